This is an optimization exercise on Yosys and OpenROAD, whose aim is small area and a short achievable clock period, not a production implementation. RTL that was checked went through simulation tests only; none was proved equivalent to the original. Order is by start time. A run may have started before the one above it ended, and the first run may already hold edits. Not every run is shown, and edits may drop behaviour that the tests do not exercise. Only the layout flow was run in runs 2 to 7, 9, 10, 12, 15, 18, 20 and 23; the RTL was not checked for function there.

File: flow/run.sh
#!/bin/bash
# synth_recipe.tcl (not shown) runs the flow's synth.tcl, then flattens the netlist and writes it again
# the make line also repeats each setting of config.mk as NAME=value (left out here)
make -C /OpenROAD-flow-scripts/flow DESIGN_CONFIG=/design/flow/config.mk WORK_HOME=/design/flow/orfs CLKGATE_MAP_FILE= SYNTH_SCRIPT=/design/flow/synth_recipe.tcl finish
File: flow/config.mk
export PLATFORM = sky130hd
export DESIGN_NAME = Subsystem
export DESIGN_NICKNAME = Subsystem
export VERILOG_FILES = /design/flow/design.v
export SDC_FILE = /design/flow/constraint.sdc
export NUM_CORES = 4
export LEC_CHECK = 0
export CAP_MARGIN = 20
export CORE_MARGIN = 2
export CORE_UTILIZATION = 40
export SLEW_MARGIN = 20
File: flow/StepTable.mem
0007
0008
0009
000a
000b
000c
000d
000e
0010
0011
0013
0015
0017
0019
001c
001f
0022
0025
0029
002d
0032
0037
003c
0042
0049
0050
0058
0061
006b
0076
0082
008f
009d
00ad
00be
00d1
00e6
00fd
0117
0133
0151
0173
0198
01c1
01ee
0220
0256
0292
02d4
031c
036c
03c3
0424
048e
0502
0583
0610
06ab
0756
0812
08e0
09c3
0abd
0bd0
0cff
0e4c
0fba
114c
1307
14ee
1706
1954
1bdc
1ea5
21b6
2515
28ca
2cdf
315b
364b
3bb9
41b2
4844
4f7e
5771
602f
69ce
7462
7fff
File: flow/IndexTable.mem
ff
ff
ff
ff
02
04
06
08
ff
ff
ff
ff
02
04
06
08
File: flow/constraint.sdc
create_clock -name core_clock -period 15.0 [get_ports {clk}]
set_input_delay 3.0000 -clock core_clock [delete_from_list [all_inputs] [get_ports {clk}]]
set_output_delay 3.0000 -clock core_clock [all_outputs]
set_load 0.01 [all_outputs]
File: flow/design.v
 module quantizer(
    input   logic   [15:0]                                      diff_in,
    input   logic   [14:0]                                      step_size_in,
    input   logic                                               sign_in,
    output  logic   signed  [2:0]                               data_out,
    output  logic   signed  [16:0]                              diff_out
 );
    logic   signed  [16:0]                                  temp_result1;
    logic   signed  [16:0]                                  temp_result2;
    logic   signed  [16:0]                                  temp_result3;
    logic   [15:0]                                          temp_diff1;
    logic   [15:0]                                          temp_diff2;
    logic   [14:0]                                          temp_step1;
    logic   [14:0]                                          temp_step2;
    always_comb begin
        temp_result1                                    =   {5'b0, step_size_in[14:3]};
        if (diff_in >= step_size_in) begin
            data_out[2]                                 =   1;
            temp_diff1                                  =   diff_in - step_size_in;
            temp_result2                                =   temp_result1 + step_size_in;
        end
        else begin
            data_out[2]                                 =   0;
            temp_diff1                                  =   diff_in;
            temp_result2                                =   temp_result1;
        end
        temp_step1                                      =   {1'b0, step_size_in[14:1]};
        if (temp_diff1 >= temp_step1) begin
            data_out[1]                                 =   1;
            temp_diff2                                  =   temp_diff1 - temp_step1;
            temp_result3                                =   temp_result2 + temp_step1;
        end
        else begin
            data_out[1]                                 =   0;
            temp_diff2                                  =   temp_diff1;
            temp_result3                                =   temp_result2;
        end
        temp_step2                                      =   {1'b0, temp_step1[14:1]};
        if (temp_diff2 >= temp_step2) begin
            data_out[0]                                 =   1;
            diff_out                                    =   temp_result3 + temp_step2;
        end
        else begin
            data_out[0]                                 =   0;
            diff_out                                    =   temp_result3;
        end
    end
 endmodule
 module predictor
 (
    input   logic                                               clk,
    input   logic                                               rst,
    input   logic   signed  [15:0]                              pre_sample_in,
    input   logic   signed  [16:0]                              diff_in,
    input   logic   signed  [3:0]                               temp_result_in,
    input   logic   [7:0]                                       index_in,
    output  logic   signed  [15:0]                              pre_sample_out,
    output  logic   [7:0]                                       index_out
 );
    logic   [7:0]                                          index_table      [15:0];
    initial begin
        $readmemh("IndexTable.mem", index_table);
    end
    logic   signed  [8:0]                                   temp_index;
    logic   signed  [15:0]                                  temp_pre_sample;
    always_ff @(posedge clk) begin
        if (rst) begin
            temp_index                                  <=  0;
            temp_pre_sample                             <=  0;
        end
        else begin
            temp_index                                  <=  $signed({1'b0,index_in}) + $signed(index_table[$unsigned(temp_result_in)]);
            temp_pre_sample                             <=  (temp_result_in[3] == 0)? pre_sample_in + diff_in : pre_sample_in - diff_in;
        end
    end
    always_comb begin
        if (temp_index[8] == 1) begin
            index_out                           =   0;
        end
        else if (temp_index > 88) begin
            index_out                           =   88;
        end
        else begin
            index_out                           =   temp_index[7:0];
        end
        if (temp_pre_sample > 32767) begin
            pre_sample_out                      =   32767;
        end
        else if (temp_pre_sample < -32767) begin
            pre_sample_out                      =   -32767;
        end
        else begin
            pre_sample_out                      =   temp_pre_sample;
        end
    end
 endmodule
 module predict_updator
 (
    input   logic   signed  [3:0]                               code_in,
    input   logic   signed  [15:0]                              predict_in,
    input   logic   [14:0]                                      step_size_in,
    output  logic   signed  [15:0]                              predict_out
 );
    logic   signed  [15:0]                                  step_size;
    assign  step_size                                   =   $signed({1'b0, step_size_in});
    logic   signed  [15:0]                                  diff_temp1;
    logic   signed  [15:0]                                  diff_temp2;
    logic   signed  [15:0]                                  diff_temp3;
    logic   signed  [15:0]                                  diff_temp4;
    logic   signed  [16:0]                                  temp_result;
    always_comb begin
        diff_temp1                                      =   {3'b0, step_size[15:3]};
        if (code_in[2]) begin
            diff_temp2                                  =   diff_temp1 + step_size;
        end
        else begin
            diff_temp2                                  =   diff_temp1;
        end
        if (code_in[1]) begin
            diff_temp3                                  =   diff_temp2 + {1'b0, step_size[15:1]};
        end
        else begin
            diff_temp3                                  =   diff_temp2;
        end
        if (code_in[0]) begin
            diff_temp4                                  =   diff_temp3 + {2'b0, step_size[15:2]};
        end
        else begin
            diff_temp4                                  =   diff_temp3;
        end
    end
    always_comb begin
        temp_result                                     =  (code_in[3] == 0)? predict_in + diff_temp4 : predict_in - diff_temp4;
        if (temp_result > 32767) begin
            predict_out                         =   32767;
        end
        else if (temp_result < -32767) begin
            predict_out                         =   -32767;
        end
        else begin
            predict_out                         =   temp_result;
        end
    end
 endmodule
module index_updator
(
    input   logic                                               clk,
    input   logic                                               rst,
    input   logic   [7:0]                                       index_in,
    input   logic   signed  [3:0]                               code_in,
    output  logic   [7:0]                                       index_out
);
    logic   [7:0]                                          index_table      [15:0];
    initial begin
        $readmemh("IndexTable.mem", index_table);
    end
    logic   signed  [8:0]                                   temp_index;
    always_ff @(posedge clk) begin
        if (rst) begin
            temp_index                                  <=  0;
        end
        else begin
            temp_index                                  <=  $signed({1'b0,index_in}) + $signed(index_table[$unsigned(code_in)]);
        end
    end
    always_comb begin
        if (temp_index[8] == 1) begin
            index_out                           =   0;
        end
        else if (temp_index > 88) begin
            index_out                           =   88;
        end
        else begin
            index_out                           =   temp_index[7:0];
        end
    end
endmodule
 module ADPCMEncoder
 (
    input   logic                                               clk,
    input   logic                                               rst,
    input   logic   signed  [15:0]                              data_in,
    input   logic                                               eanble_in,
    output  logic   signed  [3:0]                               data_out,
    output  logic                                               valid_out
 );
    logic   signed  [15:0]                                  temp_data;
    logic                                                   temp_valid;
    always_ff @(posedge clk) begin
        if (rst) begin
            temp_data                                   <=  0;
            temp_valid                                  <=  0;
        end
        else begin
            temp_data                                   <=  data_in;
            temp_valid                                  <=  eanble_in;
        end
    end     
    logic   signed  [15:0]                                  pre_sample;
    logic   [7:0]                                           index;
    logic   [14:0]                                          step_table      [88:0];
    initial begin
        $readmemh("StepTable.mem", step_table);
    end
    logic   [14:0]                                          step_size;
    assign  step_size                                   =   step_table[index];
    logic   signed  [16:0]                                  diff;
    logic   signed  [3:0]                                   temp_result;
    logic   signed  [16:0]                                  quant_diff;
    always_comb begin
        if (temp_data >= pre_sample) begin
            temp_result[3]                              =   0;
            diff                                        =   {temp_data[15], temp_data} - {pre_sample[15], pre_sample};
        end
        else begin
            temp_result[3]                              =   1;
            diff                                        =   {pre_sample[15], pre_sample} - {temp_data[15], temp_data};
        end
    end
    quantizer   quantizer_inst
    (
        .diff_in                                        (diff[15:0]),
        .step_size_in                                   (step_size),
        .sign_in                                        (temp_result[3]),
        .data_out                                       (temp_result[2:0]),
        .diff_out                                       (quant_diff)
    );
    always_ff @(posedge clk) begin
        if (rst) begin
            data_out                                    <=  0;
            valid_out                                   <=  0;
        end
        else begin
            data_out                                    <=  temp_result;
            valid_out                                   <=  temp_valid;
        end
    end
    logic   signed  [15:0]                                  pre_sample_temp;
    logic           [7:0]                                   index_temp;
    predictor predictor_inst
    (
        .clk                                            (clk),
        .rst                                            (rst),
        .pre_sample_in                                  (pre_sample),
        .diff_in                                        (quant_diff),
        .temp_result_in                                 (temp_result),
        .index_in                                       (index),
        .pre_sample_out                                 (pre_sample_temp),
        .index_out                                      (index_temp)
    );
    assign  pre_sample                                  =   pre_sample_temp;
    assign  index                                       =   index_temp;
 endmodule
module ADPCMDecoder
(
    input   logic                                               clk,
    input   logic                                               rst,
    input   logic   signed  [3:0]                               data_in,
    input   logic                                               enable_in,
    output  logic   signed  [15:0]                              data_out,
    output  logic                                               valid_out
);
    logic   signed  [3:0]                                   temp_code;
    logic                                                   temp_enable;
    always_ff @(posedge clk) begin
        if (rst) begin
            temp_code                                   <=  0;
            temp_enable                                 <=  0;
        end
        else begin
            if (enable_in) begin
                temp_code                               <=  data_in;
                temp_enable                             <=  1;
            end
            else begin
                temp_code                               <=  0;
                temp_enable                             <=  0;
            end
        end
    end
    logic   [7:0]                                           index;
    logic   [14:0]                                          step_table      [88:0];
    initial begin
        $readmemh("StepTable.mem", step_table);
    end
    logic   [14:0]                                          step_size;
    assign  step_size                                   =   step_table[index];
    index_updator   index_updator_inst
    (
        .clk                                                (clk),
        .rst                                                (rst),
        .index_in                                           (index),
        .code_in                                            (temp_code),
        .index_out                                          (index)
    );
    logic   signed  [15:0]                                  temp_result;
    predict_updator predict_updator_inst
    (
        .code_in                                            (temp_code),
        .predict_in                                         (data_out),
        .step_size_in                                       (step_size),
        .predict_out                                        (temp_result)
    );
    always_ff @(posedge clk) begin
        if (rst) begin
            data_out                                    <=  0;
        end
        else begin
            if (temp_enable) begin
                valid_out                               <=  1;
                data_out                                <=  temp_result;
            end
            else begin
                valid_out                               <=  0;
                data_out                                <=  0;
            end
        end
    end
endmodule
`timescale 1 ns / 1 ns
module Subsystem
          (clk,
           reset_x,
           clk_enable,
           in1,
           ce_out,
           Out1,
           Out2);
  input   clk;
  input   reset_x;
  input   clk_enable;
  input   signed [15:0] in1;   
  output  ce_out;
  output  signed [15:0] Out1;   
  output  signed [3:0] Out2;   
  wire signed [3:0] adpcm_encoder2_out1;   
  wire signed [15:0] ADPCM_Decoder1_out1;   
  logic   valid1;
  logic   valid2;
  ADPCMEncoder ADPCMEncoder_inst  (.clk(clk),
                                   .rst(reset_x),
                                   .eanble_in(clk_enable),
                                   .data_in(in1),   
                                   .data_out(adpcm_encoder2_out1),   
                                   .valid_out(valid1)
                                   );
  ADPCMDecoder ADPCMDncoder_inst (.clk(clk),
                                   .rst(reset_x),
                                   .enable_in(valid1),
                                   .data_in(adpcm_encoder2_out1),   
                                   .data_out(ADPCM_Decoder1_out1),   
                                   .valid_out(valid2)
                                   );
  assign Out1 = ADPCM_Decoder1_out1;
  assign Out2 = adpcm_encoder2_out1;
  assign ce_out = clk_enable;
endmodule   
==> summary.md, run 1 <==
| Metric | Value |
|---|---|
| Status | no timing/DRC/antenna violations |
| TritonRoute pass-1 iters | 6 |
| Least-Margin Pin Slew | 0.992 ns |
| Detailed Route WL | 58,900 microns |
| Distinct cell type count after synthesis | 129 |
| Syn Inst Count | 2,455 |
| Drc violations | 0 |
| First-pass GRT wire length | 94,400 microns |
| IO Port Bufs | 39 |
| Synth area leaders | ha_1 (17%), dfxtp_1 (9.0%), a21oi_1 (5.8%) |
| Clock latency (worst-skew pair) | 0.36 ns |
| Placed cell count | 3,006 |
| Post-synth ARST share | 0% |
| Vias | 18,450 |
| Slew HR | 33.4% |
| Largest area contributor in the netlist | ha_1 |
| Clk root buf | clkbuf_16 |
| Clock skew | 0.0119 ns |
| Setup TNS | 0 ns |
| Clock transition at path regs | 0.07 ns |
| Final hold viol count | 0 |
| Row count | 77 |
| Antenna cells | 0 |
| Achievable Freq | 0.0703 GHz |
| Wire length per cell | 19.4 microns |
| Die Ht | 216 microns |
| Most frequently used flop master after synthesis | dfxtp_1 |
| Layout cells sized above 1 | 9.21% |
| DRT iter0 DRCs | 1,784 |
| Avg Inst Size Synth | 7.31 sq um |
| Yosys top cell area share | 16.8% |
| Worst hold slack | 0.445 ns |
| Synth Warn # | 7 |
| Initial Util | 40.6% |
| Fin util | 43.8% |
| CTS tree | done |
| Worst Hold Class | reg2reg |
| Post-DRT Antenna Nets | 0 |
| Placer congestion estimate | 0.970 |
| Total GRT Usage | 24.7% |
| Layout area overhead | 7.91% |
| Num CTS Buffers | 9 |
| Vias per inst | 6.08 |
| Period utilization | 94.8% |
| Required @ worst endpoint | 15.25 ns |
| Area of the multi-input gates | 0.0153 sq mm |
| Pin count of the biggest net entering global routing | 61 |
| Max-capacitance violation count | 0 |
| Setup crit start kind | flop |
| Seq/Total Area, Yosys | 9.03% |
| Final setup viols | 0 |
| Die width | 216 microns |
| Clock buffer depth | 2 |
| Commonest cells post-synth | ha_1 (241), nor2_1 (217), a21oi_1 (207), nand2_1 (176), o21ai_0 (172) |
| # IOs | 40 |
| Fillers | 4,483 |
| Critical path peak fanout | 15 |
| Fin crit period | 14.22 ns |
| Setup crit end kind | flop |
| Register area | 0.00162 sq mm |
| Slowest cell on crit path | fa_2 |
| Most common cell in the netlist | ha_1 |
| Slew Limit Fails | 0 |
| DPL Wire Length | 45,700 microns |
| Final non-filler cell total | 3,034 |
| CTS H-tree depth | 3 |
| Syn Std Cell Area | 0.0179 sq mm |
| Final nets | 2,711 |
| Arr. time, crit path | 14.47 ns |
| Global route overflow | 0 |
| Hold buffers post-CTS | 0 |
| Clk sinks | 81 |
| Number of flops mapped to enable cells by yosys | 0 |
| CP max stage delay | 0.44 ns |
| Core Area | 0.0442 sq mm |
| Critical path class | reg2reg |
| Initial antenna violation count | 0 |
| Die ar. | 0.0466 sq mm |
| #FFs+latches synth | 81 |
| Vias in the first global route | 17,628 |
==> final cells by class <==
class	count	area share (%)
Multi-Input combinational cell	2103	79.1
Sequential cell	81	8.37
Timing Repair Buffer	89	4.08
Tap cell	592	3.82
Inverter	153	2.98
Clock buffer	10	1.23
Clock inverter	6	0.375
==> cells in the final DEF (no fill, tap or decap), types with 33 or more instances in the layout <==
| master | netlist | layout |
|---|---|---|
| a21o_1 | 54 | 54 |
| a21oi_1 | 207 | 205 |
| buf_4 | 6 | 47 |
| clkdlybuf4s50_1 | 0 | 38 |
| dfxtp_1 | 81 | 81 |
| ha_1 | 241 | 238 |
| inv_1 | 144 | 144 |
| mux2_2 | 33 | 33 |
| mux2i_1 | 34 | 33 |
| nand2_1 | 176 | 176 |
| nand3_1 | 39 | 39 |
| nor2_1 | 217 | 217 |
| nor2b_1 | 65 | 62 |
| nor3_1 | 71 | 71 |
| o21a_1 | 40 | 40 |
| o21ai_0 | 172 | 166 |
| xnor2_1 | 91 | 91 |
| xor2_1 | 61 | 60 |
==> worst max-delay path, delay by kind of cell, from the launching register on <==
family / cells / cell delay [ns]
AND/OR/NAND/NOR: 22 / 4.71
flip-flops: 1 / 0.32
XOR/XNOR: 2 / 0.27
AO/OA/AOI/OAI: 26 / 4.89
buffers and inverters: 4 / 0.52
adder cells (fa/ha/maj): 8 / 2.34
multiplexers: 4 / 1.04
==> worst paths after layout <==
| check | from | to | slack [ns] | cells past startpoint |
|---|---|---|---|---|
| max | flop | flop | 0.78 | 66 |
| max reg2reg | flop | flop | 0.78 | 66 |
| min reg2reg | ADPCMEncoder_inst.temp_valid$_SDFF_PP0_ | ADPCMEncoder_inst.valid_out$_SDFF_PP0_ | 0.44 | 1 |
| min | ADPCMEncoder_inst.temp_valid$_SDFF_PP0_ | ADPCMEncoder_inst.valid_out$_SDFF_PP0_ | 0.44 | 1 |
==> logic make-up (layout without fill, tap and decap cells) <==
group / Yosys count / count (layout) / share of synthesized area, %
compound gates: 838 / 838 / 32.1
other cells: 1 / 2 / 0.0209
flops: 81 / 81 / 9.03
fa+ha+maj: 255 / 255 / 18.4
simple gates: 783 / 783 / 22.0
buf+inv: 272 / 258 / 6.51
xor+xnor: 153 / 153 / 7.55
mux: 72 / 72 / 4.36
==> layer usage <==
metal	part of all wire (%)	wire length (microns)	global-route usage (%)
met5	0	0	0
met4	2.8	1620	7.95
met3	5.5	3250	2.27
met2	47	27800	42.4
met1	45	26300	32.5
==> metrics by stage <==
stage	instance area [sq um]	setup slack (ns)
finish	19400	0.778
global route	19400	-0.0756
CTS	19100	0.175
detailed placement	18800	0.228
global placement	18800	0.568
floorplan	18000	0.0391
==> flip-flops by register name, summed over array words and instances (netlist names), 4 cells and up, named ones only <==
register                                          cells
ADPCMDncoder_inst.data_out                           16
ADPCMEncoder_inst.predictor_inst.temp_pre_sample     16
ADPCMEncoder_inst.temp_data                          16
ADPCMDncoder_inst.index_updator_inst.temp_index       9
ADPCMEncoder_inst.predictor_inst.temp_index           9
ADPCMDncoder_inst.temp_code                           4
ADPCMEncoder_inst.data_out                            4
==> what timing repair did <==
item	4_1_cts	5_1_grt
setup buffers	0	12
endpoints found under the setup margin	0	8
resized for setup	0	30
Power of run 1 is left out: the tool's default activity adds up to more than one toggle a clock period on the data nets, which glitch-free logic cannot reach.
==> run 2: changes to the inputs <==
==> flow/design.v (replaced) <==
module quantizer (
    input  logic [15:0] diff_in,
    input  logic [14:0] step_in,
    output logic [2:0]  code,
    output logic [16:0] dq
);
    logic [15:0] d1, d2;
    logic [14:0] s1, s2;
    assign s1 = {1'b0, step_in[14:1]};
    assign s2 = {2'b0, step_in[14:2]};
    always_comb begin
        code[2] = diff_in >= {1'b0, step_in};
        d1      = code[2] ? diff_in - {1'b0, step_in} : diff_in;
        code[1] = d1 >= {1'b0, s1};
        d2      = code[1] ? d1 - {1'b0, s1} : d1;
        code[0] = d2 >= {1'b0, s2};
        dq      = {5'd0, step_in[14:3]} + (code[2] ? {2'd0, step_in} : 17'd0)
                + (code[1] ? {2'd0, s1} : 17'd0) + (code[0] ? {2'd0, s2} : 17'd0);
    end
endmodule
module step_rom (
    input  logic [6:0]  idx,
    output logic [14:0] step
);
    always_comb begin
        case (idx)
            7'd0: step = 15'd7;
            7'd1: step = 15'd8;
            7'd2: step = 15'd9;
            7'd3: step = 15'd10;
            7'd4: step = 15'd11;
            7'd5: step = 15'd12;
            7'd6: step = 15'd13;
            7'd7: step = 15'd14;
            7'd8: step = 15'd16;
            7'd9: step = 15'd17;
            7'd10: step = 15'd19;
            7'd11: step = 15'd21;
            7'd12: step = 15'd23;
            7'd13: step = 15'd25;
            7'd14: step = 15'd28;
            7'd15: step = 15'd31;
            7'd16: step = 15'd34;
            7'd17: step = 15'd37;
            7'd18: step = 15'd41;
            7'd19: step = 15'd45;
            7'd20: step = 15'd50;
            7'd21: step = 15'd55;
            7'd22: step = 15'd60;
            7'd23: step = 15'd66;
            7'd24: step = 15'd73;
            7'd25: step = 15'd80;
            7'd26: step = 15'd88;
            7'd27: step = 15'd97;
            7'd28: step = 15'd107;
            7'd29: step = 15'd118;
            7'd30: step = 15'd130;
            7'd31: step = 15'd143;
            7'd32: step = 15'd157;
            7'd33: step = 15'd173;
            7'd34: step = 15'd190;
            7'd35: step = 15'd209;
            7'd36: step = 15'd230;
            7'd37: step = 15'd253;
            7'd38: step = 15'd279;
            7'd39: step = 15'd307;
            7'd40: step = 15'd337;
            7'd41: step = 15'd371;
            7'd42: step = 15'd408;
            7'd43: step = 15'd449;
            7'd44: step = 15'd494;
            7'd45: step = 15'd544;
            7'd46: step = 15'd598;
            7'd47: step = 15'd658;
            7'd48: step = 15'd724;
            7'd49: step = 15'd796;
            7'd50: step = 15'd876;
            7'd51: step = 15'd963;
            7'd52: step = 15'd1060;
            7'd53: step = 15'd1166;
            7'd54: step = 15'd1282;
            7'd55: step = 15'd1411;
            7'd56: step = 15'd1552;
            7'd57: step = 15'd1707;
            7'd58: step = 15'd1878;
            7'd59: step = 15'd2066;
            7'd60: step = 15'd2272;
            7'd61: step = 15'd2499;
            7'd62: step = 15'd2749;
            7'd63: step = 15'd3024;
            7'd64: step = 15'd3327;
            7'd65: step = 15'd3660;
            7'd66: step = 15'd4026;
            7'd67: step = 15'd4428;
            7'd68: step = 15'd4871;
            7'd69: step = 15'd5358;
            7'd70: step = 15'd5894;
            7'd71: step = 15'd6484;
            7'd72: step = 15'd7132;
            7'd73: step = 15'd7845;
            7'd74: step = 15'd8630;
            7'd75: step = 15'd9493;
            7'd76: step = 15'd10442;
            7'd77: step = 15'd11487;
            7'd78: step = 15'd12635;
            7'd79: step = 15'd13899;
            7'd80: step = 15'd15289;
            7'd81: step = 15'd16818;
            7'd82: step = 15'd18500;
            7'd83: step = 15'd20350;
            7'd84: step = 15'd22385;
            7'd85: step = 15'd24623;
            7'd86: step = 15'd27086;
            7'd87: step = 15'd29794;
            7'd88: step = 15'd32767;
            default: step = 15'd32767;
        endcase
    end
endmodule
module predict_updator (
    input  logic        [3:0]  code,
    input  logic signed [15:0] pred,
    input  logic        [14:0] step,
    output logic signed [15:0] pred_next
);
    logic [15:0] dq;
    logic signed [16:0] sum;
    always_comb begin
        dq  = {4'd0, step[14:3]} + (code[2] ? {1'b0, step} : 16'd0)
            + (code[1] ? {2'd0, step[14:1]} : 16'd0) + (code[0] ? {3'd0, step[14:2]} : 16'd0);
        sum = code[3] ? {pred[15], pred} - {dq[15], dq} : {pred[15], pred} + {dq[15], dq};
        if (sum > 17'sd32767)       pred_next = 16'sd32767;
        else if (sum < -17'sd32767) pred_next = -16'sd32767;
        else                        pred_next = sum[15:0];
    end
endmodule
module index_updator (
    input  logic [6:0] idx,
    input  logic [2:0] code,
    output logic [6:0] idx_next
);
    logic [7:0] sum;
    always_comb begin
        sum = {1'b0, idx} + {4'd0, code[1:0], 1'b0} + 8'd2;
        if (code[2]) begin
            idx_next = (sum > 8'd88) ? 7'd88 : sum[6:0];
        end else begin
            idx_next = (idx == 7'd0) ? 7'd0 : idx - 7'd1;
        end
    end
endmodule
module Subsystem
          (clk,
           reset_x,
           clk_enable,
           in1,
           ce_out,
           Out1,
           Out2);
  input   clk;
  input   reset_x;
  input   clk_enable;
  input   signed [15:0] in1;
  output  ce_out;
  output  signed [15:0] Out1;
  output  signed [3:0] Out2;
  logic signed [15:0] enc_x;       
  logic               enc_v;       
  logic        [3:0]  enc_code;    
  logic               enc_vo;      
  logic        [6:0]  enc_idx;     
  logic signed [15:0] enc_pre;     
  logic [14:0] enc_step;
  step_rom enc_rom (.idx(enc_idx), .step(enc_step));
  logic [16:0] e_diff;
  logic        e_sign;
  logic [15:0] e_mag;
  logic [2:0]  e_q;
  logic [16:0] e_dq;
  logic [15:0] e_pre_n;
  logic [6:0]  e_idx_n;
  assign e_diff = {enc_x[15], enc_x} - {enc_pre[15], enc_pre};
  assign e_sign = e_diff[16];
  assign e_mag  = e_sign ? (16'd0 - e_diff[15:0]) : e_diff[15:0];
  quantizer enc_q (.diff_in(e_mag), .step_in(enc_step), .code(e_q), .dq(e_dq));
  assign e_pre_n = e_sign ? (enc_pre - e_dq[15:0]) : (enc_pre + e_dq[15:0]);
  index_updator enc_iu (.idx(enc_idx), .code(e_q), .idx_next(e_idx_n));
  always_ff @(posedge clk) begin
    if (reset_x) begin
      enc_x    <= 16'sd0;
      enc_v    <= 1'b0;
      enc_code <= 4'd0;
      enc_vo   <= 1'b0;
      enc_idx  <= 7'd0;
      enc_pre  <= 16'sd0;
    end else begin
      enc_x    <= in1;
      enc_v    <= clk_enable;
      enc_code <= {e_sign, e_q};
      enc_vo   <= enc_v;
      enc_idx  <= e_idx_n;
      enc_pre  <= (e_pre_n == 16'h8000) ? 16'sh8001 : e_pre_n;
    end
  end
  logic        [3:0]  dec_code;    
  logic               dec_en;
  logic        [6:0]  dec_idx;
  logic signed [15:0] dec_out;     
  logic [14:0] dec_step;
  step_rom dec_rom (.idx(dec_idx), .step(dec_step));
  logic [6:0]  d_idx_n;
  index_updator dec_iu (.idx(dec_idx), .code(dec_code[2:0]), .idx_next(d_idx_n));
  logic signed [15:0] d_next;
  predict_updator dec_pu (.code(dec_code), .pred(dec_out), .step(dec_step), .pred_next(d_next));
  always_ff @(posedge clk) begin
    if (reset_x) begin
      dec_code <= 4'd0;
      dec_en   <= 1'b0;
      dec_idx  <= 7'd0;
      dec_out  <= 16'sd0;
    end else begin
      dec_code <= enc_vo ? enc_code : 4'd0;
      dec_en   <= enc_vo;
      dec_idx  <= d_idx_n;
      dec_out  <= dec_en ? d_next : 16'sd0;
    end
  end
  assign Out1   = dec_out;
  assign Out2   = enc_code;
  assign ce_out = clk_enable;
endmodule
removed: flow/IndexTable.mem
removed: flow/StepTable.mem
==> run 2 against run 1 <==
  * Still clean on timing, DRC and antenna
  * Routed wire length fell by 23%
  * Global-route usage fell by 1.7 points
  * Final area fell by 15%
==> summary.md, run 2 <==
| Metric | Value |
|---|---|
| Status | no timing/DRC/antenna violations |
| Most frequent cells in the layout | nand2_1 (202), nor2_1 (201), inv_1 (187), ha_1 (154), a21oi_1 (140) |
| Distinct cell type count after synthesis | 96 (-26%) |
| Reg-to-reg critical path startpoint | enc_pre[2]$_SDFF_PP0_ |
| Setup crit start kind | flop |
| Hold buffers post-CTS | 0 (unchanged) |
| Achievable Freq | 0.0696 GHz (-0.97%) |
| Slew HR | 32.5% (-0.95 points) |
| Vias per inst | 5.91 (-2.9%) |
| DRT iter0 DRCs | 1,323 (-26%) |
| Clock transition at path regs | 0.08 ns (about the same) |
| DPL Wire Length | 34,200 microns (-25%) |
| Largest area contributor in the netlist | ha_1 |
| Final hold viol count | 0 (unchanged) |
| Max-capacitance violation count | 0 (unchanged) |
| Most common cell in the netlist | nand2_1 |
| Required @ worst endpoint | 15.31 ns (+0.06 ns) |
| Commonest cells post-synth | nand2_1 (204), nor2_1 (202), inv_1 (188), ha_1 (168), a21oi_1 (161) |
| Avg Inst Size Synth | 7.32 sq um (about the same) |
| Clk root buf | clkbuf_16 |
| Arr. time, crit path | 14.67 ns (+0.20 ns) |
| Seq/Total Area, Yosys | 13.9% (+4.8 points) |
| Core Area | 0.0366 sq mm (-17%) |
| Clock skew | 0.0175 ns (+0.00562 ns) |
| Biggest registers after layout | dec_out (16), enc_pre (16), enc_x (16) |
| Layout cells sized above 1 | 9.87% (+0.66 points) |
| Period utilization | 95.7% (+0.93 points) |
| Least-Margin Pin Slew | 1.01 ns (+0.0198 ns) |
| Critical path peak fanout | 7 (-8) |
| Row count | 70 (-9.1%) |
| R2r setup slk | 0.64 ns (-0.14 ns) |
| #FFs+latches synth | 103 (+27%) |
| Most frequently used flop master after synthesis | dfxtp_1 |
| Antenna cells | 0 (unchanged) |
| CP most frequent cell | a21o_1 |
| Vias in the first global route | 13,967 (-21%) |
| Critical path origin | enc_pre[2]$_SDFF_PP0_ |
| Slew Limit Fails | 0 (unchanged) |
| Synth area leaders | ha_1 (14%), dfxtp_1 (14%), fa_1 (7.7%) |
| Hold path startpoint | enc_code[0]$_SDFF_PP0_ |
| Clock buffer depth | 2 (unchanged) |
| Most common cell after layout, fill and taps aside | nand2_1 |
| First-pass GRT wire length | 72,700 microns (-23%) |
| IO Port Bufs | 39 (unchanged) |
| Syn Std Cell Area | 0.0149 sq mm (-17%) |
| # IOs | 40 (unchanged) |
| Post-DRT Antenna Nets | 0 (unchanged) |
| Placer congestion estimate | 0.940 (-3.1%) |
| Yosys top cell area share | 14.1% (-2.7 points) |
| Total GRT Usage | 23.0% (-1.7 points) |
| Final setup viols | 0 (unchanged) |
| Final nets | 2,275 (-16%) |
| Drc violations | 0 (unchanged) |
| TritonRoute pass-1 iters | 5 (-1) |
| Slowest cell on crit path | or4_4 |
| Clk sinks | 103 (+27%) |
| Placed cell count | 2,478 (-18%) |
| Die width | 197 microns (-8.8%) |
| Die Ht | 197 microns (-8.8%) |
| Num CTS Buffers | 9 (unchanged) |
| Number of flops mapped to enable cells by yosys | 0 (unchanged) |
| Initial Util | 40.6% (about the same) |
| CTS H-tree depth | 3 (unchanged) |
| CTS tree | done |
| Global route overflow | 0 (unchanged) |
| Wire length per cell | 18.1 microns (-6.9%) |
| Synth Warn # | 5 (-2) |
| Setup crit end kind | flop |
| Worst Hold Class | reg2reg |
| Detailed Route WL | 45,300 microns (-23%) |
| Layout area overhead | 11.3% |
| Post-synth ARST share | 0% (unchanged) |
| Final non-filler cell total | 2,504 (-17%) |
| Syn Inst Count | 2,033 (-17%) |
| Pin count of the biggest net entering global routing | 66 (+8.2%) |
| Initial antenna violation count | 0 (unchanged) |
| CP max stage delay | 0.60 ns (+0.16 ns) |
| Die ar. | 0.0387 sq mm (-17%) |
| Vias | 14,787 (-20%) |
| Critical path class | reg2reg |
| Clock latency (worst-skew pair) | 0.37 ns (about the same) |
| Fin crit period | 14.36 ns (+0.140 ns) |
-- run 2: metal layers --
metal | GRT usage [%] | vias to the layer above | share of wire (%)
li1 | - | 7107 | -
met1 | 30.8 | 7035 | 44
met2 | 38.8 | 548 | 47
met3 | 2.36 | 97 | 5.4
met4 | 7.21 | 0 | 3.2
met5 | 0 | - | 0
-- run 2: final cells by class --
class / count / area [sq um]
Multi-Input combinational cell: 1632 / 12000
Sequential cell: 103 / 2070
Tap cell: 468 / 586
Fill cell: 3679 / 20100
Clock inverter: 7 / 98.8
Clock buffer: 9 / 225
Inverter: 194 / 728
Timing Repair Buffer: 91 / 803
-- run 2: logic make-up after synthesis --
group | after synthesis | share of synthesized area [%]
AND/OR/NAND/NOR | 693 | 22.0
XOR/XNOR | 123 | 7.44
multiplexers | 20 | 1.44
flip-flops | 103 | 13.9
buffers and inverters | 298 | 8.12
AO/OA/AOI/OAI | 568 | 25.1
adder cells (fa/ha/maj) | 228 | 22.0
-- run 2: through the flow --
stage	setup slack (ns)	instance area, sq um	hold WS, ns	utilization, %	setup TNS, ns
final	0.638	16500	0.480	45.2	0
after global placement	-0.194	15700	0.454	42.9	-0.194
after CTS	0.00602	16100	0.486	43.9	0
after global routing	-0.201	16500	0.501	45.2	-0.201
after detailed placement	-0.320	15700	0.467	42.9	-0.422
after floorplan	0.0311	14900	0.414	-	0
-- run 2: worst paths after layout --
path / to / depth (start not counted)
hold / removal: dec_code[0]$_SDFF_PP0_ / 1
hold reg to reg: dec_code[0]$_SDFF_PP0_ / 1
setup / recovery: enc_pre[0]$_SDFF_PP0_ / 74
setup reg to reg: enc_pre[0]$_SDFF_PP0_ / 74
-- run 2: repair_timing --
| action | 4_1_cts | 5_1_grt |
|---|---|---|
| gates resized for setup | 9 | 102 |
| pin swaps | 2 | 49 |
| endpoints found under the hold margin | 0 | 0 |
| buffers inserted | 0 | 10 |
| setup endpoints to repair | 3 | 23 |
-- run 2: worst max-delay path, delay by kind of cell, from the launching register on --
family | cells | cell delay, ns
buffers and inverters | 4 | 0.27
xor gates and xnor gates | 4 | 0.72
AOI/OAI and AO/OA | 36 | 5.83
DFF | 1 | 0.36
and+or+nand+nor | 19 | 3.45
muxes | 1 | 0.33
adders and majority gates | 10 | 3.27
Power of run 2 is left out for the same reason.
==> run 3: changes to the inputs <==
--- a/flow/config.mk
+++ b/flow/config.mk
@@ -6,4 +6,5 @@
 export NUM_CORES = 4
 export LEC_CHECK = 0
+export ABC_AREA = 1
 export CAP_MARGIN = 20
 export CORE_MARGIN = 2
==> run 3 against run 2 <==
  * Hold slack got worse by 0.063 ns
  * Critical endpoint is now enc_pre[11]$_SDFF_PP0_
  * Non-clock buffer count down 33
  * Sequential share of layout area increased by 0.25 points
  * Synthesized cell count is 17% higher
  * Register-to-register slack improved by 0.63 ns
==> summary.md, run 3 <==
| Metric | Value |
|---|---|
| Clock latency (worst-skew pair) | 0.38 ns (about the same) |
| Seq/Total Area, Yosys | 13.7% (-0.16 points) |
| Distinct cell type count after synthesis | 56 (-42%) |
| Mux contribution to synthesized area | 0% (-1.4 points) |
| DRT iter0 DRCs | 1,257 (-5.0%) |
| Die width | 198 microns (+0.56%) |
| Status | no timing/DRC/antenna violations |
| CP most frequent cell | nand2_1 |
| Initial Util | 40.3% (-0.30 points) |
| Layout area overhead | 7.62% |
| Arr. time, crit path | 14.00 ns (-0.67 ns) |
| Final non-filler cell total | 2,868 (+15%) |
| Reg-to-reg critical path startpoint | enc_pre[4]$_SDFF_PP0_ |
| # IOs | 40 (unchanged) |
| Syn Inst Count | 2,384 (+17%) |
| Clock transition at path regs | 0.08 ns (about the same) |
| Most frequent cells in the layout | nand2_1 (596), inv_1 (414), nor2_1 (189), ha_1 (168), a21oi_1 (160) |
| Setup crit end kind | flop |
| Synth Area in Compound Gates | 14.9% (-10 points) |
| Clk sinks | 103 (unchanged) |
| Global route overflow | 0 (unchanged) |
| Total GRT Usage | 21.8% (-1.2 points) |
| Synth Area in Adders | 21.6% (-0.45 points) |
| Die Ht | 198 microns (+0.56%) |
| Placed cell count | 2,842 (+15%) |
| Core Area | 0.0373 sq mm (+1.9%) |
| Synth Warn # | 5 (unchanged) |
| Largest area contributor in the netlist | nand2_1 |
| Yosys top cell area share | 14.9% (+0.76 points) |
| Worst Setup Slack post-DPL | 0.262 ns (+0.582 ns) |
| Cell count along the critical path | 83 (+12%) |
| Synth area leaders | nand2_1 (15%), ha_1 (14%), dfxtp_1 (14%) |
| #FFs+latches synth | 103 (unchanged) |
| Post-DRT Antenna Nets | 0 (unchanged) |
| Initial antenna violation count | 0 (unchanged) |
| Slew HR | 47.6% (+15 points) |
| Placer congestion estimate | 0.963 (+2.4%) |
| Num CTS Buffers | 9 (unchanged) |
| Layout cells sized above 1 | 4.34% (-5.5 points) |
| Antenna cells | 0 (unchanged) |
| Simple-gate share of the synthesized area | 29.4% (+7.4 points) |
| Clock buffer depth | 2 (unchanged) |
| CP max stage delay | 0.53 ns (-0.07 ns) |
| Most common cell after layout, fill and taps aside | nand2_1 |
| Wire length per cell | 14.9 microns (-18%) |
| Clk root buf | clkbuf_16 |
| Xor/xnor cell area share of the yosys netlist | 7.49% (+0.057 points) |
| Achievable Freq | 0.0728 GHz (+4.6%) |
| Vias | 14,999 (+1.4%) |
| Number of flops mapped to enable cells by yosys | 0 (unchanged) |
| Least-Margin Pin Slew | 0.784 ns (-0.228 ns) |
| Crit path buf inv count | 13 (+9) |
| Avg Inst Size Synth | 6.31 sq um (-14%) |
| Max-capacitance violation count | 0 (unchanged) |
| Fin crit period | 13.73 ns (-0.630 ns) |
| Critical path peak fanout | 21 (+14) |
| Hold path startpoint | enc_v$_SDFF_PP0_ |
| Largest family of logic cells by synthesized area | simple AND/OR/NAND/NOR gates |
| DPL Wire Length | 33,700 microns (-1.6%) |
| First-pass GRT wire length | 69,400 microns (-4.5%) |
| Hold endpoint | enc_vo$_SDFF_PP0_ |
| Row count | 71 (+1.4%) |
| Period utilization | 91.5% (-4.2 points) |
| Critical path's top delay family | compound AO/OA/AOI/OAI gates |
| Setup crit start kind | flop |
| Slowest cell on crit path | fa_1 |
| Register-to-Register Path Depth | 83 (+12%) |
| Slew Limit Fails | 0 (unchanged) |
| Final nets | 2,633 (+16%) |
| Post-synth ARST share | 0% (unchanged) |
| Worst Hold Depth | 2 (+1) |
| CTS H-tree depth | 3 (unchanged) |
| Vias in the first global route | 14,080 (+0.81%) |
| Final setup viols | 0 (unchanged) |
| Most frequently used flop master after synthesis | dfxtp_1 |
| Worst setup slack after layout | 1.27 ns (+0.630 ns) |
| Vias per inst | 5.23 (-11%) |
| Worst reg2reg endpoint | enc_pre[11]$_SDFF_PP0_ |
| IO Port Bufs | 39 (unchanged) |
| R2r setup slk | 1.27 ns (+0.63 ns) |
| Most common cell in the netlist | nand2_1 |
| Biggest registers after layout | dec_out (16), enc_pre (16), enc_x (16) |
| Syn Std Cell Area | 0.0150 sq mm (+1.2%) |
| Critical path class | reg2reg |
| Die ar. | 0.0392 sq mm (+1.1%) |
| TritonRoute pass-1 iters | 6 (+1) |
| Commonest cells post-synth | nand2_1 (597), inv_1 (415), nor2_1 (189), ha_1 (168), a21oi_1 (161) |
| Worst Hold Class | reg2reg |
| CTS tree | done |
| Required @ worst endpoint | 15.27 ns (-0.04 ns) |
| Detailed Route WL | 42,700 microns (-5.8%) |
| Clock skew | 0.0104 ns (-0.00713 ns) |
| Final hold viol count | 0 (unchanged) |
| Drc violations | 0 (unchanged) |
| Pin count of the biggest net entering global routing | 39 (-41%) |
-- run 3: cell types whose count changed in the layout (fill, tap and decap cells not counted), sizes merged, moves of 40 or more --
cell / before / now
inv: 197 / 424
nand3: 41 / 156
nand2: 205 / 616
xnor2: 78 / 38
xor2: 43 / 89
nor2b: 45 / 0
-- run 3: repair_timing --
action | CTS | global route
buffers inserted | 0 | 8
setup endpoints to repair | 0 | 16
resized for setup | 0 | 16
hold buffers | 0 | 0
endpoints found under the hold margin | 0 | 0
-- run 3: cells by family after synthesis --
family / count (synthesis)
buf+inv: 492
fa+ha+maj: 225
xor+xnor: 127
compound gates: 398
flops: 103
simple gates: 1039
-- run 3: worst min-delay path, stage by stage, from the launching register on --
cell and delay [ns]:
dfxtp_1 0.30, inv_1 0.05, nor2_1 0.03
-- run 3: how the worst max path moves through the flow --
stage                                from                     end  slack (ns)
floorplan             enc_x[0]$_SDFF_PP0_   enc_pre[6]$_SDFF_PP0_        1.90
global placement    enc_pre[0]$_SDFF_PP0_  enc_pre[11]$_SDFF_PP0_        0.73
detailed placement  enc_pre[0]$_SDFF_PP0_  enc_pre[11]$_SDFF_PP0_        0.26
CTS                 enc_pre[0]$_SDFF_PP0_  enc_pre[11]$_SDFF_PP0_        0.23
global route        enc_pre[8]$_SDFF_PP0_   enc_pre[8]$_SDFF_PP0_       -0.01
finish              enc_pre[4]$_SDFF_PP0_  enc_pre[11]$_SDFF_PP0_        1.27
-- run 3: layout make-up --
| type | instances | area [sq um] |
|---|---|---|
| inverter | 426 | 1610 |
| sequential | 103 | 2060 |
| timing repair inverter | 1 | 5.00 |
| multi-input combinational | 1790 | 11100 |
| clock buffer | 11 | 243 |
| timing repair buffer | 58 | 537 |
| clock inverter | 5 | 41.3 |
| tap | 474 | 593 |
| fill | 3956 | 21100 |
-- run 3: per-layer routing --
| layer | global-route usage (%) | vias to the layer above | routed length [microns] |
|---|---|---|---|
| li1 | - | 7628 | - |
| met1 | 29.9 | 6834 | 20300 |
| met2 | 35.6 | 475 | 19000 |
| met3 | 2.54 | 62 | 2480 |
| met4 | 6.99 | 0 | 929 |
| met5 | 0 | - | 0 |
-- run 3: stage by stage --
stage                     hold slack (ns)  instance area [sq um]  util, %  setup TNS, ns
final                               0.417                  16200     43.4              0
after global placement              0.406                  15800     42.2              0
after floorplan                     0.388                  15000        -              0
after detailed placement            0.408                  15800     42.2              0
after CTS                           0.422                  16000     43.0              0
after global routing                0.453                  16200     43.4        -0.0186
Power of run 3 is left out for the same reason.
==> run 4: changes to the inputs <==
==> flow/design.v (replaced) <==
module step_rom(idx, step);
  input [6:0] idx;
  wire [6:0] idx;
  output [14:0] step;
  wire [14:0] step;
  wire n0;
  wire n1;
  wire n10;
  wire n100;
  wire n101;
  wire n102;
  wire n103;
  wire n104;
  wire n105;
  wire n106;
  wire n107;
  wire n108;
  wire n109;
  wire n11;
  wire n110;
  wire n111;
  wire n112;
  wire n113;
  wire n114;
  wire n115;
  wire n116;
  wire n117;
  wire n118;
  wire n119;
  wire n12;
  wire n120;
  wire n121;
  wire n122;
  wire n123;
  wire n124;
  wire n125;
  wire n126;
  wire n127;
  wire n128;
  wire n129;
  wire n13;
  wire n130;
  wire n131;
  wire n132;
  wire n133;
  wire n134;
  wire n135;
  wire n136;
  wire n137;
  wire n138;
  wire n139;
  wire n14;
  wire n140;
  wire n141;
  wire n142;
  wire n143;
  wire n144;
  wire n145;
  wire n146;
  wire n147;
  wire n148;
  wire n149;
  wire n15;
  wire n150;
  wire n151;
  wire n152;
  wire n153;
  wire n154;
  wire n155;
  wire n156;
  wire n157;
  wire n158;
  wire n159;
  wire n16;
  wire n160;
  wire n161;
  wire n162;
  wire n163;
  wire n164;
  wire n165;
  wire n166;
  wire n167;
  wire n168;
  wire n169;
  wire n17;
  wire n170;
  wire n171;
  wire n172;
  wire n173;
  wire n174;
  wire n175;
  wire n176;
  wire n177;
  wire n178;
  wire n179;
  wire n18;
  wire n180;
  wire n181;
  wire n182;
  wire n183;
  wire n184;
  wire n185;
  wire n186;
  wire n187;
  wire n188;
  wire n189;
  wire n19;
  wire n190;
  wire n191;
  wire n192;
  wire n193;
  wire n194;
  wire n195;
  wire n196;
  wire n197;
  wire n198;
  wire n199;
  wire n2;
  wire n20;
  wire n200;
  wire n201;
  wire n202;
  wire n203;
  wire n204;
  wire n205;
  wire n206;
  wire n207;
  wire n208;
  wire n209;
  wire n21;
  wire n210;
  wire n211;
  wire n212;
  wire n213;
  wire n214;
  wire n215;
  wire n216;
  wire n217;
  wire n22;
  wire n23;
  wire n24;
  wire n25;
  wire n26;
  wire n27;
  wire n28;
  wire n29;
  wire n3;
  wire n30;
  wire n31;
  wire n32;
  wire n33;
  wire n34;
  wire n35;
  wire n36;
  wire n37;
  wire n38;
  wire n39;
  wire n4;
  wire n40;
  wire n41;
  wire n42;
  wire n43;
  wire n44;
  wire n45;
  wire n46;
  wire n47;
  wire n48;
  wire n49;
  wire n5;
  wire n50;
  wire n51;
  wire n52;
  wire n53;
  wire n54;
  wire n55;
  wire n56;
  wire n57;
  wire n58;
  wire n59;
  wire n6;
  wire n60;
  wire n61;
  wire n62;
  wire n63;
  wire n64;
  wire n65;
  wire n66;
  wire n67;
  wire n68;
  wire n69;
  wire n7;
  wire n70;
  wire n71;
  wire n72;
  wire n73;
  wire n74;
  wire n75;
  wire n76;
  wire n77;
  wire n78;
  wire n79;
  wire n8;
  wire n80;
  wire n81;
  wire n82;
  wire n83;
  wire n84;
  wire n85;
  wire n86;
  wire n87;
  wire n88;
  wire n89;
  wire n9;
  wire n90;
  wire n91;
  wire n92;
  wire n93;
  wire n94;
  wire n95;
  wire n96;
  wire n97;
  wire n98;
  wire n99;
  assign n195 = ~idx[6];
  assign n194 = ~(idx[2] | idx[0]);
  assign n193 = n194 & ~(idx[1]);
  assign n192 = n193 | idx[3];
  assign n191 = ~(idx[1] | idx[0]);
  assign n190 = idx[2] & ~(n191);
  assign n189 = ~((n190 | n192) & idx[4]);
  assign n188 = ~(idx[2] | idx[1]);
  assign n187 = ~n188;
  assign n186 = idx[3] & ~(idx[4]);
  assign n185 = ~((n186 & n187) | idx[5]);
  assign step[13] = ~((n185 & n189) | n195);
  assign n184 = ~idx[5];
  assign n183 = ~idx[4];
  assign n182 = ~idx[3];
  assign n181 = ~idx[2];
  assign n180 = idx[1] & idx[0];
  assign n179 = n181 & ~(n180);
  assign n178 = idx[2] & ~(idx[1]);
  assign n177 = idx[1] & ~(idx[2]);
  assign n176 = ~(n177 | n178);
  assign n175 = ~n176;
  assign n174 = n182 ? n179 : n175;
  assign n173 = ~n191;
  assign n172 = n180 & ~(n181);
  assign n171 = n172 | idx[3];
  assign n170 = n173 & ~(n171);
  assign n169 = n183 ? n174 : n170;
  assign step[12] = ~((n169 & n184) | n195);
  assign n168 = idx[3] & ~(n179);
  assign n167 = ~(idx[5] & idx[4]);
  assign n166 = n168 & ~(n167);
  assign n165 = ~(n172 | n179);
  assign n164 = idx[3] ? idx[1] : n165;
  assign n163 = idx[2] & idx[0];
  assign n162 = ~n163;
  assign n161 = idx[0] & ~(idx[1]);
  assign n160 = ~(n161 | n178);
  assign n159 = ~((n160 & n162) | idx[3]);
  assign n158 = n183 ? n164 : n159;
  assign n157 = ~(n158 & n184);
  assign step[11] = n195 ? n166 : n157;
  assign n156 = n182 & ~(n180);
  assign n155 = n178 & ~(idx[0]);
  assign n154 = n155 | ~(n156);
  assign n153 = ~(idx[3] & idx[0]);
  assign n152 = ~((n153 & n154) | idx[4]);
  assign n151 = ~((n154 & idx[4]) | n152);
  assign n150 = ~((idx[3] | idx[2]) & idx[4]);
  assign n149 = n150 | n184;
  assign n148 = n149 | n168;
  assign step[10] = ~((n148 & n195) | (n151 & n184));
  assign n147 = ~idx[1];
  assign n146 = idx[2] ? n147 : n180;
  assign n145 = n182 ? idx[2] : n146;
  assign n144 = ~(n190 & idx[3]);
  assign n143 = idx[4] ? n145 : n144;
  assign n142 = idx[5] & ~(n143);
  assign n141 = idx[2] & idx[1];
  assign n140 = ~(n180 | n191);
  assign n139 = ~((n140 | n141) & n182);
  assign n138 = idx[2] & ~(idx[0]);
  assign n137 = ~(n140 & n181);
  assign n136 = n137 & ~(n138);
  assign n135 = ~n136;
  assign n134 = n181 ? n147 : n180;
  assign n133 = n182 ? n135 : n134;
  assign n132 = idx[4] ? n139 : n133;
  assign n131 = n132 | idx[5];
  assign step[9] = n195 ? n142 : n131;
  assign n130 = ~(n178 | n193);
  assign n129 = ~n130;
  assign n128 = idx[1] & ~(idx[0]);
  assign n127 = n128 | idx[2];
  assign n126 = n138 | ~(n127);
  assign n125 = n182 ? n129 : n126;
  assign n124 = ~n141;
  assign n123 = idx[3] ? n190 : n124;
  assign n122 = idx[4] ? n125 : n123;
  assign n121 = idx[5] & ~(n122);
  assign n120 = n126 | idx[3];
  assign n119 = n161 | n181;
  assign n118 = n177 | idx[3];
  assign n117 = n118 | ~(n119);
  assign n116 = n181 & ~(n161);
  assign n115 = idx[3] & ~(n128);
  assign n114 = n115 & ~(n116);
  assign n113 = n117 & ~(n114);
  assign n112 = idx[4] ? n120 : n113;
  assign n111 = n112 | idx[5];
  assign step[8] = n195 ? n121 : n111;
  assign n110 = idx[4] & ~(idx[5]);
  assign n109 = ~n110;
  assign n108 = ~(n141 & idx[3]);
  assign n107 = idx[3] ? n116 : n135;
  assign n106 = n181 ? n147 : n140;
  assign n105 = n182 ? n141 : n106;
  assign n104 = idx[4] ? n107 : n105;
  assign n103 = ~((n104 | n184) & (n108 | n109));
  assign n102 = n181 ? n147 : n128;
  assign n101 = n182 & ~(n102);
  assign n100 = idx[1] & ~(n194);
  assign n99 = n100 | n182;
  assign n98 = ~idx[0];
  assign n97 = n181 ? n98 : n161;
  assign n96 = ~(n97 & n182);
  assign n95 = n96 & n99;
  assign n94 = idx[4] ? n101 : n95;
  assign n93 = ~(n94 & n184);
  assign step[7] = n195 ? n103 : n93;
  assign n92 = n115 ? idx[2] : n116;
  assign n91 = n182 ? n146 : n126;
  assign n90 = idx[4] ? n92 : n91;
  assign n89 = idx[3] ? n124 : n172;
  assign n88 = n89 & ~(n183);
  assign n87 = idx[5] ? n90 : n88;
  assign n86 = ~(n127 & n162);
  assign n85 = n191 | idx[2];
  assign n84 = n182 ? n86 : n85;
  assign n83 = idx[4] ? n117 : n84;
  assign n82 = n83 | idx[5];
  assign step[6] = n195 ? n87 : n82;
  assign n81 = ~((n128 & n182) | n183);
  assign n80 = ~((n137 | n182) & n96);
  assign n79 = ~((n80 & n183) | n81);
  assign n78 = ~(n79 & n184);
  assign n77 = ~(n146 & idx[3]);
  assign n76 = n77 & n171;
  assign n75 = n177 & ~(idx[0]);
  assign n74 = ~(n75 | n155);
  assign n73 = idx[0] & ~(idx[2]);
  assign n72 = n73 & ~(idx[1]);
  assign n71 = ~(n138 | n72);
  assign n70 = n182 ? n74 : n71;
  assign n69 = ~n140;
  assign n68 = idx[2] ? n128 : n69;
  assign n67 = idx[3] ? n160 : n68;
  assign n66 = idx[4] ? n70 : n67;
  assign n65 = ~((n66 | n184) & (n76 | n109));
  assign step[5] = idx[6] ? n78 : n65;
  assign n64 = n140 & ~(n181);
  assign n63 = ~(n64 | n116);
  assign n62 = ~(n172 | n194);
  assign n61 = idx[3] ? n63 : n62;
  assign n60 = ~n128;
  assign n59 = ~((n162 & n60) | idx[3]);
  assign n58 = n183 ? n61 : n59;
  assign n57 = ~(n58 & n184);
  assign n56 = n147 ? idx[0] : n194;
  assign n55 = ~(n56 & idx[3]);
  assign n54 = ~(n156 & idx[2]);
  assign n53 = n183 ? n182 : n54;
  assign n52 = ~(n53 & n55);
  assign n51 = ~n146;
  assign n50 = n116 | n190;
  assign n49 = idx[3] ? n51 : n50;
  assign n48 = n182 ? n188 : n160;
  assign n47 = n183 ? n49 : n48;
  assign n46 = n184 ? n52 : n47;
  assign step[4] = idx[6] ? n57 : n46;
  assign n45 = n147 ? n73 : n138;
  assign n44 = n182 ? n56 : n45;
  assign n43 = ~n74;
  assign n42 = n161 | n194;
  assign n41 = idx[3] ? n43 : n42;
  assign n40 = idx[4] ? n44 : n41;
  assign n39 = ~(n144 & n192);
  assign n38 = n181 ? idx[1] : n128;
  assign n37 = n181 ? idx[0] : n140;
  assign n36 = ~n37;
  assign n35 = n182 ? n38 : n36;
  assign n34 = n183 ? n39 : n35;
  assign n33 = idx[5] ? n40 : n34;
  assign n32 = n182 ? n119 : n85;
  assign n31 = n176 ^ idx[0];
  assign n30 = n31 | idx[3];
  assign n29 = n183 ? n32 : n30;
  assign n28 = n29 | idx[5];
  assign step[3] = n195 ? n33 : n28;
  assign n27 = idx[3] ? n162 : n36;
  assign n26 = ~(n190 | n193);
  assign n25 = n182 ? n26 : n42;
  assign n24 = idx[4] ? n27 : n25;
  assign n23 = idx[3] ? n60 : n100;
  assign n22 = ~n180;
  assign n21 = ~((n138 | n182) & n22);
  assign n20 = idx[4] ? n23 : n21;
  assign n19 = n20 | n184;
  assign n18 = ~((n24 | idx[5]) & n19);
  assign n17 = ~n75;
  assign n16 = n182 ? n17 : n119;
  assign n15 = n118 | n64;
  assign n14 = n183 ? n16 : n15;
  assign n13 = n14 | idx[5];
  assign step[2] = n195 ? n18 : n13;
  assign n12 = idx[2] ? n191 : n22;
  assign n11 = ~(n141 | n191);
  assign n10 = ~n11;
  assign n9 = n182 ? n12 : n10;
  assign n8 = idx[3] ? n72 : n75;
  assign n7 = n119 & ~(n8);
  assign n6 = idx[4] ? n9 : n7;
  assign n5 = n6 | n184;
  assign n4 = ~(idx[3] | idx[0]);
  assign n3 = n4 | idx[2];
  assign n2 = n181 ? n128 : n69;
  assign n1 = n182 ? n69 : n2;
  assign n0 = ~((n1 & n183) | (n3 & n81));
  assign n217 = ~((n0 | idx[5]) & n5);
  assign n216 = n141 | ~(n4);
  assign n215 = n181 ? n98 : n22;
  assign n214 = idx[3] ? n127 : n215;
  assign n213 = idx[4] ? n216 : n214;
  assign n212 = n213 | idx[5];
  assign step[1] = n195 ? n217 : n212;
  assign n211 = n181 ? n98 : n191;
  assign n210 = n182 ? n173 : n211;
  assign n209 = ~((n130 & n182) | n183);
  assign n208 = n184 & ~(n209);
  assign n207 = ~((n210 | idx[4]) & n208);
  assign n206 = ~((n127 & idx[3]) | n43);
  assign n205 = n181 ? n161 : n140;
  assign n196 = n182 ? n180 : n205;
  assign n197 = n183 ? n206 : n196;
  assign n198 = idx[3] ? n69 : n11;
  assign n199 = n181 ? n173 : n60;
  assign n200 = n182 ? n98 : n199;
  assign n201 = idx[4] ? n198 : n200;
  assign n202 = idx[5] ? n197 : n201;
  assign step[0] = idx[6] ? n207 : n202;
  assign n203 = n191 | n183;
  assign n204 = n150 & ~(idx[5]);
  assign step[14] = ~((n204 & n203) | n195);
endmodule
module index_updator (
    input  logic [6:0] idx,
    input  logic [2:0] code,
    output logic [6:0] idx_next
);
    logic [7:0] sum;
    always_comb begin
        sum = {1'b0, idx} + {4'd0, code[1:0], 1'b0} + 8'd2;
        if (code[2]) begin
            idx_next = (sum > 8'd88) ? 7'd88 : sum[6:0];
        end else begin
            idx_next = (idx == 7'd0) ? 7'd0 : idx - 7'd1;
        end
    end
endmodule
module rca #(parameter W = 16) (
    input  logic [W-1:0] a,
    input  logic [W-1:0] b,
    input  logic         ci,
    output logic [W-1:0] s,
    output logic         co
);
    logic [W:0] c;
    assign c[0] = ci;
    genvar i;
    generate for (i = 0; i < W; i = i + 1) begin : g
        assign s[i]   = a[i] ^ b[i] ^ c[i];
        assign c[i+1] = (a[i] & b[i]) | (c[i] & (a[i] ^ b[i]));
    end endgenerate
    assign co = c[W];
endmodule
module pfa #(parameter W = 16) (
    input  logic [W-1:0] a,
    input  logic [W-1:0] b,
    input  logic         ci,
    output logic [W-1:0] s,
    output logic         co
);
    localparam L = $clog2(W + 1);
    logic [W:0] g [0:L];
    logic [W:0] p [0:L];
    assign g[0][0] = ci;
    assign p[0][0] = 1'b0;
    genvar i, l;
    generate
        for (i = 0; i < W; i = i + 1) begin : gi
            assign g[0][i+1] = a[i] & b[i];
            assign p[0][i+1] = a[i] ^ b[i];
        end
        for (l = 0; l < L; l = l + 1) begin : gl
            for (i = 0; i <= W; i = i + 1) begin : gb
                if (((i >> l) & 1) == 1) begin : cmb
                    localparam integer J = ((i >> l) << l) - 1;
                    assign g[l+1][i] = g[l][i] | (p[l][i] & g[l][J]);
                    assign p[l+1][i] = p[l][i] & p[l][J];
                end else begin : pas
                    assign g[l+1][i] = g[l][i];
                    assign p[l+1][i] = p[l][i];
                end
            end
        end
        for (i = 0; i < W; i = i + 1) begin : gs
            assign s[i] = p[0][i+1] ^ g[L][i];
        end
    endgenerate
    assign co = g[L][W];
endmodule
module Subsystem
          (clk,
           reset_x,
           clk_enable,
           in1,
           ce_out,
           Out1,
           Out2);
  input   clk;
  input   reset_x;
  input   clk_enable;
  input   signed [15:0] in1;
  output  ce_out;
  output  signed [15:0] Out1;
  output  signed [3:0] Out2;
  logic [15:0] enc_x;       
  logic        enc_v;       
  logic [3:0]  enc_code;    
  logic        enc_vo;      
  logic [6:0]  enc_idx;     
  logic [15:0] enc_pre;     
  logic [14:0] es;
  step_rom enc_rom (.idx(enc_idx), .step(es));
  logic [16:0] e;
  logic        e_co;
  pfa #(17) u_e (.a({enc_x[15], enc_x}), .b(~{enc_pre[15], enc_pre}), .ci(1'b1), .s(e), .co(e_co));
  logic sgn;
  assign sgn = e[16];
  logic [15:0] en, m;
  logic        en_co;
  pfa #(16) u_en (.a(enc_pre), .b(~enc_x), .ci(1'b1), .s(en), .co(en_co));
  assign m = sgn ? en : e[15:0];
  logic [15:0] d1, d2, d3, r1, r2, r3;
  logic        b2, b1, b0;
  pfa #(16) u_q1 (.a(m),  .b(~{1'b0, es}),        .ci(1'b1), .s(d1), .co(b2));
  assign r1 = b2 ? d1 : m;
  pfa #(16) u_q2 (.a(r1), .b(~{2'b0, es[14:1]}),  .ci(1'b1), .s(d2), .co(b1));
  assign r2 = b1 ? d2 : r1;
  pfa #(16) u_q3 (.a(r2), .b(~{3'b0, es[14:2]}),  .ci(1'b1), .s(d3), .co(b0));
  assign r3 = b0 ? d3 : r2;
  logic [15:0] y, pn;
  logic        y_co, pn_co;
  rca #(16) u_y (.a(enc_x), .b({4'd0, es[14:3]} ^ {16{sgn}}), .ci(sgn), .s(y), .co(y_co));
  pfa #(16) u_p (.a(y), .b(r3 ^ {16{~sgn}}), .ci(~sgn), .s(pn), .co(pn_co));
  logic [6:0] e_idx_n;
  index_updator enc_iu (.idx(enc_idx), .code({b2, b1, b0}), .idx_next(e_idx_n));
  always_ff @(posedge clk) begin
    if (reset_x) begin
      enc_x    <= 16'd0;
      enc_v    <= 1'b0;
      enc_code <= 4'd0;
      enc_vo   <= 1'b0;
      enc_idx  <= 7'd0;
      enc_pre  <= 16'd0;
    end else begin
      enc_x    <= in1;
      enc_v    <= clk_enable;
      enc_code <= {sgn, b2, b1, b0};
      enc_vo   <= enc_v;
      enc_idx  <= e_idx_n;
      enc_pre  <= {pn[15:1], pn[0] | (pn[15] & ~|pn[14:0])};
    end
  end
  logic [3:0]  dec_code;    
  logic        dec_en;
  logic [6:0]  dec_idx;
  logic [15:0] dec_out;     
  logic [14:0] ds;
  step_rom dec_rom (.idx(dec_idx), .step(ds));
  logic [6:0]  d_idx_n;
  index_updator dec_iu (.idx(dec_idx), .code(dec_code[2:0]), .idx_next(d_idx_n));
  logic [15:0] t0, t1, t2, t3;
  assign t0 = {4'd0, ds[14:3]};
  assign t1 = dec_code[2] ? {1'b0, ds} : 16'd0;
  assign t2 = dec_code[1] ? {2'd0, ds[14:1]} : 16'd0;
  assign t3 = dec_code[0] ? {3'd0, ds[14:2]} : 16'd0;
  logic [15:0] cs1, cc1, cs2, cc2, dq;
  logic        dq_co;
  assign cs1 = t0 ^ t1 ^ t2;
  assign cc1 = {(t0[14:0] & t1[14:0]) | (t0[14:0] & t2[14:0]) | (t1[14:0] & t2[14:0]), 1'b0};
  assign cs2 = cs1 ^ cc1 ^ t3;
  assign cc2 = {(cs1[14:0] & cc1[14:0]) | (cs1[14:0] & t3[14:0]) | (cc1[14:0] & t3[14:0]), 1'b0};
  rca #(16) u_dq (.a(cs2), .b(cc2), .ci(1'b0), .s(dq), .co(dq_co));
  logic [16:0] sm;
  logic        sm_co;
  rca #(17) u_o (.a({dec_out[15], dec_out}), .b({dq[15], dq} ^ {17{dec_code[3]}}), .ci(dec_code[3]),
                  .s(sm), .co(sm_co));
  logic [15:0] d_next;
  always_comb begin
    if (sm[16] != sm[15])                  d_next = sm[16] ? 16'h8001 : 16'h7fff;
    else if (sm[15:0] == 16'h8000)         d_next = 16'h8001;
    else                                   d_next = sm[15:0];
  end
  always_ff @(posedge clk) begin
    if (reset_x) begin
      dec_code <= 4'd0;
      dec_en   <= 1'b0;
      dec_idx  <= 7'd0;
      dec_out  <= 16'd0;
    end else begin
      dec_code <= enc_vo ? enc_code : 4'd0;
      dec_en   <= enc_vo;
      dec_idx  <= d_idx_n;
      dec_out  <= dec_en ? d_next : 16'd0;
    end
  end
  assign Out1   = dec_out;
  assign Out2   = enc_code;
  assign ce_out = clk_enable;
endmodule
==> run 4 against run 3 <==
  * Final area fell by 20%
  * Global-route usage rose by 0.85 points
  * Clock-buffer cell count fell by 1
  * Non-clock buffer count fell by 6
  * Critical path type unchanged
==> summary.md, run 4 <==
| Metric | Value |
|---|---|
| Status | no timing/DRC/antenna violations |
| Xor/xnor cell area share of the yosys netlist | 6.58% (-0.91 points) |
| Reg-to-reg critical path startpoint | enc_x[1]$_SDFF_PP0_ |
| Post-route cell area | 0.0129 sq mm (-20%) |
| Most frequently used flop master after synthesis | dfxtp_1 |
| Most common cell after layout, fill and taps aside | nand2_1 |
| Worst Setup Slack post-DPL | 2.27 ns (+2.01 ns) |
| Vias | 11,398 (-24%) |
| Clock buffer depth | 2 (unchanged) |
| Worst reg2reg endpoint | enc_pre[0]$_SDFF_PP0_ |
| Vias in the first global route | 10,969 (-22%) |
| Number of flops mapped to enable cells by yosys | 0 (unchanged) |
| Slew Limit Fails | 0 (unchanged) |
| Setup Fix Bufs, Post-CTS | 0 (unchanged) |
| R2r setup slk | 2.22 ns (+0.95 ns) |
| Avg Inst Size Synth | 6.83 sq um (+8.3%) |
| Placed inst area | 0.0126 sq mm (-20%) |
| Max-capacitance violation count | 0 (unchanged) |
| Layout cells sized above 1 | 5.38% (+1.0 points) |
| Fillers | 3,031 (-23%) |
| Largest family of logic cells by synthesized area | adder cells |
| Setup TNS | 0 ns (unchanged) |
| RSZ-0062 raised after global routing | no |
| Worst Hold Class | reg2reg |
| Pin count of the biggest net entering global routing | 46 (+18%) |
| Worst Hold Depth | 2 (unchanged) |
| Die width | 176 microns (-11%) |
| Syn Inst Count | 1,734 (-27%) |
| Most common cell in the netlist | nand2_1 |
| Register-to-Register Path Depth | 65 (-22%) |
| Clk sinks | 73 (-29%) |
| Antenna cells | 0 (unchanged) |
| Distinct cell type count after synthesis | 61 (+8.9%) |
| Wire length per cell | 16.2 microns (+9.1%) |
| Placer congestion estimate | 0.956 (-0.77%) |
| First-pass GRT wire length | 55,900 microns (-19%) |
| Clock skew | 0.00636 ns (-0.00400 ns) |
| Synth Area in Compound Gates | 16.1% (+1.2 points) |
| Required @ worst endpoint | 15.29 ns (+0.02 ns) |
| Synth Area in Adders | 28.2% (+6.7 points) |
| Synth area leaders | fa_1 (15%), ha_1 (13%), dfxtp_1 (12%) |
| Clock transition at path regs | 0.06 ns (-0.02 ns) |
| #FFs+latches synth | 73 (-29%) |
| Global route overflow | 0 (unchanged) |
| Yosys top cell area share | 15.0% (+0.14 points) |
| Seq/Total Area, Yosys | 12.3% (-1.4 points) |
| Biggest registers after layout | dec_out (16), enc_pre (16), enc_x (16) |
| # IOs | 40 (unchanged) |
| Simple-gate share of the synthesized area | 25.8% (-3.7 points) |
| Slowest cell on crit path | inv_2 |
| Mux contribution to synthesized area | 0.0951% (+0.095 points) |
| Synth Warn # | 8 (+3) |
| IO Port Bufs | 39 (unchanged) |
| Critical path peak fanout | 41 (+95%) |
| Register area | 0.00146 sq mm (-29%) |
| Commonest cells post-synth | nand2_1 (331), inv_1 (274), nor2_1 (212), ha_1 (125), o21ai_0 (101) |
| Drc violations | 0 (unchanged) |
| Layout area overhead | 8.97% |
| Detailed Route WL | 34,700 microns (-19%) |
| DPL Wire Length | 27,700 microns (-18%) |
| Initial antenna violation count | 0 (unchanged) |
| Area of the multi-input gates | 0.00909 sq mm (-18%) |
| Final hold viol count | 0 (unchanged) |
| Achievable Freq | 0.0782 GHz (+7.4%) |
| Die Ht | 176 microns (-11%) |
| Post-DRT Antenna Nets | 0 (unchanged) |
| Period utilization | 85.2% (-6.3 points) |
| Setup crit start kind | flop |
| Least-Margin Pin Slew | 0.896 ns (+0.112 ns) |
| Initial Util | 40.3% (about the same) |
| Final nets | 1,975 (-25%) |
| CTS tree | done |
| Setup crit end kind | flop |
| Clock latency (worst-skew pair) | 0.35 ns (-0.03 ns) |
| Core Area | 0.0294 sq mm (-21%) |
| Hold endpoint | enc_vo$_SDFF_PP0_ |
| Arr. time, crit path | 13.07 ns (-0.93 ns) |
| Slew HR | 40.3% (-7.3 points) |
| Total GRT Usage | 22.6% (+0.85 points) |
| Post-synth ARST share | 0% (unchanged) |
| Fin crit period | 12.79 ns (-0.947 ns) |
| Clk root buf | clkbuf_16 |
| CP most frequent cell | nand2_1 |
| Critical path class | reg2reg |
| Worst setup slack after layout | 2.22 ns (+0.947 ns) |
| Largest area contributor in the netlist | fa_1 |
| TritonRoute pass-1 iters | 7 (+1) |
| Die ar. | 0.0310 sq mm (-21%) |
| Syn Std Cell Area | 0.0118 sq mm (-21%) |
| Hold buffers post-CTS | 0 (unchanged) |
| CTS H-tree depth | 3 (unchanged) |
| DRT iter0 DRCs | 919 (-27%) |
| Most frequent cells in the layout | nand2_1 (331), inv_1 (273), nor2_1 (212), ha_1 (125), o21ai_0 (101) |
| Vias per inst | 5.33 (+2.0%) |
| Final setup viols | 0 (unchanged) |
| CP max stage delay | 0.65 ns (+0.12 ns) |
| Num CTS Buffers | 9 (unchanged) |
| Row count | 63 (-11%) |
| Fin util | 43.9% (+0.51 points) |
| Gates resized, CTS repair | 0 (unchanged) |
| Hold path startpoint | enc_v$_SDFF_PP0_ |
[run 4: changes by cell type in the layout (fill, tap and decap cells not counted), sizes merged, moves of 34 or more]
cell / previous run / this run
nand2: 616 / 352
inv: 424 / 279
nand3: 156 / 84
a21oi: 165 / 104
ha: 168 / 125
o21ai: 146 / 103
xor2: 89 / 55
[run 4: critical path: cells and delay by family (launching register included)]
family / cells / cell delay [ns]
flops: 1 / 0.44
compound gates: 16 / 2.78
xor+xnor: 3 / 0.56
buf+inv: 6 / 2.02
simple gates: 33 / 4.31
fa+ha+maj: 7 / 2.55
[run 4: worst max path at each step]
stage                        startpoint               endpoint  slack [ns]  cells after the start
finish              enc_x[1]$_SDFF_PP0_  enc_pre[0]$_SDFF_PP0_        2.22                     65
global route        enc_x[3]$_SDFF_PP0_  enc_pre[0]$_SDFF_PP0_        0.91                     65
CTS                 enc_x[1]$_SDFF_PP0_  enc_pre[0]$_SDFF_PP0_        2.26                     65
detailed placement  enc_x[1]$_SDFF_PP0_  enc_pre[0]$_SDFF_PP0_        2.27                     65
global placement    enc_x[1]$_SDFF_PP0_  enc_pre[0]$_SDFF_PP0_        2.66                     66
floorplan           enc_x[7]$_SDFF_PP0_  enc_pre[0]$_SDFF_PP0_        4.19                     72
[run 4: cell type report]
cell class                 instances  area share, %
clock buffer                      10           1.77
clock inverter                     6          0.708
inverter                         284           8.26
multi-input combinational       1322           70.4
sequential                        73           11.3
tap                              390           3.78
timing repair buffer              52           3.74
[run 4: cell families after synthesis]
family,count (synthesis)
xor+xnor,89
compound gates,313
flops,73
simple gates,705
mux,1
fa+ha+maj,214
buf+inv,339
[run 4: layer usage]
layer	share of wire [%]	track usage, %	routed length (microns)
met1	44	29.5	15200
met2	47	38.2	16400
met5	0	0	0
met4	2.8	7.61	963
met3	6.2	3.53	2170
[run 4: stage by stage]
stage                     cells  hold slack [ns]
after floorplan            1734            0.388
after global placement     2121            0.413
after detailed placement   2121            0.402
after CTS                  2137            0.414
after global routing       2137            0.450
final                      2137            0.411
Power of run 4 is left out for the same reason.
==> run 5: changes to the inputs <==
--- a/flow/design.v
+++ b/flow/design.v
@@ -471,20 +471,4 @@
     end
 endmodule
-module rca #(parameter W = 16) (
-    input  logic [W-1:0] a,
-    input  logic [W-1:0] b,
-    input  logic         ci,
-    output logic [W-1:0] s,
-    output logic         co
-);
-    logic [W:0] c;
-    assign c[0] = ci;
-    genvar i;
-    generate for (i = 0; i < W; i = i + 1) begin : g
-        assign s[i]   = a[i] ^ b[i] ^ c[i];
-        assign c[i+1] = (a[i] & b[i]) | (c[i] & (a[i] ^ b[i]));
-    end endgenerate
-    assign co = c[W];
-endmodule
 module pfa #(parameter W = 16) (
     input  logic [W-1:0] a,
@@ -523,4 +507,59 @@
     assign co = g[L][W];
 endmodule
+module pfa2 #(parameter W = 16) (
+    input  logic [W-1:0] a,
+    input  logic [W-1:0] b,
+    output logic [W-1:0] s0,
+    output logic [W-1:0] s1
+);
+    localparam L = $clog2(W);
+    logic [W-1:0] g [0:L];
+    logic [W-1:0] p [0:L];
+    genvar i, l;
+    generate
+        for (i = 0; i < W; i = i + 1) begin : gi
+            assign g[0][i] = a[i] & b[i];
+            assign p[0][i] = a[i] ^ b[i];
+        end
+        for (l = 0; l < L; l = l + 1) begin : gl
+            for (i = 0; i < W; i = i + 1) begin : gb
+                if (((i >> l) & 1) == 1) begin : cmb
+                    localparam integer J = ((i >> l) << l) - 1;
+                    assign g[l+1][i] = g[l][i] | (p[l][i] & g[l][J]);
+                    assign p[l+1][i] = p[l][i] & p[l][J];
+                end else begin : pas
+                    assign g[l+1][i] = g[l][i];
+                    assign p[l+1][i] = p[l][i];
+                end
+            end
+        end
+        assign s0[0] = p[0][0];
+        assign s1[0] = ~p[0][0];
+        for (i = 1; i < W; i = i + 1) begin : gs
+            assign s0[i] = p[0][i] ^ g[L][i-1];
+            assign s1[i] = p[0][i] ^ (g[L][i-1] | p[L][i-1]);
+        end
+    endgenerate
+endmodule
+module pco #(parameter W = 16) (
+    input  logic [W-1:0] a,
+    input  logic [W-1:0] b,
+    output logic         co
+);
+    logic [W-1:0] s;
+    logic         c;
+    pfa #(W) u (.a(a), .b(b), .ci(1'b0), .s(s), .co(c));
+    assign co = c;
+endmodule
+module csa #(parameter W = 16) (
+    input  logic [W-1:0] a,
+    input  logic [W-1:0] b,
+    input  logic [W-1:0] c,
+    output logic [W-1:0] s,
+    output logic [W-1:0] cy
+);
+    assign s  = a ^ b ^ c;
+    assign cy = (a & b) | (a & c) | (b & c);
+endmodule
 module Subsystem
           (clk,
@@ -546,25 +585,49 @@
   logic [14:0] es;
   step_rom enc_rom (.idx(enc_idx), .step(es));
-  logic [16:0] e;
-  logic        e_co;
-  pfa #(17) u_e (.a({enc_x[15], enc_x}), .b(~{enc_pre[15], enc_pre}), .ci(1'b1), .s(e), .co(e_co));
+  logic [15:0] s0, sh1, sh2, sh3;    
+  assign s0  = {1'b0, es};
+  assign sh1 = {2'b0, es[14:1]};
+  assign sh2 = {3'b0, es[14:2]};
+  assign sh3 = {4'b0, es[14:3]};
+  logic [16:0] e, em1;
+  pfa2 #(17) u_e (.a({enc_x[15], enc_x}), .b(~{enc_pre[15], enc_pre}), .s0(em1), .s1(e));
   logic sgn;
   assign sgn = e[16];
-  logic [15:0] en, m;
-  logic        en_co;
-  pfa #(16) u_en (.a(enc_pre), .b(~enc_x), .ci(1'b1), .s(en), .co(en_co));
-  assign m = sgn ? en : e[15:0];
-  logic [15:0] d1, d2, d3, r1, r2, r3;
-  logic        b2, b1, b0;
-  pfa #(16) u_q1 (.a(m),  .b(~{1'b0, es}),        .ci(1'b1), .s(d1), .co(b2));
-  assign r1 = b2 ? d1 : m;
-  pfa #(16) u_q2 (.a(r1), .b(~{2'b0, es[14:1]}),  .ci(1'b1), .s(d2), .co(b1));
-  assign r2 = b1 ? d2 : r1;
-  pfa #(16) u_q3 (.a(r2), .b(~{3'b0, es[14:2]}),  .ci(1'b1), .s(d3), .co(b0));
-  assign r3 = b0 ? d3 : r2;
-  logic [15:0] y, pn;
-  logic        y_co, pn_co;
-  rca #(16) u_y (.a(enc_x), .b({4'd0, es[14:3]} ^ {16{sgn}}), .ci(sgn), .s(y), .co(y_co));
-  pfa #(16) u_p (.a(y), .b(r3 ^ {16{~sgn}}), .ci(~sgn), .s(pn), .co(pn_co));
+  logic [15:0] nm;
+  assign nm = sgn ? em1[15:0] : ~e[15:0];
+  logic c1, c2, c3, c4, c5, c6, c7;
+  logic k1, k2, k4;
+  pco #(16) u_c1 (.a(nm), .b(sh2), .co(k1));
+  pco #(16) u_c2 (.a(nm), .b(sh1), .co(k2));
+  pco #(16) u_c4 (.a(nm), .b(s0),  .co(k4));
+  assign c1 = ~k1;
+  assign c2 = ~k2;
+  assign c4 = ~k4;
+  logic [15:0] sa, ca, sb, cb, sc, cc, sd, cd;
+  logic        ka, kb, kc, kd;
+  csa #(16) u_ra (.a(nm), .b(s0),  .c(sh2), .s(sa), .cy(ca));           
+  pco #(16) u_c5 (.a(sa), .b({ca[14:0], 1'b0}), .co(ka));
+  assign c5 = ~(ka | ca[15]);
+  csa #(16) u_rb (.a(sa), .b({ca[14:0], 1'b0}), .c(sh1), .s(sb), .cy(cb));  
+  pco #(16) u_c7 (.a(sb), .b({cb[14:0], 1'b0}), .co(kb));
+  assign c7 = ~(kb | ca[15] | cb[15]);
+  csa #(16) u_rc (.a(nm), .b(sh1), .c(sh2), .s(sc), .cy(cc));          
+  pco #(16) u_c3 (.a(sc), .b({cc[14:0], 1'b0}), .co(kc));
+  assign c3 = ~(kc | cc[15]);
+  csa #(16) u_rd (.a(nm), .b(s0),  .c(sh1), .s(sd), .cy(cd));           
+  pco #(16) u_c6 (.a(sd), .b({cd[14:0], 1'b0}), .co(kd));
+  assign c6 = ~(kd | cd[15]);
+  logic b2, b1, b0;
+  assign b2 = c4;
+  assign b1 = b2 ? c6 : c2;
+  assign b0 = b2 ? (b1 ? c7 : c5) : (b1 ? c3 : c1);
+  logic [15:0] msk;
+  assign msk = {16{sgn}};
+  logic [15:0] q1, q2, q3, r1, r2, r3, pn;
+  logic        pn_co;
+  csa #(16) u_p1 (.a(enc_pre), .b(sh3 ^ msk), .c((s0 & {16{b2}}) ^ msk), .s(q1), .cy(r1));
+  csa #(16) u_p2 (.a(q1), .b({r1[14:0], sgn}), .c((sh1 & {16{b1}}) ^ msk), .s(q2), .cy(r2));
+  csa #(16) u_p3 (.a(q2), .b({r2[14:0], sgn}), .c((sh2 & {16{b0}}) ^ msk), .s(q3), .cy(r3));
+  pfa #(16) u_p (.a(q3), .b({r3[14:0], sgn}), .ci(sgn), .s(pn), .co(pn_co));
   logic [6:0] e_idx_n;
   index_updator enc_iu (.idx(enc_idx), .code({b2, b1, b0}), .idx_next(e_idx_n));
@@ -601,13 +664,11 @@
   logic [15:0] cs1, cc1, cs2, cc2, dq;
   logic        dq_co;
-  assign cs1 = t0 ^ t1 ^ t2;
-  assign cc1 = {(t0[14:0] & t1[14:0]) | (t0[14:0] & t2[14:0]) | (t1[14:0] & t2[14:0]), 1'b0};
-  assign cs2 = cs1 ^ cc1 ^ t3;
-  assign cc2 = {(cs1[14:0] & cc1[14:0]) | (cs1[14:0] & t3[14:0]) | (cc1[14:0] & t3[14:0]), 1'b0};
-  rca #(16) u_dq (.a(cs2), .b(cc2), .ci(1'b0), .s(dq), .co(dq_co));
+  csa #(16) u_d1 (.a(t0), .b(t1), .c(t2), .s(cs1), .cy(cc1));
+  csa #(16) u_d2 (.a(cs1), .b({cc1[14:0], 1'b0}), .c(t3), .s(cs2), .cy(cc2));
+  pfa #(16) u_dq (.a(cs2), .b({cc2[14:0], 1'b0}), .ci(1'b0), .s(dq), .co(dq_co));
   logic [16:0] sm;
   logic        sm_co;
-  rca #(17) u_o (.a({dec_out[15], dec_out}), .b({dq[15], dq} ^ {17{dec_code[3]}}), .ci(dec_code[3]),
-                  .s(sm), .co(sm_co));
+  pfa #(17) u_o (.a({dec_out[15], dec_out}), .b({dq[15], dq} ^ {17{dec_code[3]}}), .ci(dec_code[3]),
+                 .s(sm), .co(sm_co));
   logic [15:0] d_next;
   always_comb begin
==> run 5 against run 4 <==
  * Synthesized cell count is 20% higher
  * Hold slack gained 0.017 ns
  * Clock skew up 0.0038 ns
  * Routed wire length up 20%
  * Largest cell class unchanged
  * Critical endpoint unchanged
  * Global-route usage decreased by 0.40 points
==> summary.md, run 5 <==
| Metric | Value |
|---|---|
| Status | no timing/DRC/antenna violations |
| Wire length per cell | 16.3 microns (+0.61%) |
| Die Ht | 195 microns (+11%) |
| Total GRT Usage | 22.2% (-0.40 points) |
| Biggest registers after layout | dec_out (16), enc_pre (16), enc_x (16) |
| Critical path peak fanout | 36 (-12%) |
| Initial Util | 40.7% (+0.45 points) |
| Vias per inst | 5.26 (-1.3%) |
| Syn Std Cell Area | 0.0146 sq mm (+23%) |
| Synth Warn # | 11 (+3) |
| Most common cell in the netlist | inv_1 |
| Placed cell count | 2,538 (+20%) |
| Drc violations | 0 (unchanged) |
| Initial antenna violation count | 0 (unchanged) |
| Least-Margin Pin Slew | 1.00 ns (+0.106 ns) |
| TritonRoute pass-1 iters | 8 (+1) |
| CTS H-tree depth | 3 (unchanged) |
| Setup TNS | 0 ns (unchanged) |
| Vias | 13,444 (+18%) |
| Core Area | 0.0357 sq mm (+22%) |
| Setup Fix Bufs, Post-CTS | 0 (unchanged) |
| Slew Limit Fails | 0 (unchanged) |
| Achievable Freq | 0.101 GHz (+29%) |
| Synth area leaders | fa_1 (18%), ha_1 (16%), inv_1 (11%) |
| Placer congestion estimate | 0.956 (about the same) |
| Clock transition at path regs | 0.06 ns (about the same) |
| Required @ worst endpoint | 15.28 ns (about the same) |
| Hold buffers post-CTS | 0 (unchanged) |
| Yosys top cell area share | 18.3% (+3.2 points) |
| Period utilization | 65.8% (-19 points) |
| CTS tree | done |
| Global route overflow | 0 (unchanged) |
| Commonest cells post-synth | inv_1 (416), nand2_1 (364), nor2_1 (198), ha_1 (191), fa_1 (133) |
| Row count | 69 (+9.5%) |
| Most common cell after layout, fill and taps aside | inv_1 |
| #FFs+latches synth | 73 (unchanged) |
| Number of flops mapped to enable cells by yosys | 0 (unchanged) |
| Final hold viol count | 0 (unchanged) |
| Clock latency (worst-skew pair) | 0.35 ns (about the same) |
| Clock skew | 0.0101 ns (+0.00376 ns) |
| Layout cells sized above 1 | 6.07% (+0.69 points) |
| Die width | 195 microns (+11%) |
| Largest area contributor in the netlist | fa_1 |
| Antenna cells | 0 (unchanged) |
| Clock buffer depth | 2 (unchanged) |
| Num CTS Buffers | 9 (unchanged) |
| Distinct cell type count after synthesis | 64 (+4.9%) |
| IO Port Bufs | 39 (unchanged) |
| Final non-filler cell total | 2,554 (+20%) |
| Setup crit start kind | flop |
| Post-synth ARST share | 0% (unchanged) |
| Critical path class | reg2reg |
| First-pass GRT wire length | 68,700 microns (+23%) |
| Detailed Route WL | 41,700 microns (+20%) |
| Pin count of the biggest net entering global routing | 49 (+6.5%) |
| Vias in the first global route | 13,501 (+23%) |
| Clk sinks | 73 (unchanged) |
| Final nets | 2,431 (+23%) |
| Slew HR | 33.2% (-7.0 points) |
| Avg Inst Size Synth | 7.02 sq um (+2.7%) |
| CP max stage delay | 0.52 ns (-0.13 ns) |
| Fin crit period | 9.88 ns (-2.91 ns) |
| Syn Inst Count | 2,075 (+20%) |
| Gates resized, CTS repair | 0 (unchanged) |
| Setup crit end kind | flop |
| Arr. time, crit path | 10.15 ns (-2.92 ns) |
| DRT iter0 DRCs | 1,196 (+30%) |
| Clk root buf | clkbuf_16 |
| Seq/Total Area, Yosys | 10.0% (-2.3 points) |
| Final setup viols | 0 (unchanged) |
| Post-DRT Antenna Nets | 0 (unchanged) |
| Most frequently used flop master after synthesis | dfxtp_1 |
| Max-capacitance violation count | 0 (unchanged) |
| DPL Wire Length | 34,300 microns (+24%) |
| Slowest cell on crit path | inv_1 |
| RSZ-0062 raised after global routing | no |
| Die ar. | 0.0379 sq mm (+22%) |
| Worst Hold Class | reg2reg |
| # IOs | 40 (unchanged) |
| Most frequent cells in the layout | inv_1 (416), nand2_1 (364), nor2_1 (198), ha_1 (191), fa_1 (133) |
| Worst hold slack | 0.429 ns (+0.0173 ns) |
| Layout area overhead | 7.55% |
==> run 5: changes by cell type in the layout (fill, tap and decap cells not counted), moves of 11 or more <==
cell,previous run,this run
a211oi_1,5,16
a21oi_1,98,129
fa_1,89,133
ha_1,125,191
nor2_1,212,198
inv_2,5,16
inv_1,273,416
nand2_1,331,364
==> run 5: metal layers <==
metal	GRT usage [%]	up-vias	share of wire, %	routed length [microns]
met4	6.05	0	2.2	933
met5	0	-	0	0
li1	-	6623	-	-
met1	30.0	6296	45	18800
met2	38.1	454	47	19700
met3	2.00	71	5.7	2370
==> run 5: cell type report <==
cell class,instances,area (sq um)
Sequential cell,73,1460
Fill cell,3726,20100
Inverter,443,1680
Tap cell,461,577
Timing Repair Buffer,54,498
Clock buffer,10,239
Clock inverter,6,50.0
Multi-Input combinational cell,1507,11200
==> run 5: logic make-up after synthesis <==
family          share of synthesized area (%)
fa+ha+maj                                34.7
flops                                    10.0
buf+inv                                  13.4
compound gates                           14.2
mux                                     0.206
simple gates                             22.4
xor+xnor                                 4.98
==> run 5: worst max-delay path: cells and delay by family (launching register included) <==
kind / cells / cell delay [ns]
fa+ha+maj: 7 / 2.76
buf+inv: 9 / 1.40
xor+xnor: 1 / 0.48
compound gates: 6 / 1.32
simple gates: 22 / 3.40
flops: 1 / 0.38
==> run 5: worst paths after layout <==
path / end / slack (ns) / from / cells past startpoint
max: enc_pre[0]$_SDFF_PP0_ / 5.12 / enc_pre[0]$_SDFF_PP0_ / 45
min: dec_code[2]$_SDFF_PP0_ / 0.43 / enc_code[2]$_SDFF_PP0_ / 2
max reg2reg: enc_pre[0]$_SDFF_PP0_ / 5.12 / enc_pre[0]$_SDFF_PP0_ / 45
min reg2reg: dec_code[2]$_SDFF_PP0_ / 0.43 / enc_code[2]$_SDFF_PP0_ / 2
==> run 5: per-stage QoR <==
stage	setup WS, ns	util [%]	area [sq um]
after floorplan	6.90	-	14600
after global placement	5.54	43.0	15400
after detailed placement	5.17	43.0	15400
after CTS	5.15	43.8	15700
after global routing	4.24	43.8	15700
final	5.12	43.8	15700
Power of run 5 is left out for the same reason.
==> run 6: changes to the inputs <==
==> flow/design.v: back to that of run 4 <==
--- a/flow/config.mk
+++ b/flow/config.mk
@@ -10,3 +10,4 @@
 export CORE_MARGIN = 2
 export CORE_UTILIZATION = 40
+export SETUP_SLACK_MARGIN = 4
 export SLEW_MARGIN = 20
==> run 6 against run 5 <==
  * Register-to-register slack worse by 0.65 ns
  * Critical path type unchanged
  * Sequential cell count stayed put
  * First-iteration DRC count is 18% lower
  * Still clean on timing, DRC and antenna
==> summary.md, run 6 <==
| Metric | Value |
|---|---|
| Status | no timing/DRC/antenna violations |
| CTS H-tree depth | 3 (unchanged) |
| Slew HR | 34.7% (+1.4 points) |
| Post-synth ARST share | 0% (unchanged) |
| Die width | 176 microns (-9.6%) |
| Die ar. | 0.0310 sq mm (-18%) |
| Final nets | 2,013 (-17%) |
| Critical path origin | dec_idx[3]$_SDFF_PP0_ |
| Pin count of the biggest net entering global routing | 46 (-6.1%) |
| Seq/Total Area, Yosys | 12.3% (+2.3 points) |
| Hold buffers post-CTS | 0 (unchanged) |
| Most frequent cells in the layout | nand2_1 (324), inv_1 (265), nor2_1 (206), ha_1 (116) |
| Critical path class | reg2reg |
| Cell count along the critical path | 32 (-29%) |
| Layout area overhead | 14.5% |
| Register-to-Register Path Depth | 32 (-29%) |
| CP max stage delay | 0.55 ns (+0.03 ns) |
| Slowest cell on crit path | fa_1 |
| DPL Wire Length | 27,700 microns (-19%) |
| Crit path buf inv count | 6 (-3) |
| Total GRT Usage | 23.0% (+0.79 points) |
| #FFs+latches synth | 73 (unchanged) |
| Least-Margin Pin Slew | 0.980 ns (-0.0215 ns) |
| Synth Warn # | 8 (-3) |
| Most common cell after layout, fill and taps aside | nand2_1 |
| Clock buffer depth | 2 (unchanged) |
| Fillers | 2,981 (-20%) |
| Layout cells sized above 1 | 11.1% (+5.0 points) |
| Setup crit start kind | flop |
| Fin crit period | 10.52 ns (+0.645 ns) |
| CP most frequent cell | fa_1 |
| Slew Limit Fails | 0 (unchanged) |
| TritonRoute pass-1 iters | 8 (unchanged) |
| Yosys top cell area share | 15.0% (-3.2 points) |
| Core Area | 0.0294 sq mm (-18%) |
| Drc violations | 0 (unchanged) |
| Critical path's top delay family | adder cells |
| Most frequently used flop master after synthesis | dfxtp_1 |
| Period utilization | 70.2% (+4.3 points) |
| Initial Util | 40.3% (-0.45 points) |
| Biggest registers after layout | dec_out (16), enc_pre (16), enc_x (16) |
| Final hold viol count | 0 (unchanged) |
| Distinct cell type count after synthesis | 61 (-4.7%) |
| Crit path to | dec_out[11]$_SDFF_PP0_ |
| Worst reg2reg endpoint | dec_out[11]$_SDFF_PP0_ |
| Clock skew | 0.00825 ns (-0.00187 ns) |
| Vias | 11,660 (-13%) |
| Detailed Route WL | 36,400 microns (-13%) |
| Initial antenna violation count | 0 (unchanged) |
| Final setup viols | 0 (unchanged) |
| Achievable Freq | 0.0950 GHz (-6.1%) |
| R2r setup slk | 4.48 ns (-0.65 ns) |
| Die Ht | 176 microns (-9.6%) |
| Synth area leaders | fa_1 (15%), ha_1 (13%), dfxtp_1 (12%) |
| Largest area contributor in the netlist | fa_1 |
| Worst setup slack after layout | 4.48 ns (-0.645 ns) |
| Commonest cells post-synth | nand2_1 (331), inv_1 (274), nor2_1 (212), ha_1 (125), o21ai_0 (101) |
| DRT iter0 DRCs | 985 (-18%) |
| Reg-to-reg critical path startpoint | dec_idx[3]$_SDFF_PP0_ |
| Global route overflow | 0 (unchanged) |
| Num CTS Buffers | 9 (unchanged) |
| Syn Inst Count | 1,734 (-16%) |
| RSZ-0062 raised after global routing | yes |
| Row count | 63 (-8.7%) |
| Most common cell in the netlist | nand2_1 |
| Syn Std Cell Area | 0.0118 sq mm (-19%) |
| CTS tree | done |
| IO Port Bufs | 39 (unchanged) |
| Critical path peak fanout | 28 (-22%) |
| Clk root buf | clkbuf_16 |
| Vias per inst | 5.36 (+1.8%) |
| Clock transition at path regs | 0.06 ns (about the same) |
| Vias in the first global route | 11,099 (-18%) |
| Wire length per cell | 16.7 microns (+2.5%) |
| Antenna cells | 0 (unchanged) |
| # IOs | 40 (unchanged) |
| Number of flops mapped to enable cells by yosys | 0 (unchanged) |
| Setup TNS | 0 ns (unchanged) |
| Clk sinks | 73 (unchanged) |
| Clock latency (worst-skew pair) | 0.35 ns (about the same) |
| First-pass GRT wire length | 56,800 microns (-17%) |
| Required @ worst endpoint | 15.28 ns (about the same) |
| Worst Setup Slack post-DPL | 2.27 ns (-2.90 ns) |
| Placer congestion estimate | 0.956 (about the same) |
| Avg Inst Size Synth | 6.83 sq um (-2.6%) |
| Post-DRT Antenna Nets | 0 (unchanged) |
| Max-capacitance violation count | 0 (unchanged) |
| Setup crit end kind | flop |
| Worst Hold Class | reg2reg |
| Arr. time, crit path | 10.80 ns (+0.65 ns) |
run 6: cell types whose count changed after synthesis, sizes merged, moves of 7 or more:
cell	previous run	this run
inv	437	278
o31ai	4	11
xnor2	26	34
o21ai	111	103
o211ai	11	18
clkbuf	26	40
buf	26	15
a21oi	132	104
nand2	386	352
ha	191	125
a211oi	16	5
nand3	91	84
fa	133	89
run 6: stage by stage:
step	hold slack (ns)	cell area [sq um]	util, %	std cells
floorplan	0.388	11800	-	1734
global placement	0.413	12600	42.8	2121
detailed placement	0.402	12600	42.8	2121
CTS	0.414	13100	44.4	2148
global route	0.450	13600	46.1	2175
finish	0.409	13600	46.1	2175
run 6: cell families (layout without fill, tap and decap cells):
group                    count (synthesis)  after routing  synth area share (%)
AO/OA/AOI/OAI                          313            313                  16.1
XOR/XNOR                                89             89                  6.58
adder cells (fa/ha/maj)                214            214                  28.2
buffers and inverters                  339            388                  10.9
flip-flops                              73             73                  12.3
multiplexers                             1              1                0.0951
AND/OR/NAND/NOR                        705            707                  25.8
run 6: layer usage:
layer  part of all wire, %  global-route usage (%)  vias to the layer above
li1                      -                       -                     5703
met1                    44                    30.2                     5394
met2                    47                    38.7                      467
met3                   6.7                    3.49                       96
met4                   3.0                    7.95                        0
met5                     0                       0                        -
run 6: what timing repair did:
| item | in CTS | in global routing |
|---|---|---|
| gates cloned | 5 | 3 |
| setup buffers | 6 | 24 |
| pin swaps | 4 | 11 |
| gates resized for setup | 23 | 78 |
| endpoints found under the setup margin | 39 | 37 |
run 6: cell type report:
class / count / area [sq um] / share of cell area [%]
multi-input cells: 1324 / 9380 / 69.1
flip-flops and latches: 73 / 1490 / 11.0
inverters: 284 / 1110 / 8.21
repair buffers: 82 / 737 / 5.43
well taps: 390 / 488 / 3.60
clock buffers: 10 / 229 / 1.69
clock inverters: 6 / 91.3 / 0.673
repair inverters: 6 / 42.5 / 0.314
run 6: worst min path at each step:
stage | slack [ns] | startpoint | to | depth (start not counted)
5_1_grt | 0.45 | enc_v$_SDFF_PP0_ | enc_vo$_SDFF_PP0_ | 2
2_1_floorplan | 0.39 | enc_v$_SDFF_PP0_ | enc_vo$_SDFF_PP0_ | 2
3_3_place_gp | 0.41 | enc_v$_SDFF_PP0_ | enc_vo$_SDFF_PP0_ | 2
3_5_place_dp | 0.40 | enc_v$_SDFF_PP0_ | enc_vo$_SDFF_PP0_ | 2
4_1_cts | 0.41 | enc_v$_SDFF_PP0_ | enc_vo$_SDFF_PP0_ | 2
6_report | 0.41 | enc_v$_SDFF_PP0_ | enc_vo$_SDFF_PP0_ | 2
run 6: worst reg2reg max path: cells and delay by family (launching register included):
kind	cells	cell delay, ns
flops	1	0.30
buf+inv	6	1.08
xor+xnor	1	0.17
simple gates	5	0.71
compound gates	2	0.44
fa+ha+maj	18	7.74
Power of run 6 is left out for the same reason.
==> run 7: changes to the inputs <==
==> flow/design.v: back to that of run 5 <==
--- a/flow/config.mk
+++ b/flow/config.mk
@@ -10,4 +10,4 @@
 export CORE_MARGIN = 2
 export CORE_UTILIZATION = 40
-export SETUP_SLACK_MARGIN = 4
+export SETUP_SLACK_MARGIN = 5
 export SLEW_MARGIN = 20
==> run 7 against run 6 <==
  * Final area is 16% higher
  * Cell count up 18%
  * Hold slack better by 0.019 ns
  * First-iteration DRC count up 19%
==> summary.md, run 7 <==
| Metric | Value |
|---|---|
| Status | no timing/DRC/antenna violations |
| Most common cell in the netlist | inv_1 |
| Die width | 195 microns (+11%) |
| Vias per inst | 5.29 (-1.4%) |
| Clk sinks | 73 (unchanged) |
| Die ar. | 0.0379 sq mm (+22%) |
| Layout cells sized above 1 | 6.76% (-4.3 points) |
| Number of flops mapped to enable cells by yosys | 0 (unchanged) |
| Clk root buf | clkbuf_16 |
| Row count | 69 (+9.5%) |
| Least-Margin Pin Slew | 1.00 ns (+0.0228 ns) |
| Final nets | 2,438 (+21%) |
| Worst setup slack after layout | 5.75 ns (+1.27 ns) |
| Global route overflow | 0 (unchanged) |
| Initial Util | 40.7% (+0.45 points) |
| Slew HR | 33.1% (-1.5 points) |
| Setup TNS | 0 ns (unchanged) |
| Clock buffer depth | 2 (unchanged) |
| Layout area overhead | 8.32% |
| Biggest registers after layout | dec_out (16), enc_pre (16), enc_x (16) |
| DPL Wire Length | 34,300 microns (+24%) |
| Required @ worst endpoint | 15.27 ns (about the same) |
| Distinct cell type count after synthesis | 64 (+4.9%) |
| Most frequent cells in the layout | inv_1 (414), nand2_1 (364), nor2_1 (198), ha_1 (191), fa_1 (133) |
| Setup crit end kind | flop |
| CTS H-tree depth | 3 (unchanged) |
| Setup crit start kind | flop |
| Largest area contributor in the netlist | fa_1 |
| Worst Hold Class | reg2reg |
| Antenna cells | 0 (unchanged) |
| CTS tree | done |
| Critical path class | reg2reg |
| GR Util met1 | 30.0% (-0.12 points) |
| Post-synth ARST share | 0% (unchanged) |
| Clock transition at path regs | 0.06 ns (about the same) |
| Period utilization | 61.7% (-8.5 points) |
| Num CTS Buffers | 9 (unchanged) |
| RSZ-0062 raised after global routing | no |
| Synth area leaders | fa_1 (18%), ha_1 (16%), inv_1 (11%) |
| Seq/Total Area, Yosys | 10.0% (-2.3 points) |
| Die Ht | 195 microns (+11%) |
| Most common cell after layout, fill and taps aside | inv_1 |
| Clock skew | 0.0109 ns (+0.00261 ns) |
| Final setup viols | 0 (unchanged) |
| Detailed Route WL | 42,000 microns (+15%) |
| Pin count of the biggest net entering global routing | 49 (+6.5%) |
| Syn Std Cell Area | 0.0146 sq mm (+23%) |
| CP most frequent cell | inv_1 |
| Slew Limit Fails | 0 (unchanged) |
| Placer congestion estimate | 0.956 (about the same) |
| #FFs+latches synth | 73 (unchanged) |
| Achievable Freq | 0.108 GHz (+14%) |
| Most frequently used flop master after synthesis | dfxtp_1 |
| Wire length per cell | 16.4 microns (-2.0%) |
| Core Area | 0.0357 sq mm (+22%) |
| Synth Warn # | 11 (+3) |
| First-pass GRT wire length | 68,700 microns (+21%) |
| DRT iter0 DRCs | 1,168 (+19%) |
| Global routing's busiest layer | met2 |
| Fin crit period | 9.25 ns (-1.27 ns) |
| Met2 Use GR | 38.1% (-0.62 points) |
| Initial antenna violation count | 0 (unchanged) |
| Drc violations | 0 (unchanged) |
| Vias | 13,541 (+16%) |
| CP max stage delay | 0.52 ns (-0.03 ns) |
| Hold buffers post-CTS | 0 (unchanged) |
| Slowest cell on crit path | fa_1 |
| Critical path peak fanout | 18 (-36%) |
| Yosys top cell area share | 18.3% (+3.2 points) |
| Commonest cells post-synth | inv_1 (416), nand2_1 (364), nor2_1 (198), ha_1 (191), fa_1 (133) |
| Vias in the first global route | 13,501 (+22%) |
| Post-DRT Antenna Nets | 0 (unchanged) |
| Arr. time, crit path | 9.52 ns (-1.28 ns) |
| Avg Inst Size Synth | 7.02 sq um (+2.7%) |
| Final hold viol count | 0 (unchanged) |
| Total GRT Usage | 22.2% (-0.79 points) |
| Syn Inst Count | 2,075 (+20%) |
| Max-capacitance violation count | 0 (unchanged) |
| IO Port Bufs | 39 (unchanged) |
| Clock latency (worst-skew pair) | 0.35 ns (about the same) |
| # IOs | 40 (unchanged) |
| TritonRoute pass-1 iters | 6 (-2) |
| Grt met3 use | 2.00% (-1.5 points) |
| Worst Setup Slack post-DPL | 5.17 ns (+2.90 ns) |
## run 7: final cells by class
| cell class | count | area, sq um |
|---|---|---|
| clock inverters | 6 | 50.0 |
| multi-input cells | 1508 | 11200 |
| well taps | 461 | 577 |
| flip-flops and latches | 73 | 1460 |
| inverters | 443 | 1680 |
| clock buffers | 10 | 239 |
| repair buffers | 60 | 543 |
| fillers | 3713 | 20000 |
## run 7: worst max-delay path: cells and delay by family (launching register included)
| family | cells | cell delay [ns] |
|---|---|---|
| AO/OA/AOI/OAI | 6 | 1.36 |
| XOR/XNOR | 1 | 0.38 |
| adder cells (fa/ha/maj) | 8 | 3.22 |
| buffers and inverters | 7 | 0.69 |
| flip-flops | 1 | 0.38 |
| multiplexers | 1 | 0.23 |
| AND/OR/NAND/NOR | 22 | 2.90 |
## run 7: final timing paths
check,from,end,slack (ns),cells past startpoint
worst max-delay path,enc_pre[0]$_SDFF_PP0_,enc_pre[0]$_SDFF_PP0_,5.75,45
worst min-delay path,enc_code[2]$_SDFF_PP0_,dec_code[2]$_SDFF_PP0_,0.43,2
worst max register to register,enc_pre[0]$_SDFF_PP0_,enc_pre[0]$_SDFF_PP0_,5.75,45
worst min register to register,enc_code[2]$_SDFF_PP0_,dec_code[2]$_SDFF_PP0_,0.43,2
## run 7: cell families after synthesis
group,synth area share (%)
AND/OR/NAND/NOR,22.4
multiplexers,0.206
flip-flops,10.0
adder cells (fa/ha/maj),34.7
XOR/XNOR,4.98
buffers and inverters,13.4
AO/OA/AOI/OAI,14.2
## run 7: per-layer routing
layer | routed length (microns) | vias up
met3 | 2270 | 75
met1 | 18900 | 6358
met4 | 969 | 0
met5 | 0 | -
met2 | 19900 | 472
li1 | - | 6636
## run 7: repair_timing
item,4_1_cts,5_1_grt
endpoints found under the setup margin,0,1
setup buffers,0,6
gates resized for setup,0,13
endpoints found under the hold margin,0,0
## run 7: stage by stage
stage | instances | utilization, % | hold WS [ns] | instance area (sq um)
after floorplan | 2075 | - | 0.388 | 14600
after global placement | 2538 | 43.0 | 0.414 | 15400
after detailed placement | 2538 | 43.0 | 0.424 | 15400
after CTS | 2554 | 43.8 | 0.434 | 15700
after global routing | 2561 | 44.1 | 0.452 | 15800
final | 2561 | 44.1 | 0.429 | 15800
Power of run 7 is left out for the same reason.
==> run 8: changes to the inputs <==
--- a/flow/design.v
+++ b/flow/design.v
@@ -471,4 +471,20 @@
     end
 endmodule
+module rca #(parameter W = 16) (
+    input  logic [W-1:0] a,
+    input  logic [W-1:0] b,
+    input  logic         ci,
+    output logic [W-1:0] s,
+    output logic         co
+);
+    logic [W:0] c;
+    assign c[0] = ci;
+    genvar i;
+    generate for (i = 0; i < W; i = i + 1) begin : g
+        assign s[i]   = a[i] ^ b[i] ^ c[i];
+        assign c[i+1] = (a[i] & b[i]) | (c[i] & (a[i] ^ b[i]));
+    end endgenerate
+    assign co = c[W];
+endmodule
 module pfa #(parameter W = 16) (
     input  logic [W-1:0] a,
@@ -478,5 +494,5 @@
     output logic         co
 );
-    localparam L = $clog2(W + 1);
+    localparam L = ((W + 1) <= 2 ? 1 : (W + 1) <= 4 ? 2 : (W + 1) <= 8 ? 3 : (W + 1) <= 16 ? 4 : (W + 1) <= 32 ? 5 : 6);
     logic [W:0] g [0:L];
     logic [W:0] p [0:L];
@@ -507,59 +523,4 @@
     assign co = g[L][W];
 endmodule
-module pfa2 #(parameter W = 16) (
-    input  logic [W-1:0] a,
-    input  logic [W-1:0] b,
-    output logic [W-1:0] s0,
-    output logic [W-1:0] s1
-);
-    localparam L = $clog2(W);
-    logic [W-1:0] g [0:L];
-    logic [W-1:0] p [0:L];
-    genvar i, l;
-    generate
-        for (i = 0; i < W; i = i + 1) begin : gi
-            assign g[0][i] = a[i] & b[i];
-            assign p[0][i] = a[i] ^ b[i];
-        end
-        for (l = 0; l < L; l = l + 1) begin : gl
-            for (i = 0; i < W; i = i + 1) begin : gb
-                if (((i >> l) & 1) == 1) begin : cmb
-                    localparam integer J = ((i >> l) << l) - 1;
-                    assign g[l+1][i] = g[l][i] | (p[l][i] & g[l][J]);
-                    assign p[l+1][i] = p[l][i] & p[l][J];
-                end else begin : pas
-                    assign g[l+1][i] = g[l][i];
-                    assign p[l+1][i] = p[l][i];
-                end
-            end
-        end
-        assign s0[0] = p[0][0];
-        assign s1[0] = ~p[0][0];
-        for (i = 1; i < W; i = i + 1) begin : gs
-            assign s0[i] = p[0][i] ^ g[L][i-1];
-            assign s1[i] = p[0][i] ^ (g[L][i-1] | p[L][i-1]);
-        end
-    endgenerate
-endmodule
-module pco #(parameter W = 16) (
-    input  logic [W-1:0] a,
-    input  logic [W-1:0] b,
-    output logic         co
-);
-    logic [W-1:0] s;
-    logic         c;
-    pfa #(W) u (.a(a), .b(b), .ci(1'b0), .s(s), .co(c));
-    assign co = c;
-endmodule
-module csa #(parameter W = 16) (
-    input  logic [W-1:0] a,
-    input  logic [W-1:0] b,
-    input  logic [W-1:0] c,
-    output logic [W-1:0] s,
-    output logic [W-1:0] cy
-);
-    assign s  = a ^ b ^ c;
-    assign cy = (a & b) | (a & c) | (b & c);
-endmodule
 module Subsystem
           (clk,
@@ -585,49 +546,25 @@
   logic [14:0] es;
   step_rom enc_rom (.idx(enc_idx), .step(es));
-  logic [15:0] s0, sh1, sh2, sh3;    
-  assign s0  = {1'b0, es};
-  assign sh1 = {2'b0, es[14:1]};
-  assign sh2 = {3'b0, es[14:2]};
-  assign sh3 = {4'b0, es[14:3]};
-  logic [16:0] e, em1;
-  pfa2 #(17) u_e (.a({enc_x[15], enc_x}), .b(~{enc_pre[15], enc_pre}), .s0(em1), .s1(e));
+  logic [16:0] e;
+  logic        e_co;
+  pfa #(17) u_e (.a({enc_x[15], enc_x}), .b(~{enc_pre[15], enc_pre}), .ci(1'b1), .s(e), .co(e_co));
   logic sgn;
   assign sgn = e[16];
-  logic [15:0] nm;
-  assign nm = sgn ? em1[15:0] : ~e[15:0];
-  logic c1, c2, c3, c4, c5, c6, c7;
-  logic k1, k2, k4;
-  pco #(16) u_c1 (.a(nm), .b(sh2), .co(k1));
-  pco #(16) u_c2 (.a(nm), .b(sh1), .co(k2));
-  pco #(16) u_c4 (.a(nm), .b(s0),  .co(k4));
-  assign c1 = ~k1;
-  assign c2 = ~k2;
-  assign c4 = ~k4;
-  logic [15:0] sa, ca, sb, cb, sc, cc, sd, cd;
-  logic        ka, kb, kc, kd;
-  csa #(16) u_ra (.a(nm), .b(s0),  .c(sh2), .s(sa), .cy(ca));           
-  pco #(16) u_c5 (.a(sa), .b({ca[14:0], 1'b0}), .co(ka));
-  assign c5 = ~(ka | ca[15]);
-  csa #(16) u_rb (.a(sa), .b({ca[14:0], 1'b0}), .c(sh1), .s(sb), .cy(cb));  
-  pco #(16) u_c7 (.a(sb), .b({cb[14:0], 1'b0}), .co(kb));
-  assign c7 = ~(kb | ca[15] | cb[15]);
-  csa #(16) u_rc (.a(nm), .b(sh1), .c(sh2), .s(sc), .cy(cc));          
-  pco #(16) u_c3 (.a(sc), .b({cc[14:0], 1'b0}), .co(kc));
-  assign c3 = ~(kc | cc[15]);
-  csa #(16) u_rd (.a(nm), .b(s0),  .c(sh1), .s(sd), .cy(cd));           
-  pco #(16) u_c6 (.a(sd), .b({cd[14:0], 1'b0}), .co(kd));
-  assign c6 = ~(kd | cd[15]);
-  logic b2, b1, b0;
-  assign b2 = c4;
-  assign b1 = b2 ? c6 : c2;
-  assign b0 = b2 ? (b1 ? c7 : c5) : (b1 ? c3 : c1);
-  logic [15:0] msk;
-  assign msk = {16{sgn}};
-  logic [15:0] q1, q2, q3, r1, r2, r3, pn;
-  logic        pn_co;
-  csa #(16) u_p1 (.a(enc_pre), .b(sh3 ^ msk), .c((s0 & {16{b2}}) ^ msk), .s(q1), .cy(r1));
-  csa #(16) u_p2 (.a(q1), .b({r1[14:0], sgn}), .c((sh1 & {16{b1}}) ^ msk), .s(q2), .cy(r2));
-  csa #(16) u_p3 (.a(q2), .b({r2[14:0], sgn}), .c((sh2 & {16{b0}}) ^ msk), .s(q3), .cy(r3));
-  pfa #(16) u_p (.a(q3), .b({r3[14:0], sgn}), .ci(sgn), .s(pn), .co(pn_co));
+  logic [15:0] en, m;
+  logic        en_co;
+  pfa #(16) u_en (.a(enc_pre), .b(~enc_x), .ci(1'b1), .s(en), .co(en_co));
+  assign m = sgn ? en : e[15:0];
+  logic [15:0] d1, d2, d3, r1, r2, r3;
+  logic        b2, b1, b0;
+  pfa #(16) u_q1 (.a(m),  .b(~{1'b0, es}),        .ci(1'b1), .s(d1), .co(b2));
+  assign r1 = b2 ? d1 : m;
+  pfa #(16) u_q2 (.a(r1), .b(~{2'b0, es[14:1]}),  .ci(1'b1), .s(d2), .co(b1));
+  assign r2 = b1 ? d2 : r1;
+  pfa #(16) u_q3 (.a(r2), .b(~{3'b0, es[14:2]}),  .ci(1'b1), .s(d3), .co(b0));
+  assign r3 = b0 ? d3 : r2;
+  logic [15:0] y, pn;
+  logic        y_co, pn_co;
+  rca #(16) u_y (.a(enc_x), .b({4'd0, es[14:3]} ^ {16{sgn}}), .ci(sgn), .s(y), .co(y_co));
+  pfa #(16) u_p (.a(y), .b(r3 ^ {16{~sgn}}), .ci(~sgn), .s(pn), .co(pn_co));
   logic [6:0] e_idx_n;
   index_updator enc_iu (.idx(enc_idx), .code({b2, b1, b0}), .idx_next(e_idx_n));
@@ -664,11 +601,13 @@
   logic [15:0] cs1, cc1, cs2, cc2, dq;
   logic        dq_co;
-  csa #(16) u_d1 (.a(t0), .b(t1), .c(t2), .s(cs1), .cy(cc1));
-  csa #(16) u_d2 (.a(cs1), .b({cc1[14:0], 1'b0}), .c(t3), .s(cs2), .cy(cc2));
-  pfa #(16) u_dq (.a(cs2), .b({cc2[14:0], 1'b0}), .ci(1'b0), .s(dq), .co(dq_co));
+  assign cs1 = t0 ^ t1 ^ t2;
+  assign cc1 = {(t0[14:0] & t1[14:0]) | (t0[14:0] & t2[14:0]) | (t1[14:0] & t2[14:0]), 1'b0};
+  assign cs2 = cs1 ^ cc1 ^ t3;
+  assign cc2 = {(cs1[14:0] & cc1[14:0]) | (cs1[14:0] & t3[14:0]) | (cc1[14:0] & t3[14:0]), 1'b0};
+  rca #(16) u_dq (.a(cs2), .b(cc2), .ci(1'b0), .s(dq), .co(dq_co));
   logic [16:0] sm;
   logic        sm_co;
-  pfa #(17) u_o (.a({dec_out[15], dec_out}), .b({dq[15], dq} ^ {17{dec_code[3]}}), .ci(dec_code[3]),
-                 .s(sm), .co(sm_co));
+  rca #(17) u_o (.a({dec_out[15], dec_out}), .b({dq[15], dq} ^ {17{dec_code[3]}}), .ci(dec_code[3]),
+                  .s(sm), .co(sm_co));
   logic [15:0] d_next;
   always_comb begin
==> run 8 against run 7 <==
  * Sequential cell count stayed put
  * Still clean on timing, DRC and antenna
  * Synthesized cell count is 16% lower
  * Largest cell class unchanged
  * Via count fell by 11%
  * Fmax decreased by 5.2%
  * Critical endpoint unchanged
  * Global-route usage up 1.7 points
==> summary.md, run 8 <==
| Metric | Value |
|---|---|
| Status | no timing/DRC/antenna violations |
| Clock buffer depth | 2 (unchanged) |
| Max-capacitance violation count | 0 (unchanged) |
| Die Ht | 176 microns (-9.6%) |
| CP most frequent cell | nand2_1 |
| Vias | 12,087 (-11%) |
| Largest area contributor in the netlist | fa_1 |
| Achievable Freq | 0.102 GHz (-5.2%) |
| Slew HR | 36.0% (+2.8 points) |
| Hold buffers post-CTS | 0 (unchanged) |
| Num CTS Buffers | 9 (unchanged) |
| Commonest cells post-synth | nand2_1 (331), inv_1 (274), nor2_1 (212), ha_1 (125), o21ai_0 (101) |
| Final setup viols | 0 (unchanged) |
| Setup crit start kind | flop |
| R2r setup slk | 5.24 ns (-0.51 ns) |
| Layout area overhead | 23.2% |
| Critical path peak fanout | 9 (-9) |
| Slowest cell on crit path | fa_2 |
| CTS H-tree depth | 3 (unchanged) |
| Initial Util | 40.3% (-0.45 points) |
| Global route overflow | 0 (unchanged) |
| Yosys top cell area share | 15.0% (-3.2 points) |
| Setup crit end kind | flop |
| Seq/Total Area, Yosys | 12.3% (+2.3 points) |
| Critical path class | reg2reg |
| Arr. time, crit path | 10.05 ns (+0.53 ns) |
| Distinct cell type count after synthesis | 61 (-4.7%) |
| Worst Hold Class | reg2reg |
| Hold path startpoint | enc_v$_SDFF_PP0_ |
| CP max stage delay | 0.47 ns (-0.05 ns) |
| Avg Inst Size Synth | 6.83 sq um (-2.6%) |
| DPL Wire Length | 27,800 microns (-19%) |
| Drc violations | 0 (unchanged) |
| Initial antenna violation count | 0 (unchanged) |
| Wire length per cell | 17.0 microns (+3.4%) |
| # IOs | 40 (unchanged) |
| IO Port Bufs | 39 (unchanged) |
| Total GRT Usage | 24.0% (+1.7 points) |
| Most common cell in the netlist | nand2_1 |
| DRT iter0 DRCs | 931 (-20%) |
| Least-Margin Pin Slew | 0.960 ns (-0.0427 ns) |
| Worst reg2reg endpoint | enc_pre[0]$_SDFF_PP0_ |
| Syn Inst Count | 1,734 (-16%) |
| RSZ-0062 raised after global routing | yes |
| Die width | 176 microns (-9.6%) |
| Core Area | 0.0294 sq mm (-18%) |
| Clk root buf | clkbuf_16 |
| Vias per inst | 5.42 (+2.5%) |
| Fin crit period | 9.76 ns (+0.511 ns) |
| Syn Std Cell Area | 0.0118 sq mm (-19%) |
| Layout cells sized above 1 | 18.9% (+12 points) |
| Clk sinks | 73 (unchanged) |
| Number of flops mapped to enable cells by yosys | 0 (unchanged) |
| Placer congestion estimate | 0.959 (+0.32%) |
| Most frequent cells in the layout | nand2_1 (316), inv_1 (257), nor2_1 (197), ha_1 (101) |
| Vias in the first global route | 11,588 (-14%) |
| Worst hold slack | 0.414 ns (-0.0150 ns) |
| Most frequently used flop master after synthesis | dfxtp_1 |
| Antenna cells | 0 (unchanged) |
| Hold endpoint | enc_vo$_SDFF_PP0_ |
| Final nets | 2,069 (-15%) |
| Row count | 63 (-8.7%) |
| Slew Limit Fails | 0 (unchanged) |
| Clock transition at path regs | 0.07 ns (about the same) |
| Post-synth ARST share | 0% (unchanged) |
| Post-DRT Antenna Nets | 0 (unchanged) |
| #FFs+latches synth | 73 (unchanged) |
| Clock skew | 0.0124 ns (+0.00156 ns) |
| Clock latency (worst-skew pair) | 0.36 ns (about the same) |
| Most common cell after layout, fill and taps aside | nand2_1 |
| Register-to-Register Path Depth | 64 (+42%) |
| CTS tree | done |
| Worst Hold Depth | 2 (unchanged) |
| Synth area leaders | fa_1 (15%), ha_1 (13%), dfxtp_1 (12%) |
| Synth Warn # | 8 (-3) |
| Final hold viol count | 0 (unchanged) |
| Pin count of the biggest net entering global routing | 46 (-6.1%) |
| Period utilization | 65.1% (+3.4 points) |
| TritonRoute pass-1 iters | 6 (unchanged) |
| Die ar. | 0.0310 sq mm (-18%) |
| Biggest registers after layout | dec_out (16), enc_pre (16), enc_x (16) |
| Reg-to-reg critical path startpoint | enc_x[13]$_SDFF_PP0_ |
| Setup TNS | 0 ns (unchanged) |
| First-pass GRT wire length | 59,600 microns (-13%) |
| Detailed Route WL | 37,900 microns (-10%) |
| Required @ worst endpoint | 15.29 ns (+0.02 ns) |
-- run 8: cell type report --
| class | count | area (sq um) |
|---|---|---|
| well taps | 390 | 488 |
| flip-flops and latches | 73 | 1510 |
| repair inverters | 6 | 38.8 |
| fillers | 2855 | 14800 |
| multi-input cells | 1323 | 9870 |
| clock buffers | 10 | 239 |
| inverters | 284 | 1120 |
| repair buffers | 139 | 1250 |
| clock inverters | 6 | 72.6 |
-- run 8: worst max-delay path, delay by kind of cell (launching register included) --
kind                       cells  cell delay [ns]
and+or+nand+nor               30             3.19
adders and majority gates      6             1.83
buffers and inverters          8             1.03
DFF                            1             0.34
xor gates and xnor gates       2             0.44
AOI/OAI and AO/OA             18             2.83
-- run 8: worst max-delay path by stage --
stage,endpoint,cells past startpoint,start
5_1_grt,enc_pre[0]$_SDFF_PP0_,69,enc_x[8]$_SDFF_PP0_
3_3_place_gp,enc_pre[0]$_SDFF_PP0_,67,enc_x[6]$_SDFF_PP0_
2_1_floorplan,enc_pre[0]$_SDFF_PP0_,72,enc_x[2]$_SDFF_PP0_
4_1_cts,enc_pre[0]$_SDFF_PP0_,70,enc_x[5]$_SDFF_PP0_
6_report,enc_pre[0]$_SDFF_PP0_,64,enc_x[13]$_SDFF_PP0_
3_5_place_dp,enc_pre[0]$_SDFF_PP0_,67,enc_x[6]$_SDFF_PP0_
-- run 8: repair_timing --
| action | CTS | global route |
|---|---|---|
| endpoints found under the setup margin | 40 | 36 |
| setup buffers | 36 | 46 |
| pin swaps | 21 | 56 |
| cloned | 7 | 2 |
| resized for setup | 86 | 138 |
-- run 8: cell families after synthesis --
| family | share of synthesized area [%] |
|---|---|
| flip-flops | 12.3 |
| adder cells (fa/ha/maj) | 28.2 |
| multiplexers | 0.0951 |
| buffers and inverters | 10.9 |
| XOR/XNOR | 6.58 |
| AO/OA/AOI/OAI | 16.1 |
| AND/OR/NAND/NOR | 25.8 |
-- run 8: per-layer routing --
metal  wire length [microns]  track usage (%)  up-vias
met2                   17500             39.5      535
li1                        -                -     5803
met5                       0                0        -
met1                   16300             32.2     5642
met4                    1320             8.40        0
met3                    2710             3.17      107
-- run 8: through the flow --
stage	worst slack, ns	instance area (sq um)	utilization, %	std cells
after floorplan	4.99	11900	-	1734
after global placement	2.63	12700	43.1	2124
after detailed placement	2.26	12700	43.1	2124
after CTS	4.97	13600	46.3	2183
after global routing	4.59	14600	49.6	2231
final	5.24	14600	49.6	2231
Power of run 8 is left out for the same reason.
==> run 9: changes to the inputs <==
--- a/flow/design.v
+++ b/flow/design.v
@@ -471,20 +471,4 @@
     end
 endmodule
-module rca #(parameter W = 16) (
-    input  logic [W-1:0] a,
-    input  logic [W-1:0] b,
-    input  logic         ci,
-    output logic [W-1:0] s,
-    output logic         co
-);
-    logic [W:0] c;
-    assign c[0] = ci;
-    genvar i;
-    generate for (i = 0; i < W; i = i + 1) begin : g
-        assign s[i]   = a[i] ^ b[i] ^ c[i];
-        assign c[i+1] = (a[i] & b[i]) | (c[i] & (a[i] ^ b[i]));
-    end endgenerate
-    assign co = c[W];
-endmodule
 module pfa #(parameter W = 16) (
     input  logic [W-1:0] a,
@@ -523,4 +507,78 @@
     assign co = g[L][W];
 endmodule
+module pfa2 #(parameter W = 16) (
+    input  logic [W-1:0] a,
+    input  logic [W-1:0] b,
+    output logic [W-1:0] s0,
+    output logic [W-1:0] s1
+);
+    localparam L = (W <= 2 ? 1 : W <= 4 ? 2 : W <= 8 ? 3 : W <= 16 ? 4 : W <= 32 ? 5 : 6);
+    logic [W-1:0] g [0:L];
+    logic [W-1:0] p [0:L];
+    genvar i, l;
+    generate
+        for (i = 0; i < W; i = i + 1) begin : gi
+            assign g[0][i] = a[i] & b[i];
+            assign p[0][i] = a[i] ^ b[i];
+        end
+        for (l = 0; l < L; l = l + 1) begin : gl
+            for (i = 0; i < W; i = i + 1) begin : gb
+                if (((i >> l) & 1) == 1) begin : cmb
+                    localparam integer J = ((i >> l) << l) - 1;
+                    assign g[l+1][i] = g[l][i] | (p[l][i] & g[l][J]);
+                    assign p[l+1][i] = p[l][i] & p[l][J];
+                end else begin : pas
+                    assign g[l+1][i] = g[l][i];
+                    assign p[l+1][i] = p[l][i];
+                end
+            end
+        end
+        assign s0[0] = p[0][0];
+        assign s1[0] = ~p[0][0];
+        for (i = 1; i < W; i = i + 1) begin : gs
+            assign s0[i] = p[0][i] ^ g[L][i-1];
+            assign s1[i] = p[0][i] ^ (g[L][i-1] | p[L][i-1]);
+        end
+    endgenerate
+endmodule
+module pco #(parameter W = 16) (
+    input  logic [W-1:0] a,
+    input  logic [W-1:0] b,
+    output logic         co
+);
+    localparam L = (W <= 2 ? 1 : W <= 4 ? 2 : W <= 8 ? 3 : W <= 16 ? 4 : W <= 32 ? 5 : 6);
+    logic [W-1:0] g [0:L];
+    logic [W-1:0] t [0:L];
+    genvar i, l;
+    generate
+        for (i = 0; i < W; i = i + 1) begin : gi
+            assign g[0][i] = a[i] & b[i];
+            assign t[0][i] = a[i] | b[i];
+        end
+        for (l = 0; l < L; l = l + 1) begin : gl
+            for (i = 0; i < W; i = i + 1) begin : gb
+                if (((i >> l) & 1) == 1) begin : cmb
+                    localparam integer J = ((i >> l) << l) - 1;
+                    assign g[l+1][i] = g[l][i] | (t[l][i] & g[l][J]);
+                    assign t[l+1][i] = t[l][i] & t[l][J];
+                end else begin : pas
+                    assign g[l+1][i] = g[l][i];
+                    assign t[l+1][i] = t[l][i];
+                end
+            end
+        end
+    endgenerate
+    assign co = g[L][W-1];
+endmodule
+module csa #(parameter W = 16) (
+    input  logic [W-1:0] a,
+    input  logic [W-1:0] b,
+    input  logic [W-1:0] c,
+    output logic [W-1:0] s,
+    output logic [W-1:0] cy
+);
+    assign s  = a ^ b ^ c;
+    assign cy = (a & b) | (a & c) | (b & c);
+endmodule
 module Subsystem
           (clk,
@@ -544,27 +602,53 @@
   logic [6:0]  enc_idx;     
   logic [15:0] enc_pre;     
+  logic [15:0] pre;         
+  assign pre = {enc_pre[15:1], enc_pre[0] | (enc_pre[15] & ~|enc_pre[14:0])};
   logic [14:0] es;
   step_rom enc_rom (.idx(enc_idx), .step(es));
-  logic [16:0] e;
-  logic        e_co;
-  pfa #(17) u_e (.a({enc_x[15], enc_x}), .b(~{enc_pre[15], enc_pre}), .ci(1'b1), .s(e), .co(e_co));
+  logic [15:0] s0, sh1, sh2, sh3;    
+  assign s0  = {1'b0, es};
+  assign sh1 = {2'b0, es[14:1]};
+  assign sh2 = {3'b0, es[14:2]};
+  assign sh3 = {4'b0, es[14:3]};
+  logic [16:0] e, em1;
+  pfa2 #(17) u_e (.a({enc_x[15], enc_x}), .b(~{pre[15], pre}), .s0(em1), .s1(e));
   logic sgn;
   assign sgn = e[16];
-  logic [15:0] en, m;
-  logic        en_co;
-  pfa #(16) u_en (.a(enc_pre), .b(~enc_x), .ci(1'b1), .s(en), .co(en_co));
-  assign m = sgn ? en : e[15:0];
-  logic [15:0] d1, d2, d3, r1, r2, r3;
-  logic        b2, b1, b0;
-  pfa #(16) u_q1 (.a(m),  .b(~{1'b0, es}),        .ci(1'b1), .s(d1), .co(b2));
-  assign r1 = b2 ? d1 : m;
-  pfa #(16) u_q2 (.a(r1), .b(~{2'b0, es[14:1]}),  .ci(1'b1), .s(d2), .co(b1));
-  assign r2 = b1 ? d2 : r1;
-  pfa #(16) u_q3 (.a(r2), .b(~{3'b0, es[14:2]}),  .ci(1'b1), .s(d3), .co(b0));
-  assign r3 = b0 ? d3 : r2;
-  logic [15:0] y, pn;
-  logic        y_co, pn_co;
-  rca #(16) u_y (.a(enc_x), .b({4'd0, es[14:3]} ^ {16{sgn}}), .ci(sgn), .s(y), .co(y_co));
-  pfa #(16) u_p (.a(y), .b(r3 ^ {16{~sgn}}), .ci(~sgn), .s(pn), .co(pn_co));
+  logic [15:0] nm;
+  assign nm = sgn ? em1[15:0] : ~e[15:0];
+  logic c1, c2, c3, c4, c5, c6, c7;
+  logic k1, k2, k4;
+  pco #(16) u_c1 (.a(nm), .b(sh2), .co(k1));
+  pco #(16) u_c2 (.a(nm), .b(sh1), .co(k2));
+  pco #(16) u_c4 (.a(nm), .b(s0),  .co(k4));
+  assign c1 = ~k1;
+  assign c2 = ~k2;
+  assign c4 = ~k4;
+  logic [15:0] sa, ca, sb, cb, sc, cc, sd, cd;
+  logic        ka, kb, kc, kd;
+  csa #(16) u_ra (.a(nm), .b(s0),  .c(sh2), .s(sa), .cy(ca));           
+  pco #(16) u_c5 (.a(sa), .b({ca[14:0], 1'b0}), .co(ka));
+  assign c5 = ~(ka | ca[15]);
+  csa #(16) u_rb (.a(sa), .b({ca[14:0], 1'b0}), .c(sh1), .s(sb), .cy(cb));  
+  pco #(16) u_c7 (.a(sb), .b({cb[14:0], 1'b0}), .co(kb));
+  assign c7 = ~(kb | ca[15] | cb[15]);
+  csa #(16) u_rc (.a(nm), .b(sh1), .c(sh2), .s(sc), .cy(cc));          
+  pco #(16) u_c3 (.a(sc), .b({cc[14:0], 1'b0}), .co(kc));
+  assign c3 = ~(kc | cc[15]);
+  csa #(16) u_rd (.a(nm), .b(s0),  .c(sh1), .s(sd), .cy(cd));           
+  pco #(16) u_c6 (.a(sd), .b({cd[14:0], 1'b0}), .co(kd));
+  assign c6 = ~(kd | cd[15]);
+  logic b2, b1, b0;
+  assign b2 = c4;
+  assign b1 = b2 ? c6 : c2;
+  assign b0 = b2 ? (b1 ? c7 : c5) : (b1 ? c3 : c1);
+  logic [15:0] msk;
+  assign msk = {16{sgn}};
+  logic [15:0] q1, q2, q3, r1, r2, r3, pn;
+  logic        pn_co;
+  csa #(16) u_p1 (.a(pre), .b(sh3 ^ msk), .c((s0 & {16{b2}}) ^ msk), .s(q1), .cy(r1));
+  csa #(16) u_p2 (.a(q1), .b({r1[14:0], sgn}), .c((sh1 & {16{b1}}) ^ msk), .s(q2), .cy(r2));
+  csa #(16) u_p3 (.a(q2), .b({r2[14:0], sgn}), .c((sh2 & {16{b0}}) ^ msk), .s(q3), .cy(r3));
+  pfa #(16) u_p (.a(q3), .b({r3[14:0], sgn}), .ci(sgn), .s(pn), .co(pn_co));
   logic [6:0] e_idx_n;
   index_updator enc_iu (.idx(enc_idx), .code({b2, b1, b0}), .idx_next(e_idx_n));
@@ -583,5 +667,5 @@
       enc_vo   <= enc_v;
       enc_idx  <= e_idx_n;
-      enc_pre  <= {pn[15:1], pn[0] | (pn[15] & ~|pn[14:0])};
+      enc_pre  <= pn;
     end
   end
@@ -589,5 +673,11 @@
   logic        dec_en;
   logic [6:0]  dec_idx;
+  logic [16:0] dec_sum;     
   logic [15:0] dec_out;     
+  always_comb begin
+    if (dec_sum[16] != dec_sum[15])        dec_out = dec_sum[16] ? 16'h8001 : 16'h7fff;
+    else if (dec_sum[15:0] == 16'h8000)    dec_out = 16'h8001;
+    else                                   dec_out = dec_sum[15:0];
+  end
   logic [14:0] ds;
   step_rom dec_rom (.idx(dec_idx), .step(ds));
@@ -601,19 +691,11 @@
   logic [15:0] cs1, cc1, cs2, cc2, dq;
   logic        dq_co;
-  assign cs1 = t0 ^ t1 ^ t2;
-  assign cc1 = {(t0[14:0] & t1[14:0]) | (t0[14:0] & t2[14:0]) | (t1[14:0] & t2[14:0]), 1'b0};
-  assign cs2 = cs1 ^ cc1 ^ t3;
-  assign cc2 = {(cs1[14:0] & cc1[14:0]) | (cs1[14:0] & t3[14:0]) | (cc1[14:0] & t3[14:0]), 1'b0};
-  rca #(16) u_dq (.a(cs2), .b(cc2), .ci(1'b0), .s(dq), .co(dq_co));
+  csa #(16) u_d1 (.a(t0), .b(t1), .c(t2), .s(cs1), .cy(cc1));
+  csa #(16) u_d2 (.a(cs1), .b({cc1[14:0], 1'b0}), .c(t3), .s(cs2), .cy(cc2));
+  pfa #(16) u_dq (.a(cs2), .b({cc2[14:0], 1'b0}), .ci(1'b0), .s(dq), .co(dq_co));
   logic [16:0] sm;
   logic        sm_co;
-  rca #(17) u_o (.a({dec_out[15], dec_out}), .b({dq[15], dq} ^ {17{dec_code[3]}}), .ci(dec_code[3]),
-                  .s(sm), .co(sm_co));
-  logic [15:0] d_next;
-  always_comb begin
-    if (sm[16] != sm[15])                  d_next = sm[16] ? 16'h8001 : 16'h7fff;
-    else if (sm[15:0] == 16'h8000)         d_next = 16'h8001;
-    else                                   d_next = sm[15:0];
-  end
+  pfa #(17) u_o (.a({dec_out[15], dec_out}), .b({dq[15], dq} ^ {17{dec_code[3]}}), .ci(dec_code[3]),
+                 .s(sm), .co(sm_co));
   always_ff @(posedge clk) begin
     if (reset_x) begin
@@ -621,10 +703,10 @@
       dec_en   <= 1'b0;
       dec_idx  <= 7'd0;
-      dec_out  <= 16'd0;
+      dec_sum  <= 17'd0;
     end else begin
       dec_code <= enc_vo ? enc_code : 4'd0;
       dec_en   <= enc_vo;
       dec_idx  <= d_idx_n;
-      dec_out  <= dec_en ? d_next : 16'd0;
+      dec_sum  <= dec_en ? sm : 17'd0;
     end
   end
==> run 9 against run 8 <==
  * Setup slack gained 0.77 ns
  * Synthesized cell count grew 30%
  * Non-clock buffer count shrank 91
  * Routed wire length grew 15%
  * Hold slack lost 0.0049 ns
  * Final area grew 8.9%
  * Global-route usage shrank 0.87 points
  * Sequential share of layout area shrank 1.0 points
  * First-iteration DRC count grew 17%
  * Clock skew shrank 0.0014 ns
  * Die area grew 24%
  * Critical endpoint is now enc_pre[10]$_SDFF_PP0_
  * Highest routed layer unchanged
==> summary.md, run 9 <==
| Metric | Value |
|---|---|
| Status | no timing/DRC/antenna violations |
| Gates resized, CTS repair | 0 (-100%) |
| Row count | 70 (+11%) |
| Layout area overhead | 7.25% |
| Clock skew | 0.0110 ns (-0.00140 ns) |
| Placer congestion estimate | 0.974 (+1.6%) |
| Placed cell count | 2,714 (+28%) |
| Drc violations | 0 (unchanged) |
| Global route overflow | 0 (unchanged) |
| Syn Std Cell Area | 0.0148 sq mm (+25%) |
| Fin util | 43.5% (-6.1 points) |
| Synth Area in Compound Gates | 14.3% (-1.8 points) |
| Number of flip-flops in the largest register | 17 |
| Number of flops mapped to enable cells by yosys | 0 (unchanged) |
| Initial Util | 40.6% (+0.28 points) |
| TritonRoute pass-1 iters | 8 (+2) |
| Initial antenna violation count | 0 (unchanged) |
| Most common cell after layout, fill and taps aside | nand2_1 |
| Hold path startpoint | enc_v$_SDFF_PP0_ |
| Synth area leaders | fa_1 (17%), ha_1 (15%), nand2_1 (12%) |
| Arr. time, crit path | 9.29 ns (-0.76 ns) |
| Pin count of the biggest net entering global routing | 41 (-11%) |
| Hold endpoint | enc_vo$_SDFF_PP0_ |
| CTS H-tree depth | 3 (unchanged) |
| Mux contribution to synthesized area | 0% (-0.095 points) |
| Final hold viol count | 0 (unchanged) |
| Final setup viols | 0 (unchanged) |
| Most frequently used flop master after synthesis | dfxtp_1 |
| Largest area contributor in the netlist | fa_1 |
| Layout cells sized above 1 | 3.45% (-15 points) |
| Num CTS Buffers | 9 (unchanged) |
| Commonest cells post-synth | nand2_1 (475), inv_1 (438), nor2_1 (250), ha_1 (172), nand3_1 (138) |
| Max-capacitance violation count | 0 (unchanged) |
| RSZ-0062 raised after global routing | no |
| Fin crit period | 9.00 ns (-0.767 ns) |
| Die Ht | 196 microns (+12%) |
| Setup crit start kind | flop |
| Setup TNS | 0 ns (unchanged) |
| CTS tree | done |
| Setup Fix Bufs, Post-CTS | 0 (-100%) |
| Clk sinks | 74 (+1.4%) |
| DRT iter0 DRCs | 1,086 (+17%) |
| Final nets | 2,572 (+24%) |
| Synth Area in Adders | 31.3% (+3.0 points) |
| IO Port Bufs | 39 (unchanged) |
| Slowest cell on crit path | nand2_2 |
| Seq/Total Area, Yosys | 10.0% (-2.3 points) |
| # IOs | 40 (unchanged) |
| Least-Margin Pin Slew | 0.965 ns (+0.00446 ns) |
| Clock transition at path regs | 0.07 ns (about the same) |
| Slew HR | 35.3% (-0.73 points) |
| #FFs+latches synth | 74 (+1.4%) |
| Reg-to-reg critical path startpoint | enc_pre[9]$_SDFF_PP0_ |
| Hold buffers post-CTS | 0 (unchanged) |
| Xor/xnor cell area share of the yosys netlist | 4.49% (-2.1 points) |
| Distinct cell type count after synthesis | 63 (+3.3%) |
| DPL Wire Length | 35,200 microns (+27%) |
| Achievable Freq | 0.111 GHz (+8.5%) |
| Register-to-Register Path Depth | 44 (-31%) |
| Biggest registers after layout | dec_sum (17), enc_pre (16), enc_x (16) |
| Most frequent cells in the layout | nand2_1 (475), inv_1 (438), nor2_1 (250), ha_1 (172), nand3_1 (138) |
| Yosys top cell area share | 16.8% (+1.7 points) |
| Avg Inst Size Synth | 6.57 sq um (-3.8%) |
| Core Area | 0.0365 sq mm (+24%) |
| First-pass GRT wire length | 71,800 microns (+20%) |
| Critical path class | reg2reg |
| Most common cell in the netlist | nand2_1 |
| Post-DRT Antenna Nets | 0 (unchanged) |
| Setup crit end kind | flop |
| Die ar. | 0.0386 sq mm (+24%) |
| Detailed Route WL | 43,500 microns (+15%) |
| Vias | 14,242 (+18%) |
| Total GRT Usage | 23.1% (-0.87 points) |
| Top reg by flops | dec_sum |
| Final non-filler cell total | 2,730 (+22%) |
| Clk root buf | clkbuf_16 |
| Worst Hold Depth | 2 (unchanged) |
| Simple-gate share of the synthesized area | 26.5% (+0.70 points) |
| CP most frequent cell | nand2_1 |
| Required @ worst endpoint | 15.30 ns (about the same) |
| Worst Hold Class | reg2reg |
| CP max stage delay | 0.65 ns (+0.18 ns) |
| Clock latency (worst-skew pair) | 0.36 ns (about the same) |
| Period utilization | 60.0% (-5.1 points) |
| Synth Warn # | 14 (+6) |
| Vias per inst | 5.22 (-3.7%) |
| Worst reg2reg endpoint | enc_pre[10]$_SDFF_PP0_ |
| Wire length per cell | 15.9 microns (-6.1%) |
| R2r setup slk | 6.00 ns (+0.77 ns) |
| Critical path peak fanout | 38 (+29) |
| Vias in the first global route | 14,113 (+22%) |
| Worst hold slack | 0.409 ns (-0.00489 ns) |
| Clock buffer depth | 2 (unchanged) |
| Syn Inst Count | 2,254 (+30%) |
| Largest family of logic cells by synthesized area | adder cells |
| Die width | 196 microns (+12%) |
| Antenna cells | 0 (unchanged) |
| Slew Limit Fails | 0 (unchanged) |
| Post-synth ARST share | 0% (unchanged) |
-- run 9: cell types whose count changed after synthesis, moves of 21 or more --
cell and delta:
a21oi_1 +21, o21ai_0 +31, ha_1 +47, fa_1 +35, nor2_1 +38, nand3_1 +64
nand2_1 +144, inv_1 +164
-- run 9: worst max path at each step --
stage                            from                      to  slack, ns  depth (start not counted)
2_1_floorplan  enc_pre[14]$_SDFF_PP0_  enc_pre[14]$_SDFF_PP0_       7.71                         44
3_3_place_gp   enc_pre[14]$_SDFF_PP0_  enc_pre[14]$_SDFF_PP0_       6.31                         45
3_5_place_dp    enc_pre[9]$_SDFF_PP0_  enc_pre[14]$_SDFF_PP0_       6.08                         45
4_1_cts         enc_pre[9]$_SDFF_PP0_  enc_pre[14]$_SDFF_PP0_       6.07                         45
5_1_grt         enc_pre[9]$_SDFF_PP0_  enc_pre[14]$_SDFF_PP0_       5.23                         45
6_report        enc_pre[9]$_SDFF_PP0_  enc_pre[10]$_SDFF_PP0_       6.00                         44
-- run 9: cell families (layout without fill, tap and decap cells) --
logic type	Yosys count	in the layout
adders and majority gates	296	296
xor gates and xnor gates	76	76
and+or+nand+nor	940	940
AOI/OAI and AO/OA	358	358
buffers and inverters	510	518
DFF	74	74
-- run 9: final cells by class --
type / instances / area [sq um]
flip-flops and latches: 74 / 1480
well taps: 468 / 586
clock inverters: 7 / 100
repair buffers: 48 / 453
fillers: 3883 / 20600
multi-input cells: 1670 / 11300
clock buffers: 9 / 225
inverters: 454 / 1710
-- run 9: through the flow --
step | setup slack (ns) | instance area (sq um)
finish | 6.00 | 15900
global placement | 6.31 | 15600
global route | 5.23 | 15900
detailed placement | 6.08 | 15600
floorplan | 7.71 | 14800
CTS | 6.07 | 15900
-- run 9: routing by layer --
| layer | GRT usage [%] | vias to the layer above | wire, microns |
|---|---|---|---|
| met1 | 29.8 | 6621 | 19500 |
| li1 | - | 7084 | - |
| met4 | 9.43 | 0 | 1560 |
| met5 | 0 | - | 0 |
| met2 | 39.1 | 441 | 20300 |
| met3 | 2.93 | 96 | 2130 |
-- run 9: critical path, delay by kind of cell (launching register included) --
family                   cells  cell delay (ns)
adder cells (fa/ha/maj)      6             2.57
flip-flops                   1             0.30
AO/OA/AOI/OAI               12             2.28
AND/OR/NAND/NOR             21             3.36
buffers and inverters        5             0.44
Power of run 9 is left out for the same reason.
==> run 10: changes to the inputs <==
--- a/flow/config.mk
+++ b/flow/config.mk
@@ -9,5 +9,6 @@
 export CAP_MARGIN = 20
 export CORE_MARGIN = 2
-export CORE_UTILIZATION = 40
+export CORE_UTILIZATION = 60
+export PLACE_DENSITY = 0.75
 export SETUP_SLACK_MARGIN = 5
 export SLEW_MARGIN = 20
==> run 10 against run 9 <==
  * Still clean on timing, DRC and antenna
  * Register-to-register slack about the same
  * Sequential share of layout area increased by 0.12 points
  * Via count increased by 2.5%
  * Clock skew is 0.0011 ns lower
  * Cell count down 5.2%
  * Setup slack better by 0.012 ns
  * Fmax up 0.13%
  * Synthesized cell count is the same
  * Utilization increased by 21 points
  * Critical path depth up 2
  * Routed wire length shrank 3.3%
  * Critical path type unchanged
  * Highest routed layer unchanged
==> summary.md, run 10 <==
| Metric | Value |
|---|---|
| Hold buffers post-CTS | 0 (unchanged) |
| Worst Hold Class | reg2reg |
| Row count | 57 (-19%) |
| Biggest registers after layout | dec_sum (17), enc_pre (16), enc_x (16) |
| Layout area overhead | 5.87% |
| Period utilization | 59.9% (-0.079 points) |
| Post-synth ARST share | 0% (unchanged) |
| R2r setup slk | 6.02 ns (about the same) |
| Required @ worst endpoint | 15.25 ns (-0.05 ns) |
| Register-to-Register Path Depth | 46 (+4.5%) |
| Initial Util | 61.1% (+21 points) |
| Yosys top cell area share | 16.8% (unchanged) |
| Initial antenna violation count | 0 (unchanged) |
| CP max stage delay | 0.64 ns (about the same) |
| Post-DRT Antenna Nets | 0 (unchanged) |
| Wire length per cell | 16.3 microns (+2.0%) |
| Clock latency (worst-skew pair) | 0.35 ns (about the same) |
| Die Ht | 161 microns (-18%) |
| Clk sinks | 74 (unchanged) |
| Total GRT Usage | 32.9% (+9.8 points) |
| Synth Warn # | 14 (unchanged) |
| Number of flip-flops in the largest register | 17 (unchanged) |
| Worst reg2reg endpoint | enc_pre[15]$_SDFF_PP0_ |
| Final nets | 2,574 (+0.078%) |
| Most frequent cells in the layout | nand2_1 (475), inv_1 (438), nor2_1 (250), ha_1 (172), nand3_1 (138) |
| Die ar. | 0.0260 sq mm (-33%) |
| Slew HR | 38.7% (+3.5 points) |
| Distinct cell type count after synthesis | 63 (unchanged) |
| Num CTS Buffers | 9 (unchanged) |
| TritonRoute pass-1 iters | 7 (-1) |
| DRT iter0 DRCs | 1,288 (+19%) |
| Hold path startpoint | enc_v$_SDFF_PP0_ |
| Clk root buf | clkbuf_16 |
| Pin count of the biggest net entering global routing | 41 (unchanged) |
| Placer congestion estimate | 0.968 (-0.66%) |
| Vias per inst | 5.64 (+8.1%) |
| Least-Margin Pin Slew | 0.916 ns (-0.0491 ns) |
| Commonest cells post-synth | nand2_1 (475), inv_1 (438), nor2_1 (250), ha_1 (172), nand3_1 (138) |
| Syn Inst Count | 2,254 (unchanged) |
| Worst Hold Depth | 2 (unchanged) |
| Avg Inst Size Synth | 6.57 sq um (unchanged) |
| Seq/Total Area, Yosys | 10.0% (unchanged) |
| Gates resized, CTS repair | 0 (unchanged) |
| CP most frequent cell | nand2_1 |
| Slowest cell on crit path | nand2_2 |
| Most common cell after layout, fill and taps aside | nand2_1 |
| Top reg by flops | dec_sum |
| Met2 Use GR | 57.0% (+18 points) |
| First-pass GRT wire length | 69,200 microns (-3.6%) |
| Vias in the first global route | 13,981 (-0.94%) |
| Max-capacitance violation count | 0 (unchanged) |
| Detailed Route WL | 42,100 microns (-3.3%) |
| Setup Fix Bufs, Post-CTS | 0 (unchanged) |
| Layout cells sized above 1 | 3.45% (about the same) |
| Setup crit end kind | flop |
| Synth area leaders | fa_1 (17%), ha_1 (15%), nand2_1 (12%) |
| # IOs | 40 (unchanged) |
| Drc violations | 0 (unchanged) |
| Critical path class | reg2reg |
| Global routing's busiest layer | met2 |
| Vias | 14,601 (+2.5%) |
| Global route overflow | 0 (unchanged) |
| Setup crit start kind | flop |
| Most common cell in the netlist | nand2_1 |
| Hold endpoint | enc_vo$_SDFF_PP0_ |
| Status | no timing/DRC/antenna violations |
| Setup TNS | 0 ns (unchanged) |
| Reg-to-reg critical path startpoint | enc_pre[14]$_SDFF_PP0_ |
| CTS tree | done |
| Clock skew | 0.00995 ns (-0.00106 ns) |
| Slew Limit Fails | 0 (unchanged) |
| Die width | 161 microns (-18%) |
| Fillers | 2,274 (-41%) |
| Grt met3 use | 4.55% (+1.6 points) |
| Fin crit period | 8.98 ns (-0.0118 ns) |
| Clock buffer depth | 2 (unchanged) |
| Final hold viol count | 0 (unchanged) |
| Achievable Freq | 0.111 GHz (+0.13%) |
| RSZ-0062 raised after global routing | no |
| CTS H-tree depth | 3 (unchanged) |
| Clock transition at path regs | 0.07 ns (about the same) |
| GR Util met1 | 42.4% (+13 points) |
| Core Area | 0.0242 sq mm (-34%) |
| #FFs+latches synth | 74 (unchanged) |
| Number of flops mapped to enable cells by yosys | 0 (unchanged) |
| Syn Std Cell Area | 0.0148 sq mm (unchanged) |
| DPL Wire Length | 33,900 microns (-3.8%) |
| Largest area contributor in the netlist | fa_1 |
| Antenna cells | 0 (unchanged) |
| IO Port Bufs | 39 (unchanged) |
| Arr. time, crit path | 9.23 ns (-0.06 ns) |
| Most frequently used flop master after synthesis | dfxtp_1 |
| Critical path peak fanout | 38 (unchanged) |
| Final setup viols | 0 (unchanged) |
[run 10: cell counts after synthesis]
Identical to the previous run, type by type.
[run 10: cell families after synthesis]
| kind of cell | synth area share [%] |
|---|---|
| AO/OA/AOI/OAI | 14.3 |
| buffers and inverters | 13.5 |
| adder cells (fa/ha/maj) | 31.3 |
| XOR/XNOR | 4.49 |
| flip-flops | 10.0 |
| AND/OR/NAND/NOR | 26.5 |
[run 10: stage by stage]
step | instance area (sq um) | std cells | hold slack (ns) | util [%] | setup slack (ns)
after global placement | 15400 | 2571 | 0.390 | 63.5 | 6.45
after global routing | 15700 | 2588 | 0.442 | 64.7 | 5.19
after detailed placement | 15400 | 2571 | 0.396 | 63.5 | 6.09
after floorplan | 14800 | 2254 | 0.388 | - | 7.71
after CTS | 15700 | 2587 | 0.404 | 64.7 | 6.08
final | 15700 | 2588 | 0.404 | 64.7 | 6.02
[run 10: worst max-delay path by stage]
stage	start	endpoint	slack, ns	cells after the start
finish	enc_pre[14]$_SDFF_PP0_	enc_pre[15]$_SDFF_PP0_	6.02	46
global route	enc_pre[14]$_SDFF_PP0_	enc_pre[15]$_SDFF_PP0_	5.19	46
CTS	enc_pre[14]$_SDFF_PP0_	enc_pre[15]$_SDFF_PP0_	6.08	46
detailed placement	enc_pre[14]$_SDFF_PP0_	enc_pre[15]$_SDFF_PP0_	6.09	46
global placement	enc_pre[9]$_SDFF_PP0_	enc_pre[14]$_SDFF_PP0_	6.45	45
floorplan	enc_pre[14]$_SDFF_PP0_	enc_pre[14]$_SDFF_PP0_	7.71	44
[run 10: critical path, delay by kind of cell, from the launching register on]
kind,cells,cell delay [ns]
adder cells (fa/ha/maj),6,2.16
AO/OA/AOI/OAI,12,2.26
buffers and inverters,4,0.38
AND/OR/NAND/NOR,24,3.67
flip-flops,1,0.33
[run 10: area by class of cell]
cell class / instances / area, sq um / area share, %
clock buffers: 11 / 243 / 1.55
clock inverters: 5 / 37.5 / 0.239
inverters: 454 / 1710 / 10.9
multi-input cells: 1670 / 11300 / 72.3
flip-flops and latches: 74 / 1480 / 9.44
well taps: 324 / 405 / 2.58
repair buffers: 50 / 473 / 3.02
[run 10: metal layers]
layer / part of all wire (%) / vias up
li1: - / 7101
met1: 42 / 6763
met2: 48 / 633
met3: 7.1 / 104
met4: 3.0 / 0
met5: 0 / -
Power of run 10 is left out for the same reason.
==> run 11: changes to the inputs <==
--- a/flow/design.v
+++ b/flow/design.v
@@ -602,6 +602,8 @@
   logic [6:0]  enc_idx;     
   logic [15:0] enc_pre;     
+  logic        pflag;       
   logic [15:0] pre;         
-  assign pre = {enc_pre[15:1], enc_pre[0] | (enc_pre[15] & ~|enc_pre[14:0])};
+  assign pflag = enc_pre[15] & ~|enc_pre[14:0];
+  assign pre   = {enc_pre[15:1], enc_pre[0] | pflag};
   logic [14:0] es;
   step_rom enc_rom (.idx(enc_idx), .step(es));
@@ -611,10 +613,10 @@
   assign sh2 = {3'b0, es[14:2]};
   assign sh3 = {4'b0, es[14:3]};
-  logic [16:0] e, em1;
-  pfa2 #(17) u_e (.a({enc_x[15], enc_x}), .b(~{pre[15], pre}), .s0(em1), .s1(e));
+  logic [16:0] ex, ex1;
+  pfa2 #(17) u_e (.a({enc_x[15], enc_x}), .b(~{enc_pre[15], enc_pre}), .s0(ex1), .s1(ex));
   logic sgn;
-  assign sgn = e[16];
+  assign sgn = pflag ? ex1[16] : ex[16];
   logic [15:0] nm;
-  assign nm = sgn ? em1[15:0] : ~e[15:0];
+  assign nm = pflag ? (ex1[16] ? 16'hfffe : ~ex1[15:0]) : (ex[16] ? ex1[15:0] : ~ex[15:0]);
   logic c1, c2, c3, c4, c5, c6, c7;
   logic k1, k2, k4;
--- a/flow/config.mk
+++ b/flow/config.mk
@@ -9,6 +9,5 @@
 export CAP_MARGIN = 20
 export CORE_MARGIN = 2
-export CORE_UTILIZATION = 60
-export PLACE_DENSITY = 0.75
+export CORE_UTILIZATION = 40
 export SETUP_SLACK_MARGIN = 5
 export SLEW_MARGIN = 20
==> run 11 against run 10 <==
  * Clock skew is 0.0011 ns higher
  * Critical path depth is 14 lower
  * Final area is 3.9% higher
  * Sequential cell count stayed put
  * Die area is 52% higher
  * Global-route usage is 9.4 points lower
  * Cell count is 7.6% higher
  * Via count is 0.41% higher
  * Sequential share of layout area is 0.35 points lower
  * Setup slack better by 0.32 ns
  * Clock-buffer cell count stayed put
  * Critical path type unchanged
==> summary.md, run 11 <==
| Metric | Value |
|---|---|
| Status | no timing/DRC/antenna violations |
| Arr. time, crit path | 8.94 ns (-0.29 ns) |
| Synth Area in Adders | 31.5% (+0.20 points) |
| Most common cell after layout, fill and taps aside | nand2_1 |
| Simple-gate share of the synthesized area | 26.4% (-0.050 points) |
| Number of flip-flops in the largest register | 17 (unchanged) |
| Slew HR | 33.4% (-5.3 points) |
| Detailed Route WL | 45,500 microns (+8.0%) |
| DRT iter0 DRCs | 1,010 (-22%) |
| Final setup viols | 0 (unchanged) |
| Synth Area in Compound Gates | 14.4% (+0.077 points) |
| Max-capacitance violation count | 0 (unchanged) |
| Largest family of logic cells by synthesized area | adder cells |
| Crit path buf inv count | 4 (unchanged) |
| Most common cell in the netlist | nand2_1 |
| Setup crit end kind | flop |
| Achievable Freq | 0.115 GHz (+3.7%) |
| Layout area overhead | 7.63% |
| Die width | 199 microns (+23%) |
| Worst Hold Class | reg2reg |
| Setup crit start kind | flop |
| Num CTS Buffers | 9 (unchanged) |
| Seq/Total Area, Yosys | 9.79% (-0.21 points) |
| Core Area | 0.0375 sq mm (+55%) |
| Row count | 71 (+25%) |
| RSZ-0062 raised after global routing | no |
| Vias per inst | 5.27 (-6.7%) |
| Critical path's top delay family | adder cells |
| Layout cells sized above 1 | 5.50% (+2.1 points) |
| Placed inst area | 0.0160 sq mm (+3.9%) |
| Hold path startpoint | enc_v$_SDFF_PP0_ |
| Worst hold slack | 0.410 ns (+0.00528 ns) |
| Critical path class | reg2reg |
| Clock skew | 0.0110 ns (+0.00110 ns) |
| Wire length per cell | 16.3 microns (+0.44%) |
| TritonRoute pass-1 iters | 6 (-1) |
| Gates resized, CTS repair | 0 (unchanged) |
| Fillers | 4,005 (+76%) |
| Largest area contributor in the netlist | fa_1 |
| Vias in the first global route | 14,354 (+2.7%) |
| Pin count of the biggest net entering global routing | 43 (+4.9%) |
| Avg Inst Size Synth | 6.70 sq um (+1.9%) |
| Clock latency (worst-skew pair) | 0.36 ns (about the same) |
| Clk root buf | clkbuf_16 |
| IO Port Bufs | 39 (unchanged) |
| First-pass GRT wire length | 73,900 microns (+6.9%) |
| Clock buffer depth | 2 (unchanged) |
| Die Ht | 199 microns (+23%) |
| Synth area leaders | fa_1 (17%), ha_1 (15%), nand2_1 (11%) |
| Yosys top cell area share | 16.9% (+0.17 points) |
| Synth Warn # | 14 (unchanged) |
| Hold buffers post-CTS | 0 (unchanged) |
| Global route overflow | 0 (unchanged) |
| Xor/xnor cell area share of the yosys netlist | 4.97% (+0.47 points) |
| Most frequent cells in the layout | nand2_1 (438), inv_1 (419), nor2_1 (229), ha_1 (176), nand3_1 (154) |
| Setup TNS | 0 ns (unchanged) |
| Least-Margin Pin Slew | 0.989 ns (+0.0731 ns) |
| Antenna cells | 0 (unchanged) |
| Number of flops mapped to enable cells by yosys | 0 (unchanged) |
| Commonest cells post-synth | nand2_1 (438), inv_1 (419), nor2_1 (229), ha_1 (176), nand3_1 (154) |
| Most frequently used flop master after synthesis | dfxtp_1 |
| Syn Std Cell Area | 0.0151 sq mm (+2.2%) |
| Slowest cell on crit path | o21ai_0 |
| Setup Fix Bufs, Post-CTS | 0 (unchanged) |
| Critical path origin | enc_idx[1]$_SDFF_PP0_ |
| Post-synth ARST share | 0% (unchanged) |
| Critical path peak fanout | 16 (-58%) |
| Post-DRT Antenna Nets | 0 (unchanged) |
| Required @ worst endpoint | 15.28 ns (+0.03 ns) |
| Slew Limit Fails | 0 (unchanged) |
| Drc violations | 0 (unchanged) |
| Mux contribution to synthesized area | 0% (unchanged) |
| Period utilization | 57.7% (-2.2 points) |
| #FFs+latches synth | 74 (unchanged) |
| CP most frequent cell | nand2_1 |
| DPL Wire Length | 36,900 microns (+8.9%) |
| Final hold viol count | 0 (unchanged) |
| Placer congestion estimate | 0.919 (-5.0%) |
| Top reg by flops | dec_sum |
| Initial Util | 40.4% (-21 points) |
| CTS tree | done |
| Total GRT Usage | 23.5% (-9.4 points) |
| Clock transition at path regs | 0.06 ns (about the same) |
| CP max stage delay | 0.77 ns (+0.13 ns) |
| Biggest registers after layout | dec_sum (17), enc_pre (16), enc_x (16) |
| Vias | 14,661 (+0.41%) |
| Clk sinks | 74 (unchanged) |
| CTS H-tree depth | 3 (unchanged) |
| Final nets | 2,591 (+0.66%) |
| Fin crit period | 8.66 ns (-0.323 ns) |
| Initial antenna violation count | 0 (unchanged) |
| Post-route cell area | 0.0163 sq mm (+3.9%) |
| Die ar. | 0.0394 sq mm (+52%) |
| Reg-to-reg critical path startpoint | enc_idx[1]$_SDFF_PP0_ |
| Distinct cell type count after synthesis | 68 (+7.9%) |
| # IOs | 40 (unchanged) |
| Syn Inst Count | 2,261 (+0.31%) |
==> run 11: cell count changes after synthesis, sizes merged, moves of 5 or more <==
cell    previous run  this run
buf               27        22
clkbuf            29        35
nand2            492       453
nand3            141       161
nor2             255       245
nor4               2         9
or2                7        12
xor2              56        63
==> run 11: layer usage <==
layer / vias up / routed length (microns) / global-route usage (%)
li1: 7180 / - / -
met1: 6864 / 19200 / 29.4
met2: 519 / 22400 / 42.2
met3: 98 / 2550 / 2.34
met4: 0 / 1340 / 7.30
met5: - / 0 / 0
==> run 11: worst register-to-register path: cells and delay by family (launching register included) <==
family                   cells  cell delay [ns]
AO/OA/AOI/OAI                7             2.02
adder cells (fa/ha/maj)      7             2.78
buffers and inverters        4             0.83
flip-flops                   1             0.54
AND/OR/NAND/NOR             14             2.43
==> run 11: cell type report <==
| type | count | area [sq um] | share of cell area [%] |
|---|---|---|---|
| timing repair buffer | 53 | 490 | 3.01 |
| sequential | 74 | 1480 | 9.09 |
| clock inverter | 5 | 55.1 | 0.338 |
| inverter | 451 | 1690 | 10.4 |
| multi-input combinational | 1679 | 11700 | 71.8 |
| clock buffer | 11 | 233 | 1.43 |
| tap | 511 | 639 | 3.92 |
==> run 11: worst paths after layout <==
| kind | endpoint | depth (start not counted) | slack, ns |
|---|---|---|---|
| setup / recovery | enc_pre[7]$_SDFF_PP0_ | 32 | 6.34 |
| hold / removal | enc_vo$_SDFF_PP0_ | 2 | 0.41 |
| setup reg to reg | enc_pre[7]$_SDFF_PP0_ | 32 | 6.34 |
| hold reg to reg | enc_vo$_SDFF_PP0_ | 2 | 0.41 |
==> run 11: kinds of logic (layout without fill, tap and decap cells) <==
| group | count (synthesis) | in the layout |
|---|---|---|
| adders and majority gates | 304 | 304 |
| DFF | 74 | 74 |
| xor gates and xnor gates | 85 | 85 |
| and+or+nand+nor | 925 | 925 |
| buffers and inverters | 508 | 520 |
| AOI/OAI and AO/OA | 365 | 365 |
==> run 11: through the flow <==
stage	setup slack, ns	cells	util [%]
global route	5.49	2784	43.5
global placement	6.37	2768	42.7
finish	6.34	2784	43.5
CTS	6.36	2784	43.4
detailed placement	6.35	2768	42.7
floorplan	7.97	2261	-
Power of run 11 is left out for the same reason.
==> run 12: changes to the inputs <==
--- a/flow/design.v
+++ b/flow/design.v
@@ -471,4 +471,17 @@
     end
 endmodule
+module index_updator_fast (
+    input  logic [6:0] idx,
+    input  logic [2:0] code,
+    output logic [6:0] idx_next
+);
+    logic [6:0] dn, u2, u4, u6, u8;
+    assign dn = (idx == 7'd0)  ? 7'd0  : idx - 7'd1;
+    assign u2 = (idx >= 7'd87) ? 7'd88 : idx + 7'd2;
+    assign u4 = (idx >= 7'd85) ? 7'd88 : idx + 7'd4;
+    assign u6 = (idx >= 7'd83) ? 7'd88 : idx + 7'd6;
+    assign u8 = (idx >= 7'd81) ? 7'd88 : idx + 7'd8;
+    assign idx_next = code[2] ? (code[1] ? (code[0] ? u8 : u6) : (code[0] ? u4 : u2)) : dn;
+endmodule
 module pfa #(parameter W = 16) (
     input  logic [W-1:0] a,
@@ -654,5 +667,5 @@
   pfa #(16) u_p (.a(q3), .b({r3[14:0], sgn}), .ci(sgn), .s(pn), .co(pn_co));
   logic [6:0] e_idx_n;
-  index_updator enc_iu (.idx(enc_idx), .code({b2, b1, b0}), .idx_next(e_idx_n));
+  index_updator_fast enc_iu (.idx(enc_idx), .code({b2, b1, b0}), .idx_next(e_idx_n));
   always_ff @(posedge clk) begin
     if (reset_x) begin
@@ -682,18 +695,21 @@
     else                                   dec_out = dec_sum[15:0];
   end
-  logic [14:0] ds;
-  step_rom dec_rom (.idx(dec_idx), .step(ds));
   logic [6:0]  d_idx_n;
   index_updator dec_iu (.idx(dec_idx), .code(dec_code[2:0]), .idx_next(d_idx_n));
+  logic [3:0]  cn;
+  assign cn = enc_vo ? enc_code : 4'd0;
+  logic [14:0] ds;
+  step_rom dec_rom (.idx(d_idx_n), .step(ds));
   logic [15:0] t0, t1, t2, t3;
   assign t0 = {4'd0, ds[14:3]};
-  assign t1 = dec_code[2] ? {1'b0, ds} : 16'd0;
-  assign t2 = dec_code[1] ? {2'd0, ds[14:1]} : 16'd0;
-  assign t3 = dec_code[0] ? {3'd0, ds[14:2]} : 16'd0;
-  logic [15:0] cs1, cc1, cs2, cc2, dq;
+  assign t1 = cn[2] ? {1'b0, ds} : 16'd0;
+  assign t2 = cn[1] ? {2'd0, ds[14:1]} : 16'd0;
+  assign t3 = cn[0] ? {3'd0, ds[14:2]} : 16'd0;
+  logic [15:0] cs1, cc1, cs2, cc2, dqn;
   logic        dq_co;
   csa #(16) u_d1 (.a(t0), .b(t1), .c(t2), .s(cs1), .cy(cc1));
   csa #(16) u_d2 (.a(cs1), .b({cc1[14:0], 1'b0}), .c(t3), .s(cs2), .cy(cc2));
-  pfa #(16) u_dq (.a(cs2), .b({cc2[14:0], 1'b0}), .ci(1'b0), .s(dq), .co(dq_co));
+  pfa #(16) u_dq (.a(cs2), .b({cc2[14:0], 1'b0}), .ci(1'b0), .s(dqn), .co(dq_co));
+  logic [15:0] dq;          
   logic [16:0] sm;
   logic        sm_co;
@@ -706,9 +722,11 @@
       dec_idx  <= 7'd0;
       dec_sum  <= 17'd0;
+      dq       <= 16'd0;
     end else begin
-      dec_code <= enc_vo ? enc_code : 4'd0;
+      dec_code <= cn;
       dec_en   <= enc_vo;
       dec_idx  <= d_idx_n;
       dec_sum  <= dec_en ? sm : 17'd0;
+      dq       <= dqn;
     end
   end
--- a/flow/config.mk
+++ b/flow/config.mk
@@ -7,7 +7,7 @@
 export LEC_CHECK = 0
 export ABC_AREA = 1
-export CAP_MARGIN = 20
+export CAP_MARGIN = 50
 export CORE_MARGIN = 2
 export CORE_UTILIZATION = 40
 export SETUP_SLACK_MARGIN = 5
-export SLEW_MARGIN = 20
+export SLEW_MARGIN = 70
==> run 12 against run 11 <==
  * Critical path depth up 11
  * First-iteration DRC count grew 28%
  * Cell count rose by 6.1%
==> summary.md, run 12 <==
| Metric | Value |
|---|---|
| Clock transition at path regs | 0.07 ns (about the same) |
| Most frequently used flop master after synthesis | dfxtp_1 |
| Initial antenna violation count | 0 (unchanged) |
| Worst Setup Slack post-DPL | 6.88 ns (+0.533 ns) |
| Layout area overhead | 8.87% |
| Critical path class | reg2reg |
| Worst Hold Class | reg2reg |
| Slew HR | 68.8% (+35 points) |
| Period utilization | 54.4% (-3.4 points) |
| Initial Util | 40.3% (about the same) |
| Pin count of the biggest net entering global routing | 51 (+19%) |
| Die width | 204 microns (+2.7%) |
| Syn Std Cell Area | 0.0160 sq mm (+5.7%) |
| Clk sinks | 90 (+22%) |
| First-pass GRT wire length | 78,100 microns (+5.6%) |
| Most common cell in the netlist | nand2_1 |
| Number of flip-flops in the largest register | 17 (unchanged) |
| Largest family of logic cells by synthesized area | adder cells |
| Setup TNS | 0 ns (unchanged) |
| Die Ht | 204 microns (+2.7%) |
| Row count | 73 (+2.8%) |
| Critical path origin | enc_pre[5]$_SDFF_PP0_ |
| Least-Margin Pin Slew | 0.467 ns (-0.522 ns) |
| Detailed Route WL | 48,000 microns (+5.6%) |
| Clock skew | 0.00834 ns (-0.00271 ns) |
| Fin util | 43.9% (+0.47 points) |
| Final hold viol count | 0 (unchanged) |
| Gates resized, CTS repair | 0 (unchanged) |
| Worst setup slack after layout | 6.84 ns (+0.504 ns) |
| Syn Inst Count | 2,416 (+6.9%) |
| Post-DRT Antenna Nets | 0 (unchanged) |
| IO Port Bufs | 39 (unchanged) |
| Most common cell after layout, fill and taps aside | nand2_1 |
| Register-to-Register Path Depth | 43 (+34%) |
| Clk root buf | clkbuf_16 |
| Drc violations | 0 (unchanged) |
| Distinct cell type count after synthesis | 57 (-16%) |
| Avg Inst Size Synth | 6.62 sq um (-1.1%) |
| CP max stage delay | 0.57 ns (-0.20 ns) |
| Required @ worst endpoint | 15.26 ns (-0.02 ns) |
| Die ar. | 0.0416 sq mm (+5.5%) |
| Hold buffers post-CTS | 0 (unchanged) |
| Vias in the first global route | 14,982 (+4.4%) |
| Total GRT Usage | 23.3% (-0.12 points) |
| Achievable Freq | 0.123 GHz (+6.2%) |
| #FFs+latches synth | 90 (+22%) |
| Max-capacitance violation count | 0 (unchanged) |
| Arr. time, crit path | 8.41 ns (-0.53 ns) |
| Worst reg2reg endpoint | enc_pre[13]$_SDFF_PP0_ |
| Synth area leaders | fa_1 (16%), ha_1 (14%), nand2_1 (12%) |
| Top reg by flops | dec_sum |
| R2r setup slk | 6.84 ns (+0.50 ns) |
| Slew Limit Fails | 0 (unchanged) |
| Yosys top cell area share | 15.9% (-1.0 points) |
| Status | no timing/DRC/antenna violations |
| Mux contribution to synthesized area | 0.0704% (+0.070 points) |
| Commonest cells post-synth | nand2_1 (491), inv_1 (428), nor2_1 (302), ha_1 (181), nand3_1 (162) |
| Crit path to | enc_pre[13]$_SDFF_PP0_ |
| Layout cells sized above 1 | 6.38% (+0.88 points) |
| Synth Warn # | 14 (unchanged) |
| Vias | 15,542 (+6.0%) |
| Wire length per cell | 16.3 microns (-0.44%) |
| # IOs | 40 (unchanged) |
| Setup Fix Bufs, Post-CTS | 0 (unchanged) |
| Simple-gate share of the synthesized area | 28.4% (+2.0 points) |
| Synth Area in Compound Gates | 13.2% (-1.2 points) |
| Clock latency (worst-skew pair) | 0.37 ns (about the same) |
| CTS H-tree depth | 3 (unchanged) |
| Final setup viols | 0 (unchanged) |
| Final nets | 2,750 (+6.1%) |
| Setup crit start kind | flop |
| Fin crit period | 8.16 ns (-0.504 ns) |
| Clock buffer depth | 2 (unchanged) |
| Largest area contributor in the netlist | fa_1 |
| Vias per inst | 5.26 (about the same) |
| Most frequent cells in the layout | nand2_1 (483), inv_1 (419), nor2_1 (295), ha_1 (181), nand3_1 (161) |
| DRT iter0 DRCs | 1,297 (+28%) |
| Synth Area in Adders | 30.1% (-1.4 points) |
| Global route overflow | 0 (unchanged) |
| Number of flops mapped to enable cells by yosys | 0 (unchanged) |
| Critical path peak fanout | 28 (+12) |
| Xor/xnor cell area share of the yosys netlist | 4.71% (-0.26 points) |
| Core Area | 0.0396 sq mm (+5.7%) |
| RSZ-0062 raised after global routing | no |
| Reg-to-reg critical path startpoint | enc_pre[5]$_SDFF_PP0_ |
| Num CTS Buffers | 9 (unchanged) |
| DPL Wire Length | 38,100 microns (+3.1%) |
| Setup crit end kind | flop |
| TritonRoute pass-1 iters | 8 (+2) |
| CP most frequent cell | inv_1 |
| Placer congestion estimate | 0.977 (+6.3%) |
| CTS tree | done |
| Antenna cells | 0 (unchanged) |
| Post-synth ARST share | 0% (unchanged) |
| Slowest cell on crit path | fa_1 |
| Seq/Total Area, Yosys | 11.3% (+1.5 points) |
## run 12: cell types whose count changed after synthesis, moves of 8 or more
cell,change
nand2_1,+53
dfxtp_1,+16
a21oi_1,-15
clkinv_1,+8
nor2_1,+73
inv_1,+9
o21ai_1,+9
inv_2,-15
o21ai_2,-10
xor2_1,+9
nand3_1,+8
## run 12: worst min path at each step
stage	slack, ns	endpoint	depth (start not counted)	startpoint
3_5_place_dp	0.40	enc_vo$_SDFF_PP0_	2	enc_v$_SDFF_PP0_
6_report	0.40	enc_vo$_SDFF_PP0_	2	enc_v$_SDFF_PP0_
5_1_grt	0.45	enc_vo$_SDFF_PP0_	2	enc_v$_SDFF_PP0_
3_3_place_gp	0.39	enc_vo$_SDFF_PP0_	2	enc_v$_SDFF_PP0_
4_1_cts	0.41	enc_vo$_SDFF_PP0_	2	enc_v$_SDFF_PP0_
2_1_floorplan	0.39	enc_vo$_SDFF_PP0_	2	enc_v$_SDFF_PP0_
## run 12: stage by stage
step	cell area [sq um]	hold WS (ns)	std cells
final	17400	0.405	2953
after global routing	17400	0.446	2953
after CTS	17400	0.407	2953
after detailed placement	17000	0.396	2937
after global placement	16900	0.391	2937
after floorplan	16000	0.388	2416
## run 12: routing by layer
| layer | GRT usage (%) | routed length (microns) |
|---|---|---|
| met1 | 30.2 | 20900 |
| met5 | 0 | 0 |
| met3 | 2.79 | 2380 |
| met2 | 40.7 | 23500 |
| met4 | 6.88 | 1190 |
## run 12: final cells by class
class / instances / area (sq um)
Tap cell: 525 / 657
Timing Repair Buffer: 53 / 502
Clock inverter: 6 / 58.8
Clock buffer: 10 / 250
Sequential cell: 90 / 1810
Multi-Input combinational cell: 1816 / 12400
Fill cell: 4181 / 22200
Inverter: 453 / 1710
## run 12: logic make-up after synthesis
group                    count (synthesis)
AND/OR/NAND/NOR                       1063
buffers and inverters                  510
AO/OA/AOI/OAI                          358
adder cells (fa/ha/maj)                308
flip-flops                              90
XOR/XNOR                                86
multiplexers                             1
## run 12: critical path: cells and delay by family, from the launching register on
kind	cells	cell delay [ns]
AOI/OAI and AO/OA	11	2.07
adders and majority gates	5	2.15
buffers and inverters	8	0.90
DFF	1	0.30
and+or+nand+nor	19	2.61
Power of run 12 is left out for the same reason.
==> run 13: changes to the inputs <==
==> flow/design.v: back to that of run 11 <==
--- a/flow/config.mk
+++ b/flow/config.mk
@@ -7,7 +7,7 @@
 export LEC_CHECK = 0
 export ABC_AREA = 1
-export CAP_MARGIN = 50
+export CAP_MARGIN = 80
 export CORE_MARGIN = 2
 export CORE_UTILIZATION = 40
 export SETUP_SLACK_MARGIN = 5
-export SLEW_MARGIN = 70
+export SLEW_MARGIN = 90
==> run 13 against run 12 <==
  * The flow now stops in global routing
  * Synthesized cell count shrank 6.4%
  * Area after synthesis shrank 5.4%
==> summary.md, run 13 <==
| Metric | Value |
|---|---|
| Number of flops mapped to enable cells by yosys | 0 (unchanged) |
| Row count | 71 (-2.7%) |
| Clk sinks | 74 (-18%) |
| Initial Util | 40.4% (about the same) |
| Clk root buf | clkbuf_16 |
| Distinct cell type count after synthesis | 68 (+19%) |
| Most frequently used flop master after synthesis | dfxtp_1 |
| Total GRT Usage | 69.8% |
| Global route overflow | 187 |
| Num CTS Buffers | 9 (unchanged) |
| # IOs | 40 (unchanged) |
| Placed inst area | 0.0265 sq mm (+55%) |
| Failed at | global routing |
| Die Ht | 199 microns (-2.7%) |
| IO Port Bufs | 39 (unchanged) |
| Synth Warn # | 14 (unchanged) |
| Synth area leaders | fa_1 (17%), ha_1 (15%), nand2_1 (11%) |
| Commonest cells post-synth | nand2_1 (438), inv_1 (419), nor2_1 (229), ha_1 (176), nand3_1 (154) |
| Hold buffers post-CTS | 0 (unchanged) |
| Placer congestion estimate | 0.919 (-5.9%) |
| CTS H-tree depth | 3 (unchanged) |
| Yosys top cell area share | 16.9% (+1.0 points) |
| Pin count of the biggest net entering global routing | 16 |
| Die width | 199 microns (-2.7%) |
| DPL Wire Length | 52,900 microns (+39%) |
| Avg Inst Size Synth | 6.70 sq um (+1.1%) |
| Syn Std Cell Area | 0.0151 sq mm (-5.4%) |
| Post-synth ARST share | 0% (unchanged) |
| Largest area contributor in the netlist | fa_1 |
| Status | stopped before the end |
| Seq/Total Area, Yosys | 9.79% (-1.5 points) |
| Err | [ERROR GRT-0232] Routing congestion too high. Check the congestion heatmap in the GUI. |
| Syn Inst Count | 2,261 (-6.4%) |
| #FFs+latches synth | 74 (-18%) |
| Most common cell in the netlist | nand2_1 |
| Clock buffer depth | 2 (unchanged) |
[run 13: cell families after synthesis]
kind of cell,Yosys count,synth area share [%]
AOI/OAI and AO/OA,365,14.4
xor gates and xnor gates,85,4.97
adders and majority gates,304,31.5
buffers and inverters,508,13.0
DFF,74,9.79
and+or+nand+nor,925,26.4
[run 13: worst max path at each step]
| stage | startpoint | end | slack [ns] | depth (start not counted) |
|---|---|---|---|---|
| after floorplan | dec_idx[0]$_SDFFE_PP0P_ | dec_sum[15]$_SDFF_PP0_ | 7.97 | 38 |
| after global placement | enc_idx[1]$_SDFF_PP0_ | enc_pre[7]$_SDFF_PP0_ | 6.37 | 32 |
| after detailed placement | dec_idx[0]$_SDFFE_PP0P_ | dec_sum[15]$_SDFF_PP0_ | -7.12 | 66 |
| after CTS | dec_idx[1]$_SDFF_PP0_ | dec_sum[15]$_SDFF_PP0_ | 4.99 | 58 |
[run 13: stage by stage]
step                      setup TNS, ns  hold WS [ns]  std cells  util [%]  worst slack, ns
after floorplan                       0         0.388       2261         -             7.97
after global placement                0         0.390       2768      42.7             6.37
after detailed placement        -143.13         0.399       3371      70.6            -7.12
after CTS                             0         0.409       3539      75.6             4.99
[run 13: timing repair]
| action | CTS |
|---|---|
| setup endpoints to repair | 41 |
| pin swaps | 121 |
| gates resized for setup | 625 |
| setup buffers | 152 |
[run 13: metal layers]
layer,GRT overflow,track usage [%]
met4,107,74.4
met3,3,52.0
met5,0,16.2
met2,76,90.4
met1,1,66.9
==> run 14: changes to the inputs <==
--- a/flow/config.mk
+++ b/flow/config.mk
@@ -7,7 +7,7 @@
 export LEC_CHECK = 0
 export ABC_AREA = 1
-export CAP_MARGIN = 80
+export CAP_MARGIN = 50
 export CORE_MARGIN = 2
 export CORE_UTILIZATION = 40
 export SETUP_SLACK_MARGIN = 5
-export SLEW_MARGIN = 90
+export SLEW_MARGIN = 70
==> run 14 against run 13 <==
  * Now clean on timing, DRC and antenna
  * Area after synthesis unchanged
  * Synthesized cell count stayed put
==> summary.md, run 14 <==
| Metric | Value |
|---|---|
| Setup crit end kind | flop |
| Die ar. | 0.0394 sq mm |
| R2r setup slk | 6.84 ns |
| Least-Margin Pin Slew | 0.415 ns |
| Total GRT Usage | 23.5% |
| Vias per inst | 5.24 |
| Critical path class | reg2reg |
| Synth Warn # | 14 (unchanged) |
| Most frequent cells in the layout | nand2_1 (428), inv_1 (406), nor2_1 (224), ha_1 (176), nand3_1 (154) |
| Setup crit start kind | flop |
| CP max stage delay | 0.53 ns |
| Clock latency (worst-skew pair) | 0.36 ns |
| Post-DRT Antenna Nets | 0 |
| Final setup viols | 0 |
| Clock skew | 0.0118 ns |
| CP most frequent cell | nand2_1 |
| Die width | 199 microns (unchanged) |
| Critical path peak fanout | 17 |
| Hold buffers post-CTS | 0 (unchanged) |
| #FFs+latches synth | 74 (unchanged) |
| Global route overflow | 0 |
| RSZ-0062 raised after global routing | no |
| Required @ worst endpoint | 15.29 ns |
| Fin crit period | 8.16 ns |
| Final nets | 2,591 |
| Period utilization | 54.4% |
| Largest area contributor in the netlist | fa_1 |
| Synth area leaders | fa_1 (17%), ha_1 (15%), nand2_1 (11%) |
| Status | no timing/DRC/antenna violations |
| Register-to-Register Path Depth | 41 |
| Clock transition at path regs | 0.06 ns |
| Syn Inst Count | 2,261 (unchanged) |
| Max-capacitance violation count | 0 |
| Number of flip-flops in the largest register | 17 |
| Slowest cell on crit path | fa_1 |
| Worst Hold Depth | 2 |
| Detailed Route WL | 45,600 microns |
| Arr. time, crit path | 8.45 ns |
| Initial antenna violation count | 0 |
| Number of flops mapped to enable cells by yosys | 0 (unchanged) |
| Pin count of the biggest net entering global routing | 43 |
| Crit path buf inv count | 6 |
| Initial Util | 40.4% (unchanged) |
| First-pass GRT wire length | 74,000 microns |
| Placer congestion estimate | 0.919 (unchanged) |
| Yosys top cell area share | 16.9% (unchanged) |
| Cell count along the critical path | 41 |
| Syn Std Cell Area | 0.0151 sq mm (unchanged) |
| Clk sinks | 74 (unchanged) |
| Row count | 71 (unchanged) |
| Vias in the first global route | 14,476 |
| Clk root buf | clkbuf_16 |
| Wire length per cell | 16.4 microns |
| Distinct cell type count after synthesis | 68 (unchanged) |
| Most frequently used flop master after synthesis | dfxtp_1 |
| Final hold viol count | 0 |
| Num CTS Buffers | 9 (unchanged) |
| Seq/Total Area, Yosys | 9.79% (unchanged) |
| Slew HR | 72.0% |
| Layout area overhead | 8.98% |
| Commonest cells post-synth | nand2_1 (438), inv_1 (419), nor2_1 (229), ha_1 (176), nand3_1 (154) |
| DRT iter0 DRCs | 898 |
| Layout cells sized above 1 | 7.92% |
| Critical path's top delay family | simple AND/OR/NAND/NOR gates |
| Top reg by flops | dec_sum |
| Vias | 14,587 |
| Avg Inst Size Synth | 6.70 sq um (unchanged) |
| CTS tree | done |
| Gates resized, CTS repair | 0 (-100%) |
| IO Port Bufs | 39 (unchanged) |
| # IOs | 40 (unchanged) |
| Achievable Freq | 0.123 GHz |
| Die Ht | 199 microns (unchanged) |
| DPL Wire Length | 37,000 microns (-30%) |
| Setup TNS | 0 ns |
| Most common cell after layout, fill and taps aside | nand2_1 |
| Most common cell in the netlist | nand2_1 |
| CTS H-tree depth | 3 (unchanged) |
| Core Area | 0.0375 sq mm |
| Post-synth ARST share | 0% (unchanged) |
| Setup Fix Bufs, Post-CTS | 0 (-100%) |
| TritonRoute pass-1 iters | 5 |
| Biggest registers after layout | dec_sum (17), enc_pre (16), enc_x (16) |
| Drc violations | 0 |
| Worst Hold Class | reg2reg |
| Clock buffer depth | 2 (unchanged) |
| Slew Limit Fails | 0 |
| Antenna cells | 0 |
[run 14: cell type report]
class                   instances  area, sq um
clock buffers                  11          253
clock inverters                 5         35.0
fillers                      4006        21000
inverters                     451         1700
multi-input cells            1679        11900
flip-flops and latches         74         1500
well taps                     511          639
repair buffers                 53          498
[run 14: cell families after synthesis]
family	count (synthesis)	share of synthesized area, %
AND/OR/NAND/NOR	925	26.4
buffers and inverters	508	13.0
AO/OA/AOI/OAI	365	14.4
adder cells (fa/ha/maj)	304	31.5
XOR/XNOR	85	4.97
flip-flops	74	9.79
[run 14: per-stage QoR]
stage | setup WS, ns | hold slack, ns | std cells | utilization (%) | cell area (sq um)
2_1_floorplan | 7.97 | 0.388 | 2261 | - | 15100
3_3_place_gp | 6.37 | 0.390 | 2768 | 42.7 | 16000
3_5_place_dp | 6.81 | 0.396 | 2768 | 43.1 | 16200
4_1_cts | 6.79 | 0.405 | 2784 | 43.9 | 16500
5_1_grt | 6.07 | 0.426 | 2784 | 44.0 | 16500
6_report | 6.84 | 0.402 | 2784 | 44.0 | 16500
[run 14: final timing paths]
path,from,end
setup / recovery,enc_pre[0]$_SDFF_PP0_,enc_pre[7]$_SDFF_PP0_
hold / removal,enc_v$_SDFF_PP0_,enc_vo$_SDFF_PP0_
setup reg to reg,enc_pre[0]$_SDFF_PP0_,enc_pre[7]$_SDFF_PP0_
hold reg to reg,enc_v$_SDFF_PP0_,enc_vo$_SDFF_PP0_
[run 14: tightest hold or removal path, stage by stage, from the launching register on]
cell     delay [ns]
dfxtp_1        0.30
inv_1          0.04
nor2_1         0.03
[run 14: per-layer routing]
| layer | up-vias | part of all wire, % | global-route usage (%) |
|---|---|---|---|
| met1 | 6812 | 42 | 29.3 |
| met4 | 0 | 3.4 | 8.49 |
| met3 | 107 | 5.1 | 2.56 |
| li1 | 7177 | - | - |
| met2 | 491 | 49 | 41.9 |
| met5 | - | 0 | 0 |
Power of run 14 is left out for the same reason.
==> run 15: changes to the inputs <==
--- a/flow/design.v
+++ b/flow/design.v
@@ -627,15 +627,17 @@
   assign c2 = ~k2;
   assign c4 = ~k4;
-  logic [15:0] sa, ca, sb, cb, sc, cc, sd, cd;
+  logic [15:0] ts12;
+  logic        ts12_co;
+  pfa #(16) u_t3 (.a(sh1), .b(sh2), .ci(1'b0), .s(ts12), .co(ts12_co));
+  logic [15:0] sa, ca, sb, cb, sd, cd;
   logic        ka, kb, kc, kd;
   csa #(16) u_ra (.a(nm), .b(s0),  .c(sh2), .s(sa), .cy(ca));           
   pco #(16) u_c5 (.a(sa), .b({ca[14:0], 1'b0}), .co(ka));
   assign c5 = ~(ka | ca[15]);
-  csa #(16) u_rb (.a(sa), .b({ca[14:0], 1'b0}), .c(sh1), .s(sb), .cy(cb));  
+  csa #(16) u_rb (.a(nm), .b(s0), .c(ts12), .s(sb), .cy(cb));            
   pco #(16) u_c7 (.a(sb), .b({cb[14:0], 1'b0}), .co(kb));
-  assign c7 = ~(kb | ca[15] | cb[15]);
-  csa #(16) u_rc (.a(nm), .b(sh1), .c(sh2), .s(sc), .cy(cc));          
-  pco #(16) u_c3 (.a(sc), .b({cc[14:0], 1'b0}), .co(kc));
-  assign c3 = ~(kc | cc[15]);
+  assign c7 = ~(kb | cb[15]);
+  pco #(16) u_c3 (.a(nm), .b(ts12), .co(kc));                            
+  assign c3 = ~kc;
   csa #(16) u_rd (.a(nm), .b(s0),  .c(sh1), .s(sd), .cy(cd));           
   pco #(16) u_c6 (.a(sd), .b({cd[14:0], 1'b0}), .co(kd));
@@ -647,10 +649,10 @@
   logic [15:0] msk;
   assign msk = {16{sgn}};
-  logic [15:0] q1, q2, q3, r1, r2, r3, pn;
+  logic [15:0] v, q1, q2, r1, r2, pn;
   logic        pn_co;
+  assign v = b1 ? (b0 ? ts12 : sh1) : (b0 ? sh2 : 16'd0);               
   csa #(16) u_p1 (.a(pre), .b(sh3 ^ msk), .c((s0 & {16{b2}}) ^ msk), .s(q1), .cy(r1));
-  csa #(16) u_p2 (.a(q1), .b({r1[14:0], sgn}), .c((sh1 & {16{b1}}) ^ msk), .s(q2), .cy(r2));
-  csa #(16) u_p3 (.a(q2), .b({r2[14:0], sgn}), .c((sh2 & {16{b0}}) ^ msk), .s(q3), .cy(r3));
-  pfa #(16) u_p (.a(q3), .b({r3[14:0], sgn}), .ci(sgn), .s(pn), .co(pn_co));
+  csa #(16) u_p2 (.a(q1), .b({r1[14:0], sgn}), .c(v ^ msk), .s(q2), .cy(r2));
+  pfa #(16) u_p (.a(q2), .b({r2[14:0], sgn}), .ci(sgn), .s(pn), .co(pn_co));
   logic [6:0] e_idx_n;
   index_updator enc_iu (.idx(enc_idx), .code({b2, b1, b0}), .idx_next(e_idx_n));
==> run 15 against run 14 <==
  * Final area decreased by 1.8%
  * Largest cell class unchanged
  * Via count increased by 3.7%
  * Highest routed layer unchanged
  * Cell count increased by 0.14%
  * Still clean on timing, DRC and antenna
  * Critical path type unchanged
==> summary.md, run 15 <==
| Metric | Value |
|---|---|
| Vias per inst | 5.43 (+3.5%) |
| Final non-filler cell total | 2,788 (+0.14%) |
| Avg Inst Size Synth | 6.46 sq um (-3.5%) |
| Post-synth ARST share | 0% (unchanged) |
| Status | no timing/DRC/antenna violations |
| Row count | 70 (-1.4%) |
| Synth area leaders | fa_1 (14%), nand2_1 (13%), ha_1 (12%) |
| Most frequently used flop master after synthesis | dfxtp_1 |
| Die ar. | 0.0389 sq mm (-1.4%) |
| Grt met3 use | 2.10% (-0.46 points) |
| Fillers | 3,885 (-3.0%) |
| Clock buffer depth | 2 (unchanged) |
| Slowest cell on crit path | fa_1 |
| Die width | 197 microns (-0.70%) |
| Max-capacitance violation count | 0 (unchanged) |
| Final setup viols | 0 (unchanged) |
| Vias | 15,126 (+3.7%) |
| Most common cell in the netlist | nand2_1 |
| Most common cell after layout, fill and taps aside | nand2_1 |
| Most frequent cells in the layout | nand2_1 (518), inv_1 (356), nor2_1 (248), nand3_1 (142), ha_1 (140) |
| Global route overflow | 0 (unchanged) |
| Placer congestion estimate | 0.984 (+7.0%) |
| Setup Fix Bufs, Post-CTS | 0 (unchanged) |
| Hold buffers post-CTS | 0 (unchanged) |
| Core Area | 0.0367 sq mm (-2.1%) |
| Antenna cells | 0 (unchanged) |
| Seq/Total Area, Yosys | 9.93% (+0.14 points) |
| Setup crit end kind | flop |
| Num CTS Buffers | 9 (unchanged) |
| TritonRoute pass-1 iters | 5 (unchanged) |
| CTS tree | done |
| Biggest registers after layout | dec_sum (17), enc_pre (16), enc_x (16) |
| Die Ht | 197 microns (-0.70%) |
| Total GRT Usage | 24.9% (+1.4 points) |
| Clk sinks | 74 (unchanged) |
| Critical path class | reg2reg |
| Setup TNS | 0 ns (unchanged) |
| GR Util met1 | 34.8% (+5.5 points) |
| Gates resized, CTS repair | 0 (unchanged) |
| CP most frequent cell | nand2_1 |
| RSZ-0062 raised after global routing | no |
| Synth Warn # | 14 (unchanged) |
| Syn Inst Count | 2,309 (+2.1%) |
| Worst Hold Class | reg2reg |
| Register area | 0.00149 sq mm (-0.42%) |
| Top reg by flops | dec_sum |
| Layout area overhead | 8.59% |
| First-pass GRT wire length | 77,100 microns (+4.2%) |
| Drc violations | 0 (unchanged) |
| Vias in the first global route | 14,234 (-1.7%) |
| Clk root buf | clkbuf_16 |
| Wire length per cell | 17.3 microns (+5.8%) |
| Clock transition at path regs | 0.07 ns (about the same) |
| Distinct cell type count after synthesis | 64 (-5.9%) |
| Detailed Route WL | 48,400 microns (+5.9%) |
| Fin util | 44.2% (+0.15 points) |
| Slew HR | 69.6% (-2.3 points) |
| Largest area contributor in the netlist | fa_1 |
| Clock latency (worst-skew pair) | 0.35 ns (about the same) |
| DRT iter0 DRCs | 1,198 (+33%) |
| Initial antenna violation count | 0 (unchanged) |
| Number of flip-flops in the largest register | 17 (unchanged) |
| Commonest cells post-synth | nand2_1 (523), inv_1 (364), nor2_1 (254), nand3_1 (143), ha_1 (140) |
| Achievable Freq | 0.112 GHz (-8.8%) |
| CP max stage delay | 0.59 ns (+0.06 ns) |
| Global routing's busiest layer | met2 |
| Period utilization | 59.7% (+5.3 points) |
| Final hold viol count | 0 (unchanged) |
| Area of the multi-input gates | 0.0119 sq mm (-0.19%) |
| Syn Std Cell Area | 0.0149 sq mm (-1.4%) |
| Final nets | 2,582 (-0.35%) |
| Clock skew | 0.0141 ns (+0.00232 ns) |
| Least-Margin Pin Slew | 0.454 ns (+0.0391 ns) |
| CTS H-tree depth | 3 (unchanged) |
| Critical path peak fanout | 17 (unchanged) |
| IO Port Bufs | 39 (unchanged) |
| Required @ worst endpoint | 15.29 ns (about the same) |
| Pin count of the biggest net entering global routing | 41 (-4.7%) |
| #FFs+latches synth | 74 (unchanged) |
| Met2 Use GR | 41.0% (-0.87 points) |
| Setup crit start kind | flop |
| Fin crit period | 8.95 ns (+0.788 ns) |
| # IOs | 40 (unchanged) |
| Layout cells sized above 1 | 8.32% (+0.40 points) |
| Yosys top cell area share | 14.5% (-2.4 points) |
| Number of flops mapped to enable cells by yosys | 0 (unchanged) |
| Slew Limit Fails | 0 (unchanged) |
| Arr. time, crit path | 9.24 ns (+0.79 ns) |
| Initial Util | 40.7% (+0.28 points) |
| Post-DRT Antenna Nets | 0 (unchanged) |
| Placed cell count | 2,772 (+0.14%) |
| DPL Wire Length | 38,700 microns (+4.6%) |
| Worst hold slack | 0.414 ns (+0.0126 ns) |
run 15: final timing paths:
kind / cells after the start / slack, ns / to / start
worst max-delay path: 53 / 6.05 / enc_pre[15]$_SDFF_PP0_ / enc_idx[0]$_SDFFE_PP0P_
worst min register to register: 2 / 0.41 / dec_code[3]$_SDFF_PP0_ / enc_code[3]$_SDFF_PP0_
worst min-delay path: 2 / 0.41 / dec_code[3]$_SDFF_PP0_ / enc_code[3]$_SDFF_PP0_
worst max register to register: 53 / 6.05 / enc_pre[15]$_SDFF_PP0_ / enc_idx[0]$_SDFFE_PP0P_
run 15: cell families after synthesis:
kind of cell	share of synthesized area (%)
AOI/OAI and AO/OA	15.5
xor gates and xnor gates	5.33
adders and majority gates	26.2
buffers and inverters	11.8
DFF	9.93
and+or+nand+nor	31.2
run 15: layer usage:
layer | part of all wire [%] | wire length [microns]
met1 | 47 | 22600
met2 | 45 | 21900
met3 | 5.4 | 2600
met4 | 2.7 | 1310
met5 | 0 | 0
run 15: final cells by class:
class / count / area share, %
clock buffers: 11 / 1.50
multi-input cells: 1784 / 73.2
clock inverters: 5 / 0.232
well taps: 468 / 3.61
inverters: 388 / 9.03
repair buffers: 58 / 3.24
flip-flops and latches: 74 / 9.21
run 15: stage by stage:
step | cell area (sq um) | setup slack, ns
CTS | 16200 | 6.04
finish | 16200 | 6.05
detailed placement | 15900 | 6.08
global placement | 15700 | 5.71
floorplan | 14900 | 7.20
global route | 16200 | 5.36
run 15: critical path, delay by kind of cell (launching register included):
kind                     cells  cell delay [ns]
AO/OA/AOI/OAI               10             1.63
adder cells (fa/ha/maj)      6             2.55
flip-flops                   1             0.57
buffers and inverters        9             1.31
AND/OR/NAND/NOR             28             2.81
Power of run 15 is left out for the same reason.
==> run 16: changes to the inputs <==
--- a/flow/design.v
+++ b/flow/design.v
@@ -627,17 +627,15 @@
   assign c2 = ~k2;
   assign c4 = ~k4;
-  logic [15:0] ts12;
-  logic        ts12_co;
-  pfa #(16) u_t3 (.a(sh1), .b(sh2), .ci(1'b0), .s(ts12), .co(ts12_co));
-  logic [15:0] sa, ca, sb, cb, sd, cd;
+  logic [15:0] sa, ca, sb, cb, sc, cc, sd, cd;
   logic        ka, kb, kc, kd;
   csa #(16) u_ra (.a(nm), .b(s0),  .c(sh2), .s(sa), .cy(ca));           
   pco #(16) u_c5 (.a(sa), .b({ca[14:0], 1'b0}), .co(ka));
   assign c5 = ~(ka | ca[15]);
-  csa #(16) u_rb (.a(nm), .b(s0), .c(ts12), .s(sb), .cy(cb));            
+  csa #(16) u_rb (.a(sa), .b({ca[14:0], 1'b0}), .c(sh1), .s(sb), .cy(cb));  
   pco #(16) u_c7 (.a(sb), .b({cb[14:0], 1'b0}), .co(kb));
-  assign c7 = ~(kb | cb[15]);
-  pco #(16) u_c3 (.a(nm), .b(ts12), .co(kc));                            
-  assign c3 = ~kc;
+  assign c7 = ~(kb | ca[15] | cb[15]);
+  csa #(16) u_rc (.a(nm), .b(sh1), .c(sh2), .s(sc), .cy(cc));          
+  pco #(16) u_c3 (.a(sc), .b({cc[14:0], 1'b0}), .co(kc));
+  assign c3 = ~(kc | cc[15]);
   csa #(16) u_rd (.a(nm), .b(s0),  .c(sh1), .s(sd), .cy(cd));           
   pco #(16) u_c6 (.a(sd), .b({cd[14:0], 1'b0}), .co(kd));
@@ -649,10 +647,10 @@
   logic [15:0] msk;
   assign msk = {16{sgn}};
-  logic [15:0] v, q1, q2, r1, r2, pn;
+  logic [15:0] q1, q2, q3, r1, r2, r3, pn;
   logic        pn_co;
-  assign v = b1 ? (b0 ? ts12 : sh1) : (b0 ? sh2 : 16'd0);               
   csa #(16) u_p1 (.a(pre), .b(sh3 ^ msk), .c((s0 & {16{b2}}) ^ msk), .s(q1), .cy(r1));
-  csa #(16) u_p2 (.a(q1), .b({r1[14:0], sgn}), .c(v ^ msk), .s(q2), .cy(r2));
-  pfa #(16) u_p (.a(q2), .b({r2[14:0], sgn}), .ci(sgn), .s(pn), .co(pn_co));
+  csa #(16) u_p2 (.a(q1), .b({r1[14:0], sgn}), .c((sh1 & {16{b1}}) ^ msk), .s(q2), .cy(r2));
+  csa #(16) u_p3 (.a(q2), .b({r2[14:0], sgn}), .c((sh2 & {16{b0}}) ^ msk), .s(q3), .cy(r3));
+  pfa #(16) u_p (.a(q3), .b({r3[14:0], sgn}), .ci(sgn), .s(pn), .co(pn_co));
   logic [6:0] e_idx_n;
   index_updator enc_iu (.idx(enc_idx), .code({b2, b1, b0}), .idx_next(e_idx_n));
--- a/flow/config.mk
+++ b/flow/config.mk
@@ -7,7 +7,7 @@
 export LEC_CHECK = 0
 export ABC_AREA = 1
-export CAP_MARGIN = 50
+export CAP_MARGIN = 60
 export CORE_MARGIN = 2
 export CORE_UTILIZATION = 40
 export SETUP_SLACK_MARGIN = 5
-export SLEW_MARGIN = 70
+export SLEW_MARGIN = 80
==> run 16 against run 15 <==
  * Largest cell class unchanged
  * Global-route usage decreased by 1.3 points
  * Hold slack got worse by 0.013 ns
  * Critical path type unchanged
  * Clock skew increased by 0.0021 ns
  * Still clean
  * Fmax increased by 14%
==> summary.md, run 16 <==
| Metric | Value |
|---|---|
| Worst Setup Slack post-DPL | 7.12 ns (+1.04 ns) |
| Post-synth ARST share | 0% (unchanged) |
| Slowest cell on crit path | fa_1 |
| Syn Inst Count | 2,261 (-2.1%) |
| CTS H-tree depth | 3 (unchanged) |
| Hold buffers post-CTS | 0 (unchanged) |
| Most common cell in the netlist | nand2_1 |
| Placed cell count | 2,782 (+0.36%) |
| Initial Util | 40.4% (-0.28 points) |
| CP most frequent cell | nand2_1 |
| Total GRT Usage | 23.6% (-1.3 points) |
| Clk sinks | 74 (unchanged) |
| Core Area | 0.0375 sq mm (+2.2%) |
| Layout cells sized above 1 | 12.5% (+4.1 points) |
| Global route overflow | 0 (unchanged) |
| CTS tree | done |
| Syn Std Cell Area | 0.0151 sq mm (+1.4%) |
| Required @ worst endpoint | 15.29 ns (about the same) |
| Register area | 0.00151 sq mm (+1.4%) |
| #FFs+latches synth | 74 (unchanged) |
| Largest area contributor in the netlist | fa_1 |
| Yosys top cell area share | 16.9% (+2.4 points) |
| Setup crit start kind | flop |
| DPL Wire Length | 37,400 microns (-3.4%) |
| Clock transition at path regs | 0.07 ns (about the same) |
| Achievable Freq | 0.127 GHz (+14%) |
| Area of the multi-input gates | 0.0125 sq mm (+5.1%) |
| First-pass GRT wire length | 74,200 microns (-3.7%) |
| Fin crit period | 7.87 ns (-1.08 ns) |
| Clock skew | 0.0163 ns (+0.00212 ns) |
| Biggest registers after layout | dec_sum (17), enc_pre (16), enc_x (16) |
| Vias | 14,740 (-2.6%) |
| Final hold viol count | 0 (unchanged) |
| TritonRoute pass-1 iters | 5 (unchanged) |
| Num CTS Buffers | 9 (unchanged) |
| Wire length per cell | 16.3 microns (-6.0%) |
| Synth area leaders | fa_1 (17%), ha_1 (15%), nand2_1 (11%) |
| Layout area overhead | 14.6% |
| Vias in the first global route | 14,455 (+1.6%) |
| Slew Limit Fails | 0 (unchanged) |
| Die ar. | 0.0394 sq mm (+1.4%) |
| RSZ-0062 raised after global routing | no |
| Critical path class | reg2reg |
| Avg Inst Size Synth | 6.70 sq um (+3.6%) |
| R2r setup slk | 7.13 ns (+1.08 ns) |
| Initial antenna violation count | 0 (unchanged) |
| Worst reg2reg endpoint | enc_pre[7]$_SDFF_PP0_ |
| Placed inst area | 0.0169 sq mm (+6.2%) |
| Max-capacitance violation count | 0 (unchanged) |
| DRT iter0 DRCs | 891 (-26%) |
| Die Ht | 199 microns (+0.71%) |
| Detailed Route WL | 45,600 microns (-5.6%) |
| Fillers | 3,876 (-0.23%) |
| Top reg by flops | dec_sum |
| Post-DRT Antenna Nets | 0 (unchanged) |
| # IOs | 40 (unchanged) |
| Setup TNS | 0 ns (unchanged) |
| Clock latency (worst-skew pair) | 0.36 ns (about the same) |
| Most frequently used flop master after synthesis | dfxtp_1 |
| Final nets | 2,607 (+0.97%) |
| Arr. time, crit path | 8.16 ns (-1.08 ns) |
| IO Port Bufs | 39 (unchanged) |
| Worst setup slack after layout | 7.13 ns (+1.08 ns) |
| Final setup viols | 0 (unchanged) |
| Number of flops mapped to enable cells by yosys | 0 (unchanged) |
| Setup Fix Bufs, Post-CTS | 0 (unchanged) |
| Critical path origin | enc_pre[0]$_SDFF_PP0_ |
| Slew HR | 80.2% (+11 points) |
| Crit path to | enc_pre[7]$_SDFF_PP0_ |
| Period utilization | 52.5% (-7.2 points) |
| Final non-filler cell total | 2,799 (+0.39%) |
| Critical path peak fanout | 17 (unchanged) |
| Post-route cell area | 0.0173 sq mm (+7.0%) |
| Distinct cell type count after synthesis | 68 (+6.3%) |
| CP max stage delay | 0.48 ns (-0.11 ns) |
| Vias per inst | 5.27 (-2.9%) |
| Clock buffer depth | 2 (unchanged) |
| Most common cell after layout, fill and taps aside | nand2_1 |
| Status | no timing/DRC/antenna violations |
| Clk root buf | clkbuf_16 |
| Register-to-Register Path Depth | 44 (-17%) |
| Least-Margin Pin Slew | 0.292 ns (-0.162 ns) |
| Setup crit end kind | flop |
| Antenna cells | 0 (unchanged) |
| Seq/Total Area, Yosys | 9.79% (-0.14 points) |
| Placer congestion estimate | 0.919 (-6.6%) |
| Gates resized, CTS repair | 0 (unchanged) |
| Most frequent cells in the layout | nand2_1 (418), inv_1 (393), nor2_1 (212), ha_1 (173), nand3_1 (153) |
| Number of flip-flops in the largest register | 17 (unchanged) |
| Drc violations | 0 (unchanged) |
| Pin count of the biggest net entering global routing | 38 (-7.3%) |
| Synth Warn # | 14 (unchanged) |
| Commonest cells post-synth | nand2_1 (438), inv_1 (419), nor2_1 (229), ha_1 (176), nand3_1 (154) |
| Worst Hold Class | reg2reg |
| Row count | 71 (+1.4%) |
| Die width | 199 microns (+0.71%) |
| Reg-to-reg critical path startpoint | enc_pre[0]$_SDFF_PP0_ |
run 16: changes by cell type after synthesis, moves of 10 or more:
cell and change:
nand3_1 +11, nand4_1 -15, nand3_2 -15, nand2_2 -12
inv_2 +11, nand2_1 -85, ha_1 +36, inv_1 +55
nor2_2 +10, nor2_1 -25, o21ai_1 -13, fa_1 +20
run 16: per-layer routing:
layer	wire, microns	vias to the layer above	track usage, %
li1	-	7212	-
met1	19200	6928	29.5
met2	22500	498	41.8
met3	2410	102	2.64
met4	1530	0	8.93
met5	0	-	0
run 16: kinds of logic after synthesis:
logic type / after synthesis / synth area share, %
AO/OA/AOI/OAI: 365 / 14.4
XOR/XNOR: 85 / 4.97
adder cells (fa/ha/maj): 304 / 31.5
buffers and inverters: 508 / 13.0
flip-flops: 74 / 9.79
AND/OR/NAND/NOR: 925 / 26.4
run 16: cell type report:
class / count / area share (%)
Clock buffer: 11 / 1.46
Clock inverter: 4 / 0.296
Inverter: 451 / 10.0
Multi-Input combinational cell: 1679 / 71.9
Sequential cell: 74 / 8.73
Tap cell: 511 / 3.69
Timing Repair Buffer: 69 / 3.94
run 16: worst min-delay path by stage:
stage | end | slack [ns] | from | depth (start not counted)
2_1_floorplan | enc_vo$_SDFF_PP0_ | 0.39 | enc_v$_SDFF_PP0_ | 2
3_3_place_gp | enc_vo$_SDFF_PP0_ | 0.39 | enc_v$_SDFF_PP0_ | 2
3_5_place_dp | enc_vo$_SDFF_PP0_ | 0.39 | enc_v$_SDFF_PP0_ | 2
4_1_cts | enc_vo$_SDFF_PP0_ | 0.40 | enc_v$_SDFF_PP0_ | 2
5_1_grt | enc_vo$_SDFF_PP0_ | 0.41 | enc_v$_SDFF_PP0_ | 2
6_report | enc_vo$_SDFF_PP0_ | 0.40 | enc_v$_SDFF_PP0_ | 2
run 16: critical path, delay by kind of cell (launching register included):
| kind | cells | cell delay [ns] |
|---|---|---|
| simple gates | 26 | 3.37 |
| fa+ha+maj | 7 | 2.82 |
| buf+inv | 7 | 0.71 |
| flops | 1 | 0.43 |
| compound gates | 4 | 0.42 |
run 16: metrics by stage:
| step | utilization, % | hold WS [ns] |
|---|---|---|
| finish | 46.3 | 0.401 |
| global route | 46.3 | 0.413 |
| CTS | 45.8 | 0.401 |
| detailed placement | 45.0 | 0.392 |
| global placement | 42.7 | 0.390 |
| floorplan | - | 0.388 |
Power of run 16 is left out for the same reason.
==> run 17: changes to the inputs <==
--- a/flow/config.mk
+++ b/flow/config.mk
@@ -7,7 +7,7 @@
 export LEC_CHECK = 0
 export ABC_AREA = 1
-export CAP_MARGIN = 60
+export CAP_MARGIN = 50
 export CORE_MARGIN = 2
-export CORE_UTILIZATION = 40
+export CORE_UTILIZATION = 55
 export SETUP_SLACK_MARGIN = 5
-export SLEW_MARGIN = 80
+export SLEW_MARGIN = 70
==> run 17 against run 16 <==
  * Still clean
  * Clock-buffer cell count fell by 1
  * Sequential cell count unchanged
  * Routed wire length fell by 1.2%
  * Global-route usage increased by 7.9 points
  * Sequential share of layout area grew 0.49 points
  * Fmax down 3.2%
  * Cell count down 6.7%
  * Die area fell by 27%
  * Non-clock buffer count down 19
  * Critical endpoint unchanged
==> summary.md, run 17 <==
| Metric | Value |
|---|---|
| Commonest cells post-synth | nand2_1 (438), inv_1 (419), nor2_1 (229), ha_1 (176), nand3_1 (154) |
| Die ar. | 0.0289 sq mm (-27%) |
| CTS H-tree depth | 3 (unchanged) |
| Setup crit start kind | flop |
| Most frequent cells in the layout | nand2_1 (427), inv_1 (405), nor2_1 (223), ha_1 (176), nand3_1 (154) |
| Least-Margin Pin Slew | 0.456 ns (+0.164 ns) |
| Setup Fix Bufs, Post-CTS | 0 (unchanged) |
| Distinct cell type count after synthesis | 68 (unchanged) |
| Die width | 170 microns (-14%) |
| Post-synth ARST share | 0% (unchanged) |
| Final hold viol count | 0 (unchanged) |
| RSZ-0062 raised after global routing | no |
| Final setup viols | 0 (unchanged) |
| Core Area | 0.0270 sq mm (-28%) |
| Most frequently used flop master after synthesis | dfxtp_1 |
| IO Port Bufs | 39 (unchanged) |
| Synth Warn # | 14 (unchanged) |
| Layout area overhead | 7.76% |
| Vias per inst | 5.76 (+9.4%) |
| Die Ht | 170 microns (-14%) |
| Status | no timing/DRC/antenna violations |
| Max-capacitance violation count | 0 (unchanged) |
| Seq/Total Area, Yosys | 9.79% (unchanged) |
| Clk sinks | 74 (unchanged) |
| Clock latency (worst-skew pair) | 0.37 ns (about the same) |
| R2r setup slk | 6.87 ns (-0.26 ns) |
| Placer congestion estimate | 0.975 (+6.1%) |
| Vias | 15,037 (+2.0%) |
| Period utilization | 54.2% (+1.7 points) |
| CP max stage delay | 0.58 ns (+0.10 ns) |
| Clock buffer depth | 2 (unchanged) |
| Initial Util | 56.0% (+16 points) |
| Achievable Freq | 0.123 GHz (-3.2%) |
| First-pass GRT wire length | 72,700 microns (-2.1%) |
| Drc violations | 0 (unchanged) |
| Critical path class | reg2reg |
| Detailed Route WL | 45,100 microns (-1.2%) |
| Clk root buf | clkbuf_16 |
| Clock transition at path regs | 0.09 ns (+0.02 ns) |
| Vias in the first global route | 13,955 (-3.5%) |
| Biggest registers after layout | dec_sum (17), enc_pre (16), enc_x (16) |
| CTS tree | done |
| Critical path peak fanout | 17 (unchanged) |
| Num CTS Buffers | 9 (unchanged) |
| Most common cell after layout, fill and taps aside | nand2_1 |
| Wire length per cell | 17.3 microns (+5.9%) |
| Most common cell in the netlist | nand2_1 |
| Global route overflow | 0 (unchanged) |
| Arr. time, crit path | 8.41 ns (+0.25 ns) |
| CP most frequent cell | nand2_1 |
| Total GRT Usage | 31.5% (+7.9 points) |
| Largest area contributor in the netlist | fa_1 |
| Slew HR | 69.5% (-11 points) |
| Setup TNS | 0 ns (unchanged) |
| Antenna cells | 0 (unchanged) |
| Number of flops mapped to enable cells by yosys | 0 (unchanged) |
| Row count | 60 (-15%) |
| Worst hold slack | 0.417 ns (+0.0166 ns) |
| Final nets | 2,588 (-0.73%) |
| Top reg by flops | dec_sum |
| Avg Inst Size Synth | 6.70 sq um (unchanged) |
| Slew Limit Fails | 0 (unchanged) |
| DPL Wire Length | 36,200 microns (-3.4%) |
| Number of flip-flops in the largest register | 17 (unchanged) |
| Syn Std Cell Area | 0.0151 sq mm (unchanged) |
| Slowest cell on crit path | fa_1 |
| DRT iter0 DRCs | 1,683 (+89%) |
| Clock skew | 0.0256 ns (+0.00930 ns) |
| Setup crit end kind | flop |
| Pin count of the biggest net entering global routing | 43 (+13%) |
| Gates resized, CTS repair | 0 (unchanged) |
| Worst Hold Class | reg2reg |
| Hold buffers post-CTS | 0 (unchanged) |
| # IOs | 40 (unchanged) |
| #FFs+latches synth | 74 (unchanged) |
| Synth area leaders | fa_1 (17%), ha_1 (15%), nand2_1 (11%) |
| Fillers | 2,610 (-33%) |
| Post-DRT Antenna Nets | 0 (unchanged) |
| Syn Inst Count | 2,261 (unchanged) |
| Initial antenna violation count | 0 (unchanged) |
| Required @ worst endpoint | 15.28 ns (about the same) |
| TritonRoute pass-1 iters | 6 (+1) |
| Fin crit period | 8.13 ns (+0.260 ns) |
| Yosys top cell area share | 16.9% (unchanged) |
| Layout cells sized above 1 | 8.19% (-4.3 points) |
-- run 17: routing by layer --
metal	vias to the layer above	wire length, microns	track usage [%]
li1	7164	-	-
met1	7095	20700	46.2
met2	670	19200	48.2
met3	108	3690	3.70
met4	0	1470	10.1
met5	-	0	0
-- run 17: final cells by class --
| class | instances | area, sq um | share of cell area (%) |
|---|---|---|---|
| clock buffer | 10 | 250 | 1.53 |
| clock inverter | 6 | 53.8 | 0.330 |
| inverter | 451 | 1700 | 10.4 |
| multi-input combinational | 1679 | 11900 | 73.0 |
| sequential | 74 | 1500 | 9.22 |
| tap | 341 | 427 | 2.62 |
| timing repair buffer | 50 | 472 | 2.89 |
-- run 17: through the flow --
stage               std cells  worst slack (ns)  util, %  cell area [sq um]
global placement         2594              6.27     58.3              15800
finish                   2611              6.87     60.4              16300
CTS                      2611              6.91     60.1              16200
detailed placement       2595              6.98     59.0              15900
floorplan                2261              7.97        -              15100
global route             2611              6.34     60.4              16300
-- run 17: worst paths after layout --
kind / start / to / cells past startpoint
worst min register to register: enc_v$_SDFF_PP0_ / enc_vo$_SDFF_PP0_ / 2
worst max register to register: enc_pre[0]$_SDFF_PP0_ / enc_pre[7]$_SDFF_PP0_ / 43
worst max-delay path: enc_pre[0]$_SDFF_PP0_ / enc_pre[7]$_SDFF_PP0_ / 43
worst min-delay path: enc_v$_SDFF_PP0_ / enc_vo$_SDFF_PP0_ / 2
-- run 17: critical path: cells and delay by family (launching register included) --
family	cells	cell delay, ns
AO/OA/AOI/OAI	4	0.43
flip-flops	1	0.44
AND/OR/NAND/NOR	26	3.70
buffers and inverters	6	0.50
adder cells (fa/ha/maj)	7	2.93
-- run 17: cells by family after synthesis --
group | Yosys count | share of synthesized area (%)
xor+xnor | 85 | 4.97
fa+ha+maj | 304 | 31.5
simple gates | 925 | 26.4
compound gates | 365 | 14.4
buf+inv | 508 | 13.0
flops | 74 | 9.79
Power of run 17 is left out for the same reason.
==> run 18: changes to the inputs <==
--- a/flow/design.v
+++ b/flow/design.v
@@ -647,10 +647,11 @@
   logic [15:0] msk;
   assign msk = {16{sgn}};
-  logic [15:0] q1, q2, q3, r1, r2, r3, pn;
-  logic        pn_co;
+  logic [15:0] ts12, v, q1, q2, r1, r2, pn;
+  logic        ts12_co, pn_co;
+  pfa #(16) u_t3 (.a(sh1), .b(sh2), .ci(1'b0), .s(ts12), .co(ts12_co));
+  assign v = b1 ? (b0 ? ts12 : sh1) : (b0 ? sh2 : 16'd0);
   csa #(16) u_p1 (.a(pre), .b(sh3 ^ msk), .c((s0 & {16{b2}}) ^ msk), .s(q1), .cy(r1));
-  csa #(16) u_p2 (.a(q1), .b({r1[14:0], sgn}), .c((sh1 & {16{b1}}) ^ msk), .s(q2), .cy(r2));
-  csa #(16) u_p3 (.a(q2), .b({r2[14:0], sgn}), .c((sh2 & {16{b0}}) ^ msk), .s(q3), .cy(r3));
-  pfa #(16) u_p (.a(q3), .b({r3[14:0], sgn}), .ci(sgn), .s(pn), .co(pn_co));
+  csa #(16) u_p2 (.a(q1), .b({r1[14:0], sgn}), .c(v ^ msk), .s(q2), .cy(r2));
+  pfa #(16) u_p (.a(q2), .b({r2[14:0], sgn}), .ci(sgn), .s(pn), .co(pn_co));
   logic [6:0] e_idx_n;
   index_updator enc_iu (.idx(enc_idx), .code({b2, b1, b0}), .idx_next(e_idx_n));
--- a/flow/config.mk
+++ b/flow/config.mk
@@ -9,5 +9,5 @@
 export CAP_MARGIN = 50
 export CORE_MARGIN = 2
-export CORE_UTILIZATION = 55
+export CORE_UTILIZATION = 40
 export SETUP_SLACK_MARGIN = 5
 export SLEW_MARGIN = 70
==> run 18 against run 17 <==
  * Sequential share of layout area is 0.24 points lower
  * Setup slack worse by 0.29 ns
  * Fmax down 3.4%
  * Routed wire length up 5.5%
==> summary.md, run 18 <==
| Metric | Value |
|---|---|
| Slew Limit Fails | 0 (unchanged) |
| Avg Inst Size Synth | 6.65 sq um (-0.74%) |
| Register area | 0.00151 sq mm (+0.25%) |
| Grt met3 use | 2.14% (-1.6 points) |
| #FFs+latches synth | 74 (unchanged) |
| Distinct cell type count after synthesis | 63 (-7.4%) |
| Hold buffers post-CTS | 0 (unchanged) |
| Required @ worst endpoint | 15.24 ns (-0.04 ns) |
| Detailed Route WL | 47,600 microns (+5.5%) |
| Seq/Total Area, Yosys | 9.57% (-0.22 points) |
| Clock buffer depth | 2 (unchanged) |
| Critical path class | reg2reg |
| Arr. time, crit path | 8.66 ns (+0.25 ns) |
| Vias | 15,050 (+0.086%) |
| Number of flip-flops in the largest register | 17 (unchanged) |
| Clock skew | 0.0150 ns (-0.0105 ns) |
| Area of the multi-input gates | 0.0122 sq mm (+2.7%) |
| Most frequent cells in the layout | nand2_1 (443), inv_1 (381), nor2_1 (238), ha_1 (192), nand3_1 (159) |
| Post-synth ARST share | 0% (unchanged) |
| Die ar. | 0.0403 sq mm (+40%) |
| Most frequently used flop master after synthesis | dfxtp_1 |
| Worst hold slack | 0.408 ns (-0.00901 ns) |
| Setup crit end kind | flop |
| Period utilization | 56.1% (+1.9 points) |
| Layout cells sized above 1 | 7.86% (-0.34 points) |
| DPL Wire Length | 38,400 microns (+6.2%) |
| Commonest cells post-synth | nand2_1 (450), inv_1 (396), nor2_1 (242), ha_1 (192), nand3_1 (160) |
| Final hold viol count | 0 (unchanged) |
| # IOs | 40 (unchanged) |
| Setup crit start kind | flop |
| Largest area contributor in the netlist | ha_1 |
| Pin count of the biggest net entering global routing | 42 (-2.3%) |
| CP max stage delay | 0.52 ns (-0.06 ns) |
| Synth area leaders | ha_1 (16%), fa_1 (15%), nand2_1 (11%) |
| Clk root buf | clkbuf_16 |
| GR Util met1 | 34.8% (-11 points) |
| RSZ-0062 raised after global routing | no |
| R2r setup slk | 6.58 ns (-0.29 ns) |
| Slowest cell on crit path | fa_1 |
| Global route overflow | 0 (unchanged) |
| Max-capacitance violation count | 0 (unchanged) |
| Core Area | 0.0385 sq mm (+42%) |
| Yosys top cell area share | 15.5% (-1.4 points) |
| Antenna cells | 0 (unchanged) |
| CTS tree | done |
| Fillers | 4,043 (+55%) |
| Fin util | 43.6% (-17 points) |
| Die width | 201 microns (+18%) |
| TritonRoute pass-1 iters | 6 (unchanged) |
| CTS H-tree depth | 3 (unchanged) |
| Least-Margin Pin Slew | 0.417 ns (-0.0391 ns) |
| Die Ht | 201 microns (+18%) |
| Fin crit period | 8.42 ns (+0.290 ns) |
| Final setup viols | 0 (unchanged) |
| Drc violations | 0 (unchanged) |
| Clock transition at path regs | 0.06 ns (-0.03 ns) |
| Worst Hold Class | reg2reg |
| Wire length per cell | 16.7 microns (-3.3%) |
| Status | no timing/DRC/antenna violations |
| Final nets | 2,653 (+2.5%) |
| Number of flops mapped to enable cells by yosys | 0 (unchanged) |
| Achievable Freq | 0.119 GHz (-3.4%) |
| DRT iter0 DRCs | 1,303 (-23%) |
| Clock latency (worst-skew pair) | 0.36 ns (about the same) |
| Setup TNS | 0 ns (unchanged) |
| Slew HR | 71.8% (+2.3 points) |
| Gates resized, CTS repair | 0 (unchanged) |
| Initial Util | 40.3% (-16 points) |
| Setup Fix Bufs, Post-CTS | 0 (unchanged) |
| Syn Std Cell Area | 0.0155 sq mm (+2.3%) |
| Placer congestion estimate | 0.957 (-1.9%) |
| Synth Warn # | 14 (unchanged) |
| Global routing's busiest layer | met2 |
| Most common cell after layout, fill and taps aside | nand2_1 |
| Initial antenna violation count | 0 (unchanged) |
| Layout area overhead | 8.42% |
| Post-DRT Antenna Nets | 0 (unchanged) |
| Met2 Use GR | 37.8% (-10 points) |
| Critical path peak fanout | 40 (+23) |
| Vias in the first global route | 14,435 (+3.4%) |
| Total GRT Usage | 23.8% (-7.7 points) |
| Biggest registers after layout | dec_sum (17), enc_pre (16), enc_x (16) |
| First-pass GRT wire length | 77,500 microns (+6.7%) |
| IO Port Bufs | 39 (unchanged) |
| Num CTS Buffers | 9 (unchanged) |
| Row count | 72 (+20%) |
| Syn Inst Count | 2,330 (+3.1%) |
| Vias per inst | 5.29 (-8.2%) |
| Clk sinks | 74 (unchanged) |
| Top reg by flops | dec_sum |
| Most common cell in the netlist | nand2_1 |
| CP most frequent cell | nand2_1 |
-- run 18: layout make-up --
class / instances / area share (%)
repair buffers: 50 / 2.81
well taps: 518 / 3.86
flip-flops and latches: 74 / 8.98
clock buffers: 9 / 1.34
multi-input cells: 1766 / 72.8
clock inverters: 7 / 0.641
inverters: 423 / 9.53
-- run 18: path summary, 6_finish.rpt --
path                                        startpoint                      to  cells past startpoint
worst min register to register        enc_v$_SDFF_PP0_       enc_vo$_SDFF_PP0_                      2
worst max-delay path            enc_pre[12]$_SDFF_PP0_  enc_pre[13]$_SDFF_PP0_                     49
worst max register to register  enc_pre[12]$_SDFF_PP0_  enc_pre[13]$_SDFF_PP0_                     49
worst min-delay path                  enc_v$_SDFF_PP0_       enc_vo$_SDFF_PP0_                      2
-- run 18: critical path: cells and delay by family (launching register included) --
| family | cells | cell delay [ns] |
|---|---|---|
| AND/OR/NAND/NOR | 28 | 3.45 |
| adder cells (fa/ha/maj) | 4 | 1.80 |
| AO/OA/AOI/OAI | 9 | 1.48 |
| buffers and inverters | 8 | 1.09 |
| flip-flops | 1 | 0.46 |
-- run 18: routing by layer --
| layer | up-vias | part of all wire [%] | wire length (microns) |
|---|---|---|---|
| met2 | 515 | 44 | 21100 |
| met4 | 0 | 1.9 | 924 |
| met3 | 59 | 6.0 | 2860 |
| met5 | - | 0 | 0 |
| li1 | 7430 | - | - |
| met1 | 7046 | 48 | 22700 |
-- run 18: cells by family (layout without fill, tap and decap cells) --
family	Yosys count	after routing	share of synthesized area, %
compound gates	383	383	14.7
fa+ha+maj	310	310	30.8
simple gates	984	984	27.5
xor+xnor	89	89	5.03
flops	74	74	9.57
buf+inv	490	489	12.4
-- run 18: per-stage QoR --
step           worst slack [ns]  cell area [sq um]  std cells
2_1_floorplan              8.18              15500       2330
3_3_place_gp               6.06              16200       2828
3_5_place_dp               6.87              16400       2829
4_1_cts                    6.84              16700       2845
5_1_grt                    5.86              16800       2847
6_report                   6.58              16800       2847
Power of run 18 is left out for the same reason.
==> run 19: changes to the inputs <==
--- a/flow/design.v
+++ b/flow/design.v
@@ -647,11 +647,10 @@
   logic [15:0] msk;
   assign msk = {16{sgn}};
-  logic [15:0] ts12, v, q1, q2, r1, r2, pn;
-  logic        ts12_co, pn_co;
-  pfa #(16) u_t3 (.a(sh1), .b(sh2), .ci(1'b0), .s(ts12), .co(ts12_co));
-  assign v = b1 ? (b0 ? ts12 : sh1) : (b0 ? sh2 : 16'd0);
+  logic [15:0] q1, q2, q3, r1, r2, r3, pn;
+  logic        pn_co;
   csa #(16) u_p1 (.a(pre), .b(sh3 ^ msk), .c((s0 & {16{b2}}) ^ msk), .s(q1), .cy(r1));
-  csa #(16) u_p2 (.a(q1), .b({r1[14:0], sgn}), .c(v ^ msk), .s(q2), .cy(r2));
-  pfa #(16) u_p (.a(q2), .b({r2[14:0], sgn}), .ci(sgn), .s(pn), .co(pn_co));
+  csa #(16) u_p2 (.a(q1), .b({r1[14:0], sgn}), .c((sh1 & {16{b1}}) ^ msk), .s(q2), .cy(r2));
+  csa #(16) u_p3 (.a(q2), .b({r2[14:0], sgn}), .c((sh2 & {16{b0}}) ^ msk), .s(q3), .cy(r3));
+  pfa #(16) u_p (.a(q3), .b({r3[14:0], sgn}), .ci(sgn), .s(pn), .co(pn_co));
   logic [6:0] e_idx_n;
   index_updator enc_iu (.idx(enc_idx), .code({b2, b1, b0}), .idx_next(e_idx_n));
--- a/flow/config.mk
+++ b/flow/config.mk
@@ -9,5 +9,6 @@
 export CAP_MARGIN = 50
 export CORE_MARGIN = 2
-export CORE_UTILIZATION = 40
+export CORE_UTILIZATION = 65
+export PLACE_DENSITY = 0.7
 export SETUP_SLACK_MARGIN = 5
 export SLEW_MARGIN = 70
==> run 19 against run 18 <==
  * Still clean
  * Routed wire length is 2.4% lower
  * Sequential cell count stayed put
  * Clock-buffer cell count is 1 higher
  * Synthesized cell count is 3.0% lower
  * Via count is 2.7% higher
  * Sequential share of layout area is 0.19 points higher
  * Largest cell class unchanged
  * Highest routed layer unchanged
==> summary.md, run 19 <==
| Metric | Value |
|---|---|
| DPL Wire Length | 36,700 microns (-4.3%) |
| Hold buffers post-CTS | 0 (unchanged) |
| #FFs+latches synth | 74 (unchanged) |
| Worst Hold Class | reg2reg |
| Setup TNS | 0 ns (unchanged) |
| Drc violations | 0 (unchanged) |
| TritonRoute pass-1 iters | 9 (+3) |
| Placed inst area | 0.0159 sq mm (-2.9%) |
| Arr. time, crit path | 8.61 ns (-0.05 ns) |
| First-pass GRT wire length | 75,100 microns (-3.1%) |
| Post-DRT Antenna Nets | 0 (unchanged) |
| Reg-to-reg critical path startpoint | enc_pre[0]$_SDFF_PP0_ |
| Setup crit start kind | flop |
| # IOs | 40 (unchanged) |
| Final hold viol count | 0 (unchanged) |
| Fillers | 1,848 (-54%) |
| CP most frequent cell | nand2_1 |
| Max-capacitance violation count | 0 (unchanged) |
| Global route overflow | 0 (unchanged) |
| Achievable Freq | 0.120 GHz (+0.93%) |
| Final nets | 2,589 (-2.4%) |
| Most frequently used flop master after synthesis | dfxtp_1 |
| Least-Margin Pin Slew | 0.449 ns (+0.0322 ns) |
| Slowest cell on crit path | fa_1 |
| Initial Util | 66.5% (+26 points) |
| Most common cell after layout, fill and taps aside | nand2_1 |
| Worst setup slack after layout | 6.66 ns (+0.0779 ns) |
| Number of flip-flops in the largest register | 17 (unchanged) |
| Distinct cell type count after synthesis | 68 (+7.9%) |
| Hold endpoint | enc_vo$_SDFF_PP0_ |
| Area of the multi-input gates | 0.0119 sq mm (-2.3%) |
| Pin count of the biggest net entering global routing | 43 (+2.4%) |
| Syn Std Cell Area | 0.0151 sq mm (-2.2%) |
| Synth area leaders | fa_1 (17%), ha_1 (15%), nand2_1 (11%) |
| Row count | 55 (-24%) |
| Slew Limit Fails | 0 (unchanged) |
| Worst Setup Slack post-DPL | 6.92 ns (+0.0482 ns) |
| Setup Fix Bufs, Post-CTS | 0 (unchanged) |
| Setup crit end kind | flop |
| Die ar. | 0.0245 sq mm (-39%) |
| Final setup viols | 0 (unchanged) |
| Most frequent cells in the layout | nand2_1 (427), inv_1 (406), nor2_1 (224), ha_1 (176), nand3_1 (154) |
| Clock skew | 0.0214 ns (+0.00638 ns) |
| Required @ worst endpoint | 15.27 ns (+0.03 ns) |
| Largest area contributor in the netlist | fa_1 |
| Seq/Total Area, Yosys | 9.79% (+0.22 points) |
| Commonest cells post-synth | nand2_1 (438), inv_1 (419), nor2_1 (229), ha_1 (176), nand3_1 (154) |
| Post-synth ARST share | 0% (unchanged) |
| Yosys top cell area share | 16.9% (+1.4 points) |
| Vias per inst | 5.98 (+13%) |
| Num CTS Buffers | 9 (unchanged) |
| Clock buffer depth | 2 (unchanged) |
| Worst reg2reg endpoint | enc_pre[7]$_SDFF_PP0_ |
| Worst hold slack | 0.408 ns (-0.000277 ns) |
| CP max stage delay | 0.54 ns (+0.02 ns) |
| R2r setup slk | 6.66 ns (+0.08 ns) |
| Number of flops mapped to enable cells by yosys | 0 (unchanged) |
| Biggest registers after layout | dec_sum (17), enc_pre (16), enc_x (16) |
| Fin crit period | 8.34 ns (-0.0779 ns) |
| RSZ-0062 raised after global routing | no |
| CTS tree | done |
| Clk sinks | 74 (unchanged) |
| Initial antenna violation count | 0 (unchanged) |
| Hold path startpoint | enc_v$_SDFF_PP0_ |
| Status | no timing/DRC/antenna violations |
| Die Ht | 157 microns (-22%) |
| Avg Inst Size Synth | 6.70 sq um (+0.75%) |
| Vias in the first global route | 14,797 (+2.5%) |
| Critical path peak fanout | 16 (-60%) |
| Clock transition at path regs | 0.07 ns (about the same) |
| Period utilization | 55.6% (-0.52 points) |
| Gates resized, CTS repair | 0 (unchanged) |
| Clock latency (worst-skew pair) | 0.36 ns (about the same) |
| Vias | 15,454 (+2.7%) |
| Clk root buf | clkbuf_16 |
| Register area | 0.00150 sq mm (-0.66%) |
| Layout area overhead | 7.86% |
| Total GRT Usage | 38.5% (+15 points) |
| Syn Inst Count | 2,261 (-3.0%) |
| Worst Hold Depth | 2 (unchanged) |
| Synth Warn # | 14 (unchanged) |
| Layout cells sized above 1 | 8.19% (+0.33 points) |
| Register-to-Register Path Depth | 40 (-18%) |
| CTS H-tree depth | 3 (unchanged) |
| Post-route cell area | 0.0163 sq mm (-2.7%) |
| Critical path origin | enc_pre[0]$_SDFF_PP0_ |
| Top reg by flops | dec_sum |
| IO Port Bufs | 39 (unchanged) |
| Most common cell in the netlist | nand2_1 |
| Detailed Route WL | 46,400 microns (-2.4%) |
| Wire length per cell | 17.9 microns (+7.4%) |
| Die width | 157 microns (-22%) |
| DRT iter0 DRCs | 2,179 (+67%) |
| Core Area | 0.0228 sq mm (-41%) |
| Placer congestion estimate | 0.986 (+3.1%) |
| Slew HR | 70.1% (-1.7 points) |
| Critical path class | reg2reg |
-- run 19: changes by cell type after synthesis, moves of 6 or more --
cell,delta
inv_1,+23
nand2_1,-12
or2_2,-6
o21ai_0,+8
nand2_2,-10
nor2_1,-13
a21oi_2,-7
fa_1,+10
ha_1,-16
nor3_1,-19
inv_2,+6
o21ai_2,+11
o21ai_1,-33
nand3_1,-6
-- run 19: metal layers --
layer	up-vias	track usage, %	part of all wire [%]
li1	7170	-	-
met1	7166	52.9	41
met2	960	60.3	44
met3	158	7.12	11
met4	0	14.9	3.5
met5	-	0	0
-- run 19: layout make-up --
| type | instances | area share [%] |
|---|---|---|
| Inverter | 451 | 10.4 |
| Clock buffer | 10 | 1.53 |
| Sequential cell | 74 | 9.17 |
| Timing Repair Buffer | 51 | 2.90 |
| Tap cell | 313 | 2.40 |
| Multi-Input combinational cell | 1679 | 73.1 |
| Antenna cell | 2 | 0.0307 |
| Clock inverter | 6 | 0.429 |
-- run 19: worst max-delay path: cells and delay by family, from the launching register on --
kind	cells	cell delay, ns
buffers and inverters	6	0.57
DFF	1	0.42
adders and majority gates	7	2.76
AOI/OAI and AO/OA	5	1.06
and+or+nand+nor	22	3.42
-- run 19: how the worst max path moves through the flow --
stage	to	slack (ns)
global route	enc_pre[9]$_SDFF_PP0_	6.02
detailed placement	enc_pre[7]$_SDFF_PP0_	6.92
global placement	enc_pre[7]$_SDFF_PP0_	6.40
CTS	enc_pre[7]$_SDFF_PP0_	6.80
floorplan	dec_sum[15]$_SDFF_PP0_	7.97
finish	enc_pre[7]$_SDFF_PP0_	6.66
-- run 19: cell families (layout without fill, tap and decap cells) --
family	count (synthesis)	after routing	share of synthesized area, %
buffers and inverters	508	518	13.0
AO/OA/AOI/OAI	365	365	14.4
other	0	2	0
AND/OR/NAND/NOR	925	925	26.4
flip-flops	74	74	9.79
XOR/XNOR	85	85	4.97
adder cells (fa/ha/maj)	304	304	31.5
-- run 19: through the flow --
stage | cells | utilization [%]
3_3_place_gp | 2566 | 69.0
2_1_floorplan | 2261 | -
6_report | 2586 | 71.7
3_5_place_dp | 2567 | 69.9
4_1_cts | 2583 | 71.3
5_1_grt | 2584 | 71.7
Power of run 19 is left out for the same reason.
==> run 20: changes to the inputs <==
--- a/flow/design.v
+++ b/flow/design.v
@@ -691,13 +691,18 @@
   assign t2 = dec_code[1] ? {2'd0, ds[14:1]} : 16'd0;
   assign t3 = dec_code[0] ? {3'd0, ds[14:2]} : 16'd0;
-  logic [15:0] cs1, cc1, cs2, cc2, dq;
-  logic        dq_co;
+  logic [15:0] cs1, cc1, cs2, cc2;
   csa #(16) u_d1 (.a(t0), .b(t1), .c(t2), .s(cs1), .cy(cc1));
   csa #(16) u_d2 (.a(cs1), .b({cc1[14:0], 1'b0}), .c(t3), .s(cs2), .cy(cc2));
-  pfa #(16) u_dq (.a(cs2), .b({cc2[14:0], 1'b0}), .ci(1'b0), .s(dq), .co(dq_co));
-  logic [16:0] sm;
+  logic        k15, dq15;
+  pco #(15) u_k15 (.a(cs2[14:0]), .b({cc2[13:0], 1'b0}), .co(k15));
+  assign dq15 = cs2[15] ^ cc2[14] ^ k15;
+  logic [16:0] dm, ds1, dc1, sm;
   logic        sm_co;
-  pfa #(17) u_o (.a({dec_out[15], dec_out}), .b({dq[15], dq} ^ {17{dec_code[3]}}), .ci(dec_code[3]),
-                 .s(sm), .co(sm_co));
+  assign dm = {17{dec_code[3]}};
+  csa #(17) u_o1 (.a({dec_out[15], dec_out}), .b({1'b0, cs2} ^ dm), .c({1'b0, cc2[14:0], 1'b0} ^ dm),
+                  .s(ds1), .cy(dc1));
+  logic [16:0] smr;
+  pfa #(17) u_o (.a(ds1), .b({dc1[15:0], dec_code[3]}), .ci(dec_code[3]), .s(smr), .co(sm_co));
+  assign sm = {smr[16] ^ dq15, smr[15:0]};
   always_ff @(posedge clk) begin
     if (reset_x) begin
--- a/flow/config.mk
+++ b/flow/config.mk
@@ -9,6 +9,5 @@
 export CAP_MARGIN = 50
 export CORE_MARGIN = 2
-export CORE_UTILIZATION = 65
-export PLACE_DENSITY = 0.7
+export CORE_UTILIZATION = 40
 export SETUP_SLACK_MARGIN = 5
 export SLEW_MARGIN = 70
==> run 20 against run 19 <==
  * Hold slack got worse by 0.0021 ns
  * Clock-buffer cell count fell by 1
  * Register-to-register slack improved by 0.34 ns
  * Final area rose by 2.0%
  * Critical path type unchanged
  * Highest routed layer unchanged
==> summary.md, run 20 <==
| Metric | Value |
|---|---|
| Avg Inst Size Synth | 6.70 sq um (about the same) |
| Layout cells sized above 1 | 7.38% (-0.81 points) |
| Most frequent cells in the layout | nand2_1 (460), inv_1 (413), nor2_1 (257), ha_1 (165), fa_1 (139) |
| Total GRT Usage | 22.4% (-16 points) |
| Pin count of the biggest net entering global routing | 45 (+4.7%) |
| TritonRoute pass-1 iters | 6 (-3) |
| Syn Std Cell Area | 0.0154 sq mm (+1.6%) |
| CP max stage delay | 0.56 ns (+0.02 ns) |
| Register-to-Register Path Depth | 42 (+5.0%) |
| Row count | 71 (+29%) |
| Layout area overhead | 8.28% |
| DRT iter0 DRCs | 1,022 (-53%) |
| Setup crit end kind | flop |
| Yosys top cell area share | 18.1% (+1.2 points) |
| Num CTS Buffers | 9 (unchanged) |
| Hold buffers post-CTS | 0 (unchanged) |
| Antenna cells | 0 (-2) |
| Worst Hold Class | reg2reg |
| Initial Util | 40.8% (-26 points) |
| Largest area contributor in the netlist | fa_1 |
| Detailed Route WL | 45,000 microns (-3.0%) |
| Setup crit start kind | flop |
| Gates resized, CTS repair | 0 (unchanged) |
| Most common cell in the netlist | nand2_1 |
| #FFs+latches synth | 74 (unchanged) |
| Vias per inst | 5.27 (-12%) |
| Setup TNS | 0 ns (unchanged) |
| Clock buffer depth | 2 (unchanged) |
| Post-route cell area | 0.0167 sq mm (+2.0%) |
| Final nets | 2,622 (+1.3%) |
| Clock transition at path regs | 0.07 ns (about the same) |
| Die ar. | 0.0401 sq mm (+63%) |
| RSZ-0062 raised after global routing | no |
| Status | no timing/DRC/antenna violations |
| Global route overflow | 0 (unchanged) |
| Top reg by flops | dec_sum |
| Die width | 200 microns (+28%) |
| Biggest registers after layout | dec_sum (17), enc_pre (16), enc_x (16) |
| Placed cell count | 2,799 (+9.0%) |
| Clk sinks | 74 (unchanged) |
| Max-capacitance violation count | 0 (unchanged) |
| First-pass GRT wire length | 73,500 microns (-2.1%) |
| # IOs | 40 (unchanged) |
| Final setup viols | 0 (unchanged) |
| Critical path class | reg2reg |
| Syn Inst Count | 2,296 (+1.5%) |
| Critical path peak fanout | 17 (+1) |
| Core Area | 0.0378 sq mm (+66%) |
| Slowest cell on crit path | fa_1 |
| Seq/Total Area, Yosys | 9.63% (-0.16 points) |
| Worst setup slack after layout | 7.00 ns (+0.341 ns) |
| Number of flip-flops in the largest register | 17 (unchanged) |
| Synth Warn # | 17 (+3) |
| Clock skew | 0.0103 ns (-0.0111 ns) |
| Vias | 14,839 (-4.0%) |
| IO Port Bufs | 39 (unchanged) |
| Number of flops mapped to enable cells by yosys | 0 (unchanged) |
| Arr. time, crit path | 8.23 ns (-0.38 ns) |
| Most frequently used flop master after synthesis | dfxtp_1 |
| Most common cell after layout, fill and taps aside | nand2_1 |
| Post-DRT Antenna Nets | 0 (unchanged) |
| Required @ worst endpoint | 15.23 ns (-0.04 ns) |
| Die Ht | 200 microns (+28%) |
| CTS H-tree depth | 3 (unchanged) |
| Fin crit period | 8.00 ns (-0.341 ns) |
| Vias in the first global route | 14,423 (-2.5%) |
| Least-Margin Pin Slew | 0.422 ns (-0.0268 ns) |
| Achievable Freq | 0.125 GHz (+4.3%) |
| Slew HR | 71.6% (+1.6 points) |
| Setup Fix Bufs, Post-CTS | 0 (unchanged) |
| Clock latency (worst-skew pair) | 0.35 ns (about the same) |
| CP most frequent cell | nand2_1 |
| Final non-filler cell total | 2,815 (+8.9%) |
| Placed inst area | 0.0163 sq mm (+2.7%) |
| Clk root buf | clkbuf_16 |
| Wire length per cell | 16.0 microns (-11%) |
| Slew Limit Fails | 0 (unchanged) |
| Commonest cells post-synth | nand2_1 (466), inv_1 (423), nor2_1 (261), ha_1 (165), fa_1 (139) |
| Distinct cell type count after synthesis | 65 (-4.4%) |
| Placer congestion estimate | 1.03 (+4.3%) |
| Post-synth ARST share | 0% (unchanged) |
| Initial antenna violation count | 0 (unchanged) |
| Worst Setup Slack post-DPL | 7.05 ns (+0.127 ns) |
| CTS tree | done |
| DPL Wire Length | 36,500 microns (-0.59%) |
| Synth area leaders | fa_1 (18%), ha_1 (13%), nand2_1 (11%) |
| Drc violations | 0 (unchanged) |
| Worst Hold Depth | 2 (unchanged) |
| Period utilization | 53.3% (-2.3 points) |
| Final hold viol count | 0 (unchanged) |
==> run 20: cell types whose count changed after synthesis, sizes merged, moves of 10 or more <==
cell,before,now
o21ai,140,127
nor3,14,24
fa,128,139
ha,176,165
nand2,453,493
nand3,161,147
a21oi,120,107
xnor2,22,34
nor2,245,273
xor2,63,51
==> run 20: area by class of cell <==
class                   count  area, sq um
clock inverters             7         76.3
well taps                 511          639
fillers                  3905        21100
repair buffers             54          512
inverters                 451         1700
multi-input cells        1709        12000
clock buffers               9          225
flip-flops and latches     74         1490
==> run 20: layer usage <==
metal  part of all wire [%]  GRT usage (%)  up-vias
li1                       -              -     7208
met1                     42           28.1     6943
met2                     48           38.7      563
met3                    6.1           2.91      125
met4                    4.1           9.06        0
met5                      0              0        -
==> run 20: cells by family after synthesis <==
family / count (synthesis) / share of synthesized area (%)
flops: 74 / 9.63
xor+xnor: 85 / 4.84
compound gates: 338 / 13.3
simple gates: 982 / 27.5
fa+ha+maj: 304 / 31.5
buf+inv: 513 / 13.2
==> run 20: final timing paths <==
check                           slack [ns]              startpoint               endpoint
worst max-delay path                  7.00  enc_pre[15]$_SDFF_PP0_  enc_pre[8]$_SDFF_PP0_
worst min register to register        0.41        enc_v$_SDFF_PP0_      enc_vo$_SDFF_PP0_
worst min-delay path                  0.41        enc_v$_SDFF_PP0_      enc_vo$_SDFF_PP0_
worst max register to register        7.00  enc_pre[15]$_SDFF_PP0_  enc_pre[8]$_SDFF_PP0_
==> run 20: per-stage QoR <==
| step | hold slack [ns] | utilization [%] |
|---|---|---|
| 2_1_floorplan | 0.388 | - |
| 3_3_place_gp | 0.390 | 42.8 |
| 3_5_place_dp | 0.403 | 43.3 |
| 4_1_cts | 0.411 | 44.1 |
| 5_1_grt | 0.417 | 44.1 |
| 6_report | 0.406 | 44.1 |
==> run 20: critical path, delay by kind of cell (launching register included) <==
| kind | cells | cell delay, ns |
|---|---|---|
| AOI/OAI and AO/OA | 6 | 0.93 |
| xor gates and xnor gates | 1 | 0.16 |
| adders and majority gates | 6 | 2.72 |
| buffers and inverters | 9 | 1.12 |
| DFF | 1 | 0.45 |
| and+or+nand+nor | 20 | 2.47 |
Power of run 20 is left out for the same reason.
==> run 21: changes to the inputs <==
==> flow/design.v: back to that of run 8 <==
==> run 21 against run 20 <==
  * Cell count decreased by 20%
  * Critical endpoint is now enc_pre[0]$_SDFF_PP0_
  * Hold slack better by 0.0073 ns
  * Fmax decreased by 18%
  * Via count fell by 18%
  * Final area fell by 9.5%
  * Clock-buffer cell count is 1 higher
  * Non-clock buffer count rose by 100
  * Routed wire length decreased by 14%
  * Clock skew is 0.00064 ns lower
  * Area after synthesis down 23%
==> summary.md, run 21 <==
| Metric | Value |
|---|---|
| Post-route cell area | 0.0151 sq mm (-9.5%) |
| Avg Inst Size Synth | 6.83 sq um (+1.9%) |
| Clk root buf | clkbuf_16 |
| Worst Hold Depth | 2 (unchanged) |
| Die ar. | 0.0310 sq mm (-23%) |
| Critical path class | reg2reg |
| Register-to-Register Path Depth | 66 (+57%) |
| Post-synth ARST share | 0% (unchanged) |
| Seq/Total Area, Yosys | 12.3% (+2.7 points) |
| Most frequent cells in the layout | nand2_1 (303), inv_1 (237), nor2_1 (194), buf_4 (96), ha_1 (91) |
| Detailed Route WL | 38,600 microns (-14%) |
| Global route overflow | 0 (unchanged) |
| Most frequently used flop master after synthesis | dfxtp_1 |
| Syn Std Cell Area | 0.0118 sq mm (-23%) |
| Number of flops mapped to enable cells by yosys | 0 (unchanged) |
| Wire length per cell | 17.2 microns (+7.7%) |
| CTS tree | done |
| Worst Hold Class | reg2reg |
| DPL Wire Length | 27,900 microns (-24%) |
| R2r setup slk | 5.22 ns (-1.78 ns) |
| Yosys top cell area share | 15.0% (-3.0 points) |
| TritonRoute pass-1 iters | 6 (unchanged) |
| CP most frequent cell | nand2_1 |
| Hold endpoint | enc_vo$_SDFF_PP0_ |
| DRT iter0 DRCs | 977 (-4.4%) |
| First-pass GRT wire length | 59,500 microns (-19%) |
| Antenna cells | 0 (unchanged) |
| Required @ worst endpoint | 15.29 ns (+0.06 ns) |
| Fin util | 51.3% (+7.1 points) |
| Total GRT Usage | 24.1% (+1.7 points) |
| Hold buffers post-CTS | 0 (unchanged) |
| Clock buffer depth | 2 (unchanged) |
| Worst Setup Slack post-DPL | 2.77 ns (-4.28 ns) |
| Commonest cells post-synth | nand2_1 (331), inv_1 (274), nor2_1 (212), ha_1 (125), o21ai_0 (101) |
| Max-capacitance violation count | 0 (unchanged) |
| Die Ht | 176 microns (-12%) |
| Most common cell in the netlist | nand2_1 |
| Core Area | 0.0294 sq mm (-22%) |
| Layout area overhead | 27.2% |
| Reg-to-reg critical path startpoint | enc_x[13]$_SDFF_PP0_ |
| Fin crit period | 9.78 ns (+1.78 ns) |
| Least-Margin Pin Slew | 0.485 ns (+0.0626 ns) |
| Initial antenna violation count | 0 (unchanged) |
| Distinct cell type count after synthesis | 61 (-6.2%) |
| Num CTS Buffers | 9 (unchanged) |
| Fillers | 2,868 (-27%) |
| #FFs+latches synth | 73 (-1.4%) |
| Clock transition at path regs | 0.07 ns (about the same) |
| Post-DRT Antenna Nets | 0 (unchanged) |
| Slew Limit Fails | 0 (unchanged) |
| IO Port Bufs | 39 (unchanged) |
| Syn Inst Count | 1,734 (-24%) |
| RSZ-0062 raised after global routing | yes |
| Vias in the first global route | 11,611 (-19%) |
| CP max stage delay | 0.55 ns (about the same) |
| Clock latency (worst-skew pair) | 0.36 ns (about the same) |
| Slowest cell on crit path | fa_4 |
| Period utilization | 65.2% (+12 points) |
| Drc violations | 0 (unchanged) |
| Clock skew | 0.00963 ns (-0.000637 ns) |
| Synth area leaders | fa_1 (15%), ha_1 (13%), dfxtp_1 (12%) |
| Most common cell after layout, fill and taps aside | nand2_1 |
| Setup TNS | 0 ns (unchanged) |
| Placer congestion estimate | 0.959 (-6.7%) |
| Pin count of the biggest net entering global routing | 46 (+2.2%) |
| Largest area contributor in the netlist | fa_1 |
| Hold path startpoint | enc_v$_SDFF_PP0_ |
| Status | no timing/DRC/antenna violations |
| Clk sinks | 73 (-1.4%) |
| Arr. time, crit path | 10.07 ns (+1.84 ns) |
| Critical path peak fanout | 7 (-10) |
| Vias | 12,202 (-18%) |
| Initial Util | 40.3% (-0.46 points) |
| Row count | 63 (-11%) |
| Biggest registers after layout | dec_out (16), enc_pre (16), enc_x (16) |
| Setup crit start kind | flop |
| Layout cells sized above 1 | 23.5% (+16 points) |
| Achievable Freq | 0.102 GHz (-18%) |
| Worst reg2reg endpoint | enc_pre[0]$_SDFF_PP0_ |
| Setup crit end kind | flop |
| Die width | 176 microns (-12%) |
| CTS H-tree depth | 3 (unchanged) |
| Synth Warn # | 8 (-9) |
| Vias per inst | 5.44 (+3.2%) |
| Final setup viols | 0 (unchanged) |
| Worst setup slack after layout | 5.22 ns (-1.78 ns) |
| Slew HR | 67.6% (-4.0 points) |
| Final hold viol count | 0 (unchanged) |
| Final nets | 2,081 (-21%) |
| Placed inst area | 0.0128 sq mm (-22%) |
| # IOs | 40 (unchanged) |
run 21: worst max path at each step:
stage / from / to / slack [ns] / cells after the start
floorplan: enc_x[2]$_SDFF_PP0_ / enc_pre[0]$_SDFF_PP0_ / 4.99 / 72
global placement: enc_x[6]$_SDFF_PP0_ / enc_pre[0]$_SDFF_PP0_ / 2.63 / 67
detailed placement: enc_x[6]$_SDFF_PP0_ / enc_pre[0]$_SDFF_PP0_ / 2.77 / 69
CTS: enc_x[7]$_SDFF_PP0_ / enc_pre[0]$_SDFF_PP0_ / 4.95 / 75
global route: enc_x[13]$_SDFF_PP0_ / enc_pre[0]$_SDFF_PP0_ / 4.64 / 64
finish: enc_x[13]$_SDFF_PP0_ / enc_pre[0]$_SDFF_PP0_ / 5.22 / 66
run 21: cell type report:
| cell class | count | area [sq um] | share of cell area (%) |
|---|---|---|---|
| multi-input cells | 1322 | 10200 | 67.5 |
| flip-flops and latches | 73 | 1520 | 10.1 |
| repair buffers | 154 | 1420 | 9.39 |
| inverters | 284 | 1140 | 7.55 |
| well taps | 390 | 488 | 3.24 |
| clock buffers | 10 | 239 | 1.59 |
| clock inverters | 6 | 71.3 | 0.473 |
| repair inverters | 4 | 26.3 | 0.174 |
run 21: logic make-up after synthesis:
group	Yosys count	share of synthesized area [%]
simple gates	705	25.8
buf+inv	339	10.9
compound gates	313	16.1
fa+ha+maj	214	28.2
xor+xnor	89	6.58
flops	73	12.3
mux	1	0.0951
run 21: worst max-delay path, delay by kind of cell (launching register included):
kind / cells / cell delay, ns
compound gates: 13 / 1.75
xor+xnor: 3 / 0.55
fa+ha+maj: 8 / 2.68
buf+inv: 11 / 1.15
flops: 1 / 0.36
simple gates: 31 / 3.17
run 21: through the flow:
step	std cells	hold WS (ns)
detailed placement	2125	0.411
global route	2243	0.438
finish	2243	0.413
global placement	2124	0.412
floorplan	1734	0.388
CTS	2184	0.421
run 21: what timing repair did:
| action | CTS | global route |
|---|---|---|
| resized for setup | 93 | 210 |
| setup endpoints to repair | 39 | 36 |
| setup buffers | 39 | 55 |
| pin swaps | 27 | 89 |
| cloned | 4 | 3 |
run 21: layer usage:
metal / track usage [%] / part of all wire, %
met5: 0 / 0
met2: 39.8 / 47
met3: 4.16 / 7.9
met1: 31.8 / 41
met4: 8.13 / 3.7
Power of run 21 is left out for the same reason.
==> run 22: changes to the inputs <==
==> flow/design.v (replaced) <==
module step_rom(idx, step);
  input [6:0] idx;
  wire [6:0] idx;
  output [14:0] step;
  wire [14:0] step;
  wire n0;
  wire n1;
  wire n10;
  wire n100;
  wire n101;
  wire n102;
  wire n103;
  wire n104;
  wire n105;
  wire n106;
  wire n107;
  wire n108;
  wire n109;
  wire n11;
  wire n110;
  wire n111;
  wire n112;
  wire n113;
  wire n114;
  wire n115;
  wire n116;
  wire n117;
  wire n118;
  wire n119;
  wire n12;
  wire n120;
  wire n121;
  wire n122;
  wire n123;
  wire n124;
  wire n125;
  wire n126;
  wire n127;
  wire n128;
  wire n129;
  wire n13;
  wire n130;
  wire n131;
  wire n132;
  wire n133;
  wire n134;
  wire n135;
  wire n136;
  wire n137;
  wire n138;
  wire n139;
  wire n14;
  wire n140;
  wire n141;
  wire n142;
  wire n143;
  wire n144;
  wire n145;
  wire n146;
  wire n147;
  wire n148;
  wire n149;
  wire n15;
  wire n150;
  wire n151;
  wire n152;
  wire n153;
  wire n154;
  wire n155;
  wire n156;
  wire n157;
  wire n158;
  wire n159;
  wire n16;
  wire n160;
  wire n161;
  wire n162;
  wire n163;
  wire n164;
  wire n165;
  wire n166;
  wire n167;
  wire n168;
  wire n169;
  wire n17;
  wire n170;
  wire n171;
  wire n172;
  wire n173;
  wire n174;
  wire n175;
  wire n176;
  wire n177;
  wire n178;
  wire n179;
  wire n18;
  wire n180;
  wire n181;
  wire n182;
  wire n183;
  wire n184;
  wire n185;
  wire n186;
  wire n187;
  wire n188;
  wire n189;
  wire n19;
  wire n190;
  wire n191;
  wire n192;
  wire n193;
  wire n194;
  wire n195;
  wire n196;
  wire n197;
  wire n198;
  wire n199;
  wire n2;
  wire n20;
  wire n200;
  wire n201;
  wire n202;
  wire n203;
  wire n204;
  wire n205;
  wire n206;
  wire n207;
  wire n208;
  wire n209;
  wire n21;
  wire n210;
  wire n211;
  wire n212;
  wire n213;
  wire n22;
  wire n23;
  wire n24;
  wire n25;
  wire n26;
  wire n27;
  wire n28;
  wire n29;
  wire n3;
  wire n30;
  wire n31;
  wire n32;
  wire n33;
  wire n34;
  wire n35;
  wire n36;
  wire n37;
  wire n38;
  wire n39;
  wire n4;
  wire n40;
  wire n41;
  wire n42;
  wire n43;
  wire n44;
  wire n45;
  wire n46;
  wire n47;
  wire n48;
  wire n49;
  wire n5;
  wire n50;
  wire n51;
  wire n52;
  wire n53;
  wire n54;
  wire n55;
  wire n56;
  wire n57;
  wire n58;
  wire n59;
  wire n6;
  wire n60;
  wire n61;
  wire n62;
  wire n63;
  wire n64;
  wire n65;
  wire n66;
  wire n67;
  wire n68;
  wire n69;
  wire n7;
  wire n70;
  wire n71;
  wire n72;
  wire n73;
  wire n74;
  wire n75;
  wire n76;
  wire n77;
  wire n78;
  wire n79;
  wire n8;
  wire n80;
  wire n81;
  wire n82;
  wire n83;
  wire n84;
  wire n85;
  wire n86;
  wire n87;
  wire n88;
  wire n89;
  wire n9;
  wire n90;
  wire n91;
  wire n92;
  wire n93;
  wire n94;
  wire n95;
  wire n96;
  wire n97;
  wire n98;
  wire n99;
  assign n191 = ~idx[6];
  assign n190 = ~idx[4];
  assign n189 = idx[2] & ~(idx[3]);
  assign n188 = ~idx[3];
  assign n187 = ~(idx[1] | idx[0]);
  assign n186 = n188 & ~(n187);
  assign n185 = ~(n186 | n189);
  assign n184 = idx[2] & ~(n187);
  assign n183 = ~n184;
  assign n182 = n183 & ~(n185);
  assign n181 = n182 | n190;
  assign n180 = ~(idx[2] | idx[1]);
  assign n179 = ~n180;
  assign n178 = idx[3] & ~(idx[4]);
  assign n177 = ~((n178 & n179) | idx[5]);
  assign step[13] = ~((n177 & n181) | n191);
  assign n176 = idx[4] & ~(idx[5]);
  assign n175 = n176 & n186;
  assign n174 = idx[0] & ~(idx[1]);
  assign n173 = idx[1] & ~(idx[0]);
  assign n172 = ~(n173 | n174);
  assign n171 = ~(n172 & idx[2]);
  assign n170 = idx[2] & idx[1];
  assign n169 = ~(n170 | n180);
  assign n168 = idx[3] & ~(n169);
  assign n167 = ~(idx[5] | idx[4]);
  assign n166 = ~idx[2];
  assign n165 = idx[1] & idx[0];
  assign n164 = n166 & ~(n165);
  assign n163 = ~((n164 | idx[3]) & n167);
  assign n162 = ~((n163 | n168) & idx[6]);
  assign step[12] = ~((n171 & n175) | n162);
  assign n161 = ~idx[5];
  assign n160 = n164 | n188;
  assign n159 = ~n160;
  assign n158 = ~((n159 & idx[4]) | idx[6]);
  assign n157 = ~idx[0];
  assign n156 = idx[3] & idx[0];
  assign n155 = ~n156;
  assign n154 = ~((n155 & n166) | n168);
  assign n153 = n157 & ~(n154);
  assign n152 = ~idx[1];
  assign n151 = idx[2] ? n152 : n165;
  assign n150 = n165 | idx[3];
  assign n149 = n150 & ~(n151);
  assign n148 = ~n149;
  assign n147 = ~((n148 & n155) | n168);
  assign n146 = ~(n147 | n153);
  assign n145 = n146 | idx[3];
  assign n144 = ~((n189 | idx[1]) & n190);
  assign n143 = n145 & ~(n144);
  assign n142 = ~((n174 | idx[2]) & idx[4]);
  assign n141 = n188 & ~(n173);
  assign n140 = n141 & ~(n142);
  assign n139 = n140 | n191;
  assign step[11] = ~((n139 | n143) & (n158 | n161));
  assign n138 = ~(idx[3] | idx[2]);
  assign n137 = idx[4] & ~(n138);
  assign n136 = ~((n137 & n160) | idx[6]);
  assign n135 = n171 & ~(n150);
  assign n134 = n156 | idx[4];
  assign n133 = ~(n134 | n135);
  assign n132 = n135 & ~(n190);
  assign n131 = n132 | n191;
  assign step[10] = ~((n131 | n133) & (n136 | n161));
  assign n130 = idx[4] & ~(n154);
  assign n129 = n178 & n184;
  assign n128 = ~((n129 | n130) & idx[5]);
  assign n127 = n172 & ~(n170);
  assign n126 = idx[4] & ~(idx[3]);
  assign n125 = ~(n126 & n161);
  assign n124 = idx[1] & ~(idx[3]);
  assign n123 = n124 & ~(idx[0]);
  assign n122 = ~(idx[3] | idx[1]);
  assign n121 = ~n122;
  assign n120 = ~(idx[2] | idx[0]);
  assign n119 = idx[2] & idx[0];
  assign n118 = ~(n119 | n120);
  assign n117 = n118 & ~(n121);
  assign n116 = n117 | n123;
  assign n115 = ~n167;
  assign n114 = idx[2] & ~(idx[0]);
  assign n113 = n168 & ~(n114);
  assign n112 = n113 | n115;
  assign n111 = ~((n112 | n116) & (n125 | n127));
  assign step[9] = ~((n128 & n191) | n111);
  assign n110 = n118 | n187;
  assign n109 = idx[3] & ~(n110);
  assign n108 = idx[4] & ~(n124);
  assign n107 = n172 | ~(n138);
  assign n106 = n107 & n108;
  assign n105 = n106 & ~(n109);
  assign n104 = n190 & ~(n170);
  assign n103 = n104 & ~(idx[3]);
  assign n102 = n103 | n129;
  assign n101 = n102 | n105;
  assign n100 = idx[3] & idx[2];
  assign n99 = ~(n138 | n100);
  assign n98 = n171 & ~(n180);
  assign n97 = n98 | n99;
  assign n96 = n97 & ~(n174);
  assign n95 = n126 & ~(n110);
  assign n94 = idx[6] & ~(n95);
  assign n93 = ~((n96 | idx[4]) & n94);
  assign step[8] = ~((n93 & n161) | (n101 & n191));
  assign n92 = n165 | ~(n104);
  assign n91 = n92 | n117;
  assign n90 = n169 & ~(idx[0]);
  assign n89 = ~(n90 | n119);
  assign n88 = n89 | idx[3];
  assign n87 = n124 & ~(n157);
  assign n86 = idx[4] & ~(n87);
  assign n85 = ~(n86 & n88);
  assign n84 = ~((n85 & n91) | n191);
  assign n83 = ~(n100 & n176);
  assign n82 = ~((n90 | n165) & n178);
  assign n81 = n142 & ~(n126);
  assign n80 = n191 & ~(n103);
  assign n79 = ~((n81 | n116) & n80);
  assign n78 = n82 & ~(n79);
  assign n77 = ~((n78 | n161) & (n83 | n152));
  assign step[7] = n77 | n84;
  assign n76 = idx[3] & ~(idx[1]);
  assign n75 = n76 | n147;
  assign n74 = n188 ? n151 : n110;
  assign n73 = n74 | idx[4];
  assign n72 = n140 | n161;
  assign n71 = ~((n89 & n137) | n72);
  assign n70 = ~((n71 & n73) | (n75 & n176));
  assign n69 = ~n90;
  assign n68 = ~(idx[3] | idx[0]);
  assign n67 = ~(n68 | n156);
  assign n66 = ~((n67 & n69) | n115);
  assign n65 = ~(n99 | n169);
  assign n64 = n65 | n100;
  assign n63 = n66 & ~(n64);
  assign n62 = n114 | ~(n176);
  assign n61 = ~((n62 | n121) & idx[6]);
  assign step[6] = ~((n61 | n63) & (n70 | idx[6]));
  assign n60 = idx[3] & ~(n165);
  assign n59 = ~n60;
  assign n58 = n171 & ~(n120);
  assign n57 = n58 & ~(n59);
  assign n56 = ~n57;
  assign n55 = ~((n56 & n69) | n109);
  assign n54 = ~n120;
  assign n53 = ~((n54 & n152) | idx[4]);
  assign n52 = ~((n53 & n88) | n161);
  assign n51 = ~((n55 | n190) & n52);
  assign n50 = ~((n148 & n176) | idx[6]);
  assign n49 = ~(n170 | n187);
  assign n48 = idx[3] & ~(n49);
  assign n47 = n48 | n100;
  assign n46 = n47 | n91;
  assign n45 = n123 | n190;
  assign n44 = idx[6] & ~(idx[5]);
  assign n43 = n44 & n45;
  assign step[5] = ~((n43 & n46) | (n50 & n51));
  assign n42 = n190 & ~(n146);
  assign n41 = n165 | ~(n137);
  assign n40 = ~(n41 | n48);
  assign n39 = n178 | idx[6];
  assign n38 = ~((n45 | n95) & idx[6]);
  assign n37 = ~((n38 | n42) & (n39 | n40));
  assign n36 = ~((n117 | n159) & n104);
  assign n35 = n65 | n81;
  assign n34 = ~(n35 & n36);
  assign n33 = idx[5] & ~(idx[6]);
  assign step[4] = ~((n33 & n34) | (n37 & n161));
  assign n32 = n172 & n189;
  assign n31 = idx[4] & ~(n32);
  assign n30 = ~(n31 & n107);
  assign n29 = n118 | idx[1];
  assign n28 = ~((n99 & n29) | idx[4]);
  assign n27 = n44 & ~(n28);
  assign n26 = ~((n69 & n121) | n32);
  assign n25 = n188 & ~(n49);
  assign n24 = n25 | n172;
  assign n23 = ~((n24 | n109) & idx[4]);
  assign n22 = n23 & ~(n161);
  assign n21 = ~((n26 | idx[4]) & n22);
  assign n20 = n98 | ~(n126);
  assign n19 = ~(n183 & n185);
  assign n18 = ~((n19 | idx[4]) & n161);
  assign n17 = ~((n58 & n108) | n18);
  assign n16 = ~((n17 & n20) | idx[6]);
  assign step[3] = ~((n16 & n21) | (n27 & n30));
  assign n15 = n190 & ~(n100);
  assign n14 = n15 & ~(n90);
  assign n13 = ~((n59 | n114) & n190);
  assign n12 = n13 | n141;
  assign n11 = ~((n12 | n14) & n20);
  assign n10 = ~((n54 & n188) | n119);
  assign n9 = n10 | ~(n31);
  assign n8 = n13 | n182;
  assign n7 = n8 & n9;
  assign n6 = ~n114;
  assign n5 = idx[4] ? n173 : n114;
  assign n4 = n5 | ~(n150);
  assign n3 = ~((n9 | n6) & n4);
  assign n2 = n161 ? n7 : n3;
  assign step[2] = ~((n2 & n191) | (n11 & n44));
  assign n1 = n55 | n170;
  assign n0 = n1 & ~(idx[4]);
  assign n213 = n48 | n190;
  assign n212 = ~(n150 | n184);
  assign n211 = ~((n212 | n213) & idx[5]);
  assign n210 = ~((n179 | n188) & n190);
  assign n209 = n124 ? n157 : n58;
  assign n208 = n166 & ~(n68);
  assign n207 = ~((n208 | n45) & (n209 | n210));
  assign n206 = ~((n207 | idx[5]) & (n211 | n0));
  assign n205 = ~((n124 | n166) & idx[0]);
  assign n204 = n210 | ~(n205);
  assign n203 = n170 | ~(n68);
  assign n202 = ~((n203 & idx[4]) | idx[5]);
  assign n201 = n202 & ~(n191);
  assign step[1] = ~((n201 & n204) | (n206 & n191));
  assign n200 = ~((n67 | n173) & n44);
  assign n199 = ~(n200 | n106);
  assign n198 = n57 | n87;
  assign n197 = n198 & ~(n190);
  assign n192 = ~((n197 | n14) & idx[5]);
  assign n193 = n176 & ~(n25);
  assign n194 = ~((n172 | n188) & n193);
  assign n195 = n66 | idx[6];
  assign n196 = n194 & ~(n195);
  assign step[0] = ~((n196 & n192) | (n199 & n56));
  assign step[14] = ~((n202 & n35) | n191);
endmodule
module index_updator (
    input  logic [6:0] idx,
    input  logic [2:0] code,
    output logic [6:0] idx_next
);
    logic [7:0] sum;
    always_comb begin
        sum = {1'b0, idx} + {4'd0, code[1:0], 1'b0} + 8'd2;
        if (code[2]) begin
            idx_next = (sum > 8'd88) ? 7'd88 : sum[6:0];
        end else begin
            idx_next = (idx == 7'd0) ? 7'd0 : idx - 7'd1;
        end
    end
endmodule
module pfa #(parameter W = 16) (
    input  logic [W-1:0] a,
    input  logic [W-1:0] b,
    input  logic         ci,
    output logic [W-1:0] s,
    output logic         co
);
    localparam L = ((W + 1) <= 2 ? 1 : (W + 1) <= 4 ? 2 : (W + 1) <= 8 ? 3 : (W + 1) <= 16 ? 4 : (W + 1) <= 32 ? 5 : 6);
    logic [W:0] g [0:L];
    logic [W:0] p [0:L];
    assign g[0][0] = ci;
    assign p[0][0] = 1'b0;
    genvar i, l;
    generate
        for (i = 0; i < W; i = i + 1) begin : gi
            assign g[0][i+1] = a[i] & b[i];
            assign p[0][i+1] = a[i] ^ b[i];
        end
        for (l = 0; l < L; l = l + 1) begin : gl
            for (i = 0; i <= W; i = i + 1) begin : gb
                if (((i >> l) & 1) == 1) begin : cmb
                    localparam integer J = ((i >> l) << l) - 1;
                    assign g[l+1][i] = g[l][i] | (p[l][i] & g[l][J]);
                    assign p[l+1][i] = p[l][i] & p[l][J];
                end else begin : pas
                    assign g[l+1][i] = g[l][i];
                    assign p[l+1][i] = p[l][i];
                end
            end
        end
        for (i = 0; i < W; i = i + 1) begin : gs
            assign s[i] = p[0][i+1] ^ g[L][i];
        end
    endgenerate
    assign co = g[L][W];
endmodule
module pfa2 #(parameter W = 16) (
    input  logic [W-1:0] a,
    input  logic [W-1:0] b,
    output logic [W-1:0] s0,
    output logic [W-1:0] s1
);
    localparam L = (W <= 2 ? 1 : W <= 4 ? 2 : W <= 8 ? 3 : W <= 16 ? 4 : W <= 32 ? 5 : 6);
    logic [W-1:0] g [0:L];
    logic [W-1:0] p [0:L];
    genvar i, l;
    generate
        for (i = 0; i < W; i = i + 1) begin : gi
            assign g[0][i] = a[i] & b[i];
            assign p[0][i] = a[i] ^ b[i];
        end
        for (l = 0; l < L; l = l + 1) begin : gl
            for (i = 0; i < W; i = i + 1) begin : gb
                if (((i >> l) & 1) == 1) begin : cmb
                    localparam integer J = ((i >> l) << l) - 1;
                    assign g[l+1][i] = g[l][i] | (p[l][i] & g[l][J]);
                    assign p[l+1][i] = p[l][i] & p[l][J];
                end else begin : pas
                    assign g[l+1][i] = g[l][i];
                    assign p[l+1][i] = p[l][i];
                end
            end
        end
        assign s0[0] = p[0][0];
        assign s1[0] = ~p[0][0];
        for (i = 1; i < W; i = i + 1) begin : gs
            assign s0[i] = p[0][i] ^ g[L][i-1];
            assign s1[i] = p[0][i] ^ (g[L][i-1] | p[L][i-1]);
        end
    endgenerate
endmodule
module pco #(parameter W = 16) (
    input  logic [W-1:0] a,
    input  logic [W-1:0] b,
    output logic         co
);
    localparam L = (W <= 2 ? 1 : W <= 4 ? 2 : W <= 8 ? 3 : W <= 16 ? 4 : W <= 32 ? 5 : 6);
    logic [W-1:0] g [0:L];
    logic [W-1:0] t [0:L];
    genvar i, l;
    generate
        for (i = 0; i < W; i = i + 1) begin : gi
            assign g[0][i] = a[i] & b[i];
            assign t[0][i] = a[i] | b[i];
        end
        for (l = 0; l < L; l = l + 1) begin : gl
            for (i = 0; i < W; i = i + 1) begin : gb
                if (((i >> l) & 1) == 1) begin : cmb
                    localparam integer J = ((i >> l) << l) - 1;
                    assign g[l+1][i] = g[l][i] | (t[l][i] & g[l][J]);
                    assign t[l+1][i] = t[l][i] & t[l][J];
                end else begin : pas
                    assign g[l+1][i] = g[l][i];
                    assign t[l+1][i] = t[l][i];
                end
            end
        end
    endgenerate
    assign co = g[L][W-1];
endmodule
module csa #(parameter W = 16) (
    input  logic [W-1:0] a,
    input  logic [W-1:0] b,
    input  logic [W-1:0] c,
    output logic [W-1:0] s,
    output logic [W-1:0] cy
);
    assign s  = a ^ b ^ c;
    assign cy = (a & b) | (a & c) | (b & c);
endmodule
module Subsystem
          (clk,
           reset_x,
           clk_enable,
           in1,
           ce_out,
           Out1,
           Out2);
  input   clk;
  input   reset_x;
  input   clk_enable;
  input   signed [15:0] in1;
  output  ce_out;
  output  signed [15:0] Out1;
  output  signed [3:0] Out2;
  logic [15:0] enc_x;       
  logic        enc_v;       
  logic [3:0]  enc_code;    
  logic        enc_vo;      
  logic [6:0]  enc_idx;     
  logic [15:0] enc_pre;     
  logic        pflag;       
  logic [15:0] pre;         
  assign pflag = enc_pre[15] & ~|enc_pre[14:0];
  assign pre   = {enc_pre[15:1], enc_pre[0] | pflag};
  logic [14:0] es;
  step_rom enc_rom (.idx(enc_idx), .step(es));
  logic [15:0] s0, sh1, sh2, sh3;    
  assign s0  = {1'b0, es};
  assign sh1 = {2'b0, es[14:1]};
  assign sh2 = {3'b0, es[14:2]};
  assign sh3 = {4'b0, es[14:3]};
  logic [16:0] ex, ex1;
  pfa2 #(17) u_e (.a({enc_x[15], enc_x}), .b(~{enc_pre[15], enc_pre}), .s0(ex1), .s1(ex));
  logic sgn;
  assign sgn = pflag ? ex1[16] : ex[16];
  logic [15:0] nm;
  assign nm = pflag ? (ex1[16] ? 16'hfffe : ~ex1[15:0]) : (ex[16] ? ex1[15:0] : ~ex[15:0]);
  logic c1, c2, c3, c4, c5, c6, c7;
  logic k1, k2, k4;
  pco #(16) u_c1 (.a(nm), .b(sh2), .co(k1));
  pco #(16) u_c2 (.a(nm), .b(sh1), .co(k2));
  pco #(16) u_c4 (.a(nm), .b(s0),  .co(k4));
  assign c1 = ~k1;
  assign c2 = ~k2;
  assign c4 = ~k4;
  logic [15:0] sa, ca, sb, cb, sc, cc, sd, cd;
  logic        ka, kb, kc, kd;
  csa #(16) u_ra (.a(nm), .b(s0),  .c(sh2), .s(sa), .cy(ca));           
  pco #(16) u_c5 (.a(sa), .b({ca[14:0], 1'b0}), .co(ka));
  assign c5 = ~(ka | ca[15]);
  csa #(16) u_rb (.a(sa), .b({ca[14:0], 1'b0}), .c(sh1), .s(sb), .cy(cb));  
  pco #(16) u_c7 (.a(sb), .b({cb[14:0], 1'b0}), .co(kb));
  assign c7 = ~(kb | ca[15] | cb[15]);
  csa #(16) u_rc (.a(nm), .b(sh1), .c(sh2), .s(sc), .cy(cc));          
  pco #(16) u_c3 (.a(sc), .b({cc[14:0], 1'b0}), .co(kc));
  assign c3 = ~(kc | cc[15]);
  csa #(16) u_rd (.a(nm), .b(s0),  .c(sh1), .s(sd), .cy(cd));           
  pco #(16) u_c6 (.a(sd), .b({cd[14:0], 1'b0}), .co(kd));
  assign c6 = ~(kd | cd[15]);
  logic b2, b1, b0;
  assign b2 = c4;
  assign b1 = b2 ? c6 : c2;
  assign b0 = b2 ? (b1 ? c7 : c5) : (b1 ? c3 : c1);
  logic [15:0] msk;
  assign msk = {16{sgn}};
  logic [15:0] q1, q2, q3, r1, r2, r3, pn;
  logic        pn_co;
  csa #(16) u_p1 (.a(pre), .b(sh3 ^ msk), .c((s0 & {16{b2}}) ^ msk), .s(q1), .cy(r1));
  csa #(16) u_p2 (.a(q1), .b({r1[14:0], sgn}), .c((sh1 & {16{b1}}) ^ msk), .s(q2), .cy(r2));
  csa #(16) u_p3 (.a(q2), .b({r2[14:0], sgn}), .c((sh2 & {16{b0}}) ^ msk), .s(q3), .cy(r3));
  pfa #(16) u_p (.a(q3), .b({r3[14:0], sgn}), .ci(sgn), .s(pn), .co(pn_co));
  logic [6:0] e_idx_n;
  index_updator enc_iu (.idx(enc_idx), .code({b2, b1, b0}), .idx_next(e_idx_n));
  always_ff @(posedge clk) begin
    if (reset_x) begin
      enc_x    <= 16'd0;
      enc_v    <= 1'b0;
      enc_code <= 4'd0;
      enc_vo   <= 1'b0;
      enc_idx  <= 7'd0;
      enc_pre  <= 16'd0;
    end else begin
      enc_x    <= in1;
      enc_v    <= clk_enable;
      enc_code <= {sgn, b2, b1, b0};
      enc_vo   <= enc_v;
      enc_idx  <= e_idx_n;
      enc_pre  <= pn;
    end
  end
  logic [3:0]  dec_code;    
  logic        dec_en;
  logic [6:0]  dec_idx;
  logic [16:0] dec_sum;     
  logic [15:0] dec_out;     
  always_comb begin
    if (dec_sum[16] != dec_sum[15])        dec_out = dec_sum[16] ? 16'h8001 : 16'h7fff;
    else if (dec_sum[15:0] == 16'h8000)    dec_out = 16'h8001;
    else                                   dec_out = dec_sum[15:0];
  end
  logic [14:0] ds;
  step_rom dec_rom (.idx(dec_idx), .step(ds));
  logic [6:0]  d_idx_n;
  index_updator dec_iu (.idx(dec_idx), .code(dec_code[2:0]), .idx_next(d_idx_n));
  logic [15:0] t0, t1, t2, t3;
  assign t0 = {4'd0, ds[14:3]};
  assign t1 = dec_code[2] ? {1'b0, ds} : 16'd0;
  assign t2 = dec_code[1] ? {2'd0, ds[14:1]} : 16'd0;
  assign t3 = dec_code[0] ? {3'd0, ds[14:2]} : 16'd0;
  logic [15:0] cs1, cc1, cs2, cc2;
  csa #(16) u_d1 (.a(t0), .b(t1), .c(t2), .s(cs1), .cy(cc1));
  csa #(16) u_d2 (.a(cs1), .b({cc1[14:0], 1'b0}), .c(t3), .s(cs2), .cy(cc2));
  logic        k15, dq15;
  pco #(15) u_k15 (.a(cs2[14:0]), .b({cc2[13:0], 1'b0}), .co(k15));
  assign dq15 = cs2[15] ^ cc2[14] ^ k15;
  logic [16:0] dm, ds1, dc1, sm;
  logic        sm_co;
  assign dm = {17{dec_code[3]}};
  csa #(17) u_o1 (.a({dec_out[15], dec_out}), .b({1'b0, cs2} ^ dm), .c({1'b0, cc2[14:0], 1'b0} ^ dm),
                  .s(ds1), .cy(dc1));
  logic [16:0] smr;
  pfa #(17) u_o (.a(ds1), .b({dc1[15:0], dec_code[3]}), .ci(dec_code[3]), .s(smr), .co(sm_co));
  assign sm = {smr[16] ^ dq15, smr[15:0]};
  always_ff @(posedge clk) begin
    if (reset_x) begin
      dec_code <= 4'd0;
      dec_en   <= 1'b0;
      dec_idx  <= 7'd0;
      dec_sum  <= 17'd0;
    end else begin
      dec_code <= enc_vo ? enc_code : 4'd0;
      dec_en   <= enc_vo;
      dec_idx  <= d_idx_n;
      dec_sum  <= dec_en ? sm : 17'd0;
    end
  end
  assign Out1   = dec_out;
  assign Out2   = enc_code;
  assign ce_out = clk_enable;
endmodule
==> run 22 against run 21 <==
  * Still clean on timing, DRC and antenna
  * Sequential cell count is 1 higher
  * Clock skew is 0.00066 ns higher
  * Hold slack worse by 0.0088 ns
  * Clock-buffer cell count stayed put
  * Cell count is 19% higher
  * Critical path depth is 24 lower
  * First-iteration DRC count is 4.8% lower
  * Fmax is 19% higher
  * Global-route usage is 0.46 points lower
  * Largest cell class unchanged
==> summary.md, run 22 <==
| Metric | Value |
|---|---|
| Status | no timing/DRC/antenna violations |
| Arr. time, crit path | 8.45 ns (-1.62 ns) |
| Initial antenna violation count | 0 (unchanged) |
| Final nets | 2,524 (+21%) |
| Fin crit period | 8.21 ns (-1.57 ns) |
| Commonest cells post-synth | inv_1 (410), nand2_1 (406), nor2_1 (238), ha_1 (174), fa_1 (139) |
| Met3 wire len | 2180 microns (-28%) |
| Clk root buf | clkbuf_16 |
| Row count | 70 (+11%) |
| Largest area contributor in the netlist | fa_1 |
| Hold path startpoint | enc_v$_SDFF_PP0_ |
| #FFs+latches synth | 74 (+1.4%) |
| Core Area | 0.0367 sq mm (+25%) |
| Final setup viols | 0 (unchanged) |
| Die Ht | 197 microns (+12%) |
| Critical path peak fanout | 15 (+8) |
| Most frequent cells in the layout | inv_1 (400), nand2_1 (400), nor2_1 (232), ha_1 (174), fa_1 (139) |
| Clock skew | 0.0103 ns (+0.000664 ns) |
| Required @ worst endpoint | 15.24 ns (-0.05 ns) |
| Vias per inst | 5.27 (-3.1%) |
| Setup crit end kind | flop |
| RSZ-0062 raised after global routing | no |
| Distinct cell type count after synthesis | 64 (+4.9%) |
| Layout cells sized above 1 | 8.24% (-15 points) |
| Global route overflow | 0 (unchanged) |
| DPL Wire Length | 36,700 microns (+32%) |
| TritonRoute pass-1 iters | 6 (unchanged) |
| Pin count of the biggest net entering global routing | 44 (-4.3%) |
| Synth area leaders | fa_1 (19%), ha_1 (15%), inv_1 (10%) |
| Top reg by flops | dec_sum |
| WL met1 | 19,000 microns (+20%) |
| Clock buffer depth | 2 (unchanged) |
| Seq/Total Area, Yosys | 9.90% (-2.4 points) |
| # IOs | 40 (unchanged) |
| Most frequently used flop master after synthesis | dfxtp_1 |
| Syn Std Cell Area | 0.0150 sq mm (+26%) |
| Worst Hold Class | reg2reg |
| Placed inst area | 0.0160 sq mm (+25%) |
| Num CTS Buffers | 9 (unchanged) |
| Yosys top cell area share | 18.6% (+3.5 points) |
| Clock transition at path regs | 0.07 ns (about the same) |
| Setup TNS | 0 ns (unchanged) |
| Most common cell in the netlist | inv_1 |
| Post-route cell area | 0.0164 sq mm (+8.7%) |
| Clock latency (worst-skew pair) | 0.37 ns (about the same) |
| Placed cell count | 2,648 (+25%) |
| Least-Margin Pin Slew | 0.447 ns (-0.0381 ns) |
| Top sig layer | met4 |
| Period utilization | 54.7% (-10 points) |
| Setup Fix Bufs, Post-CTS | 0 (-100%) |
| CTS tree | done |
| Vias | 14,046 (+15%) |
| Fillers | 3,809 (+33%) |
| R2r setup slk | 6.79 ns (+1.57 ns) |
| Register-to-Register Path Depth | 42 (-36%) |
| Slowest cell on crit path | fa_1 |
| Slew Limit Fails | 0 (unchanged) |
| Met2 Routed Length | 22,400 microns (+23%) |
| Number of flops mapped to enable cells by yosys | 0 (unchanged) |
| Gates resized, CTS repair | 0 (-100%) |
| Total GRT Usage | 23.6% (-0.46 points) |
| Number of flip-flops in the largest register | 17 |
| Slew HR | 70.1% (+2.5 points) |
| Final non-filler cell total | 2,665 (+19%) |
| Hold buffers post-CTS | 0 (unchanged) |
| Worst setup slack after layout | 6.79 ns (+1.57 ns) |
| Biggest registers after layout | dec_sum (17), enc_pre (16), enc_x (16) |
| Clk sinks | 74 (+1.4%) |
| Final hold viol count | 0 (unchanged) |
| Placer congestion estimate | 0.976 (+1.7%) |
| Initial Util | 40.8% (+0.50 points) |
| Antenna cells | 0 (unchanged) |
| Worst reg2reg endpoint | enc_pre[8]$_SDFF_PP0_ |
| First-pass GRT wire length | 73,600 microns (+24%) |
| Hold endpoint | enc_vo$_SDFF_PP0_ |
| Drc violations | 0 (unchanged) |
| IO Port Bufs | 39 (unchanged) |
| Die ar. | 0.0390 sq mm (+26%) |
| Post-synth ARST share | 0% (unchanged) |
| Die width | 197 microns (+12%) |
| Setup crit start kind | flop |
| Critical path class | reg2reg |
| CTS H-tree depth | 3 (unchanged) |
| Avg Inst Size Synth | 6.86 sq um (+0.42%) |
| Reg-to-reg critical path startpoint | enc_pre[0]$_SDFF_PP0_ |
| Layout area overhead | 9.40% |
| Synth Warn # | 17 (+9) |
| Max-capacitance violation count | 0 (unchanged) |
| CP max stage delay | 0.53 ns (-0.02 ns) |
| Syn Inst Count | 2,182 (+26%) |
| Post-DRT Antenna Nets | 0 (unchanged) |
| Wire length per cell | 16.7 microns (-3.3%) |
| Vias in the first global route | 14,440 (+24%) |
| CP most frequent cell | nand2_1 |
| Detailed Route WL | 44,400 microns (+15%) |
| Worst Hold Depth | 2 (unchanged) |
| Worst Setup Slack post-DPL | 6.83 ns (+4.07 ns) |
| DRT iter0 DRCs | 930 (-4.8%) |
| Achievable Freq | 0.122 GHz (+19%) |
==> run 22: kinds of logic after synthesis <==
group	share of synthesized area, %
AOI/OAI and AO/OA	13.8
DFF	9.90
buffers and inverters	12.7
adders and majority gates	33.2
and+or+nand+nor	24.9
xor gates and xnor gates	5.44
==> run 22: worst max-delay path by stage <==
stage,from,endpoint,slack (ns),cells past startpoint
5_1_grt,enc_pre[0]$_SDFF_PP0_,enc_pre[8]$_SDFF_PP0_,6.13,44
3_5_place_dp,enc_pre[0]$_SDFF_PP0_,enc_pre[8]$_SDFF_PP0_,6.83,42
4_1_cts,enc_pre[0]$_SDFF_PP0_,enc_pre[8]$_SDFF_PP0_,6.80,42
6_report,enc_pre[0]$_SDFF_PP0_,enc_pre[8]$_SDFF_PP0_,6.79,42
2_1_floorplan,enc_pre[0]$_SDFF_PP0_,enc_pre[8]$_SDFF_PP0_,7.81,43
3_3_place_gp,enc_idx[3]$_SDFF_PP0_,enc_pre[8]$_SDFF_PP0_,6.24,34
==> run 22: worst max-delay path, delay by kind of cell (launching register included) <==
kind                     cells  cell delay (ns)
flip-flops                   1             0.37
XOR/XNOR                     2             0.28
adder cells (fa/ha/maj)      8             3.24
AO/OA/AOI/OAI                6             1.36
AND/OR/NAND/NOR             20             2.31
buffers and inverters        6             0.54
==> run 22: layout make-up <==
cell class / count / area [sq um] / area share (%)
timing repair buffer: 49 / 483 / 2.95
clock buffer: 10 / 250 / 1.53
inverter: 440 / 1660 / 10.1
clock inverter: 6 / 55.1 / 0.336
multi-input combinational: 1618 / 11800 / 72.3
tap: 468 / 586 / 3.58
sequential: 74 / 1500 / 9.17
==> run 22: per-stage QoR <==
stage | utilization (%) | hold WS (ns)
after CTS | 44.4 | 0.405
final | 44.6 | 0.405
after detailed placement | 43.6 | 0.395
after floorplan | - | 0.388
after global routing | 44.6 | 0.421
after global placement | 42.9 | 0.391
==> run 22: metal layers <==
metal	vias to the layer above	track usage, %
met5	-	0
li1	6859	-
met2	373	43.2
met4	0	5.40
met3	60	2.66
met1	6754	29.6
Power of run 22 is left out for the same reason.
==> run 23: changes to the inputs <==
--- a/flow/design.v
+++ b/flow/design.v
@@ -463,4 +463,17 @@
     end
 endmodule
+module index_updator_fast (
+    input  logic [6:0] idx,
+    input  logic [2:0] code,
+    output logic [6:0] idx_next
+);
+    logic [6:0] dn, u2, u4, u6, u8;
+    assign dn = (idx == 7'd0)  ? 7'd0  : idx - 7'd1;
+    assign u2 = (idx >= 7'd87) ? 7'd88 : idx + 7'd2;
+    assign u4 = (idx >= 7'd85) ? 7'd88 : idx + 7'd4;
+    assign u6 = (idx >= 7'd83) ? 7'd88 : idx + 7'd6;
+    assign u8 = (idx >= 7'd81) ? 7'd88 : idx + 7'd8;
+    assign idx_next = code[2] ? (code[1] ? (code[0] ? u8 : u6) : (code[0] ? u4 : u2)) : dn;
+endmodule
 module pfa #(parameter W = 16) (
     input  logic [W-1:0] a,
@@ -646,5 +659,5 @@
   pfa #(16) u_p (.a(q3), .b({r3[14:0], sgn}), .ci(sgn), .s(pn), .co(pn_co));
   logic [6:0] e_idx_n;
-  index_updator enc_iu (.idx(enc_idx), .code({b2, b1, b0}), .idx_next(e_idx_n));
+  index_updator_fast enc_iu (.idx(enc_idx), .code({b2, b1, b0}), .idx_next(e_idx_n));
   always_ff @(posedge clk) begin
     if (reset_x) begin
@@ -674,8 +687,8 @@
     else                                   dec_out = dec_sum[15:0];
   end
-  logic [14:0] ds;
-  step_rom dec_rom (.idx(dec_idx), .step(ds));
   logic [6:0]  d_idx_n;
   index_updator dec_iu (.idx(dec_idx), .code(dec_code[2:0]), .idx_next(d_idx_n));
+  logic [14:0] ds, ds_n;
+  step_rom dec_rom (.idx(d_idx_n), .step(ds_n));
   logic [15:0] t0, t1, t2, t3;
   assign t0 = {4'd0, ds[14:3]};
@@ -703,4 +716,5 @@
       dec_idx  <= 7'd0;
       dec_sum  <= 17'd0;
+      ds       <= 15'd7;
     end else begin
       dec_code <= enc_vo ? enc_code : 4'd0;
@@ -708,4 +722,5 @@
       dec_idx  <= d_idx_n;
       dec_sum  <= dec_en ? sm : 17'd0;
+      ds       <= ds_n;
     end
   end
==> run 23 against run 22 <==
  * Still clean on timing, DRC and antenna
  * Sequential share of layout area is 1.2 points higher
  * Setup slack got worse by 0.070 ns
  * Clock-buffer cell count stayed put
  * First-iteration DRC count shrank 2.6%
  * Register-to-register slack worse by 0.07 ns
  * Area after synthesis rose by 6.2%
  * Non-clock buffer count unchanged
  * Critical path depth grew 3
  * Critical endpoint unchanged
  * Largest cell class unchanged
==> summary.md, run 23 <==
| Metric | Value |
|---|---|
| Slew Limit Fails | 0 (unchanged) |
| Clock buffer depth | 2 (unchanged) |
| Setup crit end kind | flop |
| Avg Inst Size Synth | 6.76 sq um (-1.5%) |
| Seq/Total Area, Yosys | 11.2% (+1.3 points) |
| Die ar. | 0.0413 sq mm (+6.1%) |
| Clk sinks | 89 (+20%) |
| CTS tree | done |
| Post-synth ARST share | 0% (unchanged) |
| Drc violations | 0 (unchanged) |
| Worst Hold Class | reg2reg |
| Setup TNS | 0 ns (unchanged) |
| Core Area | 0.0395 sq mm (+7.5%) |
| Vias in the first global route | 14,876 (+3.0%) |
| Setup crit start kind | flop |
| Critical path peak fanout | 34 (+19) |
| Final nets | 2,697 (+6.9%) |
| Row count | 73 (+4.3%) |
| Initial antenna violation count | 0 (unchanged) |
| Period utilization | 55.2% (+0.47 points) |
| Hold buffers post-CTS | 0 (unchanged) |
| Detailed Route WL | 46,700 microns (+5.1%) |
| CTS H-tree depth | 3 (unchanged) |
| Distinct cell type count after synthesis | 59 (-7.8%) |
| Placer congestion estimate | 0.977 (about the same) |
| Slowest cell on crit path | fa_1 |
| Reg-to-reg critical path startpoint | enc_pre[9]$_SDFF_PP0_ |
| Slew HR | 69.5% (-0.61 points) |
| Worst Hold Depth | 2 (unchanged) |
| Layout area overhead | 8.86% |
| Hold path startpoint | enc_v$_SDFF_PP0_ |
| Fin crit period | 8.28 ns (+0.0704 ns) |
| Fillers | 4,113 (+8.0%) |
| Number of flip-flops in the largest register | 17 (unchanged) |
| Final setup viols | 0 (unchanged) |
| Required @ worst endpoint | 15.25 ns (about the same) |
| Clock skew | 0.0154 ns (+0.00507 ns) |
| Gates resized, CTS repair | 0 (unchanged) |
| # IOs | 40 (unchanged) |
| Vias per inst | 5.22 (-0.87%) |
| CP max stage delay | 0.58 ns (+0.05 ns) |
| Max-capacitance violation count | 0 (unchanged) |
| Clk root buf | clkbuf_16 |
| CP most frequent cell | nand2_1 |
| DPL Wire Length | 38,100 microns (+3.8%) |
| Post-DRT Antenna Nets | 0 (unchanged) |
| Critical path origin | enc_pre[9]$_SDFF_PP0_ |
| Vias | 15,100 (+7.5%) |
| IO Port Bufs | 39 (unchanged) |
| Arr. time, crit path | 8.53 ns (+0.08 ns) |
| Achievable Freq | 0.121 GHz (-0.85%) |
| Most common cell after layout, fill and taps aside | nand2_1 |
| Global route overflow | 0 (unchanged) |
| Yosys top cell area share | 17.4% (-1.2 points) |
| Wire length per cell | 16.1 microns (-3.1%) |
| Syn Std Cell Area | 0.0159 sq mm (+6.2%) |
| DRT iter0 DRCs | 906 (-2.6%) |
| Register-to-Register Path Depth | 45 (+7.1%) |
| Most common cell in the netlist | nand2_1 |
| TritonRoute pass-1 iters | 5 (-1) |
| Pin count of the biggest net entering global routing | 46 (+4.5%) |
| Most frequent cells in the layout | nand2_1 (495), inv_1 (407), nor2_1 (230), ha_1 (180), nand3_1 (153) |
| Commonest cells post-synth | nand2_1 (502), inv_1 (421), nor2_1 (236), ha_1 (180), nand3_1 (153) |
| Num CTS Buffers | 9 (unchanged) |
| Most frequently used flop master after synthesis | dfxtp_1 |
| Die Ht | 203 microns (+3.0%) |
| First-pass GRT wire length | 76,900 microns (+4.5%) |
| Total GRT Usage | 23.2% (-0.42 points) |
| Syn Inst Count | 2,353 (+7.8%) |
| Top reg by flops | dec_sum |
| Clock transition at path regs | 0.08 ns (about the same) |
| Initial Util | 40.3% (-0.51 points) |
| Biggest registers after layout | dec_sum (17), enc_pre (16), enc_x (16) |
| RSZ-0062 raised after global routing | no |
| Synth area leaders | fa_1 (17%), ha_1 (14%), nand2_1 (12%) |
| Number of flops mapped to enable cells by yosys | 0 (unchanged) |
| Antenna cells | 0 (unchanged) |
| Clock latency (worst-skew pair) | 0.37 ns (about the same) |
| Least-Margin Pin Slew | 0.458 ns (+0.0108 ns) |
| Status | no timing/DRC/antenna violations |
| Layout cells sized above 1 | 6.30% (-1.9 points) |
| #FFs+latches synth | 89 (+20%) |
| Synth Warn # | 17 (unchanged) |
| Die width | 203 microns (+3.0%) |
| Final hold viol count | 0 (unchanged) |
| Critical path class | reg2reg |
| Setup Fix Bufs, Post-CTS | 0 (unchanged) |
| Largest area contributor in the netlist | fa_1 |
run 23: cell types whose count changed after synthesis, sizes merged, moves of 4 or more:
cell / change
a21oi: +5
buf: +5
dfxtp: +15
ha: +6
nand2: +102
nand3: +37
nand4: +6
nor3b: -4
nor4: +4
o21ai: +13
o22ai: -4
xnor2: +4
xor2: -8
run 23: per-layer routing:
metal | global-route usage (%) | part of all wire, % | vias up | routed length, microns
li1 | - | - | 7430 | -
met1 | 29.1 | 43 | 7065 | 19900
met2 | 40.3 | 48 | 498 | 22500
met3 | 3.08 | 5.5 | 107 | 2550
met4 | 9.02 | 3.8 | 0 | 1780
met5 | 0 | 0 | - | 0
run 23: cell type report:
| cell class | count | area [sq um] | area share [%] |
|---|---|---|---|
| sequential | 89 | 1800 | 10.4 |
| clock inverter | 6 | 73.8 | 0.427 |
| inverter | 439 | 1660 | 9.57 |
| tap | 525 | 657 | 3.80 |
| timing repair buffer | 49 | 485 | 2.81 |
| multi-input combinational | 1772 | 12400 | 71.7 |
| clock buffer | 10 | 229 | 1.32 |
run 23: cells by family after synthesis:
kind of cell,Yosys count,synth area share (%)
buffers and inverters,492,12.0
flip-flops,89,11.2
AO/OA/AOI/OAI,354,12.9
adder cells (fa/ha/maj),319,31.6
AND/OR/NAND/NOR,1010,27.4
XOR/XNOR,89,4.90
run 23: final timing paths:
check	to	slack, ns
max reg2reg	enc_pre[8]$_SDFF_PP0_	6.72
min	enc_vo$_SDFF_PP0_	0.42
max	enc_pre[8]$_SDFF_PP0_	6.72
min reg2reg	enc_vo$_SDFF_PP0_	0.42
run 23: critical path, delay by kind of cell, from the launching register on:
family          cells  cell delay, ns
xor+xnor            1            0.14
compound gates      4            0.94
fa+ha+maj           6            2.52
buf+inv             9            0.76
flops               1            0.33
simple gates       25            3.45
run 23: per-stage QoR:
stage / worst slack [ns] / area (sq um) / hold slack (ns) / util [%] / cells
after CTS: 6.66 / 17300 / 0.422 / 43.7 / 2890
final: 6.72 / 17300 / 0.420 / 43.9 / 2890
after detailed placement: 6.69 / 17000 / 0.411 / 43.0 / 2874
after global routing: 6.00 / 17300 / 0.449 / 43.9 / 2890
after global placement: 6.00 / 16700 / 0.393 / 42.4 / 2869
after floorplan: 7.68 / 15900 / 0.388 / - / 2353
Power of run 23 is left out for the same reason.
==> run 24: changes to the inputs <==
--- a/flow/design.v
+++ b/flow/design.v
@@ -463,17 +463,4 @@
     end
 endmodule
-module index_updator_fast (
-    input  logic [6:0] idx,
-    input  logic [2:0] code,
-    output logic [6:0] idx_next
-);
-    logic [6:0] dn, u2, u4, u6, u8;
-    assign dn = (idx == 7'd0)  ? 7'd0  : idx - 7'd1;
-    assign u2 = (idx >= 7'd87) ? 7'd88 : idx + 7'd2;
-    assign u4 = (idx >= 7'd85) ? 7'd88 : idx + 7'd4;
-    assign u6 = (idx >= 7'd83) ? 7'd88 : idx + 7'd6;
-    assign u8 = (idx >= 7'd81) ? 7'd88 : idx + 7'd8;
-    assign idx_next = code[2] ? (code[1] ? (code[0] ? u8 : u6) : (code[0] ? u4 : u2)) : dn;
-endmodule
 module pfa #(parameter W = 16) (
     input  logic [W-1:0] a,
@@ -659,5 +646,5 @@
   pfa #(16) u_p (.a(q3), .b({r3[14:0], sgn}), .ci(sgn), .s(pn), .co(pn_co));
   logic [6:0] e_idx_n;
-  index_updator_fast enc_iu (.idx(enc_idx), .code({b2, b1, b0}), .idx_next(e_idx_n));
+  index_updator enc_iu (.idx(enc_idx), .code({b2, b1, b0}), .idx_next(e_idx_n));
   always_ff @(posedge clk) begin
     if (reset_x) begin
@@ -687,8 +674,8 @@
     else                                   dec_out = dec_sum[15:0];
   end
+  logic [14:0] ds;
+  step_rom dec_rom (.idx(dec_idx), .step(ds));
   logic [6:0]  d_idx_n;
   index_updator dec_iu (.idx(dec_idx), .code(dec_code[2:0]), .idx_next(d_idx_n));
-  logic [14:0] ds, ds_n;
-  step_rom dec_rom (.idx(d_idx_n), .step(ds_n));
   logic [15:0] t0, t1, t2, t3;
   assign t0 = {4'd0, ds[14:3]};
@@ -716,5 +703,4 @@
       dec_idx  <= 7'd0;
       dec_sum  <= 17'd0;
-      ds       <= 15'd7;
     end else begin
       dec_code <= enc_vo ? enc_code : 4'd0;
@@ -722,5 +708,4 @@
       dec_idx  <= d_idx_n;
       dec_sum  <= dec_en ? sm : 17'd0;
-      ds       <= ds_n;
     end
   end
--- a/flow/config.mk
+++ b/flow/config.mk
@@ -6,8 +6,8 @@
 export NUM_CORES = 4
 export LEC_CHECK = 0
-export ABC_AREA = 1
+export ABC_AREA = 0
 export CAP_MARGIN = 50
 export CORE_MARGIN = 2
-export CORE_UTILIZATION = 40
+export CORE_UTILIZATION = 55
 export SETUP_SLACK_MARGIN = 5
 export SLEW_MARGIN = 70
==> run 24 against run 23 <==
  * Sequential cell count decreased by 15
  * Synthesized cell count decreased by 17%
  * Final area decreased by 3.1%
  * Via count decreased by 8.1%
  * Area after synthesis decreased by 3.3%
  * Sequential share of layout area decreased by 1.5 points
  * Routed wire length decreased by 5.7%
  * Register-to-register slack got worse by 1.1 ns
  * Die area decreased by 29%
  * Setup slack got worse by 1.1 ns
  * Clock skew decreased by 0.0030 ns
  * Critical path type unchanged
  * Highest routed layer unchanged
==> summary.md, run 24 <==
| Metric | Value |
|---|---|
| Status | no timing/DRC/antenna violations |
| Setup crit end kind | flop |
| Distinct cell type count after synthesis | 95 (+61%) |
| DPL Wire Length | 34,400 microns (-9.8%) |
| Achievable Freq | 0.106 GHz (-12%) |
| First-pass GRT wire length | 72,100 microns (-6.2%) |
| Initial antenna violation count | 0 (unchanged) |
| DRT iter0 DRCs | 1,373 (+52%) |
| Number of flip-flops in the largest register | 17 (unchanged) |
| Post-synth ARST share | 0% (unchanged) |
| Commonest cells post-synth | inv_1 (233), nor2_1 (194), ha_1 (174), fa_1 (139), nand2_1 (132) |
| Die width | 171 microns (-16%) |
| Die ar. | 0.0293 sq mm (-29%) |
| Total GRT Usage | 30.9% (+7.7 points) |
| Least-Margin Pin Slew | 0.476 ns (+0.0188 ns) |
| CTS tree | done |
| Clock buffer depth | 2 (unchanged) |
| Most common cell after layout, fill and taps aside | inv_1 |
| IO Port Bufs | 39 (unchanged) |
| Setup TNS | 0 ns (unchanged) |
| Antenna cells | 0 (unchanged) |
| Hold buffers post-CTS | 0 (unchanged) |
| Slew Limit Fails | 0 (unchanged) |
| Final setup viols | 0 (unchanged) |
| Biggest registers after layout | dec_sum (17), enc_pre (16), enc_x (16) |
| Largest area contributor in the netlist | fa_1 |
| Avg Inst Size Synth | 7.90 sq um (+17%) |
| Placer congestion estimate | 0.944 (-3.3%) |
| Slew HR | 67.9% (-1.5 points) |
| Drc violations | 0 (unchanged) |
| Clock transition at path regs | 0.06 ns (-0.02 ns) |
| Critical path class | reg2reg |
| Wire length per cell | 18.9 microns (+17%) |
| Row count | 61 (-16%) |
| Number of flops mapped to enable cells by yosys | 0 (unchanged) |
| Clk root buf | clkbuf_16 |
| Pin count of the biggest net entering global routing | 56 (+22%) |
| Slowest cell on crit path | fa_1 |
| Layout area overhead | 9.06% |
| Vias | 13,874 (-8.1%) |
| Most common cell in the netlist | inv_1 |
| Worst Hold Class | reg2reg |
| Final nets | 2,277 (-16%) |
| Layout cells sized above 1 | 8.92% (+2.6 points) |
| CP max stage delay | 0.53 ns (-0.05 ns) |
| Clock latency (worst-skew pair) | 0.34 ns (-0.03 ns) |
| Die Ht | 171 microns (-16%) |
| Vias per inst | 5.96 (+14%) |
| Detailed Route WL | 44,000 microns (-5.7%) |
| Syn Inst Count | 1,944 (-17%) |
| Core Area | 0.0276 sq mm (-30%) |
| Post-DRT Antenna Nets | 0 (unchanged) |
| Yosys top cell area share | 18.1% (+0.73 points) |
| CTS H-tree depth | 3 (unchanged) |
| Syn Std Cell Area | 0.0154 sq mm (-3.3%) |
| #FFs+latches synth | 74 (-17%) |
| Fillers | 2,551 (-38%) |
| Clock skew | 0.0124 ns (-0.00301 ns) |
| Max-capacitance violation count | 0 (unchanged) |
| Critical path peak fanout | 13 (-62%) |
| Global route overflow | 0 (unchanged) |
| Setup crit start kind | flop |
| RSZ-0062 raised after global routing | no |
| # IOs | 40 (unchanged) |
| Arr. time, crit path | 9.64 ns (+1.11 ns) |
| Top reg by flops | dec_sum |
| Vias in the first global route | 13,803 (-7.2%) |
| Period utilization | 62.8% (+7.6 points) |
| Initial Util | 55.6% (+15 points) |
| Most frequently used flop master after synthesis | dfxtp_1 |
| Final hold viol count | 0 (unchanged) |
| Fin crit period | 9.42 ns (+1.14 ns) |
| Synth area leaders | fa_1 (18%), ha_1 (14%), dfxtp_1 (9.6%) |
| Required @ worst endpoint | 15.22 ns (-0.03 ns) |
| Worst hold slack | 0.442 ns (+0.0224 ns) |
| Most frequent cells in the layout | inv_1 (224), nor2_1 (192), ha_1 (174), fa_1 (139), nand2_1 (131) |
| Seq/Total Area, Yosys | 9.64% (-1.6 points) |
| R2r setup slk | 5.58 ns (-1.14 ns) |
| Synth Warn # | 17 (unchanged) |
| TritonRoute pass-1 iters | 6 (+1) |
| Clk sinks | 74 (-17%) |
| Num CTS Buffers | 9 (unchanged) |
[run 24: changes by cell type after synthesis, moves of 43 or more]
cell / delta
nand2_1: -370
inv_1: -188
nand3_1: -127
xnor2_1: +70
o21ai_0: -51
nor2b_1: +43
[run 24: critical path, delay by kind of cell, from the launching register on]
kind,cells,cell delay (ns)
xor+xnor,2,0.29
compound gates,15,3.50
buf+inv,6,0.58
flops,1,0.38
simple gates,7,1.33
fa+ha+maj,8,3.21
[run 24: cell type report]
class | instances | area (sq um) | area share, %
Multi-Input combinational cell | 1542 | 12900 | 77.1
Clock inverter | 6 | 65.1 | 0.388
Inverter | 240 | 908 | 5.42
Sequential cell | 74 | 1500 | 8.95
Timing Repair Buffer | 78 | 664 | 3.96
Clock buffer | 10 | 229 | 1.37
Tap cell | 378 | 473 | 2.82
[run 24: per-stage QoR]
| step | utilization [%] | cell area [sq um] | setup WS [ns] | std cells |
|---|---|---|---|---|
| 5_1_grt | 60.7 | 16800 | 5.07 | 2328 |
| 3_3_place_gp | 58.0 | 16000 | 5.21 | 2298 |
| 4_1_cts | 60.4 | 16700 | 5.42 | 2326 |
| 2_1_floorplan | - | 15400 | 5.81 | 1944 |
| 6_report | 60.7 | 16800 | 5.58 | 2328 |
| 3_5_place_dp | 59.3 | 16400 | 5.45 | 2310 |
[run 24: kinds of logic after synthesis]
family | after synthesis | share of synthesized area (%)
AOI/OAI and AO/OA | 484 | 22.0
xor gates and xnor gates | 130 | 7.41
and+or+nand+nor | 593 | 18.9
adders and majority gates | 326 | 33.1
buffers and inverters | 328 | 8.40
muxes | 9 | 0.594
DFF | 74 | 9.64
[run 24: repair_timing]
| item | in CTS | in global routing |
|---|---|---|
| gates resized for setup | 0 | 2 |
| buffers inserted | 0 | 1 |
| hold endpoints to repair | 0 | 0 |
| setup endpoints to repair | 0 | 2 |
[run 24: routing by layer]
layer  global-route usage, %  part of all wire, %
met1                    39.1                   42
met2                    54.7                   50
met3                    3.47                  4.9
met4                    10.0                  3.2
met5                       0                    0
[run 24: worst paths after layout]
path	start	end	depth (start not counted)
worst max-delay path	enc_pre[0]$_SDFF_PP0_	enc_pre[15]$_SDFF_PP0_	38
worst min-delay path	enc_code[1]$_SDFF_PP0_	dec_code[1]$_SDFF_PP0_	1
worst max register to register	enc_pre[0]$_SDFF_PP0_	enc_pre[15]$_SDFF_PP0_	38
worst min register to register	enc_code[1]$_SDFF_PP0_	dec_code[1]$_SDFF_PP0_	1
Power of run 24 is left out for the same reason.
==> run 25: changes to the inputs <==
--- a/flow/config.mk
+++ b/flow/config.mk
@@ -6,5 +6,5 @@
 export NUM_CORES = 4
 export LEC_CHECK = 0
-export ABC_AREA = 0
+export ABC_AREA = 1
 export CAP_MARGIN = 50
 export CORE_MARGIN = 2
==> run 25 against run 24 <==
  * Still clean on timing, DRC and antenna
  * Sequential share of layout area grew 0.32 points
  * Hold slack better by 0.018 ns
  * Synthesized cell count increased by 12%
  * Cell count grew 9.1%
  * Area after synthesis down 2.6%
  * Sequential cell count did not move
  * Utilization shrank 0.29 points
  * Routed wire length fell by 3.0%
  * Global-route usage down 0.069 points
  * Final area shrank 3.5%
  * Via count grew 3.0%
  * First-iteration DRC count down 24%
==> summary.md, run 25 <==
| Metric | Value |
|---|---|
| Hold buffers post-CTS | 0 (unchanged) |
| Setup TNS | 0 ns (unchanged) |
| Setup crit end kind | flop |
| Vias | 14,292 (+3.0%) |
| Biggest registers after layout | dec_sum (17), enc_pre (16), enc_x (16) |
| Most common cell in the netlist | inv_1 |
| CP max stage delay | 0.53 ns (about the same) |
| Clock buffer depth | 2 (unchanged) |
| Setup crit start kind | flop |
| Num CTS Buffers | 9 (unchanged) |
| Worst setup slack after layout | 6.86 ns (+1.28 ns) |
| Core Area | 0.0268 sq mm (-3.0%) |
| Syn Std Cell Area | 0.0150 sq mm (-2.6%) |
| CTS tree | done |
| Die ar. | 0.0286 sq mm (-2.5%) |
| Distinct cell type count after synthesis | 64 (-33%) |
| Pin count of the biggest net entering global routing | 44 (-21%) |
| Clock transition at path regs | 0.07 ns (about the same) |
| Initial Util | 55.9% (+0.23 points) |
| Reg-to-reg critical path startpoint | enc_pre[0]$_SDFF_PP0_ |
| # IOs | 40 (unchanged) |
| #FFs+latches synth | 74 (unchanged) |
| Vias in the first global route | 14,336 (+3.9%) |
| Required @ worst endpoint | 15.22 ns (about the same) |
| Final non-filler cell total | 2,540 (+9.1%) |
| Global route overflow | 0 (unchanged) |
| Period utilization | 54.3% (-8.5 points) |
| Detailed Route WL | 42,600 microns (-3.0%) |
| Layout area overhead | 8.09% |
| Slew Limit Fails | 0 (unchanged) |
| Critical path's top delay family | adder cells |
| Post-DRT Antenna Nets | 0 (unchanged) |
| Clock latency (worst-skew pair) | 0.35 ns (about the same) |
| Setup Fix Bufs, Post-CTS | 0 (unchanged) |
| Slew HR | 69.5% (+1.5 points) |
| DRT iter0 DRCs | 1,040 (-24%) |
| Post-synth ARST share | 0% (unchanged) |
| Worst Hold Depth | 2 (+1) |
| DPL Wire Length | 34,800 microns (+1.1%) |
| Worst reg2reg endpoint | enc_pre[8]$_SDFF_PP0_ |
| Yosys top cell area share | 18.6% (+0.48 points) |
| Most frequently used flop master after synthesis | dfxtp_1 |
| Die width | 169 microns (-1.3%) |
| Avg Inst Size Synth | 6.86 sq um (-13%) |
| Fin crit period | 8.14 ns (-1.28 ns) |
| Synth area leaders | fa_1 (19%), ha_1 (15%), inv_1 (10%) |
| TritonRoute pass-1 iters | 7 (+1) |
| First-pass GRT wire length | 70,700 microns (-1.9%) |
| Cell count along the critical path | 42 (+11%) |
| Layout cells sized above 1 | 8.19% (-0.73 points) |
| Row count | 60 (-1.6%) |
| Drc violations | 0 (unchanged) |
| Placed cell count | 2,521 (+9.1%) |
| Clk root buf | clkbuf_16 |
| Register-to-Register Path Depth | 42 (+11%) |
| Gates resized, CTS repair | 0 (unchanged) |
| Top reg by flops | dec_sum |
| Number of flops mapped to enable cells by yosys | 0 (unchanged) |
| Clock skew | 0.0116 ns (-0.000755 ns) |
| Status | no timing/DRC/antenna violations |
| Critical path origin | enc_pre[0]$_SDFF_PP0_ |
| Total GRT Usage | 30.8% (-0.069 points) |
| Largest area contributor in the netlist | fa_1 |
| Seq/Total Area, Yosys | 9.90% (+0.26 points) |
| Worst Setup Slack post-DPL | 6.99 ns (+1.54 ns) |
| Vias per inst | 5.63 (-5.6%) |
| Arr. time, crit path | 8.37 ns (-1.27 ns) |
| Die Ht | 169 microns (-1.3%) |
| R2r setup slk | 6.86 ns (+1.28 ns) |
| Most common cell after layout, fill and taps aside | nand2_1 |
| Final nets | 2,525 (+11%) |
| Final hold viol count | 0 (unchanged) |
| CTS H-tree depth | 3 (unchanged) |
| Least-Margin Pin Slew | 0.458 ns (-0.0185 ns) |
| Initial antenna violation count | 1 (+1) |
| Worst hold slack | 0.460 ns (+0.0179 ns) |
| Critical path class | reg2reg |
| IO Port Bufs | 39 (unchanged) |
| Most frequent cells in the layout | nand2_1 (399), inv_1 (398), nor2_1 (230), ha_1 (174), fa_1 (139) |
| Critical path peak fanout | 15 (+2) |
| CP most frequent cell | nand2_1 |
| Slowest cell on crit path | fa_1 |
| Crit path buf inv count | 6 (unchanged) |
| Synth Warn # | 17 (unchanged) |
| Placer congestion estimate | 0.967 (+2.4%) |
| Commonest cells post-synth | inv_1 (410), nand2_1 (406), nor2_1 (238), ha_1 (174), fa_1 (139) |
| Number of flip-flops in the largest register | 17 (unchanged) |
| Crit path to | enc_pre[8]$_SDFF_PP0_ |
| Wire length per cell | 16.8 microns (-11%) |
| RSZ-0062 raised after global routing | no |
| Clk sinks | 74 (unchanged) |
| Final setup viols | 0 (unchanged) |
| Syn Inst Count | 2,182 (+12%) |
| Achievable Freq | 0.123 GHz (+16%) |
| Worst Hold Class | reg2reg |
| Max-capacitance violation count | 0 (unchanged) |
==> run 25: changes by cell type after synthesis, moves of 42 or more <==
cell | before | now
xnor2_1 | 106 | 32
and2_1 | 42 | 0
nand2_1 | 132 | 406
nand3_1 | 26 | 114
nor2_1 | 194 | 238
inv_1 | 233 | 410
nor2b_1 | 43 | 0
==> run 25: routing by layer <==
metal | up-vias | global-route usage, % | share of wire [%]
met2 | 534 | 53.5 | 48
li1 | 6884 | - | -
met1 | 6759 | 38.4 | 42
met5 | - | 0 | 0
met4 | 0 | 13.5 | 4.1
met3 | 115 | 4.02 | 5.8
==> run 25: worst reg2reg max path: cells and delay by family (launching register included) <==
family	cells	cell delay (ns)
adder cells (fa/ha/maj)	8	3.22
AND/OR/NAND/NOR	20	2.29
AO/OA/AOI/OAI	6	1.41
buffers and inverters	6	0.51
flip-flops	1	0.34
XOR/XNOR	2	0.27
==> run 25: layout make-up <==
type / count / area, sq um
clock buffers: 10 / 229
repair buffers: 50 / 477
diodes: 1 / 2.50
clock inverters: 6 / 65.1
well taps: 341 / 427
inverters: 440 / 1660
fillers: 2588 / 10600
multi-input cells: 1618 / 11800
flip-flops and latches: 74 / 1500
==> run 25: worst min path at each step <==
stage | startpoint | to | slack (ns)
2_1_floorplan | enc_v$_SDFF_PP0_ | enc_vo$_SDFF_PP0_ | 0.39
3_3_place_gp | enc_v$_SDFF_PP0_ | enc_vo$_SDFF_PP0_ | 0.45
3_5_place_dp | enc_v$_SDFF_PP0_ | enc_vo$_SDFF_PP0_ | 0.46
4_1_cts | enc_v$_SDFF_PP0_ | enc_vo$_SDFF_PP0_ | 0.47
5_1_grt | enc_v$_SDFF_PP0_ | enc_vo$_SDFF_PP0_ | 0.46
6_report | enc_v$_SDFF_PP0_ | enc_vo$_SDFF_PP0_ | 0.46
==> run 25: through the flow <==
stage	instance area [sq um]	util, %
global route	16200	60.4
CTS	16100	60.1
finish	16200	60.4
global placement	15600	58.1
floorplan	15000	-
detailed placement	15800	59.0
==> run 25: cells by family (layout without fill, tap and decap cells) <==
logic type | Yosys count | count (layout) | synth area share, %
adders and majority gates | 314 | 314 | 33.2
and+or+nand+nor | 861 | 861 | 24.9
other | 0 | 1 | 0
DFF | 74 | 74 | 9.90
AOI/OAI and AO/OA | 350 | 350 | 13.8
buffers and inverters | 490 | 506 | 12.7
xor gates and xnor gates | 93 | 93 | 5.44
Power of run 25 is left out for the same reason.
==> run 26: changes to the inputs <==
--- a/flow/config.mk
+++ b/flow/config.mk
@@ -7,7 +7,7 @@
 export LEC_CHECK = 0
 export ABC_AREA = 1
-export CAP_MARGIN = 50
+export CAP_MARGIN = 40
 export CORE_MARGIN = 2
-export CORE_UTILIZATION = 55
+export CORE_UTILIZATION = 50
 export SETUP_SLACK_MARGIN = 5
-export SLEW_MARGIN = 70
+export SLEW_MARGIN = 60
==> run 26 against run 25 <==
  * Hold slack got worse by 0.040 ns
  * Critical path depth is the same
  * Critical endpoint unchanged
  * Clock skew is 0.0021 ns higher
  * Fmax decreased by 1.6%
  * Via count decreased by 2.6%
  * Still clean
  * Register-to-register slack got worse by 0.13 ns
  * Utilization is 5.9 points lower
  * Cell count is 1.8% higher
  * Clock-buffer cell count did not move
  * Final area down 0.55%
==> summary.md, run 26 <==
| Metric | Value |
|---|---|
| DRT iter0 DRCs | 936 (-10%) |
| Most frequent cells in the layout | inv_1 (406), nand2_1 (402), nor2_1 (235), ha_1 (174), fa_1 (139) |
| Total GRT Usage | 28.1% (-2.7 points) |
| Vias in the first global route | 13,886 (-3.1%) |
| Area of the multi-input gates | 0.0117 sq mm (-1.2%) |
| Critical path peak fanout | 16 (+1) |
| Most common cell after layout, fill and taps aside | inv_1 |
| Global route overflow | 0 (unchanged) |
| CTS tree | done |
| Fin crit period | 8.28 ns (+0.135 ns) |
| Post-route cell area | 0.0161 sq mm (-0.55%) |
| Clock transition at path regs | 0.06 ns (about the same) |
| Arr. time, crit path | 8.52 ns (+0.15 ns) |
| Syn Inst Count | 2,182 (unchanged) |
| Slew HR | 62.9% (-6.6 points) |
| Setup crit end kind | flop |
| Setup Fix Bufs, Post-CTS | 0 (unchanged) |
| Final nets | 2,524 (-0.040%) |
| Setup crit start kind | flop |
| Clock latency (worst-skew pair) | 0.34 ns (about the same) |
| Hold buffers post-CTS | 0 (unchanged) |
| Synth Warn # | 17 (unchanged) |
| Number of flops mapped to enable cells by yosys | 0 (unchanged) |
| Core Area | 0.0296 sq mm (+10%) |
| Synth area leaders | fa_1 (19%), ha_1 (15%), inv_1 (10%) |
| Clk sinks | 74 (unchanged) |
| Max-capacitance violation count | 0 (unchanged) |
| Initial Util | 50.6% (-5.2 points) |
| #FFs+latches synth | 74 (unchanged) |
| Most common cell in the netlist | inv_1 |
| Most frequently used flop master after synthesis | dfxtp_1 |
| Die width | 177 microns (+4.8%) |
| Final setup viols | 0 (unchanged) |
| Least-Margin Pin Slew | 0.556 ns (+0.0980 ns) |
| Num CTS Buffers | 9 (unchanged) |
| Vias | 13,922 (-2.6%) |
| Pin count of the biggest net entering global routing | 44 (unchanged) |
| Seq/Total Area, Yosys | 9.90% (unchanged) |
| Placer congestion estimate | 0.914 (-5.5%) |
| Vias per inst | 5.39 (-4.3%) |
| Syn Std Cell Area | 0.0150 sq mm (unchanged) |
| CP max stage delay | 0.69 ns (+0.16 ns) |
| Worst Hold Class | reg2reg |
| Commonest cells post-synth | inv_1 (410), nand2_1 (406), nor2_1 (238), ha_1 (174), fa_1 (139) |
| Largest area contributor in the netlist | fa_1 |
| Critical path's top delay family | compound AO/OA/AOI/OAI gates |
| Post-synth ARST share | 0% (unchanged) |
| Placed inst area | 0.0157 sq mm (-0.42%) |
| Global routing's busiest layer | met2 |
| Status | no timing/DRC/antenna violations |
| Period utilization | 55.2% (+0.90 points) |
| Biggest registers after layout | dec_sum (17), enc_pre (16), enc_x (16) |
| Distinct cell type count after synthesis | 64 (unchanged) |
| Detailed Route WL | 42,600 microns (about the same) |
| Required @ worst endpoint | 15.24 ns (+0.02 ns) |
| Top reg by flops | dec_sum |
| First-pass GRT wire length | 70,400 microns (-0.39%) |
| Gates resized, CTS repair | 0 (unchanged) |
| Grt met3 use | 2.79% (-1.2 points) |
| Fillers | 2,995 (+16%) |
| Drc violations | 0 (unchanged) |
| Met2 Use GR | 49.7% (-3.8 points) |
| Final hold viol count | 0 (unchanged) |
| Row count | 63 (+5.0%) |
| GR Util met1 | 36.3% (-2.0 points) |
| Post-DRT Antenna Nets | 0 (unchanged) |
| Clk root buf | clkbuf_16 |
| IO Port Bufs | 39 (unchanged) |
| Critical path class | reg2reg |
| TritonRoute pass-1 iters | 8 (+1) |
| Clock buffer depth | 2 (unchanged) |
| Die Ht | 177 microns (+4.8%) |
| RSZ-0062 raised after global routing | no |
| Crit path buf inv count | 7 (+1) |
| Layout area overhead | 7.50% |
| Slew Limit Fails | 0 (unchanged) |
| Slowest cell on crit path | fa_1 |
| Achievable Freq | 0.121 GHz (-1.6%) |
| Avg Inst Size Synth | 6.86 sq um (unchanged) |
| CP most frequent cell | nand2_1 |
| Register area | 0.00149 sq mm (-0.58%) |
| # IOs | 40 (unchanged) |
| CTS H-tree depth | 3 (unchanged) |
| Layout cells sized above 1 | 6.38% (-1.8 points) |
| Die ar. | 0.0313 sq mm (+9.8%) |
| Number of flip-flops in the largest register | 17 (unchanged) |
| Wire length per cell | 16.5 microns (-1.8%) |
| Antenna cells | 0 (-1) |
| Initial antenna violation count | 0 (-1) |
| DPL Wire Length | 35,300 microns (+1.6%) |
| Clock skew | 0.0137 ns (+0.00213 ns) |
| Setup TNS | 0 ns (unchanged) |
| Yosys top cell area share | 18.6% (unchanged) |
[run 26: path summary, 6_finish.rpt]
| check | from | to | slack, ns | depth (start not counted) |
|---|---|---|---|---|
| setup / recovery | enc_idx[1]$_SDFF_PP0_ | enc_pre[8]$_SDFF_PP0_ | 6.72 | 42 |
| hold / removal | enc_v$_SDFF_PP0_ | enc_vo$_SDFF_PP0_ | 0.42 | 2 |
| setup reg to reg | enc_idx[1]$_SDFF_PP0_ | enc_pre[8]$_SDFF_PP0_ | 6.72 | 42 |
| hold reg to reg | enc_v$_SDFF_PP0_ | enc_vo$_SDFF_PP0_ | 0.42 | 2 |
[run 26: final cells by class]
cell class,instances,share of cell area [%]
clock buffer,10,1.56
clock inverter,4,0.319
inverter,440,10.3
multi-input combinational,1618,72.6
sequential,74,9.27
tap,390,3.03
timing repair buffer,49,2.92
[run 26: metal layers]
metal,vias to the layer above,part of all wire (%)
met5,-,0
met4,0,2.5
met3,74,3.9
met2,372,49
met1,6611,45
li1,6865,-
[run 26: kinds of logic after synthesis]
kind of cell | count (synthesis) | synth area share (%)
AOI/OAI and AO/OA | 350 | 13.8
xor gates and xnor gates | 93 | 5.44
buffers and inverters | 490 | 12.7
DFF | 74 | 9.90
adders and majority gates | 314 | 33.2
and+or+nand+nor | 861 | 24.9
[run 26: through the flow]
step / util (%) / setup WS (ns) / hold slack, ns / instances
floorplan: - / 7.81 / 0.388 / 2182
global placement: 52.9 / 6.05 / 0.397 / 2568
detailed placement: 53.2 / 6.76 / 0.402 / 2569
CTS: 54.3 / 6.75 / 0.419 / 2583
global route: 54.4 / 5.96 / 0.455 / 2585
finish: 54.4 / 6.72 / 0.420 / 2585
[run 26: worst min-delay path: cells and delay by family, from the launching register on]
kind | cells | cell delay, ns
buffers and inverters | 1 | 0.05
flip-flops | 1 | 0.30
AND/OR/NAND/NOR | 1 | 0.03
Power of run 26 is left out for the same reason.

[what the ideal ports hide]
The results above use ideal ports. As a check the final layouts listed here were re-extracted and re-timed, cells and wires unchanged.
Step 1: set_driving_cell puts a clkbuf_16 on clk and a buf_2 on each other input, an assumption about the parent block.
Step 2 also shifts input and output timing later by t, the mid clock arrival at the registers, as if the neighbouring blocks saw the same clock.
Three values: no drivers, after step 1, after step 2; two values: the first two.
run	shift t [ns]	setup WS [ns]	worst hold slack (ns)	worst setup path after step 2	worst slew at a driven data input, ns
run 1	0.411	0.778 / 0.778 / 0.778	0.445 / 0.445 / 0.445	register to register	0.04
run 2	0.413	0.638 / 0.638 / 0.638	0.480 / 0.480 / 0.480	register to register	0.04
run 3	0.431	1.268 / 1.268 / 1.268	0.417 / 0.417 / 0.417	register to register	0.06
run 4	0.398	2.215 / 2.215 / 2.215	0.411 / 0.411 / 0.411	register to register	0.05
run 5	0.389	5.123 / 5.123 / 5.123	0.429 / 0.429 / 0.429	register to register	0.07
run 6	0.399	4.477 / 4.477 / 4.477	0.409 / 0.409 / 0.409	register to register	0.05
run 7	0.387	5.748 / 5.748 / 5.748	0.429 / 0.429 / 0.429	register to register	0.07
run 8	0.403	5.237 / 5.237 / 5.237	0.414 / 0.414 / 0.414	register to register	0.05
run 9	0.416	6.004 / 6.005 / 6.005	0.409 / 0.409 / 0.409	register to register	0.03
run 10	0.396	6.016 / 6.016 / 6.016	0.404 / 0.404 / 0.404	register to register	0.04
run 11	0.396	6.339 / 6.339 / 6.339	0.410 / 0.410 / 0.410	register to register	0.04
run 12	0.415	6.843 / 6.843 / 6.843	0.405 / 0.405 / 0.405	register to register	0.04
run 14	0.402	6.841 / 6.841 / 6.841	0.402 / 0.402 / 0.402	register to register	0.05
run 15	0.391	6.052 / 6.052 / 6.052	0.414 / 0.414 / 0.414	register to register	0.04
run 16	0.402	7.131 / 7.131 / 7.131	0.401 / 0.401 / 0.401	register to register	0.04
run 17	0.402	6.871 / 6.871 / 6.871	0.417 / 0.417 / 0.417	register to register	0.06
run 18	0.402	6.581 / 6.581 / 6.581	0.408 / 0.408 / 0.408	register to register	0.05
run 19	0.398	6.658 / 6.658 / 6.658	0.408 / 0.408 / 0.408	register to register	0.06
run 20	0.386	6.999 / 6.999 / 6.999	0.406 / 0.406 / 0.406	register to register	0.05
run 21	0.397	5.216 / 5.216 / 5.216	0.413 / 0.413 / 0.413	register to register	0.06
run 22	0.411	6.790 / 6.790 / 6.790	0.405 / 0.405 / 0.405	register to register	0.09
run 23	0.419	6.719 / 6.719 / 6.719	0.420 / 0.420 / 0.420	register to register	0.05
run 24	0.382	5.575 / 5.575 / 5.575	0.442 / 0.442 / 0.442	register to register	0.04
run 25	0.393	6.856 / 6.856 / 6.856	0.460 / 0.460 / 0.460	register to register	0.05
run 26	0.383	6.721 / 6.721 / 6.721	0.420 / 0.420 / 0.420	register to register	0.03
After both steps setup and hold are still met in every run listed.
